Source: an optimization exercise on an open RTL-to-GDS flow (aim: small area and a short achievable clock period). Production flows keep margins and buffers that such runs may drop. Where RTL was checked, it was by simulation tests only, not by an equivalence proof against the original. Order is by start time. A run may have started before the one above it ended, and the first run may already hold edits. Not every run is shown, and edits may drop behaviour that the tests do not exercise. No functional check of the RTL was part of runs 1, 6 to 8, 10, 14, 15, 23 and 25 to 28.

==> design.v <==
function [31:0] crc_serial;
  input [31:0] crc;
  input        data;
begin
  crc_serial[0] = crc[1];
  crc_serial[1] = crc[2];
  crc_serial[2] = crc[3];
  crc_serial[3] = crc[4];
  crc_serial[4] = crc[5];
  crc_serial[5] = crc[0] ^ crc[6] ^ data;
  crc_serial[6] = crc[7];
  crc_serial[7] = crc[8];
  crc_serial[8] = crc[0] ^ crc[9] ^ data;
  crc_serial[9] = crc[0] ^ crc[10] ^ data;
  crc_serial[10] = crc[11];
  crc_serial[11] = crc[12];
  crc_serial[12] = crc[13];
  crc_serial[13] = crc[14];
  crc_serial[14] = crc[15];
  crc_serial[15] = crc[0] ^ crc[16] ^ data;
  crc_serial[16] = crc[17];
  crc_serial[17] = crc[18];
  crc_serial[18] = crc[19];
  crc_serial[19] = crc[0] ^ crc[20] ^ data;
  crc_serial[20] = crc[0] ^ crc[21] ^ data;
  crc_serial[21] = crc[0] ^ crc[22] ^ data;
  crc_serial[22] = crc[23];
  crc_serial[23] = crc[0] ^ crc[24] ^ data;
  crc_serial[24] = crc[0] ^ crc[25] ^ data;
  crc_serial[25] = crc[26];
  crc_serial[26] = crc[0] ^ crc[27] ^ data;
  crc_serial[27] = crc[0] ^ crc[28] ^ data;
  crc_serial[28] = crc[29];
  crc_serial[29] = crc[0] ^ crc[30] ^ data;
  crc_serial[30] = crc[0] ^ crc[31] ^ data;
  crc_serial[31] = crc[0] ^ data;
end
endfunction
function [31:0] crc_iteration;
  input [7:0] iters;
  input [31:0] crc;
  input [127:0] data;
  integer i;
begin
  crc_iteration = crc;
  for(i=0;i<iters;i=i+1) begin
    crc_iteration = crc_serial(crc_iteration, data[i]);
  end
end
endfunction
`timescale 1ns / 1ps
module eth_crc_8
(
    input  wire [7:0] data_in,
    input  wire [31:0] crc_state,
    output wire [31:0] crc_next
);
function [31:0] crc_serial;
  input [31:0] crc;
  input        data;
begin
  crc_serial[0] = crc[1];
  crc_serial[1] = crc[2];
  crc_serial[2] = crc[3];
  crc_serial[3] = crc[4];
  crc_serial[4] = crc[5];
  crc_serial[5] = crc[0] ^ crc[6] ^ data;
  crc_serial[6] = crc[7];
  crc_serial[7] = crc[8];
  crc_serial[8] = crc[0] ^ crc[9] ^ data;
  crc_serial[9] = crc[0] ^ crc[10] ^ data;
  crc_serial[10] = crc[11];
  crc_serial[11] = crc[12];
  crc_serial[12] = crc[13];
  crc_serial[13] = crc[14];
  crc_serial[14] = crc[15];
  crc_serial[15] = crc[0] ^ crc[16] ^ data;
  crc_serial[16] = crc[17];
  crc_serial[17] = crc[18];
  crc_serial[18] = crc[19];
  crc_serial[19] = crc[0] ^ crc[20] ^ data;
  crc_serial[20] = crc[0] ^ crc[21] ^ data;
  crc_serial[21] = crc[0] ^ crc[22] ^ data;
  crc_serial[22] = crc[23];
  crc_serial[23] = crc[0] ^ crc[24] ^ data;
  crc_serial[24] = crc[0] ^ crc[25] ^ data;
  crc_serial[25] = crc[26];
  crc_serial[26] = crc[0] ^ crc[27] ^ data;
  crc_serial[27] = crc[0] ^ crc[28] ^ data;
  crc_serial[28] = crc[29];
  crc_serial[29] = crc[0] ^ crc[30] ^ data;
  crc_serial[30] = crc[0] ^ crc[31] ^ data;
  crc_serial[31] = crc[0] ^ data;
end
endfunction
function [31:0] crc_iteration;
  input [7:0] iters;
  input [31:0] crc;
  input [127:0] data;
  integer i;
begin
  crc_iteration = crc;
  for(i=0;i<iters;i=i+1) begin
    crc_iteration = crc_serial(crc_iteration, data[i]);
  end
end
endfunction
assign crc_next = crc_iteration( 8, crc_state, { 120'h0, data_in} );
endmodule
module eth_crc_16
(
    input  wire [15:0] data_in,
    input  wire [31:0] crc_state,
    output wire [31:0] crc_next
);
function [31:0] crc_serial;
  input [31:0] crc;
  input        data;
begin
  crc_serial[0] = crc[1];
  crc_serial[1] = crc[2];
  crc_serial[2] = crc[3];
  crc_serial[3] = crc[4];
  crc_serial[4] = crc[5];
  crc_serial[5] = crc[0] ^ crc[6] ^ data;
  crc_serial[6] = crc[7];
  crc_serial[7] = crc[8];
  crc_serial[8] = crc[0] ^ crc[9] ^ data;
  crc_serial[9] = crc[0] ^ crc[10] ^ data;
  crc_serial[10] = crc[11];
  crc_serial[11] = crc[12];
  crc_serial[12] = crc[13];
  crc_serial[13] = crc[14];
  crc_serial[14] = crc[15];
  crc_serial[15] = crc[0] ^ crc[16] ^ data;
  crc_serial[16] = crc[17];
  crc_serial[17] = crc[18];
  crc_serial[18] = crc[19];
  crc_serial[19] = crc[0] ^ crc[20] ^ data;
  crc_serial[20] = crc[0] ^ crc[21] ^ data;
  crc_serial[21] = crc[0] ^ crc[22] ^ data;
  crc_serial[22] = crc[23];
  crc_serial[23] = crc[0] ^ crc[24] ^ data;
  crc_serial[24] = crc[0] ^ crc[25] ^ data;
  crc_serial[25] = crc[26];
  crc_serial[26] = crc[0] ^ crc[27] ^ data;
  crc_serial[27] = crc[0] ^ crc[28] ^ data;
  crc_serial[28] = crc[29];
  crc_serial[29] = crc[0] ^ crc[30] ^ data;
  crc_serial[30] = crc[0] ^ crc[31] ^ data;
  crc_serial[31] = crc[0] ^ data;
end
endfunction
function [31:0] crc_iteration;
  input [7:0] iters;
  input [31:0] crc;
  input [127:0] data;
  integer i;
begin
  crc_iteration = crc;
  for(i=0;i<iters;i=i+1) begin
    crc_iteration = crc_serial(crc_iteration, data[i]);
  end
end
endfunction
assign crc_next = crc_iteration( 16, crc_state, { 112'h0, data_in} );
endmodule
module eth_crc_24
(
    input  wire [23:0] data_in,
    input  wire [31:0] crc_state,
    output wire [31:0] crc_next
);
function [31:0] crc_serial;
  input [31:0] crc;
  input        data;
begin
  crc_serial[0] = crc[1];
  crc_serial[1] = crc[2];
  crc_serial[2] = crc[3];
  crc_serial[3] = crc[4];
  crc_serial[4] = crc[5];
  crc_serial[5] = crc[0] ^ crc[6] ^ data;
  crc_serial[6] = crc[7];
  crc_serial[7] = crc[8];
  crc_serial[8] = crc[0] ^ crc[9] ^ data;
  crc_serial[9] = crc[0] ^ crc[10] ^ data;
  crc_serial[10] = crc[11];
  crc_serial[11] = crc[12];
  crc_serial[12] = crc[13];
  crc_serial[13] = crc[14];
  crc_serial[14] = crc[15];
  crc_serial[15] = crc[0] ^ crc[16] ^ data;
  crc_serial[16] = crc[17];
  crc_serial[17] = crc[18];
  crc_serial[18] = crc[19];
  crc_serial[19] = crc[0] ^ crc[20] ^ data;
  crc_serial[20] = crc[0] ^ crc[21] ^ data;
  crc_serial[21] = crc[0] ^ crc[22] ^ data;
  crc_serial[22] = crc[23];
  crc_serial[23] = crc[0] ^ crc[24] ^ data;
  crc_serial[24] = crc[0] ^ crc[25] ^ data;
  crc_serial[25] = crc[26];
  crc_serial[26] = crc[0] ^ crc[27] ^ data;
  crc_serial[27] = crc[0] ^ crc[28] ^ data;
  crc_serial[28] = crc[29];
  crc_serial[29] = crc[0] ^ crc[30] ^ data;
  crc_serial[30] = crc[0] ^ crc[31] ^ data;
  crc_serial[31] = crc[0] ^ data;
end
endfunction
function [31:0] crc_iteration;
  input [7:0] iters;
  input [31:0] crc;
  input [127:0] data;
  integer i;
begin
  crc_iteration = crc;
  for(i=0;i<iters;i=i+1) begin
    crc_iteration = crc_serial(crc_iteration, data[i]);
  end
end
endfunction
assign crc_next = crc_iteration( 24, crc_state, { 104'h0, data_in} );
endmodule
module eth_crc_32
(
    input  wire [31:0] data_in,
    input  wire [31:0] crc_state,
    output wire [31:0] crc_next
);
function [31:0] crc_serial;
  input [31:0] crc;
  input        data;
begin
  crc_serial[0] = crc[1];
  crc_serial[1] = crc[2];
  crc_serial[2] = crc[3];
  crc_serial[3] = crc[4];
  crc_serial[4] = crc[5];
  crc_serial[5] = crc[0] ^ crc[6] ^ data;
  crc_serial[6] = crc[7];
  crc_serial[7] = crc[8];
  crc_serial[8] = crc[0] ^ crc[9] ^ data;
  crc_serial[9] = crc[0] ^ crc[10] ^ data;
  crc_serial[10] = crc[11];
  crc_serial[11] = crc[12];
  crc_serial[12] = crc[13];
  crc_serial[13] = crc[14];
  crc_serial[14] = crc[15];
  crc_serial[15] = crc[0] ^ crc[16] ^ data;
  crc_serial[16] = crc[17];
  crc_serial[17] = crc[18];
  crc_serial[18] = crc[19];
  crc_serial[19] = crc[0] ^ crc[20] ^ data;
  crc_serial[20] = crc[0] ^ crc[21] ^ data;
  crc_serial[21] = crc[0] ^ crc[22] ^ data;
  crc_serial[22] = crc[23];
  crc_serial[23] = crc[0] ^ crc[24] ^ data;
  crc_serial[24] = crc[0] ^ crc[25] ^ data;
  crc_serial[25] = crc[26];
  crc_serial[26] = crc[0] ^ crc[27] ^ data;
  crc_serial[27] = crc[0] ^ crc[28] ^ data;
  crc_serial[28] = crc[29];
  crc_serial[29] = crc[0] ^ crc[30] ^ data;
  crc_serial[30] = crc[0] ^ crc[31] ^ data;
  crc_serial[31] = crc[0] ^ data;
end
endfunction
function [31:0] crc_iteration;
  input [7:0] iters;
  input [31:0] crc;
  input [127:0] data;
  integer i;
begin
  crc_iteration = crc;
  for(i=0;i<iters;i=i+1) begin
    crc_iteration = crc_serial(crc_iteration, data[i]);
  end
end
endfunction
assign crc_next = crc_iteration( 32, crc_state, { 96'h0, data_in} );
endmodule
module eth_crc_40
(
    input  wire [39:0] data_in,
    input  wire [31:0] crc_state,
    output wire [31:0] crc_next
);
function [31:0] crc_serial;
  input [31:0] crc;
  input        data;
begin
  crc_serial[0] = crc[1];
  crc_serial[1] = crc[2];
  crc_serial[2] = crc[3];
  crc_serial[3] = crc[4];
  crc_serial[4] = crc[5];
  crc_serial[5] = crc[0] ^ crc[6] ^ data;
  crc_serial[6] = crc[7];
  crc_serial[7] = crc[8];
  crc_serial[8] = crc[0] ^ crc[9] ^ data;
  crc_serial[9] = crc[0] ^ crc[10] ^ data;
  crc_serial[10] = crc[11];
  crc_serial[11] = crc[12];
  crc_serial[12] = crc[13];
  crc_serial[13] = crc[14];
  crc_serial[14] = crc[15];
  crc_serial[15] = crc[0] ^ crc[16] ^ data;
  crc_serial[16] = crc[17];
  crc_serial[17] = crc[18];
  crc_serial[18] = crc[19];
  crc_serial[19] = crc[0] ^ crc[20] ^ data;
  crc_serial[20] = crc[0] ^ crc[21] ^ data;
  crc_serial[21] = crc[0] ^ crc[22] ^ data;
  crc_serial[22] = crc[23];
  crc_serial[23] = crc[0] ^ crc[24] ^ data;
  crc_serial[24] = crc[0] ^ crc[25] ^ data;
  crc_serial[25] = crc[26];
  crc_serial[26] = crc[0] ^ crc[27] ^ data;
  crc_serial[27] = crc[0] ^ crc[28] ^ data;
  crc_serial[28] = crc[29];
  crc_serial[29] = crc[0] ^ crc[30] ^ data;
  crc_serial[30] = crc[0] ^ crc[31] ^ data;
  crc_serial[31] = crc[0] ^ data;
end
endfunction
function [31:0] crc_iteration;
  input [7:0] iters;
  input [31:0] crc;
  input [127:0] data;
  integer i;
begin
  crc_iteration = crc;
  for(i=0;i<iters;i=i+1) begin
    crc_iteration = crc_serial(crc_iteration, data[i]);
  end
end
endfunction
assign crc_next = crc_iteration( 40, crc_state, { 88'h0, data_in} );
endmodule
module eth_crc_48
(
    input  wire [47:0] data_in,
    input  wire [31:0] crc_state,
    output wire [31:0] crc_next
);
function [31:0] crc_serial;
  input [31:0] crc;
  input        data;
begin
  crc_serial[0] = crc[1];
  crc_serial[1] = crc[2];
  crc_serial[2] = crc[3];
  crc_serial[3] = crc[4];
  crc_serial[4] = crc[5];
  crc_serial[5] = crc[0] ^ crc[6] ^ data;
  crc_serial[6] = crc[7];
  crc_serial[7] = crc[8];
  crc_serial[8] = crc[0] ^ crc[9] ^ data;
  crc_serial[9] = crc[0] ^ crc[10] ^ data;
  crc_serial[10] = crc[11];
  crc_serial[11] = crc[12];
  crc_serial[12] = crc[13];
  crc_serial[13] = crc[14];
  crc_serial[14] = crc[15];
  crc_serial[15] = crc[0] ^ crc[16] ^ data;
  crc_serial[16] = crc[17];
  crc_serial[17] = crc[18];
  crc_serial[18] = crc[19];
  crc_serial[19] = crc[0] ^ crc[20] ^ data;
  crc_serial[20] = crc[0] ^ crc[21] ^ data;
  crc_serial[21] = crc[0] ^ crc[22] ^ data;
  crc_serial[22] = crc[23];
  crc_serial[23] = crc[0] ^ crc[24] ^ data;
  crc_serial[24] = crc[0] ^ crc[25] ^ data;
  crc_serial[25] = crc[26];
  crc_serial[26] = crc[0] ^ crc[27] ^ data;
  crc_serial[27] = crc[0] ^ crc[28] ^ data;
  crc_serial[28] = crc[29];
  crc_serial[29] = crc[0] ^ crc[30] ^ data;
  crc_serial[30] = crc[0] ^ crc[31] ^ data;
  crc_serial[31] = crc[0] ^ data;
end
endfunction
function [31:0] crc_iteration;
  input [7:0] iters;
  input [31:0] crc;
  input [127:0] data;
  integer i;
begin
  crc_iteration = crc;
  for(i=0;i<iters;i=i+1) begin
    crc_iteration = crc_serial(crc_iteration, data[i]);
  end
end
endfunction
assign crc_next = crc_iteration( 48, crc_state, { 80'h0, data_in} );
endmodule
module eth_crc_56
(
    input  wire [55:0] data_in,
    input  wire [31:0] crc_state,
    output wire [31:0] crc_next
);
function [31:0] crc_serial;
  input [31:0] crc;
  input        data;
begin
  crc_serial[0] = crc[1];
  crc_serial[1] = crc[2];
  crc_serial[2] = crc[3];
  crc_serial[3] = crc[4];
  crc_serial[4] = crc[5];
  crc_serial[5] = crc[0] ^ crc[6] ^ data;
  crc_serial[6] = crc[7];
  crc_serial[7] = crc[8];
  crc_serial[8] = crc[0] ^ crc[9] ^ data;
  crc_serial[9] = crc[0] ^ crc[10] ^ data;
  crc_serial[10] = crc[11];
  crc_serial[11] = crc[12];
  crc_serial[12] = crc[13];
  crc_serial[13] = crc[14];
  crc_serial[14] = crc[15];
  crc_serial[15] = crc[0] ^ crc[16] ^ data;
  crc_serial[16] = crc[17];
  crc_serial[17] = crc[18];
  crc_serial[18] = crc[19];
  crc_serial[19] = crc[0] ^ crc[20] ^ data;
  crc_serial[20] = crc[0] ^ crc[21] ^ data;
  crc_serial[21] = crc[0] ^ crc[22] ^ data;
  crc_serial[22] = crc[23];
  crc_serial[23] = crc[0] ^ crc[24] ^ data;
  crc_serial[24] = crc[0] ^ crc[25] ^ data;
  crc_serial[25] = crc[26];
  crc_serial[26] = crc[0] ^ crc[27] ^ data;
  crc_serial[27] = crc[0] ^ crc[28] ^ data;
  crc_serial[28] = crc[29];
  crc_serial[29] = crc[0] ^ crc[30] ^ data;
  crc_serial[30] = crc[0] ^ crc[31] ^ data;
  crc_serial[31] = crc[0] ^ data;
end
endfunction
function [31:0] crc_iteration;
  input [7:0] iters;
  input [31:0] crc;
  input [127:0] data;
  integer i;
begin
  crc_iteration = crc;
  for(i=0;i<iters;i=i+1) begin
    crc_iteration = crc_serial(crc_iteration, data[i]);
  end
end
endfunction
assign crc_next = crc_iteration( 56, crc_state, { 72'h0, data_in} );
endmodule
module eth_crc_64
(
    input  wire [63:0] data_in,
    input  wire [31:0] crc_state,
    output wire [31:0] crc_next
);
function [31:0] crc_serial;
  input [31:0] crc;
  input        data;
begin
  crc_serial[0] = crc[1];
  crc_serial[1] = crc[2];
  crc_serial[2] = crc[3];
  crc_serial[3] = crc[4];
  crc_serial[4] = crc[5];
  crc_serial[5] = crc[0] ^ crc[6] ^ data;
  crc_serial[6] = crc[7];
  crc_serial[7] = crc[8];
  crc_serial[8] = crc[0] ^ crc[9] ^ data;
  crc_serial[9] = crc[0] ^ crc[10] ^ data;
  crc_serial[10] = crc[11];
  crc_serial[11] = crc[12];
  crc_serial[12] = crc[13];
  crc_serial[13] = crc[14];
  crc_serial[14] = crc[15];
  crc_serial[15] = crc[0] ^ crc[16] ^ data;
  crc_serial[16] = crc[17];
  crc_serial[17] = crc[18];
  crc_serial[18] = crc[19];
  crc_serial[19] = crc[0] ^ crc[20] ^ data;
  crc_serial[20] = crc[0] ^ crc[21] ^ data;
  crc_serial[21] = crc[0] ^ crc[22] ^ data;
  crc_serial[22] = crc[23];
  crc_serial[23] = crc[0] ^ crc[24] ^ data;
  crc_serial[24] = crc[0] ^ crc[25] ^ data;
  crc_serial[25] = crc[26];
  crc_serial[26] = crc[0] ^ crc[27] ^ data;
  crc_serial[27] = crc[0] ^ crc[28] ^ data;
  crc_serial[28] = crc[29];
  crc_serial[29] = crc[0] ^ crc[30] ^ data;
  crc_serial[30] = crc[0] ^ crc[31] ^ data;
  crc_serial[31] = crc[0] ^ data;
end
endfunction
function [31:0] crc_iteration;
  input [7:0] iters;
  input [31:0] crc;
  input [127:0] data;
  integer i;
begin
  crc_iteration = crc;
  for(i=0;i<iters;i=i+1) begin
    crc_iteration = crc_serial(crc_iteration, data[i]);
  end
end
endfunction
assign crc_next = crc_iteration( 64, crc_state, { 64'h0, data_in} );
endmodule
module eth_crc_72
(
    input  wire [71:0] data_in,
    input  wire [31:0] crc_state,
    output wire [31:0] crc_next
);
function [31:0] crc_serial;
  input [31:0] crc;
  input        data;
begin
  crc_serial[0] = crc[1];
  crc_serial[1] = crc[2];
  crc_serial[2] = crc[3];
  crc_serial[3] = crc[4];
  crc_serial[4] = crc[5];
  crc_serial[5] = crc[0] ^ crc[6] ^ data;
  crc_serial[6] = crc[7];
  crc_serial[7] = crc[8];
  crc_serial[8] = crc[0] ^ crc[9] ^ data;
  crc_serial[9] = crc[0] ^ crc[10] ^ data;
  crc_serial[10] = crc[11];
  crc_serial[11] = crc[12];
  crc_serial[12] = crc[13];
  crc_serial[13] = crc[14];
  crc_serial[14] = crc[15];
  crc_serial[15] = crc[0] ^ crc[16] ^ data;
  crc_serial[16] = crc[17];
  crc_serial[17] = crc[18];
  crc_serial[18] = crc[19];
  crc_serial[19] = crc[0] ^ crc[20] ^ data;
  crc_serial[20] = crc[0] ^ crc[21] ^ data;
  crc_serial[21] = crc[0] ^ crc[22] ^ data;
  crc_serial[22] = crc[23];
  crc_serial[23] = crc[0] ^ crc[24] ^ data;
  crc_serial[24] = crc[0] ^ crc[25] ^ data;
  crc_serial[25] = crc[26];
  crc_serial[26] = crc[0] ^ crc[27] ^ data;
  crc_serial[27] = crc[0] ^ crc[28] ^ data;
  crc_serial[28] = crc[29];
  crc_serial[29] = crc[0] ^ crc[30] ^ data;
  crc_serial[30] = crc[0] ^ crc[31] ^ data;
  crc_serial[31] = crc[0] ^ data;
end
endfunction
function [31:0] crc_iteration;
  input [7:0] iters;
  input [31:0] crc;
  input [127:0] data;
  integer i;
begin
  crc_iteration = crc;
  for(i=0;i<iters;i=i+1) begin
    crc_iteration = crc_serial(crc_iteration, data[i]);
  end
end
endfunction
assign crc_next = crc_iteration( 72, crc_state, { 56'h0, data_in} );
endmodule
module eth_crc_80
(
    input  wire [79:0] data_in,
    input  wire [31:0] crc_state,
    output wire [31:0] crc_next
);
function [31:0] crc_serial;
  input [31:0] crc;
  input        data;
begin
  crc_serial[0] = crc[1];
  crc_serial[1] = crc[2];
  crc_serial[2] = crc[3];
  crc_serial[3] = crc[4];
  crc_serial[4] = crc[5];
  crc_serial[5] = crc[0] ^ crc[6] ^ data;
  crc_serial[6] = crc[7];
  crc_serial[7] = crc[8];
  crc_serial[8] = crc[0] ^ crc[9] ^ data;
  crc_serial[9] = crc[0] ^ crc[10] ^ data;
  crc_serial[10] = crc[11];
  crc_serial[11] = crc[12];
  crc_serial[12] = crc[13];
  crc_serial[13] = crc[14];
  crc_serial[14] = crc[15];
  crc_serial[15] = crc[0] ^ crc[16] ^ data;
  crc_serial[16] = crc[17];
  crc_serial[17] = crc[18];
  crc_serial[18] = crc[19];
  crc_serial[19] = crc[0] ^ crc[20] ^ data;
  crc_serial[20] = crc[0] ^ crc[21] ^ data;
  crc_serial[21] = crc[0] ^ crc[22] ^ data;
  crc_serial[22] = crc[23];
  crc_serial[23] = crc[0] ^ crc[24] ^ data;
  crc_serial[24] = crc[0] ^ crc[25] ^ data;
  crc_serial[25] = crc[26];
  crc_serial[26] = crc[0] ^ crc[27] ^ data;
  crc_serial[27] = crc[0] ^ crc[28] ^ data;
  crc_serial[28] = crc[29];
  crc_serial[29] = crc[0] ^ crc[30] ^ data;
  crc_serial[30] = crc[0] ^ crc[31] ^ data;
  crc_serial[31] = crc[0] ^ data;
end
endfunction
function [31:0] crc_iteration;
  input [7:0] iters;
  input [31:0] crc;
  input [127:0] data;
  integer i;
begin
  crc_iteration = crc;
  for(i=0;i<iters;i=i+1) begin
    crc_iteration = crc_serial(crc_iteration, data[i]);
  end
end
endfunction
assign crc_next = crc_iteration( 80, crc_state, { 48'h0, data_in} );
endmodule
module eth_crc_88
(
    input  wire [87:0] data_in,
    input  wire [31:0] crc_state,
    output wire [31:0] crc_next
);
function [31:0] crc_serial;
  input [31:0] crc;
  input        data;
begin
  crc_serial[0] = crc[1];
  crc_serial[1] = crc[2];
  crc_serial[2] = crc[3];
  crc_serial[3] = crc[4];
  crc_serial[4] = crc[5];
  crc_serial[5] = crc[0] ^ crc[6] ^ data;
  crc_serial[6] = crc[7];
  crc_serial[7] = crc[8];
  crc_serial[8] = crc[0] ^ crc[9] ^ data;
  crc_serial[9] = crc[0] ^ crc[10] ^ data;
  crc_serial[10] = crc[11];
  crc_serial[11] = crc[12];
  crc_serial[12] = crc[13];
  crc_serial[13] = crc[14];
  crc_serial[14] = crc[15];
  crc_serial[15] = crc[0] ^ crc[16] ^ data;
  crc_serial[16] = crc[17];
  crc_serial[17] = crc[18];
  crc_serial[18] = crc[19];
  crc_serial[19] = crc[0] ^ crc[20] ^ data;
  crc_serial[20] = crc[0] ^ crc[21] ^ data;
  crc_serial[21] = crc[0] ^ crc[22] ^ data;
  crc_serial[22] = crc[23];
  crc_serial[23] = crc[0] ^ crc[24] ^ data;
  crc_serial[24] = crc[0] ^ crc[25] ^ data;
  crc_serial[25] = crc[26];
  crc_serial[26] = crc[0] ^ crc[27] ^ data;
  crc_serial[27] = crc[0] ^ crc[28] ^ data;
  crc_serial[28] = crc[29];
  crc_serial[29] = crc[0] ^ crc[30] ^ data;
  crc_serial[30] = crc[0] ^ crc[31] ^ data;
  crc_serial[31] = crc[0] ^ data;
end
endfunction
function [31:0] crc_iteration;
  input [7:0] iters;
  input [31:0] crc;
  input [127:0] data;
  integer i;
begin
  crc_iteration = crc;
  for(i=0;i<iters;i=i+1) begin
    crc_iteration = crc_serial(crc_iteration, data[i]);
  end
end
endfunction
assign crc_next = crc_iteration( 88, crc_state, { 40'h0, data_in} );
endmodule
module eth_crc_96
(
    input  wire [95:0] data_in,
    input  wire [31:0] crc_state,
    output wire [31:0] crc_next
);
function [31:0] crc_serial;
  input [31:0] crc;
  input        data;
begin
  crc_serial[0] = crc[1];
  crc_serial[1] = crc[2];
  crc_serial[2] = crc[3];
  crc_serial[3] = crc[4];
  crc_serial[4] = crc[5];
  crc_serial[5] = crc[0] ^ crc[6] ^ data;
  crc_serial[6] = crc[7];
  crc_serial[7] = crc[8];
  crc_serial[8] = crc[0] ^ crc[9] ^ data;
  crc_serial[9] = crc[0] ^ crc[10] ^ data;
  crc_serial[10] = crc[11];
  crc_serial[11] = crc[12];
  crc_serial[12] = crc[13];
  crc_serial[13] = crc[14];
  crc_serial[14] = crc[15];
  crc_serial[15] = crc[0] ^ crc[16] ^ data;
  crc_serial[16] = crc[17];
  crc_serial[17] = crc[18];
  crc_serial[18] = crc[19];
  crc_serial[19] = crc[0] ^ crc[20] ^ data;
  crc_serial[20] = crc[0] ^ crc[21] ^ data;
  crc_serial[21] = crc[0] ^ crc[22] ^ data;
  crc_serial[22] = crc[23];
  crc_serial[23] = crc[0] ^ crc[24] ^ data;
  crc_serial[24] = crc[0] ^ crc[25] ^ data;
  crc_serial[25] = crc[26];
  crc_serial[26] = crc[0] ^ crc[27] ^ data;
  crc_serial[27] = crc[0] ^ crc[28] ^ data;
  crc_serial[28] = crc[29];
  crc_serial[29] = crc[0] ^ crc[30] ^ data;
  crc_serial[30] = crc[0] ^ crc[31] ^ data;
  crc_serial[31] = crc[0] ^ data;
end
endfunction
function [31:0] crc_iteration;
  input [7:0] iters;
  input [31:0] crc;
  input [127:0] data;
  integer i;
begin
  crc_iteration = crc;
  for(i=0;i<iters;i=i+1) begin
    crc_iteration = crc_serial(crc_iteration, data[i]);
  end
end
endfunction
assign crc_next = crc_iteration( 96, crc_state, { 32'h0, data_in} );
endmodule
module eth_crc_104
(
    input  wire [103:0] data_in,
    input  wire [31:0] crc_state,
    output wire [31:0] crc_next
);
function [31:0] crc_serial;
  input [31:0] crc;
  input        data;
begin
  crc_serial[0] = crc[1];
  crc_serial[1] = crc[2];
  crc_serial[2] = crc[3];
  crc_serial[3] = crc[4];
  crc_serial[4] = crc[5];
  crc_serial[5] = crc[0] ^ crc[6] ^ data;
  crc_serial[6] = crc[7];
  crc_serial[7] = crc[8];
  crc_serial[8] = crc[0] ^ crc[9] ^ data;
  crc_serial[9] = crc[0] ^ crc[10] ^ data;
  crc_serial[10] = crc[11];
  crc_serial[11] = crc[12];
  crc_serial[12] = crc[13];
  crc_serial[13] = crc[14];
  crc_serial[14] = crc[15];
  crc_serial[15] = crc[0] ^ crc[16] ^ data;
  crc_serial[16] = crc[17];
  crc_serial[17] = crc[18];
  crc_serial[18] = crc[19];
  crc_serial[19] = crc[0] ^ crc[20] ^ data;
  crc_serial[20] = crc[0] ^ crc[21] ^ data;
  crc_serial[21] = crc[0] ^ crc[22] ^ data;
  crc_serial[22] = crc[23];
  crc_serial[23] = crc[0] ^ crc[24] ^ data;
  crc_serial[24] = crc[0] ^ crc[25] ^ data;
  crc_serial[25] = crc[26];
  crc_serial[26] = crc[0] ^ crc[27] ^ data;
  crc_serial[27] = crc[0] ^ crc[28] ^ data;
  crc_serial[28] = crc[29];
  crc_serial[29] = crc[0] ^ crc[30] ^ data;
  crc_serial[30] = crc[0] ^ crc[31] ^ data;
  crc_serial[31] = crc[0] ^ data;
end
endfunction
function [31:0] crc_iteration;
  input [7:0] iters;
  input [31:0] crc;
  input [127:0] data;
  integer i;
begin
  crc_iteration = crc;
  for(i=0;i<iters;i=i+1) begin
    crc_iteration = crc_serial(crc_iteration, data[i]);
  end
end
endfunction
assign crc_next = crc_iteration( 104, crc_state, { 24'h0, data_in} );
endmodule
module eth_crc_112
(
    input  wire [111:0] data_in,
    input  wire [31:0] crc_state,
    output wire [31:0] crc_next
);
function [31:0] crc_serial;
  input [31:0] crc;
  input        data;
begin
  crc_serial[0] = crc[1];
  crc_serial[1] = crc[2];
  crc_serial[2] = crc[3];
  crc_serial[3] = crc[4];
  crc_serial[4] = crc[5];
  crc_serial[5] = crc[0] ^ crc[6] ^ data;
  crc_serial[6] = crc[7];
  crc_serial[7] = crc[8];
  crc_serial[8] = crc[0] ^ crc[9] ^ data;
  crc_serial[9] = crc[0] ^ crc[10] ^ data;
  crc_serial[10] = crc[11];
  crc_serial[11] = crc[12];
  crc_serial[12] = crc[13];
  crc_serial[13] = crc[14];
  crc_serial[14] = crc[15];
  crc_serial[15] = crc[0] ^ crc[16] ^ data;
  crc_serial[16] = crc[17];
  crc_serial[17] = crc[18];
  crc_serial[18] = crc[19];
  crc_serial[19] = crc[0] ^ crc[20] ^ data;
  crc_serial[20] = crc[0] ^ crc[21] ^ data;
  crc_serial[21] = crc[0] ^ crc[22] ^ data;
  crc_serial[22] = crc[23];
  crc_serial[23] = crc[0] ^ crc[24] ^ data;
  crc_serial[24] = crc[0] ^ crc[25] ^ data;
  crc_serial[25] = crc[26];
  crc_serial[26] = crc[0] ^ crc[27] ^ data;
  crc_serial[27] = crc[0] ^ crc[28] ^ data;
  crc_serial[28] = crc[29];
  crc_serial[29] = crc[0] ^ crc[30] ^ data;
  crc_serial[30] = crc[0] ^ crc[31] ^ data;
  crc_serial[31] = crc[0] ^ data;
end
endfunction
function [31:0] crc_iteration;
  input [7:0] iters;
  input [31:0] crc;
  input [127:0] data;
  integer i;
begin
  crc_iteration = crc;
  for(i=0;i<iters;i=i+1) begin
    crc_iteration = crc_serial(crc_iteration, data[i]);
  end
end
endfunction
assign crc_next = crc_iteration( 112, crc_state, { 16'h0, data_in} );
endmodule
module eth_crc_120
(
    input  wire [119:0] data_in,
    input  wire [31:0] crc_state,
    output wire [31:0] crc_next
);
function [31:0] crc_serial;
  input [31:0] crc;
  input        data;
begin
  crc_serial[0] = crc[1];
  crc_serial[1] = crc[2];
  crc_serial[2] = crc[3];
  crc_serial[3] = crc[4];
  crc_serial[4] = crc[5];
  crc_serial[5] = crc[0] ^ crc[6] ^ data;
  crc_serial[6] = crc[7];
  crc_serial[7] = crc[8];
  crc_serial[8] = crc[0] ^ crc[9] ^ data;
  crc_serial[9] = crc[0] ^ crc[10] ^ data;
  crc_serial[10] = crc[11];
  crc_serial[11] = crc[12];
  crc_serial[12] = crc[13];
  crc_serial[13] = crc[14];
  crc_serial[14] = crc[15];
  crc_serial[15] = crc[0] ^ crc[16] ^ data;
  crc_serial[16] = crc[17];
  crc_serial[17] = crc[18];
  crc_serial[18] = crc[19];
  crc_serial[19] = crc[0] ^ crc[20] ^ data;
  crc_serial[20] = crc[0] ^ crc[21] ^ data;
  crc_serial[21] = crc[0] ^ crc[22] ^ data;
  crc_serial[22] = crc[23];
  crc_serial[23] = crc[0] ^ crc[24] ^ data;
  crc_serial[24] = crc[0] ^ crc[25] ^ data;
  crc_serial[25] = crc[26];
  crc_serial[26] = crc[0] ^ crc[27] ^ data;
  crc_serial[27] = crc[0] ^ crc[28] ^ data;
  crc_serial[28] = crc[29];
  crc_serial[29] = crc[0] ^ crc[30] ^ data;
  crc_serial[30] = crc[0] ^ crc[31] ^ data;
  crc_serial[31] = crc[0] ^ data;
end
endfunction
function [31:0] crc_iteration;
  input [7:0] iters;
  input [31:0] crc;
  input [127:0] data;
  integer i;
begin
  crc_iteration = crc;
  for(i=0;i<iters;i=i+1) begin
    crc_iteration = crc_serial(crc_iteration, data[i]);
  end
end
endfunction
assign crc_next = crc_iteration( 120, crc_state, { 8'h0, data_in} );
endmodule
module eth_crc_128
(
    input  wire [127:0] data_in,
    input  wire [31:0] crc_state,
    output wire [31:0] crc_next
);
function [31:0] crc_serial;
  input [31:0] crc;
  input        data;
begin
  crc_serial[0] = crc[1];
  crc_serial[1] = crc[2];
  crc_serial[2] = crc[3];
  crc_serial[3] = crc[4];
  crc_serial[4] = crc[5];
  crc_serial[5] = crc[0] ^ crc[6] ^ data;
  crc_serial[6] = crc[7];
  crc_serial[7] = crc[8];
  crc_serial[8] = crc[0] ^ crc[9] ^ data;
  crc_serial[9] = crc[0] ^ crc[10] ^ data;
  crc_serial[10] = crc[11];
  crc_serial[11] = crc[12];
  crc_serial[12] = crc[13];
  crc_serial[13] = crc[14];
  crc_serial[14] = crc[15];
  crc_serial[15] = crc[0] ^ crc[16] ^ data;
  crc_serial[16] = crc[17];
  crc_serial[17] = crc[18];
  crc_serial[18] = crc[19];
  crc_serial[19] = crc[0] ^ crc[20] ^ data;
  crc_serial[20] = crc[0] ^ crc[21] ^ data;
  crc_serial[21] = crc[0] ^ crc[22] ^ data;
  crc_serial[22] = crc[23];
  crc_serial[23] = crc[0] ^ crc[24] ^ data;
  crc_serial[24] = crc[0] ^ crc[25] ^ data;
  crc_serial[25] = crc[26];
  crc_serial[26] = crc[0] ^ crc[27] ^ data;
  crc_serial[27] = crc[0] ^ crc[28] ^ data;
  crc_serial[28] = crc[29];
  crc_serial[29] = crc[0] ^ crc[30] ^ data;
  crc_serial[30] = crc[0] ^ crc[31] ^ data;
  crc_serial[31] = crc[0] ^ data;
end
endfunction
function [31:0] crc_iteration;
  input [7:0] iters;
  input [31:0] crc;
  input [127:0] data;
  integer i;
begin
  crc_iteration = crc;
  for(i=0;i<iters;i=i+1) begin
    crc_iteration = crc_serial(crc_iteration, data[i]);
  end
end
endfunction
assign crc_next = crc_iteration( 128, crc_state,  data_in );
endmodule
module axis_eth_fcs
(
    input  wire        clk,
    input  wire        rst,
    input  wire [127:0]  input_axis_tdata,
    input  wire [15:0]   input_axis_tstrb,
    input  wire          input_axis_tvalid,
    output wire          input_axis_tready,
    input  wire          input_axis_tlast,
    output wire [31:0] output_fcs,
    output wire        output_fcs_valid
);
reg [31:0] crc_state;
reg [31:0] fcs_reg;
reg fcs_valid_reg;
wire [31:0] crc_next;
wire [31:0] crc_next_array [15:0];
assign input_axis_tready = 1;
assign output_fcs = fcs_reg;
assign output_fcs_valid = fcs_valid_reg;
always @(posedge clk or posedge rst) begin
    if (rst) begin
        crc_state <= 32'hFFFFFFFF;
        fcs_reg <= 0;
        fcs_valid_reg <= 0;
    end else begin
        fcs_valid_reg <= 0;
        if (input_axis_tvalid) begin
            if (input_axis_tlast) begin
                crc_state <= 32'hFFFFFFFF;
                fcs_reg <= ~crc_next;
                fcs_valid_reg <= 1;
            end else begin
                crc_state <= crc_next;
            end
        end
    end
end
eth_crc_8 eth_crc_8_inst (
    .data_in(input_axis_tdata[7:0]),
    .crc_state(crc_state),
    .crc_next(crc_next_array[0])
);
eth_crc_16 eth_crc_16_inst (
    .data_in(input_axis_tdata[15:0]),
    .crc_state(crc_state),
    .crc_next(crc_next_array[1])
);
eth_crc_24 eth_crc_24_inst (
    .data_in(input_axis_tdata[23:0]),
    .crc_state(crc_state),
    .crc_next(crc_next_array[2])
);
eth_crc_32 eth_crc_32_inst (
    .data_in(input_axis_tdata[31:0]),
    .crc_state(crc_state),
    .crc_next(crc_next_array[3])
);
eth_crc_40 eth_crc_40_inst (
    .data_in(input_axis_tdata[39:0]),
    .crc_state(crc_state),
    .crc_next(crc_next_array[4])
);
eth_crc_48 eth_crc_48_inst (
    .data_in(input_axis_tdata[47:0]),
    .crc_state(crc_state),
    .crc_next(crc_next_array[5])
);
eth_crc_56 eth_crc_56_inst (
    .data_in(input_axis_tdata[55:0]),
    .crc_state(crc_state),
    .crc_next(crc_next_array[6])
);
eth_crc_64 eth_crc_64_inst (
    .data_in(input_axis_tdata[63:0]),
    .crc_state(crc_state),
    .crc_next(crc_next_array[7])
);
eth_crc_72 eth_crc_72_inst (
    .data_in(input_axis_tdata[71:0]),
    .crc_state(crc_state),
    .crc_next(crc_next_array[8])
);
eth_crc_80 eth_crc_80_inst (
    .data_in(input_axis_tdata[79:0]),
    .crc_state(crc_state),
    .crc_next(crc_next_array[9])
);
eth_crc_88 eth_crc_88_inst (
    .data_in(input_axis_tdata[87:0]),
    .crc_state(crc_state),
    .crc_next(crc_next_array[10])
);
eth_crc_96 eth_crc_96_inst (
    .data_in(input_axis_tdata[95:0]),
    .crc_state(crc_state),
    .crc_next(crc_next_array[11])
);
eth_crc_104 eth_crc_104_inst (
    .data_in(input_axis_tdata[103:0]),
    .crc_state(crc_state),
    .crc_next(crc_next_array[12])
);
eth_crc_112 eth_crc_112_inst (
    .data_in(input_axis_tdata[111:0]),
    .crc_state(crc_state),
    .crc_next(crc_next_array[13])
);
eth_crc_120 eth_crc_120_inst (
    .data_in(input_axis_tdata[119:0]),
    .crc_state(crc_state),
    .crc_next(crc_next_array[14])
);
eth_crc_128 eth_crc_128_inst (
    .data_in(input_axis_tdata),
    .crc_state(crc_state),
    .crc_next(crc_next_array[15])
);
assign crc_next = input_axis_tstrb == 16'h0001 ? crc_next_array[0] :
                  input_axis_tstrb == 16'h0003 ? crc_next_array[1] :
                  input_axis_tstrb == 16'h0007 ? crc_next_array[2] :
                  input_axis_tstrb == 16'h000F ? crc_next_array[3] :
                  input_axis_tstrb == 16'h001F ? crc_next_array[4] :
                  input_axis_tstrb == 16'h003F ? crc_next_array[5] :
                  input_axis_tstrb == 16'h007F ? crc_next_array[6] :
                  input_axis_tstrb == 16'h00FF ? crc_next_array[7] :
                  input_axis_tstrb == 16'h01FF ? crc_next_array[8] :
                  input_axis_tstrb == 16'h03FF ? crc_next_array[9] :
                  input_axis_tstrb == 16'h07FF ? crc_next_array[10] :
                  input_axis_tstrb == 16'h0FFF ? crc_next_array[11] :
                  input_axis_tstrb == 16'h1FFF ? crc_next_array[12] :
                  input_axis_tstrb == 16'h3FFF ? crc_next_array[13] :
                  input_axis_tstrb == 16'h7FFF ? crc_next_array[14] :
                  input_axis_tstrb == 16'hFFFF ? crc_next_array[15] :
                  32'h0;
endmodule
==> run.sh <==
#!/bin/bash
# synth_recipe.tcl (not shown) runs the flow's synth.tcl, then flattens the netlist and writes it again
# the make line also repeats each setting of config.mk as NAME=value (left out here)
make -C /OpenROAD-flow-scripts/flow DESIGN_CONFIG=/design/flow/config.mk WORK_HOME=/design/flow/orfs CLKGATE_MAP_FILE= SYNTH_SCRIPT=/design/flow/synth_recipe.tcl finish
==> config.mk <==
export PLATFORM = sky130hd
export DESIGN_NAME = axis_eth_fcs
export DESIGN_NICKNAME = axis_eth_fcs
export VERILOG_FILES = /design/flow/design.v
export SDC_FILE = /design/flow/constraint.sdc
export NUM_CORES = 4
export LEC_CHECK = 0
export CAP_MARGIN = 20
export CORE_MARGIN = 2
export CORE_UTILIZATION = 40
export SETUP_SLACK_MARGIN = 0.3
export SLEW_MARGIN = 20
==> constraint.sdc <==
create_clock -name core_clock -period 16.0 [get_ports {clk}]
set_input_delay 3.2000 -clock core_clock [delete_from_list [all_inputs] [get_ports {clk}]]
set_output_delay 3.2000 -clock core_clock [all_outputs]
set_load 0.01 [all_outputs]
==> results.yml, run 1 <==
place:
  dp_hpwl_um: 110500
  gp_congestion: 1.052
  io_buffers: 180
finish:
  antenna_cells: 0
  fillers: 6309
  fin_util: 0.5228
  drive_gt1_frac: 0.3009
  nets: 3383
  syn2layout_area_growth_pct: 28.87
timing:
  worst_slew_pin_slew_ns: 1.050
  rsz0062_at_grt: "yes"
  fin_skew_ns: 0.008418
  whs_ns: 0.4767
  final-hold-violation-count: 0
  setup_viol: 0
  setup_tns_ns: 0
  post-route-period-util: 0.9675
  relSlewSlack: 0.2980
  max_clock_freq_mhz: 64.60
  drv_slew: 0
  period_minus_slack_ns: 15.48
global_routing:
  grt_max_degree: 66
  grt_antenna_before_repair: 1
  overflow: 0
  grt_pass1_vias: 24010
  grt_pass1_wl_um: 182900
  grt_usage: 0.3572
synth:
  synth_compound_area_frac: 0.1173
  ys.warnings.count: 17
  syn_nets: 2760
  postSynthAreaPerCell_um2: 10.71
  synth_mux_area_frac: 0.005099
  synthSimpleGateAreaFrac: 0.04504
  ys_seq_area_frac: 0.05958
  postSynth.asyncResetShare: 1.000
  synth_flop_cell: "dfrtp_1"
  synth_fa_ha_area_frac: 0
  synth_top_family_by_area: "XOR/XNOR gates"
  synthesis.area_um2: 27970
  syn_inst: 2612
  synth_enable_flop_cells: 0
  synth_xor_area_frac: 0.7512
  ys_seq_elements: 65
  ys_types: 74
cts:
  cts_tree: "built"
  clock-sinks: 65
  hold_buffers: 0
  cts_max_level: 3
  numCtsBuffers: 9
  cts_root_buffer: "clkbuf_16"
  cts_max_path_buffers: 2
  clk_latency_ns: 0.33
  cts.reportedPaths.clkPinSlew_ns: 0.06
worst_setup_path:
  crit_type: "in2reg"
  crit_slowest_cell: "xnor3_2"
  critPathRequiredTime_ns: 16.26
  max_stage_delay_ns: 0.54
  crit_arrival_ns: 15.74
  cp_max_fo: 8
  cp-start-kind: "input port"
  end_kind: "flip-flop"
  reg2regPathDepth: 37
  crit_top_cell: "xnor3_2"
route:
  dr.pass1.iters: 7
  vias: 24100
  drc: 0
  first_iter_violations: 3205
  ant_nets: 0
  wl_per_cell_um: 31.42
  wl_um: 131000
  vias_per_cell: 5.778
hold_path:
  min_path_type: "reg2reg"
  holdPathStages: 2
floorplan:
  dieHeight_um: 268.4
  start_util: 0.4057
  coreArea_um2: 68950
  pin_count: 182
  dieArea_um2: 72060
  die_w_um: 268.4
  rows: 96
flow_run:
  drv_cap: 0
status:
  status: "timing/DRC/antenna clean"
[routing by layer]
metal | vias up | share of wire | routed length [um] | global-route usage
met5 | - | 0.000092 | 12 | 0
met4 | 2 | 0.045 | 5877 | 0.1287
met3 | 258 | 0.081 | 10560 | 0.04009
met2 | 1443 | 0.46 | 60790 | 0.5822
met1 | 12080 | 0.41 | 53810 | 0.4912
li1 | 10320 | - | - | -
[placed cells by master, fill, tap and decap left out, drive strengths merged, types with 15 or more instances in the layout]
master / count
a2111oi: 15
a211oi: 28
a21oi: 139
a221oi: 39
a31oi: 16
buf: 549
clkdlybuf4s50: 176
dfrtp: 33
dfstp: 32
inv: 22
nand2: 112
nor2: 115
nor3: 19
o211ai: 20
o21ai: 136
o221ai: 36
o22ai: 16
xnor2: 861
xnor3: 338
xor2: 326
xor3: 67
[layout make-up]
type / instances / area (um2) / area share
tap: 931 / 1165 / 0.03231
clock buffer: 10 / 239.0 / 0.006629
sequential: 65 / 1667 / 0.04623
inverter: 23 / 86.33 / 0.002395
multi-input combinational: 2408 / 26830 / 0.7442
clock inverter: 6 / 90.09 / 0.002499
timing repair buffer: 728 / 5976 / 0.1658
[critical path: cells and delay by family]
family	cells	cell delay (ns)
buffers and inverters	7	1.72
AO/OA/AOI/OAI	3	0.73
XOR/XNOR	26	9.93
AND/OR/NAND/NOR	2	0.14
[path summary, 6_finish.rpt]
| kind | from | to | slack, ns |
|---|---|---|---|
| max | input_axis_tdata[4] | fcs_reg[15] | 0.52 |
| max reg2reg | crc_state[0] | fcs_reg[15] | 3.24 |
| max in group asynchronous | rst | fcs_reg[31] | 12.02 |
| min reg2reg | crc_state[12] | crc_state[12] | 0.48 |
| min | crc_state[12] | crc_state[12] | 0.48 |
| min in group asynchronous | rst | fcs_valid_reg | 3.42 |
[what timing repair did]
action | in CTS | in global routing
resized for setup | 63 | 140
pin swaps | 8 | 45
setup buffers | 11 | 64
endpoints found under the setup margin | 56 | 53
[kinds of logic (layout without fill, tap and decap cells)]
family | count (synthesis) | after routing
buffers and inverters | 139 | 767
DFF | 65 | 65
AOI/OAI and AO/OA | 507 | 507
muxes | 13 | 13
other | 1 | 1
xor gates and xnor gates | 1592 | 1592
and+or+nand+nor | 295 | 295
[cells in the mapped netlist (17+ instances only)]
master	count	share of area
a211oi_1	28	0.0075
a21oi_1	139	0.025
a221oi_1	39	0.012
buf_2	17	0.0030
clkbuf_1	81	0.011
dfrtp_1	33	0.030
dfstp_2	32	0.030
inv_1	20	0.0027
nand2_1	112	0.015
nor2_1	115	0.015
nor3_1	19	0.0034
o211ai_1	20	0.0054
o21ai_0	133	0.024
o221ai_1	36	0.011
xnor2_1	778	0.24
xnor2_2	52	0.030
xnor2_4	31	0.031
xnor3_1	293	0.24
xnor3_2	44	0.037
xor2_1	290	0.091
xor2_2	28	0.016
xor3_1	52	0.044
[through the flow]
step / instances / setup WS [ns] / cell area (um2)
floorplan: 2612 / 0.5892 / 27970
global placement: 4080 / -0.8161 / 34030
detailed placement: 4080 / -0.8949 / 34030
CTS: 4107 / 0.3053 / 34790
global route: 4171 / 0.2382 / 36050
finish: 4171 / 0.5205 / 36050
Power of run 1 is not shown: default switching activity piles up to over one toggle a cycle in this logic, so the estimate is an artifact.
==> inputs of run 2 (changes only) <==
==> design.v (replaced) <==
`timescale 1ns / 1ps
module axis_eth_fcs
(
    input  wire        clk,
    input  wire        rst,
    input  wire [127:0]  input_axis_tdata,
    input  wire [15:0]   input_axis_tstrb,
    input  wire          input_axis_tvalid,
    output wire          input_axis_tready,
    input  wire          input_axis_tlast,
    output wire [31:0] output_fcs,
    output wire        output_fcs_valid
);
reg [31:0] crc_reg;
reg crc_restart;
reg fcs_valid_reg;
assign input_axis_tready = 1'b1;
assign output_fcs = crc_reg;
assign output_fcs_valid = fcs_valid_reg;
wire [15:0] s = input_axis_tstrb;
wire [31:0] crc = ~crc_reg | {32{crc_restart}};
wire m3 = ~s[8];
wire m2 = ~s[4] | (s[8] & ~s[12]);
wire m1 = ~s[2] | (s[4] & ~s[6]) | (s[8] & ~s[10]) | (s[12] & ~s[14]);
wire m0 = ~s[1] | (s[2] & ~s[3]) | (s[4] & ~s[5]) | (s[6] & ~s[7]) |
          (s[8] & ~s[9]) | (s[10] & ~s[11]) | (s[12] & ~s[13]) | (s[14] & ~s[15]);
wire [127:0] w0 = input_axis_tdata ^ {96'h0, crc};
wire [127:0] w1 = m3 ? {w0[63:0], 64'h0} : w0;
wire [127:0] w2 = m2 ? {w1[95:0], 32'h0} : w1;
wire [127:0] w3 = m1 ? {w2[111:0], 16'h0} : w2;
wire [127:0] w  = m0 ? {w3[119:0], 8'h0} : w3;
wire [31:0] ovf = (s[3:1] == 3'b000) ? {8'h0, crc[31:8]} :
                  (s[3:1] == 3'b001) ? {16'h0, crc[31:16]} :
                  (s[3:1] == 3'b011) ? {24'h0, crc[31:24]} : 32'h0;
wire [31:0] t;
assign t[0] = w[0] ^ w[1] ^ w[2] ^ w[3] ^ w[5] ^ w[9] ^ w[10] ^ w[11] ^ w[12] ^ w[14] ^ w[15] ^ w[17] ^ w[18] ^ w[22] ^ w[24] ^ w[25] ^ w[27] ^ w[29] ^ w[30] ^ w[31] ^ w[32] ^ w[33] ^ w[34] ^ w[41] ^ w[43] ^ w[44] ^ w[45] ^ w[46] ^ w[47] ^ w[49] ^ w[55] ^ w[56] ^ w[60] ^ w[61] ^ w[62] ^ w[63] ^ w[65] ^ w[67] ^ w[68] ^ w[70] ^ w[73] ^ w[74] ^ w[75] ^ w[78] ^ w[80] ^ w[81] ^ w[83] ^ w[84] ^ w[91] ^ w[94] ^ w[96] ^ w[97] ^ w[98] ^ w[99] ^ w[100] ^ w[102] ^ w[103] ^ w[104] ^ w[112] ^ w[116] ^ w[118] ^ w[119] ^ w[122];
assign t[1] = w[1] ^ w[2] ^ w[3] ^ w[4] ^ w[6] ^ w[10] ^ w[11] ^ w[12] ^ w[13] ^ w[15] ^ w[16] ^ w[18] ^ w[19] ^ w[23] ^ w[25] ^ w[26] ^ w[28] ^ w[30] ^ w[31] ^ w[32] ^ w[33] ^ w[34] ^ w[35] ^ w[42] ^ w[44] ^ w[45] ^ w[46] ^ w[47] ^ w[48] ^ w[50] ^ w[56] ^ w[57] ^ w[61] ^ w[62] ^ w[63] ^ w[64] ^ w[66] ^ w[68] ^ w[69] ^ w[71] ^ w[74] ^ w[75] ^ w[76] ^ w[79] ^ w[81] ^ w[82] ^ w[84] ^ w[85] ^ w[92] ^ w[95] ^ w[97] ^ w[98] ^ w[99] ^ w[100] ^ w[101] ^ w[103] ^ w[104] ^ w[105] ^ w[113] ^ w[117] ^ w[119] ^ w[120] ^ w[123];
assign t[2] = w[2] ^ w[3] ^ w[4] ^ w[5] ^ w[7] ^ w[11] ^ w[12] ^ w[13] ^ w[14] ^ w[16] ^ w[17] ^ w[19] ^ w[20] ^ w[24] ^ w[26] ^ w[27] ^ w[29] ^ w[31] ^ w[32] ^ w[33] ^ w[34] ^ w[35] ^ w[36] ^ w[43] ^ w[45] ^ w[46] ^ w[47] ^ w[48] ^ w[49] ^ w[51] ^ w[57] ^ w[58] ^ w[62] ^ w[63] ^ w[64] ^ w[65] ^ w[67] ^ w[69] ^ w[70] ^ w[72] ^ w[75] ^ w[76] ^ w[77] ^ w[80] ^ w[82] ^ w[83] ^ w[85] ^ w[86] ^ w[93] ^ w[96] ^ w[98] ^ w[99] ^ w[100] ^ w[101] ^ w[102] ^ w[104] ^ w[105] ^ w[106] ^ w[114] ^ w[118] ^ w[120] ^ w[121] ^ w[124];
assign t[3] = w[3] ^ w[4] ^ w[5] ^ w[6] ^ w[8] ^ w[12] ^ w[13] ^ w[14] ^ w[15] ^ w[17] ^ w[18] ^ w[20] ^ w[21] ^ w[25] ^ w[27] ^ w[28] ^ w[30] ^ w[32] ^ w[33] ^ w[34] ^ w[35] ^ w[36] ^ w[37] ^ w[44] ^ w[46] ^ w[47] ^ w[48] ^ w[49] ^ w[50] ^ w[52] ^ w[58] ^ w[59] ^ w[63] ^ w[64] ^ w[65] ^ w[66] ^ w[68] ^ w[70] ^ w[71] ^ w[73] ^ w[76] ^ w[77] ^ w[78] ^ w[81] ^ w[83] ^ w[84] ^ w[86] ^ w[87] ^ w[94] ^ w[97] ^ w[99] ^ w[100] ^ w[101] ^ w[102] ^ w[103] ^ w[105] ^ w[106] ^ w[107] ^ w[115] ^ w[119] ^ w[121] ^ w[122] ^ w[125];
assign t[4] = w[0] ^ w[4] ^ w[5] ^ w[6] ^ w[7] ^ w[9] ^ w[13] ^ w[14] ^ w[15] ^ w[16] ^ w[18] ^ w[19] ^ w[21] ^ w[22] ^ w[26] ^ w[28] ^ w[29] ^ w[31] ^ w[33] ^ w[34] ^ w[35] ^ w[36] ^ w[37] ^ w[38] ^ w[45] ^ w[47] ^ w[48] ^ w[49] ^ w[50] ^ w[51] ^ w[53] ^ w[59] ^ w[60] ^ w[64] ^ w[65] ^ w[66] ^ w[67] ^ w[69] ^ w[71] ^ w[72] ^ w[74] ^ w[77] ^ w[78] ^ w[79] ^ w[82] ^ w[84] ^ w[85] ^ w[87] ^ w[88] ^ w[95] ^ w[98] ^ w[100] ^ w[101] ^ w[102] ^ w[103] ^ w[104] ^ w[106] ^ w[107] ^ w[108] ^ w[116] ^ w[120] ^ w[122] ^ w[123] ^ w[126];
assign t[5] = w[1] ^ w[5] ^ w[6] ^ w[7] ^ w[8] ^ w[10] ^ w[14] ^ w[15] ^ w[16] ^ w[17] ^ w[19] ^ w[20] ^ w[22] ^ w[23] ^ w[27] ^ w[29] ^ w[30] ^ w[32] ^ w[34] ^ w[35] ^ w[36] ^ w[37] ^ w[38] ^ w[39] ^ w[46] ^ w[48] ^ w[49] ^ w[50] ^ w[51] ^ w[52] ^ w[54] ^ w[60] ^ w[61] ^ w[65] ^ w[66] ^ w[67] ^ w[68] ^ w[70] ^ w[72] ^ w[73] ^ w[75] ^ w[78] ^ w[79] ^ w[80] ^ w[83] ^ w[85] ^ w[86] ^ w[88] ^ w[89] ^ w[96] ^ w[99] ^ w[101] ^ w[102] ^ w[103] ^ w[104] ^ w[105] ^ w[107] ^ w[108] ^ w[109] ^ w[117] ^ w[121] ^ w[123] ^ w[124] ^ w[127];
assign t[6] = w[1] ^ w[3] ^ w[5] ^ w[6] ^ w[7] ^ w[8] ^ w[10] ^ w[12] ^ w[14] ^ w[16] ^ w[20] ^ w[21] ^ w[22] ^ w[23] ^ w[25] ^ w[27] ^ w[28] ^ w[29] ^ w[32] ^ w[34] ^ w[35] ^ w[36] ^ w[37] ^ w[38] ^ w[39] ^ w[40] ^ w[41] ^ w[43] ^ w[44] ^ w[45] ^ w[46] ^ w[50] ^ w[51] ^ w[52] ^ w[53] ^ w[56] ^ w[60] ^ w[63] ^ w[65] ^ w[66] ^ w[69] ^ w[70] ^ w[71] ^ w[75] ^ w[76] ^ w[78] ^ w[79] ^ w[83] ^ w[86] ^ w[87] ^ w[89] ^ w[90] ^ w[91] ^ w[94] ^ w[96] ^ w[98] ^ w[99] ^ w[105] ^ w[106] ^ w[108] ^ w[109] ^ w[110] ^ w[112] ^ w[116] ^ w[119] ^ w[124] ^ w[125];
assign t[7] = w[0] ^ w[2] ^ w[4] ^ w[6] ^ w[7] ^ w[8] ^ w[9] ^ w[11] ^ w[13] ^ w[15] ^ w[17] ^ w[21] ^ w[22] ^ w[23] ^ w[24] ^ w[26] ^ w[28] ^ w[29] ^ w[30] ^ w[33] ^ w[35] ^ w[36] ^ w[37] ^ w[38] ^ w[39] ^ w[40] ^ w[41] ^ w[42] ^ w[44] ^ w[45] ^ w[46] ^ w[47] ^ w[51] ^ w[52] ^ w[53] ^ w[54] ^ w[57] ^ w[61] ^ w[64] ^ w[66] ^ w[67] ^ w[70] ^ w[71] ^ w[72] ^ w[76] ^ w[77] ^ w[79] ^ w[80] ^ w[84] ^ w[87] ^ w[88] ^ w[90] ^ w[91] ^ w[92] ^ w[95] ^ w[97] ^ w[99] ^ w[100] ^ w[106] ^ w[107] ^ w[109] ^ w[110] ^ w[111] ^ w[113] ^ w[117] ^ w[120] ^ w[125] ^ w[126];
assign t[8] = w[0] ^ w[1] ^ w[3] ^ w[5] ^ w[7] ^ w[8] ^ w[9] ^ w[10] ^ w[12] ^ w[14] ^ w[16] ^ w[18] ^ w[22] ^ w[23] ^ w[24] ^ w[25] ^ w[27] ^ w[29] ^ w[30] ^ w[31] ^ w[34] ^ w[36] ^ w[37] ^ w[38] ^ w[39] ^ w[40] ^ w[41] ^ w[42] ^ w[43] ^ w[45] ^ w[46] ^ w[47] ^ w[48] ^ w[52] ^ w[53] ^ w[54] ^ w[55] ^ w[58] ^ w[62] ^ w[65] ^ w[67] ^ w[68] ^ w[71] ^ w[72] ^ w[73] ^ w[77] ^ w[78] ^ w[80] ^ w[81] ^ w[85] ^ w[88] ^ w[89] ^ w[91] ^ w[92] ^ w[93] ^ w[96] ^ w[98] ^ w[100] ^ w[101] ^ w[107] ^ w[108] ^ w[110] ^ w[111] ^ w[112] ^ w[114] ^ w[118] ^ w[121] ^ w[126] ^ w[127];
assign t[9] = w[3] ^ w[4] ^ w[5] ^ w[6] ^ w[8] ^ w[12] ^ w[13] ^ w[14] ^ w[18] ^ w[19] ^ w[22] ^ w[23] ^ w[26] ^ w[27] ^ w[28] ^ w[29] ^ w[33] ^ w[34] ^ w[35] ^ w[37] ^ w[38] ^ w[39] ^ w[40] ^ w[42] ^ w[45] ^ w[48] ^ w[53] ^ w[54] ^ w[59] ^ w[60] ^ w[61] ^ w[62] ^ w[65] ^ w[66] ^ w[67] ^ w[69] ^ w[70] ^ w[72] ^ w[75] ^ w[79] ^ w[80] ^ w[82] ^ w[83] ^ w[84] ^ w[86] ^ w[89] ^ w[90] ^ w[91] ^ w[92] ^ w[93] ^ w[96] ^ w[98] ^ w[100] ^ w[101] ^ w[103] ^ w[104] ^ w[108] ^ w[109] ^ w[111] ^ w[113] ^ w[115] ^ w[116] ^ w[118] ^ w[127];
assign t[10] = w[1] ^ w[2] ^ w[3] ^ w[4] ^ w[6] ^ w[7] ^ w[10] ^ w[11] ^ w[12] ^ w[13] ^ w[17] ^ w[18] ^ w[19] ^ w[20] ^ w[22] ^ w[23] ^ w[25] ^ w[28] ^ w[31] ^ w[32] ^ w[33] ^ w[35] ^ w[36] ^ w[38] ^ w[39] ^ w[40] ^ w[44] ^ w[45] ^ w[47] ^ w[54] ^ w[56] ^ w[65] ^ w[66] ^ w[71] ^ w[74] ^ w[75] ^ w[76] ^ w[78] ^ w[85] ^ w[87] ^ w[90] ^ w[92] ^ w[93] ^ w[96] ^ w[98] ^ w[100] ^ w[101] ^ w[103] ^ w[105] ^ w[109] ^ w[110] ^ w[114] ^ w[117] ^ w[118] ^ w[122];
assign t[11] = w[2] ^ w[3] ^ w[4] ^ w[5] ^ w[7] ^ w[8] ^ w[11] ^ w[12] ^ w[13] ^ w[14] ^ w[18] ^ w[19] ^ w[20] ^ w[21] ^ w[23] ^ w[24] ^ w[26] ^ w[29] ^ w[32] ^ w[33] ^ w[34] ^ w[36] ^ w[37] ^ w[39] ^ w[40] ^ w[41] ^ w[45] ^ w[46] ^ w[48] ^ w[55] ^ w[57] ^ w[66] ^ w[67] ^ w[72] ^ w[75] ^ w[76] ^ w[77] ^ w[79] ^ w[86] ^ w[88] ^ w[91] ^ w[93] ^ w[94] ^ w[97] ^ w[99] ^ w[101] ^ w[102] ^ w[104] ^ w[106] ^ w[110] ^ w[111] ^ w[115] ^ w[118] ^ w[119] ^ w[123];
assign t[12] = w[0] ^ w[3] ^ w[4] ^ w[5] ^ w[6] ^ w[8] ^ w[9] ^ w[12] ^ w[13] ^ w[14] ^ w[15] ^ w[19] ^ w[20] ^ w[21] ^ w[22] ^ w[24] ^ w[25] ^ w[27] ^ w[30] ^ w[33] ^ w[34] ^ w[35] ^ w[37] ^ w[38] ^ w[40] ^ w[41] ^ w[42] ^ w[46] ^ w[47] ^ w[49] ^ w[56] ^ w[58] ^ w[67] ^ w[68] ^ w[73] ^ w[76] ^ w[77] ^ w[78] ^ w[80] ^ w[87] ^ w[89] ^ w[92] ^ w[94] ^ w[95] ^ w[98] ^ w[100] ^ w[102] ^ w[103] ^ w[105] ^ w[107] ^ w[111] ^ w[112] ^ w[116] ^ w[119] ^ w[120] ^ w[124];
assign t[13] = w[1] ^ w[4] ^ w[5] ^ w[6] ^ w[7] ^ w[9] ^ w[10] ^ w[13] ^ w[14] ^ w[15] ^ w[16] ^ w[20] ^ w[21] ^ w[22] ^ w[23] ^ w[25] ^ w[26] ^ w[28] ^ w[31] ^ w[34] ^ w[35] ^ w[36] ^ w[38] ^ w[39] ^ w[41] ^ w[42] ^ w[43] ^ w[47] ^ w[48] ^ w[50] ^ w[57] ^ w[59] ^ w[68] ^ w[69] ^ w[74] ^ w[77] ^ w[78] ^ w[79] ^ w[81] ^ w[88] ^ w[90] ^ w[93] ^ w[95] ^ w[96] ^ w[99] ^ w[101] ^ w[103] ^ w[104] ^ w[106] ^ w[108] ^ w[112] ^ w[113] ^ w[117] ^ w[120] ^ w[121] ^ w[125];
assign t[14] = w[2] ^ w[5] ^ w[6] ^ w[7] ^ w[8] ^ w[10] ^ w[11] ^ w[14] ^ w[15] ^ w[16] ^ w[17] ^ w[21] ^ w[22] ^ w[23] ^ w[24] ^ w[26] ^ w[27] ^ w[29] ^ w[32] ^ w[35] ^ w[36] ^ w[37] ^ w[39] ^ w[40] ^ w[42] ^ w[43] ^ w[44] ^ w[48] ^ w[49] ^ w[51] ^ w[58] ^ w[60] ^ w[69] ^ w[70] ^ w[75] ^ w[78] ^ w[79] ^ w[80] ^ w[82] ^ w[89] ^ w[91] ^ w[94] ^ w[96] ^ w[97] ^ w[100] ^ w[102] ^ w[104] ^ w[105] ^ w[107] ^ w[109] ^ w[113] ^ w[114] ^ w[118] ^ w[121] ^ w[122] ^ w[126];
assign t[15] = w[0] ^ w[3] ^ w[6] ^ w[7] ^ w[8] ^ w[9] ^ w[11] ^ w[12] ^ w[15] ^ w[16] ^ w[17] ^ w[18] ^ w[22] ^ w[23] ^ w[24] ^ w[25] ^ w[27] ^ w[28] ^ w[30] ^ w[33] ^ w[36] ^ w[37] ^ w[38] ^ w[40] ^ w[41] ^ w[43] ^ w[44] ^ w[45] ^ w[49] ^ w[50] ^ w[52] ^ w[59] ^ w[61] ^ w[70] ^ w[71] ^ w[76] ^ w[79] ^ w[80] ^ w[81] ^ w[83] ^ w[90] ^ w[92] ^ w[95] ^ w[97] ^ w[98] ^ w[101] ^ w[103] ^ w[105] ^ w[106] ^ w[108] ^ w[110] ^ w[114] ^ w[115] ^ w[119] ^ w[122] ^ w[123] ^ w[127];
assign t[16] = w[2] ^ w[3] ^ w[4] ^ w[5] ^ w[7] ^ w[8] ^ w[11] ^ w[13] ^ w[14] ^ w[15] ^ w[16] ^ w[19] ^ w[22] ^ w[23] ^ w[26] ^ w[27] ^ w[28] ^ w[30] ^ w[32] ^ w[33] ^ w[37] ^ w[38] ^ w[39] ^ w[42] ^ w[43] ^ w[47] ^ w[49] ^ w[50] ^ w[51] ^ w[53] ^ w[55] ^ w[56] ^ w[61] ^ w[63] ^ w[65] ^ w[67] ^ w[68] ^ w[70] ^ w[71] ^ w[72] ^ w[73] ^ w[74] ^ w[75] ^ w[77] ^ w[78] ^ w[82] ^ w[83] ^ w[93] ^ w[94] ^ w[97] ^ w[100] ^ w[103] ^ w[106] ^ w[107] ^ w[109] ^ w[111] ^ w[112] ^ w[115] ^ w[118] ^ w[119] ^ w[120] ^ w[122] ^ w[123] ^ w[124];
assign t[17] = w[3] ^ w[4] ^ w[5] ^ w[6] ^ w[8] ^ w[9] ^ w[12] ^ w[14] ^ w[15] ^ w[16] ^ w[17] ^ w[20] ^ w[23] ^ w[24] ^ w[27] ^ w[28] ^ w[29] ^ w[31] ^ w[33] ^ w[34] ^ w[38] ^ w[39] ^ w[40] ^ w[43] ^ w[44] ^ w[48] ^ w[50] ^ w[51] ^ w[52] ^ w[54] ^ w[56] ^ w[57] ^ w[62] ^ w[64] ^ w[66] ^ w[68] ^ w[69] ^ w[71] ^ w[72] ^ w[73] ^ w[74] ^ w[75] ^ w[76] ^ w[78] ^ w[79] ^ w[83] ^ w[84] ^ w[94] ^ w[95] ^ w[98] ^ w[101] ^ w[104] ^ w[107] ^ w[108] ^ w[110] ^ w[112] ^ w[113] ^ w[116] ^ w[119] ^ w[120] ^ w[121] ^ w[123] ^ w[124] ^ w[125];
assign t[18] = w[4] ^ w[5] ^ w[6] ^ w[7] ^ w[9] ^ w[10] ^ w[13] ^ w[15] ^ w[16] ^ w[17] ^ w[18] ^ w[21] ^ w[24] ^ w[25] ^ w[28] ^ w[29] ^ w[30] ^ w[32] ^ w[34] ^ w[35] ^ w[39] ^ w[40] ^ w[41] ^ w[44] ^ w[45] ^ w[49] ^ w[51] ^ w[52] ^ w[53] ^ w[55] ^ w[57] ^ w[58] ^ w[63] ^ w[65] ^ w[67] ^ w[69] ^ w[70] ^ w[72] ^ w[73] ^ w[74] ^ w[75] ^ w[76] ^ w[77] ^ w[79] ^ w[80] ^ w[84] ^ w[85] ^ w[95] ^ w[96] ^ w[99] ^ w[102] ^ w[105] ^ w[108] ^ w[109] ^ w[111] ^ w[113] ^ w[114] ^ w[117] ^ w[120] ^ w[121] ^ w[122] ^ w[124] ^ w[125] ^ w[126];
assign t[19] = w[0] ^ w[5] ^ w[6] ^ w[7] ^ w[8] ^ w[10] ^ w[11] ^ w[14] ^ w[16] ^ w[17] ^ w[18] ^ w[19] ^ w[22] ^ w[25] ^ w[26] ^ w[29] ^ w[30] ^ w[31] ^ w[33] ^ w[35] ^ w[36] ^ w[40] ^ w[41] ^ w[42] ^ w[45] ^ w[46] ^ w[50] ^ w[52] ^ w[53] ^ w[54] ^ w[56] ^ w[58] ^ w[59] ^ w[64] ^ w[66] ^ w[68] ^ w[70] ^ w[71] ^ w[73] ^ w[74] ^ w[75] ^ w[76] ^ w[77] ^ w[78] ^ w[80] ^ w[81] ^ w[85] ^ w[86] ^ w[96] ^ w[97] ^ w[100] ^ w[103] ^ w[106] ^ w[109] ^ w[110] ^ w[112] ^ w[114] ^ w[115] ^ w[118] ^ w[121] ^ w[122] ^ w[123] ^ w[125] ^ w[126] ^ w[127];
assign t[20] = w[2] ^ w[3] ^ w[5] ^ w[6] ^ w[7] ^ w[8] ^ w[10] ^ w[14] ^ w[19] ^ w[20] ^ w[22] ^ w[23] ^ w[24] ^ w[25] ^ w[26] ^ w[29] ^ w[33] ^ w[36] ^ w[37] ^ w[42] ^ w[44] ^ w[45] ^ w[49] ^ w[51] ^ w[53] ^ w[54] ^ w[56] ^ w[57] ^ w[59] ^ w[61] ^ w[62] ^ w[63] ^ w[68] ^ w[69] ^ w[70] ^ w[71] ^ w[72] ^ w[73] ^ w[76] ^ w[77] ^ w[79] ^ w[80] ^ w[82] ^ w[83] ^ w[84] ^ w[86] ^ w[87] ^ w[91] ^ w[94] ^ w[96] ^ w[99] ^ w[100] ^ w[101] ^ w[102] ^ w[103] ^ w[107] ^ w[110] ^ w[111] ^ w[112] ^ w[113] ^ w[115] ^ w[118] ^ w[123] ^ w[124] ^ w[126] ^ w[127];
assign t[21] = w[0] ^ w[1] ^ w[2] ^ w[4] ^ w[5] ^ w[6] ^ w[7] ^ w[8] ^ w[10] ^ w[12] ^ w[14] ^ w[17] ^ w[18] ^ w[20] ^ w[21] ^ w[22] ^ w[23] ^ w[26] ^ w[29] ^ w[31] ^ w[32] ^ w[33] ^ w[37] ^ w[38] ^ w[41] ^ w[44] ^ w[47] ^ w[49] ^ w[50] ^ w[52] ^ w[54] ^ w[56] ^ w[57] ^ w[58] ^ w[61] ^ w[64] ^ w[65] ^ w[67] ^ w[68] ^ w[69] ^ w[71] ^ w[72] ^ w[75] ^ w[77] ^ w[85] ^ w[87] ^ w[88] ^ w[91] ^ w[92] ^ w[94] ^ w[95] ^ w[96] ^ w[98] ^ w[99] ^ w[101] ^ w[108] ^ w[111] ^ w[113] ^ w[114] ^ w[118] ^ w[122] ^ w[124] ^ w[125] ^ w[127];
assign t[22] = w[0] ^ w[6] ^ w[7] ^ w[8] ^ w[10] ^ w[12] ^ w[13] ^ w[14] ^ w[17] ^ w[19] ^ w[21] ^ w[23] ^ w[25] ^ w[29] ^ w[31] ^ w[38] ^ w[39] ^ w[41] ^ w[42] ^ w[43] ^ w[44] ^ w[46] ^ w[47] ^ w[48] ^ w[49] ^ w[50] ^ w[51] ^ w[53] ^ w[56] ^ w[57] ^ w[58] ^ w[59] ^ w[60] ^ w[61] ^ w[63] ^ w[66] ^ w[67] ^ w[69] ^ w[72] ^ w[74] ^ w[75] ^ w[76] ^ w[80] ^ w[81] ^ w[83] ^ w[84] ^ w[86] ^ w[88] ^ w[89] ^ w[91] ^ w[92] ^ w[93] ^ w[94] ^ w[95] ^ w[98] ^ w[103] ^ w[104] ^ w[109] ^ w[114] ^ w[115] ^ w[116] ^ w[118] ^ w[122] ^ w[123] ^ w[125] ^ w[126];
assign t[23] = w[1] ^ w[7] ^ w[8] ^ w[9] ^ w[11] ^ w[13] ^ w[14] ^ w[15] ^ w[18] ^ w[20] ^ w[22] ^ w[24] ^ w[26] ^ w[30] ^ w[32] ^ w[39] ^ w[40] ^ w[42] ^ w[43] ^ w[44] ^ w[45] ^ w[47] ^ w[48] ^ w[49] ^ w[50] ^ w[51] ^ w[52] ^ w[54] ^ w[57] ^ w[58] ^ w[59] ^ w[60] ^ w[61] ^ w[62] ^ w[64] ^ w[67] ^ w[68] ^ w[70] ^ w[73] ^ w[75] ^ w[76] ^ w[77] ^ w[81] ^ w[82] ^ w[84] ^ w[85] ^ w[87] ^ w[89] ^ w[90] ^ w[92] ^ w[93] ^ w[94] ^ w[95] ^ w[96] ^ w[99] ^ w[104] ^ w[105] ^ w[110] ^ w[115] ^ w[116] ^ w[117] ^ w[119] ^ w[123] ^ w[124] ^ w[126] ^ w[127];
assign t[24] = w[1] ^ w[3] ^ w[5] ^ w[8] ^ w[11] ^ w[16] ^ w[17] ^ w[18] ^ w[19] ^ w[21] ^ w[22] ^ w[23] ^ w[24] ^ w[29] ^ w[30] ^ w[32] ^ w[34] ^ w[40] ^ w[47] ^ w[48] ^ w[50] ^ w[51] ^ w[52] ^ w[53] ^ w[56] ^ w[58] ^ w[59] ^ w[67] ^ w[69] ^ w[70] ^ w[71] ^ w[73] ^ w[75] ^ w[76] ^ w[77] ^ w[80] ^ w[81] ^ w[82] ^ w[84] ^ w[85] ^ w[86] ^ w[88] ^ w[90] ^ w[93] ^ w[95] ^ w[98] ^ w[99] ^ w[102] ^ w[103] ^ w[104] ^ w[105] ^ w[106] ^ w[111] ^ w[112] ^ w[117] ^ w[119] ^ w[120] ^ w[122] ^ w[124] ^ w[125] ^ w[127];
assign t[25] = w[0] ^ w[1] ^ w[3] ^ w[4] ^ w[5] ^ w[6] ^ w[10] ^ w[11] ^ w[14] ^ w[15] ^ w[19] ^ w[20] ^ w[23] ^ w[27] ^ w[29] ^ w[32] ^ w[34] ^ w[35] ^ w[43] ^ w[44] ^ w[45] ^ w[46] ^ w[47] ^ w[48] ^ w[51] ^ w[52] ^ w[53] ^ w[54] ^ w[55] ^ w[56] ^ w[57] ^ w[59] ^ w[61] ^ w[62] ^ w[63] ^ w[65] ^ w[67] ^ w[71] ^ w[72] ^ w[73] ^ w[75] ^ w[76] ^ w[77] ^ w[80] ^ w[82] ^ w[84] ^ w[85] ^ w[86] ^ w[87] ^ w[89] ^ w[97] ^ w[98] ^ w[102] ^ w[105] ^ w[106] ^ w[107] ^ w[113] ^ w[116] ^ w[119] ^ w[120] ^ w[121] ^ w[122] ^ w[123] ^ w[125] ^ w[126];
assign t[26] = w[0] ^ w[1] ^ w[2] ^ w[4] ^ w[5] ^ w[6] ^ w[7] ^ w[11] ^ w[12] ^ w[15] ^ w[16] ^ w[20] ^ w[21] ^ w[24] ^ w[28] ^ w[30] ^ w[33] ^ w[35] ^ w[36] ^ w[44] ^ w[45] ^ w[46] ^ w[47] ^ w[48] ^ w[49] ^ w[52] ^ w[53] ^ w[54] ^ w[55] ^ w[56] ^ w[57] ^ w[58] ^ w[60] ^ w[62] ^ w[63] ^ w[64] ^ w[66] ^ w[68] ^ w[72] ^ w[73] ^ w[74] ^ w[76] ^ w[77] ^ w[78] ^ w[81] ^ w[83] ^ w[85] ^ w[86] ^ w[87] ^ w[88] ^ w[90] ^ w[98] ^ w[99] ^ w[103] ^ w[106] ^ w[107] ^ w[108] ^ w[114] ^ w[117] ^ w[120] ^ w[121] ^ w[122] ^ w[123] ^ w[124] ^ w[126] ^ w[127];
assign t[27] = w[0] ^ w[6] ^ w[7] ^ w[8] ^ w[9] ^ w[10] ^ w[11] ^ w[13] ^ w[14] ^ w[15] ^ w[16] ^ w[18] ^ w[21] ^ w[24] ^ w[27] ^ w[30] ^ w[32] ^ w[33] ^ w[36] ^ w[37] ^ w[41] ^ w[43] ^ w[44] ^ w[48] ^ w[50] ^ w[53] ^ w[54] ^ w[57] ^ w[58] ^ w[59] ^ w[60] ^ w[62] ^ w[64] ^ w[68] ^ w[69] ^ w[70] ^ w[77] ^ w[79] ^ w[80] ^ w[81] ^ w[82] ^ w[83] ^ w[86] ^ w[87] ^ w[88] ^ w[89] ^ w[94] ^ w[96] ^ w[97] ^ w[98] ^ w[102] ^ w[103] ^ w[107] ^ w[108] ^ w[109] ^ w[112] ^ w[115] ^ w[116] ^ w[119] ^ w[121] ^ w[123] ^ w[124] ^ w[125] ^ w[127];
assign t[28] = w[2] ^ w[3] ^ w[5] ^ w[7] ^ w[8] ^ w[16] ^ w[18] ^ w[19] ^ w[24] ^ w[27] ^ w[28] ^ w[29] ^ w[30] ^ w[32] ^ w[37] ^ w[38] ^ w[41] ^ w[42] ^ w[43] ^ w[46] ^ w[47] ^ w[51] ^ w[54] ^ w[56] ^ w[58] ^ w[59] ^ w[62] ^ w[67] ^ w[68] ^ w[69] ^ w[71] ^ w[73] ^ w[74] ^ w[75] ^ w[82] ^ w[87] ^ w[88] ^ w[89] ^ w[90] ^ w[91] ^ w[94] ^ w[95] ^ w[96] ^ w[100] ^ w[102] ^ w[108] ^ w[109] ^ w[110] ^ w[112] ^ w[113] ^ w[117] ^ w[118] ^ w[119] ^ w[120] ^ w[124] ^ w[125] ^ w[126];
assign t[29] = w[0] ^ w[3] ^ w[4] ^ w[6] ^ w[8] ^ w[9] ^ w[17] ^ w[19] ^ w[20] ^ w[25] ^ w[28] ^ w[29] ^ w[30] ^ w[31] ^ w[33] ^ w[38] ^ w[39] ^ w[42] ^ w[43] ^ w[44] ^ w[47] ^ w[48] ^ w[52] ^ w[55] ^ w[57] ^ w[59] ^ w[60] ^ w[63] ^ w[68] ^ w[69] ^ w[70] ^ w[72] ^ w[74] ^ w[75] ^ w[76] ^ w[83] ^ w[88] ^ w[89] ^ w[90] ^ w[91] ^ w[92] ^ w[95] ^ w[96] ^ w[97] ^ w[101] ^ w[103] ^ w[109] ^ w[110] ^ w[111] ^ w[113] ^ w[114] ^ w[118] ^ w[119] ^ w[120] ^ w[121] ^ w[125] ^ w[126] ^ w[127];
assign t[30] = w[2] ^ w[3] ^ w[4] ^ w[7] ^ w[11] ^ w[12] ^ w[14] ^ w[15] ^ w[17] ^ w[20] ^ w[21] ^ w[22] ^ w[24] ^ w[25] ^ w[26] ^ w[27] ^ w[33] ^ w[39] ^ w[40] ^ w[41] ^ w[46] ^ w[47] ^ w[48] ^ w[53] ^ w[55] ^ w[58] ^ w[62] ^ w[63] ^ w[64] ^ w[65] ^ w[67] ^ w[68] ^ w[69] ^ w[71] ^ w[74] ^ w[76] ^ w[77] ^ w[78] ^ w[80] ^ w[81] ^ w[83] ^ w[89] ^ w[90] ^ w[92] ^ w[93] ^ w[94] ^ w[99] ^ w[100] ^ w[103] ^ w[110] ^ w[111] ^ w[114] ^ w[115] ^ w[116] ^ w[118] ^ w[120] ^ w[121] ^ w[126] ^ w[127];
assign t[31] = w[0] ^ w[1] ^ w[2] ^ w[4] ^ w[8] ^ w[9] ^ w[10] ^ w[11] ^ w[13] ^ w[14] ^ w[16] ^ w[17] ^ w[21] ^ w[23] ^ w[24] ^ w[26] ^ w[28] ^ w[29] ^ w[30] ^ w[31] ^ w[32] ^ w[33] ^ w[40] ^ w[42] ^ w[43] ^ w[44] ^ w[45] ^ w[46] ^ w[48] ^ w[54] ^ w[55] ^ w[59] ^ w[60] ^ w[61] ^ w[62] ^ w[64] ^ w[66] ^ w[67] ^ w[69] ^ w[72] ^ w[73] ^ w[74] ^ w[77] ^ w[79] ^ w[80] ^ w[82] ^ w[83] ^ w[90] ^ w[93] ^ w[95] ^ w[96] ^ w[97] ^ w[98] ^ w[99] ^ w[101] ^ w[102] ^ w[103] ^ w[111] ^ w[115] ^ w[117] ^ w[118] ^ w[121] ^ w[127];
wire [31:0] crc_next = t ^ ovf;
always @(posedge clk or posedge rst) begin
    if (rst) begin
        crc_restart <= 1'b1;
        fcs_valid_reg <= 1'b0;
    end else begin
        fcs_valid_reg <= input_axis_tvalid & input_axis_tlast;
        if (input_axis_tvalid) begin
            crc_restart <= input_axis_tlast;
        end
    end
end
always @(posedge clk) begin
    if (input_axis_tvalid) begin
        crc_reg <= ~crc_next;
    end
end
endmodule
==> run 2 against run 1 <==
Against the previous run:
- register-to-register slack improved by 6.4 ns
- worst setup slack better by 5.2 ns
- via count down 26%
- first-iteration DRC count grew 4.1%
- flip-flop and latch count is 31 lower
- die area fell by 37%
- wire length shrank 18%
- utilization shrank 5.7 points
- worst hold slack better by 0.53 ns
- synthesized cell count fell by 24%
- final cell count decreased by 35%
- sequential share of layout area rose by 0.40 points
- critical path type unchanged
- largest cell class unchanged
- highest routed layer unchanged
==> results.yml, run 2 <==
status:
  status: "timing/DRC/antenna clean"
synth:
  synth_area_leaders: "xnor2_1 30%, xnor3_1 12%, xor2_1 11%"
  syn_nets: 2129
  synth_top_cell_by_area: "xnor2_1"
  synth_flop_cell: "edfxtp_1"
  postSynthAreaPerCell_um2: 8.881
  synth_top_area_share: 0.2977
  ys.warnings.count: 1
  ys_seq_area_frac: 0.05754
  ys_seq_elements: 34
  syn_inst: 1981
  yosys-top-cells-count: "598 x xnor2_1, 218 x xor2_1, 118 x nand2_1"
  synthesis.area_um2: 17590
  ys_types: 97
  yosysMostFrequentCell: "xnor2_1"
  postSynth.asyncResetShare: 0.05882
  synth_enable_flop_cells: 32
global_routing:
  overflow: 0
  grt_pass1_wl_um: 141800
  grt_pass1_vias: 16720
  grt_max_degree: 85
  grt_usage: 0.4633
  grt_antenna_before_repair: 8
cts:
  postCtsSetupRepairBufs: 0
  clock-sinks: 34
  ctsResizeCount: 0
  cts_max_level: 2
  cts_root_buffer: "clkbuf_16"
  hold_buffers: 0
  cts_tree: "built"
  cts.reportedPaths.clkPinSlew_ns: 0.06
  numCtsBuffers: 5
  clk_latency_ns: 0.28
  cts_max_path_buffers: 2
timing:
  final-hold-violation-count: 0
  setup_tns_ns: 0
  worst_slew_pin_slew_ns: 1.376
  max_clock_freq_mhz: 97.56
  fin_skew_ns: 0.006662
  post-route-period-util: 0.6406
  drv_slew: 0
  period_minus_slack_ns: 10.25
  setup_viol: 0
  rsz0062_at_grt: "no"
  relSlewSlack: 0.07992
  setup_slack_ns: 5.750
  whs_ns: 1.006
finish:
  fillers: 4286
  multi_input_area_um2: 15950
  register_area_um2: 1012
  largest_reg_flops: 32
  fin_util: 0.4658
  final_cell_mix: "596 x xnor2_1, 218 x xor2_1, 177 x clkdlybuf4s50_1"
  drive_gt1_frac: 0.1075
  syn2layout_area_growth_pct: 14.55
  nets: 2268
  layout_commonest_cell: "xnor2_1"
route:
  wl_per_cell_um: 39.62
  dr.pass1.iters: 6
  vias_per_cell: 6.610
  first_iter_violations: 3336
  drc: 0
  vias: 17890
  wl_um: 107300
  ant_nets: 0
place:
  dp_hpwl_um: 87260
  gp_congestion: 1.098
  preCtsSetupSlack_ns: 5.892
  io_buffers: 179
worst_setup_path:
  crit_top_cell: "xnor2_1"
  crit_type: "in2reg"
  crit_buf_inv: 2
  max_stage_delay_ns: 1.00
  crit_slowest_cell: "clkdlybuf4s50_1"
  cp_max_fo: 75
  cp-start-kind: "input port"
  crit_arrival_ns: 10.26
  critPathTopFamily: "XOR/XNOR gates"
  worstPathCellList: "clkdlybuf4s50_1, nand4_2, nor2_4, buf_4, o21ai_0, o22ai_2, xor2_1, xor2_1, xnor2_1, xnor2_1, xnor3_1, xnor2_1"
  end_kind: "flip-flop"
  critPathRequiredTime_ns: 16.01
floorplan:
  die_w_um: 213.7
  rows: 76
  coreArea_um2: 43270
  pin_count: 182
  dieHeight_um: 213.7
  dieArea_um2: 45680
  start_util: 0.4066
hold_path:
  min_path_type: "reg2reg"
flow_run:
  drv_cap: 0
run 2: changes by cell type after synthesis, sizes merged, moves of 57 or more:
cell / change
xnor3: -242
nand3: +60
xor3: -64
mux2i: +77
xnor2: -247
buf: +57
clkbuf: -59
xor2: -99
run 2: worst reg2reg max path, cell delays in order (launching register included):
cell,delay (ns)
dfstp_2,1.06
nor2b_1,0.15
xnor2_1,0.17
buf_4,0.24
a22oi_1,0.84
o22ai_1,0.39
mux2i_2,0.76
xor2_2,0.43
xnor2_1,0.17
xnor2_1,0.57
xnor3_1,0.57
xor2_1,0.62
xnor2_1,0.17
run 2: cell type report:
type | count | area share
Clock inverter | 1 | 0.0002483
Multi-Input combinational cell | 1827 | 0.7915
Inverter | 6 | 0.001118
Sequential cell | 34 | 0.05023
Antenna cell | 1 | 0.0001242
Tap cell | 585 | 0.03632
Timing Repair Buffer | 246 | 0.1134
Clock buffer | 7 | 0.007078
run 2: cells by family after synthesis:
family	synth area share
flip-flops	0.05753
multiplexers	0.06507
AND/OR/NAND/NOR	0.09800
AO/OA/AOI/OAI	0.1833
other	0.0002132
buffers and inverters	0.03954
XOR/XNOR	0.5564
run 2: final timing paths:
check	start	endpoint	slack, ns	depth (start not counted)
min in group asynchronous	rst	fcs_valid_reg	3.07	2
setup reg to reg	crc_restart	crc_reg[4]	9.60	12
hold / removal	crc_restart	crc_restart	1.01	1
hold reg to reg	crc_restart	crc_restart	1.01	1
max in group asynchronous	rst	crc_restart	12.73	2
setup / recovery	input_axis_tstrb[1]	crc_reg[18]	5.75	12
run 2: layer usage:
layer  global-route usage  share of wire  vias to the layer above  wire (um)
met4               0.3412          0.094                        6      10030
met1               0.5895           0.37                     8631      39920
met5                    0        0.00073                        -         78
li1                     -              -                     7234          -
met3               0.1405           0.14                      428      14740
met2               0.6597           0.40                     1594      42490
run 2: metrics by stage:
stage,cells,cell area (um2)
global placement,2698,19980
global route,2706,20150
floorplan,1981,17590
finish,2707,20150
detailed placement,2698,20000
CTS,2706,20140
Power of run 2 is not shown: the default activity estimate is doubtful for this run.
==> inputs of run 3 (changes only) <==
==> flow/run.sh (new file) <==
#!/bin/bash
set -euo pipefail
cd "$(dirname "$0")/.."
MARGIN=$(cat flow/margin.txt)
bash standard.sh synth > flow_synth.log 2>&1
bash standard.sh SETUP_SLACK_MARGIN=$MARGIN finish > flow_finish.log 2>&1
==> flow/margin.txt (new file) <==
8
==> standard.sh (new file) <==
#!/bin/bash
# synth_recipe.tcl (not shown) runs the flow's synth.tcl, then flattens the netlist and writes it again
# the make line also repeats each setting of config.mk as NAME=value (left out here)
make -C /OpenROAD-flow-scripts/flow DESIGN_CONFIG=/design/flow/config.mk WORK_HOME=/design/flow/orfs CLKGATE_MAP_FILE= SYNTH_SCRIPT=/design/flow/synth_recipe.tcl "${@:-finish}"
removed: run.sh
==> run 3 against run 2 <==
Against the previous run:
- die area unchanged
- cell area rose by 6.0%
- clock skew rose by 0.0013 ns
- count of clock-buffer cells in the layout stayed put
- wire length grew 1.4%
- critical endpoint is now crc_reg[22]
- critical path depth increased by 2
- synthesized cell count unchanged
- utilization up 2.8 points
==> results.yml, run 3 <==
status:
  status: "timing/DRC/antenna clean"
synth:
  synth_flop_cell: "edfxtp_1"
  synth_area_leaders: "xnor2_1 30%, xnor3_1 12%, xor2_1 11%"
  syn_nets: 2129
  postSynth.asyncResetShare: 0.05882
  yosysMostFrequentCell: "xnor2_1"
  postSynthAreaPerCell_um2: 8.881
  yosys-top-cells-count: "598 x xnor2_1, 218 x xor2_1, 118 x nand2_1"
  ys_seq_area_frac: 0.05754
  synth_top_area_share: 0.2977
  synth_enable_flop_cells: 32
  syn_inst: 1981
  synthesis.area_um2: 17590
  synth_top_cell_by_area: "xnor2_1"
  ys_types: 97
  ys.warnings.count: 1
  ys_seq_elements: 34
route:
  wl_um: 108800
  dr.pass1.iters: 6
  drc: 0
  met1Wirelength_um: 40220
  route.met2.wl_um: 42740
  wl_per_cell_um: 39.92
  first_iter_violations: 3367
  ant_nets: 0
  dr.max_layer_used: "met5"
  vias_per_cell: 6.656
  vias: 18130
  wl_met3_um: 15430
worst_setup_path:
  end_kind: "flip-flop"
  crit_slowest_cell: "o21ai_0"
  crit_type: "in2reg"
  cp-start-kind: "input port"
  critPathRequiredTime_ns: 15.96
  worstPathCellList: "buf_2, buf_12, inv_2, nor2_4, buf_6, nand2_2, nor3_1, a31oi_1, o21ai_0, xnor2_1, xnor3_1, xnor2_1, xnor2_2, xnor3_1"
  crit_arrival_ns: 8.16
  reg2regPathDepth: 11
  max_stage_delay_ns: 0.92
  cp_max_fo: 77
timing:
  drv_slew: 0
  setup_tns_ns: 0
  whs_ns: 1.000
  worst_slew_pin_slew_ns: 1.182
  setup_viol: 0
  relSlewSlack: 0.2037
  fin_skew_ns: 0.007961
  final-hold-violation-count: 0
  period_minus_slack_ns: 8.194
  max_clock_freq_mhz: 122.0
  rsz0062_at_grt: "yes"
  post-route-period-util: 0.5122
finish:
  final_cells: 2724
  largest_reg_flops: 32
  fillers: 4202
  final_cell_mix: "550 x xnor2_1, 200 x xor2_1, 174 x clkdlybuf4s50_1"
  antenna_cells: 0
  fin_util: 0.4935
  nets: 2286
  layout_commonest_cell: "xnor2_1"
  drive_gt1_frac: 0.1580
  syn2layout_area_growth_pct: 21.37
cts:
  numCtsBuffers: 5
  cts_root_buffer: "clkbuf_16"
  cts_max_level: 2
  cts_tree: "built"
  cts_max_path_buffers: 2
  clk_latency_ns: 0.28
  clock-sinks: 34
  hold_buffers: 0
  cts.reportedPaths.clkPinSlew_ns: 0.05
floorplan:
  dieArea_um2: 45680
  die_w_um: 213.7
  coreArea_um2: 43270
  start_util: 0.4066
  dieHeight_um: 213.7
  pin_count: 182
  rows: 76
place:
  gp_congestion: 1.098
  io_buffers: 179
  dp_cells: 2698
  dp_hpwl_um: 87260
global_routing:
  grt_max_degree: 85
  grt_pass1_wl_um: 144100
  overflow: 0
  grt_usage: 0.4702
  grt_antenna_before_repair: 3
  grt_pass1_vias: 16990
hold_path:
  min_path_type: "reg2reg"
  holdPathStages: 1
flow_run:
  drv_cap: 0
==> run 3: what timing repair did <==
action	CTS	global route
cloned	2	0
setup endpoints to repair	32	24
endpoints found under the hold margin	0	0
pin swaps	5	4
buffers inserted	13	3
resized for setup	137	25
==> run 3: path summary, 6_finish.rpt <==
check	slack, ns	start	end
max in group asynchronous	12.73	rst	crc_restart
min in group asynchronous	3.07	rst	fcs_valid_reg
worst min register to register	1.00	crc_restart	crc_restart
worst min-delay path	1.00	crc_restart	crc_restart
worst max register to register	10.26	crc_restart	crc_reg[22]
worst max-delay path	7.81	input_axis_tstrb[8]	crc_reg[22]
==> run 3: critical path: cells and delay by family <==
kind | cells | cell delay (ns)
buffers and inverters | 4 | 1.29
xor gates and xnor gates | 5 | 1.85
and+or+nand+nor | 3 | 0.78
AOI/OAI and AO/OA | 2 | 0.97
==> run 3: area by class of cell <==
type	instances	area [um2]	area share
Multi-Input combinational cell	1829	16910	0.7918
Timing Repair Buffer	262	2531	0.1185
Sequential cell	34	1012	0.04740
Tap cell	585	732.0	0.03428
Clock buffer	7	142.6	0.006680
Inverter	6	22.52	0.001055
Clock inverter	1	5.005	0.0002344
==> run 3: routing by layer <==
layer	GRT usage	vias to the layer above
met5	0	-
met4	0.3470	2
met3	0.1443	441
met2	0.6642	1608
met1	0.6015	8817
li1	-	7264
==> run 3: metrics by stage <==
| step | cell area (um2) | setup slack [ns] |
|---|---|---|
| floorplan | 17590 | 9.501 |
| global placement | 19980 | 5.889 |
| detailed placement | 20000 | 5.892 |
| CTS | 21180 | 8.002 |
| global route | 21350 | 7.909 |
| finish | 21350 | 7.806 |
==> run 3: cells by family (layout without fill, tap and decap cells) <==
family                    Yosys count  in the layout  synth area share
other                               1              1         0.0002132
buffers and inverters             120            276           0.03954
muxes                             104            104           0.06507
and+or+nand+nor                   354            356           0.09800
AOI/OAI and AO/OA                 428            428            0.1833
DFF                                34             34           0.05753
xor gates and xnor gates          940            940            0.5564
Power of run 3 is not shown: the default activity estimate is doubtful for this run.
==> inputs of run 4 (changes only) <==
==> flow/margin.txt (replaced) <==
9.5
==> run 4 against run 3 <==
Against the previous run:
- area after synthesis unchanged
- the run now fails in 5_1_grt
- synthesized cell count unchanged
==> results.yml, run 4 <==
synth:
  synth_enable_flop_cells: 32
  postSynth.asyncResetShare: 0.05882
  synth_flop_cell: "edfxtp_1"
  synth_top_cell_by_area: "xnor2_1"
  ys_types: 97
  ys.warnings.count: 1
  yosys-top-cells-count: "598 x xnor2_1, 218 x xor2_1, 118 x nand2_1"
  yosysMostFrequentCell: "xnor2_1"
  ys_seq_elements: 34
  syn_inst: 1981
  synth_area_leaders: "xnor2_1 30%, xnor3_1 12%, xor2_1 11%"
  syn_nets: 2129
  postSynthAreaPerCell_um2: 8.881
  synth_top_area_share: 0.2977
  ys_seq_area_frac: 0.05754
  synthesis.area_um2: 17590
status:
  status: "aborted with a tool error"
  haltStage: "5_1_grt"
  error: "[ERROR GRT-0232] Routing congestion too high. Check the congestion heatmap in the GUI."
timing:
  crit_endpoint: "crc_reg[11]$_DFFE_PP_/D"
  worstEpCategory: "register data pin"
global_routing:
  grt_max_degree: 53
  overflow: 149
  grt_usage: 0.7598
place:
  io_buffers: 179
  dp_hpwl_um: 87260
  gp_congestion: 1.098
floorplan:
  pin_count: 182
  start_util: 0.4066
  rows: 76
  die_w_um: 213.7
  dieHeight_um: 213.7
cts:
  cts_root_buffer: "clkbuf_16"
  hold_buffers: 0
  clock-sinks: 34
  cts_max_path_buffers: 2
  numCtsBuffers: 5
  cts_max_level: 2
==> run 4: cell counts after synthesis <==
Identical to the previous run, type by type.
==> run 4: cell families after synthesis <==
group,count (synthesis),share of synthesized area
buffers and inverters,120,0.03954
multiplexers,104,0.06507
AO/OA/AOI/OAI,428,0.1833
flip-flops,34,0.05753
AND/OR/NAND/NOR,354,0.09800
other,1,0.0002132
XOR/XNOR,940,0.5564
==> run 4: timing repair <==
action	4_1_cts
pin swaps	261
cloned	38
setup endpoints to repair	32
buffers inserted	382
resized for setup	929
==> run 4: how the worst max path moves through the flow <==
stage / endpoint / slack (ns) / depth (start not counted)
floorplan: crc_reg[24] / 9.50 / 13
global placement: crc_reg[22] / 5.89 / 12
detailed placement: crc_reg[22] / 5.89 / 12
CTS: crc_reg[17] / 9.42 / 12
==> run 4: layer usage <==
metal,GRT overflow,track usage
met3,6,0.6706
met2,63,0.8701
met1,8,0.7605
met4,70,0.7069
met5,2,0.5830
==> run 4: metrics by stage <==
step | area [um2] | setup slack (ns) | std cells | util | hold slack (ns)
4_1_cts | 30250 | 9.423 | 3126 | 0.6992 | 1.005
3_3_place_gp | 19980 | 5.889 | 2698 | 0.4618 | 0.9862
3_5_place_dp | 20000 | 5.892 | 2698 | 0.4621 | 0.9975
2_1_floorplan | 17590 | 9.501 | 1981 | - | 1.131
==> inputs of run 5 (changes only) <==
==> flow/run.sh (replaced) <==
#!/bin/bash
set -euo pipefail
cd "$(dirname "$0")/.."
mapfile -t ARGS < <(grep -v '^\s*$' flow/args.txt)
bash standard.sh synth > flow_synth.log 2>&1
bash standard.sh "${ARGS[@]}" finish > flow_finish.log 2>&1
==> flow/args.txt (new file) <==
SETUP_SLACK_MARGIN=8
BUFFER_PORTS_ARGS=-buffer_cell sky130_fd_sc_hd__buf_2
removed: flow/margin.txt
==> run 5 against run 4 <==
Against the previous run:
- now clean on timing, DRC and antenna
- area after synthesis is the same
- synthesized cell count unchanged
==> results.yml, run 5 <==
timing:
  rsz0062_at_grt: "yes"
  max_clock_freq_mhz: 123.7
  fin_skew_ns: 0.006483
  worst_slew_pin_slew_ns: 1.213
  setup_viol: 0
  relSlewSlack: 0.1879
  setup_tns_ns: 0
  post-route-period-util: 0.5052
  period_minus_slack_ns: 8.083
  final-hold-violation-count: 0
  drv_slew: 0
worst_setup_path:
  worstPathCellList: "buf_2, buf_6, inv_1, nor2_1, a22oi_1, o221ai_1, o21ai_2, xor2_1, xnor3_1, xnor2_1, xnor2_1, xnor3_1, xnor2_1"
  crit_slowest_cell: "xor2_1"
  crit-reg2reg-launch: "crc_restart"
  max_stage_delay_ns: 0.58
  endpoint: "crc_reg[24]"
  critPathLaunch: "input_axis_tstrb[4]"
  reg2regPathDepth: 11
  crit_top_cell: "xnor2_1"
  crit_type: "in2reg"
  rr_endpoint: "crc_reg[20]"
  cp_max_fo: 79
  end_kind: "flip-flop"
  r2r_setup_slack_ns: 10.28
  crit_arrival_ns: 8.12
  critPathRequiredTime_ns: 16.03
  cp-start-kind: "input port"
finish:
  antenna_cells: 0
  fillers: 4313
  drive_gt1_frac: 0.2210
  largest_reg_flops: 32
  syn2layout_area_growth_pct: 13.82
  layout_commonest_cell: "xnor2_1"
  final_cell_mix: "574 x xnor2_1, 210 x xor2_1, 179 x buf_2"
  multi_input_area_um2: 16470
  nets: 2283
  register_area_um2: 1012
synth:
  synthesis.area_um2: 17590
  ys_seq_area_frac: 0.05754
  postSynth.asyncResetShare: 0.05882
  ys.warnings.count: 1
  synth_enable_flop_cells: 32
  synth_top_area_share: 0.2977
  synth_area_leaders: "xnor2_1 30%, xnor3_1 12%, xor2_1 11%"
  postSynthAreaPerCell_um2: 8.881
  yosys-top-cells-count: "598 x xnor2_1, 218 x xor2_1, 118 x nand2_1"
  syn_inst: 1981
  yosysMostFrequentCell: "xnor2_1"
  syn_nets: 2129
  ys_types: 97
  ys_seq_elements: 34
  synth_flop_cell: "edfxtp_1"
  synth_top_cell_by_area: "xnor2_1"
route:
  wl_um: 107200
  ant_nets: 0
  vias: 17940
  dr.pass1.iters: 7
  vias_per_cell: 6.593
  drc: 0
  first_iter_violations: 3000
  wl_per_cell_um: 39.42
floorplan:
  dieArea_um2: 45680
  rows: 76
  die_w_um: 213.7
  start_util: 0.4066
  pin_count: 182
  dieHeight_um: 213.7
  coreArea_um2: 43270
cts:
  cts_tree: "built"
  clock-sinks: 34
  cts_max_path_buffers: 2
  hold_buffers: 0
  clk_latency_ns: 0.28
  cts_root_buffer: "clkbuf_16"
  cts_max_level: 2
  numCtsBuffers: 5
  cts.reportedPaths.clkPinSlew_ns: 0.05
hold_path:
  min_path_type: "reg2reg"
place:
  io_buffers: 179
  dp_hpwl_um: 87340
  gp_congestion: 1.071
global_routing:
  grt_usage: 0.4608
  grt_pass1_vias: 16480
  grt_pass1_wl_um: 141300
  overflow: 0
  grt_max_degree: 80
  grt_antenna_before_repair: 2
flow_run:
  drv_cap: 0
status:
  status: "timing/DRC/antenna clean"
[run 5: cell counts after synthesis]
Identical to the previous run, type by type.
[run 5: how the worst min path moves through the flow]
stage / to / from / slack, ns / cells past startpoint
after CTS: crc_restart / crc_restart / 0.98 / 1
after global placement: crc_restart / crc_restart / 0.95 / 1
after floorplan: crc_reg[10] / crc_reg[18] / 1.13 / 5
after global routing: crc_restart / crc_restart / 1.03 / 1
after detailed placement: crc_restart / crc_restart / 0.97 / 1
final: crc_restart / crc_restart / 0.99 / 1
[run 5: metrics by stage]
step / setup slack (ns) / std cells / util / cell area, um2 / hold slack, ns
after global placement: 6.374 / 2693 / 0.4401 / 19040 / 0.9522
after detailed placement: 6.712 / 2694 / 0.4404 / 19050 / 0.9730
after CTS: 7.960 / 2707 / 0.4554 / 19700 / 0.9791
after global routing: 7.914 / 2721 / 0.4628 / 20020 / 1.027
final: 7.917 / 2721 / 0.4628 / 20020 / 0.9894
after floorplan: 9.501 / 1981 / - / 17590 / 1.131
[run 5: kinds of logic after synthesis]
| logic type | Yosys count | share of synthesized area |
|---|---|---|
| xor+xnor | 940 | 0.5564 |
| compound gates | 428 | 0.1833 |
| mux | 104 | 0.06507 |
| buf+inv | 120 | 0.03954 |
| other cells | 1 | 0.0002132 |
| simple gates | 354 | 0.09800 |
| flops | 34 | 0.05753 |
[run 5: cell type report]
| cell class | count | share of cell area |
|---|---|---|
| multi-input combinational | 1828 | 0.8225 |
| timing repair buffer | 260 | 0.08223 |
| sequential | 34 | 0.05055 |
| tap | 585 | 0.03655 |
| clock buffer | 5 | 0.006248 |
| inverter | 6 | 0.001125 |
| clock inverter | 3 | 0.0008123 |
[run 5: worst max-delay path, delay by kind of cell]
family	cells	cell delay, ns
and+or+nand+nor	1	0.49
xor gates and xnor gates	6	2.38
AOI/OAI and AO/OA	3	1.04
buffers and inverters	3	0.93
[run 5: what timing repair did]
| action | in CTS | in global routing |
|---|---|---|
| endpoints found under the setup margin | 32 | 30 |
| gates resized for setup | 72 | 28 |
| gates cloned | 0 | 1 |
| buffers inserted | 5 | 13 |
| pin swaps | 6 | 6 |
[run 5: routing by layer]
metal | vias up | global-route usage | routed length [um]
li1 | 7269 | - | -
met1 | 8745 | 0.5828 | 39860
met2 | 1546 | 0.6808 | 43810
met3 | 377 | 0.1350 | 14070
met4 | 2 | 0.3034 | 9495
met5 | - | 0 | 13
Power of run 5 is not shown: the default activity estimate is doubtful for this run.
==> inputs of run 6 (changes only) <==
==> design.v (replaced) <==
`timescale 1ns / 1ps
module axis_eth_fcs
(
    input  wire        clk,
    input  wire        rst,
    input  wire [127:0]  input_axis_tdata,
    input  wire [15:0]   input_axis_tstrb,
    input  wire          input_axis_tvalid,
    output wire          input_axis_tready,
    input  wire          input_axis_tlast,
    output wire [31:0] output_fcs,
    output wire        output_fcs_valid
);
reg [31:0] crc_raw;
reg [1:0] crc_pad;
reg crc_restart;
reg fcs_valid_reg;
wire [15:0] s = input_axis_tstrb;
wire [31:0] crc;
wire [31:0] u1, y1, u2;
wire p32 = crc_raw[27] ^ crc_raw[29];
wire p33 = crc_raw[28] ^ crc_raw[30];
wire p34 = crc_raw[25] ^ crc_raw[31];
wire p35 = crc_raw[26] ^ p33;
wire p36 = crc_raw[24] ^ p32;
wire p37 = p34 ^ p36;
wire p38 = crc_raw[26] ^ crc_raw[31];
wire p39 = p32 ^ p38;
wire p40 = crc_raw[24] ^ crc_raw[27];
wire p41 = crc_raw[24] ^ p35;
wire p42 = crc_raw[25] ^ p35;
wire p43 = crc_raw[27] ^ p33;
wire p44 = crc_raw[28] ^ crc_raw[29];
wire p45 = p34 ^ p35;
wire p46 = crc_raw[26] ^ crc_raw[30];
wire p47 = crc_raw[30] ^ p32;
wire p48 = crc_raw[28] ^ p40;
assign u1[0] = p37;
assign u1[1] = p42;
assign u1[2] = p39;
assign u1[3] = p43;
assign u1[4] = crc_raw[31] ^ p44;
assign u1[5] = crc_raw[29] ^ crc_raw[30];
assign u1[6] = crc_raw[25] ^ crc_raw[30] ^ p36;
assign u1[7] = p45;
assign u1[8] = crc_raw[0] ^ p39;
assign u1[9] = crc_raw[1] ^ crc_raw[24] ^ crc_raw[29] ^ p33 ^ p34;
assign u1[10] = crc_raw[2] ^ p40 ^ p46;
assign u1[11] = crc_raw[3] ^ crc_raw[27] ^ crc_raw[28] ^ p34;
assign u1[12] = crc_raw[4] ^ crc_raw[26] ^ p44;
assign u1[13] = crc_raw[5] ^ p47;
assign u1[14] = crc_raw[6] ^ crc_raw[31] ^ p33;
assign u1[15] = crc_raw[7] ^ crc_raw[29] ^ crc_raw[31];
assign u1[16] = crc_raw[8] ^ crc_raw[30] ^ p37;
assign u1[17] = crc_raw[9] ^ p45;
assign u1[18] = crc_raw[10] ^ p39;
assign u1[19] = crc_raw[11] ^ p43;
assign u1[20] = crc_raw[12] ^ crc_raw[25] ^ p48;
assign u1[21] = crc_raw[13] ^ p38 ^ p48;
assign u1[22] = crc_raw[14] ^ crc_raw[24] ^ crc_raw[28] ^ crc_raw[31];
assign u1[23] = crc_raw[15] ^ crc_raw[25] ^ crc_raw[29];
assign u1[24] = crc_raw[16] ^ p37 ^ p46;
assign u1[25] = crc_raw[17] ^ crc_raw[29] ^ p41;
assign u1[26] = crc_raw[18] ^ p34 ^ p47;
assign u1[27] = crc_raw[19] ^ p36 ^ p42;
assign u1[28] = crc_raw[20] ^ p41;
assign u1[29] = crc_raw[21] ^ p32 ^ p34;
assign u1[30] = crc_raw[22] ^ p35 ^ p37;
assign u1[31] = crc_raw[23] ^ p41;
assign y1 = crc_pad[0] ? u1 : crc_raw;
wire q32 = y1[19] ^ y1[21];
wire q33 = y1[20] ^ y1[22];
wire q34 = y1[17] ^ y1[23];
wire q35 = y1[18] ^ y1[24];
wire q36 = y1[16] ^ y1[28];
wire q37 = y1[25] ^ y1[27];
wire q38 = y1[26] ^ y1[29];
wire q39 = y1[30] ^ q32;
wire q40 = y1[31] ^ q33;
wire q41 = y1[24] ^ y1[30];
wire q42 = q34 ^ q39;
wire q43 = y1[25] ^ q35;
wire q44 = y1[23] ^ y1[29];
wire q45 = y1[19] ^ y1[26];
wire q46 = y1[28] ^ q40;
wire q47 = y1[20] ^ y1[31];
wire q48 = y1[22] ^ y1[31];
wire q49 = y1[24] ^ y1[27];
wire q50 = q36 ^ q40;
wire q51 = y1[16] ^ q35;
wire q52 = q32 ^ q34;
wire q53 = q36 ^ q37;
wire q54 = y1[17] ^ y1[28];
wire q55 = q35 ^ q38;
wire q56 = q37 ^ q39;
wire q57 = q41 ^ q45;
wire q58 = y1[21] ^ q37;
wire q59 = y1[17] ^ q36;
wire q60 = y1[30] ^ q34;
wire q61 = y1[21] ^ q49;
wire q62 = y1[27] ^ y1[29];
wire q63 = y1[19] ^ y1[20];
wire q64 = y1[25] ^ q63;
wire q65 = y1[16] ^ q42;
wire q66 = y1[23] ^ q38;
wire q67 = y1[18] ^ q38;
wire q68 = q40 ^ q51;
assign u2[0] = q52 ^ q53;
assign u2[1] = q33 ^ q54 ^ q55;
assign u2[2] = y1[18] ^ q44 ^ q56;
assign u2[3] = q46 ^ q57;
assign u2[4] = q44 ^ q47 ^ q58;
assign u2[5] = y1[21] ^ y1[22] ^ y1[26] ^ y1[28] ^ q41;
assign u2[6] = y1[29] ^ q32 ^ q48 ^ q59;
assign u2[7] = y1[18] ^ y1[29] ^ q33 ^ q60;
assign u2[8] = y1[23] ^ y1[31] ^ q35 ^ q39;
assign u2[9] = q34 ^ q50 ^ q61;
assign u2[10] = y1[19] ^ y1[22] ^ q51 ^ q62;
assign u2[11] = y1[28] ^ q60 ^ q64;
assign u2[12] = y1[21] ^ q47 ^ q55;
assign u2[13] = y1[22] ^ q56;
assign u2[14] = y1[23] ^ y1[26] ^ q46;
assign u2[15] = q44 ^ q61;
assign u2[16] = y1[0] ^ y1[22] ^ q49 ^ q65;
assign u2[17] = y1[1] ^ q34 ^ q43 ^ q46;
assign u2[18] = y1[2] ^ q32 ^ q43 ^ q66;
assign u2[19] = y1[3] ^ q33 ^ q37 ^ q57;
assign u2[20] = y1[4] ^ y1[16] ^ y1[17] ^ q45 ^ q47;
assign u2[21] = y1[5] ^ y1[18] ^ y1[23] ^ q36 ^ q64;
assign u2[22] = y1[6] ^ y1[20] ^ y1[24] ^ q53 ^ q66;
assign u2[23] = y1[7] ^ q38 ^ q41 ^ q54 ^ q58;
assign u2[24] = y1[8] ^ q48 ^ q65 ^ q67;
assign u2[25] = y1[9] ^ y1[21] ^ y1[30] ^ q43 ^ q50;
assign u2[26] = y1[10] ^ y1[25] ^ q38 ^ q48 ^ q52;
assign u2[27] = y1[11] ^ y1[26] ^ q33 ^ q39 ^ q43 ^ q59;
assign u2[28] = y1[12] ^ q50 ^ q67;
assign u2[29] = y1[13] ^ q42 ^ q62;
assign u2[30] = y1[14] ^ q37 ^ q42 ^ q68;
assign u2[31] = y1[15] ^ y1[26] ^ y1[27] ^ q68;
assign crc = crc_pad[1] ? u2 : y1;
assign input_axis_tready = 1'b1;
assign output_fcs = ~crc;
assign output_fcs_valid = fcs_valid_reg;
wire [31:0] c = crc | {32{crc_restart}};
wire m3 = ~s[8];                      
wire m2 = s[8] ? ~s[12] : ~s[4];      
wire q3 = ~s[4];                      
wire pad0 = ~s[1] | (s[2] & ~s[3]) | (s[4] & ~s[5]) | (s[6] & ~s[7]) |
            (s[8] & ~s[9]) | (s[10] & ~s[11]) | (s[12] & ~s[13]) | (s[14] & ~s[15]);
wire pad1 = ~s[1] | (s[1] & ~s[2]) | (s[4] & ~s[5]) | (s[5] & ~s[6]) |
            (s[8] & ~s[9]) | (s[9] & ~s[10]) | (s[12] & ~s[13]) | (s[13] & ~s[14]);
wire v13 = ~(pad0 & pad1);
wire v14 = ~pad1;
wire v15 = ~pad0 & ~pad1;
wire [127:0] x0 = input_axis_tdata ^ {96'h0, c};
wire [127:0] x1 = m3 ? {x0[63:0], 64'h0} : x0;
wire [127:0] x2 = m2 ? {x1[95:0], 32'h0} : x1;
wire [127:0] w;
assign w[103:0] = x2[103:0];
assign w[111:104] = v13 ? x2[111:104] : (q3 ? c[15:8] : 8'h0);
assign w[119:112] = v14 ? x2[119:112] : (q3 ? c[23:16] : 8'h0);
assign w[127:120] = v15 ? x2[127:120] : (q3 ? c[31:24] : 8'h0);
wire [31:0] t;
wire x128 = w[5] ^ w[14];
wire x129 = w[29] ^ w[75];
wire x130 = w[33] ^ w[103];
wire x131 = w[6] ^ w[44];
wire x132 = w[7] ^ w[36];
wire x133 = w[8] ^ w[37];
wire x134 = w[47] ^ w[67];
wire x135 = w[3] ^ w[76];
wire x136 = w[4] ^ w[77];
wire x137 = w[10] ^ w[96];
wire x138 = w[12] ^ w[98];
wire x139 = w[22] ^ x128;
wire x140 = w[24] ^ w[80];
wire x141 = w[30] ^ w[68];
wire x142 = w[48] ^ w[69];
wire x143 = w[11] ^ w[32];
wire x144 = w[23] ^ w[71];
wire x145 = w[2] ^ w[118];
wire x146 = w[15] ^ w[27];
wire x147 = w[17] ^ w[70];
wire x148 = w[18] ^ w[45];
wire x149 = w[46] ^ w[99];
wire x150 = w[83] ^ x130;
wire x151 = w[16] ^ w[28];
wire x152 = w[34] ^ w[35];
wire x153 = w[57] ^ x131;
wire x154 = w[20] ^ x135;
wire x155 = w[72] ^ w[101];
wire x156 = w[21] ^ x136;
wire x157 = w[38] ^ w[39];
wire x158 = w[25] ^ w[41];
wire x159 = w[31] ^ w[74];
wire x160 = w[43] ^ w[119];
wire x161 = w[49] ^ w[122];
wire x162 = w[56] ^ w[73];
wire x163 = w[78] ^ w[100];
wire x164 = w[13] ^ w[26];
wire x165 = w[50] ^ w[123];
wire x166 = w[95] ^ w[120];
wire x167 = w[19] ^ x129;
wire x168 = w[51] ^ w[124];
wire x169 = w[52] ^ w[125];
wire x170 = w[94] ^ x133;
wire x171 = w[53] ^ w[126];
wire x172 = w[79] ^ x132;
wire x173 = w[54] ^ w[127];
wire x174 = w[40] ^ w[110];
wire x175 = w[0] ^ w[9];
wire x176 = w[102] ^ x140;
wire x177 = x137 ^ x139;
wire x178 = w[1] ^ w[85];
wire x179 = w[62] ^ w[82];
wire x180 = w[104] ^ x142;
wire x181 = w[58] ^ w[114];
wire x182 = w[59] ^ w[115];
wire x183 = w[61] ^ w[84];
wire x184 = w[63] ^ w[65];
wire x185 = w[81] ^ x141;
wire x186 = w[97] ^ x143;
wire x187 = w[112] ^ x162;
wire x188 = w[42] ^ w[92];
wire x189 = w[64] ^ w[66];
wire x190 = w[105] ^ x152;
wire x191 = w[113] ^ x153;
wire x192 = w[86] ^ w[106];
wire x193 = w[87] ^ w[107];
wire x194 = w[88] ^ w[108];
wire x195 = w[60] ^ w[89];
wire x196 = w[109] ^ x157;
wire x197 = w[90] ^ w[117];
wire x198 = w[116] ^ x134;
wire x199 = x138 ^ x144;
wire x200 = w[93] ^ x164;
wire x201 = w[121] ^ x147;
wire x202 = w[91] ^ w[111];
wire x203 = w[55] ^ x150;
wire x204 = x146 ^ x160;
wire x205 = x151 ^ x166;
wire x206 = x149 ^ x156;
wire x207 = x155 ^ x173;
wire x208 = x169 ^ x191;
wire x209 = x148 ^ x174;
wire x210 = x171 ^ x181;
wire x211 = x145 ^ x170;
wire x212 = x158 ^ x163;
wire x213 = w[100] ^ x179;
wire x214 = x159 ^ x165;
wire x215 = x183 ^ x188;
wire x216 = x128 ^ x154;
wire x217 = x167 ^ x192;
wire x218 = x184 ^ x190;
wire x219 = x150 ^ x182;
wire x220 = w[48] ^ x178;
wire x221 = w[66] ^ x196;
wire x222 = x172 ^ x177;
wire x223 = w[40] ^ x176;
wire x224 = x168 ^ x187;
wire x225 = w[94] ^ x198;
wire x226 = x129 ^ x161;
wire x227 = x186 ^ x204;
wire x228 = w[15] ^ x189;
wire x229 = w[19] ^ x130;
wire x230 = w[25] ^ w[47];
wire x231 = w[56] ^ x199;
wire x232 = x180 ^ x205;
wire x233 = w[16] ^ x201;
wire x234 = w[57] ^ x200;
wire x235 = w[18] ^ w[58];
wire x236 = w[29] ^ x175;
wire x237 = w[65] ^ x194;
wire x238 = x171 ^ x193;
wire x239 = w[23] ^ w[67];
wire x240 = w[52] ^ x220;
wire x241 = w[86] ^ x195;
wire x242 = w[32] ^ w[69];
wire x243 = w[53] ^ w[70];
wire x244 = w[22] ^ x197;
wire x245 = w[72] ^ w[76];
wire x246 = w[46] ^ w[89];
wire x247 = w[62] ^ w[121];
wire x248 = w[77] ^ x185;
wire x249 = x202 ^ x207;
wire x250 = w[111] ^ x223;
wire x251 = w[42] ^ x211;
wire x252 = w[7] ^ w[74];
wire x253 = w[8] ^ x182;
wire x254 = w[1] ^ x159;
wire x255 = w[60] ^ x203;
wire x256 = x177 ^ x212;
wire x257 = w[2] ^ x228;
wire x258 = w[4] ^ w[79];
wire x259 = w[101] ^ x230;
wire x260 = x178 ^ x231;
wire x261 = x214 ^ x232;
wire x262 = w[27] ^ w[96];
wire x263 = w[31] ^ x134;
wire x264 = w[33] ^ x155;
wire x265 = w[43] ^ x180;
wire x266 = w[45] ^ w[120];
wire x267 = w[49] ^ x168;
wire x268 = w[83] ^ x149;
wire x269 = x213 ^ x262;
wire x270 = x216 ^ x217;
wire x271 = w[12] ^ x206;
wire x272 = w[13] ^ x170;
wire x273 = w[28] ^ w[97];
wire x274 = w[50] ^ x169;
wire x275 = w[71] ^ w[102];
wire x276 = x131 ^ x163;
wire x277 = x193 ^ x272;
wire x278 = w[6] ^ x139;
wire x279 = w[38] ^ x156;
wire x280 = w[51] ^ x238;
wire x281 = w[59] ^ w[98];
wire x282 = w[106] ^ x161;
wire x283 = w[20] ^ w[78];
wire x284 = w[61] ^ x165;
wire x285 = w[73] ^ x240;
wire x286 = w[80] ^ x167;
wire x287 = x221 ^ x241;
wire x288 = x286 ^ x287;
wire x289 = w[21] ^ w[91];
wire x290 = w[87] ^ x160;
wire x291 = w[90] ^ w[108];
wire x292 = w[116] ^ x243;
wire x293 = w[11] ^ w[35];
wire x294 = w[30] ^ x147;
wire x295 = w[41] ^ x172;
wire x296 = w[54] ^ x208;
wire x297 = w[88] ^ x166;
wire x298 = x133 ^ x140;
wire x299 = x134 ^ x144;
wire x300 = w[93] ^ x210;
wire x301 = x132 ^ x209;
wire x302 = w[17] ^ w[92];
wire x303 = w[105] ^ x143;
wire x304 = x244 ^ x303;
wire x305 = w[9] ^ w[15];
wire x306 = w[68] ^ w[99];
wire x307 = w[81] ^ w[103];
wire x308 = w[125] ^ x194;
wire x309 = w[126] ^ x195;
wire x310 = x224 ^ x251;
wire x311 = x173 ^ x248;
wire x312 = w[7] ^ w[95];
wire x313 = w[14] ^ x225;
wire x314 = w[121] ^ x179;
wire x315 = w[3] ^ w[34];
wire x316 = w[44] ^ w[104];
wire x317 = x138 ^ x145;
wire x318 = x148 ^ x149;
wire x319 = x175 ^ x176;
wire x320 = x183 ^ x227;
wire x321 = x185 ^ x255;
wire x322 = x187 ^ x256;
wire x323 = w[10] ^ w[63];
wire x324 = w[75] ^ x215;
wire x325 = w[117] ^ x190;
wire x326 = w[119] ^ x135;
wire x327 = x164 ^ x229;
wire x328 = x185 ^ x259;
wire x329 = x191 ^ x213;
wire x330 = x258 ^ x261;
wire x331 = w[64] ^ x181;
wire x332 = w[85] ^ x218;
wire x333 = x132 ^ x266;
wire x334 = x136 ^ x270;
wire x335 = x233 ^ x265;
wire x336 = x234 ^ x264;
wire x337 = x263 ^ x331;
wire x338 = x267 ^ x268;
wire x339 = w[32] ^ x146;
wire x340 = w[48] ^ w[119];
wire x341 = w[73] ^ w[84];
wire x342 = x161 ^ x192;
wire x343 = x189 ^ x216;
wire x344 = x201 ^ x273;
wire x345 = x218 ^ x274;
wire x346 = x219 ^ x235;
wire x347 = x271 ^ x340;
wire x348 = x277 ^ x346;
wire x349 = w[82] ^ w[84];
wire x350 = x148 ^ x152;
wire x351 = x163 ^ x282;
wire x352 = x198 ^ x278;
wire x353 = x236 ^ x237;
wire x354 = x279 ^ x352;
wire x355 = x280 ^ x281;
wire x356 = w[6] ^ x222;
wire x357 = w[102] ^ w[104];
wire x358 = w[107] ^ x141;
wire x359 = x133 ^ x239;
wire x360 = x283 ^ x356;
wire x361 = x284 ^ x358;
wire x362 = x288 ^ x359;
wire x363 = w[27] ^ w[112];
wire x364 = w[45] ^ x151;
wire x365 = w[78] ^ x129;
wire x366 = x131 ^ x158;
wire x367 = x154 ^ x174;
wire x368 = x168 ^ x242;
wire x369 = x222 ^ x289;
wire x370 = x291 ^ x292;
wire x371 = x174 ^ x296;
wire x372 = x196 ^ x202;
wire x373 = x206 ^ x236;
wire x374 = x215 ^ x245;
wire x375 = x257 ^ x293;
wire x376 = x294 ^ x297;
wire x377 = x299 ^ x376;
wire x378 = w[43] ^ x157;
wire x379 = w[55] ^ x246;
wire x380 = w[107] ^ x199;
wire x381 = w[118] ^ x188;
wire x382 = x247 ^ x300;
wire x383 = w[3] ^ w[113];
wire x384 = w[28] ^ w[65];
wire x385 = w[118] ^ x138;
wire x386 = x219 ^ x249;
wire x387 = x269 ^ x383;
wire x388 = w[4] ^ w[114];
wire x389 = w[13] ^ x137;
wire x390 = w[35] ^ x276;
wire x391 = w[87] ^ x260;
wire x392 = w[93] ^ w[122];
wire x393 = x145 ^ x302;
wire x394 = x154 ^ x159;
wire x395 = x304 ^ x392;
wire x396 = x388 ^ x394;
wire x397 = w[24] ^ w[34];
wire x398 = w[39] ^ w[55];
wire x399 = x186 ^ x239;
wire x400 = w[49] ^ x154;
wire x401 = w[124] ^ x138;
wire x402 = x141 ^ x175;
wire x403 = x146 ^ x212;
wire x404 = w[23] ^ w[113];
wire x405 = w[42] ^ x197;
wire x406 = w[50] ^ x306;
wire x407 = w[59] ^ x308;
wire x408 = x156 ^ x158;
wire x409 = x234 ^ x305;
wire x410 = x254 ^ x405;
wire x411 = w[26] ^ w[39];
wire x412 = w[109] ^ x226;
wire x413 = w[11] ^ w[22];
wire x414 = w[81] ^ w[127];
wire x415 = x413 ^ x414;
wire x416 = w[19] ^ x310;
wire x417 = w[111] ^ w[115];
wire x418 = w[120] ^ x184;
wire x419 = x203 ^ x252;
wire x420 = x417 ^ x418;
wire x421 = x419 ^ x420;
wire x422 = w[8] ^ x224;
wire x423 = w[17] ^ w[83];
wire x424 = w[5] ^ w[99];
wire x425 = w[30] ^ w[79];
wire x426 = x205 ^ x252;
wire x427 = x210 ^ x245;
wire x428 = x250 ^ x424;
wire x429 = w[0] ^ w[26];
wire x430 = w[46] ^ x214;
wire x431 = w[76] ^ x253;
wire x432 = w[80] ^ w[122];
wire x433 = w[109] ^ x311;
wire x434 = w[63] ^ w[110];
wire x435 = w[123] ^ x144;
wire x436 = w[20] ^ x312;
wire x437 = w[41] ^ x242;
wire x438 = w[0] ^ x153;
wire x439 = w[24] ^ x290;
wire x440 = w[64] ^ x165;
wire x441 = w[96] ^ x309;
wire x442 = w[16] ^ w[21];
wire x443 = w[5] ^ x197;
wire x444 = w[14] ^ w[98];
wire x445 = x137 ^ x142;
wire x446 = x314 ^ x444;
wire x447 = x445 ^ x446;
wire x448 = w[90] ^ x142;
assign t[0] = w[62] ^ w[91] ^ x147 ^ x184 ^ x225 ^ x226 ^ x254 ^ x315 ^ x316 ^ x317 ^ x318 ^ x319 ^ x320 ^ x321 ^ x322;
assign t[1] = x186 ^ x257 ^ x260 ^ x318 ^ x323 ^ x324 ^ x325 ^ x326 ^ x327 ^ x328 ^ x329 ^ x330;
assign t[2] = x143 ^ x176 ^ x269 ^ x317 ^ x332 ^ x333 ^ x334 ^ x335 ^ x336 ^ x337 ^ x338;
assign t[3] = w[36] ^ x275 ^ x276 ^ x328 ^ x339 ^ x341 ^ x342 ^ x343 ^ x344 ^ x345 ^ x347 ^ x348;
assign t[4] = w[37] ^ w[60] ^ w[85] ^ x155 ^ x172 ^ x228 ^ x261 ^ x275 ^ x327 ^ x349 ^ x350 ^ x351 ^ x353 ^ x354 ^ x355;
assign t[5] = w[103] ^ x207 ^ x233 ^ x237 ^ x285 ^ x325 ^ x338 ^ x339 ^ x357 ^ x360 ^ x361 ^ x362;
assign t[6] = w[1] ^ x170 ^ x192 ^ x195 ^ x221 ^ x231 ^ x268 ^ x290 ^ x345 ^ x363 ^ x364 ^ x365 ^ x366 ^ x367 ^ x368 ^ x369 ^ x370;
assign t[7] = w[33] ^ w[45] ^ w[100] ^ w[106] ^ x164 ^ x244 ^ x273 ^ x280 ^ x295 ^ x298 ^ x371 ^ x372 ^ x373 ^ x374 ^ x375 ^ x377;
assign t[8] = w[16] ^ x248 ^ x249 ^ x256 ^ x263 ^ x285 ^ x298 ^ x301 ^ x315 ^ x353 ^ x363 ^ x378 ^ x379 ^ x380 ^ x381 ^ x382;
assign t[9] = w[40] ^ x180 ^ x200 ^ x215 ^ x258 ^ x278 ^ x350 ^ x362 ^ x370 ^ x384 ^ x385 ^ x386 ^ x387;
assign t[10] = w[54] ^ w[75] ^ x221 ^ x229 ^ x259 ^ x301 ^ x384 ^ x389 ^ x390 ^ x391 ^ x393 ^ x395 ^ x396;
assign t[11] = w[66] ^ w[88] ^ w[115] ^ w[123] ^ x202 ^ x209 ^ x211 ^ x270 ^ x295 ^ x336 ^ x347 ^ x357 ^ x397 ^ x398 ^ x399;
assign t[12] = w[58] ^ w[119] ^ x166 ^ x187 ^ x188 ^ x190 ^ x229 ^ x246 ^ x250 ^ x277 ^ x354 ^ x400 ^ x401 ^ x402 ^ x403;
assign t[13] = w[47] ^ w[101] ^ w[106] ^ w[112] ^ w[121] ^ x152 ^ x232 ^ x307 ^ x360 ^ x378 ^ x404 ^ x406 ^ x407 ^ x408 ^ x409 ^ x410;
assign t[14] = w[51] ^ w[82] ^ w[105] ^ w[107] ^ x146 ^ x181 ^ x186 ^ x223 ^ x251 ^ x309 ^ x335 ^ x369 ^ x390 ^ x404 ^ x411 ^ x412;
assign t[15] = w[38] ^ w[52] ^ w[92] ^ w[95] ^ w[97] ^ w[101] ^ w[105] ^ w[114] ^ x135 ^ x151 ^ x172 ^ x175 ^ x199 ^ x204 ^ x209 ^ x219 ^ x282 ^ x284 ^ x291 ^ x294 ^ x298 ^ x366 ^ x415;
assign t[16] = w[3] ^ w[72] ^ w[75] ^ w[82] ^ x136 ^ x139 ^ x151 ^ x196 ^ x200 ^ x227 ^ x243 ^ x299 ^ x351 ^ x361 ^ x416 ^ x421;
assign t[17] = w[9] ^ w[68] ^ w[84] ^ w[94] ^ w[108] ^ w[116] ^ x157 ^ x204 ^ x247 ^ x264 ^ x330 ^ x343 ^ x365 ^ x371 ^ x380 ^ x397 ^ x422 ^ x423;
assign t[18] = w[67] ^ w[108] ^ w[117] ^ x148 ^ x201 ^ x208 ^ x305 ^ x332 ^ x341 ^ x368 ^ x389 ^ x398 ^ x408 ^ x412 ^ x425 ^ x426 ^ x427 ^ x428;
assign t[19] = w[6] ^ w[42] ^ w[71] ^ w[85] ^ w[97] ^ w[118] ^ x130 ^ x169 ^ x189 ^ x210 ^ x217 ^ x233 ^ x293 ^ x301 ^ x322 ^ x429 ^ x430 ^ x431 ^ x432 ^ x433;
assign t[20] = w[25] ^ w[26] ^ w[29] ^ w[45] ^ w[69] ^ w[70] ^ w[77] ^ w[86] ^ x176 ^ x183 ^ x222 ^ x238 ^ x306 ^ x329 ^ x386 ^ x400 ^ x416 ^ x434 ^ x435;
assign t[21] = w[18] ^ w[33] ^ w[61] ^ w[124] ^ x177 ^ x208 ^ x211 ^ x226 ^ x237 ^ x249 ^ x279 ^ x302 ^ x337 ^ x391 ^ x406 ^ x429 ^ x436 ^ x437;
assign t[22] = w[13] ^ w[23] ^ w[51] ^ w[56] ^ w[88] ^ w[125] ^ x158 ^ x161 ^ x253 ^ x265 ^ x288 ^ x289 ^ x300 ^ x307 ^ x312 ^ x313 ^ x323 ^ x374 ^ x385 ^ x423 ^ x430 ^ x438;
assign t[23] = w[39] ^ w[58] ^ w[70] ^ w[99] ^ x179 ^ x209 ^ x267 ^ x285 ^ x304 ^ x311 ^ x313 ^ x316 ^ x324 ^ x409 ^ x431 ^ x436 ^ x439 ^ x440 ^ x441;
assign t[24] = w[34] ^ w[53] ^ w[77] ^ w[127] ^ x178 ^ x180 ^ x217 ^ x235 ^ x274 ^ x281 ^ x307 ^ x326 ^ x349 ^ x377 ^ x395 ^ x422 ^ x428 ^ x442;
assign t[25] = w[0] ^ w[10] ^ w[72] ^ w[102] ^ x162 ^ x198 ^ x218 ^ x220 ^ x266 ^ x296 ^ x314 ^ x320 ^ x334 ^ x355 ^ x379 ^ x432 ^ x435;
assign t[26] = w[24] ^ w[47] ^ w[63] ^ w[74] ^ w[123] ^ x151 ^ x162 ^ x173 ^ x193 ^ x194 ^ x206 ^ x240 ^ x247 ^ x283 ^ x321 ^ x333 ^ x342 ^ x375 ^ x401 ^ x427 ^ x438 ^ x443;
assign t[27] = w[112] ^ w[124] ^ x153 ^ x227 ^ x241 ^ x292 ^ x295 ^ x308 ^ x319 ^ x348 ^ x433 ^ x440 ^ x442 ^ x447;
assign t[28] = w[38] ^ w[54] ^ w[91] ^ w[109] ^ w[110] ^ w[126] ^ x134 ^ x141 ^ x167 ^ x235 ^ x246 ^ x275 ^ x310 ^ x387 ^ x407 ^ x426 ^ x437 ^ x439 ^ x443;
assign t[29] = w[8] ^ w[59] ^ w[127] ^ x155 ^ x160 ^ x167 ^ x203 ^ x208 ^ x230 ^ x297 ^ x344 ^ x372 ^ x381 ^ x396 ^ x402 ^ x434 ^ x441 ^ x448;
assign t[30] = w[64] ^ w[68] ^ w[71] ^ w[89] ^ x140 ^ x271 ^ x313 ^ x367 ^ x382 ^ x393 ^ x403 ^ x411 ^ x415 ^ x421 ^ x448;
assign t[31] = w[17] ^ w[43] ^ w[44] ^ w[61] ^ w[73] ^ w[95] ^ x145 ^ x189 ^ x200 ^ x207 ^ x250 ^ x253 ^ x255 ^ x364 ^ x373 ^ x399 ^ x410 ^ x425 ^ x447;
always @(posedge clk or posedge rst) begin
    if (rst) begin
        crc_restart <= 1'b1;
        fcs_valid_reg <= 1'b0;
    end else begin
        fcs_valid_reg <= input_axis_tvalid & input_axis_tlast;
        if (input_axis_tvalid) begin
            crc_restart <= input_axis_tlast;
        end
    end
end
always @(posedge clk) begin
    if (input_axis_tvalid) begin
        crc_raw <= t;
        crc_pad <= {pad1, pad0};
    end
end
endmodule
==> run 6 against run 5 <==
Against the previous run:
- maximum frequency is 0.30% higher
- synthesized cell count grew 10%
- register-to-register slack got worse by 2.1 ns
- critical path depth down 2
- worst setup slack improved by 0.024 ns
- clock skew shrank 0.0029 ns
- area after synthesis grew 11%
- critical path type unchanged
==> results.yml, run 6 <==
status:
  status: "timing/DRC/antenna clean"
place:
  gp_congestion: 1.096
  dp_hpwl_um: 89040
  io_buffers: 179
floorplan:
  pin_count: 182
  die_w_um: 224.8
  dieArea_um2: 50540
  start_util: 0.4068
  coreArea_um2: 47950
  dieHeight_um: 224.8
  rows: 80
route:
  first_iter_violations: 2540
  drc: 0
  dr.pass1.iters: 6
  vias: 18570
  wl_per_cell_um: 36.50
  vias_per_cell: 6.336
  wl_um: 107000
  ant_nets: 0
global_routing:
  grt_antenna_before_repair: 5
  grt_pass1_wl_um: 143100
  grt_usage: 0.4152
  overflow: 0
  grt_pass1_vias: 17410
  grt_max_degree: 63
synth:
  syn_nets: 2333
  ys_seq_elements: 36
  synth_enable_flop_cells: 34
  ys.warnings.count: 1
  synth_top_cell_by_area: "xnor2_1"
  yosys-top-cells-count: "556 x xnor2_1, 182 x xor2_1, 164 x nor2_1"
  synth_top_area_share: 0.2497
  ys_seq_area_frac: 0.05497
  yosysMostFrequentCell: "xnor2_1"
  synthesis.area_um2: 19500
  postSynthAreaPerCell_um2: 8.927
  ys_types: 110
  synth_area_leaders: "xnor2_1 25%, xnor3_1 16%, xor2_1 8.2%"
  postSynth.asyncResetShare: 0.05556
  synth_flop_cell: "edfxtp_1"
  syn_inst: 2185
worst_setup_path:
  reg2regPathDepth: 15
  crit_type: "in2reg"
  cp-start-kind: "input port"
  cp_max_fo: 46
  end_kind: "flip-flop"
  crit_arrival_ns: 8.05
  critPathRequiredTime_ns: 15.99
  r2r_setup_slack_ns: 8.19
timing:
  setup_tns_ns: 0
  period_minus_slack_ns: 8.060
  setup_viol: 0
  rsz0062_at_grt: "no"
  fin_skew_ns: 0.003619
  worst_slew_pin_slew_ns: 1.234
  final-hold-violation-count: 0
  post-route-period-util: 0.5037
  relSlewSlack: 0.1688
  max_clock_freq_mhz: 124.1
  drv_slew: 0
cts:
  clk_latency_ns: 0.28
  cts_max_path_buffers: 2
  clock-sinks: 36
  cts_root_buffer: "clkbuf_16"
  cts.reportedPaths.clkPinSlew_ns: 0.05
  cts_max_level: 2
  numCtsBuffers: 5
  hold_buffers: 0
  cts_tree: "built"
finish:
  largest_reg_flops: 32
  fillers: 4756
  layout_commonest_cell: "xnor2_1"
  syn2layout_area_growth_pct: 10.19
  final_cell_mix: "548 x xnor2_1, 180 x xor2_1, 178 x buf_2"
  drive_gt1_frac: 0.1829
  nets: 2460
flow_run:
  drv_cap: 0
hold_path:
  holdPathStages: 4
  min_path_type: "reg2reg"
[run 6: changes by cell type in the layout (fill, tap and decap cells not counted), sizes merged, moves of 17 or more]
cell / delta
nand3: -34
inv: +31
xor3: +17
o21ai: -31
nand2b: -24
xnor2: -28
a21oi: +28
nor2: +96
xnor3: +48
xor2: -36
a21o: +17
mux2i: +26
o22ai: -37
a32oi: -26
[run 6: logic make-up (layout without fill, tap and decap cells)]
family                    after synthesis  count (layout)  synth area share
and+or+nand+nor                       482             482            0.1175
buffers and inverters                 165             293           0.03656
AOI/OAI and AO/OA                     429             429            0.1597
other                                   1               4         0.0001923
muxes                                 131             131           0.07319
DFF                                    36              36           0.05497
xor gates and xnor gates              941             941            0.5578
[run 6: area by class of cell]
type / count / area (um2) / area share
multi-input cells: 1984 / 17910 / 0.8331
clock inverters: 2 / 11.26 / 0.0005239
inverters: 38 / 148.9 / 0.006927
repair buffers: 247 / 1449 / 0.06741
well taps: 615 / 769.5 / 0.03580
diodes: 3 / 7.507 / 0.0003493
flip-flops and latches: 36 / 1072 / 0.04989
clock buffers: 6 / 128.9 / 0.005996
[run 6: metal layers]
metal	vias up	track usage	wire, um
met5	-	0	11
met2	1326	0.6255	44660
met4	2	0.3147	10360
met3	353	0.07511	11340
met1	8984	0.5282	40620
li1	7906	-	-
[run 6: timing repair]
item	CTS	global route
resized for setup	14	16
endpoints found under the setup margin	33	25
setup buffers	5	7
pin swaps	1	0
[run 6: final timing paths]
kind / start / endpoint
setup / recovery: input_axis_tstrb[12] / crc_raw[24]
hold / removal: crc_restart / crc_restart
setup reg to reg: crc_raw[30] / crc_raw[20]
hold reg to reg: crc_restart / crc_restart
max in group asynchronous: rst / crc_restart
min in group asynchronous: rst / fcs_valid_reg
[run 6: through the flow]
| stage | hold WS [ns] | util | worst slack, ns | cells | area (um2) |
|---|---|---|---|---|---|
| after floorplan | 1.524 | - | 8.384 | 2185 | 19510 |
| after global placement | 1.296 | 0.4390 | 7.101 | 2908 | 21050 |
| after detailed placement | 1.308 | 0.4390 | 6.997 | 2908 | 21050 |
| after CTS | 1.319 | 0.4446 | 7.976 | 2921 | 21320 |
| after global routing | 1.394 | 0.4481 | 8.022 | 2928 | 21490 |
| final | 1.343 | 0.4483 | 7.940 | 2931 | 21490 |
[run 6: worst max-delay path: stages]
cell and delay [ns]:
buf_4 0.32, inv_1 0.12, buf_4 0.34, nand2_1 0.68, o221ai_2 1.05, xnor3_1 0.66
xnor3_1 0.26, xor2_1 0.24, xnor3_1 0.45, xnor2_1 0.25, xnor3_1 0.44
Power of run 6 is left out: the tool's default activity adds up to more than one toggle a clock period on the data nets, which glitch-free logic cannot reach.
==> inputs of run 7 (changes only) <==
--- a/design.v
+++ b/design.v
@@ -146,3 +146,2 @@
 wire m2 = s[8] ? ~s[12] : ~s[4];      
-wire q3 = ~s[4];                      
 wire pad0 = ~s[1] | (s[2] & ~s[3]) | (s[4] & ~s[5]) | (s[6] & ~s[7]) |
@@ -151,13 +150,16 @@
             (s[8] & ~s[9]) | (s[9] & ~s[10]) | (s[12] & ~s[13]) | (s[13] & ~s[14]);
-wire v13 = ~(pad0 & pad1);
-wire v14 = ~pad1;
-wire v15 = ~pad0 & ~pad1;
-wire [127:0] x0 = input_axis_tdata ^ {96'h0, c};
+wire [127:0] dm;
+genvar b;
+generate
+    for (b = 0; b < 16; b = b + 1) begin : mask
+        if (b % 4 == 0) begin : keep
+            assign dm[8*b +: 8] = input_axis_tdata[8*b +: 8];
+        end else begin : zero
+            assign dm[8*b +: 8] = input_axis_tdata[8*b +: 8] & {8{s[b]}};
+        end
+    end
+endgenerate
+wire [127:0] x0 = dm ^ {96'h0, c};
 wire [127:0] x1 = m3 ? {x0[63:0], 64'h0} : x0;
-wire [127:0] x2 = m2 ? {x1[95:0], 32'h0} : x1;
-wire [127:0] w;
-assign w[103:0] = x2[103:0];
-assign w[111:104] = v13 ? x2[111:104] : (q3 ? c[15:8] : 8'h0);
-assign w[119:112] = v14 ? x2[119:112] : (q3 ? c[23:16] : 8'h0);
-assign w[127:120] = v15 ? x2[127:120] : (q3 ? c[31:24] : 8'h0);
+wire [127:0] w  = m2 ? {x1[95:0], 32'h0} : x1;
 wire [31:0] t;
==> flow/args.txt (replaced) <==
SETUP_SLACK_MARGIN=8.5
BUFFER_PORTS_ARGS=-buffer_cell sky130_fd_sc_hd__buf_2
==> run 7 against run 6 <==
Against the previous run:
- still clean on timing, DRC and antenna
- utilization increased by 0.55 points
- non-clock buffer count increased by 24
- clock skew increased by 0.0045 ns
- critical path depth unchanged
- area after synthesis decreased by 1.1%
- sequential share of layout area about the same
==> results.yml, run 7 <==
global_routing:
  grt_pass1_vias: 17340
  grt_antenna_before_repair: 2
  grt_usage: 0.4229
  overflow: 0
  grt_pass1_wl_um: 144400
  grt_max_degree: 78
synth:
  yosys-top-cells-count: "523 x xnor2_1, 224 x xor2_1, 185 x nand2_1"
  synth_top_cell_by_area: "xnor2_1"
  yosysMostFrequentCell: "xnor2_1"
  synth_top_area_share: 0.2374
  ys.warnings.count: 1
  syn_nets: 2346
  ys_seq_area_frac: 0.05557
  synth_flop_cell: "edfxtp_1"
  synthesis.area_um2: 19290
  postSynthAreaPerCell_um2: 8.778
  ys_seq_elements: 36
  synth_area_leaders: "xnor2_1 24%, xnor3_1 16%, xor2_1 10%"
  syn_inst: 2198
  postSynth.asyncResetShare: 0.05556
  synth_enable_flop_cells: 34
  ys_types: 110
place:
  dp_hpwl_um: 89650
  gp_congestion: 1.053
  dp_cells: 2924
  io_buffers: 179
worst_setup_path:
  crit_top_cell: "xnor3_1"
  end_kind: "flip-flop"
  crit_type: "in2reg"
  crit_arrival_ns: 7.64
  cp_max_fo: 14
  worstPathCellList: "buf_2, and2_1, nor4_1, nand2b_1, o22ai_1, xor2_1, xnor2_1, xnor3_1, xnor3_1, xor2_1, xnor3_1"
  critPathTopFamily: "XOR/XNOR gates"
  cp-start-kind: "input port"
  max_stage_delay_ns: 0.60
  crit_slowest_cell: "xnor2_1"
  crit_buf_inv: 1
  critPathRequiredTime_ns: 16.00
timing:
  worst_slew_pin_slew_ns: 1.244
  rsz0062_at_grt: "yes"
  drv_slew: 0
  relSlewSlack: 0.1621
  max_clock_freq_mhz: 130.9
  post-route-period-util: 0.4774
  setup_viol: 0
  setup_tns_ns: 0
  period_minus_slack_ns: 7.639
  final-hold-violation-count: 0
  fin_skew_ns: 0.008137
flow_run:
  drv_cap: 0
status:
  status: "timing/DRC/antenna clean"
route:
  ant_nets: 0
  first_iter_violations: 2447
  wl_per_cell_um: 36.42
  vias_per_cell: 6.212
  dr.pass1.iters: 6
  drc: 0
  vias: 18380
  wl_um: 107800
cts:
  cts_max_level: 2
  numCtsBuffers: 5
  cts_tree: "built"
  clock-sinks: 36
  cts_root_buffer: "clkbuf_16"
  clk_latency_ns: 0.29
  cts.reportedPaths.clkPinSlew_ns: 0.06
  hold_buffers: 0
  cts_max_path_buffers: 2
hold_path:
  min_path_type: "reg2reg"
finish:
  syn2layout_area_growth_pct: 12.05
  final_cell_mix: "510 x xnor2_1, 217 x xor2_1, 182 x nand2_1"
  final_cells: 2959
  largest_reg_flops: 32
  fillers: 4761
  drive_gt1_frac: 0.2010
  nets: 2490
  layout_commonest_cell: "xnor2_1"
floorplan:
  dieHeight_um: 223.6
  coreArea_um2: 47650
  rows: 80
  pin_count: 182
  dieArea_um2: 50010
  die_w_um: 223.6
  start_util: 0.4050
[run 7: cell types whose count changed in the layout (fill, tap and decap cells not counted), sizes merged, moves of 12 or more]
| cell | before | now |
|---|---|---|
| mux2i | 106 | 68 |
| buf | 247 | 271 |
| a31oi | 14 | 26 |
| xor2 | 191 | 237 |
| xnor2 | 586 | 555 |
| nor3 | 26 | 38 |
| inv | 37 | 12 |
| nand2 | 132 | 185 |
| nand3 | 35 | 56 |
[run 7: worst register-to-register path, stage by stage (launching register included)]
cell,delay (ns)
edfxtp_1,0.38
buf_4,0.25
xnor2_2,0.42
xnor3_2,0.62
mux2_2,0.42
xnor2_1,0.18
xnor3_4,0.53
xnor3_1,0.61
mux2i_1,0.34
nand3_1,0.48
o22ai_1,0.95
xor2_1,0.22
xnor2_2,0.49
xnor2_1,0.24
xnor2_1,0.24
xnor2_1,0.42
xor2_1,0.43
[run 7: path summary, 6_finish.rpt]
kind | slack [ns] | cells after the start | startpoint | endpoint
max | 8.36 | 11 | input_axis_tstrb[2] | crc_raw[19]
min | 0.83 | 3 | crc_restart | crc_restart
max reg2reg | 8.52 | 16 | crc_raw[26] | crc_raw[9]
min reg2reg | 0.83 | 3 | crc_restart | crc_restart
max in group asynchronous | 13.03 | 2 | rst | crc_restart
min in group asynchronous | 2.77 | 2 | rst | fcs_valid_reg
[run 7: per-layer routing]
metal / wire [um] / global-route usage / up-vias
li1: - / - / 7883
met1: 41160 / 0.5261 / 9029
met2: 48430 / 0.6883 / 1183
met3: 8793 / 0.04696 / 286
met4: 9385 / 0.2940 / 0
met5: 0 / 0 / -
[run 7: timing repair]
item,4_1_cts,5_1_grt
buffers inserted,16,9
gates resized for setup,41,27
endpoints found under the setup margin,39,33
pin swaps,5,2
gates cloned,1,0
[run 7: layout make-up]
cell class,count,area (um2),share of cell area
Sequential cell,36,1072,0.04960
Clock buffer,6,128.9,0.005961
Antenna cell,1,2.502,0.0001157
Tap cell,615,769.5,0.03559
Clock inverter,2,11.26,0.0005208
Multi-Input combinational cell,2014,17930,0.8292
Timing Repair Buffer,271,1654,0.07650
Inverter,14,53.80,0.002488
[run 7: metrics by stage]
step,utilization,worst slack (ns),cell area (um2),hold WS [ns]
after CTS,0.4488,8.502,21380,0.8279
after global routing,0.4537,8.378,21620,0.8425
after detailed placement,0.4378,7.240,20860,0.8185
after floorplan,-,8.921,19290,1.069
final,0.4538,8.361,21620,0.8261
after global placement,0.4377,7.176,20860,0.8057
[run 7: cell families (layout without fill, tap and decap cells)]
logic type                Yosys count  count (layout)  share of synthesized area
other                               1               2                  0.0001944
and+or+nand+nor                   570             571                     0.1370
xor gates and xnor gates          957             957                     0.5777
DFF                                36              36                    0.05557
buffers and inverters             149             293                    0.03547
muxes                              84              84                    0.04935
AOI/OAI and AO/OA                 401             401                     0.1447
Power of run 7 is left out for the same reason.
==> inputs of run 8 (changes only) <==
--- a/flow/run.sh
+++ b/flow/run.sh
@@ -3,2 +3,3 @@
 cd "$(dirname "$0")/.."
+if [[ -f flow/extra.mk ]]; then cat flow/extra.mk >> config.mk; fi
 mapfile -t ARGS < <(grep -v '^\s*$' flow/args.txt)
==> flow/extra.mk (new file) <==
export DONT_USE_CELLS += sky130_fd_sc_hd__xor3_1 sky130_fd_sc_hd__xor3_2 sky130_fd_sc_hd__xor3_4 sky130_fd_sc_hd__xnor3_1 sky130_fd_sc_hd__xnor3_2 sky130_fd_sc_hd__xnor3_4
--- a/config.mk
+++ b/config.mk
@@ -12 +12,2 @@
 export SLEW_MARGIN = 20
+export DONT_USE_CELLS += sky130_fd_sc_hd__xor3_1 sky130_fd_sc_hd__xor3_2 sky130_fd_sc_hd__xor3_4 sky130_fd_sc_hd__xnor3_1 sky130_fd_sc_hd__xnor3_2 sky130_fd_sc_hd__xnor3_4
==> run 8 against run 7 <==
Against the previous run:
- still clean
- synthesized cell count fell by 1.1%
- via count fell by 10%
- die area fell by 10%
- flip-flop and latch count did not move
- first-iteration DRC count fell by 34%
- highest routed layer unchanged
==> results.yml, run 8 <==
timing:
  drv_slew: 0
  fin_skew_ns: 0.009125
  relSlewSlack: 0.2284
  setup_viol: 0
  worst_slew_pin_slew_ns: 1.157
  post-route-period-util: 0.4740
  rsz0062_at_grt: "yes"
  final-hold-violation-count: 0
  setup_tns_ns: 0
  period_minus_slack_ns: 7.583
  max_clock_freq_mhz: 131.9
synth:
  synth_flop_cell: "edfxtp_1"
  yosys-top-cells-count: "762 x xnor2_1, 238 x xor2_1, 186 x nand2_1"
  synth_top_area_share: 0.3865
  syn_inst: 2173
  synth_top_cell_by_area: "xnor2_1"
  ys.warnings.count: 1
  ys_seq_elements: 36
  ys_seq_area_frac: 0.06210
  postSynthAreaPerCell_um2: 7.947
  yosysMostFrequentCell: "xnor2_1"
  synthesis.area_um2: 17270
  synth_area_leaders: "xnor2_1 39%, xor2_1 12%, edfxtp_1 5.9%"
  synth_enable_flop_cells: 34
  syn_nets: 2321
  ys_types: 94
  postSynth.asyncResetShare: 0.05556
cts:
  cts_tree: "built"
  cts.reportedPaths.clkPinSlew_ns: 0.06
  clk_latency_ns: 0.30
  clock-sinks: 36
  cts_max_level: 2
  hold_buffers: 0
  cts_root_buffer: "clkbuf_16"
  cts_max_path_buffers: 2
  numCtsBuffers: 5
worst_setup_path:
  crit_buf_inv: 2
  critPathTopFamily: "XOR/XNOR gates"
  crit_arrival_ns: 7.63
  cp-start-kind: "input port"
  crit_type: "in2reg"
  max_stage_delay_ns: 0.91
  worstPathCellList: "buf_2, inv_1, nand2_1, o221ai_1, xor2_1, xnor2_1, xnor2_1, xnor2_1, xnor2_1, xnor2_1, xnor2_1"
  crit_slowest_cell: "o221ai_1"
  crit_top_cell: "xnor2_1"
  cp_max_fo: 14
  end_kind: "flip-flop"
  critPathRequiredTime_ns: 16.05
finish:
  nets: 2470
  design_area_um2: 19440
  drive_gt1_frac: 0.1946
  final_cell_mix: "753 x xnor2_1, 233 x xor2_1, 184 x nand2_1"
  syn2layout_area_growth_pct: 12.56
  fillers: 4361
  largest_reg_flops: 32
  layout_commonest_cell: "xnor2_1"
  antenna_cells: 0
global_routing:
  grt_max_degree: 73
  grt_antenna_before_repair: 0
  grt_usage: 0.4118
  grt_pass1_wl_um: 127100
  grt_pass1_vias: 16180
  overflow: 0
route:
  vias: 16500
  wl_per_cell_um: 31.98
  wl_um: 92990
  dr.pass1.iters: 8
  vias_per_cell: 5.674
  ant_nets: 0
  first_iter_violations: 1603
  drc: 0
place:
  io_buffers: 179
  gp_congestion: 1.034
  placed_area_um2: 18800
  dp_hpwl_um: 78380
floorplan:
  dieHeight_um: 211.8
  start_util: 0.4026
  pin_count: 182
  coreArea_um2: 42890
  rows: 76
  dieArea_um2: 44850
  die_w_um: 211.8
hold_path:
  min_path_type: "reg2reg"
flow_run:
  drv_cap: 0
status:
  status: "timing/DRC/antenna clean"
==> run 8: kinds of logic after synthesis <==
group / after synthesis / share of synthesized area
other: 1 / 0.0002172
DFF: 36 / 0.06210
AOI/OAI and AO/OA: 371 / 0.1474
and+or+nand+nor: 482 / 0.1226
xor gates and xnor gates: 1074 / 0.5867
buffers and inverters: 133 / 0.03239
muxes: 76 / 0.04862
==> run 8: stage by stage <==
step,setup WS [ns],hold slack [ns],utilization,std cells
6_report,8.417,0.9753,0.4532,2908
5_1_grt,8.431,1.003,0.4532,2908
4_1_cts,8.471,0.9713,0.4466,2889
3_5_place_dp,7.273,0.9572,0.4383,2869
3_3_place_gp,7.317,0.9296,0.4382,2869
2_1_floorplan,9.460,1.246,-,2173
==> run 8: repair_timing <==
item,in CTS,in global routing
cloned,0,0
pin swaps,3,2
gates resized for setup,17,23
setup buffers,12,19
setup endpoints to repair,36,30
==> run 8: per-layer routing <==
metal	track usage	routed length (um)
met1	0.4874	36180
met4	0.3031	8332
met5	0	0
met2	0.6825	42400
met3	0.05518	6084
==> run 8: worst paths after layout <==
check | from | to | slack, ns | cells after the start
min | crc_restart | crc_restart | 0.98 | 2
min reg2reg | crc_restart | crc_restart | 0.98 | 2
min in group asynchronous | rst | fcs_valid_reg | 2.75 | 2
max | input_axis_tstrb[4] | crc_raw[7] | 8.42 | 11
max in group asynchronous | rst | crc_restart | 13.04 | 2
max reg2reg | crc_raw[29] | crc_raw[13] | 8.85 | 20
==> run 8: layout make-up <==
type / count / area [um2] / share of cell area
Multi-Input combinational cell: 2004 / 15880 / 0.8167
Timing Repair Buffer: 257 / 1546 / 0.07956
Sequential cell: 36 / 1072 / 0.05517
Tap cell: 585 / 732.0 / 0.03766
Clock buffer: 5 / 125.1 / 0.006437
Inverter: 18 / 67.56 / 0.003476
Clock inverter: 3 / 18.77 / 0.0009656
==> run 8: worst reg2reg max path, cell delays in order (launching register included) <==
cell,delay [ns]
edfxtp_1,0.51
buf_4,0.21
xnor2_1,0.18
mux2_2,0.42
and2_2,0.36
xnor2_1,0.20
xnor2_1,0.15
xnor2_1,0.58
mux2i_1,0.30
xor2_1,0.56
nor2b_1,0.29
xor2_2,0.63
nand2_1,0.22
a21oi_1,0.31
xnor2_1,0.16
buf_4,0.20
xor2_1,0.33
xor2_2,0.24
xnor2_1,0.64
xnor2_1,0.21
xnor2_1,0.19
Power of run 8 is left out for the same reason.
==> inputs of run 9 (changes only) <==
==> design.v: back to that of run 2 <==
==> flow/args.txt (replaced) <==
SETUP_SLACK_MARGIN=8
BUFFER_PORTS_ARGS=-buffer_cell sky130_fd_sc_hd__buf_2
==> run 9 against run 8 <==
Against the previous run:
- wire length is 2.6% higher
- sequential share of layout area is 0.16 points lower
- first-iteration DRC count is 70% higher
- worst setup slack worse by 0.44 ns
- flip-flop and latch count is 2 lower
- non-clock buffer count is 22 higher
- cell area is 2.7% lower
- utilization is 2.3 points higher
- global-route usage is 3.7 points higher
- area after synthesis is 6.6% lower
- count of clock-buffer cells in the layout stayed put
- still clean
- clock skew is 0.0014 ns lower
==> results.yml, run 9 <==
floorplan:
  coreArea_um2: 39730
  rows: 73
  start_util: 0.4058
  pin_count: 182
  die_w_um: 204.8
  dieArea_um2: 41930
  dieHeight_um: 204.8
synth:
  synthesis.area_um2: 16120
  ys_seq_area_frac: 0.06278
  syn_nets: 2219
  synth_top_cell_by_area: "xnor2_1"
  synth_xor_area_frac: 0.5542
  postSynthAreaPerCell_um2: 7.786
  synth_compound_area_frac: 0.1720
  ys_types: 74
  synth_top_family_by_area: "XOR/XNOR gates"
  synth_fa_ha_area_frac: 0
  syn_inst: 2071
  synth_flop_cell: "edfxtp_1"
  ys.warnings.count: 1
  postSynth.asyncResetShare: 0.05882
  ys_seq_elements: 34
  synth_mux_area_frac: 0.06487
  synth_enable_flop_cells: 32
  synth_area_leaders: "xnor2_1 42%, xor2_1 13%, edfxtp_1 6.0%"
  yosysMostFrequentCell: "xnor2_1"
  synthSimpleGateAreaFrac: 0.1094
  yosys-top-cells-count: "768 x xnor2_1, 243 x xor2_1, 183 x nand2_1"
  synth_top_area_share: 0.4172
flow_run:
  drv_cap: 0
global_routing:
  grt_max_degree: 75
  overflow: 0
  grt_pass1_wl_um: 129700
  grt_usage: 0.4491
  grt_pass1_vias: 15990
  grt_antenna_before_repair: 2
route:
  ant_nets: 0
  vias: 17170
  first_iter_violations: 2732
  wl_um: 95450
  vias_per_cell: 6.193
  wl_per_cell_um: 34.43
  dr.pass1.iters: 8
  drc: 0
worst_setup_path:
  critPathRequiredTime_ns: 16.02
  cp-start-kind: "input port"
  crit-reg2reg-launch: "crc_restart"
  crit_arrival_ns: 8.05
  cp_max_fo: 74
  max_stage_delay_ns: 0.65
  crit_top_cell: "xnor2_1"
  r2r_setup_slack_ns: 10.40
  crit_slowest_cell: "xnor2_1"
  rr_endpoint: "crc_reg[2]"
  reg2regPathDepth: 12
  crit_type: "in2reg"
  end_kind: "flip-flop"
  worstPathCellList: "buf_2, clkbuf_8, inv_2, buf_4, o2111a_2, nand2_8, buf_8, mux2i_1, nand2_1, o21ai_1, buf_4, xnor2_1, xnor2_1, xor2_1, xnor2_1, xnor2_1, xnor2_1, xnor2_1"
timing:
  setup_tns_ns: 0
  period_minus_slack_ns: 8.027
  rsz0062_at_grt: "yes"
  fin_skew_ns: 0.007722
  setup_viol: 0
  post-route-period-util: 0.5017
  final-hold-violation-count: 0
  worst_slew_pin_slew_ns: 1.114
  relSlewSlack: 0.2522
  max_clock_freq_mhz: 124.6
  drv_slew: 0
finish:
  final_cells: 2772
  syn2layout_area_growth_pct: 17.25
  largest_reg_flops: 32
  multi_input_area_um2: 15320
  final_cell_mix: "730 x xnor2_1, 225 x xor2_1, 179 x buf_2"
  fillers: 4070
  nets: 2393
  drive_gt1_frac: 0.2093
  layout_commonest_cell: "xnor2_1"
  register_area_um2: 1012
place:
  dp_cells: 2744
  gp_congestion: 1.085
  dp_hpwl_um: 79300
  io_buffers: 179
cts:
  clk_latency_ns: 0.29
  cts_max_path_buffers: 2
  numCtsBuffers: 5
  clock-sinks: 34
  cts_max_level: 2
  cts_tree: "built"
  cts.reportedPaths.clkPinSlew_ns: 0.06
  cts_root_buffer: "clkbuf_16"
hold_path:
  hold_end: "crc_restart"
  worstHoldStart: "crc_restart"
  holdPathStages: 1
  min_path_type: "reg2reg"
status:
  status: "timing/DRC/antenna clean"
-- run 9: changes by cell type in the layout (fill, tap and decap cells not counted), moves of 13 or more --
cell,delta
nor2_1,-74
a21oi_1,-33
o21ai_0,+33
xnor2_1,-23
nor2b_1,+21
buf_4,+17
o22ai_1,+17
a32o_1,+16
a22oi_1,+14
a31oi_1,-14
and2_1,-13
o21ai_1,-13
-- run 9: metrics by stage --
| stage | setup WS [ns] | utilization | area, um2 | hold WS [ns] |
|---|---|---|---|---|
| final | 7.973 | 0.4758 | 18910 | 0.9667 |
| after global routing | 7.958 | 0.4758 | 18900 | 1.025 |
| after CTS | 7.954 | 0.4669 | 18550 | 0.9687 |
| after detailed placement | 6.627 | 0.4488 | 17830 | 0.9594 |
| after global placement | 6.561 | 0.4482 | 17810 | 0.9479 |
| after floorplan | 9.528 | - | 16120 | 1.112 |
-- run 9: worst max-delay path, delay by kind of cell --
| family | cells | cell delay, ns |
|---|---|---|
| and+or+nand+nor | 2 | 0.40 |
| xor gates and xnor gates | 7 | 2.05 |
| AOI/OAI and AO/OA | 2 | 0.51 |
| muxes | 1 | 0.34 |
| buffers and inverters | 6 | 1.43 |
-- run 9: logic make-up after synthesis --
group,Yosys count
AOI/OAI and AO/OA,398
xor gates and xnor gates,1016
other,1
and+or+nand+nor,401
muxes,99
DFF,34
buffers and inverters,122
-- run 9: worst max-delay path by stage --
stage | startpoint | endpoint | cells after the start
4_1_cts | input_axis_tstrb[1] | crc_reg[15] | 14
3_5_place_dp | input_axis_tstrb[8] | crc_reg[15] | 16
3_3_place_gp | input_axis_tstrb[8] | crc_reg[24] | 18
6_report | input_axis_tstrb[8] | crc_reg[21] | 18
5_1_grt | input_axis_tstrb[8] | crc_reg[5] | 17
2_1_floorplan | input_axis_tstrb[1] | crc_reg[27] | 15
-- run 9: what timing repair did --
action                                 CTS  global route
gates resized for setup                 86            45
setup buffers                            7            10
setup endpoints to repair               32            31
cloned                                   2             0
pin swaps                                3             6
hold buffers                             0             0
endpoints found under the hold margin    0             0
-- run 9: metal layers --
layer  wire, um  global-route usage  vias up
li1           -                   -     7323
met1      37040              0.5875     8187
met2      39880              0.6859     1401
met3      11590             0.09115      255
met4       6931              0.2503        0
met5          0                   0        -
-- run 9: area by class of cell --
class                           count  area share
Multi-Input combinational cell   1917      0.8104
Timing Repair Buffer              279     0.09212
Sequential cell                    34     0.05354
Tap cell                          525     0.03475
Clock buffer                        5    0.006618
Inverter                            8    0.001588
Clock inverter                      3   0.0008604
Antenna cell                        1   0.0001324
Power of run 9 is not shown: the default activity estimate is doubtful for this run.
==> inputs of run 10 (changes only) <==
==> design.v: back to that of run 7 <==
==> flow/args.txt (replaced) <==
SETUP_SLACK_MARGIN=9.25
BUFFER_PORTS_ARGS=-buffer_cell sky130_fd_sc_hd__buf_2
==> run 10 against run 9 <==
Against the previous run:
- still clean on timing, DRC and antenna
- worst hold slack better by 0.015 ns
- register-to-register slack worse by 1.0 ns
- cell area grew 12%
- sequential share of layout area fell by 0.28 points
- utilization increased by 1.7 points
- first-iteration DRC count fell by 35%
- wire length fell by 0.93%
- flip-flop and latch count is 2 higher
- critical endpoint is now crc_raw[8]
- largest cell class unchanged
- highest routed layer unchanged
==> results.yml, run 10 <==
synth:
  synth_top_area_share: 0.3865
  yosysMostFrequentCell: "xnor2_1"
  syn_nets: 2321
  synth_enable_flop_cells: 34
  postSynth.asyncResetShare: 0.05556
  synth_flop_cell: "edfxtp_1"
  synth_top_cell_by_area: "xnor2_1"
  synthesis.area_um2: 17270
  ys_seq_elements: 36
  ys_types: 94
  yosys-top-cells-count: "762 x xnor2_1, 238 x xor2_1, 186 x nand2_1"
  postSynthAreaPerCell_um2: 7.947
  syn_inst: 2173
  ys.warnings.count: 1
  synth_area_leaders: "xnor2_1 39%, xor2_1 12%, edfxtp_1 5.9%"
  ys_seq_area_frac: 0.06210
global_routing:
  grt_pass1_wl_um: 128300
  grt_pass1_vias: 16540
  overflow: 0
  grt_usage: 0.4149
  grt_max_degree: 73
  grt_antenna_before_repair: 1
cts:
  numCtsBuffers: 5
  cts.reportedPaths.clkPinSlew_ns: 0.06
  cts_max_path_buffers: 2
  cts_root_buffer: "clkbuf_16"
  hold_buffers: 0
  cts_max_level: 2
  cts_tree: "built"
  clk_latency_ns: 0.29
  clock-sinks: 36
finish:
  final_cell_mix: "696 x xnor2_1, 216 x xor2_1, 181 x nand2_1"
  final_cells: 2960
  layout_commonest_cell: "xnor2_1"
  nets: 2520
  largest_reg_flops: 32
  syn2layout_area_growth_pct: 22.46
  fillers: 4235
  drive_gt1_frac: 0.2638
place:
  gp_congestion: 1.034
  dp_cells: 2869
  dp_hpwl_um: 78380
  io_buffers: 179
status:
  status: "timing/DRC/antenna clean"
floorplan:
  pin_count: 182
  rows: 76
  dieHeight_um: 211.8
  die_w_um: 211.8
  coreArea_um2: 42890
  dieArea_um2: 44850
  start_util: 0.4026
flow_run:
  drv_cap: 0
route:
  vias_per_cell: 5.751
  drc: 0
  dr.pass1.iters: 6
  first_iter_violations: 1781
  vias: 17020
  wl_um: 94560
  ant_nets: 0
  wl_per_cell_um: 31.95
timing:
  post-route-period-util: 0.4235
  rsz0062_at_grt: "yes"
  relSlewSlack: 0.2234
  fin_skew_ns: 0.008115
  worst_slew_pin_slew_ns: 1.165
  period_minus_slack_ns: 6.775
  max_clock_freq_mhz: 147.6
  setup_viol: 0
  final-hold-violation-count: 0
  drv_slew: 0
  setup_tns_ns: 0
worst_setup_path:
  worstPathCellList: "buf_2, nand2_1, xor2_1, nand2_1, a21oi_4, xor2_1, xnor2_1, xnor2_1, xnor2_1, xnor2_1, xnor2_1"
  critPathRequiredTime_ns: 16.04
  crit_slowest_cell: "a21oi_4"
  crit_type: "in2reg"
  cp-start-kind: "input port"
  max_stage_delay_ns: 0.57
  cp_max_fo: 12
  end_kind: "flip-flop"
  crit_buf_inv: 1
  crit_arrival_ns: 6.82
  critPathTopFamily: "XOR/XNOR gates"
  crit_top_cell: "xnor2_1"
hold_path:
  min_path_type: "reg2reg"
run 10: worst paths after layout:
path                            slack (ns)  cells after the start             to                 from
max in group asynchronous            13.04                      2    crc_restart                  rst
worst min register to register        0.98                      2    crc_restart          crc_restart
worst max-delay path                  9.22                     11     crc_raw[8]  input_axis_tstrb[3]
worst max register to register        9.38                     21    crc_raw[25]          crc_raw[27]
worst min-delay path                  0.98                      2    crc_restart          crc_restart
min in group asynchronous             2.75                      2  fcs_valid_reg                  rst
run 10: metrics by stage:
stage / util / area [um2] / hold slack, ns / setup slack (ns)
finish: 0.4931 / 21150 / 0.9813 / 9.225
global route: 0.4929 / 21140 / 1.001 / 9.178
CTS: 0.4725 / 20260 / 0.9713 / 9.208
detailed placement: 0.4383 / 18800 / 0.9572 / 7.273
global placement: 0.4382 / 18790 / 0.9296 / 7.317
floorplan: - / 17270 / 1.246 / 9.460
run 10: cells by family (layout without fill, tap and decap cells):
kind of cell / after synthesis / after routing / share of synthesized area
buffers and inverters: 133 / 333 / 0.03239
and+or+nand+nor: 482 / 482 / 0.1226
muxes: 76 / 76 / 0.04862
DFF: 36 / 36 / 0.06210
other: 1 / 3 / 0.0002172
AOI/OAI and AO/OA: 371 / 371 / 0.1474
xor gates and xnor gates: 1074 / 1074 / 0.5867
run 10: tightest hold or removal path, cell delays in order (launching register included):
cell,delay (ns)
dfstp_2,0.36
buf_4,0.28
mux2_2,0.33
run 10: area by class of cell:
type,count,area [um2],share of cell area
clock buffers,5,125.1,0.005917
well taps,585,732.0,0.03462
inverters,18,73.82,0.003491
clock inverters,3,18.77,0.0008876
repair buffers,307,2111,0.09982
diodes,2,5.005,0.0002367
flip-flops and latches,36,1072,0.05071
multi-input cells,2004,17010,0.8043
run 10: timing repair:
action                     4_1_cts  5_1_grt
resized for setup              146       82
cloned                           1        2
setup endpoints to repair       64       51
setup buffers                   40       38
pin swaps                       15       21
run 10: routing by layer:
layer | share of wire | global-route usage | up-vias | wire [um]
li1 | - | - | 7579 | -
met1 | 0.38 | 0.4905 | 8121 | 35860
met2 | 0.45 | 0.6887 | 998 | 42800
met3 | 0.072 | 0.05237 | 326 | 6848
met4 | 0.096 | 0.3106 | 0 | 9055
met5 | 0 | 0 | - | 0
Power of run 10 is not shown: default switching activity piles up to over one toggle a cycle in this logic, so the estimate is an artifact.
==> inputs of run 11 (changes only) <==
--- a/design.v
+++ b/design.v
@@ -19,3 +19,3 @@
 wire [31:0] crc;
-wire [31:0] u1, y1, u2;
+wire [31:0] u1, u2, u3;
 wire p32 = crc_raw[27] ^ crc_raw[29];
@@ -69,26 +69,25 @@
 assign u1[31] = crc_raw[23] ^ p41;
-assign y1 = crc_pad[0] ? u1 : crc_raw;
-wire q32 = y1[19] ^ y1[21];
-wire q33 = y1[20] ^ y1[22];
-wire q34 = y1[17] ^ y1[23];
-wire q35 = y1[18] ^ y1[24];
-wire q36 = y1[16] ^ y1[28];
-wire q37 = y1[25] ^ y1[27];
-wire q38 = y1[26] ^ y1[29];
-wire q39 = y1[30] ^ q32;
-wire q40 = y1[31] ^ q33;
-wire q41 = y1[24] ^ y1[30];
+wire q32 = crc_raw[19] ^ crc_raw[21];
+wire q33 = crc_raw[20] ^ crc_raw[22];
+wire q34 = crc_raw[17] ^ crc_raw[23];
+wire q35 = crc_raw[18] ^ crc_raw[24];
+wire q36 = crc_raw[16] ^ crc_raw[28];
+wire q37 = crc_raw[25] ^ crc_raw[27];
+wire q38 = crc_raw[26] ^ crc_raw[29];
+wire q39 = crc_raw[30] ^ q32;
+wire q40 = crc_raw[31] ^ q33;
+wire q41 = crc_raw[24] ^ crc_raw[30];
 wire q42 = q34 ^ q39;
-wire q43 = y1[25] ^ q35;
-wire q44 = y1[23] ^ y1[29];
-wire q45 = y1[19] ^ y1[26];
-wire q46 = y1[28] ^ q40;
-wire q47 = y1[20] ^ y1[31];
-wire q48 = y1[22] ^ y1[31];
-wire q49 = y1[24] ^ y1[27];
+wire q43 = crc_raw[25] ^ q35;
+wire q44 = crc_raw[23] ^ crc_raw[29];
+wire q45 = crc_raw[19] ^ crc_raw[26];
+wire q46 = crc_raw[28] ^ q40;
+wire q47 = crc_raw[20] ^ crc_raw[31];
+wire q48 = crc_raw[22] ^ crc_raw[31];
+wire q49 = crc_raw[24] ^ crc_raw[27];
 wire q50 = q36 ^ q40;
-wire q51 = y1[16] ^ q35;
+wire q51 = crc_raw[16] ^ q35;
 wire q52 = q32 ^ q34;
 wire q53 = q36 ^ q37;
-wire q54 = y1[17] ^ y1[28];
+wire q54 = crc_raw[17] ^ crc_raw[28];
 wire q55 = q35 ^ q38;
@@ -96,12 +95,12 @@
 wire q57 = q41 ^ q45;
-wire q58 = y1[21] ^ q37;
-wire q59 = y1[17] ^ q36;
-wire q60 = y1[30] ^ q34;
-wire q61 = y1[21] ^ q49;
-wire q62 = y1[27] ^ y1[29];
-wire q63 = y1[19] ^ y1[20];
-wire q64 = y1[25] ^ q63;
-wire q65 = y1[16] ^ q42;
-wire q66 = y1[23] ^ q38;
-wire q67 = y1[18] ^ q38;
+wire q58 = crc_raw[21] ^ q37;
+wire q59 = crc_raw[17] ^ q36;
+wire q60 = crc_raw[30] ^ q34;
+wire q61 = crc_raw[21] ^ q49;
+wire q62 = crc_raw[27] ^ crc_raw[29];
+wire q63 = crc_raw[19] ^ crc_raw[20];
+wire q64 = crc_raw[25] ^ q63;
+wire q65 = crc_raw[16] ^ q42;
+wire q66 = crc_raw[23] ^ q38;
+wire q67 = crc_raw[18] ^ q38;
 wire q68 = q40 ^ q51;
@@ -109,33 +108,118 @@
 assign u2[1] = q33 ^ q54 ^ q55;
-assign u2[2] = y1[18] ^ q44 ^ q56;
+assign u2[2] = crc_raw[18] ^ q44 ^ q56;
 assign u2[3] = q46 ^ q57;
 assign u2[4] = q44 ^ q47 ^ q58;
-assign u2[5] = y1[21] ^ y1[22] ^ y1[26] ^ y1[28] ^ q41;
-assign u2[6] = y1[29] ^ q32 ^ q48 ^ q59;
-assign u2[7] = y1[18] ^ y1[29] ^ q33 ^ q60;
-assign u2[8] = y1[23] ^ y1[31] ^ q35 ^ q39;
+assign u2[5] = crc_raw[21] ^ crc_raw[22] ^ crc_raw[26] ^ crc_raw[28] ^ q41;
+assign u2[6] = crc_raw[29] ^ q32 ^ q48 ^ q59;
+assign u2[7] = crc_raw[18] ^ crc_raw[29] ^ q33 ^ q60;
+assign u2[8] = crc_raw[23] ^ crc_raw[31] ^ q35 ^ q39;
 assign u2[9] = q34 ^ q50 ^ q61;
-assign u2[10] = y1[19] ^ y1[22] ^ q51 ^ q62;
-assign u2[11] = y1[28] ^ q60 ^ q64;
-assign u2[12] = y1[21] ^ q47 ^ q55;
-assign u2[13] = y1[22] ^ q56;
-assign u2[14] = y1[23] ^ y1[26] ^ q46;
+assign u2[10] = crc_raw[19] ^ crc_raw[22] ^ q51 ^ q62;
+assign u2[11] = crc_raw[28] ^ q60 ^ q64;
+assign u2[12] = crc_raw[21] ^ q47 ^ q55;
+assign u2[13] = crc_raw[22] ^ q56;
+assign u2[14] = crc_raw[23] ^ crc_raw[26] ^ q46;
 assign u2[15] = q44 ^ q61;
-assign u2[16] = y1[0] ^ y1[22] ^ q49 ^ q65;
-assign u2[17] = y1[1] ^ q34 ^ q43 ^ q46;
-assign u2[18] = y1[2] ^ q32 ^ q43 ^ q66;
-assign u2[19] = y1[3] ^ q33 ^ q37 ^ q57;
-assign u2[20] = y1[4] ^ y1[16] ^ y1[17] ^ q45 ^ q47;
-assign u2[21] = y1[5] ^ y1[18] ^ y1[23] ^ q36 ^ q64;
-assign u2[22] = y1[6] ^ y1[20] ^ y1[24] ^ q53 ^ q66;
-assign u2[23] = y1[7] ^ q38 ^ q41 ^ q54 ^ q58;
-assign u2[24] = y1[8] ^ q48 ^ q65 ^ q67;
-assign u2[25] = y1[9] ^ y1[21] ^ y1[30] ^ q43 ^ q50;
-assign u2[26] = y1[10] ^ y1[25] ^ q38 ^ q48 ^ q52;
-assign u2[27] = y1[11] ^ y1[26] ^ q33 ^ q39 ^ q43 ^ q59;
-assign u2[28] = y1[12] ^ q50 ^ q67;
-assign u2[29] = y1[13] ^ q42 ^ q62;
-assign u2[30] = y1[14] ^ q37 ^ q42 ^ q68;
-assign u2[31] = y1[15] ^ y1[26] ^ y1[27] ^ q68;
-assign crc = crc_pad[1] ? u2 : y1;
+assign u2[16] = crc_raw[0] ^ crc_raw[22] ^ q49 ^ q65;
+assign u2[17] = crc_raw[1] ^ q34 ^ q43 ^ q46;
+assign u2[18] = crc_raw[2] ^ q32 ^ q43 ^ q66;
+assign u2[19] = crc_raw[3] ^ q33 ^ q37 ^ q57;
+assign u2[20] = crc_raw[4] ^ crc_raw[16] ^ crc_raw[17] ^ q45 ^ q47;
+assign u2[21] = crc_raw[5] ^ crc_raw[18] ^ crc_raw[23] ^ q36 ^ q64;
+assign u2[22] = crc_raw[6] ^ crc_raw[20] ^ crc_raw[24] ^ q53 ^ q66;
+assign u2[23] = crc_raw[7] ^ q38 ^ q41 ^ q54 ^ q58;
+assign u2[24] = crc_raw[8] ^ q48 ^ q65 ^ q67;
+assign u2[25] = crc_raw[9] ^ crc_raw[21] ^ crc_raw[30] ^ q43 ^ q50;
+assign u2[26] = crc_raw[10] ^ crc_raw[25] ^ q38 ^ q48 ^ q52;
+assign u2[27] = crc_raw[11] ^ crc_raw[26] ^ q33 ^ q39 ^ q43 ^ q59;
+assign u2[28] = crc_raw[12] ^ q50 ^ q67;
+assign u2[29] = crc_raw[13] ^ q42 ^ q62;
+assign u2[30] = crc_raw[14] ^ q37 ^ q42 ^ q68;
+assign u2[31] = crc_raw[15] ^ crc_raw[26] ^ crc_raw[27] ^ q68;
+wire r32 = crc_raw[13] ^ crc_raw[31];
+wire r33 = crc_raw[12] ^ crc_raw[14];
+wire r34 = crc_raw[11] ^ crc_raw[15];
+wire r35 = crc_raw[16] ^ crc_raw[25];
+wire r36 = crc_raw[21] ^ crc_raw[24];
+wire r37 = crc_raw[10] ^ crc_raw[26];
+wire r38 = crc_raw[8] ^ crc_raw[9];
+wire r39 = crc_raw[17] ^ crc_raw[19];
+wire r40 = crc_raw[18] ^ crc_raw[20];
+wire r41 = crc_raw[22] ^ crc_raw[29];
+wire r42 = crc_raw[23] ^ r33;
+wire r43 = r32 ^ r38;
+wire r44 = crc_raw[27] ^ r35;
+wire r45 = crc_raw[12] ^ crc_raw[30];
+wire r46 = crc_raw[13] ^ r34;
+wire r47 = crc_raw[22] ^ r37;
+wire r48 = crc_raw[21] ^ crc_raw[28];
+wire r49 = crc_raw[16] ^ crc_raw[27];
+wire r50 = crc_raw[15] ^ r36;
+wire r51 = crc_raw[17] ^ crc_raw[20];
+wire r52 = crc_raw[18] ^ crc_raw[23];
+wire r53 = crc_raw[30] ^ r42;
+wire r54 = crc_raw[20] ^ r43;
+wire r55 = crc_raw[24] ^ r39;
+wire r56 = crc_raw[26] ^ r34;
+wire r57 = r33 ^ r44;
+wire r58 = crc_raw[11] ^ r41;
+wire r59 = crc_raw[14] ^ r32;
+wire r60 = crc_raw[28] ^ r42;
+wire r61 = crc_raw[8] ^ crc_raw[29];
+wire r62 = r35 ^ r53;
+wire r63 = crc_raw[9] ^ r40;
+wire r64 = r39 ^ r48;
+wire r65 = r46 ^ r47;
+wire r66 = r40 ^ r49;
+wire r67 = crc_raw[28] ^ r39;
+wire r68 = r45 ^ r50;
+wire r69 = crc_raw[11] ^ crc_raw[14];
+wire r70 = crc_raw[25] ^ crc_raw[30];
+wire r71 = r36 ^ r70;
+wire r72 = crc_raw[15] ^ r60;
+wire r73 = crc_raw[16] ^ crc_raw[19];
+wire r74 = crc_raw[31] ^ r61;
+wire r75 = crc_raw[9] ^ crc_raw[27];
+wire r76 = r34 ^ r41;
+wire r77 = r45 ^ r51;
+wire r78 = crc_raw[10] ^ r52;
+wire r79 = crc_raw[14] ^ r43;
+wire r80 = crc_raw[17] ^ crc_raw[28];
+wire r81 = crc_raw[8] ^ r62;
+wire r82 = r41 ^ r46;
+assign u3[0] = r54 ^ r55 ^ r56;
+assign u3[1] = crc_raw[10] ^ crc_raw[21] ^ r57 ^ r63;
+assign u3[2] = r64 ^ r65;
+assign u3[3] = r42 ^ r58 ^ r66;
+assign u3[4] = crc_raw[13] ^ crc_raw[23] ^ r67 ^ r68;
+assign u3[5] = crc_raw[24] ^ r35 ^ r40 ^ r41 ^ r59;
+assign u3[6] = crc_raw[23] ^ r54 ^ r69 ^ r71;
+assign u3[7] = crc_raw[9] ^ crc_raw[25] ^ crc_raw[31] ^ r33 ^ r47 ^ r50;
+assign u3[8] = crc_raw[23] ^ r44 ^ r65;
+assign u3[9] = crc_raw[19] ^ r49 ^ r54 ^ r72;
+assign u3[10] = r37 ^ r48 ^ r69 ^ r73 ^ r74;
+assign u3[11] = r75 ^ r76 ^ r77;
+assign u3[12] = crc_raw[16] ^ r32 ^ r45 ^ r48 ^ r78;
+assign u3[13] = r55 ^ r58 ^ r59;
+assign u3[14] = crc_raw[15] ^ crc_raw[25] ^ r40 ^ r53;
+assign u3[15] = crc_raw[26] ^ r32 ^ r50 ^ r73;
+assign u3[16] = crc_raw[19] ^ crc_raw[22] ^ crc_raw[24] ^ r44 ^ r56 ^ r79;
+assign u3[17] = crc_raw[9] ^ r37 ^ r44 ^ r51 ^ r72;
+assign u3[18] = crc_raw[18] ^ crc_raw[29] ^ r36 ^ r37 ^ r46 ^ r49 ^ r80;
+assign u3[19] = crc_raw[18] ^ crc_raw[30] ^ r57 ^ r58 ^ r67;
+assign u3[20] = crc_raw[11] ^ crc_raw[24] ^ crc_raw[28] ^ crc_raw[29] ^ r38 ^ r45 ^ r52;
+assign u3[21] = crc_raw[25] ^ r34 ^ r37 ^ r61 ^ r77;
+assign u3[22] = crc_raw[8] ^ r39 ^ r66 ^ r68;
+assign u3[23] = crc_raw[22] ^ r32 ^ r35 ^ r63 ^ r64;
+assign u3[24] = crc_raw[0] ^ r36 ^ r76 ^ r78 ^ r79;
+assign u3[25] = crc_raw[1] ^ r32 ^ r47 ^ r51 ^ r81;
+assign u3[26] = crc_raw[2] ^ crc_raw[17] ^ r36 ^ r52 ^ r56 ^ r59 ^ r75;
+assign u3[27] = crc_raw[3] ^ crc_raw[11] ^ r40 ^ r43 ^ r47 ^ r57 ^ r80;
+assign u3[28] = crc_raw[4] ^ crc_raw[10] ^ crc_raw[27] ^ r36 ^ r40 ^ r60 ^ r74;
+assign u3[29] = crc_raw[5] ^ crc_raw[9] ^ crc_raw[19] ^ crc_raw[28] ^ r71 ^ r82;
+assign u3[30] = crc_raw[6] ^ crc_raw[10] ^ r38 ^ r55 ^ r62 ^ r82;
+assign u3[31] = crc_raw[7] ^ crc_raw[10] ^ crc_raw[18] ^ crc_raw[19] ^ r81;
+assign crc = crc_pad == 2'd0 ? crc_raw :
+             crc_pad == 2'd1 ? u1 :
+             crc_pad == 2'd2 ? u2 : u3;
 assign input_axis_tready = 1'b1;
@@ -144,4 +228,7 @@
 wire [31:0] c = crc | {32{crc_restart}};
-wire m3 = ~s[8];                      
-wire m2 = s[8] ? ~s[12] : ~s[4];      
+wire [3:0] sw;
+assign sw[0] = s[12];
+assign sw[1] = s[8] & ~s[12];
+assign sw[2] = s[4] & ~s[8];
+assign sw[3] = ~s[4];
 wire pad0 = ~s[1] | (s[2] & ~s[3]) | (s[4] & ~s[5]) | (s[6] & ~s[7]) |
@@ -162,4 +249,9 @@
 wire [127:0] x0 = dm ^ {96'h0, c};
-wire [127:0] x1 = m3 ? {x0[63:0], 64'h0} : x0;
-wire [127:0] w  = m2 ? {x1[95:0], 32'h0} : x1;
+wire [127:0] w;
+assign w[31:0]   = x0[31:0] & {32{sw[0]}};
+assign w[63:32]  = (x0[63:32] & {32{sw[0]}}) | (x0[31:0] & {32{sw[1]}});
+assign w[95:64]  = (x0[95:64] & {32{sw[0]}}) | (x0[63:32] & {32{sw[1]}}) |
+                   (x0[31:0] & {32{sw[2]}});
+assign w[127:96] = (x0[127:96] & {32{sw[0]}}) | (x0[95:64] & {32{sw[1]}}) |
+                   (x0[63:32] & {32{sw[2]}}) | (x0[31:0] & {32{sw[3]}});
 wire [31:0] t;
==> flow/args.txt (replaced) <==
SETUP_SLACK_MARGIN=9.75
BUFFER_PORTS_ARGS=-buffer_cell sky130_fd_sc_hd__buf_2
==> run 11 against run 10 <==
Against the previous run:
- still clean
- maximum frequency is 7.5% higher
- utilization is 4.2 points higher
- via count up 1.7%
- critical endpoint is now crc_raw[16]
==> results.yml, run 11 <==
status:
  status: "timing/DRC/antenna clean"
flow_run:
  drv_cap: 0
cts:
  clock-sinks: 36
  numCtsBuffers: 5
  cts_max_path_buffers: 2
  cts_tree: "built"
  cts.reportedPaths.clkPinSlew_ns: 0.06
  clk_latency_ns: 0.29
  cts_root_buffer: "clkbuf_16"
  hold_buffers: 0
  cts_max_level: 2
global_routing:
  grt_max_degree: 60
  gr-usage-met3: 0.07800
  grt_pass1_wl_um: 131900
  grt_pass1_vias: 16470
  use_met2: 0.6921
  grt_usage: 0.4374
  grt_antenna_before_repair: 3
  use_met1: 0.5280
  overflow: 0
  grt.busiest_layer: "met2"
finish:
  drive_gt1_frac: 0.3215
  fillers: 3975
  final_cell_mix: "767 x xnor2_1, 206 x xor2_1, 182 x buf_4"
  largest_reg_flops: 32
  syn2layout_area_growth_pct: 32.75
  nets: 2461
  fin_util: 0.5352
  design_area_um2: 22350
  layout_commonest_cell: "xnor2_1"
synth:
  synth_area_leaders: "xnor2_1 47%, xor2_1 13%, edfxtp_1 6.1%"
  ys_seq_elements: 36
  synthesis.area_um2: 16830
  ys.warnings.count: 1
  syn_inst: 2026
  ys_seq_area_frac: 0.06369
  postSynth.asyncResetShare: 0.05556
  synth_top_cell_by_area: "xnor2_1"
  synth_top_area_share: 0.4708
  postSynthAreaPerCell_um2: 8.309
  synth_flop_cell: "edfxtp_1"
  syn_nets: 2174
  yosys-top-cells-count: "905 x xnor2_1, 254 x xor2_1, 157 x nand2_1"
  synth_enable_flop_cells: 34
  yosysMostFrequentCell: "xnor2_1"
  ys_types: 79
route:
  vias_per_cell: 6.068
  drc: 0
  first_iter_violations: 2180
  vias: 17320
  wl_per_cell_um: 34.54
  ant_nets: 0
  wl_um: 98570
  dr.pass1.iters: 12
timing:
  relSlewSlack: 0.2887
  setup_tns_ns: 0
  fin_skew_ns: 0.01049
  rsz0062_at_grt: "yes"
  max_clock_freq_mhz: 158.7
  drv_slew: 0
  setup_viol: 0
  final-hold-violation-count: 0
  post-route-period-util: 0.3939
  period_minus_slack_ns: 6.303
  worst_slew_pin_slew_ns: 1.067
place:
  dp_hpwl_um: 80350
  gp_congestion: 1.118
  placed_area_um2: 18550
  io_buffers: 179
worst_setup_path:
  endpoint: "crc_raw[16]"
  rr_endpoint: "crc_raw[21]"
  crit-reg2reg-launch: "crc_raw[28]"
  cp_max_fo: 11
  end_kind: "flip-flop"
  critPathRequiredTime_ns: 16.03
  cp-start-kind: "input port"
  reg2regPathDepth: 16
  crit_type: "in2reg"
  r2r_setup_slack_ns: 10.32
  critPathLaunch: "input_axis_tstrb[2]"
  crit_arrival_ns: 6.33
floorplan:
  dieArea_um2: 43740
  rows: 75
  die_w_um: 209.2
  start_util: 0.4031
  coreArea_um2: 41760
  dieHeight_um: 209.2
  pin_count: 182
hold_path:
  min_path_type: "reg2reg"
## run 11: cell types whose count changed in the layout (fill, tap and decap cells not counted), sizes merged, moves of 13 or more
cell and change:
xnor2 +131, mux2i -27, buf +76, nand2 -30, nor2 -98, nand3 -32, a31oi -13, o21ai -60
a222oi +25, a22oi +25, a21oi -69
## run 11: cells by family after synthesis
family / count (synthesis) / share of synthesized area
xor gates and xnor gates: 1206 / 0.6544
buffers and inverters: 124 / 0.03605
DFF: 36 / 0.06369
muxes: 43 / 0.02794
AOI/OAI and AO/OA: 289 / 0.1304
and+or+nand+nor: 327 / 0.08726
other: 1 / 0.0002228
## run 11: worst max-delay path, stage by stage
cell,delay [ns]
clkbuf_4,0.27
nand2_1,0.21
xnor2_4,0.43
a22o_1,0.48
xor2_2,0.40
xnor2_1,0.18
xnor2_2,0.22
xnor2_1,0.45
xnor2_1,0.20
xnor2_1,0.15
xnor2_1,0.10
## run 11: repair_timing
item                       CTS  global route
pin swaps                   49            46
setup buffers               79            50
setup endpoints to repair   50            41
gates cloned                 1             3
resized for setup          269            96
## run 11: stage by stage
stage          hold WS (ns)  worst slack [ns]  cells
6_report             0.9968             9.697   2854
5_1_grt               1.032             9.647   2853
4_1_cts              0.9721             9.699   2800
3_5_place_dp         0.9759             7.691   2712
3_3_place_gp          1.000             7.664   2711
2_1_floorplan        0.8488             9.751   2026
## run 11: how the worst min path moves through the flow
stage / startpoint / to / slack [ns] / cells after the start
after floorplan: crc_restart / crc_restart / 0.85 / 3
after global placement: crc_restart / crc_restart / 1.00 / 2
after detailed placement: crc_restart / crc_restart / 0.98 / 2
after CTS: crc_restart / crc_restart / 0.97 / 2
after global routing: crc_restart / crc_restart / 1.03 / 2
final: crc_restart / crc_restart / 1.0 / 2
## run 11: final cells by class
cell class                      count  area [um2]  share of cell area
Clock inverter                      2       11.26           0.0005039
Tap cell                          539       674.4             0.03018
Antenna cell                        1       2.502           0.0001120
Timing Repair Buffer              386        2786              0.1247
Inverter                           18       73.82            0.003303
Multi-Input combinational cell   1866       17600              0.7875
Sequential cell                    36        1072             0.04798
Clock buffer                        6       128.9            0.005767
## run 11: routing by layer
layer / vias up / wire length (um)
met3: 410 / 9401
met2: 1259 / 43030
met4: 0 / 9906
met1: 8375 / 36240
met5: - / 0
li1: 7275 / -
Power of run 11 is left out for the same reason.
==> inputs of run 12 (changes only) <==
==> flow/args.txt (replaced) <==
SETUP_SLACK_MARGIN=9.5
BUFFER_PORTS_ARGS=-buffer_cell sky130_fd_sc_hd__buf_2
CORE_UTILIZATION=48
==> run 12 against run 11 <==
Against the previous run:
- worst hold slack improved by 0.38 ns
- wire length down 6.0%
- via count hardly changed
- clock skew grew 0.0077 ns
- sequential share of layout area increased by 0.33 points
- worst setup slack worse by 0.30 ns
- count of clock-buffer cells in the layout down 1
- final cell count fell by 5.2%
- highest routed layer unchanged
==> results.yml, run 12 <==
floorplan:
  die_w_um: 191.3
  pin_count: 182
  rows: 68
  start_util: 0.4874
  dieArea_um2: 36590
  coreArea_um2: 34540
  dieHeight_um: 191.3
synth:
  synth_xor_area_frac: 0.6544
  synth_flop_cell: "edfxtp_1"
  yosys-top-cells-count: "905 x xnor2_1, 254 x xor2_1, 157 x nand2_1"
  ys.warnings.count: 1
  synth_compound_area_frac: 0.1304
  postSynthAreaPerCell_um2: 8.309
  synth_top_area_share: 0.4708
  synth_top_family_by_area: "XOR/XNOR gates"
  synth_area_leaders: "xnor2_1 47%, xor2_1 13%, edfxtp_1 6.1%"
  ys_seq_elements: 36
  synth_top_cell_by_area: "xnor2_1"
  synth_fa_ha_area_frac: 0
  yosysMostFrequentCell: "xnor2_1"
  synth_mux_area_frac: 0.02795
  syn_inst: 2026
  synth_enable_flop_cells: 34
  synthSimpleGateAreaFrac: 0.08725
  ys_seq_area_frac: 0.06369
  syn_nets: 2174
  postSynth.asyncResetShare: 0.05556
  ys_types: 79
  synthesis.area_um2: 16830
global_routing:
  grt_max_degree: 59
  grt_pass1_vias: 16300
  overflow: 0
  grt_usage: 0.5003
  grt_antenna_before_repair: 0
  grt_pass1_wl_um: 126700
worst_setup_path:
  end_kind: "flip-flop"
  cp_max_fo: 8
  reg2regPathDepth: 16
  crit_type: "in2reg"
  rr_endpoint: "crc_raw[16]"
  cp-start-kind: "input port"
  critPathRequiredTime_ns: 16.07
  r2r_setup_slack_ns: 9.84
  crit_arrival_ns: 6.67
  crit-reg2reg-launch: "crc_raw[18]"
cts:
  clock-sinks: 36
  numCtsBuffers: 5
  hold_buffers: 0
  cts_tree: "built"
  cts.reportedPaths.clkPinSlew_ns: 0.07
  cts_root_buffer: "clkbuf_16"
  cts_max_path_buffers: 2
  cts_max_level: 2
  clk_latency_ns: 0.31
timing:
  max_clock_freq_mhz: 151.4
  period_minus_slack_ns: 6.604
  rsz0062_at_grt: "yes"
  drv_slew: 0
  setup_tns_ns: 0
  fin_skew_ns: 0.01814
  final-hold-violation-count: 0
  setup_viol: 0
  post-route-period-util: 0.4128
  relSlewSlack: 0.1255
  worst_slew_pin_slew_ns: 1.312
finish:
  layout_commonest_cell: "xnor2_1"
  final_cell_mix: "804 x xnor2_1, 216 x xor2_1, 177 x buf_2"
  nets: 2399
  syn2layout_area_growth_pct: 24.26
  largest_reg_flops: 32
  antenna_cells: 0
  drive_gt1_frac: 0.2713
route:
  route.met2.wl_um: 37880
  wl_met3_um: 11700
  wl_um: 92630
  ant_nets: 0
  drc: 0
  dr.pass1.iters: 8
  vias: 17310
  first_iter_violations: 2816
  wl_per_cell_um: 34.22
  dr.max_layer_used: "met4"
  vias_per_cell: 6.393
  met1Wirelength_um: 34520
flow_run:
  drv_cap: 0
place:
  io_buffers: 179
  gp_congestion: 1.136
  dp_hpwl_um: 75190
hold_path:
  holdPathStages: 3
  hold_end: "crc_restart"
  worstHoldStart: "crc_restart"
  min_path_type: "reg2reg"
status:
  status: "timing/DRC/antenna clean"
## run 12: changes by cell type in the layout (fill, tap and decap cells not counted), sizes merged
cell,change
buf,-59
clkbuf,-4
clkinv,+2
diode,-1
inv,-1
## run 12: metal layers
metal | vias up | global-route usage
li1 | 7140 | -
met1 | 8206 | 0.6411
met2 | 1532 | 0.7426
met3 | 428 | 0.1153
met4 | 0 | 0.3414
met5 | - | 0
## run 12: what timing repair did
action | CTS | global route
endpoints found under the setup margin | 38 | 41
setup buffers | 44 | 30
gates cloned | 1 | 1
resized for setup | 186 | 80
pin swaps | 20 | 17
## run 12: metrics by stage
step	instance area [um2]	hold WS [ns]	worst slack, ns	std cells	util
6_report	20920	1.378	9.396	2707	0.6056
3_3_place_gp	18290	1.228	7.269	2622	0.5296
4_1_cts	20090	1.259	9.383	2675	0.5816
5_1_grt	20920	1.333	9.370	2707	0.6056
2_1_floorplan	16840	0.8488	9.520	2026	-
3_5_place_dp	18290	1.250	7.252	2622	0.5296
## run 12: layout make-up
cell class,instances,area [um2]
multi-input cells,1866,16830
fillers,3123,13620
repair buffers,324,2223
flip-flops and latches,36,1072
well taps,455,569.3
clock buffers,5,125.1
inverters,18,75.07
clock inverters,3,18.77
## run 12: logic make-up (layout without fill, tap and decap cells)
| kind of cell | Yosys count | after routing |
|---|---|---|
| AOI/OAI and AO/OA | 289 | 289 |
| buffers and inverters | 124 | 350 |
| other | 1 | 1 |
| DFF | 36 | 36 |
| xor gates and xnor gates | 1206 | 1206 |
| and+or+nand+nor | 327 | 327 |
| muxes | 43 | 43 |
## run 12: how the worst max path moves through the flow
stage               slack [ns]          end                 start  depth (start not counted)
CTS                       9.38  crc_raw[23]  input_axis_tstrb[12]                         12
detailed placement        7.25  crc_raw[23]  input_axis_tstrb[12]                         17
finish                    9.40  crc_raw[30]   input_axis_tstrb[8]                         17
global placement          7.27  crc_raw[23]  input_axis_tstrb[12]                         17
floorplan                 9.52  crc_raw[16]   input_axis_tstrb[8]                         14
global route              9.37   crc_raw[8]  input_axis_tstrb[12]                         15
## run 12: critical path: stages
cell and delay (ns):
buf_2 0.19, nor2b_4 0.19, buf_4 0.16, and2_1 0.26, a22o_1 0.24, a21oi_2 0.22, o21ai_0 0.14, mux2_4 0.38
xnor2_2 0.18, xor2_1 0.18, xnor2_1 0.31, xnor2_1 0.24, xnor2_2 0.11, buf_4 0.18, xnor2_1 0.23, xnor2_1 0.17
xnor2_1 0.08
Power of run 12 is left out for the same reason.
==> inputs of run 13 (changes only) <==
==> flow/args.txt (replaced) <==
SETUP_SLACK_MARGIN=9.25
BUFFER_PORTS_ARGS=-buffer_cell sky130_fd_sc_hd__buf_2
==> run 13 against run 12 <==
Against the previous run:
- area after synthesis stayed put
- via count down 4.3%
- register-to-register slack worse by 0.12 ns
- wire length is 4.1% higher
- die area up 20%
- final cell count is 1.8% higher
- worst setup slack got worse by 0.11 ns
- critical path depth decreased by 6
- sequential share of layout area rose by 0.24 points
- critical endpoint is now crc_raw[22]
- largest cell class unchanged
- highest routed layer unchanged
==> results.yml, run 13 <==
synth:
  syn_inst: 2026
  synthesis.area_um2: 16830
  postSynth.asyncResetShare: 0.05556
  synth_area_leaders: "xnor2_1 47%, xor2_1 13%, edfxtp_1 6.1%"
  yosys-top-cells-count: "905 x xnor2_1, 254 x xor2_1, 157 x nand2_1"
  yosysMostFrequentCell: "xnor2_1"
  ys.warnings.count: 1
  ys_seq_elements: 36
  ys_seq_area_frac: 0.06369
  synth_top_area_share: 0.4708
  synth_enable_flop_cells: 34
  ys_types: 79
  postSynthAreaPerCell_um2: 8.309
  synth_top_cell_by_area: "xnor2_1"
  synth_flop_cell: "edfxtp_1"
  syn_nets: 2174
floorplan:
  rows: 75
  start_util: 0.4031
  coreArea_um2: 41760
  die_w_um: 209.2
  pin_count: 182
  dieArea_um2: 43740
  dieHeight_um: 209.2
timing:
  worst_slew_pin_slew_ns: 1.369
  period_minus_slack_ns: 6.712
  fin_skew_ns: 0.01020
  rsz0062_at_grt: "yes"
  post-route-period-util: 0.4195
  whs_ns: 1.350
  relSlewSlack: 0.08763
  setup_viol: 0
  final-hold-violation-count: 0
  setup_tns_ns: 0
  drv_slew: 0
  max_clock_freq_mhz: 149.0
global_routing:
  use_met1: 0.5193
  use_met2: 0.7033
  grt.busiest_layer: "met2"
  grt_pass1_vias: 16010
  overflow: 0
  grt_pass1_wl_um: 130200
  gr-usage-met3: 0.06372
  grt_max_degree: 51
  grt_antenna_before_repair: 0
  grt_usage: 0.4316
route:
  dr.pass1.iters: 9
  wl_per_cell_um: 35.00
  drc: 0
  first_iter_violations: 1988
  ant_nets: 0
  vias: 16560
  wl_um: 96460
  vias_per_cell: 6.008
finish:
  largest_reg_flops: 32
  syn2layout_area_growth_pct: 18.74
  antenna_cells: 0
  fin_util: 0.4787
  layout_commonest_cell: "xnor2_1"
  drive_gt1_frac: 0.2327
  nets: 2364
  final_cell_mix: "836 x xnor2_1, 228 x xor2_1, 177 x buf_2"
worst_setup_path:
  r2r_setup_slack_ns: 9.72
  crit_arrival_ns: 6.74
  critPathRequiredTime_ns: 16.03
  cp_max_fo: 11
  crit_type: "in2reg"
  endpoint: "crc_raw[22]"
  rr_endpoint: "crc_raw[27]"
  critPathLaunch: "input_axis_tstrb[2]"
  end_kind: "flip-flop"
  cp-start-kind: "input port"
  reg2regPathDepth: 15
  crit-reg2reg-launch: "crc_raw[20]"
place:
  gp_congestion: 1.114
  dp_hpwl_um: 81270
  io_buffers: 179
hold_path:
  min_path_type: "reg2reg"
cts:
  hold_buffers: 0
  numCtsBuffers: 5
  cts_max_level: 2
  cts.reportedPaths.clkPinSlew_ns: 0.06
  cts_tree: "built"
  cts_max_path_buffers: 2
  cts_root_buffer: "clkbuf_16"
  clock-sinks: 36
  clk_latency_ns: 0.29
flow_run:
  drv_cap: 0
status:
  status: "timing/DRC/antenna clean"
==> run 13: metal layers <==
layer  vias to the layer above  wire, um
li1                       7073         -
met1                      7996     35290
met2                      1142     43100
met3                       347      8918
met4                         0      9146
met5                         -         0
==> run 13: what timing repair did <==
action | 4_1_cts | 5_1_grt
setup endpoints to repair | 38 | 36
pin swaps | 9 | 8
resized for setup | 95 | 69
buffers inserted | 22 | 16
endpoints found under the hold margin | 0 | 0
==> run 13: worst max-delay path, stage by stage <==
cell and delay, ns:
buf_2 0.34, nand2_1 0.14, xnor2_1 0.79, a22o_1 0.47, xor2_2 0.40, xor2_1 0.35
xnor2_1 0.18, xnor2_2 0.34, xor2_1 0.23, xnor2_1 0.17, xnor2_1 0.12
==> run 13: logic make-up (layout without fill, tap and decap cells) <==
kind of cell,Yosys count,count (layout),synth area share
AO/OA/AOI/OAI,289,289,0.1304
XOR/XNOR,1206,1206,0.6544
buffers and inverters,124,315,0.03605
flip-flops,36,36,0.06369
multiplexers,43,43,0.02794
other,1,1,0.0002228
AND/OR/NAND/NOR,327,327,0.08726
==> run 13: how the worst min path moves through the flow <==
stage,startpoint,to,slack (ns),cells past startpoint
after CTS,crc_restart,crc_restart,1.32,4
after detailed placement,crc_restart,crc_restart,1.30,4
after global placement,crc_restart,crc_restart,1.31,4
final,crc_restart,crc_restart,1.35,4
after floorplan,crc_restart,crc_restart,0.85,3
after global routing,crc_restart,crc_restart,1.38,4
==> run 13: layout make-up <==
type / instances / area (um2)
multi-input cells: 1866 / 16220
inverters: 18 / 67.56
repair buffers: 289 / 1810
flip-flops and latches: 36 / 1072
well taps: 539 / 674.4
fillers: 4168 / 21770
clock buffers: 7 / 132.6
clock inverters: 1 / 8.758
==> run 13: through the flow <==
step                cell area (um2)  worst slack, ns  std cells
floorplan                     16830            9.405       2026
global placement              18450            7.739       2710
detailed placement            18460            7.699       2710
CTS                           19380            9.215       2740
global route                  19990            9.233       2756
finish                        19990            9.288       2756
Power of run 13 is left out for the same reason.
==> inputs of run 14 (changes only) <==
--- a/design.v
+++ b/design.v
@@ -14,3 +14,3 @@
 reg [31:0] crc_raw;
-reg [1:0] crc_pad;
+reg crc_pad;
 reg crc_restart;
@@ -18,4 +18,3 @@
 wire [15:0] s = input_axis_tstrb;
-wire [31:0] crc;
-wire [31:0] u1, u2, u3;
+wire [31:0] u1;
 wire p32 = crc_raw[27] ^ crc_raw[29];
@@ -69,157 +68,3 @@
 assign u1[31] = crc_raw[23] ^ p41;
-wire q32 = crc_raw[19] ^ crc_raw[21];
-wire q33 = crc_raw[20] ^ crc_raw[22];
-wire q34 = crc_raw[17] ^ crc_raw[23];
-wire q35 = crc_raw[18] ^ crc_raw[24];
-wire q36 = crc_raw[16] ^ crc_raw[28];
-wire q37 = crc_raw[25] ^ crc_raw[27];
-wire q38 = crc_raw[26] ^ crc_raw[29];
-wire q39 = crc_raw[30] ^ q32;
-wire q40 = crc_raw[31] ^ q33;
-wire q41 = crc_raw[24] ^ crc_raw[30];
-wire q42 = q34 ^ q39;
-wire q43 = crc_raw[25] ^ q35;
-wire q44 = crc_raw[23] ^ crc_raw[29];
-wire q45 = crc_raw[19] ^ crc_raw[26];
-wire q46 = crc_raw[28] ^ q40;
-wire q47 = crc_raw[20] ^ crc_raw[31];
-wire q48 = crc_raw[22] ^ crc_raw[31];
-wire q49 = crc_raw[24] ^ crc_raw[27];
-wire q50 = q36 ^ q40;
-wire q51 = crc_raw[16] ^ q35;
-wire q52 = q32 ^ q34;
-wire q53 = q36 ^ q37;
-wire q54 = crc_raw[17] ^ crc_raw[28];
-wire q55 = q35 ^ q38;
-wire q56 = q37 ^ q39;
-wire q57 = q41 ^ q45;
-wire q58 = crc_raw[21] ^ q37;
-wire q59 = crc_raw[17] ^ q36;
-wire q60 = crc_raw[30] ^ q34;
-wire q61 = crc_raw[21] ^ q49;
-wire q62 = crc_raw[27] ^ crc_raw[29];
-wire q63 = crc_raw[19] ^ crc_raw[20];
-wire q64 = crc_raw[25] ^ q63;
-wire q65 = crc_raw[16] ^ q42;
-wire q66 = crc_raw[23] ^ q38;
-wire q67 = crc_raw[18] ^ q38;
-wire q68 = q40 ^ q51;
-assign u2[0] = q52 ^ q53;
-assign u2[1] = q33 ^ q54 ^ q55;
-assign u2[2] = crc_raw[18] ^ q44 ^ q56;
-assign u2[3] = q46 ^ q57;
-assign u2[4] = q44 ^ q47 ^ q58;
-assign u2[5] = crc_raw[21] ^ crc_raw[22] ^ crc_raw[26] ^ crc_raw[28] ^ q41;
-assign u2[6] = crc_raw[29] ^ q32 ^ q48 ^ q59;
-assign u2[7] = crc_raw[18] ^ crc_raw[29] ^ q33 ^ q60;
-assign u2[8] = crc_raw[23] ^ crc_raw[31] ^ q35 ^ q39;
-assign u2[9] = q34 ^ q50 ^ q61;
-assign u2[10] = crc_raw[19] ^ crc_raw[22] ^ q51 ^ q62;
-assign u2[11] = crc_raw[28] ^ q60 ^ q64;
-assign u2[12] = crc_raw[21] ^ q47 ^ q55;
-assign u2[13] = crc_raw[22] ^ q56;
-assign u2[14] = crc_raw[23] ^ crc_raw[26] ^ q46;
-assign u2[15] = q44 ^ q61;
-assign u2[16] = crc_raw[0] ^ crc_raw[22] ^ q49 ^ q65;
-assign u2[17] = crc_raw[1] ^ q34 ^ q43 ^ q46;
-assign u2[18] = crc_raw[2] ^ q32 ^ q43 ^ q66;
-assign u2[19] = crc_raw[3] ^ q33 ^ q37 ^ q57;
-assign u2[20] = crc_raw[4] ^ crc_raw[16] ^ crc_raw[17] ^ q45 ^ q47;
-assign u2[21] = crc_raw[5] ^ crc_raw[18] ^ crc_raw[23] ^ q36 ^ q64;
-assign u2[22] = crc_raw[6] ^ crc_raw[20] ^ crc_raw[24] ^ q53 ^ q66;
-assign u2[23] = crc_raw[7] ^ q38 ^ q41 ^ q54 ^ q58;
-assign u2[24] = crc_raw[8] ^ q48 ^ q65 ^ q67;
-assign u2[25] = crc_raw[9] ^ crc_raw[21] ^ crc_raw[30] ^ q43 ^ q50;
-assign u2[26] = crc_raw[10] ^ crc_raw[25] ^ q38 ^ q48 ^ q52;
-assign u2[27] = crc_raw[11] ^ crc_raw[26] ^ q33 ^ q39 ^ q43 ^ q59;
-assign u2[28] = crc_raw[12] ^ q50 ^ q67;
-assign u2[29] = crc_raw[13] ^ q42 ^ q62;
-assign u2[30] = crc_raw[14] ^ q37 ^ q42 ^ q68;
-assign u2[31] = crc_raw[15] ^ crc_raw[26] ^ crc_raw[27] ^ q68;
-wire r32 = crc_raw[13] ^ crc_raw[31];
-wire r33 = crc_raw[12] ^ crc_raw[14];
-wire r34 = crc_raw[11] ^ crc_raw[15];
-wire r35 = crc_raw[16] ^ crc_raw[25];
-wire r36 = crc_raw[21] ^ crc_raw[24];
-wire r37 = crc_raw[10] ^ crc_raw[26];
-wire r38 = crc_raw[8] ^ crc_raw[9];
-wire r39 = crc_raw[17] ^ crc_raw[19];
-wire r40 = crc_raw[18] ^ crc_raw[20];
-wire r41 = crc_raw[22] ^ crc_raw[29];
-wire r42 = crc_raw[23] ^ r33;
-wire r43 = r32 ^ r38;
-wire r44 = crc_raw[27] ^ r35;
-wire r45 = crc_raw[12] ^ crc_raw[30];
-wire r46 = crc_raw[13] ^ r34;
-wire r47 = crc_raw[22] ^ r37;
-wire r48 = crc_raw[21] ^ crc_raw[28];
-wire r49 = crc_raw[16] ^ crc_raw[27];
-wire r50 = crc_raw[15] ^ r36;
-wire r51 = crc_raw[17] ^ crc_raw[20];
-wire r52 = crc_raw[18] ^ crc_raw[23];
-wire r53 = crc_raw[30] ^ r42;
-wire r54 = crc_raw[20] ^ r43;
-wire r55 = crc_raw[24] ^ r39;
-wire r56 = crc_raw[26] ^ r34;
-wire r57 = r33 ^ r44;
-wire r58 = crc_raw[11] ^ r41;
-wire r59 = crc_raw[14] ^ r32;
-wire r60 = crc_raw[28] ^ r42;
-wire r61 = crc_raw[8] ^ crc_raw[29];
-wire r62 = r35 ^ r53;
-wire r63 = crc_raw[9] ^ r40;
-wire r64 = r39 ^ r48;
-wire r65 = r46 ^ r47;
-wire r66 = r40 ^ r49;
-wire r67 = crc_raw[28] ^ r39;
-wire r68 = r45 ^ r50;
-wire r69 = crc_raw[11] ^ crc_raw[14];
-wire r70 = crc_raw[25] ^ crc_raw[30];
-wire r71 = r36 ^ r70;
-wire r72 = crc_raw[15] ^ r60;
-wire r73 = crc_raw[16] ^ crc_raw[19];
-wire r74 = crc_raw[31] ^ r61;
-wire r75 = crc_raw[9] ^ crc_raw[27];
-wire r76 = r34 ^ r41;
-wire r77 = r45 ^ r51;
-wire r78 = crc_raw[10] ^ r52;
-wire r79 = crc_raw[14] ^ r43;
-wire r80 = crc_raw[17] ^ crc_raw[28];
-wire r81 = crc_raw[8] ^ r62;
-wire r82 = r41 ^ r46;
-assign u3[0] = r54 ^ r55 ^ r56;
-assign u3[1] = crc_raw[10] ^ crc_raw[21] ^ r57 ^ r63;
-assign u3[2] = r64 ^ r65;
-assign u3[3] = r42 ^ r58 ^ r66;
-assign u3[4] = crc_raw[13] ^ crc_raw[23] ^ r67 ^ r68;
-assign u3[5] = crc_raw[24] ^ r35 ^ r40 ^ r41 ^ r59;
-assign u3[6] = crc_raw[23] ^ r54 ^ r69 ^ r71;
-assign u3[7] = crc_raw[9] ^ crc_raw[25] ^ crc_raw[31] ^ r33 ^ r47 ^ r50;
-assign u3[8] = crc_raw[23] ^ r44 ^ r65;
-assign u3[9] = crc_raw[19] ^ r49 ^ r54 ^ r72;
-assign u3[10] = r37 ^ r48 ^ r69 ^ r73 ^ r74;
-assign u3[11] = r75 ^ r76 ^ r77;
-assign u3[12] = crc_raw[16] ^ r32 ^ r45 ^ r48 ^ r78;
-assign u3[13] = r55 ^ r58 ^ r59;
-assign u3[14] = crc_raw[15] ^ crc_raw[25] ^ r40 ^ r53;
-assign u3[15] = crc_raw[26] ^ r32 ^ r50 ^ r73;
-assign u3[16] = crc_raw[19] ^ crc_raw[22] ^ crc_raw[24] ^ r44 ^ r56 ^ r79;
-assign u3[17] = crc_raw[9] ^ r37 ^ r44 ^ r51 ^ r72;
-assign u3[18] = crc_raw[18] ^ crc_raw[29] ^ r36 ^ r37 ^ r46 ^ r49 ^ r80;
-assign u3[19] = crc_raw[18] ^ crc_raw[30] ^ r57 ^ r58 ^ r67;
-assign u3[20] = crc_raw[11] ^ crc_raw[24] ^ crc_raw[28] ^ crc_raw[29] ^ r38 ^ r45 ^ r52;
-assign u3[21] = crc_raw[25] ^ r34 ^ r37 ^ r61 ^ r77;
-assign u3[22] = crc_raw[8] ^ r39 ^ r66 ^ r68;
-assign u3[23] = crc_raw[22] ^ r32 ^ r35 ^ r63 ^ r64;
-assign u3[24] = crc_raw[0] ^ r36 ^ r76 ^ r78 ^ r79;
-assign u3[25] = crc_raw[1] ^ r32 ^ r47 ^ r51 ^ r81;
-assign u3[26] = crc_raw[2] ^ crc_raw[17] ^ r36 ^ r52 ^ r56 ^ r59 ^ r75;
-assign u3[27] = crc_raw[3] ^ crc_raw[11] ^ r40 ^ r43 ^ r47 ^ r57 ^ r80;
-assign u3[28] = crc_raw[4] ^ crc_raw[10] ^ crc_raw[27] ^ r36 ^ r40 ^ r60 ^ r74;
-assign u3[29] = crc_raw[5] ^ crc_raw[9] ^ crc_raw[19] ^ crc_raw[28] ^ r71 ^ r82;
-assign u3[30] = crc_raw[6] ^ crc_raw[10] ^ r38 ^ r55 ^ r62 ^ r82;
-assign u3[31] = crc_raw[7] ^ crc_raw[10] ^ crc_raw[18] ^ crc_raw[19] ^ r81;
-assign crc = crc_pad == 2'd0 ? crc_raw :
-             crc_pad == 2'd1 ? u1 :
-             crc_pad == 2'd2 ? u2 : u3;
+wire [31:0] crc = crc_pad ? u1 : crc_raw;
 assign input_axis_tready = 1'b1;
@@ -228,19 +73,19 @@
 wire [31:0] c = crc | {32{crc_restart}};
-wire [3:0] sw;
-assign sw[0] = s[12];
-assign sw[1] = s[8] & ~s[12];
-assign sw[2] = s[4] & ~s[8];
-assign sw[3] = ~s[4];
-wire pad0 = ~s[1] | (s[2] & ~s[3]) | (s[4] & ~s[5]) | (s[6] & ~s[7]) |
-            (s[8] & ~s[9]) | (s[10] & ~s[11]) | (s[12] & ~s[13]) | (s[14] & ~s[15]);
-wire pad1 = ~s[1] | (s[1] & ~s[2]) | (s[4] & ~s[5]) | (s[5] & ~s[6]) |
-            (s[8] & ~s[9]) | (s[9] & ~s[10]) | (s[12] & ~s[13]) | (s[13] & ~s[14]);
+wire [7:0] sh;
+assign sh[0] = s[14];
+genvar i, v;
+generate
+    for (i = 1; i < 8; i = i + 1) begin : shdec
+        assign sh[i] = s[14-2*i] & ~s[16-2*i];
+    end
+endgenerate
+wire pad = ~s[1] | (s[2] & ~s[3]) | (s[4] & ~s[5]) | (s[6] & ~s[7]) |
+           (s[8] & ~s[9]) | (s[10] & ~s[11]) | (s[12] & ~s[13]) | (s[14] & ~s[15]);
 wire [127:0] dm;
-genvar b;
 generate
-    for (b = 0; b < 16; b = b + 1) begin : mask
-        if (b % 4 == 0) begin : keep
-            assign dm[8*b +: 8] = input_axis_tdata[8*b +: 8];
+    for (i = 0; i < 16; i = i + 1) begin : mask
+        if (i % 2 == 0) begin : keep
+            assign dm[8*i +: 8] = input_axis_tdata[8*i +: 8];
         end else begin : zero
-            assign dm[8*b +: 8] = input_axis_tdata[8*b +: 8] & {8{s[b]}};
+            assign dm[8*i +: 8] = input_axis_tdata[8*i +: 8] & {8{s[i]}};
         end
@@ -250,8 +95,19 @@
 wire [127:0] w;
-assign w[31:0]   = x0[31:0] & {32{sw[0]}};
-assign w[63:32]  = (x0[63:32] & {32{sw[0]}}) | (x0[31:0] & {32{sw[1]}});
-assign w[95:64]  = (x0[95:64] & {32{sw[0]}}) | (x0[63:32] & {32{sw[1]}}) |
-                   (x0[31:0] & {32{sw[2]}});
-assign w[127:96] = (x0[127:96] & {32{sw[0]}}) | (x0[95:64] & {32{sw[1]}}) |
-                   (x0[63:32] & {32{sw[2]}}) | (x0[31:0] & {32{sw[3]}});
+generate
+    for (v = 0; v < 8; v = v + 1) begin : win
+        wire [16*(v+1)-1:0] terms;
+        for (i = 0; i <= v; i = i + 1) begin : term
+            assign terms[16*i +: 16] = x0[16*(v-i) +: 16] & {16{sh[i]}};
+        end
+        for (i = 0; i < 16; i = i + 1) begin : bitor
+            wire [v:0] col;
+            genvar t;
+            for (t = 0; t <= v; t = t + 1) begin : c
+                assign col[t] = terms[16*t + i];
+            end
+            assign w[16*v + i] = |col;
+        end
+    end
+endgenerate
+wire [31:0] ovf = {16'h0, c[31:16] & {16{sh[7]}}};
 wire [31:0] t;
@@ -623,4 +479,4 @@
     if (input_axis_tvalid) begin
-        crc_raw <= t;
-        crc_pad <= {pad1, pad0};
+        crc_raw <= t ^ ovf;
+        crc_pad <= pad;
     end
==> run 14 against run 13 <==
Against the previous run:
- cell area grew 2.1%
- maximum frequency shrank 5.9%
- sequential share of layout area shrank 0.26 points
- critical endpoint is now crc_raw[18]
- synthesized cell count up 1.7%
- highest routed layer is now met5
- count of clock-buffer cells in the layout down 2
- via count increased by 13%
- final cell count about the same
- first-iteration DRC count is 74% higher
- wire length rose by 8.8%
- critical path type unchanged
- global-route usage rose by 6.0 points
- register-to-register slack is essentially flat
- clock skew down 0.0033 ns
==> results.yml, run 14 <==
cts:
  cts_max_level: 2
  cts.reportedPaths.clkPinSlew_ns: 0.07
  clock-sinks: 35
  cts_tree: "built"
  cts_max_path_buffers: 2
  clk_latency_ns: 0.30
  numCtsBuffers: 5
  hold_buffers: 0
  cts_root_buffer: "clkbuf_16"
timing:
  drv_slew: 0
  period_minus_slack_ns: 7.130
  post-route-period-util: 0.4456
  max_clock_freq_mhz: 140.3
  final-hold-violation-count: 0
  worst_slew_pin_slew_ns: 1.224
  rsz0062_at_grt: "no"
  relSlewSlack: 0.1840
  whs_ns: 1.092
  fin_skew_ns: 0.006916
  setup_viol: 0
  setup_tns_ns: 0
worst_setup_path:
  critPathRequiredTime_ns: 16.05
  r2r_setup_slack_ns: 9.72
  crit_type: "in2reg"
  end_kind: "flip-flop"
  cp-start-kind: "input port"
  cp_max_fo: 12
  crit_arrival_ns: 7.18
synth:
  synthesis.area_um2: 15930
  postSynthAreaPerCell_um2: 7.731
  ys.warnings.count: 1
  syn_nets: 2209
  postSynth.asyncResetShare: 0.05714
  synth_top_area_share: 0.3782
  synth_enable_flop_cells: 33
  synth_area_leaders: "xnor2_1 38%, xor2_1 11%, edfxtp_1 6.2%"
  ys_seq_area_frac: 0.06542
  yosys-top-cells-count: "688 x xnor2_1, 198 x xor2_1, 147 x nand2_1"
  synth_flop_cell: "edfxtp_1"
  synth_top_cell_by_area: "xnor2_1"
  ys_types: 87
  ys_seq_elements: 35
  yosysMostFrequentCell: "xnor2_1"
  syn_inst: 2061
finish:
  largest_reg_flops: 32
  final_cells: 2755
  final_cell_mix: "569 x xnor2_1, 177 x buf_2, 151 x xor2_1"
  fillers: 3813
  syn2layout_area_growth_pct: 28.09
  layout_commonest_cell: "xnor2_1"
  nets: 2376
  drive_gt1_frac: 0.2853
global_routing:
  grt_antenna_before_repair: 1
  overflow: 0
  grt_pass1_vias: 17370
  grt_usage: 0.4912
  grt_max_degree: 72
  grt_pass1_wl_um: 141100
floorplan:
  pin_count: 182
  rows: 73
  dieArea_um2: 41440
  start_util: 0.4029
  dieHeight_um: 203.6
  die_w_um: 203.6
  coreArea_um2: 39550
flow_run:
  drv_cap: 0
route:
  drc: 0
  wl_um: 105000
  vias: 18690
  vias_per_cell: 6.783
  first_iter_violations: 3456
  dr.pass1.iters: 9
  ant_nets: 0
  wl_per_cell_um: 38.10
place:
  gp_congestion: 1.110
  dp_cells: 2696
  dp_hpwl_um: 84190
  io_buffers: 180
hold_path:
  min_path_type: "reg2reg"
status:
  status: "timing/DRC/antenna clean"
==> run 14: final timing paths <==
kind | start | endpoint | cells past startpoint
setup / recovery | input_axis_tstrb[1] | crc_raw[18] | 13
hold / removal | crc_restart | crc_restart | 3
setup reg to reg | crc_raw[24] | crc_raw[26] | 14
hold reg to reg | crc_restart | crc_restart | 3
max in group asynchronous | rst | crc_restart | 2
min in group asynchronous | rst | fcs_valid_reg | 2
==> run 14: logic make-up after synthesis <==
| group | share of synthesized area |
|---|---|
| DFF | 0.06542 |
| muxes | 0.02764 |
| buffers and inverters | 0.04052 |
| and+or+nand+nor | 0.1308 |
| AOI/OAI and AO/OA | 0.2156 |
| xor gates and xnor gates | 0.5199 |
| other | 0.0002354 |
==> run 14: timing repair <==
item                                   CTS  global route
buffers inserted                        19            29
setup endpoints to repair               32            33
endpoints found under the hold margin    0             0
resized for setup                      191           147
pin swaps                               10            26
gates cloned                             0             2
==> run 14: metal layers <==
layer	vias to the layer above	wire, um	global-route usage
met5	-	155	0.03690
met4	2	6862	0.2255
met3	421	16430	0.1703
met2	1796	41710	0.7084
met1	8957	39800	0.6505
li1	7511	-	-
==> run 14: worst max-delay path, cell delays in order <==
cell	delay, ns
buf_2	0.29
nand2_1	0.27
or3_1	0.41
mux2i_4	0.30
nor3_1	0.10
o21ai_0	0.46
xor2_1	0.73
xor2_1	0.19
xnor2_1	0.19
xnor2_1	0.54
xnor2_1	0.17
xnor2_1	0.20
xnor2_1	0.11
==> run 14: final cells by class <==
type / instances / area [um2] / area share
Clock inverter: 3 / 43.79 / 0.002146
Inverter: 17 / 65.06 / 0.003188
Antenna cell: 1 / 2.502 / 0.0001226
Clock buffer: 5 / 125.1 / 0.006131
Multi-Input combinational cell: 1869 / 16430 / 0.8052
Timing Repair Buffer: 300 / 2041 / 0.09999
Sequential cell: 35 / 1042 / 0.05107
Tap cell: 525 / 656.9 / 0.03219
==> run 14: per-stage QoR <==
stage                     utilization  worst slack, ns  area [um2]
after detailed placement       0.4435            7.175       17540
after global routing           0.5160            8.933       20410
after CTS                      0.4850            9.192       19180
after global placement         0.4429            7.096       17520
final                          0.5160            8.870       20410
after floorplan                     -            9.366       15930
Power of run 14 is left out for the same reason.
==> inputs of run 15 (changes only) <==
==> flow/args.txt (replaced) <==
SETUP_SLACK_MARGIN=8.75
BUFFER_PORTS_ARGS=-buffer_cell sky130_fd_sc_hd__buf_2
==> run 15 against run 14 <==
Against the previous run:
- clock skew increased by 0.00098 ns
- global-route usage decreased by 0.40 points
- synthesized cell count unchanged
- final cell count decreased by 1.3%
- area after synthesis stayed put
- via count fell by 2.5%
- largest cell class unchanged
- highest routed layer unchanged
==> results.yml, run 15 <==
route:
  dr.pass1.iters: 10
  ant_nets: 0
  drc: 0
  first_iter_violations: 3615
  vias: 18220
  wl_per_cell_um: 38.04
  vias_per_cell: 6.701
  wl_um: 103400
global_routing:
  grt_pass1_vias: 16950
  grt_max_degree: 72
  grt_usage: 0.4872
  grt_pass1_wl_um: 139600
  grt_antenna_before_repair: 2
  overflow: 0
flow_run:
  drv_cap: 0
worst_setup_path:
  cp-start-kind: "input port"
  crit_top_cell: "xnor2_1"
  crit_type: "in2reg"
  crit_arrival_ns: 7.45
  max_stage_delay_ns: 0.79
  critPathRequiredTime_ns: 16.10
  cp_max_fo: 12
  worstPathCellList: "buf_2, nand2_1, xnor2_1, o22ai_1, nor2_1, xnor2_1, xnor2_1, xor2_1, xnor2_1, xnor2_1, xnor2_1, xnor2_1"
  crit_buf_inv: 1
  end_kind: "flip-flop"
  critPathTopFamily: "XOR/XNOR gates"
  crit_slowest_cell: "xnor2_1"
cts:
  cts_root_buffer: "clkbuf_16"
  hold_buffers: 0
  cts.reportedPaths.clkPinSlew_ns: 0.07
  cts_tree: "built"
  clock-sinks: 35
  clk_latency_ns: 0.30
  numCtsBuffers: 5
  cts_max_level: 2
  cts_max_path_buffers: 2
place:
  dp_hpwl_um: 84190
  io_buffers: 180
  gp_congestion: 1.110
timing:
  max_clock_freq_mhz: 136.1
  drv_slew: 0
  period_minus_slack_ns: 7.346
  setup_tns_ns: 0
  fin_skew_ns: 0.007895
  worst_slew_pin_slew_ns: 1.306
  relSlewSlack: 0.1283
  setup_viol: 0
  final-hold-violation-count: 0
  post-route-period-util: 0.4591
  rsz0062_at_grt: "yes"
floorplan:
  dieHeight_um: 203.6
  pin_count: 182
  coreArea_um2: 39550
  die_w_um: 203.6
  rows: 73
  dieArea_um2: 41440
  start_util: 0.4029
synth:
  syn_inst: 2061
  postSynth.asyncResetShare: 0.05714
  synth_area_leaders: "xnor2_1 38%, xor2_1 11%, edfxtp_1 6.2%"
  synth_flop_cell: "edfxtp_1"
  syn_nets: 2209
  postSynthAreaPerCell_um2: 7.731
  synth_enable_flop_cells: 33
  ys_seq_elements: 35
  synthesis.area_um2: 15930
  synth_top_area_share: 0.3782
  yosysMostFrequentCell: "xnor2_1"
  ys.warnings.count: 1
  yosys-top-cells-count: "688 x xnor2_1, 198 x xor2_1, 147 x nand2_1"
  synth_top_cell_by_area: "xnor2_1"
  ys_seq_area_frac: 0.06542
  ys_types: 87
finish:
  antenna_cells: 0
  final_cell_mix: "651 x xnor2_1, 180 x buf_2, 179 x xor2_1"
  syn2layout_area_growth_pct: 16.40
  fin_util: 0.4689
  layout_commonest_cell: "xnor2_1"
  largest_reg_flops: 32
  drive_gt1_frac: 0.2033
  nets: 2341
status:
  status: "timing/DRC/antenna clean"
hold_path:
  min_path_type: "reg2reg"
==> run 15: cell count changes in the layout (fill, tap and decap cells not counted), sizes merged <==
| cell | before | now |
|---|---|---|
| clkbuf | 9 | 6 |
| buf | 296 | 264 |
| diode | 1 | 0 |
==> run 15: kinds of logic (layout without fill, tap and decap cells) <==
| kind of cell | after synthesis | in the layout | share of synthesized area |
|---|---|---|---|
| xor+xnor | 914 | 914 | 0.5199 |
| mux | 41 | 41 | 0.02764 |
| other cells | 1 | 1 | 0.0002354 |
| simple gates | 444 | 444 | 0.1308 |
| flops | 35 | 35 | 0.06542 |
| compound gates | 469 | 469 | 0.2156 |
| buf+inv | 157 | 290 | 0.04052 |
==> run 15: cell type report <==
type	count	area [um2]
fillers	3987	21000
repair buffers	265	1617
clock buffers	5	125.1
inverters	17	65.06
clock inverters	3	43.79
multi-input cells	1869	15000
flip-flops and latches	35	1042
well taps	525	656.9
==> run 15: per-layer routing <==
layer,routed length (um),share of wire,global-route usage,vias to the layer above
met5,170,0.0016,0.02857,-
met3,16160,0.16,0.1724,353
met2,41360,0.40,0.7086,1660
met4,6029,0.058,0.2057,6
met1,39710,0.38,0.6452,8762
li1,-,-,-,7439
==> run 15: path summary, 6_finish.rpt <==
kind | start | endpoint | slack (ns) | cells past startpoint
min in group asynchronous | rst | fcs_valid_reg | 2.73 | 2
worst min register to register | crc_restart | crc_restart | 1.10 | 3
max in group asynchronous | rst | crc_restart | 13.07 | 2
worst max register to register | crc_raw[27] | crc_raw[24] | 9.37 | 14
worst max-delay path | input_axis_tstrb[1] | crc_raw[26] | 8.65 | 12
worst min-delay path | crc_restart | crc_restart | 1.10 | 3
==> run 15: timing repair <==
action	in CTS	in global routing
endpoints found under the setup margin	32	31
buffers inserted	5	9
hold endpoints to repair	0	0
pin swaps	4	5
resized for setup	50	58
==> run 15: stage by stage <==
step	setup slack, ns	hold WS [ns]	cell area [um2]	cells
6_report	8.654	1.099	18550	2719
3_5_place_dp	7.175	1.060	17540	2696
5_1_grt	8.651	1.155	18550	2719
4_1_cts	8.676	1.070	18100	2709
3_3_place_gp	7.096	1.040	17520	2695
2_1_floorplan	9.366	1.269	15930	2061
==> run 15: tightest hold or removal path: cells and delay by family, from the launching register on <==
kind	cells	cell delay, ns
DFF	1	0.50
AOI/OAI and AO/OA	1	0.13
buffers and inverters	2	0.46
Power of run 15 is left out for the same reason.
==> inputs of run 16 (changes only) <==
==> design.v: back to that of run 11 <==
==> run 16 against run 15 <==
Against the previous run:
- flip-flop and latch count rose by 1
- highest routed layer is now met4
- still clean
- worst hold slack improved by 0.27 ns
- utilization fell by 1.6 points
- critical path depth rose by 2
- global-route usage fell by 5.8 points
- first-iteration DRC count fell by 46%
- area after synthesis rose by 5.7%
- maximum frequency rose by 2.0%
- non-clock buffer count fell by 6
==> results.yml, run 16 <==
route:
  vias: 16290
  wl_per_cell_um: 35.10
  drc: 0
  vias_per_cell: 5.976
  ant_nets: 0
  wl_um: 95700
  first_iter_violations: 1945
  dr.pass1.iters: 7
timing:
  fin_skew_ns: 0.008585
  post-route-period-util: 0.4503
  setup_tns_ns: 0
  relSlewSlack: 0.1589
  setup_viol: 0
  max_clock_freq_mhz: 138.8
  period_minus_slack_ns: 7.205
  drv_slew: 0
  rsz0062_at_grt: "yes"
  final-hold-violation-count: 0
  worst_slew_pin_slew_ns: 1.262
cts:
  clk_latency_ns: 0.29
  cts_root_buffer: "clkbuf_16"
  cts.reportedPaths.clkPinSlew_ns: 0.06
  numCtsBuffers: 5
  clock-sinks: 36
  cts_max_path_buffers: 2
  cts_tree: "built"
  cts_max_level: 2
flow_run:
  drv_cap: 0
synth:
  synth_flop_cell: "edfxtp_1"
  yosys-top-cells-count: "905 x xnor2_1, 254 x xor2_1, 157 x nand2_1"
  ys_types: 79
  synth_top_cell_by_area: "xnor2_1"
  syn_nets: 2174
  ys_seq_area_frac: 0.06369
  synth_top_area_share: 0.4708
  ys.warnings.count: 1
  synth_enable_flop_cells: 34
  synth_area_leaders: "xnor2_1 47%, xor2_1 13%, edfxtp_1 6.1%"
  postSynthAreaPerCell_um2: 8.309
  synth_top_family_by_area: "XOR/XNOR gates"
  synthSimpleGateAreaFrac: 0.08725
  synth_xor_area_frac: 0.6544
  postSynth.asyncResetShare: 0.05556
  synth_compound_area_frac: 0.1304
  synth_fa_ha_area_frac: 0
  yosysMostFrequentCell: "xnor2_1"
  syn_inst: 2026
  synthesis.area_um2: 16830
  ys_seq_elements: 36
  synth_mux_area_frac: 0.02795
worst_setup_path:
  rr_endpoint: "crc_raw[13]"
  critPathRequiredTime_ns: 16.02
  end_kind: "flip-flop"
  crit_top_cell: "xnor2_1"
  crit-reg2reg-launch: "crc_raw[30]"
  r2r_setup_slack_ns: 8.89
  worstPathCellList: "buf_4, inv_1, nor2_2, buf_6, and2_1, nand2_1, o211ai_1, xor2_2, xnor2_1, xnor2_1, xnor2_1, xnor2_1, xnor2_1, xnor2_1"
  crit_slowest_cell: "o211ai_1"
  critPathTopFamily: "XOR/XNOR gates"
  cp_max_fo: 39
  cp-start-kind: "input port"
  reg2regPathDepth: 14
  crit_arrival_ns: 7.23
  crit_type: "in2reg"
  crit_buf_inv: 3
  max_stage_delay_ns: 0.53
floorplan:
  start_util: 0.4031
  dieHeight_um: 209.2
  pin_count: 182
  dieArea_um2: 43740
  die_w_um: 209.2
  rows: 75
  coreArea_um2: 41760
place:
  gp_congestion: 1.114
  dp_hpwl_um: 81270
  io_buffers: 179
global_routing:
  grt_antenna_before_repair: 0
  grt_pass1_wl_um: 129600
  grt_usage: 0.4290
  grt_max_degree: 51
  grt_pass1_vias: 15790
  overflow: 0
finish:
  syn2layout_area_growth_pct: 12.40
  fillers: 4232
  antenna_cells: 0
  drive_gt1_frac: 0.1802
  final_cell_mix: "892 x xnor2_1, 247 x xor2_1, 177 x buf_2"
  largest_reg_flops: 32
  nets: 2334
  layout_commonest_cell: "xnor2_1"
status:
  status: "timing/DRC/antenna clean"
hold_path:
  min_path_type: "reg2reg"
  worstHoldStart: "crc_restart"
  holdPathStages: 4
  hold_end: "crc_restart"
## run 16: cell types whose count changed in the layout (fill, tap and decap cells not counted), moves of 29 or more
cell	previous run	this run
xnor2_1	651	892
nor2_1	99	52
xor2_1	179	247
a21oi_1	87	48
nand3_1	45	16
## run 16: final cells by class
| type | count | area (um2) | share of cell area |
|---|---|---|---|
| Multi-Input combinational cell | 1866 | 15450 | 0.8163 |
| Timing Repair Buffer | 259 | 1521 | 0.08040 |
| Sequential cell | 36 | 1072 | 0.05667 |
| Tap cell | 539 | 674.4 | 0.03564 |
| Clock buffer | 7 | 132.6 | 0.007009 |
| Inverter | 18 | 67.56 | 0.003570 |
| Clock inverter | 1 | 8.758 | 0.0004628 |
## run 16: worst max-delay path by stage
| stage | start | endpoint | slack (ns) | cells after the start |
|---|---|---|---|---|
| after global placement | input_axis_tstrb[4] | crc_raw[28] | 7.74 | 13 |
| after floorplan | input_axis_tstrb[8] | crc_raw[16] | 9.41 | 14 |
| after detailed placement | input_axis_tstrb[4] | crc_raw[28] | 7.70 | 13 |
| after CTS | input_axis_tstrb[12] | crc_raw[27] | 8.75 | 15 |
| final | input_axis_tstrb[4] | crc_raw[27] | 8.80 | 14 |
| after global routing | input_axis_tstrb[4] | crc_raw[26] | 8.72 | 15 |
## run 16: cells by family (layout without fill, tap and decap cells)
family | after synthesis | after routing
XOR/XNOR | 1206 | 1206
AND/OR/NAND/NOR | 327 | 327
AO/OA/AOI/OAI | 289 | 289
buffers and inverters | 124 | 285
multiplexers | 43 | 43
flip-flops | 36 | 36
other | 1 | 1
## run 16: through the flow
step	hold WS, ns	cells	instance area (um2)	setup slack [ns]	utilization
floorplan	0.8488	2026	16830	9.405	-
finish	1.370	2726	18920	8.795	0.4532
CTS	1.317	2719	18700	8.755	0.4478
global placement	1.307	2710	18450	7.739	0.4419
detailed placement	1.305	2710	18460	7.699	0.4420
global route	1.375	2726	18920	8.721	0.4532
## run 16: per-layer routing
layer / GRT usage / wire length, um / vias up
met5: 0 / 0 / -
met4: 0.3030 / 8367 / 0
met3: 0.06222 / 8102 / 301
met2: 0.7016 / 43180 / 1085
met1: 0.5181 / 36040 / 7881
li1: - / - / 7024
## run 16: worst min-delay path: stages, from the launching register on
cell	delay, ns
dfstp_2	0.36
buf_4	0.32
clkinv_1	0.27
buf_4	0.29
o21bai_1	0.11
## run 16: timing repair
action                     in CTS  in global routing
resized for setup              18                 27
pin swaps                       0                  2
setup endpoints to repair      32                 30
buffers inserted                1                  7
hold buffers                    0                  0
Power of run 16 is left out for the same reason.
==> inputs of run 17 (changes only) <==
==> flow/args.txt (replaced) <==
SETUP_SLACK_MARGIN=9.25
BUFFER_PORTS_ARGS=-buffer_cell sky130_fd_sc_hd__buf_2
PLACE_DENSITY=0.75
==> run 17 against run 16 <==
Against the previous run:
- sequential share of layout area shrank 0.45 points
- cell area grew 8.7%
- non-clock buffer count grew 48
- synthesized cell count is the same
- utilization grew 3.9 points
- critical path type unchanged
- largest cell class unchanged
==> results.yml, run 17 <==
cts:
  cts_root_buffer: "clkbuf_16"
  cts.reportedPaths.clkPinSlew_ns: 0.06
  hold_buffers: 0
  cts_max_path_buffers: 2
  clk_latency_ns: 0.29
  clock-sinks: 36
  cts_tree: "built"
  numCtsBuffers: 5
  cts_max_level: 2
synth:
  synth_fa_ha_area_frac: 0
  ys_types: 79
  ys.warnings.count: 1
  synth_top_cell_by_area: "xnor2_1"
  synth_compound_area_frac: 0.1304
  syn_nets: 2174
  yosys-top-cells-count: "905 x xnor2_1, 254 x xor2_1, 157 x nand2_1"
  ys_seq_elements: 36
  synth_enable_flop_cells: 34
  synth_top_family_by_area: "XOR/XNOR gates"
  synthSimpleGateAreaFrac: 0.08725
  synth_xor_area_frac: 0.6544
  syn_inst: 2026
  postSynth.asyncResetShare: 0.05556
  synthesis.area_um2: 16830
  synth_top_area_share: 0.4708
  yosysMostFrequentCell: "xnor2_1"
  postSynthAreaPerCell_um2: 8.309
  synth_area_leaders: "xnor2_1 47%, xor2_1 13%, edfxtp_1 6.1%"
  synth_mux_area_frac: 0.02795
  synth_flop_cell: "edfxtp_1"
  ys_seq_area_frac: 0.06369
timing:
  setup_tns_ns: 0
  period_minus_slack_ns: 6.801
  max_clock_freq_mhz: 147.0
  worst_slew_pin_slew_ns: 1.160
  post-route-period-util: 0.4251
  drv_slew: 0
  whs_ns: 1.272
  relSlewSlack: 0.2220
  setup_viol: 0
  final-hold-violation-count: 0
  rsz0062_at_grt: "yes"
  fin_skew_ns: 0.009826
global_routing:
  grt_antenna_before_repair: 0
  grt_pass1_wl_um: 132200
  grt_pass1_vias: 16120
  grt_max_degree: 57
  overflow: 0
  grt_usage: 0.4410
finish:
  nets: 2382
  largest_reg_flops: 32
  layout_commonest_cell: "xnor2_1"
  fillers: 4097
  drive_gt1_frac: 0.2546
  final_cell_mix: "813 x xnor2_1, 220 x xor2_1, 179 x buf_2"
  antenna_cells: 0
  syn2layout_area_growth_pct: 22.13
route:
  first_iter_violations: 2252
  wl_per_cell_um: 35.50
  wl_um: 98480
  dr.pass1.iters: 8
  drc: 0
  vias_per_cell: 6.069
  ant_nets: 0
  vias: 16840
worst_setup_path:
  r2r_setup_slack_ns: 9.89
  worstPathCellList: "buf_2, buf_8, buf_12, and2_2, a221oi_2, xor2_1, xnor2_1, xnor2_1, xnor2_1, xnor2_1, xnor2_1, xnor2_1"
  crit_arrival_ns: 6.84
  critPathRequiredTime_ns: 16.03
  end_kind: "flip-flop"
  crit-reg2reg-launch: "crc_raw[15]"
  rr_endpoint: "crc_raw[26]"
  crit_slowest_cell: "a221oi_2"
  crit_buf_inv: 3
  reg2regPathDepth: 15
  cp-start-kind: "input port"
  cp_max_fo: 56
  crit_type: "in2reg"
  max_stage_delay_ns: 0.78
  crit_top_cell: "xnor2_1"
  critPathTopFamily: "XOR/XNOR gates"
hold_path:
  min_path_type: "reg2reg"
  hold_end: "crc_restart"
  worstHoldStart: "crc_restart"
  holdPathStages: 4
floorplan:
  dieHeight_um: 209.2
  rows: 75
  pin_count: 182
  dieArea_um2: 43740
  die_w_um: 209.2
  coreArea_um2: 41760
  start_util: 0.4031
flow_run:
  drv_cap: 0
place:
  gp_congestion: 1.125
  dp_hpwl_um: 82080
  io_buffers: 179
status:
  status: "timing/DRC/antenna clean"
[run 17: cell types whose count changed in the layout (fill, tap and decap cells not counted), moves of 4 or more]
cell and change:
and2_2 +8, buf_12 +6, buf_4 +38, xnor2_4 +9
xor2_2 +13, nor2_4 +4, and2_1 -8, xnor2_2 +70
xor2_1 -27, nor2_2 -4, xor2_4 +14, xnor2_1 -79
[run 17: cell families (layout without fill, tap and decap cells)]
kind of cell / after synthesis / in the layout
compound gates: 289 / 289
xor+xnor: 1206 / 1206
buf+inv: 124 / 333
flops: 36 / 36
mux: 43 / 43
other cells: 1 / 1
simple gates: 327 / 327
[run 17: worst max path at each step]
stage | slack, ns | depth (start not counted) | endpoint | startpoint
final | 9.20 | 12 | crc_raw[22] | input_axis_tstrb[12]
after global placement | 7.64 | 15 | crc_raw[7] | input_axis_tstrb[12]
after CTS | 9.14 | 15 | crc_raw[7] | input_axis_tstrb[12]
after floorplan | 9.41 | 14 | crc_raw[16] | input_axis_tstrb[8]
after global routing | 9.21 | 12 | crc_raw[26] | input_axis_tstrb[2]
after detailed placement | 7.64 | 15 | crc_raw[7] | input_axis_tstrb[12]
[run 17: layout make-up]
| class | instances | area, um2 | area share |
|---|---|---|---|
| tap | 539 | 674.4 | 0.03280 |
| inverter | 18 | 67.56 | 0.003286 |
| clock inverter | 3 | 17.52 | 0.0008519 |
| multi-input combinational | 1866 | 16640 | 0.8092 |
| clock buffer | 5 | 125.1 | 0.006085 |
| timing repair buffer | 307 | 1966 | 0.09560 |
| sequential | 36 | 1072 | 0.05215 |
[run 17: metrics by stage]
stage | util | cell area [um2] | worst slack [ns] | cells
floorplan | - | 16830 | 9.405 | 2026
global placement | 0.4437 | 18530 | 7.638 | 2721
detailed placement | 0.4437 | 18530 | 7.639 | 2721
CTS | 0.4834 | 20190 | 9.141 | 2766
global route | 0.4924 | 20560 | 9.210 | 2774
finish | 0.4924 | 20560 | 9.199 | 2774
[run 17: timing repair]
| item | in CTS | in global routing |
|---|---|---|
| buffers inserted | 37 | 7 |
| gates resized for setup | 174 | 50 |
| pin swaps | 20 | 6 |
| setup endpoints to repair | 35 | 34 |
[run 17: worst register-to-register path, stage by stage, from the launching register on]
cell and delay [ns]:
edfxtp_1 0.87, xor2_1 0.23, xnor2_1 0.50, xnor2_1 0.30, xnor2_1 0.26, mux2i_1 0.37, o2111ai_1 0.44, xnor2_1 0.59
nand2_1 0.30, xor2_1 0.52, xnor2_2 0.29, xnor2_2 0.42, xor2_1 0.14, xnor2_1 0.30, xnor2_1 0.19, xnor2_1 0.14
[run 17: layer usage]
metal  share of wire  vias to the layer above  wire length [um]  GRT usage
li1                -                     7120                 -          -
met1            0.36                     7977             35050     0.5104
met2            0.44                     1337             43580     0.7151
met3           0.096                      401              9469    0.08070
met4            0.11                        0             10380     0.3576
met5               0                        -                 0          0
Power of run 17 is left out for the same reason.
==> inputs of run 18 (changes only) <==
==> flow/args.txt (replaced) <==
SETUP_SLACK_MARGIN=9.25
BUFFER_PORTS_ARGS=-buffer_cell sky130_fd_sc_hd__buf_2
RECOVER_POWER=100
==> run 18 against run 17 <==
Against the previous run:
- the layout now fails its checks (max-capacitance violations, max-slew violations)
- synthesized cell count unchanged
- count of clock-buffer cells in the layout up 2
- critical endpoint is now crc_raw[9]
- critical path type unchanged
- worst hold slack better by 0.089 ns
- largest cell class unchanged
==> results.yml, run 18 <==
cts:
  cts_max_path_buffers: 2
  cts_root_buffer: "clkbuf_16"
  clk_latency_ns: 0.29
  numCtsBuffers: 5
  clock-sinks: 36
  cts_tree: "built"
  cts.reportedPaths.clkPinSlew_ns: 0.06
  cts_max_level: 2
  hold_buffers: 0
synth:
  ys_seq_area_frac: 0.06369
  synthesis.area_um2: 16830
  synth_top_area_share: 0.4708
  yosys-top-cells-count: "905 x xnor2_1, 254 x xor2_1, 157 x nand2_1"
  syn_nets: 2174
  ys_seq_elements: 36
  synth_top_cell_by_area: "xnor2_1"
  yosysMostFrequentCell: "xnor2_1"
  ys.warnings.count: 1
  synth_area_leaders: "xnor2_1 47%, xor2_1 13%, edfxtp_1 6.1%"
  syn_inst: 2026
  postSynth.asyncResetShare: 0.05556
  postSynthAreaPerCell_um2: 8.309
  ys_types: 79
  synth_flop_cell: "edfxtp_1"
  synth_enable_flop_cells: 34
route:
  wl_um: 96650
  vias: 16560
  dr.pass1.iters: 9
  vias_per_cell: 6.009
  ant_nets: 0
  first_iter_violations: 2034
  wl_per_cell_um: 35.07
  drc: 0
timing:
  post-route-period-util: 0.5948
  relSlewSlack: -0.3407
  period_minus_slack_ns: 9.517
  max_clock_freq_mhz: 105.1
  drv_slew: 119
  final-hold-violation-count: 0
  rsz0062_at_grt: "yes"
  setup_tns_ns: 0
  fin_skew_ns: 0.009602
  worst_slew_pin_slew_ns: 2.011
  setup_viol: 0
floorplan:
  pin_count: 182
  dieHeight_um: 209.2
  start_util: 0.4031
  die_w_um: 209.2
  coreArea_um2: 41760
  dieArea_um2: 43740
  rows: 75
place:
  gp_congestion: 1.114
  dp_hpwl_um: 81270
  io_buffers: 179
status:
  status: "failed layout checks"
  so.violations: "max-capacitance violations, max-slew violations"
global_routing:
  grt_usage: 0.4316
  grt_antenna_before_repair: 0
  grt_max_degree: 51
  grt_pass1_vias: 16010
  grt_pass1_wl_um: 130200
  overflow: 0
finish:
  final_cell_mix: "849 x xnor2_1, 228 x xor2_1, 157 x nand2_1"
  syn2layout_area_growth_pct: 17.51
  layout_commonest_cell: "xnor2_1"
  drive_gt1_frac: 0.2093
  nets: 2364
  antenna_cells: 0
  largest_reg_flops: 32
worst_setup_path:
  critPathRequiredTime_ns: 16.03
  cp-start-kind: "input port"
  end_kind: "flip-flop"
  crit_type: "in2reg"
  crit_arrival_ns: 9.54
  cp_max_fo: 26
flow_run:
  drv_cap: 4
hold_path:
  min_path_type: "reg2reg"
[run 18: cell counts after synthesis]
No cell type changed its count.
[run 18: worst paths after layout]
kind / slack (ns) / startpoint / depth (start not counted) / to
setup / recovery: 6.48 / input_axis_tstrb[4] / 14 / crc_raw[9]
min in group asynchronous: 2.75 / rst / 2 / fcs_valid_reg
max in group asynchronous: 13.05 / rst / 2 / crc_restart
hold / removal: 1.36 / crc_restart / 4 / crc_restart
setup reg to reg: 7.62 / crc_pad[0] / 17 / crc_raw[27]
hold reg to reg: 1.36 / crc_restart / 4 / crc_restart
[run 18: critical path, stage by stage]
cell and delay (ns):
clkbuf_1 0.67, inv_1 0.29, clkbuf_1 1.37, nand2_1 0.90, o211ai_1 0.49, a311oi_2 0.07
clkbuf_1 0.41, xnor2_1 0.60, xnor2_1 0.36, xnor2_1 0.24, xnor2_1 0.46, xnor2_1 0.15
xnor2_1 0.23, xnor2_1 0.09
[run 18: logic make-up (layout without fill, tap and decap cells)]
group,Yosys count,after routing,share of synthesized area
buffers and inverters,124,315,0.03605
other,1,1,0.0002228
muxes,43,43,0.02794
xor gates and xnor gates,1206,1206,0.6544
and+or+nand+nor,327,327,0.08726
AOI/OAI and AO/OA,289,289,0.1304
DFF,36,36,0.06369
[run 18: layout make-up]
cell class | instances | area, um2
clock inverter | 1 | 8.758
multi-input combinational | 1866 | 16080
fill | 4209 | 21980
clock buffer | 7 | 132.6
tap | 539 | 674.4
inverter | 18 | 67.56
timing repair buffer | 289 | 1743
sequential | 36 | 1072
[run 18: repair_timing]
| item | CTS | global route |
|---|---|---|
| gates resized for setup | 95 | 69 |
| endpoints found under the setup margin | 38 | 36 |
| setup buffers | 22 | 16 |
| pin swaps | 9 | 8 |
[run 18: routing by layer]
layer  share of wire  track usage
met1            0.37       0.5193
met2            0.45       0.7033
met3           0.089      0.06372
met4           0.093       0.3140
met5               0            0
[run 18: through the flow]
step | cells | hold WS (ns) | setup slack (ns) | util | area, um2
2_1_floorplan | 2026 | 0.8488 | 9.405 | - | 16830
3_3_place_gp | 2710 | 1.307 | 7.739 | 0.4419 | 18450
3_5_place_dp | 2710 | 1.305 | 7.699 | 0.4420 | 18460
4_1_cts | 2740 | 1.320 | 9.215 | 0.4640 | 19380
5_1_grt | 2756 | 1.373 | 6.504 | 0.4737 | 19780
6_report | 2756 | 1.360 | 6.483 | 0.4737 | 19780
Power of run 18 is left out for the same reason.
==> inputs of run 19 (changes only) <==
==> flow/args.txt (replaced) <==
SETUP_SLACK_MARGIN=9.25
BUFFER_PORTS_ARGS=-buffer_cell sky130_fd_sc_hd__buf_1
==> run 19 against run 18 <==
Against the previous run:
- now clean on timing, DRC and antenna
- maximum frequency is 40% higher
- wire length grew 1.0%
- flip-flop and latch count unchanged
- non-clock buffer count shrank 1
- utilization rose by 0.14 points
- worst hold slack lost 0.041 ns
- first-iteration DRC count up 2.3%
- global-route usage is 0.83 points higher
- synthesized cell count unchanged
- via count about the same
- critical path depth did not move
==> results.yml, run 19 <==
status:
  status: "timing/DRC/antenna clean"
synth:
  ys_seq_elements: 36
  postSynthAreaPerCell_um2: 8.309
  ys_seq_area_frac: 0.06369
  ys.warnings.count: 1
  syn_inst: 2026
  yosys-top-cells-count: "905 x xnor2_1, 254 x xor2_1, 157 x nand2_1"
  synth_enable_flop_cells: 34
  postSynth.asyncResetShare: 0.05556
  synth_top_area_share: 0.4708
  synth_area_leaders: "xnor2_1 47%, xor2_1 13%, edfxtp_1 6.1%"
  yosysMostFrequentCell: "xnor2_1"
  ys_types: 79
  synth_top_cell_by_area: "xnor2_1"
  synthesis.area_um2: 16830
  syn_nets: 2174
  synth_flop_cell: "edfxtp_1"
global_routing:
  grt_max_degree: 51
  overflow: 0
  grt_pass1_wl_um: 132300
  grt_pass1_vias: 15880
  grt_usage: 0.4399
  grt_antenna_before_repair: 1
timing:
  worst_slew_pin_slew_ns: 1.132
  final-hold-violation-count: 0
  drv_slew: 0
  max_clock_freq_mhz: 146.6
  rsz0062_at_grt: "yes"
  setup_viol: 0
  post-route-period-util: 0.4263
  fin_skew_ns: 0.008742
  period_minus_slack_ns: 6.820
  relSlewSlack: 0.2417
  setup_tns_ns: 0
route:
  first_iter_violations: 2081
  ant_nets: 0
  dr.pass1.iters: 6
  wl_per_cell_um: 35.42
  vias_per_cell: 6.011
  vias: 16570
  drc: 0
  wl_um: 97660
finish:
  fillers: 4184
  layout_commonest_cell: "xnor2_1"
  largest_reg_flops: 32
  drive_gt1_frac: 0.1525
  multi_input_area_um2: 16280
  nets: 2363
  final_cell_mix: "843 x xnor2_1, 225 x xor2_1, 174 x buf_1"
  syn2layout_area_growth_pct: 17.86
  register_area_um2: 1072
worst_setup_path:
  cp_max_fo: 38
  worstPathCellList: "buf_1, buf_6, inv_1, nor2_2, buf_12, a222oi_1, a21boi_4, xnor2_1, xnor2_1, xnor2_1, xnor2_1, xnor2_1, xnor2_1, xnor2_1"
  crit_slowest_cell: "xnor2_1"
  crit_type: "in2reg"
  max_stage_delay_ns: 0.82
  crit_arrival_ns: 6.87
  r2r_setup_slack_ns: 9.75
  crit_top_cell: "xnor2_1"
  end_kind: "flip-flop"
  critPathRequiredTime_ns: 16.05
  cp-start-kind: "input port"
cts:
  cts.reportedPaths.clkPinSlew_ns: 0.06
  clk_latency_ns: 0.30
  clock-sinks: 36
  cts_root_buffer: "clkbuf_16"
  numCtsBuffers: 5
  cts_tree: "built"
  cts_max_path_buffers: 2
  cts_max_level: 2
place:
  gp_congestion: 1.086
  dp_hpwl_um: 81830
  io_buffers: 179
flow_run:
  drv_cap: 0
floorplan:
  start_util: 0.4031
  coreArea_um2: 41760
  die_w_um: 209.2
  rows: 75
  dieArea_um2: 43740
  dieHeight_um: 209.2
  pin_count: 182
hold_path:
  min_path_type: "reg2reg"
-- run 19: cell counts after synthesis --
No cell type changed its count.
-- run 19: timing repair --
action,CTS,global route
hold buffers,0,0
resized for setup,109,68
pin swaps,4,15
setup endpoints to repair,33,32
setup buffers,17,14
-- run 19: worst paths after layout --
path	start	endpoint	cells past startpoint
setup / recovery	input_axis_tstrb[4]	crc_raw[18]	14
hold / removal	crc_restart	crc_restart	4
setup reg to reg	crc_raw[22]	crc_raw[27]	15
hold reg to reg	crc_restart	crc_restart	4
max in group asynchronous	rst	crc_restart	2
min in group asynchronous	rst	fcs_valid_reg	2
-- run 19: worst max-delay path: cells and delay by family --
family                    cells  cell delay, ns
AOI/OAI and AO/OA             2            0.36
and+or+nand+nor               1            0.20
xor gates and xnor gates      7            2.32
buffers and inverters         4            0.74
-- run 19: stage by stage --
stage | setup WS (ns) | util | hold slack (ns) | cells | area (um2)
floorplan | 9.405 | - | 0.8488 | 2026 | 16830
global placement | 7.192 | 0.4374 | 1.232 | 2716 | 18260
detailed placement | 7.209 | 0.4376 | 1.257 | 2716 | 18280
CTS | 9.251 | 0.4608 | 1.271 | 2741 | 19240
global route | 9.151 | 0.4751 | 1.343 | 2756 | 19840
finish | 9.180 | 0.4751 | 1.319 | 2757 | 19840
-- run 19: per-layer routing --
| layer | vias up | wire length [um] | track usage |
|---|---|---|---|
| met5 | - | 0 | 0 |
| met4 | 0 | 8486 | 0.2963 |
| met3 | 318 | 8545 | 0.07063 |
| met2 | 1116 | 43810 | 0.7139 |
| met1 | 8055 | 36810 | 0.5372 |
| li1 | 7084 | - | - |
-- run 19: area by class of cell --
cell class / count / area share
Tap cell: 539 / 0.03399
Timing Repair Buffer: 288 / 0.08078
Inverter: 18 / 0.003405
Antenna cell: 2 / 0.0002522
Clock buffer: 5 / 0.006306
Clock inverter: 3 / 0.0008828
Sequential cell: 36 / 0.05404
Multi-Input combinational cell: 1866 / 0.8203
-- run 19: logic make-up (layout without fill, tap and decap cells) --
| logic type | Yosys count | in the layout | synth area share |
|---|---|---|---|
| xor gates and xnor gates | 1206 | 1206 | 0.6544 |
| and+or+nand+nor | 327 | 327 | 0.08726 |
| other | 1 | 3 | 0.0002228 |
| buffers and inverters | 124 | 314 | 0.03605 |
| AOI/OAI and AO/OA | 289 | 289 | 0.1304 |
| muxes | 43 | 43 | 0.02794 |
| DFF | 36 | 36 | 0.06369 |
Power of run 19 is left out for the same reason.
==> inputs of run 20 (changes only) <==
--- a/flow/run.sh
+++ b/flow/run.sh
@@ -6,2 +6,7 @@
 bash standard.sh synth > flow_synth.log 2>&1
+RES=orfs/results/${FLOW_PLATFORM}/axis_eth_fcs/base
+cp $RES/1_2_yosys.v flow_1_2_yosys_standard.v
+LIB=$(ls ${FLOW_HOME}/platforms/${FLOW_PLATFORM}/lib/sky130_fd_sc_hd__tt_025C_1v80.lib)
+python3 flow/downsize.py $RES/1_2_yosys.v $LIB > flow_downsize.log 2>&1
+touch $RES/1_2_yosys.v
 bash standard.sh "${ARGS[@]}" finish > flow_finish.log 2>&1
==> flow/downsize.py (new file) <==
#!/usr/bin/env python3
"""Set every combinational cell of a synthesized netlist to its smallest
drive strength (_1, or _0 where the platform has no _1 ... as listed in the
liberty file); flip-flops keep their cells. The timing repair later sizes up
what the constraints need."""
import re, sys
net, lib = sys.argv[1], sys.argv[2]
cells = set(re.findall(r'^\s*cell\s*\(\s*"?(sky130_fd_sc_hd__\w+?)"?\s*\)', open(lib).read(), re.M))
dont = set(sys.argv[3:])
def smallest(name):
    m = re.match(r'(sky130_fd_sc_hd__[a-z0-9]+?)_(\d+)$', name)
    if not m:
        return name
    base = m.group(1)
    if re.match(r'sky130_fd_sc_hd__(e?df|sdf|dl|conb|tap|fill|decap|clk)', base):
        return name
    for d in ("1", "0"):
        cand = "%s_%s" % (base, d)
        if cand in cells and cand not in dont:
            if int(d) < int(m.group(2)):
                return cand
            return name
    return name
src = open(net).read()
n = [0]
def sub(mo):
    new = smallest(mo.group(1))
    if new != mo.group(1):
        n[0] += 1
    return new + mo.group(2)
out = re.sub(r'\b(sky130_fd_sc_hd__\w+)(\s+[\\\w])', sub, src)
open(net, "w").write(out)
print("downsized", n[0], "cells")
==> run 20 against run 19 <==
Against the previous run:
- register-to-register slack improved by 0.13 ns
- sequential share of layout area about the same
- global-route usage grew 0.52 points
- critical path depth is 2 lower
- count of clock-buffer cells in the layout unchanged
- via count rose by 1.7%
- die area fell by 4.0%
- flip-flop and latch count stayed put
==> results.yml, run 20 <==
timing:
  drv_slew: 0
  period_minus_slack_ns: 6.780
  post-route-period-util: 0.4238
  worst_slew_pin_slew_ns: 1.261
  setup_tns_ns: 0
  relSlewSlack: 0.1542
  fin_skew_ns: 0.01214
  setup_viol: 0
  final-hold-violation-count: 0
  max_clock_freq_mhz: 147.5
  rsz0062_at_grt: "yes"
cts:
  numCtsBuffers: 5
  cts_max_level: 2
  cts_root_buffer: "clkbuf_16"
  cts_max_path_buffers: 2
  cts_tree: "built"
  cts.reportedPaths.clkPinSlew_ns: 0.06
  clk_latency_ns: 0.30
  clock-sinks: 36
route:
  wl_met3_um: 9746
  ant_nets: 0
  dr.pass1.iters: 6
  met1Wirelength_um: 36500
  dr.max_layer_used: "met4"
  wl_um: 95580
  route.met2.wl_um: 40840
  first_iter_violations: 2556
  vias_per_cell: 6.083
  wl_per_cell_um: 34.48
  vias: 16860
  drc: 0
floorplan:
  dieArea_um2: 41990
  die_w_um: 204.9
  start_util: 0.4055
  pin_count: 182
  dieHeight_um: 204.9
  coreArea_um2: 39820
  rows: 73
finish:
  multi_input_area_um2: 16070
  final_cell_mix: "854 x xnor2_1, 230 x xor2_1, 173 x buf_1"
  register_area_um2: 1072
  fillers: 4061
  drive_gt1_frac: 0.1464
  layout_commonest_cell: "xnor2_1"
  largest_reg_flops: 32
  syn2layout_area_growth_pct: 23.14
  antenna_cells: 0
  nets: 2394
worst_setup_path:
  cp-start-kind: "input port"
  worstPathCellList: "buf_2, nand2_1, xnor2_2, xnor2_1, xnor2_2, mux2i_1, xnor2_2, xnor2_1, xnor2_2, xor2_1, xnor2_1, xnor2_1"
  end_kind: "flip-flop"
  crit_type: "in2reg"
  critPathRequiredTime_ns: 16.07
  crit_slowest_cell: "xnor2_2"
  crit_arrival_ns: 6.85
  crit-reg2reg-launch: "crc_raw[21]"
  max_stage_delay_ns: 0.53
  cp_max_fo: 12
  critPathTopFamily: "XOR/XNOR gates"
  rr_endpoint: "crc_raw[13]"
  reg2regPathDepth: 13
  r2r_setup_slack_ns: 9.88
  crit_buf_inv: 1
synth:
  synthesis.area_um2: 16150
  postSynthAreaPerCell_um2: 7.970
  syn_nets: 2174
  syn_inst: 2026
  ys.warnings.count: 1
global_routing:
  grt_pass1_wl_um: 128600
  grt_pass1_vias: 15830
  overflow: 0
  grt_usage: 0.4452
  grt_antenna_before_repair: 1
  grt_max_degree: 54
place:
  dp_hpwl_um: 78430
  gp_congestion: 1.074
  io_buffers: 179
hold_path:
  min_path_type: "reg2reg"
  hold_end: "crc_restart"
  worstHoldStart: "crc_restart"
  holdPathStages: 4
status:
  status: "timing/DRC/antenna clean"
flow_run:
  drv_cap: 0
-- run 20: final cells by class --
class | count | area share
Sequential cell | 36 | 0.05393
Timing Repair Buffer | 319 | 0.09426
Multi-Input combinational cell | 1866 | 0.8080
Tap cell | 525 | 0.03304
Inverter | 18 | 0.003587
Clock buffer | 5 | 0.006292
Clock inverter | 3 | 0.0008809
-- run 20: worst min-delay path, stage by stage (launching register included) --
cell	delay, ns
dfstp_2	0.36
buf_4	0.34
clkinv_1	0.13
buf_4	0.31
o21bai_1	0.12
-- run 20: how the worst max path moves through the flow --
stage,from,end,cells after the start
6_report,input_axis_tstrb[1],crc_raw[13],12
4_1_cts,input_axis_tstrb[4],crc_raw[15],17
5_1_grt,input_axis_tstrb[4],crc_raw[19],18
3_5_place_dp,input_axis_tstrb[12],crc_raw[15],14
3_3_place_gp,input_axis_tstrb[12],crc_raw[15],14
2_1_floorplan,input_axis_tstrb[8],crc_raw[16],14
-- run 20: metal layers --
layer / vias up / GRT usage
met4: 0 / 0.2924
li1: 7136 / -
met5: - / 0
met2: 1261 / 0.7011
met3: 331 / 0.07031
met1: 8134 / 0.5619
-- run 20: metrics by stage --
| step | std cells | area (um2) | utilization | hold slack, ns | setup slack, ns |
|---|---|---|---|---|---|
| finish | 2772 | 19880 | 0.4993 | 1.291 | 9.220 |
| global route | 2772 | 19880 | 0.4993 | 1.306 | 9.171 |
| CTS | 2739 | 19100 | 0.4797 | 1.222 | 9.159 |
| detailed placement | 2712 | 17800 | 0.4470 | 1.209 | 7.408 |
| global placement | 2711 | 17780 | 0.4466 | 1.190 | 7.427 |
| floorplan | 2026 | 16150 | - | 0.8488 | 9.328 |
-- run 20: what timing repair did --
action,in CTS,in global routing
hold buffers,0,0
buffers inserted,19,30
setup endpoints to repair,38,37
resized for setup,154,72
cloned,0,3
pin swaps,13,21
Power of run 20 is left out for the same reason.
==> inputs of run 21 (changes only) <==
==> flow/args.txt (replaced) <==
SETUP_SLACK_MARGIN=9.5
BUFFER_PORTS_ARGS=-buffer_cell sky130_fd_sc_hd__buf_2
==> run 21 against run 20 <==
Against the previous run:
- cell area is 4.6% higher
- non-clock buffer count is 29 higher
- maximum frequency is 4.2% higher
- worst hold slack better by 0.088 ns
- critical path type unchanged
- die area stayed put
- the layout now fails its checks (max-capacitance violations)
- sequential share of layout area is 0.24 points lower
- via count is 1.5% higher
- global-route usage is 1.2 points higher
- critical endpoint is now crc_raw[25]
- count of clock-buffer cells in the layout stayed put
- clock skew is 0.0012 ns higher
- synthesized cell count stayed put
==> results.yml, run 21 <==
route:
  dr.pass1.iters: 7
  wl_per_cell_um: 34.84
  vias: 17120
  vias_per_cell: 6.108
  drc: 0
  wl_um: 97620
  first_iter_violations: 2400
  ant_nets: 0
hold_path:
  worstHoldStart: "crc_restart"
  min_path_type: "reg2reg"
  holdPathStages: 3
  hold_end: "crc_restart"
worst_setup_path:
  crit_top_cell: "xnor2_1"
  crit_type: "in2reg"
  crit_arrival_ns: 6.54
  crit_slowest_cell: "a2bb2oi_1"
  max_stage_delay_ns: 0.71
  cp-start-kind: "input port"
  r2r_setup_slack_ns: 9.88
  cp_max_fo: 27
  worstPathCellList: "buf_16, clkinvlp_4, buf_12, nand2_1, buf_12, buf_4, a2bb2oi_1, xnor2_1, xor2_1, xnor2_1, xnor2_1, xnor2_1, xnor2_1, xnor2_1"
  end_kind: "flip-flop"
  reg2regPathDepth: 17
  crit-reg2reg-launch: "crc_raw[26]"
  rr_endpoint: "crc_raw[21]"
  critPathRequiredTime_ns: 16.03
  critPathLaunch: "input_axis_tstrb[12]"
cts:
  cts_max_level: 2
  clock-sinks: 36
  cts_tree: "built"
  hold_buffers: 0
  cts.reportedPaths.clkPinSlew_ns: 0.07
  numCtsBuffers: 5
  cts_root_buffer: "clkbuf_16"
  cts_max_path_buffers: 2
  clk_latency_ns: 0.29
synth:
  syn_nets: 2174
  syn_inst: 2026
  synthesis.area_um2: 16150
  ys.warnings.count: 1
  postSynthAreaPerCell_um2: 7.970
timing:
  max_clock_freq_mhz: 153.6
  rsz0062_at_grt: "yes"
  setup_tns_ns: 0
  final-hold-violation-count: 0
  worst_slew_pin_slew_ns: 1.506
  setup_slack_ns: 9.491
  relSlewSlack: -0.01013
  period_minus_slack_ns: 6.509
  fin_skew_ns: 0.01336
  post-route-period-util: 0.4068
  drv_slew: 2
  setup_viol: 0
finish:
  nets: 2423
  fillers: 3896
  syn2layout_area_growth_pct: 28.85
  layout_commonest_cell: "xnor2_1"
  final_cell_mix: "829 x xnor2_1, 216 x xor2_1, 177 x buf_2"
  largest_reg_flops: 32
  drive_gt1_frac: 0.2553
floorplan:
  rows: 73
  start_util: 0.4055
  dieArea_um2: 41990
  coreArea_um2: 39820
  dieHeight_um: 204.9
  die_w_um: 204.9
  pin_count: 182
global_routing:
  overflow: 0
  grt_antenna_before_repair: 1
  grt_pass1_vias: 16400
  grt_usage: 0.4570
  grt_pass1_wl_um: 131900
  grt_max_degree: 51
place:
  dp_hpwl_um: 79040
  preCtsSetupSlack_ns: 7.580
  io_buffers: 179
  gp_congestion: 1.107
flow_run:
  drv_cap: 1
status:
  status: "failed layout checks"
  so.violations: "max-capacitance violations"
[run 21: area by class of cell]
| class | count | area [um2] | area share |
|---|---|---|---|
| Sequential cell | 36 | 1072 | 0.05154 |
| Clock buffer | 5 | 125.1 | 0.006014 |
| Timing Repair Buffer | 348 | 2430 | 0.1168 |
| Clock inverter | 3 | 18.77 | 0.0009020 |
| Multi-Input combinational cell | 1866 | 16430 | 0.7895 |
| Tap cell | 525 | 656.9 | 0.03157 |
| Antenna cell | 1 | 2.502 | 0.0001203 |
| Inverter | 18 | 75.07 | 0.003608 |
[run 21: worst max path at each step]
stage / cells after the start / to / slack (ns)
detailed placement: 18 / crc_raw[5] / 7.58
global placement: 18 / crc_raw[5] / 7.53
floorplan: 14 / crc_raw[16] / 9.53
CTS: 15 / crc_raw[5] / 9.48
finish: 14 / crc_raw[25] / 9.49
global route: 15 / crc_raw[18] / 9.45
[run 21: per-stage QoR]
step | cells | area [um2] | utilization | hold WS [ns]
global placement | 2712 | 18010 | 0.4523 | 1.304
global route | 2801 | 20800 | 0.5224 | 1.399
finish | 2802 | 20810 | 0.5225 | 1.379
floorplan | 2026 | 16160 | - | 0.8488
detailed placement | 2712 | 18030 | 0.4528 | 1.302
CTS | 2771 | 19840 | 0.4983 | 1.314
[run 21: routing by layer]
metal	GRT usage	part of all wire	vias to the layer above
li1	-	-	7213
met1	0.5519	0.36	8101
met2	0.7202	0.43	1363
met3	0.07827	0.10	438
met4	0.3559	0.10	0
met5	0	0	-
[run 21: critical path: cells and delay by family]
kind            cells  cell delay, ns
xor+xnor            7            1.64
buf+inv             5            0.82
simple gates        1            0.13
compound gates      1            0.71
[run 21: repair_timing]
action                                 in CTS  in global routing
setup buffers                              49                 26
setup endpoints to repair                  49                 43
pin swaps                                  16                 20
gates cloned                                2                  4
endpoints found under the hold margin       0                  0
resized for setup                         202                 87
Power of run 21 is left out for the same reason.
==> inputs of run 22 (changes only) <==
==> flow/args.txt (replaced) <==
SETUP_SLACK_MARGIN=9.25
BUFFER_PORTS_ARGS=-buffer_cell sky130_fd_sc_hd__buf_2
==> run 22 against run 21 <==
Against the previous run:
- the run now finishes clean
- maximum frequency is 4.1% lower
- worst setup slack worse by 0.27 ns
- global-route usage fell by 1.1 points
- sequential share of layout area grew 0.32 points
- largest cell class unchanged
==> results.yml, run 22 <==
worst_setup_path:
  crit_type: "in2reg"
  rr_endpoint: "crc_raw[30]"
  crit_arrival_ns: 6.81
  crit-reg2reg-launch: "crc_raw[30]"
  reg2regPathDepth: 15
  critPathLaunch: "input_axis_tstrb[1]"
  end_kind: "flip-flop"
  max_stage_delay_ns: 0.71
  cp-start-kind: "input port"
  crit_slowest_cell: "xnor2_1"
  worstPathCellList: "buf_2, nand2_1, xnor2_1, xnor2_1, xnor2_1, mux2i_1, xnor2_2, xnor2_1, xnor2_2, xor2_1, xnor2_1, xnor2_1"
  crit_top_cell: "xnor2_1"
  r2r_setup_slack_ns: 9.60
  critPathRequiredTime_ns: 16.03
  cp_max_fo: 12
timing:
  setup_tns_ns: 0
  final-hold-violation-count: 0
  relSlewSlack: 0.2326
  worst_slew_pin_slew_ns: 1.143
  post-route-period-util: 0.4240
  max_clock_freq_mhz: 147.4
  setup_viol: 0
  drv_slew: 0
  rsz0062_at_grt: "yes"
  fin_skew_ns: 0.01811
  period_minus_slack_ns: 6.784
route:
  dr.pass1.iters: 10
  ant_nets: 0
  wl_um: 94980
  wl_per_cell_um: 34.69
  first_iter_violations: 2239
  vias_per_cell: 6.102
  vias: 16710
  drc: 0
cts:
  hold_buffers: 0
  cts_tree: "built"
  cts_max_level: 2
  clk_latency_ns: 0.31
  clock-sinks: 36
  cts_root_buffer: "clkbuf_16"
  cts_max_path_buffers: 2
  numCtsBuffers: 5
  cts.reportedPaths.clkPinSlew_ns: 0.07
floorplan:
  dieHeight_um: 204.9
  pin_count: 182
  coreArea_um2: 39820
  dieArea_um2: 41990
  start_util: 0.4055
  die_w_um: 204.9
  rows: 73
synth:
  syn_inst: 2026
  postSynthAreaPerCell_um2: 7.970
  synthesis.area_um2: 16150
  ys.warnings.count: 1
  syn_nets: 2174
status:
  status: "timing/DRC/antenna clean"
place:
  gp_congestion: 1.124
  dp_hpwl_um: 79150
  io_buffers: 179
global_routing:
  grt_antenna_before_repair: 3
  grt_pass1_wl_um: 128500
  grt_pass1_vias: 15840
  overflow: 0
  grt_usage: 0.4463
  grt_max_degree: 63
hold_path:
  hold_end: "crc_restart"
  worstHoldStart: "crc_restart"
  min_path_type: "reg2reg"
  holdPathStages: 3
finish:
  syn2layout_area_growth_pct: 21.23
  antenna_cells: 0
  final_cell_mix: "863 x xnor2_1, 232 x xor2_1, 178 x buf_2"
  layout_commonest_cell: "xnor2_1"
  drive_gt1_frac: 0.2065
  nets: 2360
  largest_reg_flops: 32
flow_run:
  drv_cap: 0
-- run 22: worst max-delay path, delay by kind of cell --
family / cells / cell delay [ns]
xor gates and xnor gates: 9 / 2.96
buffers and inverters: 1 / 0.26
muxes: 1 / 0.20
and+or+nand+nor: 1 / 0.16
-- run 22: through the flow --
stage	instances	util	hold WS (ns)	instance area [um2]	worst slack [ns]
floorplan	2026	-	0.8488	16150	9.328
global placement	2703	0.4502	1.318	17930	7.370
detailed placement	2704	0.4503	1.341	17930	7.291
CTS	2729	0.4753	1.350	18930	9.149
global route	2738	0.4916	1.380	19580	9.213
finish	2738	0.4916	1.376	19580	9.216
-- run 22: cell type report --
type                       count  area, um2
clock inverter                 3      18.77
clock buffer                   5      125.1
timing repair buffer         285       1790
multi-input combinational   1866      15840
fill                        4050      20250
tap                          525      656.9
inverter                      18      71.32
sequential                    36       1072
-- run 22: worst max path at each step --
stage                        to  cells after the start
detailed placement   crc_raw[8]                     17
global placement     crc_raw[8]                     17
global route        crc_raw[28]                     14
CTS                  crc_raw[8]                     17
floorplan           crc_raw[16]                     14
finish              crc_raw[13]                     12
-- run 22: what timing repair did --
action,4_1_cts,5_1_grt
resized for setup,117,79
endpoints found under the setup margin,42,42
buffers inserted,17,9
pin swaps,10,7
hold endpoints to repair,0,0
-- run 22: layer usage --
metal | vias to the layer above | part of all wire | global-route usage
li1 | 7071 | - | -
met4 | 0 | 0.098 | 0.3384
met2 | 1268 | 0.44 | 0.7150
met3 | 363 | 0.099 | 0.07334
met1 | 8005 | 0.36 | 0.5349
met5 | - | 0 | 0
Power of run 22 is left out for the same reason.
==> inputs of run 23 (changes only) <==
==> design.v: back to that of run 14 <==
==> flow/args.txt (replaced) <==
SETUP_SLACK_MARGIN=9.0
BUFFER_PORTS_ARGS=-buffer_cell sky130_fd_sc_hd__buf_2
==> run 23 against run 22 <==
Against the previous run:
- still clean on timing, DRC and antenna
- worst hold slack better by 0.0081 ns
- global-route usage up 2.7 points
- register-to-register slack worse by 0.21 ns
- final cell count down 0.44%
- critical endpoint is now crc_raw[22]
- largest cell class unchanged
==> results.yml, run 23 <==
route:
  wl_um: 99100
  ant_nets: 0
  wl_per_cell_um: 36.35
  vias: 18200
  drc: 0
  first_iter_violations: 3305
  vias_per_cell: 6.678
  dr.pass1.iters: 10
cts:
  cts_tree: "built"
  clk_latency_ns: 0.30
  cts.reportedPaths.clkPinSlew_ns: 0.07
  clock-sinks: 35
  cts_root_buffer: "clkbuf_16"
  cts_max_level: 2
  numCtsBuffers: 5
  cts_max_path_buffers: 2
place:
  io_buffers: 180
  dp_hpwl_um: 80480
  gp_congestion: 1.128
  placed_area_um2: 17160
worst_setup_path:
  crit_slowest_cell: "o221ai_1"
  cp-start-kind: "input port"
  crit_arrival_ns: 7.14
  crit_top_cell: "xnor2_1"
  worstPathCellList: "buf_2, nand2_1, xnor2_1, o221ai_1, xor2_2, xnor2_2, xnor2_1, xnor2_1, xor2_1, xnor2_1, xnor2_1"
  end_kind: "flip-flop"
  critPathTopFamily: "XOR/XNOR gates"
  crit_buf_inv: 1
  cp_max_fo: 12
  crit_type: "in2reg"
  critPathRequiredTime_ns: 16.04
  max_stage_delay_ns: 1.12
finish:
  fillers: 3825
  largest_reg_flops: 32
  syn2layout_area_growth_pct: 22.84
  drive_gt1_frac: 0.2105
  design_area_um2: 18960
  nets: 2361
  layout_commonest_cell: "xnor2_1"
  final_cell_mix: "635 x xnor2_1, 178 x buf_2, 174 x xor2_1"
floorplan:
  die_w_um: 200.4
  dieHeight_um: 200.4
  pin_count: 182
  start_util: 0.4079
  rows: 71
  dieArea_um2: 40180
  coreArea_um2: 37840
synth:
  syn_inst: 2061
  postSynthAreaPerCell_um2: 7.490
  syn_nets: 2209
  ys.warnings.count: 1
  synthesis.area_um2: 15440
timing:
  worst_slew_pin_slew_ns: 1.347
  post-route-period-util: 0.4440
  setup_viol: 0
  relSlewSlack: 0.1019
  period_minus_slack_ns: 7.105
  fin_skew_ns: 0.01253
  drv_slew: 0
  setup_tns_ns: 0
  max_clock_freq_mhz: 140.8
  final-hold-violation-count: 0
  rsz0062_at_grt: "yes"
global_routing:
  grt_pass1_wl_um: 134500
  grt_antenna_before_repair: 2
  grt_pass1_vias: 16780
  grt_usage: 0.4729
  overflow: 0
  grt_max_degree: 71
status:
  status: "timing/DRC/antenna clean"
flow_run:
  drv_cap: 0
hold_path:
  min_path_type: "reg2reg"
-- run 23: final cells by class --
cell class / instances / area [um2] / share of cell area
inverters: 17 / 67.56 / 0.003563
diodes: 1 / 2.502 / 0.0001320
multi-input cells: 1869 / 15150 / 0.7992
clock buffers: 6 / 128.9 / 0.006796
clock inverters: 2 / 12.51 / 0.0006598
flip-flops and latches: 35 / 1042 / 0.05497
well taps: 511 / 639.4 / 0.03372
repair buffers: 285 / 1914 / 0.1010
-- run 23: worst min-delay path: stages (launching register included) --
cell and delay, ns:
dfstp_2 0.36, buf_4 0.35, inv_1 0.16, buf_4 0.37, o21bai_1 0.13
-- run 23: stage by stage --
step	hold WS, ns	cells	worst slack (ns)	utilization
after floorplan	1.269	2061	9.057	-
after global placement	1.316	2690	6.773	0.4520
after detailed placement	1.316	2693	6.835	0.4535
after CTS	1.331	2720	8.907	0.4826
after global routing	1.450	2726	8.924	0.5011
final	1.384	2726	8.895	0.5011
-- run 23: final timing paths --
kind | from | end | slack (ns) | depth (start not counted)
max in group asynchronous | rst | crc_restart | 13.07 | 2
setup / recovery | input_axis_tstrb[1] | crc_raw[22] | 8.90 | 11
setup reg to reg | crc_raw[27] | crc_raw[14] | 9.39 | 15
hold / removal | crc_restart | crc_restart | 1.38 | 4
min in group asynchronous | rst | fcs_valid_reg | 2.73 | 2
hold reg to reg | crc_restart | crc_restart | 1.38 | 4
-- run 23: per-layer routing --
| metal | global-route usage | share of wire |
|---|---|---|
| met5 | 0 | 0.00014 |
| met4 | 0.2534 | 0.071 |
| met3 | 0.1679 | 0.16 |
| met2 | 0.6567 | 0.39 |
| met1 | 0.6341 | 0.38 |
-- run 23: repair_timing --
action / in CTS / in global routing
gates cloned: 1 / 2
hold buffers: 0 / 0
pin swaps: 12 / 5
endpoints found under the setup margin: 33 / 33
setup buffers: 18 / 3
gates resized for setup: 116 / 100
Power of run 23 is left out for the same reason.
==> inputs of run 24 (changes only) <==
==> design.v: back to that of run 11 <==
==> run 24 against run 23 <==
Against the previous run:
- non-clock buffer count fell by 6
- count of clock-buffer cells in the layout shrank 1
- critical endpoint is now crc_raw[3]
- die area is 4.5% higher
- still clean on timing, DRC and antenna
- global-route usage shrank 2.8 points
- wire length shrank 4.5%
- utilization shrank 2.4 points
- highest routed layer is now met4
- sequential share of layout area rose by 0.15 points
- clock skew grew 0.0018 ns
- maximum frequency rose by 0.92%
- area after synthesis rose by 4.6%
- cell area increased by 0.18%
- synthesized cell count fell by 1.7%
==> results.yml, run 24 <==
timing:
  post-route-period-util: 0.4400
  drv_slew: 0
  period_minus_slack_ns: 7.040
  setup_tns_ns: 0
  rsz0062_at_grt: "yes"
  worst_slew_pin_slew_ns: 1.214
  max_clock_freq_mhz: 142.0
  final-hold-violation-count: 0
  fin_skew_ns: 0.01432
  setup_viol: 0
  relSlewSlack: 0.1908
worst_setup_path:
  worst-path-stages: 12
  reg2regPathDepth: 16
  r2r_setup_slack_ns: 9.35
  crit_slowest_cell: "xnor2_1"
  worstPathCellList: "buf_6, clkinv_1, buf_4, nand2_4, o2bb2a_1, xnor2_1, xnor2_1, xnor2_1, xnor2_1, xnor2_1, xnor2_1, xnor2_1"
  crit_type: "in2reg"
  crit-reg2reg-launch: "crc_raw[30]"
  critPathRequiredTime_ns: 16.06
  rr_endpoint: "crc_raw[22]"
  cp-start-kind: "input port"
  max_stage_delay_ns: 0.94
  critPathTopFamily: "XOR/XNOR gates"
  crit_arrival_ns: 7.10
  end_kind: "flip-flop"
  crit_buf_inv: 3
  cp_max_fo: 34
  crit_top_cell: "xnor2_1"
finish:
  syn2layout_area_growth_pct: 17.64
  largest_reg_flops: 32
  final_cell_mix: "899 x xnor2_1, 237 x xor2_1, 178 x buf_2"
  nets: 2354
  layout_commonest_cell: "xnor2_1"
  drive_gt1_frac: 0.1785
floorplan:
  dieArea_um2: 41990
  start_util: 0.4055
  rows: 73
  pin_count: 182
  coreArea_um2: 39820
  dieHeight_um: 204.9
  die_w_um: 204.9
cts:
  numCtsBuffers: 5
  clock-sinks: 36
  cts.reportedPaths.clkPinSlew_ns: 0.07
  cts_root_buffer: "clkbuf_16"
  cts_max_path_buffers: 2
  cts_tree: "built"
  cts_max_level: 2
  clk_latency_ns: 0.31
  hold_buffers: 0
global_routing:
  grt_max_degree: 63
  grt.busiest_layer: "met2"
  gr-usage-met3: 0.07429
  use_met1: 0.5318
  grt_pass1_wl_um: 128200
  overflow: 0
  grt_pass1_vias: 15870
  use_met2: 0.7121
  grt_antenna_before_repair: 3
  grt_usage: 0.4449
place:
  gp_congestion: 1.124
  dp_hpwl_um: 79150
  io_buffers: 179
synth:
  syn_inst: 2026
  synthesis.area_um2: 16150
  postSynthAreaPerCell_um2: 7.970
  syn_nets: 2174
  ys.warnings.count: 1
route:
  wl_per_cell_um: 34.62
  drc: 0
  dr.pass1.iters: 9
  vias_per_cell: 6.058
  vias: 16560
  first_iter_violations: 2143
  wl_um: 94630
  ant_nets: 0
hold_path:
  worstHoldStart: "crc_restart"
  hold_end: "crc_restart"
  min_path_type: "reg2reg"
  holdPathStages: 3
status:
  status: "timing/DRC/antenna clean"
flow_run:
  drv_cap: 0
[run 24: what timing repair did]
| item | 4_1_cts | 5_1_grt |
|---|---|---|
| pin swaps | 7 | 3 |
| setup endpoints to repair | 34 | 34 |
| resized for setup | 70 | 51 |
| setup buffers | 13 | 7 |
| gates cloned | 0 | 0 |
[run 24: how the worst max path moves through the flow]
stage                    startpoint           to  slack, ns
5_1_grt         input_axis_tstrb[8]  crc_raw[20]       8.90
3_3_place_gp   input_axis_tstrb[12]   crc_raw[8]       7.37
6_report       input_axis_tstrb[12]   crc_raw[3]       8.96
2_1_floorplan   input_axis_tstrb[8]  crc_raw[16]       9.33
4_1_cts        input_axis_tstrb[12]   crc_raw[8]       8.91
3_5_place_dp   input_axis_tstrb[12]   crc_raw[8]       7.29
[run 24: layout make-up]
class / count / area, um2
Fill cell: 4118 / 20830
Sequential cell: 36 / 1072
Multi-Input combinational cell: 1866 / 15360
Clock inverter: 3 / 18.77
Timing Repair Buffer: 279 / 1687
Tap cell: 525 / 656.9
Inverter: 18 / 71.32
Antenna cell: 1 / 2.502
Clock buffer: 5 / 125.1
[run 24: worst min-delay path, cell delays in order, from the launching register on]
cell,delay (ns)
dfstp_2,0.36
buf_4,0.33
clkinv_1,0.53
o21bai_1,0.16
[run 24: per-layer routing]
| metal | routed length, um | up-vias |
|---|---|---|
| met5 | 0 | - |
| met4 | 9663 | 0 |
| met3 | 8950 | 379 |
| met2 | 41240 | 1232 |
| met1 | 34770 | 7873 |
| li1 | - | 7072 |
[run 24: stage by stage]
stage                     hold WS, ns  instance area, um2  std cells  setup slack [ns]    util
after CTS                       1.350               18620       2725             8.913  0.4675
after floorplan                0.8488               16150       2026             9.328       -
final                           1.395               19000       2733             8.960  0.4770
after global routing            1.384               18990       2732             8.902  0.4769
after global placement          1.318               17930       2703             7.370  0.4502
after detailed placement        1.341               17930       2704             7.291  0.4503
Power of run 24 is left out for the same reason.
==> inputs of run 25 (changes only) <==
--- a/design.v
+++ b/design.v
@@ -14,3 +14,3 @@
 reg [31:0] crc_raw;
-reg [1:0] crc_pad;
+reg crc_pad;
 reg crc_restart;
@@ -18,4 +18,3 @@
 wire [15:0] s = input_axis_tstrb;
-wire [31:0] crc;
-wire [31:0] u1, u2, u3;
+wire [31:0] u1;
 wire p32 = crc_raw[27] ^ crc_raw[29];
@@ -69,157 +68,3 @@
 assign u1[31] = crc_raw[23] ^ p41;
-wire q32 = crc_raw[19] ^ crc_raw[21];
-wire q33 = crc_raw[20] ^ crc_raw[22];
-wire q34 = crc_raw[17] ^ crc_raw[23];
-wire q35 = crc_raw[18] ^ crc_raw[24];
-wire q36 = crc_raw[16] ^ crc_raw[28];
-wire q37 = crc_raw[25] ^ crc_raw[27];
-wire q38 = crc_raw[26] ^ crc_raw[29];
-wire q39 = crc_raw[30] ^ q32;
-wire q40 = crc_raw[31] ^ q33;
-wire q41 = crc_raw[24] ^ crc_raw[30];
-wire q42 = q34 ^ q39;
-wire q43 = crc_raw[25] ^ q35;
-wire q44 = crc_raw[23] ^ crc_raw[29];
-wire q45 = crc_raw[19] ^ crc_raw[26];
-wire q46 = crc_raw[28] ^ q40;
-wire q47 = crc_raw[20] ^ crc_raw[31];
-wire q48 = crc_raw[22] ^ crc_raw[31];
-wire q49 = crc_raw[24] ^ crc_raw[27];
-wire q50 = q36 ^ q40;
-wire q51 = crc_raw[16] ^ q35;
-wire q52 = q32 ^ q34;
-wire q53 = q36 ^ q37;
-wire q54 = crc_raw[17] ^ crc_raw[28];
-wire q55 = q35 ^ q38;
-wire q56 = q37 ^ q39;
-wire q57 = q41 ^ q45;
-wire q58 = crc_raw[21] ^ q37;
-wire q59 = crc_raw[17] ^ q36;
-wire q60 = crc_raw[30] ^ q34;
-wire q61 = crc_raw[21] ^ q49;
-wire q62 = crc_raw[27] ^ crc_raw[29];
-wire q63 = crc_raw[19] ^ crc_raw[20];
-wire q64 = crc_raw[25] ^ q63;
-wire q65 = crc_raw[16] ^ q42;
-wire q66 = crc_raw[23] ^ q38;
-wire q67 = crc_raw[18] ^ q38;
-wire q68 = q40 ^ q51;
-assign u2[0] = q52 ^ q53;
-assign u2[1] = q33 ^ q54 ^ q55;
-assign u2[2] = crc_raw[18] ^ q44 ^ q56;
-assign u2[3] = q46 ^ q57;
-assign u2[4] = q44 ^ q47 ^ q58;
-assign u2[5] = crc_raw[21] ^ crc_raw[22] ^ crc_raw[26] ^ crc_raw[28] ^ q41;
-assign u2[6] = crc_raw[29] ^ q32 ^ q48 ^ q59;
-assign u2[7] = crc_raw[18] ^ crc_raw[29] ^ q33 ^ q60;
-assign u2[8] = crc_raw[23] ^ crc_raw[31] ^ q35 ^ q39;
-assign u2[9] = q34 ^ q50 ^ q61;
-assign u2[10] = crc_raw[19] ^ crc_raw[22] ^ q51 ^ q62;
-assign u2[11] = crc_raw[28] ^ q60 ^ q64;
-assign u2[12] = crc_raw[21] ^ q47 ^ q55;
-assign u2[13] = crc_raw[22] ^ q56;
-assign u2[14] = crc_raw[23] ^ crc_raw[26] ^ q46;
-assign u2[15] = q44 ^ q61;
-assign u2[16] = crc_raw[0] ^ crc_raw[22] ^ q49 ^ q65;
-assign u2[17] = crc_raw[1] ^ q34 ^ q43 ^ q46;
-assign u2[18] = crc_raw[2] ^ q32 ^ q43 ^ q66;
-assign u2[19] = crc_raw[3] ^ q33 ^ q37 ^ q57;
-assign u2[20] = crc_raw[4] ^ crc_raw[16] ^ crc_raw[17] ^ q45 ^ q47;
-assign u2[21] = crc_raw[5] ^ crc_raw[18] ^ crc_raw[23] ^ q36 ^ q64;
-assign u2[22] = crc_raw[6] ^ crc_raw[20] ^ crc_raw[24] ^ q53 ^ q66;
-assign u2[23] = crc_raw[7] ^ q38 ^ q41 ^ q54 ^ q58;
-assign u2[24] = crc_raw[8] ^ q48 ^ q65 ^ q67;
-assign u2[25] = crc_raw[9] ^ crc_raw[21] ^ crc_raw[30] ^ q43 ^ q50;
-assign u2[26] = crc_raw[10] ^ crc_raw[25] ^ q38 ^ q48 ^ q52;
-assign u2[27] = crc_raw[11] ^ crc_raw[26] ^ q33 ^ q39 ^ q43 ^ q59;
-assign u2[28] = crc_raw[12] ^ q50 ^ q67;
-assign u2[29] = crc_raw[13] ^ q42 ^ q62;
-assign u2[30] = crc_raw[14] ^ q37 ^ q42 ^ q68;
-assign u2[31] = crc_raw[15] ^ crc_raw[26] ^ crc_raw[27] ^ q68;
-wire r32 = crc_raw[13] ^ crc_raw[31];
-wire r33 = crc_raw[12] ^ crc_raw[14];
-wire r34 = crc_raw[11] ^ crc_raw[15];
-wire r35 = crc_raw[16] ^ crc_raw[25];
-wire r36 = crc_raw[21] ^ crc_raw[24];
-wire r37 = crc_raw[10] ^ crc_raw[26];
-wire r38 = crc_raw[8] ^ crc_raw[9];
-wire r39 = crc_raw[17] ^ crc_raw[19];
-wire r40 = crc_raw[18] ^ crc_raw[20];
-wire r41 = crc_raw[22] ^ crc_raw[29];
-wire r42 = crc_raw[23] ^ r33;
-wire r43 = r32 ^ r38;
-wire r44 = crc_raw[27] ^ r35;
-wire r45 = crc_raw[12] ^ crc_raw[30];
-wire r46 = crc_raw[13] ^ r34;
-wire r47 = crc_raw[22] ^ r37;
-wire r48 = crc_raw[21] ^ crc_raw[28];
-wire r49 = crc_raw[16] ^ crc_raw[27];
-wire r50 = crc_raw[15] ^ r36;
-wire r51 = crc_raw[17] ^ crc_raw[20];
-wire r52 = crc_raw[18] ^ crc_raw[23];
-wire r53 = crc_raw[30] ^ r42;
-wire r54 = crc_raw[20] ^ r43;
-wire r55 = crc_raw[24] ^ r39;
-wire r56 = crc_raw[26] ^ r34;
-wire r57 = r33 ^ r44;
-wire r58 = crc_raw[11] ^ r41;
-wire r59 = crc_raw[14] ^ r32;
-wire r60 = crc_raw[28] ^ r42;
-wire r61 = crc_raw[8] ^ crc_raw[29];
-wire r62 = r35 ^ r53;
-wire r63 = crc_raw[9] ^ r40;
-wire r64 = r39 ^ r48;
-wire r65 = r46 ^ r47;
-wire r66 = r40 ^ r49;
-wire r67 = crc_raw[28] ^ r39;
-wire r68 = r45 ^ r50;
-wire r69 = crc_raw[11] ^ crc_raw[14];
-wire r70 = crc_raw[25] ^ crc_raw[30];
-wire r71 = r36 ^ r70;
-wire r72 = crc_raw[15] ^ r60;
-wire r73 = crc_raw[16] ^ crc_raw[19];
-wire r74 = crc_raw[31] ^ r61;
-wire r75 = crc_raw[9] ^ crc_raw[27];
-wire r76 = r34 ^ r41;
-wire r77 = r45 ^ r51;
-wire r78 = crc_raw[10] ^ r52;
-wire r79 = crc_raw[14] ^ r43;
-wire r80 = crc_raw[17] ^ crc_raw[28];
-wire r81 = crc_raw[8] ^ r62;
-wire r82 = r41 ^ r46;
-assign u3[0] = r54 ^ r55 ^ r56;
-assign u3[1] = crc_raw[10] ^ crc_raw[21] ^ r57 ^ r63;
-assign u3[2] = r64 ^ r65;
-assign u3[3] = r42 ^ r58 ^ r66;
-assign u3[4] = crc_raw[13] ^ crc_raw[23] ^ r67 ^ r68;
-assign u3[5] = crc_raw[24] ^ r35 ^ r40 ^ r41 ^ r59;
-assign u3[6] = crc_raw[23] ^ r54 ^ r69 ^ r71;
-assign u3[7] = crc_raw[9] ^ crc_raw[25] ^ crc_raw[31] ^ r33 ^ r47 ^ r50;
-assign u3[8] = crc_raw[23] ^ r44 ^ r65;
-assign u3[9] = crc_raw[19] ^ r49 ^ r54 ^ r72;
-assign u3[10] = r37 ^ r48 ^ r69 ^ r73 ^ r74;
-assign u3[11] = r75 ^ r76 ^ r77;
-assign u3[12] = crc_raw[16] ^ r32 ^ r45 ^ r48 ^ r78;
-assign u3[13] = r55 ^ r58 ^ r59;
-assign u3[14] = crc_raw[15] ^ crc_raw[25] ^ r40 ^ r53;
-assign u3[15] = crc_raw[26] ^ r32 ^ r50 ^ r73;
-assign u3[16] = crc_raw[19] ^ crc_raw[22] ^ crc_raw[24] ^ r44 ^ r56 ^ r79;
-assign u3[17] = crc_raw[9] ^ r37 ^ r44 ^ r51 ^ r72;
-assign u3[18] = crc_raw[18] ^ crc_raw[29] ^ r36 ^ r37 ^ r46 ^ r49 ^ r80;
-assign u3[19] = crc_raw[18] ^ crc_raw[30] ^ r57 ^ r58 ^ r67;
-assign u3[20] = crc_raw[11] ^ crc_raw[24] ^ crc_raw[28] ^ crc_raw[29] ^ r38 ^ r45 ^ r52;
-assign u3[21] = crc_raw[25] ^ r34 ^ r37 ^ r61 ^ r77;
-assign u3[22] = crc_raw[8] ^ r39 ^ r66 ^ r68;
-assign u3[23] = crc_raw[22] ^ r32 ^ r35 ^ r63 ^ r64;
-assign u3[24] = crc_raw[0] ^ r36 ^ r76 ^ r78 ^ r79;
-assign u3[25] = crc_raw[1] ^ r32 ^ r47 ^ r51 ^ r81;
-assign u3[26] = crc_raw[2] ^ crc_raw[17] ^ r36 ^ r52 ^ r56 ^ r59 ^ r75;
-assign u3[27] = crc_raw[3] ^ crc_raw[11] ^ r40 ^ r43 ^ r47 ^ r57 ^ r80;
-assign u3[28] = crc_raw[4] ^ crc_raw[10] ^ crc_raw[27] ^ r36 ^ r40 ^ r60 ^ r74;
-assign u3[29] = crc_raw[5] ^ crc_raw[9] ^ crc_raw[19] ^ crc_raw[28] ^ r71 ^ r82;
-assign u3[30] = crc_raw[6] ^ crc_raw[10] ^ r38 ^ r55 ^ r62 ^ r82;
-assign u3[31] = crc_raw[7] ^ crc_raw[10] ^ crc_raw[18] ^ crc_raw[19] ^ r81;
-assign crc = crc_pad == 2'd0 ? crc_raw :
-             crc_pad == 2'd1 ? u1 :
-             crc_pad == 2'd2 ? u2 : u3;
+wire [31:0] crc = crc_pad ? u1 : crc_raw;
 assign input_axis_tready = 1'b1;
@@ -241,3 +86,3 @@
     for (b = 0; b < 16; b = b + 1) begin : mask
-        if (b % 4 == 0) begin : keep
+        if (b % 2 == 0) begin : keep
             assign dm[8*b +: 8] = input_axis_tdata[8*b +: 8];
@@ -249,9 +94,12 @@
 wire [127:0] x0 = dm ^ {96'h0, c};
-wire [127:0] w;
-assign w[31:0]   = x0[31:0] & {32{sw[0]}};
-assign w[63:32]  = (x0[63:32] & {32{sw[0]}}) | (x0[31:0] & {32{sw[1]}});
-assign w[95:64]  = (x0[95:64] & {32{sw[0]}}) | (x0[63:32] & {32{sw[1]}}) |
+wire [127:0] y;
+assign y[31:0]   = x0[31:0] & {32{sw[0]}};
+assign y[63:32]  = (x0[63:32] & {32{sw[0]}}) | (x0[31:0] & {32{sw[1]}});
+assign y[95:64]  = (x0[95:64] & {32{sw[0]}}) | (x0[63:32] & {32{sw[1]}}) |
                    (x0[31:0] & {32{sw[2]}});
-assign w[127:96] = (x0[127:96] & {32{sw[0]}}) | (x0[95:64] & {32{sw[1]}}) |
+assign y[127:96] = (x0[127:96] & {32{sw[0]}}) | (x0[95:64] & {32{sw[1]}}) |
                    (x0[63:32] & {32{sw[2]}}) | (x0[31:0] & {32{sw[3]}});
+wire h = pad1;
+wire [127:0] w = h ? {y[111:0], 16'h0} : y;
+wire [31:0] ovf = {16'h0, c[31:16] & {16{~s[2]}}};
 wire [31:0] t;
@@ -623,4 +471,4 @@
     if (input_axis_tvalid) begin
-        crc_raw <= t;
-        crc_pad <= {pad1, pad0};
+        crc_raw <= t ^ ovf;
+        crc_pad <= pad0;
     end
==> flow/args.txt (replaced) <==
SETUP_SLACK_MARGIN=9.25
BUFFER_PORTS_ARGS=-buffer_cell sky130_fd_sc_hd__buf_2
==> run 25 against run 24 <==
Against the previous run:
- wire length increased by 1.2%
- register-to-register slack improved by 0.96 ns
- utilization increased by 10 points
- synthesized cell count increased by 0.35%
- maximum frequency increased by 2.5%
- count of clock-buffer cells in the layout unchanged
- critical path depth increased by 3
- worst setup slack improved by 0.17 ns
- global-route usage increased by 2.5 points
- critical endpoint is now crc_raw[25]
==> results.yml, run 25 <==
route:
  wl_per_cell_um: 33.77
  vias: 18090
  wl_um: 95800
  ant_nets: 0
  first_iter_violations: 2695
  dr.pass1.iters: 10
  vias_per_cell: 6.376
  drc: 0
global_routing:
  grt_pass1_vias: 16660
  grt_antenna_before_repair: 1
  grt_usage: 0.4702
  grt_pass1_wl_um: 128500
  grt_max_degree: 76
  overflow: 0
synth:
  syn_inst: 2033
  postSynthAreaPerCell_um2: 7.477
  ys.warnings.count: 1
  synthesis.area_um2: 15200
  syn_nets: 2181
worst_setup_path:
  crit_arrival_ns: 6.86
  critPathLaunch: "input_axis_tstrb[5]"
  end_kind: "flip-flop"
  endpoint: "crc_raw[25]"
  crit_type: "in2reg"
  rr_endpoint: "crc_raw[26]"
  r2r_setup_slack_ns: 10.31
  cp-start-kind: "input port"
  critPathRequiredTime_ns: 16.00
  crit-reg2reg-launch: "crc_raw[27]"
  reg2regPathDepth: 14
  cp_max_fo: 10
timing:
  final-hold-violation-count: 0
  drv_slew: 0
  period_minus_slack_ns: 6.865
  rsz0062_at_grt: "yes"
  worst_slew_pin_slew_ns: 1.048
  setup_tns_ns: 0
  setup_slack_ns: 9.135
  post-route-period-util: 0.4291
  relSlewSlack: 0.3000
  max_clock_freq_mhz: 145.7
  setup_viol: 0
  fin_skew_ns: 0.003812
place:
  preCtsSetupSlack_ns: 5.972
  dp_hpwl_um: 74800
  dp_cells: 2674
  gp_congestion: 1.077
  io_buffers: 179
finish:
  layout_commonest_cell: "xnor2_1"
  syn2layout_area_growth_pct: 43.68
  final_cells: 2837
  antenna_cells: 0
  drive_gt1_frac: 0.3289
  fillers: 3461
  largest_reg_flops: 32
  final_cell_mix: "515 x xnor2_1, 184 x buf_4, 172 x buf_2"
  fin_util: 0.5812
  nets: 2473
cts:
  clock-sinks: 35
  cts_root_buffer: "clkbuf_16"
  cts_max_path_buffers: 2
  cts.reportedPaths.clkPinSlew_ns: 0.05
  cts_tree: "built"
  numCtsBuffers: 5
  clk_latency_ns: 0.27
  cts_max_level: 2
floorplan:
  dieHeight_um: 198.9
  rows: 71
  die_w_um: 198.9
  start_util: 0.4045
  coreArea_um2: 37580
  pin_count: 182
  dieArea_um2: 39580
hold_path:
  min_path_type: "reg2reg"
status:
  status: "timing/DRC/antenna clean"
flow_run:
  drv_cap: 0
==> run 25: worst min path at each step <==
stage / startpoint / to / slack, ns / cells after the start
after floorplan: crc_raw[21] / crc_raw[9] / 1.40 / 6
after global placement: crc_restart / crc_restart / 1.23 / 4
after detailed placement: crc_restart / crc_restart / 1.27 / 4
after CTS: crc_restart / crc_restart / 1.29 / 4
after global routing: crc_restart / crc_restart / 1.37 / 4
final: crc_restart / crc_restart / 1.32 / 4
==> run 25: per-stage QoR <==
| stage | instance area [um2] | hold slack (ns) |
|---|---|---|
| 2_1_floorplan | 15310 | 1.404 |
| 3_3_place_gp | 16970 | 1.232 |
| 3_5_place_dp | 16980 | 1.274 |
| 4_1_cts | 20340 | 1.285 |
| 5_1_grt | 21840 | 1.373 |
| 6_report | 21840 | 1.317 |
==> run 25: timing repair <==
| action | in CTS | in global routing |
|---|---|---|
| buffers inserted | 91 | 46 |
| pin swaps | 64 | 56 |
| resized for setup | 331 | 150 |
| cloned | 13 | 4 |
| hold buffers | 0 | 0 |
| setup endpoints to repair | 32 | 33 |
==> run 25: routing by layer <==
| metal | share of wire | routed length, um | global-route usage |
|---|---|---|---|
| met1 | 0.37 | 35520 | 0.5909 |
| met2 | 0.41 | 39070 | 0.7145 |
| met3 | 0.13 | 12150 | 0.1117 |
| met4 | 0.094 | 8976 | 0.3137 |
| met5 | 0.00094 | 90 | 0 |
==> run 25: worst max-delay path, stage by stage <==
cell	delay, ns
clkbuf_4	0.21
inv_2	0.11
o2111ai_4	0.42
nor2_4	0.14
buf_12	0.19
buf_16	0.15
o211ai_1	0.46
a21oi_2	0.20
buf_4	0.20
xnor2_4	0.34
xnor2_1	0.17
xnor2_2	0.32
xnor2_1	0.19
xnor2_2	0.37
xnor2_1	0.17
==> run 25: layout make-up <==
cell class | count | area (um2) | area share
Sequential cell | 35 | 1042 | 0.04772
Inverter | 14 | 60.06 | 0.002750
Timing Repair Buffer | 403 | 3184 | 0.1458
Clock buffer | 5 | 125.1 | 0.005729
Clock inverter | 3 | 15.01 | 0.0006874
Multi-Input combinational cell | 1866 | 16770 | 0.7680
Tap cell | 511 | 639.4 | 0.02927
Power of run 25 is left out for the same reason.
==> inputs of run 26 (changes only) <==
==> flow/args.txt (replaced) <==
SETUP_SLACK_MARGIN=9.5
BUFFER_PORTS_ARGS=-buffer_cell sky130_fd_sc_hd__buf_2
==> run 26 against run 25 <==
Against the previous run:
- global-route usage grew 0.57 points
- largest cell class unchanged
- non-clock buffer count up 54
- count of clock-buffer cells in the layout unchanged
- register-to-register slack got worse by 0.38 ns
==> results.yml, run 26 <==
status:
  status: "timing/DRC/antenna clean"
timing:
  relSlewSlack: 0.2513
  setup_tns_ns: 0
  fin_skew_ns: 0.003926
  drv_slew: 0
  whs_ns: 1.337
  post-route-period-util: 0.4136
  rsz0062_at_grt: "yes"
  final-hold-violation-count: 0
  setup_viol: 0
  max_clock_freq_mhz: 151.1
  worst_slew_pin_slew_ns: 1.123
  period_minus_slack_ns: 6.618
finish:
  register_area_um2: 1042
  syn2layout_area_growth_pct: 53.18
  layout_commonest_cell: "xnor2_1"
  drive_gt1_frac: 0.3797
  multi_input_area_um2: 17620
  final_cell_mix: "484 x xnor2_1, 226 x buf_4, 170 x buf_2"
  nets: 2525
  fillers: 3299
  final_cells: 2890
  design_area_um2: 23280
  largest_reg_flops: 32
cts:
  clk_latency_ns: 0.27
  cts_root_buffer: "clkbuf_16"
  cts.reportedPaths.clkPinSlew_ns: 0.05
  numCtsBuffers: 5
  cts_max_level: 2
  cts_tree: "built"
  cts_max_path_buffers: 2
  clock-sinks: 35
global_routing:
  grt_max_degree: 70
  grt_usage: 0.4759
  grt_pass1_vias: 17020
  grt_antenna_before_repair: 1
  overflow: 0
  grt_pass1_wl_um: 130100
route:
  ant_nets: 0
  dr.pass1.iters: 14
  wl_um: 96100
  vias: 18420
  drc: 0
  vias_per_cell: 6.372
  wl_per_cell_um: 33.25
  first_iter_violations: 3126
floorplan:
  pin_count: 182
  start_util: 0.4045
  die_w_um: 198.9
  rows: 71
  coreArea_um2: 37580
  dieArea_um2: 39580
  dieHeight_um: 198.9
synth:
  ys.warnings.count: 1
  postSynthAreaPerCell_um2: 7.477
  synthesis.area_um2: 15200
  syn_inst: 2033
  syn_nets: 2181
hold_path:
  min_path_type: "reg2reg"
worst_setup_path:
  cp-start-kind: "input port"
  crit_type: "in2reg"
  end_kind: "flip-flop"
  critPathLaunch: "input_axis_tstrb[8]"
  r2r_setup_slack_ns: 9.93
  critPathRequiredTime_ns: 16.06
  endpoint: "crc_raw[29]"
  rr_endpoint: "crc_raw[15]"
  crit_arrival_ns: 6.68
  reg2regPathDepth: 16
  crit-reg2reg-launch: "crc_restart"
  cp_max_fo: 15
place:
  dp_hpwl_um: 74880
  dp_cells: 2673
  io_buffers: 179
  placed_area_um2: 17030
  gp_congestion: 1.064
flow_run:
  drv_cap: 0
==> run 26: repair_timing <==
item,in CTS,in global routing
setup endpoints to repair,33,33
cloned,13,0
hold endpoints to repair,0,0
resized for setup,426,212
buffers inserted,104,91
pin swaps,90,109
hold buffers,0,0
==> run 26: through the flow <==
step,utilization,setup slack (ns)
after global routing,0.6196,9.374
after CTS,0.5601,9.459
after global placement,0.4532,6.631
after floorplan,-,9.488
after detailed placement,0.4532,6.575
final,0.6197,9.382
==> run 26: routing by layer <==
metal / routed length (um) / share of wire / vias to the layer above / track usage
li1: - / - / 7672 / -
met1: 35150 / 0.37 / 8800 / 0.5985
met2: 39310 / 0.41 / 1505 / 0.7246
met3: 12520 / 0.13 / 439 / 0.1136
met4: 9114 / 0.095 / 0 / 0.3126
met5: 0 / 0 / - / 0
==> run 26: worst min path at each step <==
stage / startpoint / to / slack (ns) / depth (start not counted)
after floorplan: crc_raw[21] / crc_raw[9] / 1.40 / 6
final: crc_restart / crc_restart / 1.34 / 4
after global placement: crc_restart / crc_restart / 1.23 / 4
after detailed placement: crc_restart / crc_restart / 1.26 / 4
after CTS: crc_restart / crc_restart / 1.28 / 4
after global routing: crc_restart / crc_restart / 1.39 / 4
==> run 26: layout make-up <==
class | instances | share of cell area
diodes | 1 | 0.0001075
clock buffers | 5 | 0.005373
clock inverters | 3 | 0.001666
inverters | 14 | 0.002794
multi-input cells | 1864 | 0.7567
flip-flops and latches | 35 | 0.04476
well taps | 511 | 0.02746
repair buffers | 457 | 0.1612
==> run 26: critical path, cell delays in order <==
cell and delay, ns:
buf_4 0.19, nand2b_4 0.10, o2111ai_4 0.22, buf_4 0.22
buf_12 0.12, or2_4 0.34, buf_4 0.20, o21ai_0 0.22
buf_4 0.26, xor2_4 0.35, xnor2_1 0.14, xnor2_1 0.17
xnor2_2 0.31, xnor2_1 0.18, xnor2_1 0.11, xnor2_1 0.32
Power of run 26 is left out for the same reason.
==> inputs of run 27 (changes only) <==
==> design.v (replaced) <==
`timescale 1ns / 1ps
module axis_eth_fcs
(
    input  wire        clk,
    input  wire        rst,
    input  wire [127:0]  input_axis_tdata,
    input  wire [15:0]   input_axis_tstrb,
    input  wire          input_axis_tvalid,
    output wire          input_axis_tready,
    input  wire          input_axis_tlast,
    output wire [31:0] output_fcs,
    output wire        output_fcs_valid
);
reg [31:0] crc_raw;
reg crc_pad;
reg crc_restart;
reg fcs_valid_reg;
wire [15:0] s = input_axis_tstrb;
wire [31:0] u1;
wire p32 = crc_raw[27] ^ crc_raw[29];
wire p33 = crc_raw[28] ^ crc_raw[30];
wire p34 = crc_raw[25] ^ crc_raw[31];
wire p35 = crc_raw[24] ^ crc_raw[26];
wire p36 = p32 ^ p34;
wire p37 = p33 ^ p35;
wire p38 = crc_raw[26] ^ crc_raw[31];
wire p39 = crc_raw[27] ^ crc_raw[28];
wire p40 = crc_raw[26] ^ p33;
wire p41 = p32 ^ p38;
wire p42 = crc_raw[30] ^ p36;
wire p43 = crc_raw[24] ^ crc_raw[25];
wire p44 = crc_raw[28] ^ crc_raw[29];
wire p45 = crc_raw[27] ^ p33;
wire p46 = crc_raw[30] ^ p32;
wire p47 = p34 ^ p40;
assign u1[0] = crc_raw[24] ^ p36;
assign u1[1] = crc_raw[25] ^ p40;
assign u1[2] = p41;
assign u1[3] = p45;
assign u1[4] = crc_raw[31] ^ p44;
assign u1[5] = crc_raw[29] ^ crc_raw[30];
assign u1[6] = p43 ^ p46;
assign u1[7] = p47;
assign u1[8] = crc_raw[0] ^ p41;
assign u1[9] = crc_raw[1] ^ crc_raw[24] ^ crc_raw[29] ^ p33 ^ p34;
assign u1[10] = crc_raw[2] ^ crc_raw[27] ^ crc_raw[30] ^ p35;
assign u1[11] = crc_raw[3] ^ p34 ^ p39;
assign u1[12] = crc_raw[4] ^ crc_raw[26] ^ p44;
assign u1[13] = crc_raw[5] ^ p46;
assign u1[14] = crc_raw[6] ^ crc_raw[31] ^ p33;
assign u1[15] = crc_raw[7] ^ crc_raw[29] ^ crc_raw[31];
assign u1[16] = crc_raw[8] ^ crc_raw[24] ^ p42;
assign u1[17] = crc_raw[9] ^ p47;
assign u1[18] = crc_raw[10] ^ p41;
assign u1[19] = crc_raw[11] ^ p45;
assign u1[20] = crc_raw[12] ^ p39 ^ p43;
assign u1[21] = crc_raw[13] ^ crc_raw[31] ^ p35 ^ p39;
assign u1[22] = crc_raw[14] ^ crc_raw[24] ^ crc_raw[28] ^ crc_raw[31];
assign u1[23] = crc_raw[15] ^ crc_raw[25] ^ crc_raw[29];
assign u1[24] = crc_raw[16] ^ p35 ^ p42;
assign u1[25] = crc_raw[17] ^ crc_raw[29] ^ p37;
assign u1[26] = crc_raw[18] ^ p42;
assign u1[27] = crc_raw[19] ^ crc_raw[25] ^ p32 ^ p37;
assign u1[28] = crc_raw[20] ^ p37;
assign u1[29] = crc_raw[21] ^ p36;
assign u1[30] = crc_raw[22] ^ p36 ^ p37;
assign u1[31] = crc_raw[23] ^ p37;
wire [31:0] crc = crc_pad ? u1 : crc_raw;
assign input_axis_tready = 1'b1;
assign output_fcs = ~crc;
assign output_fcs_valid = fcs_valid_reg;
wire [31:0] c = crc | {32{crc_restart}};
wire [3:0] sw;
assign sw[0] = s[12];
assign sw[1] = s[8] & ~s[12];
assign sw[2] = s[4] & ~s[8];
assign sw[3] = ~s[4];
wire pad0 = ~s[1] | (s[2] & ~s[3]) | (s[4] & ~s[5]) | (s[6] & ~s[7]) |
            (s[8] & ~s[9]) | (s[10] & ~s[11]) | (s[12] & ~s[13]) | (s[14] & ~s[15]);
wire pad1 = ~s[1] | (s[1] & ~s[2]) | (s[4] & ~s[5]) | (s[5] & ~s[6]) |
            (s[8] & ~s[9]) | (s[9] & ~s[10]) | (s[12] & ~s[13]) | (s[13] & ~s[14]);
wire [127:0] dm;
genvar b;
generate
    for (b = 0; b < 16; b = b + 1) begin : mask
        if (b % 2 == 0) begin : keep
            assign dm[8*b +: 8] = input_axis_tdata[8*b +: 8];
        end else begin : zero
            assign dm[8*b +: 8] = input_axis_tdata[8*b +: 8] & {8{s[b]}};
        end
    end
endgenerate
wire [127:0] x0 = dm ^ {96'h0, c};
wire [127:0] y;
assign y[31:0]   = x0[31:0] & {32{sw[0]}};
assign y[63:32]  = (x0[63:32] & {32{sw[0]}}) | (x0[31:0] & {32{sw[1]}});
assign y[95:64]  = (x0[95:64] & {32{sw[0]}}) | (x0[63:32] & {32{sw[1]}}) |
                   (x0[31:0] & {32{sw[2]}});
assign y[127:96] = (x0[127:96] & {32{sw[0]}}) | (x0[95:64] & {32{sw[1]}}) |
                   (x0[63:32] & {32{sw[2]}}) | (x0[31:0] & {32{sw[3]}});
wire h = pad1;
wire [127:0] w = h ? {y[111:0], 16'h0} : y;
wire [31:0] ovf = {16'h0, c[31:16] & {16{~s[2]}}};
wire [31:0] t;
wire x128 = w[5] ^ w[14];
wire x129 = w[4] ^ w[33];
wire x130 = w[6] ^ w[44];
wire x131 = w[8] ^ w[29];
wire x132 = w[7] ^ w[22];
wire x133 = w[32] ^ w[75];
wire x134 = w[3] ^ w[76];
wire x135 = w[47] ^ w[67];
wire x136 = w[10] ^ w[96];
wire x137 = w[12] ^ w[98];
wire x138 = w[21] ^ w[77];
wire x139 = w[24] ^ w[80];
wire x140 = w[30] ^ w[68];
wire x141 = w[48] ^ w[69];
wire x142 = w[83] ^ w[103];
wire x143 = w[23] ^ x131;
wire x144 = w[34] ^ x128;
wire x145 = w[11] ^ w[45];
wire x146 = w[2] ^ w[118];
wire x147 = w[15] ^ w[16];
wire x148 = w[17] ^ w[70];
wire x149 = w[20] ^ w[99];
wire x150 = w[27] ^ w[37];
wire x151 = w[28] ^ w[38];
wire x152 = w[35] ^ w[36];
wire x153 = w[39] ^ w[40];
wire x154 = w[56] ^ w[71];
wire x155 = w[57] ^ w[72];
wire x156 = w[13] ^ x129;
wire x157 = w[9] ^ w[95];
wire x158 = w[19] ^ w[100];
wire x159 = w[25] ^ w[41];
wire x160 = w[26] ^ w[42];
wire x161 = w[31] ^ w[74];
wire x162 = w[43] ^ w[119];
wire x163 = w[46] ^ w[66];
wire x164 = w[49] ^ w[122];
wire x165 = w[50] ^ w[123];
wire x166 = w[51] ^ w[124];
wire x167 = w[52] ^ w[73];
wire x168 = w[53] ^ w[126];
wire x169 = w[54] ^ w[62];
wire x170 = w[79] ^ w[101];
wire x171 = w[78] ^ x132;
wire x172 = w[105] ^ x133;
wire x173 = w[125] ^ x130;
wire x174 = w[1] ^ w[85];
wire x175 = w[18] ^ w[58];
wire x176 = w[59] ^ w[82];
wire x177 = w[102] ^ x139;
wire x178 = w[104] ^ x141;
wire x179 = w[115] ^ x142;
wire x180 = w[120] ^ x135;
wire x181 = w[65] ^ x144;
wire x182 = w[91] ^ x143;
wire x183 = w[0] ^ w[88];
wire x184 = w[60] ^ w[89];
wire x185 = w[61] ^ w[84];
wire x186 = w[64] ^ w[121];
wire x187 = w[81] ^ w[127];
wire x188 = w[86] ^ w[106];
wire x189 = w[87] ^ w[94];
wire x190 = w[90] ^ w[110];
wire x191 = w[63] ^ x134;
wire x192 = w[92] ^ x137;
wire x193 = w[97] ^ x145;
wire x194 = w[108] ^ x147;
wire x195 = w[111] ^ x138;
wire x196 = w[107] ^ x140;
wire x197 = w[109] ^ x136;
wire x198 = w[112] ^ x154;
wire x199 = w[113] ^ x155;
wire x200 = x169 ^ x176;
wire x201 = x152 ^ x171;
wire x202 = x156 ^ x158;
wire x203 = w[48] ^ x167;
wire x204 = w[93] ^ x146;
wire x205 = w[114] ^ x148;
wire x206 = w[116] ^ x162;
wire x207 = w[117] ^ x174;
wire x208 = x151 ^ x157;
wire x209 = x150 ^ x196;
wire x210 = x166 ^ x172;
wire x211 = x173 ^ x199;
wire x212 = x153 ^ x182;
wire x213 = w[46] ^ w[89];
wire x214 = w[18] ^ x170;
wire x215 = w[55] ^ x168;
wire x216 = w[63] ^ x164;
wire x217 = w[103] ^ x161;
wire x218 = x149 ^ x163;
wire x219 = x160 ^ x185;
wire x220 = x175 ^ x187;
wire x221 = w[0] ^ x193;
wire x222 = x165 ^ x194;
wire x223 = x197 ^ x201;
wire x224 = w[15] ^ w[100];
wire x225 = w[17] ^ w[114];
wire x226 = w[25] ^ w[47];
wire x227 = w[30] ^ w[99];
wire x228 = w[51] ^ w[107];
wire x229 = w[53] ^ w[70];
wire x230 = w[75] ^ w[118];
wire x231 = w[7] ^ x155;
wire x232 = w[8] ^ x189;
wire x233 = w[16] ^ x188;
wire x234 = w[52] ^ x190;
wire x235 = w[59] ^ x159;
wire x236 = w[68] ^ x149;
wire x237 = w[69] ^ x189;
wire x238 = w[71] ^ x139;
wire x239 = w[86] ^ x184;
wire x240 = w[14] ^ x179;
wire x241 = w[38] ^ x192;
wire x242 = w[43] ^ x178;
wire x243 = w[73] ^ x177;
wire x244 = w[106] ^ x208;
wire x245 = x166 ^ x198;
wire x246 = x180 ^ x195;
wire x247 = w[29] ^ x181;
wire x248 = w[3] ^ w[72];
wire x249 = w[4] ^ w[121];
wire x250 = w[5] ^ w[74];
wire x251 = w[6] ^ w[80];
wire x252 = w[9] ^ w[112];
wire x253 = w[11] ^ w[94];
wire x254 = w[13] ^ w[57];
wire x255 = w[19] ^ w[39];
wire x256 = w[26] ^ w[37];
wire x257 = w[27] ^ w[62];
wire x258 = w[28] ^ w[120];
wire x259 = w[31] ^ w[101];
wire x260 = w[33] ^ w[36];
wire x261 = w[42] ^ w[109];
wire x262 = w[45] ^ w[108];
wire x263 = w[49] ^ w[77];
wire x264 = w[56] ^ w[58];
wire x265 = w[61] ^ w[127];
wire x266 = w[88] ^ w[102];
wire x267 = w[90] ^ w[93];
wire x268 = w[96] ^ w[126];
wire x269 = w[111] ^ w[127];
wire x270 = w[1] ^ x136;
wire x271 = w[20] ^ x134;
wire x272 = w[23] ^ x130;
wire x273 = w[32] ^ x186;
wire x274 = w[41] ^ x133;
wire x275 = w[55] ^ x161;
wire x276 = w[64] ^ x132;
wire x277 = w[65] ^ x153;
wire x278 = w[76] ^ x163;
wire x279 = w[78] ^ x137;
wire x280 = w[82] ^ x147;
wire x281 = w[84] ^ x167;
wire x282 = w[87] ^ x183;
wire x283 = w[91] ^ x140;
wire x284 = w[93] ^ x135;
wire x285 = w[101] ^ x226;
wire x286 = w[113] ^ x150;
wire x287 = w[117] ^ x227;
wire x288 = w[123] ^ x188;
wire x289 = x128 ^ x146;
wire x290 = x129 ^ x186;
wire x291 = x140 ^ x165;
wire x292 = x148 ^ x224;
wire x293 = x151 ^ x229;
wire x294 = x159 ^ x213;
wire x295 = w[66] ^ x178;
wire x296 = w[67] ^ x195;
wire x297 = w[79] ^ x177;
wire x298 = w[85] ^ x205;
wire x299 = w[98] ^ x200;
wire x300 = x143 ^ x170;
wire x301 = x145 ^ x207;
wire x302 = x154 ^ x172;
wire x303 = x168 ^ x278;
wire x304 = x192 ^ x214;
wire x305 = x198 ^ x233;
wire x306 = x200 ^ x219;
wire x307 = x203 ^ x215;
wire x308 = w[35] ^ x202;
wire x309 = w[40] ^ x221;
wire x310 = w[97] ^ x209;
wire x311 = x141 ^ x240;
wire x312 = x180 ^ x202;
wire x313 = x181 ^ x218;
wire x314 = x183 ^ x241;
wire x315 = w[54] ^ x223;
wire x316 = x212 ^ x262;
wire x317 = w[6] ^ w[112];
wire x318 = w[8] ^ w[61];
wire x319 = w[10] ^ w[80];
wire x320 = w[12] ^ w[119];
wire x321 = w[16] ^ w[43];
wire x322 = w[19] ^ w[122];
wire x323 = w[22] ^ w[40];
wire x324 = w[23] ^ w[39];
wire x325 = w[24] ^ w[76];
wire x326 = w[24] ^ w[94];
wire x327 = w[26] ^ w[58];
wire x328 = w[34] ^ w[95];
wire x329 = w[36] ^ w[110];
wire x330 = w[44] ^ w[60];
wire x331 = w[50] ^ w[81];
wire x332 = w[71] ^ w[84];
wire x333 = w[77] ^ w[111];
wire x334 = w[78] ^ w[105];
wire x335 = w[81] ^ w[94];
wire x336 = w[88] ^ w[125];
wire x337 = w[95] ^ w[108];
wire x338 = w[97] ^ w[121];
wire x339 = w[103] ^ w[119];
wire x340 = w[104] ^ w[115];
wire x341 = w[107] ^ w[110];
wire x342 = w[2] ^ x152;
wire x343 = w[3] ^ x146;
wire x344 = w[7] ^ x175;
wire x345 = w[15] ^ x157;
wire x346 = w[21] ^ x184;
wire x347 = w[35] ^ x249;
wire x348 = w[45] ^ x168;
wire x349 = w[46] ^ x257;
wire x350 = w[47] ^ x138;
wire x351 = w[67] ^ x251;
wire x352 = w[70] ^ x263;
wire x353 = w[72] ^ x265;
wire x354 = w[73] ^ x162;
wire x355 = w[74] ^ x253;
wire x356 = w[83] ^ x137;
wire x357 = w[92] ^ x184;
wire x358 = w[98] ^ x176;
wire x359 = w[102] ^ x138;
wire x360 = w[104] ^ x142;
wire x361 = w[109] ^ x248;
wire x362 = w[114] ^ x169;
wire x363 = w[116] ^ x225;
wire x364 = w[124] ^ x264;
wire x365 = w[125] ^ x131;
wire x366 = x128 ^ x160;
wire x367 = x132 ^ x260;
wire x368 = x136 ^ x174;
wire x369 = x151 ^ x190;
wire x370 = x164 ^ x175;
wire x371 = x164 ^ x228;
wire x372 = x185 ^ x319;
wire x373 = x230 ^ x255;
wire x374 = x250 ^ x258;
wire x375 = x261 ^ x268;
wire x376 = x267 ^ x336;
wire x377 = x323 ^ x339;
wire x378 = w[11] ^ x220;
wire x379 = w[13] ^ x216;
wire x380 = w[20] ^ x191;
wire x381 = w[27] ^ x206;
wire x382 = w[28] ^ x156;
wire x383 = w[42] ^ x294;
wire x384 = w[50] ^ x237;
wire x385 = w[54] ^ x276;
wire x386 = w[55] ^ x204;
wire x387 = w[59] ^ x285;
wire x388 = w[60] ^ x282;
wire x389 = w[64] ^ x217;
wire x390 = w[79] ^ x234;
wire x391 = w[92] ^ x238;
wire x392 = w[120] ^ x144;
wire x393 = w[122] ^ x217;
wire x394 = x130 ^ x289;
wire x395 = x133 ^ x216;
wire x396 = x148 ^ x207;
wire x397 = x152 ^ x191;
wire x398 = x156 ^ x193;
wire x399 = x157 ^ x287;
wire x400 = x158 ^ x237;
wire x401 = x159 ^ x206;
wire x402 = x160 ^ x270;
wire x403 = x162 ^ x205;
wire x404 = x170 ^ x236;
wire x405 = x171 ^ x333;
wire x406 = x173 ^ x232;
wire x407 = x178 ^ x328;
wire x408 = x179 ^ x269;
wire x409 = x179 ^ x318;
wire x410 = x180 ^ x213;
wire x411 = x187 ^ x290;
wire x412 = x194 ^ x350;
wire x413 = x204 ^ x277;
wire x414 = x206 ^ x254;
wire x415 = x214 ^ x256;
wire x416 = x218 ^ x231;
wire x417 = x220 ^ x284;
wire x418 = x232 ^ x345;
wire x419 = x239 ^ x351;
wire x420 = x259 ^ x368;
wire x421 = x266 ^ x274;
wire x422 = x275 ^ x283;
wire x423 = x293 ^ x361;
wire x424 = x332 ^ x359;
wire x425 = w[17] ^ x300;
wire x426 = w[49] ^ x209;
wire x427 = w[87] ^ x302;
wire x428 = w[116] ^ x295;
wire x429 = x129 ^ x211;
wire x430 = x149 ^ x210;
wire x431 = x186 ^ x298;
wire x432 = x197 ^ x297;
wire x433 = x201 ^ x244;
wire x434 = x210 ^ x281;
wire x435 = x211 ^ x228;
wire x436 = x231 ^ x242;
wire x437 = x234 ^ x403;
wire x438 = x235 ^ x303;
wire x439 = x243 ^ x330;
wire x440 = x245 ^ x341;
wire x441 = x245 ^ x354;
wire x442 = x246 ^ x377;
wire x443 = x246 ^ x391;
wire x444 = x272 ^ x304;
wire x445 = x273 ^ x406;
wire x446 = x288 ^ x307;
wire x447 = x296 ^ x399;
wire x448 = x301 ^ x325;
wire x449 = x306 ^ x352;
wire x450 = x182 ^ x314;
wire x451 = x212 ^ x398;
wire x452 = x221 ^ x247;
wire x453 = x247 ^ x312;
wire x454 = x310 ^ x445;
assign t[0] = w[18] ^ w[22] ^ w[33] ^ w[56] ^ w[99] ^ x135 ^ x185 ^ x252 ^ x270 ^ x279 ^ x292 ^ x335 ^ x343 ^ x349 ^ x360 ^ x395 ^ x401 ^ x422 ^ x439 ^ x452;
assign t[1] = w[2] ^ w[10] ^ w[57] ^ w[62] ^ w[81] ^ w[99] ^ w[113] ^ w[119] ^ x163 ^ x191 ^ x193 ^ x207 ^ x219 ^ x226 ^ x258 ^ x280 ^ x291 ^ x302 ^ x308 ^ x389 ^ x407 ^ x444;
assign t[2] = w[82] ^ w[96] ^ x145 ^ x177 ^ x204 ^ x233 ^ x259 ^ x263 ^ x327 ^ x349 ^ x356 ^ x397 ^ x430 ^ x431 ^ x436 ^ x453;
assign t[3] = x179 ^ x188 ^ x203 ^ x292 ^ x313 ^ x320 ^ x331 ^ x334 ^ x370 ^ x382 ^ x387 ^ x397 ^ x424 ^ x454;
assign t[4] = w[6] ^ w[72] ^ w[85] ^ x222 ^ x348 ^ x358 ^ x371 ^ x388 ^ x389 ^ x415 ^ x424 ^ x428 ^ x433 ^ x453;
assign t[5] = w[38] ^ w[121] ^ x203 ^ x210 ^ x222 ^ x255 ^ x266 ^ x300 ^ x313 ^ x315 ^ x353 ^ x360 ^ x396 ^ x419 ^ x426;
assign t[6] = w[1] ^ x150 ^ x173 ^ x191 ^ x210 ^ x223 ^ x293 ^ x305 ^ x313 ^ x316 ^ x346 ^ x356 ^ x384 ^ x390 ^ x401;
assign t[7] = w[37] ^ w[41] ^ w[109] ^ x219 ^ x244 ^ x282 ^ x287 ^ x292 ^ x303 ^ x342 ^ x385 ^ x390 ^ x435 ^ x443 ^ x451;
assign t[8] = w[100] ^ w[118] ^ w[121] ^ x181 ^ x209 ^ x238 ^ x248 ^ x252 ^ x307 ^ x314 ^ x316 ^ x321 ^ x329 ^ x362 ^ x383 ^ x405 ^ x417 ^ x420;
assign t[9] = w[22] ^ w[96] ^ x181 ^ x230 ^ x267 ^ x286 ^ x304 ^ x306 ^ x308 ^ x316 ^ x408 ^ x419 ^ x423 ^ x428;
assign t[10] = w[18] ^ w[66] ^ x192 ^ x202 ^ x225 ^ x271 ^ x272 ^ x285 ^ x301 ^ x315 ^ x369 ^ x393 ^ x413 ^ x427;
assign t[11] = w[19] ^ w[48] ^ x134 ^ x144 ^ x288 ^ x296 ^ x320 ^ x326 ^ x329 ^ x340 ^ x386 ^ x415 ^ x416 ^ x421 ^ x451;
assign t[12] = w[0] ^ w[116] ^ x144 ^ x241 ^ x243 ^ x271 ^ x308 ^ x317 ^ x334 ^ x364 ^ x383 ^ x418 ^ x426 ^ x442;
assign t[13] = w[113] ^ w[117] ^ x217 ^ x235 ^ x242 ^ x249 ^ x254 ^ x317 ^ x324 ^ x331 ^ x376 ^ x392 ^ x402 ^ x404 ^ x412 ^ x433;
assign t[14] = w[58] ^ w[100] ^ w[126] ^ x160 ^ x172 ^ x205 ^ x212 ^ x223 ^ x242 ^ x253 ^ x280 ^ x286 ^ x297 ^ x338 ^ x346 ^ x371 ^ x394;
assign t[15] = w[30] ^ w[105] ^ x134 ^ x150 ^ x164 ^ x187 ^ x222 ^ x235 ^ x238 ^ x244 ^ x309 ^ x367 ^ x409 ^ x437 ^ x444;
assign t[16] = w[65] ^ w[106] ^ x165 ^ x280 ^ x310 ^ x312 ^ x324 ^ x355 ^ x366 ^ x386 ^ x395 ^ x405 ^ x409 ^ x423 ^ x441;
assign t[17] = w[68] ^ w[75] ^ w[83] ^ x153 ^ x161 ^ x169 ^ x208 ^ x211 ^ x222 ^ x271 ^ x279 ^ x281 ^ x290 ^ x295 ^ x326 ^ x381 ^ x392 ^ x425 ^ x440;
assign t[18] = w[29] ^ w[34] ^ w[45] ^ w[69] ^ w[76] ^ x159 ^ x194 ^ x211 ^ x215 ^ x277 ^ x298 ^ x344 ^ x347 ^ x374 ^ x379 ^ x432 ^ x434 ^ x447;
assign t[19] = w[33] ^ w[77] ^ w[110] ^ w[115] ^ x158 ^ x167 ^ x220 ^ x230 ^ x251 ^ x291 ^ x305 ^ x309 ^ x315 ^ x365 ^ x366 ^ x393 ^ x431 ^ x438;
assign t[20] = w[25] ^ w[37] ^ w[86] ^ w[123] ^ x136 ^ x182 ^ x191 ^ x199 ^ x243 ^ x348 ^ x367 ^ x394 ^ x400 ^ x404 ^ x408 ^ x440 ^ x449;
assign t[21] = w[52] ^ w[65] ^ w[124] ^ x135 ^ x154 ^ x195 ^ x225 ^ x236 ^ x256 ^ x265 ^ x274 ^ x289 ^ x337 ^ x370 ^ x384 ^ x385 ^ x420 ^ x429 ^ x450;
assign t[22] = w[21] ^ w[51] ^ w[95] ^ x161 ^ x165 ^ x173 ^ x239 ^ x240 ^ x261 ^ x264 ^ x284 ^ x335 ^ x363 ^ x372 ^ x373 ^ x379 ^ x436 ^ x438 ^ x450;
assign t[23] = w[14] ^ w[44] ^ x153 ^ x190 ^ x203 ^ x268 ^ x276 ^ x291 ^ x340 ^ x357 ^ x414 ^ x417 ^ x418 ^ x430 ^ x448 ^ x449;
assign t[24] = w[5] ^ w[50] ^ w[53] ^ x134 ^ x143 ^ x177 ^ x227 ^ x305 ^ x322 ^ x358 ^ x376 ^ x378 ^ x396 ^ x407 ^ x434 ^ x442;
assign t[25] = w[15] ^ w[23] ^ w[77] ^ w[102] ^ x174 ^ x299 ^ x322 ^ x347 ^ x372 ^ x380 ^ x381 ^ x410 ^ x427 ^ x435 ^ x446 ^ x452;
assign t[26] = w[90] ^ x130 ^ x142 ^ x196 ^ x216 ^ x279 ^ x342 ^ x362 ^ x364 ^ x374 ^ x388 ^ x411 ^ x412 ^ x416 ^ x446 ^ x448;
assign t[27] = w[7] ^ w[41] ^ w[124] ^ x138 ^ x183 ^ x222 ^ x229 ^ x239 ^ x252 ^ x260 ^ x299 ^ x311 ^ x378 ^ x414 ^ x432 ^ x454;
assign t[28] = w[16] ^ w[24] ^ w[117] ^ x200 ^ x250 ^ x283 ^ x286 ^ x337 ^ x343 ^ x344 ^ x365 ^ x369 ^ x375 ^ x400 ^ x410 ^ x421 ^ x441;
assign t[29] = w[120] ^ x131 ^ x141 ^ x142 ^ x183 ^ x208 ^ x269 ^ x338 ^ x357 ^ x373 ^ x375 ^ x380 ^ x387 ^ x422 ^ x429 ^ x437;
assign t[30] = w[12] ^ x171 ^ x190 ^ x191 ^ x215 ^ x224 ^ x236 ^ x257 ^ x294 ^ x311 ^ x327 ^ x355 ^ x363 ^ x411 ^ x413 ^ x443;
assign t[31] = w[90] ^ x163 ^ x204 ^ x273 ^ x275 ^ x299 ^ x309 ^ x311 ^ x321 ^ x353 ^ x382 ^ x402 ^ x425 ^ x439 ^ x447;
always @(posedge clk or posedge rst) begin
    if (rst) begin
        crc_restart <= 1'b1;
        fcs_valid_reg <= 1'b0;
    end else begin
        fcs_valid_reg <= input_axis_tvalid & input_axis_tlast;
        if (input_axis_tvalid) begin
            crc_restart <= input_axis_tlast;
        end
    end
end
always @(posedge clk) begin
    if (input_axis_tvalid) begin
        crc_raw <= t ^ ovf;
        crc_pad <= pad0;
    end
end
endmodule
==> flow/args.txt (replaced) <==
SETUP_SLACK_MARGIN=9.25
BUFFER_PORTS_ARGS=-buffer_cell sky130_fd_sc_hd__buf_2
==> run 27 against run 26 <==
Against the previous run:
- worst setup slack lost 0.21 ns
- cell area fell by 12%
- highest routed layer is now met5
- final cell count is 4.6% lower
- still clean on timing, DRC and antenna
- worst hold slack worse by 0.16 ns
- critical endpoint is now crc_raw[27]
- utilization is 7.5 points lower
==> results.yml, run 27 <==
status:
  status: "timing/DRC/antenna clean"
global_routing:
  grt_max_degree: 65
  grt_pass1_wl_um: 127600
  overflow: 0
  grt_antenna_before_repair: 1
  grt_usage: 0.4653
  grt_pass1_vias: 16540
timing:
  drv_slew: 0
  setup_viol: 0
  worst_slew_pin_slew_ns: 1.080
  fin_skew_ns: 0.004030
  max_clock_freq_mhz: 146.5
  relSlewSlack: 0.2784
  post-route-period-util: 0.4266
  rsz0062_at_grt: "yes"
  final-hold-violation-count: 0
  whs_ns: 1.176
  period_minus_slack_ns: 6.826
  setup_tns_ns: 0
finish:
  layout_commonest_cell: "xnor2_1"
  syn2layout_area_growth_pct: 34.01
  final_cell_mix: "602 x xnor2_1, 186 x xor2_1, 174 x buf_2"
  drive_gt1_frac: 0.2724
  nets: 2394
  fillers: 3682
  antenna_cells: 0
  fin_util: 0.5442
  largest_reg_flops: 32
cts:
  hold_buffers: 0
  cts_tree: "built"
  cts_max_path_buffers: 2
  cts.reportedPaths.clkPinSlew_ns: 0.06
  clk_latency_ns: 0.28
  clock-sinks: 35
  numCtsBuffers: 5
  cts_max_level: 2
  cts_root_buffer: "clkbuf_16"
floorplan:
  dieHeight_um: 199.6
  dieArea_um2: 39820
  die_w_um: 199.6
  coreArea_um2: 37670
  start_util: 0.4061
  pin_count: 182
  rows: 71
synth:
  postSynthAreaPerCell_um2: 7.568
  synthesis.area_um2: 15300
  syn_nets: 2169
  ys.warnings.count: 1
  syn_inst: 2021
worst_setup_path:
  cp_max_fo: 26
  critPathTopFamily: "XOR/XNOR gates"
  crit_top_cell: "xnor2_1"
  critPathLaunch: "input_axis_tstrb[4]"
  crit-reg2reg-launch: "crc_pad"
  crit_arrival_ns: 6.85
  crit_slowest_cell: "xnor2_2"
  crit_buf_inv: 5
  max_stage_delay_ns: 0.41
  crit_type: "in2reg"
  critPathRequiredTime_ns: 16.03
  worstPathCellList: "buf_8, inv_1, o2111ai_4, or2_4, buf_16, buf_16, and3_2, a21o_2, xor2_4, buf_4, xnor2_1, xnor2_1, xnor2_2, xnor2_2, xor2_1, xnor2_1"
  end_kind: "flip-flop"
  cp-start-kind: "input port"
route:
  wl_um: 95350
  vias: 17760
  dr.pass1.iters: 13
  first_iter_violations: 2913
  wl_per_cell_um: 34.57
  vias_per_cell: 6.440
  ant_nets: 0
  drc: 0
place:
  io_buffers: 179
  gp_congestion: 1.127
  dp_hpwl_um: 76420
hold_path:
  min_path_type: "reg2reg"
  worstHoldStart: "crc_restart"
flow_run:
  drv_cap: 0
-- run 27: routing by layer --
| metal | vias to the layer above | track usage | wire, um |
|---|---|---|---|
| met1 | 8501 | 0.5823 | 35390 |
| met3 | 408 | 0.1252 | 12190 |
| met5 | - | 0 | 15 |
| li1 | 7385 | - | - |
| met4 | 2 | 0.3048 | 8506 |
| met2 | 1465 | 0.7004 | 39240 |
-- run 27: layout make-up --
type | count | area (um2) | share of cell area
Multi-Input combinational cell | 1860 | 16050 | 0.7832
Tap cell | 511 | 639.4 | 0.03119
Timing Repair Buffer | 330 | 2517 | 0.1228
Clock inverter | 3 | 67.56 | 0.003296
Inverter | 14 | 52.55 | 0.002564
Sequential cell | 35 | 1042 | 0.05085
Clock buffer | 5 | 125.1 | 0.006104
-- run 27: worst paths after layout --
kind                       depth (start not counted)             to  slack, ns
setup / recovery                                  16    crc_raw[27]       9.17
min in group asynchronous                          2  fcs_valid_reg       2.76
setup reg to reg                                  13    crc_raw[25]       9.63
hold reg to reg                                    4    crc_restart       1.18
hold / removal                                     4    crc_restart       1.18
max in group asynchronous                          2    crc_restart      13.04
-- run 27: per-stage QoR --
stage	cell area (um2)	cells	setup WS, ns
2_1_floorplan	15300	2021	9.263
3_3_place_gp	16990	2668	6.953
3_5_place_dp	17010	2670	6.977
4_1_cts	19230	2721	9.201
5_1_grt	20500	2758	9.181
6_report	20500	2758	9.174
-- run 27: tightest hold or removal path, delay by kind of cell (launching register included) --
kind / cells / cell delay, ns
AOI/OAI and AO/OA: 1 / 0.12
DFF: 1 / 0.36
buffers and inverters: 3 / 0.64
-- run 27: repair_timing --
| item | CTS | global route |
|---|---|---|
| gates cloned | 8 | 4 |
| setup buffers | 35 | 33 |
| setup endpoints to repair | 32 | 32 |
| gates resized for setup | 253 | 130 |
| pin swaps | 25 | 35 |
Power of run 27 is left out for the same reason.
==> inputs of run 28 (changes only) <==
--- a/design.v
+++ b/design.v
@@ -14,3 +14,3 @@
 reg [31:0] crc_raw;
-reg crc_pad;
+reg [1:0] crc_pad;
 reg crc_restart;
@@ -18,3 +18,4 @@
 wire [15:0] s = input_axis_tstrb;
-wire [31:0] u1;
+wire [31:0] crc;
+wire [31:0] u1, u2, u3;
 wire p32 = crc_raw[27] ^ crc_raw[29];
@@ -67,3 +68,158 @@
 assign u1[31] = crc_raw[23] ^ p37;
-wire [31:0] crc = crc_pad ? u1 : crc_raw;
+wire q32 = crc_raw[19] ^ crc_raw[21];
+wire q33 = crc_raw[20] ^ crc_raw[22];
+wire q34 = crc_raw[17] ^ crc_raw[23];
+wire q35 = crc_raw[18] ^ crc_raw[24];
+wire q36 = crc_raw[16] ^ crc_raw[28];
+wire q37 = crc_raw[25] ^ crc_raw[27];
+wire q38 = crc_raw[26] ^ crc_raw[29];
+wire q39 = crc_raw[30] ^ q32;
+wire q40 = crc_raw[31] ^ q33;
+wire q41 = crc_raw[21] ^ crc_raw[24];
+wire q42 = crc_raw[28] ^ crc_raw[30];
+wire q43 = crc_raw[25] ^ q35;
+wire q44 = crc_raw[16] ^ crc_raw[22];
+wire q45 = crc_raw[19] ^ crc_raw[20];
+wire q46 = crc_raw[23] ^ crc_raw[29];
+wire q47 = crc_raw[27] ^ q34;
+wire q48 = crc_raw[31] ^ q38;
+wire q49 = crc_raw[26] ^ q40;
+wire q50 = q36 ^ q40;
+wire q51 = crc_raw[17] ^ crc_raw[26];
+wire q52 = crc_raw[19] ^ crc_raw[24];
+wire q53 = crc_raw[20] ^ crc_raw[21];
+wire q54 = crc_raw[17] ^ q38;
+wire q55 = crc_raw[18] ^ q34;
+wire q56 = crc_raw[22] ^ q32;
+wire q57 = crc_raw[23] ^ q36;
+wire q58 = crc_raw[25] ^ q34;
+wire q59 = crc_raw[27] ^ q35;
+wire q60 = crc_raw[30] ^ q33;
+wire q61 = q34 ^ q37;
+wire q62 = q37 ^ q46;
+wire q63 = q41 ^ q42;
+wire q64 = q39 ^ q47;
+assign u2[0] = q32 ^ q36 ^ q61;
+assign u2[1] = crc_raw[28] ^ q33 ^ q35 ^ q54;
+assign u2[2] = crc_raw[18] ^ q39 ^ q62;
+assign u2[3] = q42 ^ q49 ^ q52;
+assign u2[4] = crc_raw[31] ^ q53 ^ q62;
+assign u2[5] = crc_raw[22] ^ crc_raw[26] ^ q63;
+assign u2[6] = crc_raw[17] ^ crc_raw[29] ^ crc_raw[31] ^ q36 ^ q56;
+assign u2[7] = crc_raw[29] ^ q55 ^ q60;
+assign u2[8] = crc_raw[23] ^ crc_raw[31] ^ q35 ^ q39;
+assign u2[9] = q41 ^ q47 ^ q50;
+assign u2[10] = crc_raw[19] ^ crc_raw[29] ^ q44 ^ q59;
+assign u2[11] = q42 ^ q45 ^ q58;
+assign u2[12] = q35 ^ q48 ^ q53;
+assign u2[13] = crc_raw[22] ^ q37 ^ q39;
+assign u2[14] = crc_raw[23] ^ crc_raw[28] ^ q49;
+assign u2[15] = crc_raw[27] ^ q41 ^ q46;
+assign u2[16] = crc_raw[0] ^ crc_raw[24] ^ q44 ^ q64;
+assign u2[17] = crc_raw[1] ^ crc_raw[28] ^ q34 ^ q40 ^ q43;
+assign u2[18] = crc_raw[2] ^ crc_raw[23] ^ q32 ^ q38 ^ q43;
+assign u2[19] = crc_raw[3] ^ crc_raw[26] ^ q37 ^ q52 ^ q60;
+assign u2[20] = crc_raw[4] ^ crc_raw[16] ^ crc_raw[31] ^ q45 ^ q51;
+assign u2[21] = crc_raw[5] ^ crc_raw[18] ^ crc_raw[25] ^ q45 ^ q57;
+assign u2[22] = crc_raw[6] ^ crc_raw[20] ^ crc_raw[24] ^ q37 ^ q38 ^ q57;
+assign u2[23] = crc_raw[7] ^ q37 ^ q54 ^ q63;
+assign u2[24] = crc_raw[8] ^ q39 ^ q44 ^ q48 ^ q55;
+assign u2[25] = crc_raw[9] ^ crc_raw[21] ^ crc_raw[30] ^ q43 ^ q50;
+assign u2[26] = crc_raw[10] ^ q48 ^ q56 ^ q58;
+assign u2[27] = crc_raw[11] ^ q33 ^ q36 ^ q39 ^ q43 ^ q51;
+assign u2[28] = crc_raw[12] ^ crc_raw[18] ^ q38 ^ q50;
+assign u2[29] = crc_raw[13] ^ crc_raw[29] ^ q64;
+assign u2[30] = crc_raw[14] ^ crc_raw[16] ^ q35 ^ q39 ^ q40 ^ q61;
+assign u2[31] = crc_raw[15] ^ crc_raw[16] ^ q49 ^ q59;
+wire r32 = crc_raw[13] ^ crc_raw[31];
+wire r33 = crc_raw[12] ^ crc_raw[14];
+wire r34 = crc_raw[11] ^ crc_raw[15];
+wire r35 = crc_raw[16] ^ crc_raw[25];
+wire r36 = crc_raw[21] ^ crc_raw[24];
+wire r37 = crc_raw[10] ^ crc_raw[26];
+wire r38 = crc_raw[8] ^ crc_raw[9];
+wire r39 = crc_raw[17] ^ crc_raw[19];
+wire r40 = crc_raw[18] ^ crc_raw[20];
+wire r41 = crc_raw[22] ^ crc_raw[29];
+wire r42 = crc_raw[23] ^ crc_raw[30];
+wire r43 = crc_raw[27] ^ r33;
+wire r44 = crc_raw[14] ^ r32;
+wire r45 = crc_raw[13] ^ r34;
+wire r46 = crc_raw[17] ^ r37;
+wire r47 = crc_raw[22] ^ r35;
+wire r48 = crc_raw[28] ^ r43;
+wire r49 = crc_raw[21] ^ crc_raw[28];
+wire r50 = crc_raw[15] ^ r36;
+wire r51 = crc_raw[24] ^ r38;
+wire r52 = r33 ^ r42;
+wire r53 = crc_raw[8] ^ crc_raw[29];
+wire r54 = crc_raw[10] ^ crc_raw[18];
+wire r55 = crc_raw[12] ^ crc_raw[30];
+wire r56 = crc_raw[16] ^ crc_raw[19];
+wire r57 = crc_raw[11] ^ r41;
+wire r58 = crc_raw[12] ^ r42;
+wire r59 = crc_raw[20] ^ r32;
+wire r60 = crc_raw[23] ^ r36;
+wire r61 = crc_raw[26] ^ r34;
+wire r62 = crc_raw[9] ^ crc_raw[17];
+wire r63 = crc_raw[9] ^ crc_raw[25];
+wire r64 = crc_raw[15] ^ crc_raw[23];
+wire r65 = crc_raw[16] ^ crc_raw[27];
+wire r66 = crc_raw[18] ^ crc_raw[28];
+wire r67 = crc_raw[20] ^ crc_raw[25];
+wire r68 = crc_raw[9] ^ r35;
+wire r69 = crc_raw[10] ^ r40;
+wire r70 = crc_raw[11] ^ r38;
+wire r71 = crc_raw[22] ^ r37;
+wire r72 = crc_raw[27] ^ r62;
+wire r73 = crc_raw[29] ^ r66;
+wire r74 = crc_raw[31] ^ r53;
+wire r75 = r32 ^ r40;
+wire r76 = r34 ^ r41;
+wire r77 = r35 ^ r39;
+wire r78 = r39 ^ r49;
+wire r79 = crc_raw[8] ^ r52;
+wire r80 = crc_raw[24] ^ r44;
+wire r81 = crc_raw[27] ^ r47;
+wire r82 = r36 ^ r45;
+wire r83 = r39 ^ r50;
+wire r84 = r44 ^ r60;
+wire r85 = r46 ^ r47;
+wire r86 = r51 ^ r61;
+wire r87 = r48 ^ r64;
+assign u3[0] = r39 ^ r59 ^ r86;
+assign u3[1] = crc_raw[21] ^ r43 ^ r68 ^ r69;
+assign u3[2] = r45 ^ r71 ^ r78;
+assign u3[3] = crc_raw[16] ^ crc_raw[23] ^ r40 ^ r43 ^ r57;
+assign u3[4] = crc_raw[13] ^ crc_raw[28] ^ r58 ^ r83;
+assign u3[5] = r35 ^ r40 ^ r41 ^ r80;
+assign u3[6] = r36 ^ r42 ^ r44 ^ r67 ^ r70;
+assign u3[7] = crc_raw[31] ^ r33 ^ r50 ^ r63 ^ r71;
+assign u3[8] = crc_raw[23] ^ r37 ^ r45 ^ r81;
+assign u3[9] = r38 ^ r56 ^ r59 ^ r87;
+assign u3[10] = crc_raw[11] ^ crc_raw[14] ^ r37 ^ r49 ^ r56 ^ r74;
+assign u3[11] = crc_raw[20] ^ r55 ^ r72 ^ r76;
+assign u3[12] = crc_raw[16] ^ r32 ^ r49 ^ r54 ^ r58;
+assign u3[13] = r39 ^ r57 ^ r80;
+assign u3[14] = crc_raw[15] ^ crc_raw[25] ^ r40 ^ r52;
+assign u3[15] = crc_raw[26] ^ r32 ^ r50 ^ r56;
+assign u3[16] = crc_raw[19] ^ r44 ^ r81 ^ r86;
+assign u3[17] = crc_raw[20] ^ r46 ^ r68 ^ r87;
+assign u3[18] = r46 ^ r65 ^ r73 ^ r82;
+assign u3[19] = crc_raw[18] ^ crc_raw[30] ^ r48 ^ r57 ^ r77;
+assign u3[20] = crc_raw[11] ^ r51 ^ r58 ^ r73;
+assign u3[21] = r34 ^ r46 ^ r53 ^ r55 ^ r67;
+assign u3[22] = crc_raw[8] ^ r40 ^ r55 ^ r65 ^ r83;
+assign u3[23] = crc_raw[9] ^ r47 ^ r75 ^ r78;
+assign u3[24] = crc_raw[0] ^ r38 ^ r54 ^ r76 ^ r84;
+assign u3[25] = crc_raw[1] ^ r59 ^ r79 ^ r85;
+assign u3[26] = crc_raw[2] ^ crc_raw[18] ^ r61 ^ r72 ^ r84;
+assign u3[27] = crc_raw[3] ^ r48 ^ r70 ^ r75 ^ r85;
+assign u3[28] = crc_raw[4] ^ r48 ^ r60 ^ r69 ^ r74;
+assign u3[29] = crc_raw[5] ^ crc_raw[19] ^ crc_raw[28] ^ crc_raw[30] ^ r41 ^ r63 ^ r82;
+assign u3[30] = crc_raw[6] ^ crc_raw[10] ^ r41 ^ r45 ^ r51 ^ r52 ^ r77;
+assign u3[31] = crc_raw[7] ^ crc_raw[19] ^ r35 ^ r54 ^ r79;
+assign crc = crc_pad == 2'd0 ? crc_raw :
+             crc_pad == 2'd1 ? u1 :
+             crc_pad == 2'd2 ? u2 : u3;
 assign input_axis_tready = 1'b1;
@@ -85,3 +241,3 @@
     for (b = 0; b < 16; b = b + 1) begin : mask
-        if (b % 2 == 0) begin : keep
+        if (b % 4 == 0) begin : keep
             assign dm[8*b +: 8] = input_axis_tdata[8*b +: 8];
@@ -93,12 +249,9 @@
 wire [127:0] x0 = dm ^ {96'h0, c};
-wire [127:0] y;
-assign y[31:0]   = x0[31:0] & {32{sw[0]}};
-assign y[63:32]  = (x0[63:32] & {32{sw[0]}}) | (x0[31:0] & {32{sw[1]}});
-assign y[95:64]  = (x0[95:64] & {32{sw[0]}}) | (x0[63:32] & {32{sw[1]}}) |
+wire [127:0] w;
+assign w[31:0]   = x0[31:0] & {32{sw[0]}};
+assign w[63:32]  = (x0[63:32] & {32{sw[0]}}) | (x0[31:0] & {32{sw[1]}});
+assign w[95:64]  = (x0[95:64] & {32{sw[0]}}) | (x0[63:32] & {32{sw[1]}}) |
                    (x0[31:0] & {32{sw[2]}});
-assign y[127:96] = (x0[127:96] & {32{sw[0]}}) | (x0[95:64] & {32{sw[1]}}) |
+assign w[127:96] = (x0[127:96] & {32{sw[0]}}) | (x0[95:64] & {32{sw[1]}}) |
                    (x0[63:32] & {32{sw[2]}}) | (x0[31:0] & {32{sw[3]}});
-wire h = pad1;
-wire [127:0] w = h ? {y[111:0], 16'h0} : y;
-wire [31:0] ovf = {16'h0, c[31:16] & {16{~s[2]}}};
 wire [31:0] t;
@@ -476,4 +629,4 @@
     if (input_axis_tvalid) begin
-        crc_raw <= t ^ ovf;
-        crc_pad <= pad0;
+        crc_raw <= t;
+        crc_pad <= {pad1, pad0};
     end
==> run 28 against run 27 <==
Against the previous run:
- the layout now fails its checks (max-capacitance violations, max-slew violations)
- largest cell class unchanged
- count of clock-buffer cells in the layout is the same
- via count fell by 0.65%
- critical endpoint is now crc_raw[3]
- maximum frequency down 0.63%
==> results.yml, run 28 <==
finish:
  design_area_um2: 19930
  fin_util: 0.4848
  drive_gt1_frac: 0.1901
  layout_commonest_cell: "xnor2_1"
  syn2layout_area_growth_pct: 18.92
  final_cell_mix: "873 x xnor2_1, 215 x xor2_1, 176 x buf_2"
  nets: 2467
  largest_reg_flops: 32
  antenna_cells: 0
place:
  dp_hpwl_um: 81730
  io_buffers: 179
  preCtsSetupSlack_ns: 7.459
  placed_area_um2: 18500
  gp_congestion: 1.128
floorplan:
  dieHeight_um: 208.7
  pin_count: 182
  rows: 74
  dieArea_um2: 43550
  start_util: 0.4076
  coreArea_um2: 41110
  die_w_um: 208.7
cts:
  numCtsBuffers: 5
  clock-sinks: 36
  cts_tree: "built"
  cts_max_path_buffers: 2
  cts_root_buffer: "clkbuf_16"
  cts.reportedPaths.clkPinSlew_ns: 0.07
  clk_latency_ns: 0.29
  cts_max_level: 2
timing:
  final-hold-violation-count: 0
  post-route-period-util: 0.4293
  setup_tns_ns: 0
  fin_skew_ns: 0.009300
  setup_slack_ns: 9.131
  drv_slew: 1
  worst_slew_pin_slew_ns: 1.485
  relSlewSlack: -0.0005172
  setup_viol: 0
  max_clock_freq_mhz: 145.6
  rsz0062_at_grt: "yes"
  period_minus_slack_ns: 6.869
route:
  first_iter_violations: 2343
  drc: 0
  wl_um: 99130
  vias: 17650
  ant_nets: 0
  dr.pass1.iters: 7
  wl_per_cell_um: 34.76
  vias_per_cell: 6.187
worst_setup_path:
  critPathLaunch: "input_axis_tstrb[4]"
  critPathTopFamily: "XOR/XNOR gates"
  max_stage_delay_ns: 0.61
  cp-start-kind: "input port"
  crit_top_cell: "xnor2_1"
  crit-reg2reg-launch: "crc_raw[11]"
  crit_arrival_ns: 6.89
  end_kind: "flip-flop"
  cp_max_fo: 34
  critPathRequiredTime_ns: 16.02
  worstPathCellList: "buf_6, clkinvlp_4, nor2_2, buf_8, a222oi_1, o21ai_0, a311o_1, xor2_2, xnor2_1, xnor2_1, xor2_1, xnor2_1, xnor2_1, xnor2_1"
  crit_type: "in2reg"
  crit_slowest_cell: "xnor2_1"
  crit_buf_inv: 3
global_routing:
  overflow: 0
  grt_usage: 0.4427
  grt_antenna_before_repair: 1
  grt_pass1_wl_um: 134600
  grt_pass1_vias: 16720
  grt_max_degree: 54
status:
  status: "failed layout checks"
  so.violations: "max-capacitance violations, max-slew violations"
synth:
  syn_nets: 2308
  ys.warnings.count: 1
  syn_inst: 2160
  postSynthAreaPerCell_um2: 7.758
  synthesis.area_um2: 16760
flow_run:
  drv_cap: 1
hold_path:
  worstHoldStart: "crc_restart"
  min_path_type: "reg2reg"
[run 28: changes by cell type in the layout (fill, tap and decap cells not counted), sizes merged, moves of 9 or more]
cell / previous run / this run
nor2: 125 / 96
a21boi: 13 / 4
buf: 319 / 274
nand2: 144 / 155
xnor2: 700 / 939
nor2b: 28 / 10
nand3: 13 / 24
mux2i: 47 / 37
xor2: 236 / 246
o21ai: 92 / 62
a21oi: 117 / 75
[run 28: final cells by class]
class / instances / area [um2]
Fill cell: 4154 / 21180
Multi-Input combinational cell: 1980 / 16260
Timing Repair Buffer: 276 / 1704
Sequential cell: 36 / 1072
Tap cell: 532 / 665.6
Clock buffer: 5 / 125.1
Inverter: 19 / 76.32
Clock inverter: 3 / 18.77
Timing Repair inverter: 1 / 5.005
[run 28: worst reg2reg max path: stages, from the launching register on]
cell and delay, ns:
edfxtp_1 0.75, xnor2_2 0.28, xnor2_2 0.48, xnor2_1 0.27
xnor2_2 0.54, mux2i_1 0.54, a21o_1 0.28, xnor2_1 0.22
o21ai_0 1.20, xnor2_4 0.32, xor2_1 0.26, xnor2_1 0.30
xnor2_1 0.20, xnor2_1 0.29, xnor2_1 0.19, xnor2_1 0.10
[run 28: path summary, 6_finish.rpt]
path | depth (start not counted) | slack, ns | endpoint
worst max-delay path | 14 | 9.13 | crc_raw[3]
worst min-delay path | 4 | 1.35 | crc_restart
worst max register to register | 15 | 9.52 | crc_raw[2]
worst min register to register | 4 | 1.35 | crc_restart
max in group asynchronous | 2 | 13.05 | crc_restart
min in group asynchronous | 2 | 2.75 | fcs_valid_reg
[run 28: per-layer routing]
layer / track usage / routed length [um] / up-vias
met5: 0 / 13 / -
met4: 0.3222 / 9427 / 2
met3: 0.07334 / 9916 / 371
met2: 0.6926 / 42400 / 1335
met1: 0.5503 / 37370 / 8444
li1: - / - / 7494
[run 28: through the flow]
stage / std cells / hold slack (ns)
final: 2852 / 1.353
after floorplan: 2160 / 0.8389
after global placement: 2824 / 1.255
after detailed placement: 2824 / 1.284
after CTS: 2844 / 1.294
after global routing: 2852 / 1.382
[run 28: what timing repair did]
| item | 4_1_cts | 5_1_grt |
|---|---|---|
| endpoints found under the hold margin | 0 | 0 |
| cloned | 1 | 0 |
| pin swaps | 4 | 6 |
| hold buffers | 0 | 0 |
| buffers inserted | 11 | 7 |
| setup endpoints to repair | 48 | 37 |
| gates resized for setup | 111 | 74 |
Power of run 28 is left out for the same reason.
==> inputs of run 29 (changes only) <==
==> design.v: back to that of run 11 <==
==> flow/args.txt (replaced) <==
SETUP_SLACK_MARGIN=9.25
BUFFER_PORTS_ARGS=-buffer_cell sky130_fd_sc_hd__buf_2
GPL_ROUTABILITY_DRIVEN=0
==> run 29 against run 28 <==
Against the previous run:
- the run now finishes clean
- worst setup slack worse by 0.26 ns
- via count is 2.8% lower
- register-to-register slack lost 0.15 ns
- count of clock-buffer cells in the layout is the same
- critical endpoint is now crc_raw[22]
==> results.yml, run 29 <==
place:
  dp_hpwl_um: 64600
  preCtsSetupSlack_ns: 6.808
  io_buffers: 179
  placed_area_um2: 17780
route:
  drc: 0
  ant_nets: 0
  vias_per_cell: 6.290
  vias: 17150
  wl_um: 82680
  first_iter_violations: 3128
  wl_per_cell_um: 30.33
  dr.pass1.iters: 11
global_routing:
  grt_pass1_vias: 15930
  overflow: 0
  grt_usage: 0.3802
  grt_antenna_before_repair: 4
  grt_max_degree: 64
  grt_pass1_wl_um: 114100
finish:
  drive_gt1_frac: 0.1881
  antenna_cells: 0
  nets: 2348
  syn2layout_area_growth_pct: 18.88
  fillers: 3874
  largest_reg_flops: 32
  layout_commonest_cell: "xnor2_1"
  design_area_um2: 19200
  final_cell_mix: "875 x xnor2_1, 236 x xor2_1, 178 x buf_2"
cts:
  cts_root_buffer: "clkbuf_16"
  cts_max_path_buffers: 2
  numCtsBuffers: 5
  hold_buffers: 0
  clock-sinks: 36
  cts_max_level: 2
  cts_tree: "built"
  cts.reportedPaths.clkPinSlew_ns: 0.06
  clk_latency_ns: 0.29
status:
  status: "timing/DRC/antenna clean"
worst_setup_path:
  crit-reg2reg-launch: "crc_raw[28]"
  endpoint: "crc_raw[22]"
  rr_endpoint: "crc_raw[22]"
  cp_max_fo: 39
  end_kind: "flip-flop"
  cp-start-kind: "input port"
  reg2regPathDepth: 15
  critPathRequiredTime_ns: 16.03
  r2r_setup_slack_ns: 9.37
  crit_arrival_ns: 7.16
  crit_type: "in2reg"
  critPathLaunch: "input_axis_tstrb[4]"
floorplan:
  dieHeight_um: 204.9
  dieArea_um2: 41990
  rows: 73
  coreArea_um2: 39820
  start_util: 0.4055
  pin_count: 182
  die_w_um: 204.9
timing:
  whs_ns: 0.9123
  setup_slack_ns: 8.867
  relSlewSlack: 0.06957
  worst_slew_pin_slew_ns: 1.381
  period_minus_slack_ns: 7.133
  setup_tns_ns: 0
  drv_slew: 0
  final-hold-violation-count: 0
  setup_viol: 0
  rsz0062_at_grt: "yes"
  fin_skew_ns: 0.007319
  post-route-period-util: 0.4458
  max_clock_freq_mhz: 140.2
synth:
  syn_inst: 2026
  ys.warnings.count: 1
  syn_nets: 2174
  synthesis.area_um2: 16150
  postSynthAreaPerCell_um2: 7.970
flow_run:
  drv_cap: 0
hold_path:
  min_path_type: "reg2reg"
[run 29: timing repair]
item | 4_1_cts | 5_1_grt
setup buffers | 8 | 23
pin swaps | 4 | 13
endpoints found under the hold margin | 0 | 0
setup endpoints to repair | 38 | 41
gates resized for setup | 74 | 79
[run 29: cell type report]
class                   count  area [um2]  area share
inverters                  18       80.08    0.004171
clock inverters             3       18.77   0.0009776
well taps                 525       656.9     0.03422
multi-input cells        1866       15610      0.8133
repair buffers            273        1632     0.08499
flip-flops and latches     36        1072     0.05586
clock buffers               5       125.1    0.006518
[run 29: worst max-delay path, stage by stage]
cell	delay, ns
buf_2	0.08
buf_4	0.34
inv_1	0.12
nor2_2	0.13
clkbuf_8	0.33
a221oi_1	0.15
buf_4	0.21
xnor2_1	0.97
xnor2_2	0.26
xor2_1	0.52
xnor2_1	0.16
xnor2_1	0.34
xnor2_1	0.16
xnor2_1	0.16
[run 29: stage by stage]
stage	util	cells
final	0.4821	2726
after global routing	0.4821	2726
after CTS	0.4627	2701
after detailed placement	0.4465	2685
after global placement	0.4463	2685
after floorplan	-	2026
[run 29: how the worst min path moves through the flow]
stage	start	end	slack, ns	cells after the start
finish	crc_restart	crc_restart	0.91	2
detailed placement	crc_restart	crc_restart	0.89	2
floorplan	crc_restart	crc_restart	0.85	3
global placement	crc_restart	crc_restart	0.88	2
CTS	crc_restart	crc_restart	0.90	2
global route	crc_restart	crc_restart	0.94	2
[run 29: per-layer routing]
layer  share of wire  wire length, um  GRT usage  up-vias
li1                -                -          -     7048
met3            0.17            13880     0.1478      525
met4            0.10             8440     0.2798        2
met5         0.00065               54          0        -
met2            0.39            32350     0.5497     1695
met1            0.34            27950     0.4545     7876
Power of run 29 is left out for the same reason.
==> inputs of run 30 (changes only) <==
==> flow/args.txt (replaced) <==
SETUP_SLACK_MARGIN=9.25
BUFFER_PORTS_ARGS=-buffer_cell sky130_fd_sc_hd__buf_2
SLEW_MARGIN=10
CAP_MARGIN=10
==> run 30 against run 29 <==
Against the previous run:
- critical path depth decreased by 1
- still clean
- maximum frequency grew 5.2%
- flip-flop and latch count is the same
- area after synthesis is the same
- count of clock-buffer cells in the layout unchanged
- sequential share of layout area decreased by 0.077 points
- non-clock buffer count is 12 higher
- wire length grew 15%
- global-route usage up 6.5 points
- utilization rose by 0.67 points
- worst setup slack better by 0.35 ns
- largest cell class unchanged
- cell area grew 1.4%
==> results.yml, run 30 <==
synth:
  synthesis.area_um2: 16150
  syn_nets: 2174
  postSynthAreaPerCell_um2: 7.970
  ys.warnings.count: 1
  syn_inst: 2026
worst_setup_path:
  reg2regPathDepth: 14
  end_kind: "flip-flop"
  crit_arrival_ns: 6.81
  cp-start-kind: "input port"
  cp_max_fo: 49
  r2r_setup_slack_ns: 9.51
  rr_endpoint: "crc_raw[18]"
  critPathRequiredTime_ns: 16.02
  crit_type: "in2reg"
  crit-reg2reg-launch: "crc_pad[0]"
  critPathLaunch: "input_axis_tstrb[8]"
  endpoint: "crc_raw[27]"
global_routing:
  grt_max_degree: 63
  use_met2: 0.7140
  grt_usage: 0.4450
  overflow: 0
  use_met1: 0.5232
  grt_pass1_vias: 15920
  gr-usage-met3: 0.08288
  grt_pass1_wl_um: 128300
  grt.busiest_layer: "met2"
  grt_antenna_before_repair: 3
timing:
  drv_slew: 0
  setup_tns_ns: 0
  max_clock_freq_mhz: 147.4
  worst_slew_pin_slew_ns: 1.242
  post-route-period-util: 0.4240
  relSlewSlack: 0.1667
  setup_viol: 0
  final-hold-violation-count: 0
  fin_skew_ns: 0.01301
  rsz0062_at_grt: "yes"
  period_minus_slack_ns: 6.783
cts:
  cts_root_buffer: "clkbuf_16"
  cts_max_path_buffers: 2
  clock-sinks: 36
  cts.reportedPaths.clkPinSlew_ns: 0.07
  cts_tree: "built"
  clk_latency_ns: 0.30
  cts_max_level: 2
  hold_buffers: 0
  numCtsBuffers: 5
route:
  wl_um: 94890
  ant_nets: 0
  vias: 16640
  vias_per_cell: 6.071
  wl_per_cell_um: 34.62
  first_iter_violations: 2150
  dr.pass1.iters: 10
  drc: 0
flow_run:
  drv_cap: 0
floorplan:
  dieArea_um2: 41990
  coreArea_um2: 39820
  die_w_um: 204.9
  rows: 73
  start_util: 0.4055
  dieHeight_um: 204.9
  pin_count: 182
place:
  placed_area_um2: 17930
  gp_congestion: 1.124
  dp_hpwl_um: 79200
  io_buffers: 179
hold_path:
  holdPathStages: 3
  min_path_type: "reg2reg"
finish:
  fillers: 4021
  layout_commonest_cell: "xnor2_1"
  drive_gt1_frac: 0.1993
  nets: 2360
  largest_reg_flops: 32
  final_cell_mix: "873 x xnor2_1, 235 x xor2_1, 177 x buf_2"
  register_area_um2: 1072
  design_area_um2: 19460
  syn2layout_area_growth_pct: 20.54
  multi_input_area_um2: 15740
status:
  status: "timing/DRC/antenna clean"
-- run 30: worst min path at each step --
stage               slack (ns)   startpoint          end
finish                    1.39  crc_restart  crc_restart
detailed placement        1.35  crc_restart  crc_restart
floorplan                 0.85  crc_restart  crc_restart
CTS                       1.36  crc_restart  crc_restart
global placement          1.32  crc_restart  crc_restart
global route              1.39  crc_restart  crc_restart
-- run 30: layout make-up --
cell class              count  share of cell area
multi-input cells        1866              0.8084
diodes                      3           0.0003857
inverters                  18            0.003600
clock inverters             3           0.0009642
well taps                 525             0.03375
clock buffers               5            0.006428
repair buffers            285             0.09141
flip-flops and latches     36             0.05509
-- run 30: metal layers --
layer	vias to the layer above	part of all wire
li1	7083	-
met1	7903	0.36
met2	1260	0.44
met3	393	0.098
met4	2	0.10
met5	-	0.00014
-- run 30: per-stage QoR --
step	hold WS, ns	setup slack (ns)	util	cells
5_1_grt	1.389	9.142	0.4886	2738
3_3_place_gp	1.318	7.370	0.4502	2703
2_1_floorplan	0.8488	9.328	-	2026
3_5_place_dp	1.348	7.295	0.4502	2703
4_1_cts	1.358	9.236	0.4767	2730
6_report	1.395	9.217	0.4888	2741
-- run 30: repair_timing --
item | CTS | global route
resized for setup | 122 | 61
pin swaps | 9 | 8
setup endpoints to repair | 42 | 39
setup buffers | 19 | 8
hold endpoints to repair | 0 | 0
-- run 30: worst max-delay path: stages --
cell and delay, ns:
buf_2 0.19, nor2b_4 0.15, clkbuf_8 0.29, and2_2 0.34, a222oi_1 0.26, o211ai_1 0.51
xor2_2 0.55, xnor2_1 0.16, xnor2_1 0.16, xnor2_1 0.28, xnor2_1 0.20, xnor2_1 0.36
xnor2_1 0.13
Power of run 30 is left out for the same reason.
==> inputs of run 31 (changes only) <==
==> flow/args.txt (replaced) <==
SETUP_SLACK_MARGIN=9.25
BUFFER_PORTS_ARGS=-buffer_cell sky130_fd_sc_hd__buf_2
SLEW_MARGIN=0
CAP_MARGIN=0
==> run 31 against run 30 <==
Against the previous run:
- still clean
- count of clock-buffer cells in the layout did not move
- cell area did not move
- first-iteration DRC count did not move
- die area did not move
- critical path depth did not move
- sequential share of layout area did not move
- via count did not move
- worst setup slack did not move
- flip-flop and latch count did not move
- final cell count did not move
- global-route usage did not move
- wire length did not move
- highest routed layer unchanged
==> results.yml, run 31 <==
timing:
  setup_viol: 0
  setup_tns_ns: 0
  whs_ns: 1.395
  max_clock_freq_mhz: 147.4
  period_minus_slack_ns: 6.783
  drv_slew: 0
  setup_slack_ns: 9.217
  relSlewSlack: 0.1667
  rsz0062_at_grt: "yes"
  final-hold-violation-count: 0
  fin_skew_ns: 0.01301
  post-route-period-util: 0.4240
  worst_slew_pin_slew_ns: 1.242
place:
  dp_hpwl_um: 79200
  placed_area_um2: 17930
  io_buffers: 179
  preCtsSetupSlack_ns: 7.295
  gp_congestion: 1.124
worst_setup_path:
  crit_buf_inv: 2
  crit_arrival_ns: 6.81
  cp-start-kind: "input port"
  crit_slowest_cell: "xor2_2"
  end_kind: "flip-flop"
  crit_top_cell: "xnor2_1"
  worstPathCellList: "buf_2, nor2b_4, clkbuf_8, and2_2, a222oi_1, o211ai_1, xor2_2, xnor2_1, xnor2_1, xnor2_1, xnor2_1, xnor2_1, xnor2_1"
  cp_max_fo: 49
  critPathRequiredTime_ns: 16.02
  max_stage_delay_ns: 0.55
  crit_type: "in2reg"
  critPathTopFamily: "XOR/XNOR gates"
cts:
  cts_root_buffer: "clkbuf_16"
  cts_tree: "built"
  clk_latency_ns: 0.30
  cts.reportedPaths.clkPinSlew_ns: 0.07
  clock-sinks: 36
  numCtsBuffers: 5
  cts_max_level: 2
  cts_max_path_buffers: 2
route:
  vias_per_cell: 6.071
  vias: 16640
  wl_per_cell_um: 34.62
  ant_nets: 0
  first_iter_violations: 2150
  wl_um: 94890
  dr.pass1.iters: 10
  drc: 0
global_routing:
  grt_usage: 0.4450
  grt_antenna_before_repair: 3
  grt_max_degree: 63
  overflow: 0
  grt_pass1_vias: 15920
  grt_pass1_wl_um: 128300
hold_path:
  min_path_type: "reg2reg"
finish:
  multi_input_area_um2: 15740
  fillers: 4021
  drive_gt1_frac: 0.1993
  design_area_um2: 19460
  syn2layout_area_growth_pct: 20.54
  register_area_um2: 1072
  nets: 2360
  layout_commonest_cell: "xnor2_1"
  final_cell_mix: "873 x xnor2_1, 235 x xor2_1, 177 x buf_2"
  largest_reg_flops: 32
synth:
  syn_nets: 2174
  ys.warnings.count: 1
  synthesis.area_um2: 16150
  syn_inst: 2026
  postSynthAreaPerCell_um2: 7.970
floorplan:
  start_util: 0.4055
  dieArea_um2: 41990
  pin_count: 182
  dieHeight_um: 204.9
  rows: 73
  die_w_um: 204.9
  coreArea_um2: 39820
status:
  status: "timing/DRC/antenna clean"
flow_run:
  drv_cap: 0
## run 31: layout make-up
class	count	area share
clock buffer	5	0.006428
sequential	36	0.05509
clock inverter	3	0.0009642
timing repair buffer	285	0.09141
tap	525	0.03375
inverter	18	0.003600
antenna	3	0.0003857
multi-input combinational	1866	0.8084
## run 31: layer usage
metal / vias up / wire (um) / share of wire / GRT usage
li1: 7083 / - / - / -
met1: 7903 / 34450 / 0.36 / 0.5232
met2: 1260 / 41630 / 0.44 / 0.7140
met3: 393 / 9343 / 0.098 / 0.08288
met4: 2 / 9452 / 0.10 / 0.3458
met5: - / 13 / 0.00014 / 0
## run 31: repair_timing
action,in CTS,in global routing
pin swaps,9,8
hold buffers,0,0
setup endpoints to repair,42,39
buffers inserted,19,8
gates resized for setup,122,61
## run 31: per-stage QoR
stage          cells    util
6_report        2741  0.4888
5_1_grt         2738  0.4886
4_1_cts         2730  0.4767
3_5_place_dp    2703  0.4502
3_3_place_gp    2703  0.4502
2_1_floorplan   2026       -
## run 31: path summary, 6_finish.rpt
check | startpoint | endpoint | slack (ns) | cells after the start
hold reg to reg | crc_restart | crc_restart | 1.39 | 3
hold / removal | crc_restart | crc_restart | 1.39 | 3
setup / recovery | input_axis_tstrb[8] | crc_raw[27] | 9.22 | 13
max in group asynchronous | rst | crc_restart | 13.06 | 2
min in group asynchronous | rst | fcs_valid_reg | 2.74 | 2
setup reg to reg | crc_pad[0] | crc_raw[18] | 9.51 | 14
## run 31: worst min-delay path: cells and delay by family, from the launching register on
family / cells / cell delay [ns]
buffers and inverters: 2 / 0.85
DFF: 1 / 0.36
AOI/OAI and AO/OA: 1 / 0.16
Power of run 31 is left out for the same reason.
--- run 32: outline of the changes from run 31 ---
design.v: 628 -> 634 lines; modules unchanged: 0
  axis_eth_fcs: edited, 627 -> 633 lines, shown in part
==> module axis_eth_fcs, changes in run 32, first 64 of 712 lines <==
@@ -257,354 +257,360 @@
 wire x128 = w[5] ^ w[14];
-wire x129 = w[29] ^ w[75];
-wire x130 = w[33] ^ w[103];
-wire x131 = w[6] ^ w[44];
-wire x132 = w[7] ^ w[36];
-wire x133 = w[8] ^ w[37];
-wire x134 = w[47] ^ w[67];
-wire x135 = w[3] ^ w[76];
-wire x136 = w[4] ^ w[77];
-wire x137 = w[10] ^ w[96];
-wire x138 = w[12] ^ w[98];
-wire x139 = w[22] ^ x128;
-wire x140 = w[24] ^ w[80];
-wire x141 = w[30] ^ w[68];
-wire x142 = w[48] ^ w[69];
-wire x143 = w[11] ^ w[32];
-wire x144 = w[23] ^ w[71];
-wire x145 = w[2] ^ w[118];
-wire x146 = w[15] ^ w[27];
-wire x147 = w[17] ^ w[70];
-wire x148 = w[18] ^ w[45];
-wire x149 = w[46] ^ w[99];
-wire x150 = w[83] ^ x130;
-wire x151 = w[16] ^ w[28];
-wire x152 = w[34] ^ w[35];
-wire x153 = w[57] ^ x131;
-wire x154 = w[20] ^ x135;
-wire x155 = w[72] ^ w[101];
-wire x156 = w[21] ^ x136;
-wire x157 = w[38] ^ w[39];
-wire x158 = w[25] ^ w[41];
-wire x159 = w[31] ^ w[74];
-wire x160 = w[43] ^ w[119];
-wire x161 = w[49] ^ w[122];
-wire x162 = w[56] ^ w[73];
-wire x163 = w[78] ^ w[100];
-wire x164 = w[13] ^ w[26];
+wire x129 = w[4] ^ w[33];
+wire x130 = w[6] ^ w[44];
+wire x131 = w[8] ^ w[29];
+wire x132 = w[7] ^ w[22];
+wire x133 = w[32] ^ w[75];
+wire x134 = w[3] ^ w[76];
+wire x135 = w[47] ^ w[67];
+wire x136 = w[10] ^ w[96];
+wire x137 = w[12] ^ w[98];
+wire x138 = w[21] ^ w[77];
+wire x139 = w[24] ^ w[80];
+wire x140 = w[30] ^ w[68];
+wire x141 = w[48] ^ w[69];
+wire x142 = w[83] ^ w[103];
+wire x143 = w[23] ^ x131;
+wire x144 = w[34] ^ x128;
+wire x145 = w[11] ^ w[45];
+wire x146 = w[2] ^ w[118];
+wire x147 = w[15] ^ w[16];
+wire x148 = w[17] ^ w[70];
+wire x149 = w[20] ^ w[99];
+wire x150 = w[27] ^ w[37];
+wire x151 = w[28] ^ w[38];
+wire x152 = w[35] ^ w[36];
+wire x153 = w[39] ^ w[40];
+wire x154 = w[56] ^ w[71];
==> flow/args.txt (replaced) <==
SETUP_SLACK_MARGIN=9.25
BUFFER_PORTS_ARGS=-buffer_cell sky130_fd_sc_hd__buf_2
SLEW_MARGIN=10
CAP_MARGIN=10
==> run 32 against run 31 <==
Against the previous run:
- still clean
- cell area decreased by 2.1%
- utilization decreased by 0.78 points
- synthesized cell count increased by 0.35%
- register-to-register slack got worse by 0.25 ns
- via count decreased by 1.9%
- global-route usage decreased by 1.4 points
- flip-flop and latch count unchanged
- final cell count unchanged
- worst setup slack got worse by 0.063 ns
- die area decreased by 0.66%
- worst hold slack improved by 0.056 ns
- critical path type unchanged
==> results.yml, run 32 <==
status:
  status: "timing/DRC/antenna clean"
timing:
  worst_slew_pin_slew_ns: 1.210
  final-hold-violation-count: 0
  rsz0062_at_grt: "yes"
  fin_skew_ns: 0.003667
  relSlewSlack: 0.1826
  whs_ns: 1.451
  drv_slew: 0
  max_clock_freq_mhz: 146.1
  setup_viol: 0
  setup_tns_ns: 0
  period_minus_slack_ns: 6.847
  post-route-period-util: 0.4279
place:
  dp_cells: 2703
  placed_area_um2: 17810
  io_buffers: 179
  gp_congestion: 1.113
  dp_hpwl_um: 76580
flow_run:
  drv_cap: 0
route:
  first_iter_violations: 2169
  ant_nets: 0
  vias_per_cell: 5.958
  wl_um: 91340
  wl_per_cell_um: 33.33
  dr.pass1.iters: 7
  drc: 0
  vias: 16330
floorplan:
  start_util: 0.4046
  dieHeight_um: 204.2
  pin_count: 182
  coreArea_um2: 39640
  die_w_um: 204.2
  dieArea_um2: 41720
  rows: 73
synth:
  postSynthAreaPerCell_um2: 7.889
  synthesis.area_um2: 16040
  ys.warnings.count: 1
  syn_inst: 2033
  syn_nets: 2181
global_routing:
  grt_antenna_before_repair: 1
  overflow: 0
  grt_usage: 0.4310
  grt_pass1_wl_um: 124100
  grt_max_degree: 72
  grt_pass1_vias: 15790
worst_setup_path:
  critPathRequiredTime_ns: 16.03
  crit-reg2reg-launch: "crc_raw[19]"
  end_kind: "flip-flop"
  crit_arrival_ns: 6.88
  crit_type: "in2reg"
  cp-start-kind: "input port"
  cp_max_fo: 4
  critPathLaunch: "input_axis_tdata[4]"
cts:
  numCtsBuffers: 5
  clock-sinks: 36
  clk_latency_ns: 0.29
  cts_max_path_buffers: 2
  cts_root_buffer: "clkbuf_16"
  cts_tree: "built"
  cts_max_level: 2
  cts.reportedPaths.clkPinSlew_ns: 0.06
finish:
  syn2layout_area_growth_pct: 18.86
  layout_commonest_cell: "xnor2_1"
  fillers: 4080
  final_cells: 2741
  nets: 2361
  largest_reg_flops: 32
  design_area_um2: 19060
  final_cell_mix: "904 x xnor2_1, 217 x xor2_1, 177 x buf_2"
  drive_gt1_frac: 0.1816
hold_path:
  min_path_type: "reg2reg"
  worstHoldStart: "crc_restart"
[run 32: cell count changes in the layout (fill, tap and decap cells not counted), sizes merged, moves of 5 or more]
cell and change:
a21oi +8, a221oi +6, a222oi -5, a32o +5, and2 -10, and3 -6
inv +5, mux2i -14, nor2 +18, nor3b +7, o21ai +18, xor2 -7
[run 32: final cells by class]
class / count / area (um2) / area share
tap: 525 / 656.9 / 0.03446
multi-input combinational: 1864 / 15360 / 0.8055
antenna: 2 / 5.005 / 0.0002625
clock buffer: 6 / 128.9 / 0.006760
timing repair buffer: 285 / 1755 / 0.09208
sequential: 36 / 1072 / 0.05624
inverter: 21 / 78.83 / 0.004135
clock inverter: 2 / 11.26 / 0.0005907
[run 32: stage by stage]
step                setup slack (ns)  utilization
floorplan                      9.604            -
global placement               8.077       0.4494
detailed placement             8.086       0.4494
CTS                            9.037       0.4646
global route                   9.164       0.4808
finish                         9.153       0.4809
[run 32: final timing paths]
| kind | cells past startpoint | slack [ns] | endpoint |
|---|---|---|---|
| min in group asynchronous | 2 | 2.75 | fcs_valid_reg |
| max in group asynchronous | 2 | 13.06 | crc_restart |
| hold / removal | 3 | 1.45 | crc_restart |
| setup / recovery | 11 | 9.15 | crc_raw[5] |
| setup reg to reg | 15 | 9.26 | crc_raw[14] |
| hold reg to reg | 3 | 1.45 | crc_restart |
[run 32: what timing repair did]
item	4_1_cts	5_1_grt
pin swaps	2	8
hold endpoints to repair	0	0
setup endpoints to repair	40	36
hold buffers	0	0
resized for setup	67	64
buffers inserted	2	26
[run 32: routing by layer]
metal  global-route usage  part of all wire  vias to the layer above
li1                     -                 -                     7076
met1               0.4969              0.36                     7744
met2               0.7016              0.45                     1185
met3              0.06122             0.088                      326
met4               0.3706              0.11                        0
met5                    0                 0                        -
[run 32: worst max-delay path, cell delays in order]
cell     delay, ns
buf_2         0.12
xor2_1        0.66
inv_1         0.24
o21ai_1       0.56
xnor2_1       0.20
xnor2_1       0.49
xor2_1        0.40
xor2_1        0.33
xor2_1        0.34
xnor2_1       0.22
xnor2_1       0.10
Power of run 32 is left out for the same reason.
==> inputs of run 33 (changes only) <==
==> flow/args.txt (replaced) <==
SETUP_SLACK_MARGIN=9.4
BUFFER_PORTS_ARGS=-buffer_cell sky130_fd_sc_hd__buf_2
SLEW_MARGIN=10
CAP_MARGIN=10
==> run 33 against run 32 <==
Against the previous run:
- still clean
- critical endpoint is now crc_raw[13]
- sequential share of layout area shrank 0.11 points
- cell area grew 2.1%
- clock skew is essentially flat
- count of clock-buffer cells in the layout is the same
- flip-flop and latch count is the same
- first-iteration DRC count grew 6.3%
- critical path depth grew 1
- global-route usage grew 0.31 points
- synthesized cell count is the same
==> results.yml, run 33 <==
status:
  status: "timing/DRC/antenna clean"
timing:
  period_minus_slack_ns: 6.598
  final-hold-violation-count: 0
  max_clock_freq_mhz: 151.6
  rsz0062_at_grt: "yes"
  worst_slew_pin_slew_ns: 1.248
  setup_tns_ns: 0
  whs_ns: 1.447
  post-route-period-util: 0.4124
  relSlewSlack: 0.1571
  fin_skew_ns: 0.003456
  setup_slack_ns: 9.402
  drv_slew: 0
  setup_viol: 0
finish:
  syn2layout_area_growth_pct: 21.33
  antenna_cells: 0
  drive_gt1_frac: 0.2040
  fin_util: 0.4909
  largest_reg_flops: 32
  fillers: 4032
  layout_commonest_cell: "xnor2_1"
  nets: 2373
  final_cell_mix: "880 x xnor2_1, 213 x xor2_1, 177 x buf_2"
global_routing:
  overflow: 0
  grt_usage: 0.4341
  grt_antenna_before_repair: 1
  grt_pass1_wl_um: 125000
  grt_pass1_vias: 15820
  grt_max_degree: 72
hold_path:
  holdPathStages: 3
  min_path_type: "reg2reg"
  hold_end: "crc_restart"
  worstHoldStart: "crc_restart"
route:
  vias: 16370
  vias_per_cell: 5.951
  wl_per_cell_um: 33.45
  ant_nets: 0
  dr.pass1.iters: 7
  drc: 0
  wl_um: 92010
  first_iter_violations: 2306
place:
  io_buffers: 179
  dp_hpwl_um: 76580
  gp_congestion: 1.113
  preCtsSetupSlack_ns: 8.086
worst_setup_path:
  critPathTopFamily: "XOR/XNOR gates"
  end_kind: "flip-flop"
  rr_endpoint: "crc_raw[24]"
  reg2regPathDepth: 17
  crit-reg2reg-launch: "crc_raw[26]"
  crit_arrival_ns: 6.63
  worst-path-stages: 12
  critPathRequiredTime_ns: 16.03
  crit_slowest_cell: "a221oi_2"
  crit_top_cell: "xnor2_1"
  max_stage_delay_ns: 0.79
  r2r_setup_slack_ns: 9.78
  cp_max_fo: 15
  critPathLaunch: "input_axis_tstrb[8]"
  crit_type: "in2reg"
  crit_buf_inv: 2
  worstPathCellList: "buf_2, nand2b_1, buf_4, nor2_2, a221oi_2, xor2_2, xnor2_1, xnor2_1, xnor2_1, xnor2_1, xnor2_1, xnor2_1"
  cp-start-kind: "input port"
cts:
  cts_root_buffer: "clkbuf_16"
  cts_max_level: 2
  numCtsBuffers: 5
  cts_tree: "built"
  clk_latency_ns: 0.29
  hold_buffers: 0
  clock-sinks: 36
  cts_max_path_buffers: 2
  cts.reportedPaths.clkPinSlew_ns: 0.06
floorplan:
  rows: 73
  dieArea_um2: 41720
  pin_count: 182
  start_util: 0.4046
  dieHeight_um: 204.2
  die_w_um: 204.2
  coreArea_um2: 39640
synth:
  ys.warnings.count: 1
  postSynthAreaPerCell_um2: 7.889
  synthesis.area_um2: 16040
  syn_nets: 2181
  syn_inst: 2033
flow_run:
  drv_cap: 0
## run 33: worst max-delay path by stage
stage | slack (ns) | endpoint
floorplan | 9.60 | crc_raw[7]
global placement | 8.08 | crc_raw[21]
detailed placement | 8.09 | crc_raw[13]
CTS | 9.36 | crc_raw[22]
global route | 9.29 | crc_raw[21]
finish | 9.40 | crc_raw[13]
## run 33: routing by layer
| metal | up-vias | wire, um | global-route usage |
|---|---|---|---|
| li1 | 7092 | - | - |
| met3 | 336 | 7629 | 0.06409 |
| met1 | 7838 | 33100 | 0.4977 |
| met2 | 1104 | 41530 | 0.7122 |
| met4 | 0 | 9756 | 0.3654 |
| met5 | - | 0 | 0 |
## run 33: final cells by class
type / instances / area, um2 / share of cell area
multi-input combinational: 1864 / 15650 / 0.8041
inverter: 21 / 86.33 / 0.004436
tap: 525 / 656.9 / 0.03376
clock inverter: 2 / 11.26 / 0.0005787
timing repair inverter: 1 / 5.005 / 0.0002572
timing repair buffer: 296 / 1852 / 0.09516
sequential: 36 / 1072 / 0.05510
clock buffer: 6 / 128.9 / 0.006623
## run 33: worst min-delay path, stage by stage, from the launching register on
cell,delay (ns)
dfstp_2,0.36
buf_4,0.31
clkinv_1,0.60
o21bai_1,0.16
## run 33: per-stage QoR
stage | area [um2] | cells
2_1_floorplan | 16040 | 2033
3_3_place_gp | 17810 | 2703
3_5_place_dp | 17810 | 2703
4_1_cts | 18860 | 2733
5_1_grt | 19460 | 2751
6_report | 19460 | 2751
## run 33: timing repair
item | CTS | global route
buffers inserted | 21 | 18
cloned | 1 | 0
gates resized for setup | 112 | 72
pin swaps | 8 | 5
setup endpoints to repair | 43 | 39
Power of run 33 is left out for the same reason.
==> inputs of run 34 (changes only) <==
==> flow/args.txt (replaced) <==
SETUP_SLACK_MARGIN=9.1
BUFFER_PORTS_ARGS=-buffer_cell sky130_fd_sc_hd__buf_2
SLEW_MARGIN=10
CAP_MARGIN=10
==> run 34 against run 33 <==
Against the previous run:
- still clean
- critical path depth decreased by 5
- wire length decreased by 0.96%
- maximum frequency fell by 4.4%
- non-clock buffer count fell by 35
- register-to-register slack worse by 0.60 ns
- worst hold slack better by 0.017 ns
- sequential share of layout area is 0.28 points higher
- global-route usage shrank 0.36 points
- die area unchanged
- flip-flop and latch count is the same
- critical endpoint is now output_fcs[22]
==> results.yml, run 34 <==
status:
  status: "timing/DRC/antenna clean"
route:
  wl_per_cell_um: 33.57
  vias: 16090
  dr.pass1.iters: 8
  ant_nets: 0
  first_iter_violations: 2110
  wl_um: 91130
  vias_per_cell: 5.926
  drc: 0
worst_setup_path:
  crit-reg2reg-launch: "crc_raw[15]"
  rr_endpoint: "crc_raw[13]"
  crit_arrival_ns: 3.70
  critPathLaunch: "crc_raw[18]"
  end_kind: "primary output"
  crit_type: "reg2out"
  endpoint: "output_fcs[22]"
  reg2regPathDepth: 15
  r2r_setup_slack_ns: 9.18
  cp_max_fo: 8
  critPathRequiredTime_ns: 12.80
  cp-start-kind: "flip-flop"
hold_path:
  min_path_type: "reg2reg"
cts:
  cts_root_buffer: "clkbuf_16"
  cts_max_level: 2
  cts.reportedPaths.clkPinSlew_ns: 0.06
  clock-sinks: 36
  cts_max_path_buffers: 2
  numCtsBuffers: 5
  clk_latency_ns: 0.28
  cts_tree: "built"
timing:
  setup_tns_ns: 0
  worst_slew_pin_slew_ns: 1.170
  period_minus_slack_ns: 6.901
  fin_skew_ns: 0.003718
  final-hold-violation-count: 0
  relSlewSlack: 0.2146
  drv_slew: 0
  setup_slack_ns: 9.099
  max_clock_freq_mhz: 144.9
  post-route-period-util: 0.4313
  setup_viol: 0
  rsz0062_at_grt: "yes"
  whs_ns: 1.465
global_routing:
  grt_pass1_wl_um: 124100
  grt_usage: 0.4305
  gr-usage-met3: 0.06378
  grt.busiest_layer: "met2"
  grt_max_degree: 72
  use_met1: 0.4947
  overflow: 0
  use_met2: 0.7035
  grt_pass1_vias: 15730
  grt_antenna_before_repair: 0
place:
  dp_hpwl_um: 76580
  io_buffers: 179
  gp_congestion: 1.113
  preCtsSetupSlack_ns: 8.086
finish:
  antenna_cells: 0
  syn2layout_area_growth_pct: 15.45
  final_cell_mix: "921 x xnor2_1, 229 x xor2_1, 177 x buf_2"
  nets: 2337
  drive_gt1_frac: 0.1566
  layout_commonest_cell: "xnor2_1"
  largest_reg_flops: 32
floorplan:
  coreArea_um2: 39640
  start_util: 0.4046
  die_w_um: 204.2
  pin_count: 182
  dieArea_um2: 41720
  dieHeight_um: 204.2
  rows: 73
synth:
  synthesis.area_um2: 16040
  ys.warnings.count: 1
  syn_nets: 2181
  syn_inst: 2033
  postSynthAreaPerCell_um2: 7.889
flow_run:
  drv_cap: 0
## run 34: routing by layer
layer | wire length, um | share of wire | up-vias
li1 | - | - | 7024
met1 | 33280 | 0.37 | 7681
met2 | 40610 | 0.45 | 1066
met3 | 7546 | 0.083 | 317
met4 | 9692 | 0.11 | 0
met5 | 0 | 0 | -
## run 34: through the flow
step	utilization	instances	instance area (um2)
floorplan	-	2033	16040
global placement	0.4494	2703	17810
detailed placement	0.4494	2703	17810
CTS	0.4611	2713	18280
global route	0.4671	2715	18520
finish	0.4671	2715	18520
## run 34: worst min path at each step
stage | startpoint | endpoint | slack, ns | cells after the start
6_report | crc_restart | crc_restart | 1.46 | 3
5_1_grt | crc_restart | crc_restart | 1.47 | 3
4_1_cts | crc_restart | crc_restart | 1.40 | 3
3_5_place_dp | crc_restart | crc_restart | 1.39 | 3
3_3_place_gp | crc_restart | crc_restart | 1.37 | 3
2_1_floorplan | crc_restart | crc_restart | 1.00 | 4
## run 34: worst max-delay path, stage by stage (launching register included)
cell and delay, ns:
edfxtp_1 0.66, xnor2_1 0.84, xnor2_1 0.45, xnor2_1 0.24, xnor2_1 0.23, mux4_1 0.69
inv_1 0.15, buf_2 0.14
## run 34: timing repair
item / in CTS / in global routing
setup buffers: 2 / 2
endpoints found under the hold margin: 0 / 0
hold buffers: 0 / 0
setup endpoints to repair: 37 / 33
gates resized for setup: 47 / 36
pin swaps: 2 / 2
## run 34: final cells by class
type	instances	area [um2]
Multi-Input combinational cell	1864	15020
Sequential cell	36	1072
Fill cell	4118	21120
Inverter	21	78.83
Timing Repair Buffer	261	1548
Tap cell	525	656.9
Clock inverter	2	11.26
Clock buffer	6	128.9
Power of run 34 is left out for the same reason.
==> inputs of run 35 (changes only) <==
==> flow/args.txt (replaced) <==
SETUP_SLACK_MARGIN=9.55
BUFFER_PORTS_ARGS=-buffer_cell sky130_fd_sc_hd__buf_2
SLEW_MARGIN=10
CAP_MARGIN=10
==> run 35 against run 34 <==
Against the previous run:
- still clean on timing, DRC and antenna
- flip-flop and latch count unchanged
- sequential share of layout area decreased by 0.46 points
- first-iteration DRC count increased by 4.9%
- worst setup slack improved by 0.40 ns
- maximum frequency increased by 6.2%
- area after synthesis unchanged
- largest cell class unchanged
- synthesized cell count unchanged
- clock skew decreased by 0.00072 ns
==> results.yml, run 35 <==
place:
  dp_hpwl_um: 76580
  preCtsSetupSlack_ns: 8.086
  placed_area_um2: 17810
  gp_congestion: 1.113
  io_buffers: 179
worst_setup_path:
  crit_type: "in2reg"
  crit-reg2reg-launch: "crc_raw[14]"
  worst-path-stages: 11
  crit_top_cell: "xnor2_1"
  cp-start-kind: "input port"
  r2r_setup_slack_ns: 9.95
  rr_endpoint: "crc_raw[5]"
  critPathLaunch: "input_axis_tstrb[2]"
  crit_arrival_ns: 6.53
  max_stage_delay_ns: 0.60
  cp_max_fo: 9
  critPathRequiredTime_ns: 16.03
  endpoint: "crc_raw[5]"
  crit_buf_inv: 1
  critPathTopFamily: "XOR/XNOR gates"
  end_kind: "flip-flop"
  worstPathCellList: "buf_2, nand2_1, xor2_1, and2_1, xnor2_2, xnor2_1, xnor2_1, xnor2_1, xnor2_1, xnor2_2, xnor2_1"
  reg2regPathDepth: 15
  crit_slowest_cell: "xor2_1"
cts:
  clock-sinks: 36
  numCtsBuffers: 5
  clk_latency_ns: 0.29
  cts_max_path_buffers: 2
  cts_tree: "built"
  cts_max_level: 2
  cts_root_buffer: "clkbuf_16"
  cts.reportedPaths.clkPinSlew_ns: 0.06
finish:
  fillers: 4000
  nets: 2389
  syn2layout_area_growth_pct: 25.32
  layout_commonest_cell: "xnor2_1"
  drive_gt1_frac: 0.2288
  design_area_um2: 20100
  final_cell_mix: "852 x xnor2_1, 209 x xor2_1, 176 x buf_2"
  largest_reg_flops: 32
timing:
  post-route-period-util: 0.4061
  rsz0062_at_grt: "yes"
  setup_viol: 0
  drv_slew: 0
  fin_skew_ns: 0.002998
  final-hold-violation-count: 0
  relSlewSlack: 0.1762
  max_clock_freq_mhz: 153.9
  period_minus_slack_ns: 6.497
  worst_slew_pin_slew_ns: 1.226
  setup_slack_ns: 9.503
  setup_tns_ns: 0
floorplan:
  rows: 73
  pin_count: 182
  start_util: 0.4046
  coreArea_um2: 39640
  dieArea_um2: 41720
  dieHeight_um: 204.2
  die_w_um: 204.2
route:
  wl_per_cell_um: 33.47
  drc: 0
  vias_per_cell: 5.982
  first_iter_violations: 2213
  ant_nets: 0
  vias: 16570
  dr.pass1.iters: 10
  wl_um: 92680
global_routing:
  grt_antenna_before_repair: 2
  overflow: 0
  grt_pass1_wl_um: 125500
  grt_pass1_vias: 15990
  grt_max_degree: 72
  grt_usage: 0.4357
synth:
  syn_nets: 2181
  ys.warnings.count: 1
  synthesis.area_um2: 16040
  syn_inst: 2033
  postSynthAreaPerCell_um2: 7.889
hold_path:
  min_path_type: "reg2reg"
flow_run:
  drv_cap: 0
status:
  status: "timing/DRC/antenna clean"
-- run 35: layer usage --
metal  wire, um  vias up  track usage  part of all wire
li1           -     7121            -                 -
met1      32840     7923       0.4957              0.35
met2      41960     1166       0.7183              0.45
met3       8034      355      0.06712             0.087
met4       9842        0       0.3652              0.11
met5          0        -            0                 0
-- run 35: metrics by stage --
stage	utilization	cells	hold slack, ns
2_1_floorplan	-	2033	1.002
3_5_place_dp	0.4494	2703	1.392
3_3_place_gp	0.4494	2703	1.366
6_report	0.5071	2769	1.441
5_1_grt	0.5069	2767	1.466
4_1_cts	0.4884	2744	1.401
-- run 35: worst min-delay path by stage --
stage                  end  slack (ns)        start  depth (start not counted)
5_1_grt        crc_restart        1.47  crc_restart                          3
4_1_cts        crc_restart        1.40  crc_restart                          3
2_1_floorplan  crc_restart        1.00  crc_restart                          4
3_5_place_dp   crc_restart        1.39  crc_restart                          3
3_3_place_gp   crc_restart        1.37  crc_restart                          3
6_report       crc_restart        1.44  crc_restart                          3
-- run 35: timing repair --
item                       CTS  global route
pin swaps                   14            16
resized for setup          169            80
gates cloned                 1             1
hold buffers                 0             0
setup endpoints to repair   48            43
setup buffers               32            22
-- run 35: final cells by class --
class	count	area (um2)	share of cell area
Tap cell	525	656.9	0.03268
Clock buffer	6	128.9	0.006411
Antenna cell	2	5.005	0.0002490
Timing Repair Buffer	312	2044	0.1017
Multi-Input combinational cell	1864	16090	0.8005
Inverter	21	86.33	0.004295
Timing Repair inverter	1	5.005	0.0002490
Sequential cell	36	1072	0.05335
Clock inverter	2	11.26	0.0005602
-- run 35: worst min-delay path: stages, from the launching register on --
cell      delay [ns]
dfstp_2         0.36
buf_4           0.31
clkinv_1        0.59
o21bai_1        0.16
Power of run 35 is left out for the same reason.
==> inputs of run 36 (changes only) <==
==> flow/args.txt (replaced) <==
SETUP_SLACK_MARGIN=9.1
BUFFER_PORTS_ARGS=-buffer_cell sky130_fd_sc_hd__buf_2
SLEW_MARGIN=10
CAP_MARGIN=10
==> run 36 against run 35 <==
Against the previous run:
- still clean
- critical path depth down 4
- non-clock buffer count down 51
- area after synthesis unchanged
==> results.yml, run 36 <==
synth:
  syn_nets: 2181
  ys.warnings.count: 1
  synthesis.area_um2: 16040
  postSynthAreaPerCell_um2: 7.889
  syn_inst: 2033
timing:
  relSlewSlack: 0.2146
  setup_tns_ns: 0
  max_clock_freq_mhz: 144.9
  fin_skew_ns: 0.003718
  rsz0062_at_grt: "yes"
  final-hold-violation-count: 0
  setup_viol: 0
  worst_slew_pin_slew_ns: 1.170
  post-route-period-util: 0.4313
  whs_ns: 1.465
  drv_slew: 0
  period_minus_slack_ns: 6.901
finish:
  layout_commonest_cell: "xnor2_1"
  syn2layout_area_growth_pct: 15.45
  drive_gt1_frac: 0.1566
  design_area_um2: 18520
  nets: 2337
  fillers: 4118
  antenna_cells: 0
  largest_reg_flops: 32
  final_cell_mix: "921 x xnor2_1, 229 x xor2_1, 177 x buf_2"
route:
  ant_nets: 0
  first_iter_violations: 2110
  vias: 16090
  wl_um: 91130
  vias_per_cell: 5.926
  dr.pass1.iters: 8
  wl_per_cell_um: 33.57
  drc: 0
place:
  io_buffers: 179
  dp_hpwl_um: 76580
  placed_area_um2: 17810
  gp_congestion: 1.113
worst_setup_path:
  max_stage_delay_ns: 0.84
  crit_type: "reg2out"
  critPathLaunch: "crc_raw[18]"
  rr_endpoint: "crc_raw[13]"
  endpoint: "output_fcs[22]"
  critPathRequiredTime_ns: 12.80
  cp-start-kind: "flip-flop"
  reg2regPathDepth: 15
  crit_arrival_ns: 3.70
  r2r_setup_slack_ns: 9.18
  crit_slowest_cell: "xnor2_1"
  end_kind: "primary output"
  cp_max_fo: 8
  crit-reg2reg-launch: "crc_raw[15]"
  worstPathCellList: "xnor2_1, xnor2_1, xnor2_1, xnor2_1, mux4_1, inv_1, buf_2"
  crit_top_cell: "xnor2_1"
global_routing:
  grt_antenna_before_repair: 0
  grt_usage: 0.4305
  grt_max_degree: 72
  grt_pass1_wl_um: 124100
  overflow: 0
  grt_pass1_vias: 15730
cts:
  hold_buffers: 0
  cts_max_path_buffers: 2
  cts_root_buffer: "clkbuf_16"
  clock-sinks: 36
  cts_max_level: 2
  clk_latency_ns: 0.28
  cts_tree: "built"
  cts.reportedPaths.clkPinSlew_ns: 0.06
  numCtsBuffers: 5
flow_run:
  drv_cap: 0
floorplan:
  die_w_um: 204.2
  coreArea_um2: 39640
  start_util: 0.4046
  dieHeight_um: 204.2
  pin_count: 182
  rows: 73
  dieArea_um2: 41720
hold_path:
  holdPathStages: 3
  min_path_type: "reg2reg"
status:
  status: "timing/DRC/antenna clean"
[run 36: cell types whose count changed in the layout (fill, tap and decap cells not counted), sizes merged]
cell / delta
inv: +2
clkbuf: -1
buf: -50
diode: -2
clkinvlp: -3
[run 36: layout make-up]
class,count,area [um2],area share
Clock buffer,6,128.9,0.006959
Clock inverter,2,11.26,0.0006081
Tap cell,525,656.9,0.03547
Inverter,21,78.83,0.004257
Timing Repair Buffer,261,1548,0.08358
Sequential cell,36,1072,0.05791
Multi-Input combinational cell,1864,15020,0.8112
[run 36: how the worst min path moves through the flow]
stage | start | to | slack, ns
finish | crc_restart | crc_restart | 1.46
global route | crc_restart | crc_restart | 1.47
CTS | crc_restart | crc_restart | 1.40
detailed placement | crc_restart | crc_restart | 1.39
global placement | crc_restart | crc_restart | 1.37
floorplan | crc_restart | crc_restart | 1.00
[run 36: what timing repair did]
item	in CTS	in global routing
buffers inserted	2	2
resized for setup	47	36
setup endpoints to repair	37	33
pin swaps	2	2
[run 36: worst max-delay path, delay by kind of cell, from the launching register on]
family    cells  cell delay, ns
flops         1            0.66
mux           1            0.69
buf+inv       2            0.29
xor+xnor      4            1.76
[run 36: routing by layer]
metal  vias up  global-route usage  part of all wire
li1       7024                   -                 -
met1      7681              0.4947              0.37
met2      1066              0.7035              0.45
met3       317             0.06378             0.083
met4         0              0.3644              0.11
met5         -                   0                 0
[run 36: stage by stage]
step	setup WS, ns	util	std cells
finish	9.099	0.4671	2715
global route	9.047	0.4671	2715
CTS	9.037	0.4611	2713
detailed placement	8.086	0.4494	2703
global placement	8.077	0.4494	2703
floorplan	9.604	-	2033
Power of run 36 is left out for the same reason.

==> separate check: timing with driven ports <==
No port has a modelled driver above. Below, the same layouts with a new extraction and two added sets of constraints.
Step 1: set_driving_cell puts a clkbuf_16 on clk and a buf_2 on each other input, an assumption about the parent block.
Step 2 times the ports against the registers' clock, not the clock port: input delays grow and output delays shrink by t, the midpoint of the rising clock arrivals with the driver on.
Three values: ideal ports, drivers, drivers and shift; two values: the first two.
| run | t (ns) | setup slack, ns | worst setup path after step 2 | worst register clock-pin slew, ns | worst data-port slew with drivers (ns) |
|---|---|---|---|---|---|
| run 1 | 0.373 | 0.520 / 0.522 / 0.149 | input to register | 0.06 / 0.06 | 0.07 |
| run 2 | 0.304 | 5.750 / 5.749 / 5.445 | input to register | 0.06 / 0.06 | 0.09 |
| run 3 | 0.305 | 7.806 / 7.804 / 7.499 | input to register | 0.06 / 0.06 | 0.09 |
| run 5 | 0.303 | 7.917 / 7.922 / 7.618 | input to register | 0.06 / 0.06 | 0.07 |
| run 6 | 0.308 | 7.940 / 7.950 / 7.642 | input to register | 0.05 / 0.05 | 0.08 |
| run 7 | 0.327 | 8.361 / 8.389 / 8.062 | input to register | 0.06 / 0.06 | 0.06 |
| run 8 | 0.332 | 8.417 / 8.437 / 8.106 | input to register | 0.06 / 0.06 | 0.06 |
| run 9 | 0.307 | 7.973 / 7.978 / 7.670 | input to register | 0.06 / 0.06 | 0.06 |
| run 10 | 0.330 | 9.225 / 9.243 / 8.913 | input to register | 0.06 / 0.06 | 0.06 |
| run 11 | 0.331 | 9.697 / 9.713 / 9.382 | input to register | 0.06 / 0.06 | 0.15 |
| run 12 | 0.348 | 9.396 / 9.418 / 9.070 | input to register | 0.07 / 0.07 | 0.06 |
| run 13 | 0.326 | 9.288 / 9.302 / 8.976 | input to register | 0.06 / 0.06 | 0.07 |
| run 14 | 0.345 | 8.870 / 8.898 / 8.554 | input to register | 0.07 / 0.07 | 0.10 |
| run 15 | 0.344 | 8.654 / 8.636 / 8.292 | input to register | 0.07 / 0.07 | 0.08 |
| run 16 | 0.325 | 8.795 / 8.813 / 8.488 | input to register | 0.06 / 0.06 | 0.07 |
| run 17 | 0.332 | 9.199 / 9.181 / 8.866 | input to register | 0.06 / 0.06 | 0.05 |
| run 18 | 0.326 | 6.483 / 6.505 / 6.179 | input to register | 0.06 / 0.06 | 0.07 |
| run 19 | 0.343 | 9.180 / 9.203 / 8.861 | input to register | 0.06 / 0.06 | 0.07 |
| run 20 | 0.333 | 9.220 / 9.220 / 8.887 | input to register | 0.07 / 0.07 | 0.08 |
| run 21 | 0.329 | 9.491 / 9.306 / 8.977 | input to register | 0.07 / 0.07 | 0.23 |
| run 22 | 0.342 | 9.216 / 9.227 / 8.892 | input to register | 0.07 / 0.07 | 0.07 |
| run 23 | 0.334 | 8.895 / 8.807 / 8.473 | input to register | 0.07 / 0.07 | 0.22 |
| run 24 | 0.344 | 8.960 / 8.975 / 8.631 | input to register | 0.07 / 0.07 | 0.07 |
| run 25 | 0.296 | 9.135 / 8.966 / 8.670 | input to register | 0.05 / 0.05 | 0.24 |
| run 26 | 0.297 | 9.382 / 9.251 / 8.954 | input to register | 0.05 / 0.05 | 0.22 |
| run 27 | 0.307 | 9.174 / 9.090 / 8.783 | input to register | 0.06 / 0.06 | 0.20 |
| run 28 | 0.327 | 9.131 / 9.133 / 8.806 | input to register | 0.07 / 0.07 | 0.13 |
| run 29 | 0.336 | 8.867 / 8.892 / 8.556 | input to register | 0.06 / 0.06 | 0.07 |
| run 30 | 0.337 | 9.217 / 9.182 / 8.903 | input to register | 0.07 / 0.07 | 0.07 |
| run 31 | 0.337 | 9.217 / 9.182 / 8.903 | input to register | 0.07 / 0.07 | 0.07 |
| run 32 | 0.328 | 9.153 / 9.124 / 8.848 | input to register | 0.06 / 0.06 | 0.06 |
| run 33 | 0.328 | 9.402 / 9.381 / 9.096 | input to register | 0.06 / 0.06 | 0.06 |
| run 34 | 0.325 | 9.099 / 9.056 / 8.829 | input to register | 0.06 / 0.06 | 0.06 |
| run 35 | 0.328 | 9.503 / 9.502 / 9.181 | input to register | 0.06 / 0.06 | 0.06 |
| run 36 | 0.325 | 9.099 / 9.056 / 8.829 | input to register | 0.06 / 0.06 | 0.06 |
The setup slack of run 21, which loses most, moves by -0.185 ns with the drivers and by -0.514 ns with both steps.
